What follows belongs to an exercise in optimizing a design on an open flow for small area, a short achievable clock period and few clock cycles; a production flow would make more cautious choices. Where RTL was checked, it was by simulation tests only, not by an equivalence proof against the original. Runs are listed by start time; runs that overlapped did not see each other's results, and the first one shown may already differ from the original design. Some runs may be left out. An edit can pass the tests and still lose a function that they never use. The RTL of runs 2 to 5, 8 to 10, 16 to 19, 21, 23, 32 and 38 was laid out without a check of its function.

--- design/flow/run.sh ---
#!/bin/bash
# synth_recipe.tcl (not shown) runs the flow's synth.tcl, then flattens the netlist and writes it again
# the make line also repeats each setting of config.mk as NAME=value (left out here)
make -C /OpenROAD-flow-scripts/flow DESIGN_CONFIG=/design/flow/config.mk WORK_HOME=/design/flow/orfs CLKGATE_MAP_FILE= SYNTH_SCRIPT=/design/flow/synth_recipe.tcl finish
--- design/flow/config.mk ---
export PLATFORM = sky130hd
export DESIGN_NAME = sdiv_op
export DESIGN_NICKNAME = sdiv_op
export VERILOG_FILES = /design/flow/design.v
export SDC_FILE = /design/flow/constraint.sdc
export NUM_CORES = 4
export LEC_CHECK = 0
export CAP_MARGIN = 20
export CORE_MARGIN = 2
export CORE_UTILIZATION = 45
export PLACE_DENSITY = 0.6
export SLEW_MARGIN = 20
--- design/flow/constraint.sdc ---
create_clock -name core_clock -period 5.0 [get_ports {clk}]
set_input_delay 1.0000 -clock core_clock [delete_from_list [all_inputs] [get_ports {clk}]]
set_output_delay 1.0000 -clock core_clock [all_outputs]
set_load 0.01 [all_outputs]
--- design/flow/design.v ---
module joinC #(parameter N = 5)(
	input [N - 1 : 0] valid_in,
	output reg  [N - 1 : 0] ready_in,
	output valid_out,
	input ready_out
);
	assign valid_out = &valid_in; 
	reg[N - 1 : 0] singleValid;
	integer i, j;
	always @(*)begin
		for(i = 0; i < N; i = i + 1)begin
			singleValid[i] = 1;
			for(j = 0; j < N; j = j + 1)
				if(i != j)
					singleValid[i] = singleValid[i] & valid_in[j];
		end
		for(i = 0; i < N; i = i + 1)begin
			ready_in[i] = singleValid[i] & ready_out;
		end
	end
endmodule
module OEHB #(parameter INPUTS = 1,
		parameter OUTPUTS = 1,
		parameter DATA_IN_SIZE = 32,
		parameter DATA_OUT_SIZE = 32)
	(
		input clk,
		input rst,
		input [INPUTS * (DATA_IN_SIZE)- 1 : 0]data_in_bus,
		input [INPUTS - 1 : 0]valid_in_bus,
		output [INPUTS - 1 : 0] ready_in_bus,
		output [OUTPUTS * (DATA_OUT_SIZE) - 1 : 0]data_out_bus,
		output reg [OUTPUTS - 1 : 0]valid_out_bus,
		input 	[OUTPUTS - 1 : 0] ready_out_bus
);
	wire reg_en;
	reg [DATA_IN_SIZE - 1 : 0] data_reg;
	always@(posedge clk, posedge rst)
		if(rst)
			valid_out_bus[0] <= 0;
		else
			valid_out_bus[0] <= valid_in_bus[0] | ~ready_in_bus[0];
	always@(posedge clk, posedge rst)
		if(rst)
			data_reg <= 0;
		else if(reg_en)
			data_reg <= data_in_bus[0 * DATA_IN_SIZE +: DATA_IN_SIZE];
	assign data_out_bus[0 * DATA_OUT_SIZE +: DATA_OUT_SIZE] = data_reg;
	assign ready_in_bus[0] = ~valid_out_bus[0] | ready_out_bus[0];
	assign reg_en = ready_in_bus[0] & valid_in_bus[0];
endmodule
module delay_buffer #(parameter SIZE = 32) (
	input clk, rst,
	input valid_in, ready_in,
	output valid_out
);
	reg [SIZE - 1 : 0] shift_reg;
	always @(posedge clk)begin
		if(ready_in | rst)
			shift_reg[0] <= valid_in;
	end
	always @(posedge clk)begin
		if(rst)
			shift_reg[SIZE - 1 : 1] <= 0;
		else if(ready_in)
			shift_reg[SIZE - 1 : 1] <= shift_reg[SIZE - 2 : 0];
	end
	assign valid_out = shift_reg[SIZE - 1];
endmodule
`timescale 1 ns / 1 ps
module dynamatic_units_sdiv_32ns_32ns_32_36_1_div_u
#(parameter
    in0_WIDTH = 32,
    in1_WIDTH = 32,
    out_WIDTH = 32
)
(
    input                       clk,
    input                       reset,
    input                       ce,
    input       [in0_WIDTH-1:0] dividend,
    input       [in1_WIDTH-1:0] divisor,
    input       [1:0]           sign_i,
    output wire [1:0]           sign_o,
    output wire [out_WIDTH-1:0] quot,
    output wire [out_WIDTH-1:0] remd
);
localparam cal_WIDTH = (in0_WIDTH > in1_WIDTH)? in0_WIDTH : in1_WIDTH;
reg  [in0_WIDTH-1:0] dividend_tmp[0:in0_WIDTH];
reg  [in1_WIDTH-1:0] divisor_tmp[0:in0_WIDTH];
reg  [in0_WIDTH-1:0] remd_tmp[0:in0_WIDTH];
wire [in0_WIDTH-1:0] comb_tmp[0:in0_WIDTH-1];
wire [cal_WIDTH:0]   cal_tmp[0:in0_WIDTH-1];
reg  [1:0]           sign_tmp[0:in0_WIDTH];
assign  quot    = dividend_tmp[in0_WIDTH];
assign  remd    = remd_tmp[in0_WIDTH];
assign  sign_o  = sign_tmp[in0_WIDTH];
always @(posedge clk)
begin
    if (ce) begin
        dividend_tmp[0] <= dividend;
        divisor_tmp[0]  <= divisor;
        sign_tmp[0]     <= sign_i;
        remd_tmp[0]     <= 1'b0;
    end
end
genvar i;
generate 
    for (i = 0; i < in0_WIDTH; i = i + 1)
    begin : loop
        if (in0_WIDTH == 1) assign  comb_tmp[i]     = dividend_tmp[i][0];
        else                assign  comb_tmp[i]     = {remd_tmp[i][in0_WIDTH-2:0], dividend_tmp[i][in0_WIDTH-1]};
        assign  cal_tmp[i]      = {1'b0, comb_tmp[i]} - {1'b0, divisor_tmp[i]};
        always @(posedge clk)
        begin
            if (ce) begin
                if (in0_WIDTH == 1) dividend_tmp[i+1] <= ~cal_tmp[i][cal_WIDTH];
                else                dividend_tmp[i+1] <= {dividend_tmp[i][in0_WIDTH-2:0], ~cal_tmp[i][cal_WIDTH]};
                divisor_tmp[i+1]  <= divisor_tmp[i];
                remd_tmp[i+1]     <= cal_tmp[i][cal_WIDTH]? comb_tmp[i] : cal_tmp[i][in0_WIDTH-1:0];
                sign_tmp[i+1]     <= sign_tmp[i];
            end
        end
    end
endgenerate
endmodule
module dynamatic_units_sdiv_32ns_32ns_32_36_1_div
#(parameter
        in0_WIDTH   = 32,
        in1_WIDTH   = 32,
        out_WIDTH   = 32
)
(
        input                           clk,
        input                           reset,
        input                           ce,
        input           [in0_WIDTH-1:0] dividend,
        input           [in1_WIDTH-1:0] divisor,
        output  reg     [out_WIDTH-1:0] quot,
        output  reg     [out_WIDTH-1:0] remd
);
reg     [in0_WIDTH-1:0] dividend0;
reg     [in1_WIDTH-1:0] divisor0;
wire    [in0_WIDTH-1:0] dividend_u;
wire    [in1_WIDTH-1:0] divisor_u;
wire    [out_WIDTH-1:0] quot_u;
wire    [out_WIDTH-1:0] remd_u;
wire    [1:0]   sign_i;
wire    [1:0]   sign_o;
dynamatic_units_sdiv_32ns_32ns_32_36_1_div_u #(
    .in0_WIDTH      ( in0_WIDTH ),
    .in1_WIDTH      ( in1_WIDTH ),
    .out_WIDTH      ( out_WIDTH )
) dynamatic_units_sdiv_32ns_32ns_32_36_1_div_u_0 (
    .clk      ( clk ),
    .reset    ( reset ),
    .ce       ( ce ),
    .dividend ( dividend_u ),
    .divisor  ( divisor_u ),
    .sign_i   ( sign_i ),
    .sign_o   ( sign_o ),
    .quot     ( quot_u ),
    .remd     ( remd_u )
);
assign sign_i     = {dividend0[in0_WIDTH-1] ^ divisor0[in1_WIDTH-1], dividend0[in0_WIDTH-1]};
assign dividend_u = dividend0[in0_WIDTH-1]? ~dividend0[in0_WIDTH-1:0] + 1'b1 :
                                              dividend0[in0_WIDTH-1:0];
assign divisor_u  = divisor0[in1_WIDTH-1]?  ~divisor0[in1_WIDTH-1:0] + 1'b1 :
                                              divisor0[in1_WIDTH-1:0];
always @(posedge clk)
begin
    if (ce) begin
        dividend0 <= dividend;
        divisor0  <= divisor;
    end
end
always @(posedge clk)
begin
    if (ce) begin
        if (sign_o[1])
            quot <= ~quot_u + 1'b1;
        else
            quot <= quot_u;
    end
end
always @(posedge clk)
begin
    if (ce) begin
        if (sign_o[0])
            remd <= ~remd_u + 1'b1;
        else
            remd <= remd_u;
    end
end
endmodule
`timescale 1 ns / 1 ps
module dynamatic_units_sdiv_32ns_32ns_32_36_1(
    clk,
    reset,
    ce,
    din0,
    din1,
    dout);
parameter ID = 32'd1;
parameter NUM_STAGE = 32'd1;
parameter din0_WIDTH = 32'd1;
parameter din1_WIDTH = 32'd1;
parameter dout_WIDTH = 32'd1;
input clk;
input reset;
input ce;
input[din0_WIDTH - 1:0] din0;
input[din1_WIDTH - 1:0] din1;
output[dout_WIDTH - 1:0] dout;
wire[dout_WIDTH - 1:0] sig_remd;
dynamatic_units_sdiv_32ns_32ns_32_36_1_div #(
.in0_WIDTH( din0_WIDTH ),
.in1_WIDTH( din1_WIDTH ),
.out_WIDTH( dout_WIDTH ))
dynamatic_units_sdiv_32ns_32ns_32_36_1_div_U(
    .dividend( din0 ),
    .divisor( din1 ),
    .quot( dout ),
    .remd( sig_remd ),
    .clk( clk ),
    .ce( ce ),
    .reset( reset ));
endmodule
module sdiv_op #(parameter INPUTS = 2,
		parameter OUTPUTS = 1,
		parameter DATA_IN_SIZE = 32,
		parameter DATA_OUT_SIZE = 32)
		(
		input clk,
		input rst,
		input [INPUTS * (DATA_IN_SIZE)- 1 : 0]data_in_bus,
		input [INPUTS - 1 : 0]valid_in_bus,
		output [INPUTS - 1 : 0] ready_in_bus,
		output [OUTPUTS * (DATA_OUT_SIZE) - 1 : 0]data_out_bus,
		output [OUTPUTS - 1 : 0]valid_out_bus,
		input [OUTPUTS - 1 : 0] ready_out_bus
);
	localparam LATENCY = 35;
	wire join_valid;
	wire buff_valid, oehb_valid, oehb_ready;
	wire oehb_dataOut, oehb_datain;
	joinC #(
		.N(INPUTS))
		j0 (
			.valid_in(valid_in_bus),
			.ready_in(ready_in_bus),
			.valid_out(join_valid),
			.ready_out(oehb_ready));
	dynamatic_units_sdiv_32ns_32ns_32_36_1 #(
		.ID( 1 ),
		.NUM_STAGE( LATENCY + 1 ),
		.din0_WIDTH( 32 ),
		.din1_WIDTH( 32 ),
		.dout_WIDTH( 32 ))
		dynamatic_units_sdiv_32ns_32ns_32_36_1_U40 (
			.clk(clk),
			.reset(rst),
			.din0(data_in_bus[0 * DATA_IN_SIZE +: DATA_IN_SIZE]),
			.din1(data_in_bus[1 * DATA_IN_SIZE +: DATA_IN_SIZE]),
			.ce(oehb_ready),
			.dout(data_out_bus[0 * DATA_OUT_SIZE +: DATA_OUT_SIZE])
		);
	delay_buffer #(
		.SIZE(LATENCY - 1))
		d0 (
			.clk(clk),
			.rst(rst),
			.valid_in(join_valid),
			.ready_in(oehb_ready),
			.valid_out(buff_valid));
	OEHB #(
		.INPUTS(1),
		.OUTPUTS(1),
		.DATA_IN_SIZE(1),
		.DATA_OUT_SIZE(1))
		oehb_buffer (
			.clk(clk),
			.rst(rst),
			.data_in_bus(1'b0),
			.valid_in_bus(buff_valid),
			.ready_in_bus(oehb_ready),
			.data_out_bus(oehb_dataOut),
			.valid_out_bus(valid_out_bus[0]),
			.ready_out_bus(ready_out_bus[0])
		); 
endmodule
==> metrics.md, run 1 <==
| Metric | Value |
|---|---|
| Run status | finished clean |
| RSZ-0062 raised after global routing | no |
| Fin cells | 17527 |
| Synth Warn # | 9 |
| Area growth syn-to-layout | 11.9% |
| Most frequent cells after synthesis | edfxtp_1, inv_1, a21oi_1 |
| CP Data Arrival Time | 5.28 ns |
| Post-Syn Instances | roughly 12000 |
| Critical path cell sequence | ha_1 > fa_1 > nand2b_1 > a21o_1 > a21oi_1 > nor3b_1 > o21ba_2 > o31ai_1 > buf_4 > a21o_1 > a211oi_2 > nor2_4 > buf_12 > mux2_2 |
| Post-synth EDFFs | between 3000 and 4000 |
| Overall routing resource usage | 17.3% |
| Max-cap violations | 0 |
| Layout cells sized above 1 | 8.57% |
| Synth top area cells | edfxtp_1, ha_1, a21oi_1 |
| Number of antenna violations at the first check in global routing | 1 |
| Final slew viol count | 0 |
| Post-synth top area share | between 60% and 70% |
| Mapped Area | 156000 um^2 |
| HPWL after DPL | between 200 and 250 mm |
| CTS clk-pin slew, worst paths | 0.06 ns |
| Fin nets | 13760 |
| Largest family of logic cells by synthesized area | compound AO/OA/AOI/OAI gates |
| Synth Area in Compound Gates | 11.8% |
| Flop-to-flop setup slack | around 0.40 ns |
| Slew at the pin with the worst max-slew slack | roughly 1.2 ns |
| Cts bufs inserted | 353 |
| Fmax | 217 MHz |
| Crit start category | register |
| Register bit total from synthesis | 3205 |
| H-Tree Depth | 5 |
| Via/cell ratio | 5.35 |
| Insertion delay to the later sink of the worst-skew pair | 0.93 ns |
| Core ar. | roughly 350000 um^2 |
| Hold-fix buffers at CTS | 0 |
| Reg area | 95900 um^2 |
| Die X | 593 um |
| Synth Area in Adders | 8.36% |
| Gates resized, CTS repair | 0 |
| Pre-CTS setup slack | 0.377 ns |
| Final WS setup | between 0.3 and 0.4 ns |
| GR Overflow Total | 0 |
| Final Hold Fails | 0 |
| Final Util | slightly above 50% |
| Vias in the first global route | between 90000 and 100k |
| Synthesized area per cell | 12.7 um^2 |
| Worst hold path type | in2async |
| Setup TNS | 0 ns |
| Post-synth top area cell | edfxtp_1 |
| Initial DRC Count | 6492 |
| Drt drc | 0 |
| Cell Rows | around 220 |
| Fin crit share | approximately 92% |
| DR pass1 iterations | 6 |
| Setup bufs post-CTS | 0 |
| Final GP Congestion | around 0.91 |
| Routed wire length | 310 mm |
| Critical Path RT | approximately 5.7 ns |
| Port Buf Inserts | roughly 100 |
| Clock Path Buffers | 4 |
| Synth Area in Simple Gates | roughly 7% |
| Final setup violation count | 0 |
| Ports | 104 |
| Crit-path slowest cell | a21oi_1 |
| Global-route wire length before repair | 496 mm |
| Root buffer cell | clkbuf_16 |
| Clock sinks | 3205 |
| Antenna Nets Post-Route | 0 |
| Placed cell count | around 17000 |
| Multi-input logic area | 55100 um^2 |
| Post-synthesis sequential area ratio | 61.4% |
| Largest net degree at the start of global routing | 195 |
| Die Span Y | 593 um |
| Async set or reset register ratio after synthesis | 0.0312% |
| Min Tclk post-route | 4.60 ns |
| Worst rel slew slack | 23.3% |
| Area share of xor/xnor cells in the synthesized design | 4.77% |
| Crit. End Element | register |
| Number of fill cells in the layout | 29238 |
| Crit-path most repeated cell | a21o_1 |
| Starting Density | 45.2% |
| Total number of vias | roughly 94000 |
| DR WL/cell | between 15 and 20 um |
| Worst path max stage delay | 0.49 ns |
| Worst-path fanout max | 30 |
| Most common cell in the netlist | edfxtp_1 |
| Worst Skew | 0.0326 ns |
| Top_reg_cell synth | edfxtp_1 |
| CTS tree | yes |
| Unique cell type count in the Yosys netlist | 95 |
| Die area | 352000 um^2 |
| Multiplexer share of the synthesized area | 3.09% |
| Crit Path Class | reg2reg |
[area by class of cell]
type                            instances  area share (%)
Antenna cell                            1         0.00143
Clock buffer                          433            5.27
Clock inverter                        205            1.11
Inverter                             1241            2.68
Multi-Input combinational cell       7646            31.5
Sequential cell                      3205            54.8
Tap cell                             4578            3.27
Timing Repair Buffer                  218            1.36
[worst max-delay path, delay by kind of cell (launching register included)]
| kind | cells | cell delay [ns] |
|---|---|---|
| and+or+nand+nor | 3 | 0.74 |
| DFF | 1 | 0.39 |
| muxes | 1 | 0.37 |
| adders and majority gates | 2 | 0.65 |
| AOI/OAI and AO/OA | 6 | 1.76 |
| buffers and inverters | 2 | 0.40 |
[placed cells by master, fill, tap and decap left out, types with 86 or more instances in the layout]
cell             netlist  layout
a21o_1               422     421
xor2_1               332     332
nand2b_1             127     127
o21ai_0              621     620
o21a_1               148     147
ha_1                 996     996
nor2b_1              137     136
a21oi_1             1024    1023
inv_1               1238    1238
clkbuf_16              0     357
xnor2_1              519     519
nor3_1               111     111
and3_1                88      88
nor2_1               698     697
clkdlybuf4s50_1        0     102
nand3_1              151     151
edfxtp_1            3171    3171
mux2_2               371     371
nand2_1              759     759
o21bai_1              86      86
a31oi_1               96      91
[logic make-up (layout without fill, tap and decap cells)]
group                    Yosys count  count (layout)
adder cells (fa/ha/maj)         1026            1026
AO/OA/AOI/OAI                   2947            2947
buffers and inverters           1459            2097
multiplexers                     433             433
AND/OR/NAND/NOR                 2374            2374
XOR/XNOR                         851             851
flip-flops                      3205            3205
other                              1              16
[per-layer routing]
metal / track usage [%] / routed length (um) / up-vias
met4: 6.77 / 11800 / 0
li1: - / - / 46007
met5: 0 / 0 / -
met3: 2.08 / 11000 / 616
met1: 21.4 / 132000 / 45330
met2: 30.8 / 155000 / 1873
[path summary, 6_finish.rpt]
kind                            cells after the start                   endpoint
worst min-delay path                                2  oehb_buffer.valid_out_bus
worst max-delay path                               14                   register
worst min register to register                      0                   register
min in group core_clock                             0                   register
max in group asynchronous                           2  oehb_buffer.valid_out_bus
worst max register to register                     14                   register
[metrics by stage]
stage | area, um^2 | hold slack [ns]
floorplan | 156000 | 0.400
global placement | 164000 | 0.400
detailed placement | 164000 | 0.405
CTS | 175000 | 0.403
global route | 175000 | 0.196
finish | 175000 | 0.202
Testbench counts, summed over its fixed seeds: cycles 4,640.
Power of run 1 is not shown: the default activity estimate is doubtful for this run.
==> run 2: changes to the inputs <==
==> design/flow/design.v (replaced) <==
module sdiv_op #(parameter INPUTS = 2,
		parameter OUTPUTS = 1,
		parameter DATA_IN_SIZE = 32,
		parameter DATA_OUT_SIZE = 32)
		(
		input clk,
		input rst,
		input [INPUTS * (DATA_IN_SIZE)- 1 : 0]data_in_bus,
		input [INPUTS - 1 : 0]valid_in_bus,
		output [INPUTS - 1 : 0] ready_in_bus,
		output [OUTPUTS * (DATA_OUT_SIZE) - 1 : 0]data_out_bus,
		output [OUTPUTS - 1 : 0]valid_out_bus,
		input [OUTPUTS - 1 : 0] ready_out_bus
);
	localparam S_ACC = 2'd0, S_PRE = 2'd1, S_SHF = 2'd2, S_DIV = 2'd3;
	reg [1:0]  state;
	reg        neg;       
	reg [1:0]  got;       
	reg        ov;        
	reg [31:0] r;         
	reg [31:0] d;         
	reg [31:0] q;         
	reg [4:0]  cnt;
	reg        sa, sb;    
	function [4:0] msb;
		input [31:0] x;
		reg [15:0] v1; reg [15:0] p1;
		reg [7:0]  v2; reg [15:0] p2;
		reg [3:0]  v3; reg [11:0] p3;
		reg [1:0]  v4; reg [7:0]  p4;
		integer i;
		begin
			for (i = 0; i < 16; i = i + 1) begin
				v1[i] = x[2*i+1] | x[2*i];
				p1[i] = x[2*i+1];
			end
			for (i = 0; i < 8; i = i + 1) begin
				v2[i] = v1[2*i+1] | v1[2*i];
				p2[2*i +: 2] = v1[2*i+1] ? {1'b1, p1[2*i+1]} : {1'b0, p1[2*i]};
			end
			for (i = 0; i < 4; i = i + 1) begin
				v3[i] = v2[2*i+1] | v2[2*i];
				p3[3*i +: 3] = v2[2*i+1] ? {1'b1, p2[2*(2*i+1) +: 2]} : {1'b0, p2[2*(2*i) +: 2]};
			end
			for (i = 0; i < 2; i = i + 1) begin
				v4[i] = v3[2*i+1] | v3[2*i];
				p4[4*i +: 4] = v3[2*i+1] ? {1'b1, p3[3*(2*i+1) +: 3]} : {1'b0, p3[3*(2*i) +: 3]};
			end
			msb = v4[1] ? {1'b1, p4[7:4]} : {1'b0, p4[3:0]};
		end
	endfunction
	wire acc = (state == S_ACC);
	assign ready_in_bus = {2{acc}} & ~got;
	wire [1:0] fire = valid_in_bus & ready_in_bus;
	wire [1:0] got_n = got | fire;
	wire qfree = ~ov | ready_out_bus[0];
	wire [31:0] ain = data_in_bus[31:0];
	wire [31:0] bin = data_in_bus[63:32];
	reg [31:0] kg, kp, kgn, kpn;
	reg [32:0] cy;
	integer i, s;
	always @* begin
		kg = r & ~d;
		kp = r | ~d;
		for (s = 1; s < 32; s = s * 2) begin
			kgn = kg; kpn = kp;
			for (i = s; i < 32; i = i + 1) begin
				kgn[i] = kg[i] | (kp[i] & kg[i-s]);
				kpn[i] = kp[i] & kp[i-s];
			end
			kg = kgn; kp = kpn;
		end
		cy[0] = 1'b1;
		for (i = 0; i < 32; i = i + 1) cy[i+1] = kg[i] | kp[i];
	end
	wire [31:0] hx = (r | ~d) & ~(r & ~d);
	wire [31:0] diff = hx ^ cy[31:0];
	wire qb = cy[32];
	assign valid_out_bus = ov;
	assign data_out_bus = q;
	always @(posedge clk, posedge rst)
		if (rst) begin
			state <= S_ACC;
			neg <= 1'b0;
			got <= 2'b00;
			ov <= 1'b0;
		end else begin
			if (ov & ready_out_bus[0]) ov <= 1'b0;
			case (state)
				S_ACC: begin
					neg <= 1'b0;
					if (neg) ov <= 1'b1;
					if (&got_n) begin
						got <= 2'b00;
						state <= S_PRE;
					end else
						got <= got_n;
				end
				S_PRE: if (qfree) begin
					if (~qb) begin
						ov <= 1'b1;
						state <= S_ACC;
					end else
						state <= S_SHF;
				end
				S_SHF: state <= S_DIV;
				default: if (cnt == 5'd0) begin
					neg <= 1'b1;
					state <= S_ACC;
				end
			endcase
		end
	always @(posedge clk) begin
		case (state)
			S_ACC: begin
				if (ready_in_bus[0]) r <= ain[31] ? -ain : ain;
				if (ready_in_bus[1]) d <= bin[31] ? -bin : bin;
				if (ready_in_bus[0]) sa <= ain[31];
				if (ready_in_bus[1]) sb <= bin[31];
				if (neg & (sa ^ sb)) q <= -q;
			end
			S_PRE: if (qfree) begin
				cnt <= msb(r) - msb(d);
				q <= 32'd0;
			end
			S_SHF: d <= d << cnt;
			default: begin
				if (qb) r <= diff;
				q <= {q[30:0], qb};
				d <= d >> 1;
				cnt <= cnt - 5'd1;
			end
		endcase
	end
endmodule
--- a/design/flow/config.mk
+++ b/design/flow/config.mk
@@ -10,3 +10,4 @@
 export CORE_UTILIZATION = 45
 export PLACE_DENSITY = 0.6
+export SETUP_SLACK_MARGIN = 2.5
 export SLEW_MARGIN = 20
==> metrics.md, run 2 <==
| Metric | Value |
|---|---|
| Most frequent cells in the layout | buf_4, inv_1, nand2_1 |
| Most common cell after layout, fill and taps aside | buf_4 |
| Min Tclk post-route | 3.23 ns (-1.37 ns) |
| Worst hold path type | reg2reg |
| Area growth syn-to-layout | 35.7% |
| Critical Path RT | 5.11 ns (-0.57 ns) |
| Max-cap violations | 0 (unchanged) |
| Unique cell type count in the Yosys netlist | 71 (-25%) |
| Run status | finished clean |
| CTS clk-pin slew, worst paths | 0.09 ns (+0.03 ns) |
| Die Span Y | 161 um (-73%) |
| Total number of vias | 11092 (-88%) |
| Layout cells sized above 1 | 25.2% (+17 points) |
| Critical path cell sequence | buf_6 > or4_4 > or3_4 > or4b_4 > or2_4 > buf_12 > o31ai_4 > xor2_1 > o21ai_1 |
| Placed cell count | 1694 (-90%) |
| Largest net degree at the start of global routing | 85 (-56%) |
| Ant diodes | 0 (-1) |
| Top flop regs | d: 32 flops, q: 32 flops, r: 32 flops |
| Hold-fix buffers at CTS | 0 (unchanged) |
| Most common cell in the netlist | inv_1 |
| HPWL after DPL | 25.7 mm (-88%) |
| GR Overflow Total | 0 (unchanged) |
| Initial DRC Count | 794 (-88%) |
| Cts bufs inserted | 9 (-97%) |
| CP Data Arrival Time | 3.35 ns (-1.93 ns) |
| Placed Area | 12800 um^2 (-92%) |
| Most frequent cells after synthesis | inv_1, o21ai_0, nand2_1 |
| Fin nets | 1678 (-88%) |
| RSZ-0062 raised after global routing | yes |
| Register bit total from synthesis | 109 (-97%) |
| Top_reg_cell synth | edfxtp_1 |
| Cell Rows | 57 (-74%) |
| Mapped Area | 11100 um^2 (-93%) |
| Number of fill cells in the layout | 2133 (-93%) |
| Starting Density | 45.7% (+0.53 points) |
| Synth top area cells | edfxtp_1, ha_1, o21ai_0 |
| Antenna Nets Post-Route | 0 (unchanged) |
| Ports | 104 (unchanged) |
| Worst rel slew slack | 35.8% (+12 points) |
| Slew at the pin with the worst max-slew slack | 0.964 ns (-0.186 ns) |
| H-Tree Depth | 3 (-2) |
| Synth Warn # | 1 (-8) |
| Worst Skew | 0.0187 ns (-0.0140 ns) |
| Hold WS | 0.575 ns (+0.373 ns) |
| Worst path max stage delay | 0.53 ns (+0.04 ns) |
| Fin cells | 1860 (-89%) |
| Final setup violation count | 0 (unchanged) |
| Post-synth top area share | 27.8% (-33 points) |
| Routed wire length | 37.7 mm (-88%) |
| Final Hold Fails | 0 (unchanged) |
| Crit start category | input port |
| CTS tree | yes |
| Worst-path fanout max | 5 (-83%) |
| DR WL/cell | 20.3 um (+14%) |
| Overall routing resource usage | 28.3% (+11 points) |
| Via/cell ratio | 5.96 (+11%) |
| Drt drc | 0 (unchanged) |
| Post-synth EDFFs | 103 (-97%) |
| Core ar. | 24300 um^2 (-93%) |
| Root buffer cell | clkbuf_16 |
| Post-synth top area cell | edfxtp_1 |
| Crit-path slowest cell | or4_4 |
| Die X | 161 um (-73%) |
| Fin crit share | 64.7% (-27 points) |
| Die area | 26000 um^2 (-93%) |
| Port Buf Inserts | 103 (unchanged) |
| Post-synthesis sequential area ratio | 29.2% (-32 points) |
| Number of antenna violations at the first check in global routing | 0 (-1) |
| Global-route wire length before repair | 58.4 mm (-88%) |
| Vias in the first global route | 10728 (-89%) |
| Final GP Congestion | 0.911 (+0.16%) |
| DR pass1 iterations | 5 (-1) |
| Fin area | 15100 um^2 (-91%) |
| Crit Path Class | in2reg |
| Crit. End Element | register |
| Insertion delay to the later sink of the worst-skew pair | 0.38 ns (-0.55 ns) |
| Async set or reset register ratio after synthesis | 5.50% (+5.5 points) |
| Fmax | 309 MHz (+42%) |
| Clock Path Buffers | 2 (-2) |
| Synthesized area per cell | 8.41 um^2 (-34%) |
| Post-Syn Instances | 1321 (-89%) |
| Setup TNS | 0 ns (unchanged) |
| Final slew viol count | 0 (unchanged) |
| Clock sinks | 109 (-97%) |
==> run 2: cell types whose count changed in the layout (fill, tap and decap cells not counted), moves of 543 or more <==
| cell | change |
|---|---|
| nand2_1 | -655 |
| a21oi_1 | -934 |
| edfxtp_1 | -3068 |
| o21ai_0 | -543 |
| ha_1 | -933 |
| nor2_1 | -601 |
| inv_1 | -1119 |
==> run 2: layout make-up <==
cell class	count	area (um^2)	share of cell area, %
clock inverters	7	77.6	0.514
well taps	324	405	2.69
inverters	122	467	3.09
repair buffers	261	2340	15.5
flip-flops and latches	109	3240	21.5
multi-input cells	1027	8320	55.1
repair inverters	1	7.51	0.0498
clock buffers	9	225	1.49
==> run 2: logic make-up after synthesis <==
kind of cell	synth area share [%]
buffers and inverters	6.48
adder cells (fa/ha/maj)	8.85
AND/OR/NAND/NOR	16.3
AO/OA/AOI/OAI	22.6
XOR/XNOR	8.51
multiplexers	8.12
flip-flops	29.2
==> run 2: what timing repair did <==
action,CTS,global route
pin swaps,78,59
setup buffers,99,46
gates cloned,4,0
endpoints found under the setup margin,151,151
resized for setup,219,86
==> run 2: worst max-delay path, delay by kind of cell <==
family	cells	cell delay, ns
xor gates and xnor gates	1	0.18
AOI/OAI and AO/OA	2	0.27
and+or+nand+nor	4	1.66
buffers and inverters	2	0.23
==> run 2: layer usage <==
layer	vias to the layer above	global-route usage [%]	part of all wire, %
met2	329	49.0	50
met5	-	0	0
met3	65	3.98	5.1
met4	0	10.6	3.2
li1	5281	-	-
met1	5417	36.1	42
==> run 2: worst paths after layout <==
check                      slack (ns)            start      to  cells after the start
max                              1.77  data_in_bus[45]   d[20]                      9
min                              0.58              neg      ov                      2
max reg2reg                      1.84            d[25]  cnt[4]                     15
min reg2reg                      0.58              neg      ov                      2
max in group asynchronous        3.97              rst      ov                      2
min in group asynchronous        0.83              rst  got[0]                      2
==> run 2: through the flow <==
stage          utilization [%]  setup slack (ns)
4_1_cts                   59.2              1.73
2_1_floorplan                -              1.43
5_1_grt                   62.0              1.67
3_3_place_gp              52.4             0.902
3_5_place_dp              52.4             0.892
6_report                  62.0              1.77
Power of run 2 is not shown: the default activity estimate is doubtful for this run.
==> run 3: changes to the inputs <==
--- a/design/flow/config.mk
+++ b/design/flow/config.mk
@@ -10,4 +10,4 @@
 export CORE_UTILIZATION = 45
 export PLACE_DENSITY = 0.6
-export SETUP_SLACK_MARGIN = 2.5
+export SETUP_SLACK_MARGIN = 3.0
 export SLEW_MARGIN = 20
==> metrics.md, run 3 <==
| Metric | Value |
|---|---|
| Multiplexer share of the synthesized area | 8.12% (unchanged) |
| DR pass1 iterations | 6 (+1) |
| Drt drc | 0 (unchanged) |
| Worst path max stage delay | 0.49 ns (-0.04 ns) |
| Fin nets | 1808 (+7.7%) |
| Critical Path RT | 5.12 ns (about the same) |
| Multi-input logic area | 8980 um^2 (+7.9%) |
| GR Overflow Total | 0 (unchanged) |
| HPWL after DPL | 25.6 mm (-0.38%) |
| Routed wire length | 43.9 mm (+16%) |
| Antenna Nets Post-Route | 0 (unchanged) |
| Synth Area in Simple Gates | 16.3% (unchanged) |
| Crit Path Class | reg2reg |
| Worst rel slew slack | 47.6% (+12 points) |
| Most frequent cells in the layout | buf_4, buf_6, edfxtp_1 |
| Critical path cell sequence | inv_2 > nand4_1 > nor2b_4 > nand4_1 > inv_1 > o211ai_1 > o22a_1 > ha_4 > fa_2 > inv_2 > a21o_1 > a21oi_2 > xor2_1 > xnor2_1 > a21oi_1 |
| Crit. End Element | register |
| Overall routing resource usage | 31.0% (+2.7 points) |
| Fmax | 298 MHz (-3.6%) |
| Vias in the first global route | 11305 (+5.4%) |
| Placed Area | 13000 um^2 (+1.9%) |
| Total number of vias | 12299 (+11%) |
| Final Hold Fails | 0 (unchanged) |
| Async set or reset register ratio after synthesis | 5.50% (unchanged) |
| Post-synthesis sequential area ratio | 29.2% (unchanged) |
| Critical path's top delay family | compound AO/OA/AOI/OAI gates |
| R2R Path Start | d[25] |
| Core ar. | 24300 um^2 (unchanged) |
| Post-Syn Instances | 1321 (unchanged) |
| Crit-path slowest cell | edfxtp_1 |
| H-Tree Depth | 3 (unchanged) |
| Mapped Area | 11100 um^2 (unchanged) |
| Layout cells sized above 1 | 39.7% (+14 points) |
| Setup crit start | d[25] |
| Global-route wire length before repair | 63.5 mm (+8.8%) |
| Hold-fix buffers at CTS | 0 (unchanged) |
| Largest net degree at the start of global routing | 66 (-22%) |
| Starting Density | 45.7% (unchanged) |
| Final GP Congestion | 0.896 (-1.7%) |
| Synth Warn # | 1 (unchanged) |
| Fin crit share | 67.1% (+2.4 points) |
| Crit start category | register |
| Final setup violation count | 0 (unchanged) |
| Number of fill cells in the layout | 1840 (-14%) |
| Cts bufs inserted | 9 (unchanged) |
| Top flop regs | d: 32 flops, q: 32 flops, r: 32 flops |
| Hold_sp | neg |
| Ports | 104 (unchanged) |
| Fin area | 17200 um^2 (+14%) |
| Final slew viol count | 0 (unchanged) |
| Max-cap violations | 0 (unchanged) |
| Cell Rows | 57 (unchanged) |
| Clock Path Buffers | 2 (unchanged) |
| RSZ-0062 raised after global routing | yes |
| Worst Skew | 0.0167 ns (-0.00193 ns) |
| Top_reg_cell synth | edfxtp_1 |
| Die area | 26000 um^2 (unchanged) |
| Hold WS | 0.553 ns (-0.0218 ns) |
| Synth Area in Adders | 8.85% (unchanged) |
| Largest family of logic cells by synthesized area | compound AO/OA/AOI/OAI gates |
| Most common cell after layout, fill and taps aside | buf_4 |
| Min Tclk post-route | 3.35 ns (+0.121 ns) |
| Synthesized area per cell | 8.41 um^2 (unchanged) |
| Area growth syn-to-layout | 55.1% |
| Area share of xor/xnor cells in the synthesized design | 8.51% (unchanged) |
| Initial DRC Count | 1327 (+67%) |
| Reg area | 3240 um^2 (unchanged) |
| Clock sinks | 109 (unchanged) |
| Ant diodes | 0 (unchanged) |
| Register bit total from synthesis | 109 (unchanged) |
| DR WL/cell | 22.0 um (+8.8%) |
| Insertion delay to the later sink of the worst-skew pair | 0.38 ns (about the same) |
| Setup TNS | 0 ns (unchanged) |
| Worst hold path type | reg2reg |
| Number of antenna violations at the first check in global routing | 1 (+1) |
| CP Data Arrival Time | 3.48 ns (+0.13 ns) |
| Most common cell in the netlist | inv_1 |
| Die Span Y | 161 um (unchanged) |
| Die X | 161 um (unchanged) |
| Worst path bufs/invs | 3 (+1) |
| Port Buf Inserts | 103 (unchanged) |
| Run status | finished clean |
| Via/cell ratio | 6.18 (+3.6%) |
| Post-synth top area share | 27.8% (unchanged) |
| CTS tree | yes |
| Most frequent cells after synthesis | inv_1, o21ai_0, nand2_1 |
| Post-synth top area cell | edfxtp_1 |
| Synth Area in Compound Gates | 22.6% (unchanged) |
| CTS clk-pin slew, worst paths | 0.09 ns (about the same) |
| Synth top area cells | edfxtp_1, ha_1, o21ai_0 |
| Unique cell type count in the Yosys netlist | 71 (unchanged) |
| Post-synth EDFFs | 103 (unchanged) |
| Root buffer cell | clkbuf_16 |
| Slew at the pin with the worst max-slew slack | 0.786 ns (-0.178 ns) |
| Worst-path fanout max | 4 (-1) |
[run 3: changes by cell type in the layout (fill, tap and decap cells not counted), moves of 18 or more]
cell,change
clkdlybuf4s50_1,-35
inv_1,-18
buf_4,+57
dlygate4sd2_1,-18
buf_6,+87
buf_2,+18
[run 3: final cells by class]
type / instances / area share [%]
tap: 324 / 2.35
clock buffer: 9 / 1.31
inverter: 122 / 2.79
timing repair inverter: 1 / 0.0436
timing repair buffer: 392 / 22.2
sequential: 109 / 18.8
clock inverter: 7 / 0.370
multi-input combinational: 1026 / 52.1
[run 3: metal layers]
metal	up-vias	part of all wire, %	global-route usage, %
li1	5558	-	-
met5	-	0	0
met3	105	9.9	4.67
met1	5954	42	44.2
met4	0	3.1	9.17
met2	682	45	48.8
[run 3: stage by stage]
| stage | setup WS (ns) | utilization, % | std cells |
|---|---|---|---|
| 3_3_place_gp | 0.886 | 53.4 | 1694 |
| 6_report | 1.65 | 70.9 | 1990 |
| 4_1_cts | 1.69 | 64.8 | 1909 |
| 5_1_grt | 1.55 | 70.9 | 1990 |
| 3_5_place_dp | 0.817 | 53.4 | 1694 |
| 2_1_floorplan | 1.43 | - | 1321 |
[run 3: final timing paths]
path                            slack, ns  cells after the start  endpoint
worst max-delay path                 1.65                     15    cnt[4]
worst min-delay path                 0.55                      2        ov
worst max register to register       1.65                     15    cnt[4]
worst min register to register       0.55                      2        ov
max in group asynchronous            3.93                      2  state[0]
min in group asynchronous            0.85                      2    got[1]
[run 3: worst reg2reg max path: cells and delay by family, from the launching register on]
family | cells | cell delay (ns)
XOR/XNOR | 2 | 0.44
AO/OA/AOI/OAI | 5 | 0.64
buffers and inverters | 3 | 0.36
flip-flops | 1 | 0.49
AND/OR/NAND/NOR | 3 | 0.59
adder cells (fa/ha/maj) | 2 | 0.60
[run 3: cells by family (layout without fill, tap and decap cells)]
logic type | count (synthesis) | in the layout
adder cells (fa/ha/maj) | 78 | 78
flip-flops | 109 | 109
AND/OR/NAND/NOR | 370 | 370
buffers and inverters | 188 | 531
AO/OA/AOI/OAI | 400 | 402
XOR/XNOR | 108 | 108
multiplexers | 68 | 68
[run 3: timing repair]
action / in CTS / in global routing
cloned: 7 / 5
gates resized for setup: 566 / 176
setup endpoints to repair: 236 / 207
pin swaps: 120 / 90
buffers inserted: 192 / 75
Power of run 3 is not shown: the default activity estimate is doubtful for this run.
==> run 4: changes to the inputs <==
==> design/flow/design.v (replaced) <==
module sdiv_op #(parameter INPUTS = 2,
		parameter OUTPUTS = 1,
		parameter DATA_IN_SIZE = 32,
		parameter DATA_OUT_SIZE = 32)
		(
		input clk,
		input rst,
		input [INPUTS * (DATA_IN_SIZE)- 1 : 0]data_in_bus,
		input [INPUTS - 1 : 0]valid_in_bus,
		output [INPUTS - 1 : 0] ready_in_bus,
		output [OUTPUTS * (DATA_OUT_SIZE) - 1 : 0]data_out_bus,
		output [OUTPUTS - 1 : 0]valid_out_bus,
		input [OUTPUTS - 1 : 0] ready_out_bus
);
	localparam S_ACC = 2'd0, S_PRE = 2'd1, S_SHF = 2'd2, S_DIV = 2'd3;
	reg [1:0]  state;
	reg        rdy;       
	reg [1:0]  rin;       
	reg [1:0]  got;       
	reg        ov;        
	reg [31:0] r;         
	reg [31:0] d;         
	reg [31:0] q;         
	reg [4:0]  cnt;       
	reg        sa, sb;    
	function [4:0] msb;
		input [31:0] x;
		reg [15:0] v1; reg [15:0] p1;
		reg [7:0]  v2; reg [15:0] p2;
		reg [3:0]  v3; reg [11:0] p3;
		reg [1:0]  v4; reg [7:0]  p4;
		integer i;
		begin
			for (i = 0; i < 16; i = i + 1) begin
				v1[i] = x[2*i+1] | x[2*i];
				p1[i] = x[2*i+1];
			end
			for (i = 0; i < 8; i = i + 1) begin
				v2[i] = v1[2*i+1] | v1[2*i];
				p2[2*i +: 2] = v1[2*i+1] ? {1'b1, p1[2*i+1]} : {1'b0, p1[2*i]};
			end
			for (i = 0; i < 4; i = i + 1) begin
				v3[i] = v2[2*i+1] | v2[2*i];
				p3[3*i +: 3] = v2[2*i+1] ? {1'b1, p2[2*(2*i+1) +: 2]} : {1'b0, p2[2*(2*i) +: 2]};
			end
			for (i = 0; i < 2; i = i + 1) begin
				v4[i] = v3[2*i+1] | v3[2*i];
				p4[4*i +: 4] = v3[2*i+1] ? {1'b1, p3[3*(2*i+1) +: 3]} : {1'b0, p3[3*(2*i) +: 3]};
			end
			msb = v4[1] ? {1'b1, p4[7:4]} : {1'b0, p4[3:0]};
		end
	endfunction
	wire [1:0] rdy2 = {2{rdy}} & ~got;    
	assign ready_in_bus = rin;
	wire [1:0] fire = valid_in_bus & rdy2;
	wire [1:0] got_n = got | fire;
	wire qfree = ~ov | ready_out_bus[0];
	wire sq = sa ^ sb;
	wire [31:0] ain = data_in_bus[31:0];
	wire [31:0] bin = data_in_bus[63:32];
	wire [31:0] aabs;
	sdiv_abs u_abs (.a(ain), .y(aabs));
	wire [31:0] diff;
	wire qb;
	sdiv_sub u_sub (.r(r), .d(d), .cin(~sb), .diff(diff), .ge(qb));
	wire take = rdy & (&got_n);
	assign valid_out_bus = ov;
	assign data_out_bus = q;
	reg [1:0] state_n;
	reg       rdy_n, ov_n;
	reg [1:0] got_nx;
	always @* begin
		state_n = state;
		rdy_n = rdy;
		ov_n = ov & ~ready_out_bus[0];
		got_nx = got;
		if (rdy) got_nx = take ? 2'b00 : got_n;
		case (state)
			S_ACC: if (take) begin
				state_n = S_PRE;
				rdy_n = 1'b0;
			end
			S_PRE: if (qfree) begin
				if (~qb) begin
					ov_n = 1'b1;
					state_n = S_ACC;
					rdy_n = 1'b1;
				end else
					state_n = S_SHF;
			end
			S_SHF: begin
				state_n = S_DIV;
				rdy_n = (cnt == 5'd0);
			end
			default: begin
				rdy_n = (cnt == 5'd1);
				if (cnt == 5'd0) begin
					ov_n = 1'b1;
					if (take) state_n = S_PRE;
					else begin
						state_n = S_ACC;
						rdy_n = 1'b1;
					end
				end
			end
		endcase
	end
	always @(posedge clk, posedge rst)
		if (rst) begin
			state <= S_ACC;
			rdy <= 1'b1;
			rin <= 2'b11;
			got <= 2'b00;
			ov <= 1'b0;
		end else begin
			state <= state_n;
			rdy <= rdy_n;
			rin <= {2{rdy_n}} & ~got_nx;
			got <= got_nx;
			ov <= ov_n;
		end
	wire [4:0] cnt_n = msb(r) - msb(d);
	always @(posedge clk) begin
		case (state)
			S_PRE: if (qfree) begin
				cnt <= cnt_n;
				q <= {32{sq & qb}};
				if (sq) r <= diff;
			end
			S_SHF: d <= (d << cnt) | ({32{sb}} >> (6'd32 - {1'b0, cnt}));
			S_DIV: begin
				if (qb) r <= diff;
				q <= {q[30:0], qb ^ sq};
				d <= d >> 1;
				cnt <= cnt - 5'd1;
			end
			default: ;
		endcase
		if (rdy2[0]) begin
			r <= aabs;
			sa <= ain[31];
		end
		if (rdy2[1]) begin
			d <= bin ^ {32{bin[31]}};
			sb <= bin[31];
		end
	end
endmodule
module sdiv_sub (
	input  [31:0] r,
	input  [31:0] d,
	input         cin,
	output [31:0] diff,
	output        ge
);
	reg [31:0] kg, kp, kgn, kpn;
	reg [32:0] cy;
	integer i, s;
	always @* begin
		kg = r & ~d;
		kp = r | ~d;
		for (s = 1; s < 32; s = s * 2) begin
			kgn = kg; kpn = kp;
			for (i = s; i < 32; i = i + 1) begin
				kgn[i] = kg[i] | (kp[i] & kg[i-s]);
				kpn[i] = kp[i] & kp[i-s];
			end
			kg = kgn; kp = kpn;
		end
		cy[0] = cin;
		for (i = 0; i < 32; i = i + 1) cy[i+1] = kg[i] | (kp[i] & cin);
	end
	assign diff = r ^ ~d ^ cy[31:0];
	assign ge = cy[32];
endmodule
module sdiv_abs (
	input  [31:0] a,
	output [31:0] y
);
	reg [31:0] po, pon;
	integer m, t;
	always @* begin
		po = {a[30:0], 1'b0};
		for (t = 1; t < 32; t = t * 2) begin
			pon = po;
			for (m = t; m < 32; m = m + 1) pon[m] = po[m] | po[m-t];
			po = pon;
		end
	end
	assign y = a ^ ({32{a[31]}} & po);
endmodule
--- a/design/flow/config.mk
+++ b/design/flow/config.mk
@@ -10,4 +10,5 @@
 export CORE_UTILIZATION = 45
 export PLACE_DENSITY = 0.6
-export SETUP_SLACK_MARGIN = 3.0
+export SETUP_SLACK_MARGIN = 2.4
 export SLEW_MARGIN = 20
+export SYNTH_HIERARCHICAL = 1
==> metrics.md, run 4 <==
| Metric | Value |
|---|---|
| Run status | finished clean |
| Overall routing resource usage | 29.7% (-1.2 points) |
| Post-synth EDFFs | 103 (unchanged) |
| Post-synth top area share | 27.1% (-0.71 points) |
| Critical path cell sequence | or4_4 > nor4b_4 > nand2_2 > o211ai_1 > o221ai_2 > ha_2 > fa_2 > inv_1 > a21o_1 > a21oi_2 > xnor2_1 > xnor2_1 > a21oi_1 |
| Worst path max stage delay | 0.59 ns (+0.10 ns) |
| Max-cap violations | 0 (unchanged) |
| Die area | 26600 um^2 (+2.5%) |
| Root buffer cell | clkbuf_16 |
| Top_reg_cell synth | edfxtp_1 |
| Final Hold Fails | 0 (unchanged) |
| Worst hold path type | reg2reg |
| H-Tree Depth | 3 (unchanged) |
| Cts bufs inserted | 9 (unchanged) |
| Area growth syn-to-layout | 40.0% |
| Port Buf Inserts | 103 (unchanged) |
| Worst rel slew slack | 24.5% (-23 points) |
| Unique cell type count in the Yosys netlist | 95 (+34%) |
| Register bit total from synthesis | 111 (+1.8%) |
| Cell Rows | 58 (+1.8%) |
| Crit-path most repeated cell | xnor2_1 |
| Number of antenna violations at the first check in global routing | 0 (-1) |
| Most frequent cells in the layout | buf_4, edfxtp_1, inv_1 |
| Synthesized area per cell | 9.12 um^2 (+8.3%) |
| Final slew viol count | 0 (unchanged) |
| HPWL after DPL | 26.1 mm (+1.9%) |
| Clock sinks | 111 (+1.8%) |
| Crit Path Class | reg2reg |
| Largest net degree at the start of global routing | 51 (-23%) |
| Mapped Area | 11400 um^2 (+2.6%) |
| Insertion delay to the later sink of the worst-skew pair | 0.38 ns (about the same) |
| Post-synth top area cell | edfxtp_1 |
| Worst-path fanout max | 3 (-1) |
| Antenna Nets Post-Route | 0 (unchanged) |
| Worst Skew | 0.0134 ns (-0.00335 ns) |
| Most frequent cells after synthesis | inv_1, edfxtp_1, nor2_1 |
| Hold-fix buffers at CTS | 0 (unchanged) |
| Starting Density | 45.6% (-0.15 points) |
| Setup TNS | 0 ns (unchanged) |
| Clock Path Buffers | 2 (unchanged) |
| CP Data Arrival Time | 3.35 ns (-0.13 ns) |
| Post-synthesis sequential area ratio | 28.9% (-0.27 points) |
| Final GP Congestion | 0.945 (+5.5%) |
| Ports | 104 (unchanged) |
| Async set or reset register ratio after synthesis | 7.21% (+1.7 points) |
| Core ar. | 25000 um^2 (+2.9%) |
| GR Overflow Total | 0 (unchanged) |
| CTS tree | yes |
| Crit-path slowest cell | or4_4 |
| Critical Path RT | 5.12 ns (about the same) |
| Synth Warn # | 9 (+8) |
| Via/cell ratio | 6.16 (-0.34%) |
| Fin crit share | 64.6% (-2.5 points) |
| Critical path's top delay family | simple AND/OR/NAND/NOR gates |
| Global-route wire length before repair | 60.7 mm (-4.3%) |
| CTS clk-pin slew, worst paths | 0.10 ns (about the same) |
| Drt drc | 0 (unchanged) |
| Synth top area cells | edfxtp_1, ha_1, mux2_2 |
| Most common cell in the netlist | inv_1 |
| Final setup violation count | 0 (unchanged) |
| Slew at the pin with the worst max-slew slack | 1.13 ns (+0.347 ns) |
| Top flop regs | d: 32 flops, q: 32 flops, r: 32 flops |
| Post-Syn Instances | 1251 (-5.3%) |
| Fin nets | 1633 (-9.7%) |
| Die X | 163 um (+1.3%) |
| Crit. End Element | register |
| Vias in the first global route | 10301 (-8.9%) |
| Fmax | 310 MHz (+3.9%) |
| Ant diodes | 0 (unchanged) |
| Die Span Y | 163 um (+1.3%) |
| RSZ-0062 raised after global routing | yes |
| Total number of vias | 11216 (-8.8%) |
| Initial DRC Count | 863 (-35%) |
| Most common cell after layout, fill and taps aside | buf_4 |
| Min Tclk post-route | 3.23 ns (-0.125 ns) |
| Layout cells sized above 1 | 34.2% (-5.5 points) |
| Routed wire length | 41.3 mm (-5.8%) |
| DR WL/cell | 22.7 um (+2.9%) |
| DR pass1 iterations | 6 (unchanged) |
| Crit start category | register |
| Worst path bufs/invs | 1 (-2) |
## run 4: what timing repair did
item | CTS | global route
pin swaps | 58 | 45
setup endpoints to repair | 149 | 135
cloned | 5 | 2
buffers inserted | 110 | 56
gates resized for setup | 199 | 149
## run 4: cell families after synthesis
logic type	after synthesis	synth area share, %
flip-flops	111	28.9
adder cells (fa/ha/maj)	78	8.69
AND/OR/NAND/NOR	304	13.9
XOR/XNOR	99	7.60
buffers and inverters	182	6.71
multiplexers	100	10.8
AO/OA/AOI/OAI	377	23.4
## run 4: per-module statistics from Yosys, one instance, submodules excluded
module | flops+latches | area [um^2]
sdiv_abs | 0 | 769
sdiv_sub | 0 | 2690
sdiv_op | 111 | 7940
## run 4: area by class of cell
| cell class | instances | area (um^2) |
|---|---|---|
| tap | 330 | 413 |
| timing repair buffer | 285 | 2650 |
| inverter | 116 | 449 |
| fill | 2075 | 9070 |
| clock inverter | 7 | 93.8 |
| clock buffer | 9 | 225 |
| multi-input combinational | 963 | 8840 |
| sequential | 111 | 3300 |
## run 4: path summary, 6_finish.rpt
check | slack, ns | end | start | cells after the start
max in group asynchronous | 3.83 | rin[1] | rst | 2
setup / recovery | 1.77 | cnt[4] | r[20] | 13
hold / removal | 0.55 | q[31] | q[30] | 1
min in group asynchronous | 0.88 | got[0] | rst | 2
hold reg to reg | 0.55 | q[31] | q[30] | 1
setup reg to reg | 1.77 | cnt[4] | r[20] | 13
## run 4: layer usage
| metal | up-vias | part of all wire [%] | global-route usage [%] | routed length, um |
|---|---|---|---|---|
| li1 | 5112 | - | - | - |
| met1 | 5479 | 42 | 40.4 | 17400 |
| met4 | 0 | 3.9 | 11.6 | 1610 |
| met5 | - | 0 | 0 | 0 |
| met2 | 528 | 47 | 47.4 | 19200 |
| met3 | 97 | 7.3 | 4.82 | 3000 |
## run 4: through the flow
stage | cells | hold WS, ns | utilization (%) | instance area, um^2 | worst slack, ns
2_1_floorplan | 1251 | 0.541 | - | 11800 | 2.00
3_3_place_gp | 1632 | 0.527 | 51.6 | 12900 | 1.33
3_5_place_dp | 1632 | 0.536 | 51.6 | 12900 | 1.32
4_1_cts | 1763 | 0.555 | 59.5 | 14900 | 1.79
5_1_grt | 1821 | 0.570 | 63.8 | 16000 | 1.58
6_report | 1821 | 0.550 | 63.8 | 16000 | 1.77
Power of run 4 is not shown: the default activity estimate is doubtful for this run.
==> run 5: changes to the inputs <==
--- a/design/flow/config.mk
+++ b/design/flow/config.mk
@@ -12,3 +12,2 @@
 export SETUP_SLACK_MARGIN = 2.4
 export SLEW_MARGIN = 20
-export SYNTH_HIERARCHICAL = 1
==> metrics.md, run 5 <==
| Metric | Value |
|---|---|
| Run status | finished clean |
| Drt drc | 0 (unchanged) |
| Synth top area cells | edfxtp_1, ha_1, mux4_2 |
| Async set or reset register ratio after synthesis | 7.21% (unchanged) |
| Critical Path RT | 5.10 ns (-0.02 ns) |
| Global-route wire length before repair | 53.8 mm (-11%) |
| Ant diodes | 0 (unchanged) |
| Unique cell type count in the Yosys netlist | 70 (-26%) |
| Antenna Nets Post-Route | 0 (unchanged) |
| Largest net degree at the start of global routing | 61 (+20%) |
| Fin area | 14200 um^2 (-11%) |
| Mapped Area | 10300 um^2 (-9.4%) |
| Area growth syn-to-layout | 37.3% |
| Final GP Congestion | 0.952 (+0.77%) |
| Critical path's top delay family | simple AND/OR/NAND/NOR gates |
| Hold_sp | q[3] |
| Worst hold path type | reg2reg |
| RSZ-0062 raised after global routing | yes |
| Most frequent cells after synthesis | nand2_1, edfxtp_1, o21ai_0 |
| Die area | 24200 um^2 (-9.1%) |
| Most common cell in the netlist | nand2_1 |
| Most common cell after layout, fill and taps aside | edfxtp_1 |
| Fin cells | 1654 (-9.2%) |
| Ports | 104 (unchanged) |
| Number of fill cells in the layout | 1954 (-5.8%) |
| Clock Path Buffers | 2 (unchanged) |
| DR pass1 iterations | 6 (unchanged) |
| Final Hold Fails | 0 (unchanged) |
| Register bit total from synthesis | 111 (unchanged) |
| Cts bufs inserted | 9 (unchanged) |
| Port Buf Inserts | 103 (unchanged) |
| CTS clk-pin slew, worst paths | 0.08 ns (-0.02 ns) |
| Placed cell count | 1504 (-7.8%) |
| Worst hold path depth | 1 (unchanged) |
| Crit Path Class | in2reg |
| Met3 usage | 4.31% (-0.52 points) |
| Via/cell ratio | 6.03 (-2.0%) |
| DR WL/cell | 21.3 um (-6.1%) |
| Worst Skew | 0.0110 ns (-0.00235 ns) |
| CP Data Arrival Time | 3.49 ns (+0.14 ns) |
| Final setup violation count | 0 (unchanged) |
| Fmax | 295 MHz (-4.6%) |
| Worst rel slew slack | 38.3% (+14 points) |
| Critical path cell sequence | buf_6 > or4_4 > or4_4 > or4_4 > or2_4 > buf_6 > nand2b_4 > o21ai_2 > xor2_1 > mux2i_1 |
| Hold-fix buffers at CTS | 0 (unchanged) |
| Post-synthesis sequential area ratio | 31.9% (+3.0 points) |
| Total number of vias | 9981 (-11%) |
| Met1 Usage GRT | 41.4% (+1.0 points) |
| Max-cap violations | 0 (unchanged) |
| Vias in the first global route | 9577 (-7.0%) |
| Top_reg_cell synth | edfxtp_1 |
| Crit-path slowest cell | or4_4 |
| Most frequent cells in the layout | edfxtp_1, nand2_1, buf_4 |
| Top flop regs | d: 32 flops, q: 32 flops, r: 32 flops |
| Die X | 156 um (-4.7%) |
| Starting Density | 45.8% (+0.24 points) |
| CTS tree | yes |
| Layout cells sized above 1 | 27.4% (-6.8 points) |
| Fin nets | 1507 (-7.7%) |
| Post-synth top area share | 29.9% (+2.8 points) |
| Number of antenna violations at the first check in global routing | 0 (unchanged) |
| Worst path bufs/invs | 2 (+1) |
| Initial DRC Count | 949 (+10%) |
| Placed Area | 11700 um^2 (-9.1%) |
| Crit. End Element | register |
| HPWL after DPL | 23.6 mm (-9.6%) |
| WHS Endpoint | q[4] |
| Clock sinks | 111 (unchanged) |
| Final slew viol count | 0 (unchanged) |
| Worst R2R End | r[14] |
| Overall routing resource usage | 28.6% (-1.1 points) |
| Fin crit share | 67.7% (+3.1 points) |
| Post-synth EDFFs | 103 (unchanged) |
| Core ar. | 22600 um^2 (-9.8%) |
| Insertion delay to the later sink of the worst-skew pair | 0.37 ns (about the same) |
| Cell Rows | 55 (-5.2%) |
| R2R Path Start | d[1] |
| GR Overflow Total | 0 (unchanged) |
| Flop-to-flop setup slack | 1.68 ns (-0.09 ns) |
| Die Span Y | 156 um (-4.7%) |
| Gr busiest metal | met2 |
| Met2 Usage GRT | 44.3% (-3.1 points) |
| Crit start category | input port |
| Post-Syn Instances | 1163 (-7.0%) |
| Setup TNS | 0 ns (unchanged) |
| Post-synth top area cell | edfxtp_1 |
| Crit-path most repeated cell | or4_4 |
| Worst path max stage delay | 0.53 ns (-0.06 ns) |
| Min Tclk post-route | 3.38 ns (+0.156 ns) |
| Synthesized area per cell | 8.89 um^2 (-2.5%) |
| Routed wire length | 35.2 mm (-15%) |
| R2R depth | 14 (+1) |
| Synth Warn # | 3 (-6) |
| H-Tree Depth | 3 (unchanged) |
| Slew at the pin with the worst max-slew slack | 0.926 ns (-0.207 ns) |
| Worst-path fanout max | 3 (unchanged) |
| Root buffer cell | clkbuf_16 |
-- run 5: changes by cell type after synthesis, moves of 8 or more --
cell	before	now
mux2_2	50	2
o21ai_0	60	101
nand2_1	74	112
o22ai_1	28	3
mux2i_1	37	15
o211ai_1	17	38
mux4_2	12	32
xnor2_1	58	77
xor2_1	41	22
a31oi_1	22	8
clkbuf_1	41	55
inv_1	110	99
nor2b_1	18	9
nor3_1	29	21
-- run 5: metrics by stage --
step                util, %  hold slack, ns  setup WS (ns)
global route           62.9           0.571           1.57
detailed placement     52.0           0.538          0.885
finish                 62.9           0.557           1.62
CTS                    59.6           0.559           1.55
floorplan                 -           0.515           1.54
global placement       52.0           0.529          0.910
-- run 5: worst max path at each step --
| stage | start | to | slack [ns] | cells after the start |
|---|---|---|---|---|
| after detailed placement | data_in_bus[16] | r[28] | 0.89 | 9 |
| after floorplan | data_in_bus[18] | r[28] | 1.54 | 8 |
| final | data_in_bus[18] | r[30] | 1.62 | 10 |
| after global placement | d[1] | q[22] | 0.91 | 11 |
| after CTS | data_in_bus[14] | r[28] | 1.55 | 9 |
| after global routing | d[1] | r[14] | 1.57 | 14 |
-- run 5: repair_timing --
item / 4_1_cts / 5_1_grt
cloned: 7 / 1
setup buffers: 88 / 38
setup endpoints to repair: 132 / 127
gates resized for setup: 212 / 118
pin swaps: 54 / 69
-- run 5: cell type report --
type                            instances  area, um^2  area share [%]
Sequential cell                       111        3300            23.2
Clock inverter                          7        75.1           0.529
Timing Repair Buffer                  252        2420            17.0
Tap cell                              285         357            2.51
Clock buffer                            9         225            1.59
Multi-Input combinational cell        890        7440            52.4
Inverter                              100         389            2.74
-- run 5: logic make-up (layout without fill, tap and decap cells) --
logic type               Yosys count  after routing  share of synthesized area (%)
XOR/XNOR                          99             99                           8.39
AO/OA/AOI/OAI                    355            355                           22.2
adder cells (fa/ha/maj)           74             74                           9.10
buffers and inverters            166            368                           6.05
flip-flops                       111            111                           31.9
AND/OR/NAND/NOR                  309            313                           13.8
multiplexers                      49             49                           8.64
-- run 5: worst reg2reg max path, delay by kind of cell (launching register included) --
kind                       cells  cell delay (ns)
AOI/OAI and AO/OA              7             1.62
buffers and inverters          4             0.58
DFF                            1             0.44
and+or+nand+nor                2             0.30
adders and majority gates      1             0.16
-- run 5: metal layers --
| layer | share of wire [%] | vias to the layer above |
|---|---|---|
| met4 | 2.7 | 0 |
| met5 | 0 | - |
| met1 | 45 | 4861 |
| met3 | 6.4 | 58 |
| met2 | 46 | 393 |
| li1 | - | 4669 |
Power of run 5 is not shown: the default activity estimate is doubtful for this run.
==> run 6: changes to the inputs <==
==> design/flow/design.v (replaced) <==
module sdiv_op #(parameter INPUTS = 2,
		parameter OUTPUTS = 1,
		parameter DATA_IN_SIZE = 32,
		parameter DATA_OUT_SIZE = 32)
		(
		input clk,
		input rst,
		input [INPUTS * (DATA_IN_SIZE)- 1 : 0]data_in_bus,
		input [INPUTS - 1 : 0]valid_in_bus,
		output [INPUTS - 1 : 0] ready_in_bus,
		output [OUTPUTS * (DATA_OUT_SIZE) - 1 : 0]data_out_bus,
		output [OUTPUTS - 1 : 0]valid_out_bus,
		input [OUTPUTS - 1 : 0] ready_out_bus
);
	localparam S_ACC = 2'd0, S_PRE = 2'd1, S_SHF = 2'd2, S_DIV = 2'd3;
	reg [1:0]  state;
	reg        rdy;       
	reg [1:0]  rin;       
	reg [1:0]  got;       
	reg        ov;        
	reg [31:0] r;         
	reg [31:0] d;         
	reg [31:0] q;         
	reg [4:0]  cnt;       
	reg [4:0]  shr;       
	reg        zq;        
	reg        sa, sb;    
	reg        cin_f;     
	reg        sb_f;      
	wire [1:0] rdy2 = {2{rdy}} & ~got;    
	assign ready_in_bus = rin;
	wire [1:0] fire = valid_in_bus & rdy2;
	wire [1:0] got_n = got | fire;
	wire qfree = ~ov | ready_out_bus[0];
	wire sq = sa ^ sb;
	wire [31:0] ain = data_in_bus[31:0];
	wire [31:0] bin = data_in_bus[63:32];
	wire [31:0] aabs;
	sdiv_abs u_abs (.a(ain), .y(aabs));
	wire [31:0] diff;
	wire qb;
	sdiv_sub u_sub (.r(r), .d(d), .cin(cin_f), .diff(diff), .ge(qb));
	wire take = rdy & (&got_n);
	wire [31:0] dsh, d_nx;
	sdiv_dnext u_dn (.ld(rdy2[1]), .ldv(bin ^ {32{bin[31]}}), .shf(state == S_SHF), .dsh(dsh),
		.div(state == S_DIV), .d(d), .y(d_nx));
	sdiv_shl u_shl (.x(d), .fill(sb_f), .s(shr), .y(dsh));
	wire [4:0] mr, md, sh;
	wire sh_ge;
	sdiv_msb u_mr (.x(r), .m(mr));
	sdiv_msb u_md (.x(d), .m(md));
	sdiv_sub5 u_sh (.r(mr), .d(md), .cin(1'b1), .diff(sh), .ge(sh_ge));
	assign valid_out_bus = ov;
	assign data_out_bus = q;
	reg [1:0] state_n;
	reg       rdy_n, ov_n;
	reg [1:0] got_nx;
	always @* begin
		state_n = state;
		rdy_n = rdy;
		ov_n = ov & ~ready_out_bus[0];
		got_nx = got;
		if (rdy) got_nx = take ? 2'b00 : got_n;
		case (state)
			S_ACC: begin
				if (zq) ov_n = 1'b1;
				if (take) begin
					state_n = S_PRE;
					rdy_n = 1'b0;
				end
			end
			S_PRE: if (qfree) begin
				if (~qb) begin
					state_n = S_ACC;
					rdy_n = 1'b1;
				end else
					state_n = S_SHF;
			end
			S_SHF: begin
				state_n = S_DIV;
				rdy_n = (shr == 5'd0);
			end
			default: begin
				rdy_n = (cnt == 5'd1);
				if (cnt == 5'd0) begin
					ov_n = 1'b1;
					if (take) state_n = S_PRE;
					else begin
						state_n = S_ACC;
						rdy_n = 1'b1;
					end
				end
			end
		endcase
	end
	always @(posedge clk, posedge rst)
		if (rst) begin
			state <= S_ACC;
			zq <= 1'b0;
			rdy <= 1'b1;
			rin <= 2'b11;
			got <= 2'b00;
			ov <= 1'b0;
		end else begin
			state <= state_n;
			zq <= (state == S_PRE) & qfree & ~qb;
			rdy <= rdy_n;
			rin <= {2{rdy_n}} & ~got_nx;
			got <= got_nx;
			ov <= ov_n;
		end
	always @(posedge clk) begin
		case (state)
			S_ACC: if (zq) q <= 32'd0;
			S_PRE: if (qfree) begin
				q <= {32{sq}};
				if (sq) r <= diff;
			end
			S_DIV: begin
				if (qb) r <= diff;
				q <= {q[30:0], qb ^ sq};
				cnt <= cnt - 5'd1;
			end
			default: ;
		endcase
		if (rdy2[0]) begin
			r <= aabs;
			sa <= ain[31];
		end
		d <= d_nx;
		shr <= sh;
		if (state == S_SHF) cnt <= shr;
		if (rdy2[1]) begin
			sb <= bin[31];
			sb_f <= bin[31];
			cin_f <= ~bin[31];
		end
	end
endmodule
module sdiv_sub (
	input  [31:0] r,
	input  [31:0] d,
	input         cin,
	output [31:0] diff,
	output        ge
);
	wire [31:0] g0, p0;
	wire [31:0] g1, p1;
	wire [31:0] g2, p2;
	wire [31:0] g3, p3;
	wire [31:0] g4, p4;
	wire [31:0] g5, p5;
	wire [31:0] t = r ^ ~d;
	sdiv_pg0c u0_0 (.a(r[0]), .b(d[0]), .c(cin), .gn(g0[0]), .pn(p0[0]));
	sdiv_pg0 u0_1 (.a(r[1]), .b(d[1]), .gn(g0[1]), .pn(p0[1]));
	sdiv_pg0 u0_2 (.a(r[2]), .b(d[2]), .gn(g0[2]), .pn(p0[2]));
	sdiv_pg0 u0_3 (.a(r[3]), .b(d[3]), .gn(g0[3]), .pn(p0[3]));
	sdiv_pg0 u0_4 (.a(r[4]), .b(d[4]), .gn(g0[4]), .pn(p0[4]));
	sdiv_pg0 u0_5 (.a(r[5]), .b(d[5]), .gn(g0[5]), .pn(p0[5]));
	sdiv_pg0 u0_6 (.a(r[6]), .b(d[6]), .gn(g0[6]), .pn(p0[6]));
	sdiv_pg0 u0_7 (.a(r[7]), .b(d[7]), .gn(g0[7]), .pn(p0[7]));
	sdiv_pg0 u0_8 (.a(r[8]), .b(d[8]), .gn(g0[8]), .pn(p0[8]));
	sdiv_pg0 u0_9 (.a(r[9]), .b(d[9]), .gn(g0[9]), .pn(p0[9]));
	sdiv_pg0 u0_10 (.a(r[10]), .b(d[10]), .gn(g0[10]), .pn(p0[10]));
	sdiv_pg0 u0_11 (.a(r[11]), .b(d[11]), .gn(g0[11]), .pn(p0[11]));
	sdiv_pg0 u0_12 (.a(r[12]), .b(d[12]), .gn(g0[12]), .pn(p0[12]));
	sdiv_pg0 u0_13 (.a(r[13]), .b(d[13]), .gn(g0[13]), .pn(p0[13]));
	sdiv_pg0 u0_14 (.a(r[14]), .b(d[14]), .gn(g0[14]), .pn(p0[14]));
	sdiv_pg0 u0_15 (.a(r[15]), .b(d[15]), .gn(g0[15]), .pn(p0[15]));
	sdiv_pg0 u0_16 (.a(r[16]), .b(d[16]), .gn(g0[16]), .pn(p0[16]));
	sdiv_pg0 u0_17 (.a(r[17]), .b(d[17]), .gn(g0[17]), .pn(p0[17]));
	sdiv_pg0 u0_18 (.a(r[18]), .b(d[18]), .gn(g0[18]), .pn(p0[18]));
	sdiv_pg0 u0_19 (.a(r[19]), .b(d[19]), .gn(g0[19]), .pn(p0[19]));
	sdiv_pg0 u0_20 (.a(r[20]), .b(d[20]), .gn(g0[20]), .pn(p0[20]));
	sdiv_pg0 u0_21 (.a(r[21]), .b(d[21]), .gn(g0[21]), .pn(p0[21]));
	sdiv_pg0 u0_22 (.a(r[22]), .b(d[22]), .gn(g0[22]), .pn(p0[22]));
	sdiv_pg0 u0_23 (.a(r[23]), .b(d[23]), .gn(g0[23]), .pn(p0[23]));
	sdiv_pg0 u0_24 (.a(r[24]), .b(d[24]), .gn(g0[24]), .pn(p0[24]));
	sdiv_pg0 u0_25 (.a(r[25]), .b(d[25]), .gn(g0[25]), .pn(p0[25]));
	sdiv_pg0 u0_26 (.a(r[26]), .b(d[26]), .gn(g0[26]), .pn(p0[26]));
	sdiv_pg0 u0_27 (.a(r[27]), .b(d[27]), .gn(g0[27]), .pn(p0[27]));
	sdiv_pg0 u0_28 (.a(r[28]), .b(d[28]), .gn(g0[28]), .pn(p0[28]));
	sdiv_pg0 u0_29 (.a(r[29]), .b(d[29]), .gn(g0[29]), .pn(p0[29]));
	sdiv_pg0 u0_30 (.a(r[30]), .b(d[30]), .gn(g0[30]), .pn(p0[30]));
	sdiv_pg0 u0_31 (.a(r[31]), .b(d[31]), .gn(g0[31]), .pn(p0[31]));
	sdiv_inv2 u1_0 (.g(g0[0]), .p(p0[0]), .go(g1[0]), .po(p1[0]));
	sdiv_oai u1_1 (.gh(g0[1]), .ph(p0[1]), .gl(g0[0]), .pl(p0[0]), .go(g1[1]), .po(p1[1]));
	sdiv_oai u1_2 (.gh(g0[2]), .ph(p0[2]), .gl(g0[1]), .pl(p0[1]), .go(g1[2]), .po(p1[2]));
	sdiv_oai u1_3 (.gh(g0[3]), .ph(p0[3]), .gl(g0[2]), .pl(p0[2]), .go(g1[3]), .po(p1[3]));
	sdiv_oai u1_4 (.gh(g0[4]), .ph(p0[4]), .gl(g0[3]), .pl(p0[3]), .go(g1[4]), .po(p1[4]));
	sdiv_oai u1_5 (.gh(g0[5]), .ph(p0[5]), .gl(g0[4]), .pl(p0[4]), .go(g1[5]), .po(p1[5]));
	sdiv_oai u1_6 (.gh(g0[6]), .ph(p0[6]), .gl(g0[5]), .pl(p0[5]), .go(g1[6]), .po(p1[6]));
	sdiv_oai u1_7 (.gh(g0[7]), .ph(p0[7]), .gl(g0[6]), .pl(p0[6]), .go(g1[7]), .po(p1[7]));
	sdiv_oai u1_8 (.gh(g0[8]), .ph(p0[8]), .gl(g0[7]), .pl(p0[7]), .go(g1[8]), .po(p1[8]));
	sdiv_oai u1_9 (.gh(g0[9]), .ph(p0[9]), .gl(g0[8]), .pl(p0[8]), .go(g1[9]), .po(p1[9]));
	sdiv_oai u1_10 (.gh(g0[10]), .ph(p0[10]), .gl(g0[9]), .pl(p0[9]), .go(g1[10]), .po(p1[10]));
	sdiv_oai u1_11 (.gh(g0[11]), .ph(p0[11]), .gl(g0[10]), .pl(p0[10]), .go(g1[11]), .po(p1[11]));
	sdiv_oai u1_12 (.gh(g0[12]), .ph(p0[12]), .gl(g0[11]), .pl(p0[11]), .go(g1[12]), .po(p1[12]));
	sdiv_oai u1_13 (.gh(g0[13]), .ph(p0[13]), .gl(g0[12]), .pl(p0[12]), .go(g1[13]), .po(p1[13]));
	sdiv_oai u1_14 (.gh(g0[14]), .ph(p0[14]), .gl(g0[13]), .pl(p0[13]), .go(g1[14]), .po(p1[14]));
	sdiv_oai u1_15 (.gh(g0[15]), .ph(p0[15]), .gl(g0[14]), .pl(p0[14]), .go(g1[15]), .po(p1[15]));
	sdiv_oai u1_16 (.gh(g0[16]), .ph(p0[16]), .gl(g0[15]), .pl(p0[15]), .go(g1[16]), .po(p1[16]));
	sdiv_oai u1_17 (.gh(g0[17]), .ph(p0[17]), .gl(g0[16]), .pl(p0[16]), .go(g1[17]), .po(p1[17]));
	sdiv_oai u1_18 (.gh(g0[18]), .ph(p0[18]), .gl(g0[17]), .pl(p0[17]), .go(g1[18]), .po(p1[18]));
	sdiv_oai u1_19 (.gh(g0[19]), .ph(p0[19]), .gl(g0[18]), .pl(p0[18]), .go(g1[19]), .po(p1[19]));
	sdiv_oai u1_20 (.gh(g0[20]), .ph(p0[20]), .gl(g0[19]), .pl(p0[19]), .go(g1[20]), .po(p1[20]));
	sdiv_oai u1_21 (.gh(g0[21]), .ph(p0[21]), .gl(g0[20]), .pl(p0[20]), .go(g1[21]), .po(p1[21]));
	sdiv_oai u1_22 (.gh(g0[22]), .ph(p0[22]), .gl(g0[21]), .pl(p0[21]), .go(g1[22]), .po(p1[22]));
	sdiv_oai u1_23 (.gh(g0[23]), .ph(p0[23]), .gl(g0[22]), .pl(p0[22]), .go(g1[23]), .po(p1[23]));
	sdiv_oai u1_24 (.gh(g0[24]), .ph(p0[24]), .gl(g0[23]), .pl(p0[23]), .go(g1[24]), .po(p1[24]));
	sdiv_oai u1_25 (.gh(g0[25]), .ph(p0[25]), .gl(g0[24]), .pl(p0[24]), .go(g1[25]), .po(p1[25]));
	sdiv_oai u1_26 (.gh(g0[26]), .ph(p0[26]), .gl(g0[25]), .pl(p0[25]), .go(g1[26]), .po(p1[26]));
	sdiv_oai u1_27 (.gh(g0[27]), .ph(p0[27]), .gl(g0[26]), .pl(p0[26]), .go(g1[27]), .po(p1[27]));
	sdiv_oai u1_28 (.gh(g0[28]), .ph(p0[28]), .gl(g0[27]), .pl(p0[27]), .go(g1[28]), .po(p1[28]));
	sdiv_oai u1_29 (.gh(g0[29]), .ph(p0[29]), .gl(g0[28]), .pl(p0[28]), .go(g1[29]), .po(p1[29]));
	sdiv_oai u1_30 (.gh(g0[30]), .ph(p0[30]), .gl(g0[29]), .pl(p0[29]), .go(g1[30]), .po(p1[30]));
	sdiv_oai u1_31 (.gh(g0[31]), .ph(p0[31]), .gl(g0[30]), .pl(p0[30]), .go(g1[31]), .po(p1[31]));
	sdiv_inv2 u2_0 (.g(g1[0]), .p(p1[0]), .go(g2[0]), .po(p2[0]));
	sdiv_inv2 u2_1 (.g(g1[1]), .p(p1[1]), .go(g2[1]), .po(p2[1]));
	sdiv_aoi u2_2 (.gh(g1[2]), .ph(p1[2]), .gl(g1[0]), .pl(p1[0]), .go(g2[2]), .po(p2[2]));
	sdiv_aoi u2_3 (.gh(g1[3]), .ph(p1[3]), .gl(g1[1]), .pl(p1[1]), .go(g2[3]), .po(p2[3]));
	sdiv_aoi u2_4 (.gh(g1[4]), .ph(p1[4]), .gl(g1[2]), .pl(p1[2]), .go(g2[4]), .po(p2[4]));
	sdiv_aoi u2_5 (.gh(g1[5]), .ph(p1[5]), .gl(g1[3]), .pl(p1[3]), .go(g2[5]), .po(p2[5]));
	sdiv_aoi u2_6 (.gh(g1[6]), .ph(p1[6]), .gl(g1[4]), .pl(p1[4]), .go(g2[6]), .po(p2[6]));
	sdiv_aoi u2_7 (.gh(g1[7]), .ph(p1[7]), .gl(g1[5]), .pl(p1[5]), .go(g2[7]), .po(p2[7]));
	sdiv_aoi u2_8 (.gh(g1[8]), .ph(p1[8]), .gl(g1[6]), .pl(p1[6]), .go(g2[8]), .po(p2[8]));
	sdiv_aoi u2_9 (.gh(g1[9]), .ph(p1[9]), .gl(g1[7]), .pl(p1[7]), .go(g2[9]), .po(p2[9]));
	sdiv_aoi u2_10 (.gh(g1[10]), .ph(p1[10]), .gl(g1[8]), .pl(p1[8]), .go(g2[10]), .po(p2[10]));
	sdiv_aoi u2_11 (.gh(g1[11]), .ph(p1[11]), .gl(g1[9]), .pl(p1[9]), .go(g2[11]), .po(p2[11]));
	sdiv_aoi u2_12 (.gh(g1[12]), .ph(p1[12]), .gl(g1[10]), .pl(p1[10]), .go(g2[12]), .po(p2[12]));
	sdiv_aoi u2_13 (.gh(g1[13]), .ph(p1[13]), .gl(g1[11]), .pl(p1[11]), .go(g2[13]), .po(p2[13]));
	sdiv_aoi u2_14 (.gh(g1[14]), .ph(p1[14]), .gl(g1[12]), .pl(p1[12]), .go(g2[14]), .po(p2[14]));
	sdiv_aoi u2_15 (.gh(g1[15]), .ph(p1[15]), .gl(g1[13]), .pl(p1[13]), .go(g2[15]), .po(p2[15]));
	sdiv_aoi u2_16 (.gh(g1[16]), .ph(p1[16]), .gl(g1[14]), .pl(p1[14]), .go(g2[16]), .po(p2[16]));
	sdiv_aoi u2_17 (.gh(g1[17]), .ph(p1[17]), .gl(g1[15]), .pl(p1[15]), .go(g2[17]), .po(p2[17]));
	sdiv_aoi u2_18 (.gh(g1[18]), .ph(p1[18]), .gl(g1[16]), .pl(p1[16]), .go(g2[18]), .po(p2[18]));
	sdiv_aoi u2_19 (.gh(g1[19]), .ph(p1[19]), .gl(g1[17]), .pl(p1[17]), .go(g2[19]), .po(p2[19]));
	sdiv_aoi u2_20 (.gh(g1[20]), .ph(p1[20]), .gl(g1[18]), .pl(p1[18]), .go(g2[20]), .po(p2[20]));
	sdiv_aoi u2_21 (.gh(g1[21]), .ph(p1[21]), .gl(g1[19]), .pl(p1[19]), .go(g2[21]), .po(p2[21]));
	sdiv_aoi u2_22 (.gh(g1[22]), .ph(p1[22]), .gl(g1[20]), .pl(p1[20]), .go(g2[22]), .po(p2[22]));
	sdiv_aoi u2_23 (.gh(g1[23]), .ph(p1[23]), .gl(g1[21]), .pl(p1[21]), .go(g2[23]), .po(p2[23]));
	sdiv_aoi u2_24 (.gh(g1[24]), .ph(p1[24]), .gl(g1[22]), .pl(p1[22]), .go(g2[24]), .po(p2[24]));
	sdiv_aoi u2_25 (.gh(g1[25]), .ph(p1[25]), .gl(g1[23]), .pl(p1[23]), .go(g2[25]), .po(p2[25]));
	sdiv_aoi u2_26 (.gh(g1[26]), .ph(p1[26]), .gl(g1[24]), .pl(p1[24]), .go(g2[26]), .po(p2[26]));
	sdiv_aoi u2_27 (.gh(g1[27]), .ph(p1[27]), .gl(g1[25]), .pl(p1[25]), .go(g2[27]), .po(p2[27]));
	sdiv_aoi u2_28 (.gh(g1[28]), .ph(p1[28]), .gl(g1[26]), .pl(p1[26]), .go(g2[28]), .po(p2[28]));
	sdiv_aoi u2_29 (.gh(g1[29]), .ph(p1[29]), .gl(g1[27]), .pl(p1[27]), .go(g2[29]), .po(p2[29]));
	sdiv_aoi u2_30 (.gh(g1[30]), .ph(p1[30]), .gl(g1[28]), .pl(p1[28]), .go(g2[30]), .po(p2[30]));
	sdiv_aoi u2_31 (.gh(g1[31]), .ph(p1[31]), .gl(g1[29]), .pl(p1[29]), .go(g2[31]), .po(p2[31]));
	sdiv_inv2 u3_0 (.g(g2[0]), .p(p2[0]), .go(g3[0]), .po(p3[0]));
	sdiv_inv2 u3_1 (.g(g2[1]), .p(p2[1]), .go(g3[1]), .po(p3[1]));
	sdiv_inv2 u3_2 (.g(g2[2]), .p(p2[2]), .go(g3[2]), .po(p3[2]));
	sdiv_inv2 u3_3 (.g(g2[3]), .p(p2[3]), .go(g3[3]), .po(p3[3]));
	sdiv_oai u3_4 (.gh(g2[4]), .ph(p2[4]), .gl(g2[0]), .pl(p2[0]), .go(g3[4]), .po(p3[4]));
	sdiv_oai u3_5 (.gh(g2[5]), .ph(p2[5]), .gl(g2[1]), .pl(p2[1]), .go(g3[5]), .po(p3[5]));
	sdiv_oai u3_6 (.gh(g2[6]), .ph(p2[6]), .gl(g2[2]), .pl(p2[2]), .go(g3[6]), .po(p3[6]));
	sdiv_oai u3_7 (.gh(g2[7]), .ph(p2[7]), .gl(g2[3]), .pl(p2[3]), .go(g3[7]), .po(p3[7]));
	sdiv_oai u3_8 (.gh(g2[8]), .ph(p2[8]), .gl(g2[4]), .pl(p2[4]), .go(g3[8]), .po(p3[8]));
	sdiv_oai u3_9 (.gh(g2[9]), .ph(p2[9]), .gl(g2[5]), .pl(p2[5]), .go(g3[9]), .po(p3[9]));
	sdiv_oai u3_10 (.gh(g2[10]), .ph(p2[10]), .gl(g2[6]), .pl(p2[6]), .go(g3[10]), .po(p3[10]));
	sdiv_oai u3_11 (.gh(g2[11]), .ph(p2[11]), .gl(g2[7]), .pl(p2[7]), .go(g3[11]), .po(p3[11]));
	sdiv_oai u3_12 (.gh(g2[12]), .ph(p2[12]), .gl(g2[8]), .pl(p2[8]), .go(g3[12]), .po(p3[12]));
	sdiv_oai u3_13 (.gh(g2[13]), .ph(p2[13]), .gl(g2[9]), .pl(p2[9]), .go(g3[13]), .po(p3[13]));
	sdiv_oai u3_14 (.gh(g2[14]), .ph(p2[14]), .gl(g2[10]), .pl(p2[10]), .go(g3[14]), .po(p3[14]));
	sdiv_oai u3_15 (.gh(g2[15]), .ph(p2[15]), .gl(g2[11]), .pl(p2[11]), .go(g3[15]), .po(p3[15]));
	sdiv_oai u3_16 (.gh(g2[16]), .ph(p2[16]), .gl(g2[12]), .pl(p2[12]), .go(g3[16]), .po(p3[16]));
	sdiv_oai u3_17 (.gh(g2[17]), .ph(p2[17]), .gl(g2[13]), .pl(p2[13]), .go(g3[17]), .po(p3[17]));
	sdiv_oai u3_18 (.gh(g2[18]), .ph(p2[18]), .gl(g2[14]), .pl(p2[14]), .go(g3[18]), .po(p3[18]));
	sdiv_oai u3_19 (.gh(g2[19]), .ph(p2[19]), .gl(g2[15]), .pl(p2[15]), .go(g3[19]), .po(p3[19]));
	sdiv_oai u3_20 (.gh(g2[20]), .ph(p2[20]), .gl(g2[16]), .pl(p2[16]), .go(g3[20]), .po(p3[20]));
	sdiv_oai u3_21 (.gh(g2[21]), .ph(p2[21]), .gl(g2[17]), .pl(p2[17]), .go(g3[21]), .po(p3[21]));
	sdiv_oai u3_22 (.gh(g2[22]), .ph(p2[22]), .gl(g2[18]), .pl(p2[18]), .go(g3[22]), .po(p3[22]));
	sdiv_oai u3_23 (.gh(g2[23]), .ph(p2[23]), .gl(g2[19]), .pl(p2[19]), .go(g3[23]), .po(p3[23]));
	sdiv_oai u3_24 (.gh(g2[24]), .ph(p2[24]), .gl(g2[20]), .pl(p2[20]), .go(g3[24]), .po(p3[24]));
	sdiv_oai u3_25 (.gh(g2[25]), .ph(p2[25]), .gl(g2[21]), .pl(p2[21]), .go(g3[25]), .po(p3[25]));
	sdiv_oai u3_26 (.gh(g2[26]), .ph(p2[26]), .gl(g2[22]), .pl(p2[22]), .go(g3[26]), .po(p3[26]));
	sdiv_oai u3_27 (.gh(g2[27]), .ph(p2[27]), .gl(g2[23]), .pl(p2[23]), .go(g3[27]), .po(p3[27]));
	sdiv_oai u3_28 (.gh(g2[28]), .ph(p2[28]), .gl(g2[24]), .pl(p2[24]), .go(g3[28]), .po(p3[28]));
	sdiv_oai u3_29 (.gh(g2[29]), .ph(p2[29]), .gl(g2[25]), .pl(p2[25]), .go(g3[29]), .po(p3[29]));
	sdiv_oai u3_30 (.gh(g2[30]), .ph(p2[30]), .gl(g2[26]), .pl(p2[26]), .go(g3[30]), .po(p3[30]));
	sdiv_oai u3_31 (.gh(g2[31]), .ph(p2[31]), .gl(g2[27]), .pl(p2[27]), .go(g3[31]), .po(p3[31]));
	sdiv_inv2 u4_0 (.g(g3[0]), .p(p3[0]), .go(g4[0]), .po(p4[0]));
	sdiv_inv2 u4_1 (.g(g3[1]), .p(p3[1]), .go(g4[1]), .po(p4[1]));
	sdiv_inv2 u4_2 (.g(g3[2]), .p(p3[2]), .go(g4[2]), .po(p4[2]));
	sdiv_inv2 u4_3 (.g(g3[3]), .p(p3[3]), .go(g4[3]), .po(p4[3]));
	sdiv_inv2 u4_4 (.g(g3[4]), .p(p3[4]), .go(g4[4]), .po(p4[4]));
	sdiv_inv2 u4_5 (.g(g3[5]), .p(p3[5]), .go(g4[5]), .po(p4[5]));
	sdiv_inv2 u4_6 (.g(g3[6]), .p(p3[6]), .go(g4[6]), .po(p4[6]));
	sdiv_inv2 u4_7 (.g(g3[7]), .p(p3[7]), .go(g4[7]), .po(p4[7]));
	sdiv_aoi u4_8 (.gh(g3[8]), .ph(p3[8]), .gl(g3[0]), .pl(p3[0]), .go(g4[8]), .po(p4[8]));
	sdiv_aoi u4_9 (.gh(g3[9]), .ph(p3[9]), .gl(g3[1]), .pl(p3[1]), .go(g4[9]), .po(p4[9]));
	sdiv_aoi u4_10 (.gh(g3[10]), .ph(p3[10]), .gl(g3[2]), .pl(p3[2]), .go(g4[10]), .po(p4[10]));
	sdiv_aoi u4_11 (.gh(g3[11]), .ph(p3[11]), .gl(g3[3]), .pl(p3[3]), .go(g4[11]), .po(p4[11]));
	sdiv_aoi u4_12 (.gh(g3[12]), .ph(p3[12]), .gl(g3[4]), .pl(p3[4]), .go(g4[12]), .po(p4[12]));
	sdiv_aoi u4_13 (.gh(g3[13]), .ph(p3[13]), .gl(g3[5]), .pl(p3[5]), .go(g4[13]), .po(p4[13]));
	sdiv_aoi u4_14 (.gh(g3[14]), .ph(p3[14]), .gl(g3[6]), .pl(p3[6]), .go(g4[14]), .po(p4[14]));
	sdiv_aoi u4_15 (.gh(g3[15]), .ph(p3[15]), .gl(g3[7]), .pl(p3[7]), .go(g4[15]), .po(p4[15]));
	sdiv_aoi u4_16 (.gh(g3[16]), .ph(p3[16]), .gl(g3[8]), .pl(p3[8]), .go(g4[16]), .po(p4[16]));
	sdiv_aoi u4_17 (.gh(g3[17]), .ph(p3[17]), .gl(g3[9]), .pl(p3[9]), .go(g4[17]), .po(p4[17]));
	sdiv_aoi u4_18 (.gh(g3[18]), .ph(p3[18]), .gl(g3[10]), .pl(p3[10]), .go(g4[18]), .po(p4[18]));
	sdiv_aoi u4_19 (.gh(g3[19]), .ph(p3[19]), .gl(g3[11]), .pl(p3[11]), .go(g4[19]), .po(p4[19]));
	sdiv_aoi u4_20 (.gh(g3[20]), .ph(p3[20]), .gl(g3[12]), .pl(p3[12]), .go(g4[20]), .po(p4[20]));
	sdiv_aoi u4_21 (.gh(g3[21]), .ph(p3[21]), .gl(g3[13]), .pl(p3[13]), .go(g4[21]), .po(p4[21]));
	sdiv_aoi u4_22 (.gh(g3[22]), .ph(p3[22]), .gl(g3[14]), .pl(p3[14]), .go(g4[22]), .po(p4[22]));
	sdiv_aoi u4_23 (.gh(g3[23]), .ph(p3[23]), .gl(g3[15]), .pl(p3[15]), .go(g4[23]), .po(p4[23]));
	sdiv_aoi u4_24 (.gh(g3[24]), .ph(p3[24]), .gl(g3[16]), .pl(p3[16]), .go(g4[24]), .po(p4[24]));
	sdiv_aoi u4_25 (.gh(g3[25]), .ph(p3[25]), .gl(g3[17]), .pl(p3[17]), .go(g4[25]), .po(p4[25]));
	sdiv_aoi u4_26 (.gh(g3[26]), .ph(p3[26]), .gl(g3[18]), .pl(p3[18]), .go(g4[26]), .po(p4[26]));
	sdiv_aoi u4_27 (.gh(g3[27]), .ph(p3[27]), .gl(g3[19]), .pl(p3[19]), .go(g4[27]), .po(p4[27]));
	sdiv_aoi u4_28 (.gh(g3[28]), .ph(p3[28]), .gl(g3[20]), .pl(p3[20]), .go(g4[28]), .po(p4[28]));
	sdiv_aoi u4_29 (.gh(g3[29]), .ph(p3[29]), .gl(g3[21]), .pl(p3[21]), .go(g4[29]), .po(p4[29]));
	sdiv_aoi u4_30 (.gh(g3[30]), .ph(p3[30]), .gl(g3[22]), .pl(p3[22]), .go(g4[30]), .po(p4[30]));
	sdiv_aoi u4_31 (.gh(g3[31]), .ph(p3[31]), .gl(g3[23]), .pl(p3[23]), .go(g4[31]), .po(p4[31]));
	sdiv_inv2 u5_0 (.g(g4[0]), .p(p4[0]), .go(g5[0]), .po(p5[0]));
	sdiv_inv2 u5_1 (.g(g4[1]), .p(p4[1]), .go(g5[1]), .po(p5[1]));
	sdiv_inv2 u5_2 (.g(g4[2]), .p(p4[2]), .go(g5[2]), .po(p5[2]));
	sdiv_inv2 u5_3 (.g(g4[3]), .p(p4[3]), .go(g5[3]), .po(p5[3]));
	sdiv_inv2 u5_4 (.g(g4[4]), .p(p4[4]), .go(g5[4]), .po(p5[4]));
	sdiv_inv2 u5_5 (.g(g4[5]), .p(p4[5]), .go(g5[5]), .po(p5[5]));
	sdiv_inv2 u5_6 (.g(g4[6]), .p(p4[6]), .go(g5[6]), .po(p5[6]));
	sdiv_inv2 u5_7 (.g(g4[7]), .p(p4[7]), .go(g5[7]), .po(p5[7]));
	sdiv_inv2 u5_8 (.g(g4[8]), .p(p4[8]), .go(g5[8]), .po(p5[8]));
	sdiv_inv2 u5_9 (.g(g4[9]), .p(p4[9]), .go(g5[9]), .po(p5[9]));
	sdiv_inv2 u5_10 (.g(g4[10]), .p(p4[10]), .go(g5[10]), .po(p5[10]));
	sdiv_inv2 u5_11 (.g(g4[11]), .p(p4[11]), .go(g5[11]), .po(p5[11]));
	sdiv_inv2 u5_12 (.g(g4[12]), .p(p4[12]), .go(g5[12]), .po(p5[12]));
	sdiv_inv2 u5_13 (.g(g4[13]), .p(p4[13]), .go(g5[13]), .po(p5[13]));
	sdiv_inv2 u5_14 (.g(g4[14]), .p(p4[14]), .go(g5[14]), .po(p5[14]));
	sdiv_inv2 u5_15 (.g(g4[15]), .p(p4[15]), .go(g5[15]), .po(p5[15]));
	sdiv_oai u5_16 (.gh(g4[16]), .ph(p4[16]), .gl(g4[0]), .pl(p4[0]), .go(g5[16]), .po(p5[16]));
	sdiv_oai u5_17 (.gh(g4[17]), .ph(p4[17]), .gl(g4[1]), .pl(p4[1]), .go(g5[17]), .po(p5[17]));
	sdiv_oai u5_18 (.gh(g4[18]), .ph(p4[18]), .gl(g4[2]), .pl(p4[2]), .go(g5[18]), .po(p5[18]));
	sdiv_oai u5_19 (.gh(g4[19]), .ph(p4[19]), .gl(g4[3]), .pl(p4[3]), .go(g5[19]), .po(p5[19]));
	sdiv_oai u5_20 (.gh(g4[20]), .ph(p4[20]), .gl(g4[4]), .pl(p4[4]), .go(g5[20]), .po(p5[20]));
	sdiv_oai u5_21 (.gh(g4[21]), .ph(p4[21]), .gl(g4[5]), .pl(p4[5]), .go(g5[21]), .po(p5[21]));
	sdiv_oai u5_22 (.gh(g4[22]), .ph(p4[22]), .gl(g4[6]), .pl(p4[6]), .go(g5[22]), .po(p5[22]));
	sdiv_oai u5_23 (.gh(g4[23]), .ph(p4[23]), .gl(g4[7]), .pl(p4[7]), .go(g5[23]), .po(p5[23]));
	sdiv_oai u5_24 (.gh(g4[24]), .ph(p4[24]), .gl(g4[8]), .pl(p4[8]), .go(g5[24]), .po(p5[24]));
	sdiv_oai u5_25 (.gh(g4[25]), .ph(p4[25]), .gl(g4[9]), .pl(p4[9]), .go(g5[25]), .po(p5[25]));
	sdiv_oai u5_26 (.gh(g4[26]), .ph(p4[26]), .gl(g4[10]), .pl(p4[10]), .go(g5[26]), .po(p5[26]));
	sdiv_oai u5_27 (.gh(g4[27]), .ph(p4[27]), .gl(g4[11]), .pl(p4[11]), .go(g5[27]), .po(p5[27]));
	sdiv_oai u5_28 (.gh(g4[28]), .ph(p4[28]), .gl(g4[12]), .pl(p4[12]), .go(g5[28]), .po(p5[28]));
	sdiv_oai u5_29 (.gh(g4[29]), .ph(p4[29]), .gl(g4[13]), .pl(p4[13]), .go(g5[29]), .po(p5[29]));
	sdiv_oai u5_30 (.gh(g4[30]), .ph(p4[30]), .gl(g4[14]), .pl(p4[14]), .go(g5[30]), .po(p5[30]));
	sdiv_oai u5_31 (.gh(g4[31]), .ph(p4[31]), .gl(g4[15]), .pl(p4[15]), .go(g5[31]), .po(p5[31]));
	wire [32:0] c = {g5, cin};
	assign diff = t ^ c[31:0];
	assign ge = c[32];
endmodule
module sdiv_sub5 (
	input  [4:0] r,
	input  [4:0] d,
	input         cin,
	output [4:0] diff,
	output        ge
);
	wire [4:0] g0, p0;
	wire [4:0] g1, p1;
	wire [4:0] g2, p2;
	wire [4:0] g3, p3;
	wire [4:0] t = r ^ ~d;
	sdiv_pg0c u0_0 (.a(r[0]), .b(d[0]), .c(cin), .gn(g0[0]), .pn(p0[0]));
	sdiv_pg0 u0_1 (.a(r[1]), .b(d[1]), .gn(g0[1]), .pn(p0[1]));
	sdiv_pg0 u0_2 (.a(r[2]), .b(d[2]), .gn(g0[2]), .pn(p0[2]));
	sdiv_pg0 u0_3 (.a(r[3]), .b(d[3]), .gn(g0[3]), .pn(p0[3]));
	sdiv_pg0 u0_4 (.a(r[4]), .b(d[4]), .gn(g0[4]), .pn(p0[4]));
	sdiv_inv2 u1_0 (.g(g0[0]), .p(p0[0]), .go(g1[0]), .po(p1[0]));
	sdiv_oai u1_1 (.gh(g0[1]), .ph(p0[1]), .gl(g0[0]), .pl(p0[0]), .go(g1[1]), .po(p1[1]));
	sdiv_oai u1_2 (.gh(g0[2]), .ph(p0[2]), .gl(g0[1]), .pl(p0[1]), .go(g1[2]), .po(p1[2]));
	sdiv_oai u1_3 (.gh(g0[3]), .ph(p0[3]), .gl(g0[2]), .pl(p0[2]), .go(g1[3]), .po(p1[3]));
	sdiv_oai u1_4 (.gh(g0[4]), .ph(p0[4]), .gl(g0[3]), .pl(p0[3]), .go(g1[4]), .po(p1[4]));
	sdiv_inv2 u2_0 (.g(g1[0]), .p(p1[0]), .go(g2[0]), .po(p2[0]));
	sdiv_inv2 u2_1 (.g(g1[1]), .p(p1[1]), .go(g2[1]), .po(p2[1]));
	sdiv_aoi u2_2 (.gh(g1[2]), .ph(p1[2]), .gl(g1[0]), .pl(p1[0]), .go(g2[2]), .po(p2[2]));
	sdiv_aoi u2_3 (.gh(g1[3]), .ph(p1[3]), .gl(g1[1]), .pl(p1[1]), .go(g2[3]), .po(p2[3]));
	sdiv_aoi u2_4 (.gh(g1[4]), .ph(p1[4]), .gl(g1[2]), .pl(p1[2]), .go(g2[4]), .po(p2[4]));
	sdiv_inv2 u3_0 (.g(g2[0]), .p(p2[0]), .go(g3[0]), .po(p3[0]));
	sdiv_inv2 u3_1 (.g(g2[1]), .p(p2[1]), .go(g3[1]), .po(p3[1]));
	sdiv_inv2 u3_2 (.g(g2[2]), .p(p2[2]), .go(g3[2]), .po(p3[2]));
	sdiv_inv2 u3_3 (.g(g2[3]), .p(p2[3]), .go(g3[3]), .po(p3[3]));
	sdiv_oai u3_4 (.gh(g2[4]), .ph(p2[4]), .gl(g2[0]), .pl(p2[0]), .go(g3[4]), .po(p3[4]));
	wire [5:0] c = {g3, cin};
	assign diff = t ^ c[4:0];
	assign ge = c[5];
endmodule
module sdiv_pg0c (input a, input b, input c, output gn, output pn);
	assign gn = ~((a & ~b) | ((a | ~b) & c));
	assign pn = ~(a | ~b);
endmodule
module sdiv_pg0 (input a, input b, output gn, output pn);
	assign gn = ~(a & ~b);
	assign pn = ~(a | ~b);
endmodule
module sdiv_oai (input gh, input ph, input gl, input pl, output go, output po);
	assign go = ~(gh & (ph | gl));
	assign po = ~(ph | pl);
endmodule
module sdiv_aoi (input gh, input ph, input gl, input pl, output go, output po);
	assign go = ~(gh | (ph & gl));
	assign po = ~(ph & pl);
endmodule
module sdiv_inv2 (input g, input p, output go, output po);
	assign go = ~g;
	assign po = ~p;
endmodule
module sdiv_abs (
	input  [31:0] a,
	output [31:0] y
);
	wire [31:0] o0;
	wire [31:0] o1;
	wire [31:0] o2;
	wire [31:0] o3;
	wire [31:0] o4;
	wire [31:0] o5;
	assign o0 = {a[30:0], 1'b0};    
	sdiv_inv1 v1_0 (.a(o0[0]), .y(o1[0]));
	sdiv_nor2 v1_1 (.a(o0[1]), .b(o0[0]), .y(o1[1]));
	sdiv_nor2 v1_2 (.a(o0[2]), .b(o0[1]), .y(o1[2]));
	sdiv_nor2 v1_3 (.a(o0[3]), .b(o0[2]), .y(o1[3]));
	sdiv_nor2 v1_4 (.a(o0[4]), .b(o0[3]), .y(o1[4]));
	sdiv_nor2 v1_5 (.a(o0[5]), .b(o0[4]), .y(o1[5]));
	sdiv_nor2 v1_6 (.a(o0[6]), .b(o0[5]), .y(o1[6]));
	sdiv_nor2 v1_7 (.a(o0[7]), .b(o0[6]), .y(o1[7]));
	sdiv_nor2 v1_8 (.a(o0[8]), .b(o0[7]), .y(o1[8]));
	sdiv_nor2 v1_9 (.a(o0[9]), .b(o0[8]), .y(o1[9]));
	sdiv_nor2 v1_10 (.a(o0[10]), .b(o0[9]), .y(o1[10]));
	sdiv_nor2 v1_11 (.a(o0[11]), .b(o0[10]), .y(o1[11]));
	sdiv_nor2 v1_12 (.a(o0[12]), .b(o0[11]), .y(o1[12]));
	sdiv_nor2 v1_13 (.a(o0[13]), .b(o0[12]), .y(o1[13]));
	sdiv_nor2 v1_14 (.a(o0[14]), .b(o0[13]), .y(o1[14]));
	sdiv_nor2 v1_15 (.a(o0[15]), .b(o0[14]), .y(o1[15]));
	sdiv_nor2 v1_16 (.a(o0[16]), .b(o0[15]), .y(o1[16]));
	sdiv_nor2 v1_17 (.a(o0[17]), .b(o0[16]), .y(o1[17]));
	sdiv_nor2 v1_18 (.a(o0[18]), .b(o0[17]), .y(o1[18]));
	sdiv_nor2 v1_19 (.a(o0[19]), .b(o0[18]), .y(o1[19]));
	sdiv_nor2 v1_20 (.a(o0[20]), .b(o0[19]), .y(o1[20]));
	sdiv_nor2 v1_21 (.a(o0[21]), .b(o0[20]), .y(o1[21]));
	sdiv_nor2 v1_22 (.a(o0[22]), .b(o0[21]), .y(o1[22]));
	sdiv_nor2 v1_23 (.a(o0[23]), .b(o0[22]), .y(o1[23]));
	sdiv_nor2 v1_24 (.a(o0[24]), .b(o0[23]), .y(o1[24]));
	sdiv_nor2 v1_25 (.a(o0[25]), .b(o0[24]), .y(o1[25]));
	sdiv_nor2 v1_26 (.a(o0[26]), .b(o0[25]), .y(o1[26]));
	sdiv_nor2 v1_27 (.a(o0[27]), .b(o0[26]), .y(o1[27]));
	sdiv_nor2 v1_28 (.a(o0[28]), .b(o0[27]), .y(o1[28]));
	sdiv_nor2 v1_29 (.a(o0[29]), .b(o0[28]), .y(o1[29]));
	sdiv_nor2 v1_30 (.a(o0[30]), .b(o0[29]), .y(o1[30]));
	sdiv_nor2 v1_31 (.a(o0[31]), .b(o0[30]), .y(o1[31]));
	sdiv_inv1 v2_0 (.a(o1[0]), .y(o2[0]));
	sdiv_inv1 v2_1 (.a(o1[1]), .y(o2[1]));
	sdiv_nand2 v2_2 (.a(o1[2]), .b(o1[0]), .y(o2[2]));
	sdiv_nand2 v2_3 (.a(o1[3]), .b(o1[1]), .y(o2[3]));
	sdiv_nand2 v2_4 (.a(o1[4]), .b(o1[2]), .y(o2[4]));
	sdiv_nand2 v2_5 (.a(o1[5]), .b(o1[3]), .y(o2[5]));
	sdiv_nand2 v2_6 (.a(o1[6]), .b(o1[4]), .y(o2[6]));
	sdiv_nand2 v2_7 (.a(o1[7]), .b(o1[5]), .y(o2[7]));
	sdiv_nand2 v2_8 (.a(o1[8]), .b(o1[6]), .y(o2[8]));
	sdiv_nand2 v2_9 (.a(o1[9]), .b(o1[7]), .y(o2[9]));
	sdiv_nand2 v2_10 (.a(o1[10]), .b(o1[8]), .y(o2[10]));
	sdiv_nand2 v2_11 (.a(o1[11]), .b(o1[9]), .y(o2[11]));
	sdiv_nand2 v2_12 (.a(o1[12]), .b(o1[10]), .y(o2[12]));
	sdiv_nand2 v2_13 (.a(o1[13]), .b(o1[11]), .y(o2[13]));
	sdiv_nand2 v2_14 (.a(o1[14]), .b(o1[12]), .y(o2[14]));
	sdiv_nand2 v2_15 (.a(o1[15]), .b(o1[13]), .y(o2[15]));
	sdiv_nand2 v2_16 (.a(o1[16]), .b(o1[14]), .y(o2[16]));
	sdiv_nand2 v2_17 (.a(o1[17]), .b(o1[15]), .y(o2[17]));
	sdiv_nand2 v2_18 (.a(o1[18]), .b(o1[16]), .y(o2[18]));
	sdiv_nand2 v2_19 (.a(o1[19]), .b(o1[17]), .y(o2[19]));
	sdiv_nand2 v2_20 (.a(o1[20]), .b(o1[18]), .y(o2[20]));
	sdiv_nand2 v2_21 (.a(o1[21]), .b(o1[19]), .y(o2[21]));
	sdiv_nand2 v2_22 (.a(o1[22]), .b(o1[20]), .y(o2[22]));
	sdiv_nand2 v2_23 (.a(o1[23]), .b(o1[21]), .y(o2[23]));
	sdiv_nand2 v2_24 (.a(o1[24]), .b(o1[22]), .y(o2[24]));
	sdiv_nand2 v2_25 (.a(o1[25]), .b(o1[23]), .y(o2[25]));
	sdiv_nand2 v2_26 (.a(o1[26]), .b(o1[24]), .y(o2[26]));
	sdiv_nand2 v2_27 (.a(o1[27]), .b(o1[25]), .y(o2[27]));
	sdiv_nand2 v2_28 (.a(o1[28]), .b(o1[26]), .y(o2[28]));
	sdiv_nand2 v2_29 (.a(o1[29]), .b(o1[27]), .y(o2[29]));
	sdiv_nand2 v2_30 (.a(o1[30]), .b(o1[28]), .y(o2[30]));
	sdiv_nand2 v2_31 (.a(o1[31]), .b(o1[29]), .y(o2[31]));
	sdiv_inv1 v3_0 (.a(o2[0]), .y(o3[0]));
	sdiv_inv1 v3_1 (.a(o2[1]), .y(o3[1]));
	sdiv_inv1 v3_2 (.a(o2[2]), .y(o3[2]));
	sdiv_inv1 v3_3 (.a(o2[3]), .y(o3[3]));
	sdiv_nor2 v3_4 (.a(o2[4]), .b(o2[0]), .y(o3[4]));
	sdiv_nor2 v3_5 (.a(o2[5]), .b(o2[1]), .y(o3[5]));
	sdiv_nor2 v3_6 (.a(o2[6]), .b(o2[2]), .y(o3[6]));
	sdiv_nor2 v3_7 (.a(o2[7]), .b(o2[3]), .y(o3[7]));
	sdiv_nor2 v3_8 (.a(o2[8]), .b(o2[4]), .y(o3[8]));
	sdiv_nor2 v3_9 (.a(o2[9]), .b(o2[5]), .y(o3[9]));
	sdiv_nor2 v3_10 (.a(o2[10]), .b(o2[6]), .y(o3[10]));
	sdiv_nor2 v3_11 (.a(o2[11]), .b(o2[7]), .y(o3[11]));
	sdiv_nor2 v3_12 (.a(o2[12]), .b(o2[8]), .y(o3[12]));
	sdiv_nor2 v3_13 (.a(o2[13]), .b(o2[9]), .y(o3[13]));
	sdiv_nor2 v3_14 (.a(o2[14]), .b(o2[10]), .y(o3[14]));
	sdiv_nor2 v3_15 (.a(o2[15]), .b(o2[11]), .y(o3[15]));
	sdiv_nor2 v3_16 (.a(o2[16]), .b(o2[12]), .y(o3[16]));
	sdiv_nor2 v3_17 (.a(o2[17]), .b(o2[13]), .y(o3[17]));
	sdiv_nor2 v3_18 (.a(o2[18]), .b(o2[14]), .y(o3[18]));
	sdiv_nor2 v3_19 (.a(o2[19]), .b(o2[15]), .y(o3[19]));
	sdiv_nor2 v3_20 (.a(o2[20]), .b(o2[16]), .y(o3[20]));
	sdiv_nor2 v3_21 (.a(o2[21]), .b(o2[17]), .y(o3[21]));
	sdiv_nor2 v3_22 (.a(o2[22]), .b(o2[18]), .y(o3[22]));
	sdiv_nor2 v3_23 (.a(o2[23]), .b(o2[19]), .y(o3[23]));
	sdiv_nor2 v3_24 (.a(o2[24]), .b(o2[20]), .y(o3[24]));
	sdiv_nor2 v3_25 (.a(o2[25]), .b(o2[21]), .y(o3[25]));
	sdiv_nor2 v3_26 (.a(o2[26]), .b(o2[22]), .y(o3[26]));
	sdiv_nor2 v3_27 (.a(o2[27]), .b(o2[23]), .y(o3[27]));
	sdiv_nor2 v3_28 (.a(o2[28]), .b(o2[24]), .y(o3[28]));
	sdiv_nor2 v3_29 (.a(o2[29]), .b(o2[25]), .y(o3[29]));
	sdiv_nor2 v3_30 (.a(o2[30]), .b(o2[26]), .y(o3[30]));
	sdiv_nor2 v3_31 (.a(o2[31]), .b(o2[27]), .y(o3[31]));
	sdiv_inv1 v4_0 (.a(o3[0]), .y(o4[0]));
	sdiv_inv1 v4_1 (.a(o3[1]), .y(o4[1]));
	sdiv_inv1 v4_2 (.a(o3[2]), .y(o4[2]));
	sdiv_inv1 v4_3 (.a(o3[3]), .y(o4[3]));
	sdiv_inv1 v4_4 (.a(o3[4]), .y(o4[4]));
	sdiv_inv1 v4_5 (.a(o3[5]), .y(o4[5]));
	sdiv_inv1 v4_6 (.a(o3[6]), .y(o4[6]));
	sdiv_inv1 v4_7 (.a(o3[7]), .y(o4[7]));
	sdiv_nand2 v4_8 (.a(o3[8]), .b(o3[0]), .y(o4[8]));
	sdiv_nand2 v4_9 (.a(o3[9]), .b(o3[1]), .y(o4[9]));
	sdiv_nand2 v4_10 (.a(o3[10]), .b(o3[2]), .y(o4[10]));
	sdiv_nand2 v4_11 (.a(o3[11]), .b(o3[3]), .y(o4[11]));
	sdiv_nand2 v4_12 (.a(o3[12]), .b(o3[4]), .y(o4[12]));
	sdiv_nand2 v4_13 (.a(o3[13]), .b(o3[5]), .y(o4[13]));
	sdiv_nand2 v4_14 (.a(o3[14]), .b(o3[6]), .y(o4[14]));
	sdiv_nand2 v4_15 (.a(o3[15]), .b(o3[7]), .y(o4[15]));
	sdiv_nand2 v4_16 (.a(o3[16]), .b(o3[8]), .y(o4[16]));
	sdiv_nand2 v4_17 (.a(o3[17]), .b(o3[9]), .y(o4[17]));
	sdiv_nand2 v4_18 (.a(o3[18]), .b(o3[10]), .y(o4[18]));
	sdiv_nand2 v4_19 (.a(o3[19]), .b(o3[11]), .y(o4[19]));
	sdiv_nand2 v4_20 (.a(o3[20]), .b(o3[12]), .y(o4[20]));
	sdiv_nand2 v4_21 (.a(o3[21]), .b(o3[13]), .y(o4[21]));
	sdiv_nand2 v4_22 (.a(o3[22]), .b(o3[14]), .y(o4[22]));
	sdiv_nand2 v4_23 (.a(o3[23]), .b(o3[15]), .y(o4[23]));
	sdiv_nand2 v4_24 (.a(o3[24]), .b(o3[16]), .y(o4[24]));
	sdiv_nand2 v4_25 (.a(o3[25]), .b(o3[17]), .y(o4[25]));
	sdiv_nand2 v4_26 (.a(o3[26]), .b(o3[18]), .y(o4[26]));
	sdiv_nand2 v4_27 (.a(o3[27]), .b(o3[19]), .y(o4[27]));
	sdiv_nand2 v4_28 (.a(o3[28]), .b(o3[20]), .y(o4[28]));
	sdiv_nand2 v4_29 (.a(o3[29]), .b(o3[21]), .y(o4[29]));
	sdiv_nand2 v4_30 (.a(o3[30]), .b(o3[22]), .y(o4[30]));
	sdiv_nand2 v4_31 (.a(o3[31]), .b(o3[23]), .y(o4[31]));
	sdiv_inv1 v5_0 (.a(o4[0]), .y(o5[0]));
	sdiv_inv1 v5_1 (.a(o4[1]), .y(o5[1]));
	sdiv_inv1 v5_2 (.a(o4[2]), .y(o5[2]));
	sdiv_inv1 v5_3 (.a(o4[3]), .y(o5[3]));
	sdiv_inv1 v5_4 (.a(o4[4]), .y(o5[4]));
	sdiv_inv1 v5_5 (.a(o4[5]), .y(o5[5]));
	sdiv_inv1 v5_6 (.a(o4[6]), .y(o5[6]));
	sdiv_inv1 v5_7 (.a(o4[7]), .y(o5[7]));
	sdiv_inv1 v5_8 (.a(o4[8]), .y(o5[8]));
	sdiv_inv1 v5_9 (.a(o4[9]), .y(o5[9]));
	sdiv_inv1 v5_10 (.a(o4[10]), .y(o5[10]));
	sdiv_inv1 v5_11 (.a(o4[11]), .y(o5[11]));
	sdiv_inv1 v5_12 (.a(o4[12]), .y(o5[12]));
	sdiv_inv1 v5_13 (.a(o4[13]), .y(o5[13]));
	sdiv_inv1 v5_14 (.a(o4[14]), .y(o5[14]));
	sdiv_inv1 v5_15 (.a(o4[15]), .y(o5[15]));
	sdiv_nor2 v5_16 (.a(o4[16]), .b(o4[0]), .y(o5[16]));
	sdiv_nor2 v5_17 (.a(o4[17]), .b(o4[1]), .y(o5[17]));
	sdiv_nor2 v5_18 (.a(o4[18]), .b(o4[2]), .y(o5[18]));
	sdiv_nor2 v5_19 (.a(o4[19]), .b(o4[3]), .y(o5[19]));
	sdiv_nor2 v5_20 (.a(o4[20]), .b(o4[4]), .y(o5[20]));
	sdiv_nor2 v5_21 (.a(o4[21]), .b(o4[5]), .y(o5[21]));
	sdiv_nor2 v5_22 (.a(o4[22]), .b(o4[6]), .y(o5[22]));
	sdiv_nor2 v5_23 (.a(o4[23]), .b(o4[7]), .y(o5[23]));
	sdiv_nor2 v5_24 (.a(o4[24]), .b(o4[8]), .y(o5[24]));
	sdiv_nor2 v5_25 (.a(o4[25]), .b(o4[9]), .y(o5[25]));
	sdiv_nor2 v5_26 (.a(o4[26]), .b(o4[10]), .y(o5[26]));
	sdiv_nor2 v5_27 (.a(o4[27]), .b(o4[11]), .y(o5[27]));
	sdiv_nor2 v5_28 (.a(o4[28]), .b(o4[12]), .y(o5[28]));
	sdiv_nor2 v5_29 (.a(o4[29]), .b(o4[13]), .y(o5[29]));
	sdiv_nor2 v5_30 (.a(o4[30]), .b(o4[14]), .y(o5[30]));
	sdiv_nor2 v5_31 (.a(o4[31]), .b(o4[15]), .y(o5[31]));
	assign y = a ^ ({32{a[31]}} & ~o5);
endmodule
module sdiv_nor2 (input a, input b, output y);
	assign y = ~(a | b);
endmodule
module sdiv_nand2 (input a, input b, output y);
	assign y = ~(a & b);
endmodule
module sdiv_inv1 (input a, output y);
	assign y = ~a;
endmodule
module sdiv_shl (
	input  [31:0] x,
	input         fill,
	input  [4:0]  s,
	output [31:0] y
);
	wire [31:0] y0 = s[0] ? {x[30:0],  {1{fill}}}  : x;
	wire [31:0] y1 = s[1] ? {y0[29:0], {2{fill}}}  : y0;
	wire [31:0] y2 = s[2] ? {y1[27:0], {4{fill}}}  : y1;
	wire [31:0] y3 = s[3] ? {y2[23:0], {8{fill}}}  : y2;
	assign y       = s[4] ? {y3[15:0], {16{fill}}} : y3;
endmodule
module sdiv_msb (
input  [31:0] x,
output reg [4:0] m
);
	reg [15:0] v1; reg [15:0] p1;
	reg [7:0]  v2; reg [15:0] p2;
	reg [3:0]  v3; reg [11:0] p3;
	reg [1:0]  v4; reg [7:0]  p4;
	integer i;
	always @* begin
		for (i = 0; i < 16; i = i + 1) begin
			v1[i] = x[2*i+1] | x[2*i];
			p1[i] = x[2*i+1];
		end
		for (i = 0; i < 8; i = i + 1) begin
			v2[i] = v1[2*i+1] | v1[2*i];
			p2[2*i +: 2] = v1[2*i+1] ? {1'b1, p1[2*i+1]} : {1'b0, p1[2*i]};
		end
		for (i = 0; i < 4; i = i + 1) begin
			v3[i] = v2[2*i+1] | v2[2*i];
			p3[3*i +: 3] = v2[2*i+1] ? {1'b1, p2[2*(2*i+1) +: 2]} : {1'b0, p2[2*(2*i) +: 2]};
		end
		for (i = 0; i < 2; i = i + 1) begin
			v4[i] = v3[2*i+1] | v3[2*i];
			p4[4*i +: 4] = v3[2*i+1] ? {1'b1, p3[3*(2*i+1) +: 3]} : {1'b0, p3[3*(2*i) +: 3]};
		end
		m = v4[1] ? {1'b1, p4[7:4]} : {1'b0, p4[3:0]};
	end
endmodule
module sdiv_dnext (
	input         ld,
	input  [31:0] ldv,
	input         shf,
	input  [31:0] dsh,
	input         div,
	input  [31:0] d,
	output [31:0] y
);
	wire [31:0] base = div ? {1'b0, d[31:1]} : d;
	assign y = ld ? ldv : (shf ? dsh : base);
endmodule
--- a/design/flow/config.mk
+++ b/design/flow/config.mk
@@ -10,4 +10,5 @@
 export CORE_UTILIZATION = 45
 export PLACE_DENSITY = 0.6
-export SETUP_SLACK_MARGIN = 2.4
+export SETUP_SLACK_MARGIN = 2.7
 export SLEW_MARGIN = 20
+export SYNTH_HIERARCHICAL = 1
==> metrics.md, run 6 <==
| Metric | Value |
|---|---|
| Worst path bufs/invs | 3 (+1) |
| Antenna Nets Post-Route | 0 (unchanged) |
| Top flop regs | d: 32 flops, q: 32 flops, r: 32 flops |
| Ant diodes | 0 (unchanged) |
| Final GP Congestion | 0.930 (-2.3%) |
| Critical Path RT | 5.15 ns (+0.05 ns) |
| Worst R2R End | r[12] |
| Worst Skew | 0.0138 ns (+0.00279 ns) |
| Fmax | 405 MHz (+37%) |
| Synthesized area per cell | 9.11 um^2 (+2.5%) |
| Root buffer cell | clkbuf_16 |
| Final setup violation count | 0 (unchanged) |
| Core ar. | 28500 um^2 (+26%) |
| Cts bufs inserted | 17 (+8) |
| Flop-to-flop setup slack | 2.53 ns (+0.85 ns) |
| CP Data Arrival Time | 2.61 ns (-0.88 ns) |
| Critical path's top delay family | compound AO/OA/AOI/OAI gates |
| Hold-fix buffers at CTS | 0 (unchanged) |
| R2R depth | 11 (-3) |
| Clock sinks | 118 (+6.3%) |
| GR Overflow Total | 0 (unchanged) |
| Max-cap violations | 0 (unchanged) |
| Number of antenna violations at the first check in global routing | 0 (unchanged) |
| DR WL/cell | 20.4 um (-4.4%) |
| Post-Syn Instances | 1418 (+22%) |
| Fin cells | 1994 (+21%) |
| Final Hold Fails | 0 (unchanged) |
| Port Buf Inserts | 103 (unchanged) |
| Overall routing resource usage | 26.5% (-2.1 points) |
| Synth Warn # | 8 (+5) |
| Drt drc | 0 (unchanged) |
| Fin nets | 1673 (+11%) |
| Largest net degree at the start of global routing | 70 (+15%) |
| Critical path cell sequence | nor2b_4 > o21ai_2 > a21oi_2 > o21ai_2 > a21oi_2 > o21ai_4 > mux2i_4 > buf_12 > o21ai_4 > buf_4 > buf_12 |
| Insertion delay to the later sink of the worst-skew pair | 0.44 ns (+0.07 ns) |
| CTS clk-pin slew, worst paths | 0.07 ns (about the same) |
| Crit Path Class | reg2reg |
| Placed cell count | 1856 (+23%) |
| Layout cells sized above 1 | 38.6% (+11 points) |
| Die Span Y | 173 um (+11%) |
| Setup TNS | 0 ns (unchanged) |
| Worst rel slew slack | 23.9% (-14 points) |
| Most common cell after layout, fill and taps aside | nand2_1 |
| Run status | finished clean |
| Clock Path Buffers | 2 (unchanged) |
| Ports | 104 (unchanged) |
| R2R Path Start | r[9] |
| Min Tclk post-route | 2.47 ns (-0.918 ns) |
| Slew at the pin with the worst max-slew slack | 1.14 ns (+0.214 ns) |
| Crit-path slowest cell | edfxtp_1 |
| Worst hold path depth | 2 (+1) |
| Crit. End Element | register |
| Die area | 30100 um^2 (+24%) |
| Fin crit share | 49.3% (-18 points) |
| CTS tree | yes |
| Total number of vias | 11459 (+15%) |
| Mapped Area | 12900 um^2 (+25%) |
| Cell Rows | 62 (+13%) |
| Hold_sp | q[23] |
| Placed Area | 14300 um^2 (+22%) |
| Initial DRC Count | 886 (-6.6%) |
| WHS Endpoint | q[24] |
| Die X | 173 um (+11%) |
| Number of fill cells in the layout | 2553 (+31%) |
| Worst path max stage delay | 0.55 ns (+0.02 ns) |
| Via/cell ratio | 5.75 (-4.8%) |
| HPWL after DPL | 28.3 mm (+20%) |
| Vias in the first global route | 11230 (+17%) |
| H-Tree Depth | 4 (+1) |
| Starting Density | 45.4% (-0.43 points) |
| Area growth syn-to-layout | 27.7% |
| Worst-path fanout max | 8 (+5) |
| Routed wire length | 40.6 mm (+15%) |
| DR pass1 iterations | 5 (-1) |
| RSZ-0062 raised after global routing | yes |
| Crit start category | register |
| Worst hold path type | reg2reg |
| Most frequent cells in the layout | nand2_1, nor2_1, buf_4 |
| Final slew viol count | 0 (unchanged) |
| Global-route wire length before repair | 62.4 mm (+16%) |
| Fin area | 16500 um^2 (+16%) |
## run 6: changes by cell type in the layout (fill, tap and decap cells not counted), sizes merged, moves of 37 or more
cell	before	now
nor2	86	173
nand2	112	183
nor2b	9	79
ha	72	7
nand2b	10	73
dlygate4sd2	5	61
mux2i	15	68
clkdlybuf4s50	83	38
xnor2	77	32
buf	158	114
mux2	2	43
a21o	39	0
dfxtp	0	37
xnor3	0	37
## run 6: how the worst max path moves through the flow
stage | from | to | slack (ns) | depth (start not counted)
global placement | ready_out_bus[0] | r[8] | 1.88 | 4
detailed placement | shr[1] | d[27] | 1.86 | 7
floorplan | ready_out_bus[0] | q[0] | 2.65 | 2
CTS | r[5] | r[27] | 2.60 | 11
global route | cin_f | r[16] | 2.45 | 12
finish | r[9] | r[12] | 2.53 | 11
## run 6: layer usage
layer / share of wire (%) / track usage, % / vias up
met5: 0 / 0 / -
met4: 2.6 / 8.02 / 0
met3: 4.9 / 3.38 / 67
met2: 50 / 46.2 / 399
met1: 42 / 34.3 / 5612
li1: - / - / 5381
## run 6: tightest hold or removal path: stages, from the launching register on
cell	delay [ns]
edfxtp_1	0.34
nand2_1	0.05
nand2_1	0.05
## run 6: stage by stage
stage          worst slack (ns)  hold WS, ns  utilization (%)
2_1_floorplan              2.65        0.493                -
3_3_place_gp               1.88        0.526             50.2
3_5_place_dp               1.86        0.535             50.2
4_1_cts                    2.60        0.549             56.1
5_1_grt                    2.45        0.573             57.9
6_report                   2.53        0.547             57.9
## run 6: cell type report
type,instances,area (um^2),share of cell area (%)
clock buffers,17,425,2.58
clock inverters,15,159,0.963
inverters,94,357,2.16
multi-input cells,1148,9830,59.6
flip-flops and latches,118,3230,19.6
well taps,384,480,2.91
repair buffers,218,2020,12.2
## run 6: timing repair
item                                    CTS  global route
endpoints found under the setup margin  168           141
cloned                                    3             3
buffers inserted                         80            20
pin swaps                                26            35
resized for setup                       191            82
Testbench counts for the RTL of run 6, summed over its fixed seeds: cycles 16,327.
Power of run 6 is not shown: the default activity estimate is doubtful for this run.
==> run 7: changes to the inputs <==
--- a/design/flow/config.mk
+++ b/design/flow/config.mk
@@ -10,5 +10,5 @@
 export CORE_UTILIZATION = 45
 export PLACE_DENSITY = 0.6
-export SETUP_SLACK_MARGIN = 2.7
+export SETUP_SLACK_MARGIN = 2.4
 export SLEW_MARGIN = 20
 export SYNTH_HIERARCHICAL = 1
==> metrics.md, run 7 <==
| Metric | Value |
|---|---|
| Min Tclk post-route | 2.53 ns (+0.0652 ns) |
| Critical path's top delay family | simple AND/OR/NAND/NOR gates |
| CTS tree | yes |
| Cts bufs inserted | 17 (unchanged) |
| Die Span Y | 173 um (unchanged) |
| Cell Rows | 62 (unchanged) |
| Port Buf Inserts | 103 (unchanged) |
| Synth Warn # | 8 (unchanged) |
| Setup TNS | 0 ns (unchanged) |
| Crit. End Element | register |
| Worst path bufs/invs | 1 (-2) |
| Clock Path Buffers | 2 (unchanged) |
| Final slew viol count | 0 (unchanged) |
| Final setup violation count | 0 (unchanged) |
| HPWL after DPL | 28.7 mm (+1.5%) |
| Global-route wire length before repair | 60.5 mm (-3.0%) |
| Root buffer cell | clkbuf_16 |
| Final Hold Fails | 0 (unchanged) |
| Fin nets | 1606 (-4.0%) |
| Worst rel slew slack | 35.3% (+11 points) |
| Mapped Area | 12900 um^2 (unchanged) |
| Hold_sp | q[21] |
| WHS Endpoint | q[22] |
| DR WL/cell | 20.0 um (-1.7%) |
| Number of antenna violations at the first check in global routing | 0 (unchanged) |
| Routed wire length | 38.6 mm (-5.0%) |
| Initial DRC Count | 797 (-10%) |
| Starting Density | 45.4% (unchanged) |
| Crit Path Class | in2reg |
| Layout cells sized above 1 | 28.5% (-10 points) |
| Critical Path RT | 5.17 ns (+0.02 ns) |
| Flop-to-flop setup slack | 2.48 ns (-0.05 ns) |
| Ant diodes | 0 (unchanged) |
| Worst hold path depth | 2 (unchanged) |
| CTS clk-pin slew, worst paths | 0.06 ns (about the same) |
| RSZ-0062 raised after global routing | yes |
| R2R depth | 9 (-2) |
| Fin crit share | 50.6% (+1.3 points) |
| Antenna Nets Post-Route | 0 (unchanged) |
| Die X | 173 um (unchanged) |
| Top flop regs | d: 32 flops, q: 32 flops, r: 32 flops |
| Synthesized area per cell | 9.11 um^2 (unchanged) |
| Multi-input logic area | 9250 um^2 (-5.8%) |
| Core ar. | 28500 um^2 (unchanged) |
| Worst Skew | 0.0103 ns (-0.00355 ns) |
| Post-Syn Instances | 1418 (unchanged) |
| Crit start category | input port |
| Number of fill cells in the layout | 2637 (+3.3%) |
| Drt drc | 0 (unchanged) |
| Most frequent cells in the layout | nand2_1, nor2_1, clkdlybuf4s50_1 |
| Worst hold path type | reg2reg |
| Critical path cell sequence | clkdlybuf4s50_1 > nor2_1 > nand2_1 > nor2_2 > nand2_1 > nor2_1 > nand2b_2 > xnor2_1 > mux2_1 |
| Reg area | 3170 um^2 (-2.0%) |
| Run status | finished clean |
| Worst R2R End | shr[4] |
| Worst path max stage delay | 0.49 ns (-0.06 ns) |
| Ports | 104 (unchanged) |
| CP Data Arrival Time | 2.70 ns (+0.09 ns) |
| Via/cell ratio | 5.68 (-1.2%) |
| Final GP Congestion | 0.932 (+0.22%) |
| Worst-path fanout max | 3 (-5) |
| Fmax | 395 MHz (-2.6%) |
| Crit-path slowest cell | clkdlybuf4s50_1 |
| GR Overflow Total | 0 (unchanged) |
| Total number of vias | 10939 (-4.5%) |
| Max-cap violations | 0 (unchanged) |
| Largest net degree at the start of global routing | 70 (unchanged) |
| Slew at the pin with the worst max-slew slack | 0.971 ns (-0.169 ns) |
| DR pass1 iterations | 6 (+1) |
| Insertion delay to the later sink of the worst-skew pair | 0.43 ns (about the same) |
| R2R Path Start | r[14] |
| Most common cell after layout, fill and taps aside | nand2_1 |
| Overall routing resource usage | 25.5% (-0.94 points) |
| Clock sinks | 118 (unchanged) |
| H-Tree Depth | 4 (unchanged) |
| Vias in the first global route | 10766 (-4.1%) |
| Die area | 30100 um^2 (unchanged) |
| Area growth syn-to-layout | 18.3% |
run 7: area by class of cell:
class | instances | area share (%)
multi-input combinational | 1147 | 60.5
timing repair buffer | 152 | 9.52
clock inverter | 15 | 0.950
clock buffer | 17 | 2.78
inverter | 94 | 2.33
tap | 384 | 3.14
sequential | 118 | 20.7
run 7: worst max-delay path by stage:
stage	from	endpoint	depth (start not counted)	slack (ns)
after floorplan	d[21]	r[0]	8	2.50
after global placement	shr[1]	d[27]	7	1.92
after detailed placement	d[21]	r[0]	8	1.88
after CTS	state[1]	q[3]	5	2.36
after global routing	data_in_bus[2]	r[28]	9	2.37
final	data_in_bus[6]	r[28]	9	2.47
run 7: what timing repair did:
| action | CTS | global route |
|---|---|---|
| cloned | 1 | 0 |
| setup buffers | 9 | 23 |
| hold buffers | 0 | 0 |
| endpoints found under the setup margin | 65 | 98 |
| pin swaps | 2 | 3 |
| resized for setup | 19 | 42 |
run 7: routing by layer:
metal	share of wire (%)	vias to the layer above	track usage, %
met5	0	-	0
met4	3.2	0	9.53
met3	5.2	67	3.14
met2	48	377	42.0
met1	44	5248	34.5
li1	-	5247	-
run 7: worst min-delay path, cell delays in order, from the launching register on:
cell,delay (ns)
edfxtp_1,0.34
nand2_1,0.05
nand2_1,0.05
run 7: through the flow:
step / instances / util (%) / hold slack (ns) / cell area, um^2 / setup slack (ns)
2_1_floorplan: 1421 / - / 0.493 / 13000 / 2.50
3_3_place_gp: 1861 / 49.9 / 0.525 / 14200 / 1.92
3_5_place_dp: 1862 / 50.0 / 0.531 / 14200 / 1.88
4_1_cts: 1904 / 52.7 / 0.549 / 15000 / 2.36
5_1_grt: 1927 / 53.7 / 0.569 / 15300 / 2.37
6_report: 1927 / 53.7 / 0.547 / 15300 / 2.47
Power of run 7 is not shown: the default activity estimate is doubtful for this run.
==> run 8: changes to the inputs <==
--- a/design/flow/design.v
+++ b/design/flow/design.v
@@ -42,4 +42,7 @@
 	sdiv_sub u_sub (.r(r), .d(d), .cin(cin_f), .diff(diff), .ge(qb));
 	wire take = rdy & (&got_n);
+	wire [31:0] r_nx;
+	sdiv_rnext u_rn (.ld(rdy2[0]), .ldv(aabs), .en((state == S_DIV) | ((state == S_PRE) & sq & qfree)),
+		.ge(qb), .diff(diff), .r(r), .y(r_nx));
 	wire [31:0] dsh, d_nx;
 	sdiv_dnext u_dn (.ld(rdy2[1]), .ldv(bin ^ {32{bin[31]}}), .shf(state == S_SHF), .dsh(dsh),
@@ -115,8 +118,6 @@
 			S_PRE: if (qfree) begin
 				q <= {32{sq}};
-				if (sq) r <= diff;
 			end
 			S_DIV: begin
-				if (qb) r <= diff;
 				q <= {q[30:0], qb ^ sq};
 				cnt <= cnt - 5'd1;
@@ -124,6 +125,6 @@
 			default: ;
 		endcase
+		r <= r_nx;
 		if (rdy2[0]) begin
-			r <= aabs;
 			sa <= ain[31];
 		end
@@ -151,37 +152,37 @@
 	wire [31:0] g4, p4;
 	wire [31:0] g5, p5;
-	wire [31:0] t = r ^ ~d;
-	sdiv_pg0c u0_0 (.a(r[0]), .b(d[0]), .c(cin), .gn(g0[0]), .pn(p0[0]));
-	sdiv_pg0 u0_1 (.a(r[1]), .b(d[1]), .gn(g0[1]), .pn(p0[1]));
-	sdiv_pg0 u0_2 (.a(r[2]), .b(d[2]), .gn(g0[2]), .pn(p0[2]));
-	sdiv_pg0 u0_3 (.a(r[3]), .b(d[3]), .gn(g0[3]), .pn(p0[3]));
-	sdiv_pg0 u0_4 (.a(r[4]), .b(d[4]), .gn(g0[4]), .pn(p0[4]));
-	sdiv_pg0 u0_5 (.a(r[5]), .b(d[5]), .gn(g0[5]), .pn(p0[5]));
-	sdiv_pg0 u0_6 (.a(r[6]), .b(d[6]), .gn(g0[6]), .pn(p0[6]));
-	sdiv_pg0 u0_7 (.a(r[7]), .b(d[7]), .gn(g0[7]), .pn(p0[7]));
-	sdiv_pg0 u0_8 (.a(r[8]), .b(d[8]), .gn(g0[8]), .pn(p0[8]));
-	sdiv_pg0 u0_9 (.a(r[9]), .b(d[9]), .gn(g0[9]), .pn(p0[9]));
-	sdiv_pg0 u0_10 (.a(r[10]), .b(d[10]), .gn(g0[10]), .pn(p0[10]));
-	sdiv_pg0 u0_11 (.a(r[11]), .b(d[11]), .gn(g0[11]), .pn(p0[11]));
-	sdiv_pg0 u0_12 (.a(r[12]), .b(d[12]), .gn(g0[12]), .pn(p0[12]));
-	sdiv_pg0 u0_13 (.a(r[13]), .b(d[13]), .gn(g0[13]), .pn(p0[13]));
-	sdiv_pg0 u0_14 (.a(r[14]), .b(d[14]), .gn(g0[14]), .pn(p0[14]));
-	sdiv_pg0 u0_15 (.a(r[15]), .b(d[15]), .gn(g0[15]), .pn(p0[15]));
-	sdiv_pg0 u0_16 (.a(r[16]), .b(d[16]), .gn(g0[16]), .pn(p0[16]));
-	sdiv_pg0 u0_17 (.a(r[17]), .b(d[17]), .gn(g0[17]), .pn(p0[17]));
-	sdiv_pg0 u0_18 (.a(r[18]), .b(d[18]), .gn(g0[18]), .pn(p0[18]));
-	sdiv_pg0 u0_19 (.a(r[19]), .b(d[19]), .gn(g0[19]), .pn(p0[19]));
-	sdiv_pg0 u0_20 (.a(r[20]), .b(d[20]), .gn(g0[20]), .pn(p0[20]));
-	sdiv_pg0 u0_21 (.a(r[21]), .b(d[21]), .gn(g0[21]), .pn(p0[21]));
-	sdiv_pg0 u0_22 (.a(r[22]), .b(d[22]), .gn(g0[22]), .pn(p0[22]));
-	sdiv_pg0 u0_23 (.a(r[23]), .b(d[23]), .gn(g0[23]), .pn(p0[23]));
-	sdiv_pg0 u0_24 (.a(r[24]), .b(d[24]), .gn(g0[24]), .pn(p0[24]));
-	sdiv_pg0 u0_25 (.a(r[25]), .b(d[25]), .gn(g0[25]), .pn(p0[25]));
-	sdiv_pg0 u0_26 (.a(r[26]), .b(d[26]), .gn(g0[26]), .pn(p0[26]));
-	sdiv_pg0 u0_27 (.a(r[27]), .b(d[27]), .gn(g0[27]), .pn(p0[27]));
-	sdiv_pg0 u0_28 (.a(r[28]), .b(d[28]), .gn(g0[28]), .pn(p0[28]));
-	sdiv_pg0 u0_29 (.a(r[29]), .b(d[29]), .gn(g0[29]), .pn(p0[29]));
-	sdiv_pg0 u0_30 (.a(r[30]), .b(d[30]), .gn(g0[30]), .pn(p0[30]));
-	sdiv_pg0 u0_31 (.a(r[31]), .b(d[31]), .gn(g0[31]), .pn(p0[31]));
+	wire [31:0] t;
+	sdiv_pg0c u0_0 (.a(r[0]), .b(d[0]), .c(cin), .gn(g0[0]), .pn(p0[0]), .t(t[0]));
+	sdiv_pg0 u0_1 (.a(r[1]), .b(d[1]), .gn(g0[1]), .pn(p0[1]), .t(t[1]));
+	sdiv_pg0 u0_2 (.a(r[2]), .b(d[2]), .gn(g0[2]), .pn(p0[2]), .t(t[2]));
+	sdiv_pg0 u0_3 (.a(r[3]), .b(d[3]), .gn(g0[3]), .pn(p0[3]), .t(t[3]));
+	sdiv_pg0 u0_4 (.a(r[4]), .b(d[4]), .gn(g0[4]), .pn(p0[4]), .t(t[4]));
+	sdiv_pg0 u0_5 (.a(r[5]), .b(d[5]), .gn(g0[5]), .pn(p0[5]), .t(t[5]));
+	sdiv_pg0 u0_6 (.a(r[6]), .b(d[6]), .gn(g0[6]), .pn(p0[6]), .t(t[6]));
+	sdiv_pg0 u0_7 (.a(r[7]), .b(d[7]), .gn(g0[7]), .pn(p0[7]), .t(t[7]));
+	sdiv_pg0 u0_8 (.a(r[8]), .b(d[8]), .gn(g0[8]), .pn(p0[8]), .t(t[8]));
+	sdiv_pg0 u0_9 (.a(r[9]), .b(d[9]), .gn(g0[9]), .pn(p0[9]), .t(t[9]));
+	sdiv_pg0 u0_10 (.a(r[10]), .b(d[10]), .gn(g0[10]), .pn(p0[10]), .t(t[10]));
+	sdiv_pg0 u0_11 (.a(r[11]), .b(d[11]), .gn(g0[11]), .pn(p0[11]), .t(t[11]));
+	sdiv_pg0 u0_12 (.a(r[12]), .b(d[12]), .gn(g0[12]), .pn(p0[12]), .t(t[12]));
+	sdiv_pg0 u0_13 (.a(r[13]), .b(d[13]), .gn(g0[13]), .pn(p0[13]), .t(t[13]));
+	sdiv_pg0 u0_14 (.a(r[14]), .b(d[14]), .gn(g0[14]), .pn(p0[14]), .t(t[14]));
+	sdiv_pg0 u0_15 (.a(r[15]), .b(d[15]), .gn(g0[15]), .pn(p0[15]), .t(t[15]));
+	sdiv_pg0 u0_16 (.a(r[16]), .b(d[16]), .gn(g0[16]), .pn(p0[16]), .t(t[16]));
+	sdiv_pg0 u0_17 (.a(r[17]), .b(d[17]), .gn(g0[17]), .pn(p0[17]), .t(t[17]));
+	sdiv_pg0 u0_18 (.a(r[18]), .b(d[18]), .gn(g0[18]), .pn(p0[18]), .t(t[18]));
+	sdiv_pg0 u0_19 (.a(r[19]), .b(d[19]), .gn(g0[19]), .pn(p0[19]), .t(t[19]));
+	sdiv_pg0 u0_20 (.a(r[20]), .b(d[20]), .gn(g0[20]), .pn(p0[20]), .t(t[20]));
+	sdiv_pg0 u0_21 (.a(r[21]), .b(d[21]), .gn(g0[21]), .pn(p0[21]), .t(t[21]));
+	sdiv_pg0 u0_22 (.a(r[22]), .b(d[22]), .gn(g0[22]), .pn(p0[22]), .t(t[22]));
+	sdiv_pg0 u0_23 (.a(r[23]), .b(d[23]), .gn(g0[23]), .pn(p0[23]), .t(t[23]));
+	sdiv_pg0 u0_24 (.a(r[24]), .b(d[24]), .gn(g0[24]), .pn(p0[24]), .t(t[24]));
+	sdiv_pg0 u0_25 (.a(r[25]), .b(d[25]), .gn(g0[25]), .pn(p0[25]), .t(t[25]));
+	sdiv_pg0 u0_26 (.a(r[26]), .b(d[26]), .gn(g0[26]), .pn(p0[26]), .t(t[26]));
+	sdiv_pg0 u0_27 (.a(r[27]), .b(d[27]), .gn(g0[27]), .pn(p0[27]), .t(t[27]));
+	sdiv_pg0 u0_28 (.a(r[28]), .b(d[28]), .gn(g0[28]), .pn(p0[28]), .t(t[28]));
+	sdiv_pg0 u0_29 (.a(r[29]), .b(d[29]), .gn(g0[29]), .pn(p0[29]), .t(t[29]));
+	sdiv_pg0 u0_30 (.a(r[30]), .b(d[30]), .gn(g0[30]), .pn(p0[30]), .t(t[30]));
+	sdiv_pg0 u0_31 (.a(r[31]), .b(d[31]), .gn(g0[31]), .pn(p0[31]), .t(t[31]));
 	sdiv_inv2 u1_0 (.g(g0[0]), .p(p0[0]), .go(g1[0]), .po(p1[0]));
 	sdiv_oai u1_1 (.gh(g0[1]), .ph(p0[1]), .gl(g0[0]), .pl(p0[0]), .go(g1[1]), .po(p1[1]));
@@ -359,10 +360,10 @@
 	wire [4:0] g2, p2;
 	wire [4:0] g3, p3;
-	wire [4:0] t = r ^ ~d;
-	sdiv_pg0c u0_0 (.a(r[0]), .b(d[0]), .c(cin), .gn(g0[0]), .pn(p0[0]));
-	sdiv_pg0 u0_1 (.a(r[1]), .b(d[1]), .gn(g0[1]), .pn(p0[1]));
-	sdiv_pg0 u0_2 (.a(r[2]), .b(d[2]), .gn(g0[2]), .pn(p0[2]));
-	sdiv_pg0 u0_3 (.a(r[3]), .b(d[3]), .gn(g0[3]), .pn(p0[3]));
-	sdiv_pg0 u0_4 (.a(r[4]), .b(d[4]), .gn(g0[4]), .pn(p0[4]));
+	wire [4:0] t;
+	sdiv_pg0c u0_0 (.a(r[0]), .b(d[0]), .c(cin), .gn(g0[0]), .pn(p0[0]), .t(t[0]));
+	sdiv_pg0 u0_1 (.a(r[1]), .b(d[1]), .gn(g0[1]), .pn(p0[1]), .t(t[1]));
+	sdiv_pg0 u0_2 (.a(r[2]), .b(d[2]), .gn(g0[2]), .pn(p0[2]), .t(t[2]));
+	sdiv_pg0 u0_3 (.a(r[3]), .b(d[3]), .gn(g0[3]), .pn(p0[3]), .t(t[3]));
+	sdiv_pg0 u0_4 (.a(r[4]), .b(d[4]), .gn(g0[4]), .pn(p0[4]), .t(t[4]));
 	sdiv_inv2 u1_0 (.g(g0[0]), .p(p0[0]), .go(g1[0]), .po(p1[0]));
 	sdiv_oai u1_1 (.gh(g0[1]), .ph(p0[1]), .gl(g0[0]), .pl(p0[0]), .go(g1[1]), .po(p1[1]));
@@ -384,11 +385,13 @@
 	assign ge = c[5];
 endmodule
-module sdiv_pg0c (input a, input b, input c, output gn, output pn);
+module sdiv_pg0c (input a, input b, input c, output gn, output pn, output t);
 	assign gn = ~((a & ~b) | ((a | ~b) & c));
 	assign pn = ~(a | ~b);
+	assign t = a ^ ~b;
 endmodule
-module sdiv_pg0 (input a, input b, output gn, output pn);
+module sdiv_pg0 (input a, input b, output gn, output pn, output t);
 	assign gn = ~(a & ~b);
 	assign pn = ~(a | ~b);
+	assign t = a ^ ~b;
 endmodule
 module sdiv_oai (input gh, input ph, input gl, input pl, output go, output po);
@@ -639,2 +642,13 @@
 	assign y = ld ? ldv : (shf ? dsh : base);
 endmodule
+module sdiv_rnext (
+	input         ld,
+	input  [31:0] ldv,
+	input         en,
+	input         ge,
+	input  [31:0] diff,
+	input  [31:0] r,
+	output [31:0] y
+);
+	assign y = ld ? ldv : ((ge & en) ? diff : r);
+endmodule
--- a/design/flow/config.mk
+++ b/design/flow/config.mk
@@ -8,6 +8,6 @@
 export CAP_MARGIN = 20
 export CORE_MARGIN = 2
-export CORE_UTILIZATION = 45
-export PLACE_DENSITY = 0.6
+export CORE_UTILIZATION = 60
+export PLACE_DENSITY = 0.7
 export SETUP_SLACK_MARGIN = 2.4
 export SLEW_MARGIN = 20
==> metrics.md, run 8 <==
| Metric | Value |
|---|---|
| Run status | finished clean |
| Final GP Congestion | 1.00 (+7.7%) |
| Worst hold path type | reg2reg |
| Worst-path fanout max | 6 (+3) |
| Hold-fix buffers at CTS | 0 (unchanged) |
| Die area | 24100 um^2 (-20%) |
| GR Overflow Total | 0 (unchanged) |
| Layout cells sized above 1 | 26.6% (-1.8 points) |
| Final Hold Fails | 0 (unchanged) |
| Overall routing resource usage | 32.6% (+7.1 points) |
| Top flop regs | d: 32 flops, q: 32 flops, r: 32 flops |
| Fmax | 374 MHz (-5.3%) |
| HPWL after DPL | 29.4 mm (+2.2%) |
| Core ar. | 22500 um^2 (-21%) |
| Largest net degree at the start of global routing | 68 (-2.9%) |
| Ports | 104 (unchanged) |
| Hold WS | 0.552 ns (+0.00518 ns) |
| Total number of vias | 12185 (+11%) |
| Port Buf Inserts | 103 (unchanged) |
| Initial DRC Count | 1135 (+42%) |
| CP Data Arrival Time | 2.98 ns (+0.28 ns) |
| Post-Syn Instances | 1642 (+16%) |
| Final slew viol count | 0 (unchanged) |
| Fin crit share | 53.5% (+2.8 points) |
| Mapped Area | 13700 um^2 (+6.1%) |
| Clock sinks | 118 (unchanged) |
| Drt drc | 0 (unchanged) |
| Min Tclk post-route | 2.67 ns (+0.141 ns) |
| Cell Rows | 55 (-11%) |
| Final setup violation count | 0 (unchanged) |
| Setup TNS | 0 ns (unchanged) |
| Root buffer cell | clkbuf_16 |
| Worst rel slew slack | 31.3% (-4.0 points) |
| Critical path's top delay family | simple AND/OR/NAND/NOR gates |
| Fin nets | 1879 (+17%) |
| Crit Path Class | reg2reg |
| Crit-path most repeated cell | a21oi_2 |
| Critical path cell sequence | or4_1 > nor2b_4 > o211a_4 > o32ai_4 > buf_4 > ha_1 > a21oi_2 > o21ai_2 > a21oi_2 > inv_1 > xor2_1 |
| Max-cap violations | 0 (unchanged) |
| Pre-CTS setup slack | 1.90 ns (+0.0222 ns) |
| Number of antenna violations at the first check in global routing | 0 (unchanged) |
| Antenna Nets Post-Route | 0 (unchanged) |
| CTS clk-pin slew, worst paths | 0.07 ns (about the same) |
| CTS tree | yes |
| Die X | 155 um (-11%) |
| Cts bufs inserted | 17 (unchanged) |
| Area growth syn-to-layout | 16.2% |
| DR pass1 iterations | 6 (unchanged) |
| Via/cell ratio | 6.00 (+5.7%) |
| Synthesized area per cell | 8.34 um^2 (-8.4%) |
| Most frequent cells in the layout | inv_1, nand2_1, nor2_1 |
| Crit start category | register |
| Worst path max stage delay | 0.61 ns (+0.12 ns) |
| Final WS setup | 2.33 ns (-0.141 ns) |
| Slew at the pin with the worst max-slew slack | 1.02 ns (+0.0466 ns) |
| Routed wire length | 39.7 mm (+3.1%) |
| DR WL/cell | 19.6 um (-2.2%) |
| Clock Path Buffers | 2 (unchanged) |
| Die Span Y | 155 um (-11%) |
| Worst path bufs/invs | 2 (+1) |
| Synth Warn # | 8 (unchanged) |
| H-Tree Depth | 4 (unchanged) |
| Crit-path slowest cell | or4_1 |
| Most common cell after layout, fill and taps aside | inv_1 |
| Global-route wire length before repair | 61.9 mm (+2.2%) |
| Worst Skew | 0.0125 ns (+0.00225 ns) |
| Vias in the first global route | 11399 (+5.9%) |
| Starting Density | 60.9% (+16 points) |
| Insertion delay to the later sink of the worst-skew pair | 0.43 ns (about the same) |
| Critical Path RT | 5.31 ns (+0.14 ns) |
| Crit. End Element | register |
| RSZ-0062 raised after global routing | yes |
[run 8: metal layers]
layer  part of all wire, %  wire [um]  global-route usage [%]  up-vias
met4                   1.9        771                    8.60        0
li1                      -          -                       -     5813
met2                    45      18000                    52.0      528
met5                     0          0                       0        -
met1                    44      17600                    45.9     5784
met3                   8.6       3400                    5.54       60
[run 8: final timing paths]
kind,end,slack [ns],startpoint,cells after the start
setup / recovery,shr[4],2.33,r[14],11
hold / removal,r[26],0.55,r[26],2
setup reg to reg,shr[4],2.33,r[14],11
hold reg to reg,r[26],0.55,r[26],2
max in group asynchronous,rin[0],3.85,rst,2
min in group asynchronous,got[0],0.84,rst,2
[run 8: layout make-up]
type | instances | area, um^2
repair buffers | 146 | 1450
fillers | 1805 | 6580
well taps | 285 | 357
clock buffers | 17 | 425
inverters | 234 | 878
clock inverters | 15 | 184
multi-input cells | 1213 | 9700
diodes | 2 | 5.00
flip-flops and latches | 118 | 2930
[run 8: repair_timing]
item,4_1_cts,5_1_grt
endpoints found under the setup margin,70,55
gates resized for setup,53,60
gates cloned,1,0
endpoints found under the hold margin,0,0
buffers inserted,6,21
pin swaps,4,8
[run 8: worst reg2reg max path: stages, from the launching register on]
cell and delay [ns]:
dfxtp_2 0.36, or4_1 0.61, nor2b_4 0.23, o211a_4 0.24, o32ai_4 0.10, buf_4 0.19, ha_1 0.20, a21oi_2 0.18
o21ai_2 0.10, a21oi_2 0.12, inv_1 0.05, xor2_1 0.17
[run 8: metrics by stage]
step	instances	util [%]	area, um^2
floorplan	1644	-	13700
global placement	1967	65.5	14700
detailed placement	1967	65.5	14700
CTS	2006	69.2	15600
global route	2028	70.8	15900
finish	2030	70.8	15900
Power of run 8 is not shown: the default activity estimate is doubtful for this run.
## Run 9: large edit since run 8, in outline
design/flow/design.v: 654 -> 687 lines; modules unchanged: 8
  sdiv_op: edited, 140 -> 157 lines, not shown
  sdiv_sub: edited, 210 -> 245 lines, not shown
  sdiv_pg0c: edited, 5 -> 4 lines
  sdiv_pg0: edited, 5 -> 4 lines
  sdiv_xnor: new, 3 lines
  sdiv_oai_en: new, 3 lines
  sdiv_shl: edited, 12 -> 14 lines, not shown
  sdiv_dnext: edited, 12 -> 12 lines
  sdiv_rnext: edited, 11 -> 11 lines
  sdiv_shamt: new, 11 lines
  removed: sdiv_sub5
==> module sdiv_pg0c as of run 9 <==
module sdiv_pg0c (input a, input b, input c, output gn, output pn);
	assign gn = ~((a & ~b) | ((a | ~b) & c));
	assign pn = ~(a | ~b);
endmodule
==> module sdiv_pg0 as of run 9 <==
module sdiv_pg0 (input a, input b, output gn, output pn);
	assign gn = ~(a & ~b);
	assign pn = ~(a | ~b);
endmodule
==> module sdiv_xnor as of run 9 <==
module sdiv_xnor (input a, input b, output y);
	assign y = a ^ ~b;
endmodule
==> module sdiv_oai_en as of run 9 <==
module sdiv_oai_en (input gh, input ph, input gl, input en, output y);
	assign y = ~(gh & (ph | gl)) & en;
endmodule
==> module sdiv_dnext as of run 9 <==
module sdiv_dnext (
	input         ld,
	input  [31:0] ldv,
	input         shf,
	input  [31:0] dsh,
	input         div,
	input  [31:0] d,
	output [31:0] y
);
	wire [31:0] base = ld ? ldv : (div ? {1'b0, d[31:1]} : d);
	assign y = shf ? dsh : base;
endmodule
==> module sdiv_rnext as of run 9 <==
module sdiv_rnext (
	input         ld,
	input  [31:0] ldv,
	input         sel,
	input  [31:0] diff,
	input  [31:0] r,
	output [31:0] y
);
	wire [31:0] base = ld ? ldv : r;
	assign y = sel ? diff : base;
endmodule
==> module sdiv_shamt as of run 9 <==
module sdiv_shamt (
	input  [4:0] ma,
	input  [4:0] mb,
	input        pa,
	output [4:0] sh,
	output       sp
);
	wire [5:0] df = {1'b0, ma} - {1'b0, mb};
	assign sh = df[5] ? 5'd0 : df[4:0];
	assign sp = pa & ~df[5];
endmodule
--- a/design/flow/config.mk
+++ b/design/flow/config.mk
@@ -8,6 +8,6 @@
 export CAP_MARGIN = 20
 export CORE_MARGIN = 2
-export CORE_UTILIZATION = 60
-export PLACE_DENSITY = 0.7
+export CORE_UTILIZATION = 45
+export PLACE_DENSITY = 0.6
 export SETUP_SLACK_MARGIN = 2.4
 export SLEW_MARGIN = 20
==> metrics.md, run 9 <==
| Metric | Value |
|---|---|
| Most common cell after layout, fill and taps aside | nand2_1 |
| Synthesized area per cell | 8.33 um^2 (-0.18%) |
| H-Tree Depth | 4 (unchanged) |
| Crit start category | input port |
| Worst path bufs/invs | 3 (+1) |
| RSZ-0062 raised after global routing | yes |
| CTS tree | yes |
| Setup crit start | data_in_bus[3] |
| Drt drc | 0 (unchanged) |
| Antenna Nets Post-Route | 0 (unchanged) |
| Clock sinks | 131 (+11%) |
| Pre-CTS setup slack | 1.66 ns (-0.241 ns) |
| Worst path max stage delay | 0.66 ns (+0.05 ns) |
| Setup TNS | 0 ns (unchanged) |
| Die X | 183 um (+18%) |
| Final GP Congestion | 1.00 (-0.42%) |
| GR Overflow Total | 0 (unchanged) |
| Slew at the pin with the worst max-slew slack | 0.876 ns (-0.141 ns) |
| Number of fill cells in the layout | 3019 (+67%) |
| Die area | 33500 um^2 (+39%) |
| Crit Path Class | in2reg |
| Initial DRC Count | 1042 (-8.2%) |
| Post-Syn Instances | 1731 (+5.4%) |
| Cts bufs inserted | 17 (unchanged) |
| Final Hold Fails | 0 (unchanged) |
| Ant diodes | 0 (-2) |
| Final slew viol count | 0 (unchanged) |
| Crit. End Element | register |
| DR pass1 iterations | 5 (-1) |
| Wire length on met3 | 2.66 mm (-22%) |
| Fmax | 391 MHz (+4.5%) |
| Cell Rows | 65 (+18%) |
| Total number of vias | 12914 (+6.0%) |
| Min Tclk post-route | 2.56 ns (-0.116 ns) |
| Area growth syn-to-layout | 16.0% |
| Layout cells sized above 1 | 23.9% (-2.7 points) |
| Insertion delay to the later sink of the worst-skew pair | 0.44 ns (about the same) |
| Final setup violation count | 0 (unchanged) |
| Overall routing resource usage | 27.1% (-5.5 points) |
| Final WS setup | 2.44 ns (+0.116 ns) |
| Crit-path most repeated cell | inv_1 |
| Top Layer Used | met4 |
| Port Buf Inserts | 103 (unchanged) |
| HPWL after DPL | 34.3 mm (+17%) |
| Worst rel slew slack | 41.1% (+9.8 points) |
| Worst Skew | 0.0145 ns (+0.00201 ns) |
| Clock Path Buffers | 2 (unchanged) |
| Met2 WL | 20.8 mm (+15%) |
| Root buffer cell | clkbuf_16 |
| Run status | finished clean |
| Die Span Y | 183 um (+18%) |
| Critical Path RT | 5.36 ns (+0.05 ns) |
| R2R Path Start | shr[1] |
| Mapped Area | 14400 um^2 (+5.2%) |
| Crit-path slowest cell | clkdlybuf4s50_1 |
| Worst hold path type | reg2reg |
| Met1 WL | 20.4 mm (+16%) |
| Fin crit share | 51.1% (-2.3 points) |
| Ports | 104 (unchanged) |
| Synth Warn # | 8 (unchanged) |
| Critical path's top delay family | buffers and inverters |
| Most frequent cells in the layout | nand2_1, nor2_1, inv_1 |
| Global-route wire length before repair | 70.1 mm (+13%) |
| Via/cell ratio | 5.78 (-3.7%) |
| Core ar. | 31600 um^2 (+40%) |
| Max-cap violations | 0 (unchanged) |
| Largest net degree at the start of global routing | 82 (+21%) |
| Worst-path fanout max | 6 (unchanged) |
| Number of antenna violations at the first check in global routing | 3 (+3) |
| DR WL/cell | 20.5 um (+4.9%) |
| Critical path cell sequence | clkdlybuf4s50_1 > nor2_2 > nand2_1 > nor2_1 > inv_1 > inv_1 > nand2b_2 > xnor2_1 > mux2i_1 > o21ai_1 |
| Top flop regs | d: 32 flops, q: 32 flops, r: 32 flops |
| Fin nets | 1901 (+1.2%) |
| Routed wire length | 45.8 mm (+15%) |
| CP Data Arrival Time | 2.92 ns (-0.06 ns) |
| Starting Density | 45.7% (-15 points) |
| Hold_sp | pa |
| CTS clk-pin slew, worst paths | 0.07 ns (about the same) |
| Vias in the first global route | 12407 (+8.8%) |
==> run 9: layer usage <==
metal | up-vias | GRT usage [%]
li1 | 6199 | -
met1 | 6180 | 36.6
met2 | 441 | 43.2
met3 | 94 | 4.01
met4 | 0 | 12.2
met5 | - | 0
==> run 9: worst paths after layout <==
kind                       cells after the start      to  slack [ns]
max                                           10    r[5]        2.44
min                                            1     spr        0.47
max reg2reg                                    8   d[19]        2.46
min reg2reg                                    1     spr        0.47
max in group asynchronous                      2  rin[0]        3.86
min in group asynchronous                      2  got[1]        0.83
==> run 9: worst register-to-register path, cell delays in order, from the launching register on <==
cell      delay [ns]
dfxtp_4         0.39
buf_12          0.16
mux4_1          0.60
mux4_2          0.54
mux2_2          0.31
nor2_1          0.09
a31oi_1         0.06
nor2b_1         0.19
a211oi_2        0.06
==> run 9: stage by stage <==
step / instances / hold WS (ns) / area, um^2 / utilization (%)
after detailed placement: 2179 / 0.461 / 15700 / 49.7
after CTS: 2221 / 0.470 / 16400 / 52.1
final: 2233 / 0.467 / 16700 / 53.0
after floorplan: 1738 / 0.429 / 14600 / -
after global placement: 2179 / 0.456 / 15700 / 49.7
after global routing: 2233 / 0.508 / 16700 / 53.0
==> run 9: layout make-up <==
cell class | instances | area, um^2 | area share [%]
Clock buffer | 17 | 425 | 2.54
Clock inverter | 15 | 188 | 1.12
Inverter | 104 | 394 | 2.36
Multi-Input combinational cell | 1425 | 10600 | 63.5
Sequential cell | 131 | 3220 | 19.3
Tap cell | 402 | 503 | 3.01
Timing Repair Buffer | 139 | 1380 | 8.23
==> run 9: what timing repair did <==
action                                 in CTS  in global routing
hold buffers                                0                  0
pin swaps                                   3                  0
setup buffers                               7                 11
endpoints found under the hold margin       0                  0
gates resized for setup                    21                 60
gates cloned                                3                  1
setup endpoints to repair                  71                111
Power of run 9 is not shown: the default activity estimate is doubtful for this run.
==> run 10: changes to the inputs <==
==> design/flow/flow/run.sh (new file) <==
#!/bin/bash
# The standard layout, with small plain buffers on the ports instead of the
# delay cells buffer_ports picks by default. Every port still gets a buffer.
set -euo pipefail
export BUFFER_PORTS_ARGS="-buffer_cell sky130_fd_sc_hd__buf_2"
bash standard.sh > standard.log 2>&1
==> design/flow/standard.sh (new file) <==
#!/bin/bash
# synth_recipe.tcl (not shown) runs the flow's synth.tcl, then flattens the netlist and writes it again
# the make line also repeats each setting of config.mk as NAME=value (left out here)
make -C /OpenROAD-flow-scripts/flow DESIGN_CONFIG=/design/flow/config.mk WORK_HOME=/design/flow/orfs CLKGATE_MAP_FILE= SYNTH_SCRIPT=/design/flow/synth_recipe.tcl "${@:-finish}"
removed: design/flow/run.sh
==> metrics.md, run 10 <==
| Metric | Value |
|---|---|
| Clock Path Buffers | 2 (unchanged) |
| Via/cell ratio | 5.78 (about the same) |
| Setup TNS | 0 ns (unchanged) |
| DR pass1 iterations | 7 (+2) |
| Ports | 104 (unchanged) |
| Final Util | 50.6% (-2.4 points) |
| Area growth syn-to-layout | 10.8% |
| Slew at the pin with the worst max-slew slack | 1.09 ns (+0.214 ns) |
| Run status | finished clean |
| Die X | 183 um (unchanged) |
| Cts bufs inserted | 17 (unchanged) |
| GR Overflow Total | 0 (unchanged) |
| Initial DRC Count | 1143 (+9.7%) |
| Fin nets | 1892 (-0.47%) |
| Final Hold Fails | 0 (unchanged) |
| Root buffer cell | clkbuf_16 |
| Layout cells sized above 1 | 28.3% (+4.3 points) |
| Fin crit share | 50.1% (-1.0 points) |
| Number of antenna violations at the first check in global routing | 0 (-3) |
| Most frequent cells in the layout | nand2_1, nor2_1, inv_1, mux2i_1, buf_2 |
| Worst Skew | 0.0139 ns (-0.000588 ns) |
| Die area | 33500 um^2 (unchanged) |
| HPWL after DPL | 33.9 mm (-1.2%) |
| Max-cap violations | 0 (unchanged) |
| Starting Density | 45.7% (unchanged) |
| Fmax | 399 MHz (+2.1%) |
| Number of fill cells in the layout | 3019 (unchanged) |
| Worst-path fanout max | 14 (+8) |
| Synthesized area per cell | 8.33 um^2 (unchanged) |
| Worst hold path type | reg2reg |
| Crit. End Element | register |
| Crit start category | register |
| Antenna Nets Post-Route | 0 (unchanged) |
| Min Tclk post-route | 2.50 ns (-0.0519 ns) |
| Worst rel slew slack | 27.1% (-14 points) |
| Largest net degree at the start of global routing | 82 (unchanged) |
| CTS clk-pin slew, worst paths | 0.07 ns (about the same) |
| Crit Path Class | reg2reg |
| CP Data Arrival Time | 2.78 ns (-0.14 ns) |
| Hold-fix buffers at CTS | 0 (unchanged) |
| Final GP Congestion | 0.956 (-4.4%) |
| Overall routing resource usage | 26.5% (-0.63 points) |
| Final slew viol count | 0 (unchanged) |
| CTS tree | yes |
| Routed wire length | 44.6 mm (-2.7%) |
| Port Buf Inserts | 103 (unchanged) |
| Final setup violation count | 0 (unchanged) |
| Synth Warn # | 8 (unchanged) |
| H-Tree Depth | 4 (unchanged) |
| Most common cell after layout, fill and taps aside | nand2_1 |
| Top flop regs | d: 32 flops, q: 32 flops, r: 32 flops |
| Core ar. | 31600 um^2 (unchanged) |
| Insertion delay to the later sink of the worst-skew pair | 0.44 ns (about the same) |
| Clock sinks | 131 (unchanged) |
| Global-route wire length before repair | 69.2 mm (-1.2%) |
| Post-Syn Instances | 1731 (unchanged) |
| Mapped Area | 14400 um^2 (unchanged) |
| Hold WS | 0.495 ns (+0.0283 ns) |
| Cell Rows | 65 (unchanged) |
| Drt drc | 0 (unchanged) |
| Critical Path RT | 5.27 ns (-0.09 ns) |
| Total number of vias | 12857 (-0.44%) |
| RSZ-0062 raised after global routing | no |
| DR WL/cell | 20.0 um (-2.3%) |
| Vias in the first global route | 12330 (-0.62%) |
| Die Span Y | 183 um (unchanged) |
==> run 10: critical path, cell delays in order, from the launching register on <==
cell and delay (ns):
dfxtp_4 0.51, buf_6 0.24, mux2_2 0.38, a22o_1 0.25
o31ai_2 0.41, o21a_1 0.22, mux2i_1 0.11, nor2b_1 0.17
a211oi_2 0.06
==> run 10: area by class of cell <==
| type | count | area, um^2 | area share, % |
|---|---|---|---|
| Inverter | 104 | 390 | 2.44 |
| Timing Repair Buffer | 132 | 777 | 4.86 |
| Multi-Input combinational cell | 1423 | 10500 | 65.7 |
| Antenna cell | 1 | 2.50 | 0.0157 |
| Clock buffer | 17 | 425 | 2.66 |
| Tap cell | 402 | 503 | 3.15 |
| Sequential cell | 131 | 3220 | 20.1 |
| Clock inverter | 15 | 158 | 0.987 |
==> run 10: layer usage <==
metal | track usage, % | vias to the layer above | wire (um)
met3 | 3.65 | 82 | 2430
met1 | 36.3 | 6143 | 20200
met5 | 0 | - | 0
met4 | 9.44 | 0 | 1370
li1 | - | 6193 | -
met2 | 42.8 | 439 | 20600
==> run 10: path summary, 6_finish.rpt <==
path / from / end / slack [ns] / depth (start not counted)
max: shr[1] / d[26] / 2.50 / 8
min: pa / spr / 0.50 / 1
max reg2reg: shr[1] / d[26] / 2.50 / 8
min reg2reg: pa / spr / 0.50 / 1
max in group asynchronous: rst / rin[0] / 4.19 / 2
min in group asynchronous: rst / zq / 0.51 / 2
==> run 10: what timing repair did <==
item / in CTS / in global routing
cloned: 2 / 0
buffers inserted: 2 / 7
pin swaps: 2 / 2
endpoints found under the setup margin: 67 / 63
resized for setup: 12 / 27
==> run 10: per-stage QoR <==
stage / area [um^2] / setup WS [ns] / std cells
2_1_floorplan: 14600 / 2.35 / 1738
3_3_place_gp: 15200 / 1.78 / 2181
3_5_place_dp: 15200 / 1.66 / 2181
4_1_cts: 15800 / 2.40 / 2217
5_1_grt: 16000 / 2.33 / 2224
6_report: 16000 / 2.50 / 2225
Power of run 10 is not shown: the default activity estimate is doubtful for this run.
==> run 11: changes to the inputs <==
==> design/flow/design.v: back to that of run 6 <==
==> metrics.md, run 11 <==
| Metric | Value |
|---|---|
| Cts bufs inserted | 17 (unchanged) |
| Overall routing resource usage | 25.6% (-0.91 points) |
| Run status | finished clean |
| Clock Path Buffers | 2 (unchanged) |
| Starting Density | 45.4% (-0.33 points) |
| Synthesized area per cell | 9.11 um^2 (+9.3%) |
| Root buffer cell | clkbuf_16 |
| Cell Rows | 62 (-4.6%) |
| H-Tree Depth | 4 (unchanged) |
| Total number of vias | 10932 (-15%) |
| Ports | 104 (unchanged) |
| HPWL after DPL | 29.0 mm (-14%) |
| Routed wire length | 38.6 mm (-13%) |
| Final GP Congestion | 0.925 (-3.3%) |
| Worst R2R End | shr[4] |
| Crit-path slowest cell | or4_4 |
| DR pass1 iterations | 8 (+1) |
| CP Data Arrival Time | 2.80 ns (+0.02 ns) |
| Critical Path Sink | shr[4] |
| Flop-to-flop setup slack | 2.50 ns (about the same) |
| Core ar. | 28500 um^2 (-9.8%) |
| Initial DRC Count | 1192 (+4.3%) |
| Antenna Nets Post-Route | 0 (unchanged) |
| CTS tree | yes |
| DR WL/cell | 20.1 um (+0.45%) |
| Placed Area | 13700 um^2 (-9.5%) |
| CTS clk-pin slew, worst paths | 0.06 ns (about the same) |
| Worst Skew | 0.0104 ns (-0.00352 ns) |
| R2R depth | 9 (+1) |
| Insertion delay to the later sink of the worst-skew pair | 0.42 ns (-0.02 ns) |
| Clock sinks | 118 (-9.9%) |
| Largest net degree at the start of global routing | 70 (-15%) |
| RSZ-0062 raised after global routing | no |
| Most common cell after layout, fill and taps aside | nand2_1 |
| Port Buf Inserts | 103 (unchanged) |
| Worst hold path type | in2async |
| Final Hold Fails | 0 (unchanged) |
| Die area | 30100 um^2 (-10%) |
| Layout cells sized above 1 | 34.2% (+6.0 points) |
| Setup crit start | r[12] |
| Ant diodes | 0 (-1) |
| Die Span Y | 173 um (-5.2%) |
| Min Tclk post-route | 2.50 ns (-0.00180 ns) |
| GR Overflow Total | 0 (unchanged) |
| Final Util | 51.8% (+1.2 points) |
| Worst path max stage delay | 0.56 ns (+0.05 ns) |
| Worst rel slew slack | 32.3% (+5.1 points) |
| Most frequent cells in the layout | nand2_1, nor2_1, buf_2 |
| Hold-fix buffers at CTS | 0 (unchanged) |
| Vias in the first global route | 10699 (-13%) |
| Fin nets | 1596 (-16%) |
| Area growth syn-to-layout | 14.2% |
| Critical path cell sequence | or4_4 > nor2b_4 > a32o_1 > o21ai_1 > nand2b_1 > o21ai_2 > a21oi_2 > inv_1 > xnor3_1 |
| Critical Path RT | 5.30 ns (+0.03 ns) |
| Setup TNS | 0 ns (unchanged) |
| Slew at the pin with the worst max-slew slack | 1.01 ns (-0.0770 ns) |
| Mapped Area | 12900 um^2 (-10%) |
| Fin area | 14800 um^2 (-7.7%) |
| Fmax | 400 MHz (about the same) |
| Drt drc | 0 (unchanged) |
| Post-Syn Instances | 1418 (-18%) |
| Die X | 173 um (-5.2%) |
| Final setup violation count | 0 (unchanged) |
| R2R Path Start | r[12] |
| Crit Path Class | reg2reg |
| Final slew viol count | 0 (unchanged) |
| Worst-path fanout max | 6 (-8) |
| Max-cap violations | 0 (unchanged) |
| Via/cell ratio | 5.70 (-1.3%) |
| Crit start category | register |
| Synth Warn # | 8 (unchanged) |
| Number of antenna violations at the first check in global routing | 2 (+2) |
| Top flop regs | d: 32 flops, q: 32 flops, r: 32 flops |
| Fin crit share | 50.1% (about the same) |
| Global-route wire length before repair | 60.4 mm (-13%) |
| Crit. End Element | register |
-- run 11: changes by cell type in the layout (fill, tap and decap cells not counted), moves of 12 or more --
cell      before  now
xnor2_1       65   32
o21ai_0       35   23
o21ai_1       32    5
dfxtp_1       55   14
mux2_1         0   32
edfxtp_1      52   72
xor2_1        88   35
mux2i_1      103   67
xnor3_1        0   37
nor2_1       187  163
a21oi_1       48   24
nand2_1      239  183
-- run 11: how the worst min path moves through the flow --
| stage | from | endpoint | slack [ns] | cells past startpoint |
|---|---|---|---|---|
| final | rst | got[1] | 0.52 | 2 |
| after global routing | rst | got[1] | 0.55 | 2 |
| after CTS | rst | got[1] | 0.52 | 2 |
| after detailed placement | q[21] | q[22] | 0.53 | 2 |
| after global placement | q[29] | q[30] | 0.52 | 2 |
| after floorplan | state[0] | state[1] | 0.49 | 1 |
-- run 11: what timing repair did --
item | in CTS | in global routing
pin swaps | 2 | 2
endpoints found under the setup margin | 66 | 90
gates cloned | 1 | 0
resized for setup | 19 | 37
endpoints found under the hold margin | 0 | 0
buffers inserted | 9 | 12
-- run 11: worst max-delay path: cells and delay by family (launching register included) --
family	cells	cell delay [ns]
AND/OR/NAND/NOR	3	0.98
AO/OA/AOI/OAI	4	0.65
buffers and inverters	1	0.05
flip-flops	1	0.51
XOR/XNOR	1	0.18
-- run 11: stage by stage --
stage          instances  worst slack (ns)  hold WS (ns)
6_report            1917              2.50         0.524
3_3_place_gp        1862              1.87         0.522
3_5_place_dp        1863              1.78         0.530
4_1_cts             1905              2.41         0.518
5_1_grt             1917              2.40         0.555
2_1_floorplan       1421              2.50         0.493
-- run 11: layout make-up --
class | count | area [um^2]
Timing Repair Buffer | 142 | 867
Tap cell | 384 | 480
Multi-Input combinational cell | 1147 | 9280
Clock buffer | 17 | 425
Clock inverter | 15 | 170
Inverter | 94 | 357
Sequential cell | 118 | 3170
Fill cell | 2659 | 13700
-- run 11: layer usage --
layer  vias up  share of wire [%]  routed length (um)  GRT usage, %
li1       5203                  -                   -             -
met1      5261                 45               17400          35.4
met2       380                 46               17900          41.3
met3        88                4.6                1790          3.31
met4         0                3.7                1420          9.22
met5         -                  0                   0             0
Testbench counts for the RTL of run 11, summed over its fixed seeds: cycles 16,327.
Power of run 11 is not shown: the default activity estimate is doubtful for this run.
==> run 12: changes to the inputs <==
--- a/design/flow/config.mk
+++ b/design/flow/config.mk
@@ -10,5 +10,5 @@
 export CORE_UTILIZATION = 45
 export PLACE_DENSITY = 0.6
-export SETUP_SLACK_MARGIN = 2.4
+export SETUP_SLACK_MARGIN = 2.0
 export SLEW_MARGIN = 20
 export SYNTH_HIERARCHICAL = 1
==> metrics.md, run 12 <==
| Metric | Value |
|---|---|
| Global-route wire length before repair | 58.9 mm (-2.4%) |
| Starting Density | 45.4% (unchanged) |
| Die area | 30100 um^2 (unchanged) |
| Number of antenna violations at the first check in global routing | 1 (-1) |
| Crit start category | register |
| Drt drc | 0 (unchanged) |
| Die Span Y | 173 um (unchanged) |
| Cts bufs inserted | 17 (unchanged) |
| Clock Path Buffers | 2 (unchanged) |
| R2R depth | 9 (unchanged) |
| Min Tclk post-route | 2.79 ns (+0.289 ns) |
| CTS tree | yes |
| RSZ-0062 raised after global routing | no |
| Final slew viol count | 0 (unchanged) |
| Post-Syn Instances | 1418 (unchanged) |
| Worst hold path type | in2async |
| Vias in the first global route | 10671 (-0.26%) |
| Antenna Nets Post-Route | 0 (unchanged) |
| CTS clk-pin slew, worst paths | 0.07 ns (about the same) |
| Fin nets | 1574 (-1.4%) |
| GR Overflow Total | 0 (unchanged) |
| Via/cell ratio | 5.67 (-0.52%) |
| Synth Warn # | 8 (unchanged) |
| Overall routing resource usage | 25.0% (-0.59 points) |
| Hold-fix buffers at CTS | 0 (unchanged) |
| Fmax | 358 MHz (-10%) |
| Insertion delay to the later sink of the worst-skew pair | 0.44 ns (+0.02 ns) |
| Run status | finished clean |
| Mapped Area | 12900 um^2 (unchanged) |
| Worst Skew | 0.0131 ns (+0.00265 ns) |
| Largest net degree at the start of global routing | 68 (-2.9%) |
| HPWL after DPL | 28.3 mm (-2.4%) |
| Most common cell after layout, fill and taps aside | nand2_1 |
| Total number of vias | 10750 (-1.7%) |
| Crit. End Element | register |
| Top flop regs | d: 32 flops, q: 32 flops, r: 32 flops |
| Die X | 173 um (unchanged) |
| Area growth syn-to-layout | 11.3% |
| Core ar. | 28500 um^2 (unchanged) |
| Layout cells sized above 1 | 30.3% (-3.9 points) |
| Final setup violation count | 0 (unchanged) |
| Setup TNS | 0 ns (unchanged) |
| Worst rel slew slack | 31.7% (-0.57 points) |
| Routed wire length | 37.5 mm (-2.9%) |
| Clock sinks | 118 (unchanged) |
| Port Buf Inserts | 103 (unchanged) |
| Fin crit share | 55.8% (+5.8 points) |
| Ant diodes | 0 (unchanged) |
| DR pass1 iterations | 5 (-3) |
| H-Tree Depth | 4 (unchanged) |
| Crit Path Class | reg2reg |
| DR WL/cell | 19.8 um (-1.7%) |
| CP Data Arrival Time | 2.89 ns (+0.09 ns) |
| Root buffer cell | clkbuf_16 |
| Max-cap violations | 0 (unchanged) |
| Critical Path RT | 5.10 ns (-0.20 ns) |
| Ports | 104 (unchanged) |
| Cell Rows | 62 (unchanged) |
| Initial DRC Count | 762 (-36%) |
| Synthesized area per cell | 9.11 um^2 (unchanged) |
| Worst-path fanout max | 32 (+26) |
| Final Hold Fails | 0 (unchanged) |
| Final GP Congestion | 0.947 (+2.5%) |
| Most frequent cells in the layout | nand2_1, nor2_1, buf_2 |
| Slew at the pin with the worst max-slew slack | 1.02 ns (+0.0110 ns) |
-- run 12: path summary, 6_finish.rpt --
kind | from | end | slack (ns)
hold reg to reg | state[0] | state[1] | 0.55
setup / recovery | d[17] | r[6] | 2.21
max in group asynchronous | rst | rin[0] | 4.18
hold / removal | rst | got[1] | 0.52
setup reg to reg | d[17] | r[6] | 2.21
min in group core_clock | state[0] | state[1] | 0.55
-- run 12: layout make-up --
type                            instances  area (um^2)
Clock buffer                           17          425
Clock inverter                         15          203
Fill cell                            2817        14100
Inverter                               94          353
Multi-Input combinational cell       1146         9100
Sequential cell                       118         3140
Tap cell                              384          480
Timing Repair Buffer                  121          674
-- run 12: through the flow --
step                      area, um^2  utilization (%)  setup WS (ns)  cells  hold WS, ns
after floorplan                12900                -           2.00   1421        0.493
after global placement         13700             48.1           2.07   1861        0.520
after detailed placement       13700             48.1           2.04   1861        0.531
after CTS                      14300             50.3           2.17   1893        0.522
after global routing           14400             50.5           2.01   1895        0.544
final                          14400             50.5           2.21   1895        0.518
-- run 12: what timing repair did --
item / CTS / global route
setup buffers: 0 / 0
pin swaps: 0 / 0
setup endpoints to repair: 1 / 32
gates resized for setup: 1 / 1
-- run 12: routing by layer --
metal  part of all wire, %  global-route usage, %
met4                   3.0                   9.29
met2                    49                   42.4
met1                    44                   32.8
met3                   3.9                   3.03
met5                     0                      0
-- run 12: critical path: stages, from the launching register on --
cell and delay [ns]:
dfxtp_1 0.49, nor2b_2 0.27, nor2_1 0.25, nand2_1 0.18
nor2_1 0.25, nand2_1 0.11, o21ai_2 0.27, mux2i_1 0.14
o21ai_2 0.15, buf_6 0.29
Power of run 12 is not shown: the default activity estimate is doubtful for this run.
==> run 13: changes to the inputs <==
--- a/design/flow/config.mk
+++ b/design/flow/config.mk
@@ -6,9 +6,10 @@
 export NUM_CORES = 4
 export LEC_CHECK = 0
+export ABC_AREA = 1
 export CAP_MARGIN = 20
 export CORE_MARGIN = 2
 export CORE_UTILIZATION = 45
 export PLACE_DENSITY = 0.6
-export SETUP_SLACK_MARGIN = 2.0
+export SETUP_SLACK_MARGIN = 2.4
 export SLEW_MARGIN = 20
 export SYNTH_HIERARCHICAL = 1
==> metrics.md, run 13 <==
| Metric | Value |
|---|---|
| Crit-path slowest cell | dfxtp_1 |
| Final Hold Fails | 0 (unchanged) |
| Largest net degree at the start of global routing | 65 (-4.4%) |
| Pre-CTS setup slack | 2.29 ns (+0.247 ns) |
| Layout cells sized above 1 | 18.6% (-12 points) |
| DR WL/cell | 15.2 um (-23%) |
| Critical path cell sequence | inv_1 > nand2_1 > o21ai_2 > a21oi_2 > o21ai_2 > a21oi_2 > o21ai_4 > inv_2 > nand2_1 > o21ai_2 > o31ai_4 > buf_6 > clkbuf_16 |
| Die Span Y | 178 um (+2.6%) |
| Cell Rows | 63 (+1.6%) |
| Fin cells | 2848 (+50%) |
| Flop-to-flop setup slack | 2.46 ns (+0.25 ns) |
| Worst-path fanout max | 9 (-72%) |
| CP Data Arrival Time | 2.70 ns (-0.19 ns) |
| Crit start category | register |
| Root buffer cell | clkbuf_16 |
| Worst rel slew slack | 26.2% (-5.5 points) |
| Clock sinks | 118 (unchanged) |
| CTS clk-pin slew, worst paths | 0.07 ns (about the same) |
| Final slew viol count | 0 (unchanged) |
| Crit. End Element | register |
| Min Tclk post-route | 2.54 ns (-0.251 ns) |
| Max-cap violations | 0 (unchanged) |
| Insertion delay to the later sink of the worst-skew pair | 0.45 ns (about the same) |
| Vias in the first global route | 13097 (+23%) |
| DR pass1 iterations | 9 (+4) |
| Setup TNS | 0 ns (unchanged) |
| Placed cell count | 2799 (+50%) |
| Number of antenna violations at the first check in global routing | 0 (-1) |
| GR Overflow Total | 0 (unchanged) |
| Area growth syn-to-layout | 11.2% (about the same) |
| Synthesized area per cell | 5.74 um^2 (-37%) |
| Worst path max stage delay | 0.39 ns (-0.10 ns) |
| Mapped Area | 13600 um^2 (+5.4%) |
| Final GP Congestion | 0.940 (-0.83%) |
| Slew at the pin with the worst max-slew slack | 1.11 ns (+0.0818 ns) |
| Via/cell ratio | 5.09 (-10%) |
| Global-route wire length before repair | 68.2 mm (+16%) |
| Most frequent cells in the layout | nand2_1, inv_1, nand3_1 |
| Most common cell after layout, fill and taps aside | nand2_1 |
| Final WS setup | 2.46 ns (+0.251 ns) |
| H-Tree Depth | 4 (unchanged) |
| Ant diodes | 0 (unchanged) |
| Die area | 31600 um^2 (+5.2%) |
| Fin nets | 2521 (+60%) |
| Multi-input logic area | 8560 um^2 (-5.9%) |
| Final setup violation count | 0 (unchanged) |
| Crit-path most repeated cell | o21ai_2 |
| Routed wire length | 43.3 mm (+15%) |
| Cts bufs inserted | 17 (unchanged) |
| Clock Path Buffers | 2 (unchanged) |
| Critical Path RT | 5.16 ns (+0.06 ns) |
| Starting Density | 45.8% (+0.43 points) |
| Synth Warn # | 8 (unchanged) |
| RSZ-0062 raised after global routing | yes |
| Ports | 104 (unchanged) |
| Crit Path Class | reg2reg |
| Reg area | 3170 um^2 (+1.2%) |
| Drt drc | 0 (unchanged) |
| R2R depth | 13 (+4) |
| Run status | finished clean |
| Fmax | 394 MHz (+9.9%) |
| Worst hold path type | in2async |
| Initial DRC Count | 1205 (+58%) |
| Fin crit share | 50.8% (-5.0 points) |
| Total number of vias | 14493 (+35%) |
| Worst R2R End | r[18] |
| CTS tree | yes |
| R2R Path Start | d[10] |
| Die X | 178 um (+2.6%) |
| Worst path bufs/invs | 4 (+3) |
| Top flop regs | d: 32 flops, q: 32 flops, r: 32 flops |
| Worst Skew | 0.0104 ns (-0.00265 ns) |
| Number of fill cells in the layout | 3185 (+13%) |
| Critical path's top delay family | compound AO/OA/AOI/OAI gates |
| Post-Syn Instances | 2371 (+67%) |
| HPWL after DPL | 33.2 mm (+17%) |
| Overall routing resource usage | 27.4% (+2.4 points) |
| Crit. path cell count | 13 (+4) |
| Antenna Nets Post-Route | 0 (unchanged) |
| Port Buf Inserts | 103 (unchanged) |
| Core ar. | 29700 um^2 (+4.4%) |
[run 13: metal layers]
| layer | track usage [%] | share of wire (%) | vias to the layer above |
|---|---|---|---|
| met5 | 0 | 0 | - |
| met4 | 6.83 | 1.7 | 0 |
| met3 | 4.95 | 7.2 | 52 |
| met2 | 43.0 | 44 | 500 |
| met1 | 38.8 | 47 | 6474 |
| li1 | - | - | 7467 |
[run 13: worst max-delay path by stage]
stage          startpoint    end  slack, ns
2_1_floorplan       r[14]   r[0]       2.38
3_3_place_gp         d[5]   r[1]       2.32
4_1_cts            shr[2]   d[6]       2.42
5_1_grt              r[0]  r[29]       2.31
6_report            d[10]  r[18]       2.46
3_5_place_dp         d[1]   r[2]       2.29
[run 13: what timing repair did]
| action | 4_1_cts | 5_1_grt |
|---|---|---|
| gates cloned | 0 | 5 |
| pin swaps | 0 | 1 |
| gates resized for setup | 2 | 29 |
| buffers inserted | 0 | 11 |
| endpoints found under the setup margin | 32 | 75 |
| hold buffers | 0 | 0 |
| hold endpoints to repair | 0 | 0 |
[run 13: stage by stage]
stage               util [%]  cell area [um^2]  hold WS [ns]
floorplan                  -             13700         0.489
global placement        48.0             14300         0.521
detailed placement      48.0             14300         0.537
CTS                     50.1             14900         0.492
global route            50.9             15100         0.523
finish                  50.9             15100         0.497
[run 13: area by class of cell]
cell class,count,share of cell area (%)
Clock buffer,17,2.81
Clock inverter,15,1.13
Inverter,404,10.1
Multi-Input combinational cell,1776,56.6
Sequential cell,118,21.0
Tap cell,390,3.22
Timing Repair Buffer,127,5.13
Timing Repair inverter,1,0.0331
[run 13: worst reg2reg max path: cells and delay by family (launching register included)]
kind	cells	cell delay, ns
buffers and inverters	4	0.58
AO/OA/AOI/OAI	7	1.11
flip-flops	1	0.39
AND/OR/NAND/NOR	2	0.17
Power of run 13 is not shown: the default activity estimate is doubtful for this run.
==> run 14: changes to the inputs <==
--- a/design/flow/config.mk
+++ b/design/flow/config.mk
@@ -6,5 +6,4 @@
 export NUM_CORES = 4
 export LEC_CHECK = 0
-export ABC_AREA = 1
 export CAP_MARGIN = 20
 export CORE_MARGIN = 2
@@ -14,2 +13,3 @@
 export SLEW_MARGIN = 20
 export SYNTH_HIERARCHICAL = 1
+export TNS_END_PERCENT = 10
==> metrics.md, run 14 <==
| Metric | Value |
|---|---|
| Run status | finished clean |
| Met2 WL | 18.0 mm (-6.2%) |
| Area growth syn-to-layout | 12.6% |
| Port Buf Inserts | 103 (unchanged) |
| Fin nets | 1586 (-37%) |
| Cts bufs inserted | 17 (unchanged) |
| DR WL/cell | 19.7 um (+30%) |
| Top flop regs | d: 32 flops, q: 32 flops, r: 32 flops |
| Starting Density | 45.4% (-0.43 points) |
| H-Tree Depth | 4 (unchanged) |
| Clock sinks | 118 (unchanged) |
| Crit Path Class | reg2reg |
| Most frequent cells in the layout | nand2_1, nor2_1, buf_2 |
| Insertion delay to the later sink of the worst-skew pair | 0.43 ns (-0.02 ns) |
| Routed wire length | 37.5 mm (-13%) |
| R2R Path Start | r[15] |
| Ant diodes | 0 (unchanged) |
| Worst-path fanout max | 6 (-3) |
| Antenna Nets Post-Route | 0 (unchanged) |
| Min Tclk post-route | 2.57 ns (+0.0263 ns) |
| Ports | 104 (unchanged) |
| Largest net degree at the start of global routing | 68 (+4.6%) |
| Layout cells sized above 1 | 33.4% (+15 points) |
| Post-Syn Instances | 1418 (-40%) |
| Overall routing resource usage | 24.9% (-2.5 points) |
| Crit. End Element | register |
| Worst hold path type | in2async |
| DR pass1 iterations | 7 (-2) |
| Max-cap violations | 0 (unchanged) |
| Die Span Y | 173 um (-2.5%) |
| Final GP Congestion | 0.966 (+2.9%) |
| Setup TNS | 0 ns (unchanged) |
| Met1 WL | 16.6 mm (-18%) |
| Number of antenna violations at the first check in global routing | 0 (unchanged) |
| Slew at the pin with the worst max-slew slack | 0.995 ns (-0.111 ns) |
| RSZ-0062 raised after global routing | yes |
| Crit start category | register |
| Most common cell after layout, fill and taps aside | nand2_1 |
| Die X | 173 um (-2.5%) |
| CTS clk-pin slew, worst paths | 0.07 ns (about the same) |
| Total number of vias | 10734 (-26%) |
| Final slew viol count | 0 (unchanged) |
| Fmax | 390 MHz (-1.0%) |
| Die area | 30100 um^2 (-5.0%) |
| Mapped Area | 12900 um^2 (-5.1%) |
| Top Layer Used | met4 |
| Wire length on met3 | 1.68 mm (-46%) |
| CTS tree | yes |
| Fin crit share | 51.3% (+0.53 points) |
| Final Hold Fails | 0 (unchanged) |
| Root buffer cell | clkbuf_16 |
| Setup crit start | r[15] |
| Clock Path Buffers | 2 (unchanged) |
| Number of fill cells in the layout | 2726 (-14%) |
| Worst Skew | 0.0124 ns (+0.00197 ns) |
| Cell Rows | 62 (-1.6%) |
| Synthesized area per cell | 9.11 um^2 (+59%) |
| Synth Warn # | 8 (unchanged) |
| Worst rel slew slack | 33.5% (+7.3 points) |
| HPWL after DPL | 28.3 mm (-15%) |
| CP Data Arrival Time | 2.87 ns (+0.17 ns) |
| Final setup violation count | 0 (unchanged) |
| Core ar. | 28500 um^2 (-4.2%) |
| Via/cell ratio | 5.63 (+11%) |
| Global-route wire length before repair | 58.8 mm (-14%) |
| Initial DRC Count | 808 (-33%) |
| Critical Path RT | 5.31 ns (+0.15 ns) |
| GR Overflow Total | 0 (unchanged) |
| Drt drc | 0 (unchanged) |
| Vias in the first global route | 10705 (-18%) |
==> run 14: what timing repair did <==
item / 4_1_cts / 5_1_grt
setup endpoints to repair: 67 / 64
hold buffers: 0 / 0
setup buffers: 1 / 13
pin swaps: 0 / 2
resized for setup: 3 / 46
==> run 14: worst paths after layout <==
path                           to  slack [ns]  depth (start not counted)
max                        shr[3]        2.43                          9
min reg2reg                 q[19]        0.54                          2
max in group asynchronous  rin[0]        4.19                          2
min in group core_clock     q[19]        0.54                          2
min                        got[1]        0.52                          2
max reg2reg                shr[3]        2.43                          9
==> run 14: routing by layer <==
layer,global-route usage [%],vias up
met4,9.25,0
met3,3.18,75
met5,0,-
li1,-,5176
met2,41.7,322
met1,33.0,5161
==> run 14: cell type report <==
cell class,count,area [um^2],area share [%]
sequential,118,3160,21.8
timing repair buffer,133,777,5.34
tap,384,480,3.30
multi-input combinational,1146,9190,63.2
inverter,94,353,2.43
clock inverter,15,153,1.05
clock buffer,17,425,2.92
==> run 14: through the flow <==
step                      utilization, %  hold WS (ns)  setup WS (ns)  cells  area, um^2
after floorplan                        -         0.493           2.22   1421       12900
after global placement              48.1         0.522           2.07   1860       13700
after detailed placement            48.2         0.529           2.07   1861       13700
after CTS                           50.3         0.519           2.24   1894       14300
after global routing                51.1         0.538           2.33   1907       14500
final                               51.1         0.516           2.43   1907       14500
==> run 14: critical path, cell delays in order, from the launching register on <==
cell,delay [ns]
edfxtp_1,0.52
or4_1,0.62
nor2b_4,0.22
a32o_1,0.28
o21ai_1,0.15
nor2b_2,0.21
nor2_1,0.07
a21oi_2,0.13
inv_1,0.05
xnor3_1,0.18
Power of run 14 is not shown: the default activity estimate is doubtful for this run.
==> run 15: changes to the inputs <==
==> design/flow/flow/run.sh (replaced) <==
#!/bin/bash
# The standard layout, with two changes to how it is made:
#  - small plain buffers on the ports instead of the delay cells buffer_ports
#    picks by default (every port still gets a buffer);
#  - the resizer may swap a cell for one with a different footprint
#    (MATCH_CELL_FOOTPRINT=0), so timing repair can upsize weak cells.
set -euo pipefail
export BUFFER_PORTS_ARGS="-buffer_cell sky130_fd_sc_hd__buf_2"
bash standard.sh MATCH_CELL_FOOTPRINT=0 finish > standard.log 2>&1
--- a/design/flow/config.mk
+++ b/design/flow/config.mk
@@ -13,3 +13,2 @@
 export SLEW_MARGIN = 20
 export SYNTH_HIERARCHICAL = 1
-export TNS_END_PERCENT = 10
==> metrics.md, run 15 <==
| Metric | Value |
|---|---|
| Final setup violation count | 0 (unchanged) |
| Fin crit share | 50.4% (-0.99 points) |
| Setup TNS | 0 ns (unchanged) |
| Ports | 104 (unchanged) |
| HPWL after DPL | 29.0 mm (+2.8%) |
| Initial DRC Count | 1063 (+32%) |
| Top flop regs | d: 32 flops, q: 32 flops, r: 32 flops |
| Slew at the pin with the worst max-slew slack | 1.02 ns (+0.0258 ns) |
| CTS tree | yes |
| Clock sinks | 118 (unchanged) |
| R2R depth | 9 (unchanged) |
| Die area | 30100 um^2 (unchanged) |
| Placed cell count | 1863 (+0.11%) |
| Vias in the first global route | 10694 (-0.10%) |
| Root buffer cell | clkbuf_16 |
| Largest net degree at the start of global routing | 70 (+2.9%) |
| Drt drc | 0 (unchanged) |
| Worst rel slew slack | 31.8% (-1.7 points) |
| Fin cells | 1917 (+0.52%) |
| CP Data Arrival Time | 2.82 ns (-0.05 ns) |
| Flop-to-flop setup slack | 2.48 ns (+0.05 ns) |
| Total number of vias | 10869 (+1.3%) |
| Die X | 173 um (unchanged) |
| Most frequent cells in the layout | nand2_1, nor2_1, buf_2 |
| H-Tree Depth | 4 (unchanged) |
| Layout cells sized above 1 | 34.2% (+0.83 points) |
| Worst Skew | 0.0112 ns (-0.00119 ns) |
| R2R Path Start | r[12] |
| Max-cap violations | 0 (unchanged) |
| Mapped Area | 12900 um^2 (unchanged) |
| Die Span Y | 173 um (unchanged) |
| RSZ-0062 raised after global routing | no |
| Cts bufs inserted | 17 (unchanged) |
| Synth Warn # | 8 (unchanged) |
| Worst R2R End | shr[4] |
| Critical Path RT | 5.30 ns (about the same) |
| Worst-path fanout max | 6 (unchanged) |
| Final Hold Fails | 0 (unchanged) |
| Via/cell ratio | 5.67 (+0.73%) |
| Core ar. | 28500 um^2 (unchanged) |
| Worst hold path type | in2async |
| Cell Rows | 62 (unchanged) |
| Overall routing resource usage | 25.6% (+0.64 points) |
| Port Buf Inserts | 103 (unchanged) |
| Crit Path Class | reg2reg |
| DR WL/cell | 20.1 um (+2.4%) |
| Post-Syn Instances | 1418 (unchanged) |
| Insertion delay to the later sink of the worst-skew pair | 0.43 ns (about the same) |
| Crit. End Element | register |
| Fin nets | 1596 (+0.63%) |
| Crit start category | register |
| Final GP Congestion | 0.925 (-4.3%) |
| Ant diodes | 0 (unchanged) |
| Starting Density | 45.4% (unchanged) |
| Final slew viol count | 0 (unchanged) |
| Global-route wire length before repair | 60.3 mm (+2.5%) |
| Fmax | 397 MHz (+2.0%) |
| CTS clk-pin slew, worst paths | 0.06 ns (about the same) |
| Antenna Nets Post-Route | 0 (unchanged) |
| DR pass1 iterations | 6 (-1) |
| Hold-fix buffers at CTS | 0 (unchanged) |
| Min Tclk post-route | 2.52 ns (-0.0493 ns) |
| Number of antenna violations at the first check in global routing | 2 (+2) |
| GR Overflow Total | 0 (unchanged) |
| Clock Path Buffers | 2 (unchanged) |
| Area growth syn-to-layout | 14.3% |
| Synthesized area per cell | 9.11 um^2 (unchanged) |
| Routed wire length | 38.6 mm (+2.9%) |
| Most common cell after layout, fill and taps aside | nand2_1 |
| Run status | finished clean |
==> run 15: cell count changes in the layout (fill, tap and decap cells not counted), moves of 3 or more <==
| cell | delta |
|---|---|
| nor2_2 | -3 |
| o41ai_1 | -3 |
| o41ai_2 | +3 |
| buf_4 | +7 |
| nor2_1 | +3 |
| inv_8 | -4 |
==> run 15: metal layers <==
layer	up-vias	global-route usage (%)	wire, um	share of wire, %
met4	0	9.22	1460	3.8
met1	5207	35.3	17200	45
met3	89	3.31	1960	5.1
met5	-	0	0	0
met2	378	41.2	18000	47
li1	5195	-	-	-
==> run 15: what timing repair did <==
| action | CTS | global route |
|---|---|---|
| pin swaps | 2 | 2 |
| resized for setup | 19 | 37 |
| endpoints found under the setup margin | 66 | 90 |
| setup buffers | 9 | 12 |
| cloned | 1 | 0 |
==> run 15: critical path, stage by stage, from the launching register on <==
cell      delay [ns]
edfxtp_1        0.51
or4_4           0.56
nor2b_4         0.23
a32o_1          0.28
o21ai_1         0.16
nand2b_1        0.19
o21ai_2         0.09
a21oi_2         0.12
inv_1           0.06
xnor3_1         0.18
==> run 15: area by class of cell <==
| class | count | area (um^2) |
|---|---|---|
| well taps | 384 | 480 |
| fillers | 2658 | 13700 |
| clock inverters | 15 | 170 |
| repair buffers | 142 | 877 |
| multi-input cells | 1147 | 9280 |
| clock buffers | 17 | 425 |
| flip-flops and latches | 118 | 3170 |
| inverters | 94 | 357 |
==> run 15: per-stage QoR <==
step                      setup slack, ns  hold WS, ns  util [%]  area, um^2
after global routing                 2.40        0.555      51.9       14800
after detailed placement             1.78        0.530      48.3       13700
after CTS                            2.41        0.518      51.0       14500
after global placement               1.87        0.522      48.2       13700
final                                2.48        0.523      51.9       14800
after floorplan                      2.50        0.493         -       13000
==> run 15: worst max-delay path by stage <==
| stage | from | endpoint | slack [ns] |
|---|---|---|---|
| floorplan | d[21] | r[0] | 2.50 |
| global placement | d[21] | r[4] | 1.87 |
| detailed placement | d[21] | r[5] | 1.78 |
| CTS | r[15] | shr[4] | 2.41 |
| global route | r[10] | r[21] | 2.40 |
| finish | r[12] | shr[4] | 2.48 |
Power of run 15 is not shown: the default activity estimate is doubtful for this run.
==> run 16: changes to the inputs <==
--- a/design/flow/design.v
+++ b/design/flow/design.v
@@ -151,5 +151,37 @@
 	wire [31:0] g4, p4;
 	wire [31:0] g5, p5;
-	wire [31:0] t = r ^ ~d;
+	wire [31:0] t;
+	sdiv_xnor ut_0 (.a(r[0]), .b(d[0]), .y(t[0]));
+	sdiv_xnor ut_1 (.a(r[1]), .b(d[1]), .y(t[1]));
+	sdiv_xnor ut_2 (.a(r[2]), .b(d[2]), .y(t[2]));
+	sdiv_xnor ut_3 (.a(r[3]), .b(d[3]), .y(t[3]));
+	sdiv_xnor ut_4 (.a(r[4]), .b(d[4]), .y(t[4]));
+	sdiv_xnor ut_5 (.a(r[5]), .b(d[5]), .y(t[5]));
+	sdiv_xnor ut_6 (.a(r[6]), .b(d[6]), .y(t[6]));
+	sdiv_xnor ut_7 (.a(r[7]), .b(d[7]), .y(t[7]));
+	sdiv_xnor ut_8 (.a(r[8]), .b(d[8]), .y(t[8]));
+	sdiv_xnor ut_9 (.a(r[9]), .b(d[9]), .y(t[9]));
+	sdiv_xnor ut_10 (.a(r[10]), .b(d[10]), .y(t[10]));
+	sdiv_xnor ut_11 (.a(r[11]), .b(d[11]), .y(t[11]));
+	sdiv_xnor ut_12 (.a(r[12]), .b(d[12]), .y(t[12]));
+	sdiv_xnor ut_13 (.a(r[13]), .b(d[13]), .y(t[13]));
+	sdiv_xnor ut_14 (.a(r[14]), .b(d[14]), .y(t[14]));
+	sdiv_xnor ut_15 (.a(r[15]), .b(d[15]), .y(t[15]));
+	sdiv_xnor ut_16 (.a(r[16]), .b(d[16]), .y(t[16]));
+	sdiv_xnor ut_17 (.a(r[17]), .b(d[17]), .y(t[17]));
+	sdiv_xnor ut_18 (.a(r[18]), .b(d[18]), .y(t[18]));
+	sdiv_xnor ut_19 (.a(r[19]), .b(d[19]), .y(t[19]));
+	sdiv_xnor ut_20 (.a(r[20]), .b(d[20]), .y(t[20]));
+	sdiv_xnor ut_21 (.a(r[21]), .b(d[21]), .y(t[21]));
+	sdiv_xnor ut_22 (.a(r[22]), .b(d[22]), .y(t[22]));
+	sdiv_xnor ut_23 (.a(r[23]), .b(d[23]), .y(t[23]));
+	sdiv_xnor ut_24 (.a(r[24]), .b(d[24]), .y(t[24]));
+	sdiv_xnor ut_25 (.a(r[25]), .b(d[25]), .y(t[25]));
+	sdiv_xnor ut_26 (.a(r[26]), .b(d[26]), .y(t[26]));
+	sdiv_xnor ut_27 (.a(r[27]), .b(d[27]), .y(t[27]));
+	sdiv_xnor ut_28 (.a(r[28]), .b(d[28]), .y(t[28]));
+	sdiv_xnor ut_29 (.a(r[29]), .b(d[29]), .y(t[29]));
+	sdiv_xnor ut_30 (.a(r[30]), .b(d[30]), .y(t[30]));
+	sdiv_xnor ut_31 (.a(r[31]), .b(d[31]), .y(t[31]));
 	sdiv_pg0c u0_0 (.a(r[0]), .b(d[0]), .c(cin), .gn(g0[0]), .pn(p0[0]));
 	sdiv_pg0 u0_1 (.a(r[1]), .b(d[1]), .gn(g0[1]), .pn(p0[1]));
@@ -359,5 +391,10 @@
 	wire [4:0] g2, p2;
 	wire [4:0] g3, p3;
-	wire [4:0] t = r ^ ~d;
+	wire [4:0] t;
+	sdiv_xnor ut_0 (.a(r[0]), .b(d[0]), .y(t[0]));
+	sdiv_xnor ut_1 (.a(r[1]), .b(d[1]), .y(t[1]));
+	sdiv_xnor ut_2 (.a(r[2]), .b(d[2]), .y(t[2]));
+	sdiv_xnor ut_3 (.a(r[3]), .b(d[3]), .y(t[3]));
+	sdiv_xnor ut_4 (.a(r[4]), .b(d[4]), .y(t[4]));
 	sdiv_pg0c u0_0 (.a(r[0]), .b(d[0]), .c(cin), .gn(g0[0]), .pn(p0[0]));
 	sdiv_pg0 u0_1 (.a(r[1]), .b(d[1]), .gn(g0[1]), .pn(p0[1]));
@@ -392,4 +429,7 @@
 	assign pn = ~(a | ~b);
 endmodule
+module sdiv_xnor (input a, input b, output y);
+	assign y = a ^ ~b;
+endmodule
 module sdiv_oai (input gh, input ph, input gl, input pl, output go, output po);
 	assign go = ~(gh & (ph | gl));
@@ -636,5 +676,5 @@
 	output [31:0] y
 );
-	wire [31:0] base = div ? {1'b0, d[31:1]} : d;
-	assign y = ld ? ldv : (shf ? dsh : base);
+	wire [31:0] base = ld ? ldv : (div ? {1'b0, d[31:1]} : d);
+	assign y = shf ? dsh : base;
 endmodule
==> design/flow/flow/run.sh (replaced) <==
#!/bin/bash
# The standard layout, with small plain buffers on the ports instead of the
# delay cells buffer_ports picks by default. Every port still gets a buffer.
set -euo pipefail
export BUFFER_PORTS_ARGS="-buffer_cell sky130_fd_sc_hd__buf_2"
bash standard.sh > standard.log 2>&1
==> metrics.md, run 16 <==
| Metric | Value |
|---|---|
| CTS clk-pin slew, worst paths | 0.06 ns (about the same) |
| Most frequent cells in the layout | nand2_1, nor2_1, buf_2 |
| Die X | 172 um (-0.70%) |
| Min Tclk post-route | 2.58 ns (+0.0578 ns) |
| Run status | finished clean |
| HPWL after DPL | 28.4 mm (-2.2%) |
| Ant diodes | 0 (unchanged) |
| Fmax | 388 MHz (-2.2%) |
| Clock sinks | 118 (unchanged) |
| Final GP Congestion | 0.981 (+6.1%) |
| Fin nets | 1633 (+2.3%) |
| Total number of vias | 10842 (-0.25%) |
| Die Span Y | 172 um (-0.70%) |
| Worst path max stage delay | 0.63 ns (+0.07 ns) |
| Overall routing resource usage | 24.9% (-0.64 points) |
| Synthesized area per cell | 8.75 um^2 (-3.9%) |
| Insertion delay to the later sink of the worst-skew pair | 0.42 ns (about the same) |
| Crit start category | register |
| Crit. End Element | register |
| Synth Warn # | 8 (unchanged) |
| Antenna Nets Post-Route | 0 (unchanged) |
| Clock Path Buffers | 2 (unchanged) |
| CTS tree | yes |
| Largest net degree at the start of global routing | 70 (unchanged) |
| Crit-path slowest cell | or4_1 |
| GR Overflow Total | 0 (unchanged) |
| Critical path's top delay family | simple AND/OR/NAND/NOR gates |
| Root buffer cell | clkbuf_16 |
| Setup TNS | 0 ns (unchanged) |
| Slew at the pin with the worst max-slew slack | 1.06 ns (+0.0392 ns) |
| DR WL/cell | 18.9 um (-6.0%) |
| Max-cap violations | 0 (unchanged) |
| Global-route wire length before repair | 56.8 mm (-5.8%) |
| Drt drc | 0 (unchanged) |
| Layout cells sized above 1 | 33.1% (-1.2 points) |
| Critical Path RT | 5.29 ns (about the same) |
| Critical path cell sequence | or4_1 > nor2b_4 > a32o_1 > o21ai_1 > nor2b_2 > o21ai_2 > a21oi_2 > inv_1 > xor2_1 |
| Crit Path Class | reg2reg |
| Number of antenna violations at the first check in global routing | 0 (-2) |
| Final setup violation count | 0 (unchanged) |
| Die area | 29600 um^2 (-1.4%) |
| RSZ-0062 raised after global routing | yes |
| Final Hold Fails | 0 (unchanged) |
| Post-Syn Instances | 1455 (+2.6%) |
| Hold-fix buffers at CTS | 0 (unchanged) |
| DR pass1 iterations | 5 (-1) |
| Worst rel slew slack | 29.3% (-2.5 points) |
| Final slew viol count | 0 (unchanged) |
| Worst hold path type | in2async |
| Port Buf Inserts | 103 (unchanged) |
| Core ar. | 27800 um^2 (-2.4%) |
| Worst path bufs/invs | 1 (unchanged) |
| H-Tree Depth | 4 (unchanged) |
| Area growth syn-to-layout | 13.4% |
| Most common cell after layout, fill and taps aside | nand2_1 |
| Worst-path fanout max | 3 (-3) |
| Via/cell ratio | 5.57 (-1.8%) |
| Starting Density | 45.8% (+0.46 points) |
| Vias in the first global route | 10056 (-6.0%) |
| Mapped Area | 12700 um^2 (-1.4%) |
| Routed wire length | 36.9 mm (-4.5%) |
| CP Data Arrival Time | 2.87 ns (+0.05 ns) |
| Initial DRC Count | 1048 (-1.4%) |
| Cts bufs inserted | 17 (unchanged) |
| Fin crit share | 51.5% (+1.2 points) |
| Cell Rows | 61 (-1.6%) |
| Ports | 104 (unchanged) |
| Top flop regs | d: 32 flops, q: 32 flops, r: 32 flops |
| Worst Skew | 0.0137 ns (+0.00255 ns) |
==> run 16: final timing paths <==
path / startpoint / to / slack (ns) / cells after the start
min in group core_clock: q[13] / q[14] / 0.55 / 2
hold reg to reg: q[13] / q[14] / 0.55 / 2
max in group asynchronous: rst / rdy / 4.16 / 2
hold / removal: rst / ov / 0.53 / 2
setup / recovery: r[14] / shr[4] / 2.42 / 9
setup reg to reg: r[14] / shr[4] / 2.42 / 9
==> run 16: repair_timing <==
| action | in CTS | in global routing |
|---|---|---|
| gates cloned | 0 | 0 |
| hold endpoints to repair | 0 | 0 |
| resized for setup | 13 | 31 |
| setup buffers | 5 | 15 |
| setup endpoints to repair | 66 | 83 |
| pin swaps | 1 | 3 |
==> run 16: per-stage QoR <==
stage | instance area, um^2 | hold WS [ns] | std cells | util [%] | worst slack, ns
after CTS | 14200 | 0.526 | 1932 | 51.2 | 2.40
final | 14400 | 0.535 | 1948 | 52.0 | 2.42
after floorplan | 12800 | 0.493 | 1458 | - | 2.49
after global placement | 13500 | 0.525 | 1894 | 48.7 | 1.82
after global routing | 14400 | 0.551 | 1948 | 52.0 | 2.37
after detailed placement | 13600 | 0.535 | 1895 | 48.8 | 1.98
==> run 16: area by class of cell <==
type	count	area, um^2
Clock buffer	18	429
Clock inverter	14	118
Fill cell	2725	13300
Inverter	94	353
Multi-Input combinational cell	1183	9010
Sequential cell	118	3160
Tap cell	378	473
Timing Repair Buffer	143	888
==> run 16: metal layers <==
metal | part of all wire (%) | up-vias | global-route usage [%] | wire length [um]
met5 | 0 | - | 0 | 0
met4 | 2.8 | 0 | 8.00 | 1020
met3 | 5.1 | 64 | 3.57 | 1880
met2 | 45 | 370 | 39.3 | 16800
met1 | 47 | 5109 | 35.2 | 17200
li1 | - | 5299 | - | -
Power of run 16 is not shown: the default activity estimate is doubtful for this run.
==> run 17: changes to the inputs <==
==> design/flow/flow/run.sh (replaced) <==
#!/bin/bash
# The standard layout, with small plain buffers on the ports instead of the
# delay cells buffer_ports picks by default. Every port still gets a buffer.
set -euo pipefail
export BUFFER_PORTS_ARGS="-buffer_cell sky130_fd_sc_hd__buf_1"
bash standard.sh > standard.log 2>&1
--- a/design/flow/config.mk
+++ b/design/flow/config.mk
@@ -8,6 +8,7 @@
 export CAP_MARGIN = 20
 export CORE_MARGIN = 2
-export CORE_UTILIZATION = 45
-export PLACE_DENSITY = 0.6
+export CORE_UTILIZATION = 55
+export CTS_BUF_LIST = sky130_fd_sc_hd__clkbuf_4 sky130_fd_sc_hd__clkbuf_8
+export PLACE_DENSITY = 0.65
 export SETUP_SLACK_MARGIN = 2.4
 export SLEW_MARGIN = 20
==> metrics.md, run 17 <==
| Metric | Value |
|---|---|
| Overall routing resource usage | 29.9% (+4.9 points) |
| Starting Density | 56.1% (+10 points) |
| Worst Skew | 0.0228 ns (+0.00909 ns) |
| Antenna Nets Post-Route | 0 (unchanged) |
| Final setup violation count | 0 (unchanged) |
| Global-route wire length before repair | 56.1 mm (-1.2%) |
| Worst-path fanout max | 6 (+3) |
| Hold WS | 0.470 ns (-0.0643 ns) |
| Worst rel slew slack | 25.7% (-3.6 points) |
| HPWL after DPL | 28.5 mm (+0.29%) |
| Cts bufs inserted | 17 (unchanged) |
| Crit. End Element | register |
| Routed wire length | 36.8 mm (-0.27%) |
| Root buffer cell | clkbuf_8 |
| Mapped Area | 12700 um^2 (unchanged) |
| DR pass1 iterations | 6 (+1) |
| Post-Syn Instances | 1455 (unchanged) |
| Synthesized area per cell | 8.75 um^2 (unchanged) |
| Initial DRC Count | 947 (-9.6%) |
| Critical path cell sequence | or4_4 > nor2b_4 > a32o_1 > o21ai_1 > nor2b_2 > o21ai_2 > a21oi_2 > inv_1 > xor2_2 |
| Port Buf Inserts | 103 (unchanged) |
| Clock Path Buffers | 2 (unchanged) |
| Drt drc | 0 (unchanged) |
| Setup TNS | 0 ns (unchanged) |
| Crit Path Class | reg2reg |
| Layout cells sized above 1 | 26.6% (-6.4 points) |
| GR Overflow Total | 0 (unchanged) |
| CTS clk-pin slew, worst paths | 0.09 ns (+0.03 ns) |
| CP Data Arrival Time | 2.93 ns (+0.06 ns) |
| Area growth syn-to-layout | 10.2% |
| Die X | 156 um (-9.3%) |
| Largest net degree at the start of global routing | 78 (+11%) |
| Worst hold path type | in2async |
| Number of antenna violations at the first check in global routing | 0 (unchanged) |
| Total number of vias | 10851 (+0.083%) |
| Via/cell ratio | 5.88 (+5.6%) |
| Top flop regs | d: 32 flops, q: 32 flops, r: 32 flops |
| Crit-path slowest cell | or4_4 |
| RSZ-0062 raised after global routing | no |
| Die area | 24400 um^2 (-18%) |
| Core ar. | 22700 um^2 (-18%) |
| Slew at the pin with the worst max-slew slack | 1.11 ns (+0.0544 ns) |
| H-Tree Depth | 4 (unchanged) |
| Worst path bufs/invs | 1 (unchanged) |
| Fin nets | 1624 (-0.55%) |
| Number of fill cells in the layout | 2069 (-24%) |
| Final slew viol count | 0 (unchanged) |
| Ant diodes | 0 (unchanged) |
| Insertion delay to the later sink of the worst-skew pair | 0.45 ns (+0.03 ns) |
| Critical path's top delay family | simple AND/OR/NAND/NOR gates |
| Most common cell after layout, fill and taps aside | nand2_1 |
| Vias in the first global route | 9909 (-1.5%) |
| Critical Path RT | 5.34 ns (+0.05 ns) |
| Worst R2R End | shr[4] |
| R2R Path Start | r[12] |
| Fin crit share | 51.9% (+0.38 points) |
| Crit start category | register |
| Most frequent cells in the layout | nand2_1, nor2_1, buf_1 |
| Final GP Congestion | 0.986 (+0.49%) |
| Max-cap violations | 0 (unchanged) |
| Flop-to-flop setup slack | 2.41 ns (-0.02 ns) |
| DR WL/cell | 19.9 um (+5.2%) |
| Run status | finished clean |
| R2R depth | 9 (unchanged) |
| Synth Warn # | 8 (unchanged) |
| Cell Rows | 55 (-9.8%) |
| CTS tree | yes |
| Die Span Y | 156 um (-9.3%) |
| Fmax | 385 MHz (-0.73%) |
| Final Hold Fails | 0 (unchanged) |
| Min Tclk post-route | 2.59 ns (+0.0189 ns) |
| Ports | 104 (unchanged) |
| Worst path max stage delay | 0.56 ns (-0.07 ns) |
| Clock sinks | 118 (unchanged) |
| Hold-fix buffers at CTS | 0 (unchanged) |
run 17: repair_timing:
item                                    4_1_cts  5_1_grt
gates resized for setup                      14       39
buffers inserted                              5        7
gates cloned                                  1        0
endpoints found under the setup margin       91       47
pin swaps                                     2        2
run 17: area by class of cell:
cell class | instances | area [um^2] | area share, %
multi-input cells | 1184 | 9090 | 64.8
inverters | 94 | 353 | 2.52
clock inverters | 15 | 144 | 1.03
well taps | 285 | 357 | 2.54
flip-flops and latches | 118 | 3170 | 22.6
clock buffers | 17 | 234 | 1.67
repair buffers | 133 | 676 | 4.82
run 17: how the worst max path moves through the flow:
stage | start | to | slack (ns) | depth (start not counted)
global route | r[14] | shr[4] | 2.37 | 9
CTS | shr[1] | d[26] | 2.40 | 7
detailed placement | d[21] | r[3] | 1.85 | 8
floorplan | d[21] | r[0] | 2.49 | 8
global placement | d[21] | r[3] | 1.88 | 8
finish | r[12] | shr[4] | 2.41 | 9
run 17: through the flow:
step                cell area (um^2)  cells  setup WS [ns]  util (%)
floorplan                      12800   1458           2.49         -
global placement               13300   1800           1.88      58.5
detailed placement             13300   1800           1.85      58.5
CTS                            13800   1838           2.40      60.9
global route                   14000   1846           2.37      61.8
finish                         14000   1846           2.41      61.8
run 17: layer usage:
metal / part of all wire [%] / global-route usage, % / up-vias / routed length, um
met3: 6.5 / 5.14 / 48 / 2380
met4: 1.9 / 7.65 / 0 / 687
li1: - / - / 5278 / -
met2: 46 / 47.3 / 385 / 16900
met1: 46 / 42.3 / 5140 / 16800
met5: 0 / 0 / - / 0
Power of run 17 is not shown: the default activity estimate is doubtful for this run.
==> run 18: changes to the inputs <==
--- a/design/flow/design.v
+++ b/design/flow/design.v
@@ -639,31 +639,107 @@
 endmodule
 module sdiv_msb (
-input  [31:0] x,
-output reg [4:0] m
+	input  [31:0] x,
+	output [4:0]  m
 );
-	reg [15:0] v1; reg [15:0] p1;
-	reg [7:0]  v2; reg [15:0] p2;
-	reg [3:0]  v3; reg [11:0] p3;
-	reg [1:0]  v4; reg [7:0]  p4;
-	integer i;
-	always @* begin
-		for (i = 0; i < 16; i = i + 1) begin
-			v1[i] = x[2*i+1] | x[2*i];
-			p1[i] = x[2*i+1];
-		end
-		for (i = 0; i < 8; i = i + 1) begin
-			v2[i] = v1[2*i+1] | v1[2*i];
-			p2[2*i +: 2] = v1[2*i+1] ? {1'b1, p1[2*i+1]} : {1'b0, p1[2*i]};
-		end
-		for (i = 0; i < 4; i = i + 1) begin
-			v3[i] = v2[2*i+1] | v2[2*i];
-			p3[3*i +: 3] = v2[2*i+1] ? {1'b1, p2[2*(2*i+1) +: 2]} : {1'b0, p2[2*(2*i) +: 2]};
-		end
-		for (i = 0; i < 2; i = i + 1) begin
-			v4[i] = v3[2*i+1] | v3[2*i];
-			p4[4*i +: 4] = v3[2*i+1] ? {1'b1, p3[3*(2*i+1) +: 3]} : {1'b0, p3[3*(2*i) +: 3]};
-		end
-		m = v4[1] ? {1'b1, p4[7:4]} : {1'b0, p4[3:0]};
-	end
+	wire [31:0] a0 = x;
+	wire [15:0] a1;
+	sdiv_or2 o1_0 (.a(a0[1]), .b(a0[0]), .y(a1[0]));
+	sdiv_or2 o1_1 (.a(a0[3]), .b(a0[2]), .y(a1[1]));
+	sdiv_or2 o1_2 (.a(a0[5]), .b(a0[4]), .y(a1[2]));
+	sdiv_or2 o1_3 (.a(a0[7]), .b(a0[6]), .y(a1[3]));
+	sdiv_or2 o1_4 (.a(a0[9]), .b(a0[8]), .y(a1[4]));
+	sdiv_or2 o1_5 (.a(a0[11]), .b(a0[10]), .y(a1[5]));
+	sdiv_or2 o1_6 (.a(a0[13]), .b(a0[12]), .y(a1[6]));
+	sdiv_or2 o1_7 (.a(a0[15]), .b(a0[14]), .y(a1[7]));
+	sdiv_or2 o1_8 (.a(a0[17]), .b(a0[16]), .y(a1[8]));
+	sdiv_or2 o1_9 (.a(a0[19]), .b(a0[18]), .y(a1[9]));
+	sdiv_or2 o1_10 (.a(a0[21]), .b(a0[20]), .y(a1[10]));
+	sdiv_or2 o1_11 (.a(a0[23]), .b(a0[22]), .y(a1[11]));
+	sdiv_or2 o1_12 (.a(a0[25]), .b(a0[24]), .y(a1[12]));
+	sdiv_or2 o1_13 (.a(a0[27]), .b(a0[26]), .y(a1[13]));
+	sdiv_or2 o1_14 (.a(a0[29]), .b(a0[28]), .y(a1[14]));
+	sdiv_or2 o1_15 (.a(a0[31]), .b(a0[30]), .y(a1[15]));
+	wire [7:0] a2;
+	sdiv_or2 o2_0 (.a(a1[1]), .b(a1[0]), .y(a2[0]));
+	sdiv_or2 o2_1 (.a(a1[3]), .b(a1[2]), .y(a2[1]));
+	sdiv_or2 o2_2 (.a(a1[5]), .b(a1[4]), .y(a2[2]));
+	sdiv_or2 o2_3 (.a(a1[7]), .b(a1[6]), .y(a2[3]));
+	sdiv_or2 o2_4 (.a(a1[9]), .b(a1[8]), .y(a2[4]));
+	sdiv_or2 o2_5 (.a(a1[11]), .b(a1[10]), .y(a2[5]));
+	sdiv_or2 o2_6 (.a(a1[13]), .b(a1[12]), .y(a2[6]));
+	sdiv_or2 o2_7 (.a(a1[15]), .b(a1[14]), .y(a2[7]));
+	wire [3:0] a3;
+	sdiv_or2 o3_0 (.a(a2[1]), .b(a2[0]), .y(a3[0]));
+	sdiv_or2 o3_1 (.a(a2[3]), .b(a2[2]), .y(a3[1]));
+	sdiv_or2 o3_2 (.a(a2[5]), .b(a2[4]), .y(a3[2]));
+	sdiv_or2 o3_3 (.a(a2[7]), .b(a2[6]), .y(a3[3]));
+	wire [1:0] a4;
+	sdiv_or2 o4_0 (.a(a3[1]), .b(a3[0]), .y(a4[0]));
+	sdiv_or2 o4_1 (.a(a3[3]), .b(a3[2]), .y(a4[1]));
+	wire [0:0] a5;
+	sdiv_or2 o5_0 (.a(a4[1]), .b(a4[0]), .y(a5[0]));
+	wire f0_0_0;
+	sdiv_pm p0_0_0 (.fh(a0[3]), .ah(a1[1]), .fl(a0[1]), .f(f0_0_0));
+	wire f0_0_1;
+	sdiv_pm p0_0_1 (.fh(a0[7]), .ah(a1[3]), .fl(a0[5]), .f(f0_0_1));
+	wire f0_0_2;
+	sdiv_pm p0_0_2 (.fh(a0[11]), .ah(a1[5]), .fl(a0[9]), .f(f0_0_2));
+	wire f0_0_3;
+	sdiv_pm p0_0_3 (.fh(a0[15]), .ah(a1[7]), .fl(a0[13]), .f(f0_0_3));
+	wire f0_0_4;
+	sdiv_pm p0_0_4 (.fh(a0[19]), .ah(a1[9]), .fl(a0[17]), .f(f0_0_4));
+	wire f0_0_5;
+	sdiv_pm p0_0_5 (.fh(a0[23]), .ah(a1[11]), .fl(a0[21]), .f(f0_0_5));
+	wire f0_0_6;
+	sdiv_pm p0_0_6 (.fh(a0[27]), .ah(a1[13]), .fl(a0[25]), .f(f0_0_6));
+	wire f0_0_7;
+	sdiv_pm p0_0_7 (.fh(a0[31]), .ah(a1[15]), .fl(a0[29]), .f(f0_0_7));
+	wire f0_1_0;
+	sdiv_pm p0_1_0 (.fh(f0_0_1), .ah(a2[1]), .fl(f0_0_0), .f(f0_1_0));
+	wire f0_1_1;
+	sdiv_pm p0_1_1 (.fh(f0_0_3), .ah(a2[3]), .fl(f0_0_2), .f(f0_1_1));
+	wire f0_1_2;
+	sdiv_pm p0_1_2 (.fh(f0_0_5), .ah(a2[5]), .fl(f0_0_4), .f(f0_1_2));
+	wire f0_1_3;
+	sdiv_pm p0_1_3 (.fh(f0_0_7), .ah(a2[7]), .fl(f0_0_6), .f(f0_1_3));
+	wire f0_2_0;
+	sdiv_pm p0_2_0 (.fh(f0_1_1), .ah(a3[1]), .fl(f0_1_0), .f(f0_2_0));
+	wire f0_2_1;
+	sdiv_pm p0_2_1 (.fh(f0_1_3), .ah(a3[3]), .fl(f0_1_2), .f(f0_2_1));
+	wire f0_3_0;
+	sdiv_pm p0_3_0 (.fh(f0_2_1), .ah(a4[1]), .fl(f0_2_0), .f(f0_3_0));
+	assign m[0] = f0_3_0;
+	wire f1_0_0;
+	sdiv_pm p1_0_0 (.fh(a1[3]), .ah(a2[1]), .fl(a1[1]), .f(f1_0_0));
+	wire f1_0_1;
+	sdiv_pm p1_0_1 (.fh(a1[7]), .ah(a2[3]), .fl(a1[5]), .f(f1_0_1));
+	wire f1_0_2;
+	sdiv_pm p1_0_2 (.fh(a1[11]), .ah(a2[5]), .fl(a1[9]), .f(f1_0_2));
+	wire f1_0_3;
+	sdiv_pm p1_0_3 (.fh(a1[15]), .ah(a2[7]), .fl(a1[13]), .f(f1_0_3));
+	wire f1_1_0;
+	sdiv_pm p1_1_0 (.fh(f1_0_1), .ah(a3[1]), .fl(f1_0_0), .f(f1_1_0));
+	wire f1_1_1;
+	sdiv_pm p1_1_1 (.fh(f1_0_3), .ah(a3[3]), .fl(f1_0_2), .f(f1_1_1));
+	wire f1_2_0;
+	sdiv_pm p1_2_0 (.fh(f1_1_1), .ah(a4[1]), .fl(f1_1_0), .f(f1_2_0));
+	assign m[1] = f1_2_0;
+	wire f2_0_0;
+	sdiv_pm p2_0_0 (.fh(a2[3]), .ah(a3[1]), .fl(a2[1]), .f(f2_0_0));
+	wire f2_0_1;
+	sdiv_pm p2_0_1 (.fh(a2[7]), .ah(a3[3]), .fl(a2[5]), .f(f2_0_1));
+	wire f2_1_0;
+	sdiv_pm p2_1_0 (.fh(f2_0_1), .ah(a4[1]), .fl(f2_0_0), .f(f2_1_0));
+	assign m[2] = f2_1_0;
+	wire f3_0_0;
+	sdiv_pm p3_0_0 (.fh(a3[3]), .ah(a4[1]), .fl(a3[1]), .f(f3_0_0));
+	assign m[3] = f3_0_0;
+	assign m[4] = a4[1];
+endmodule
+module sdiv_pm (input fh, input ah, input fl, output f);
+	assign f = fh | (~ah & fl);
+endmodule
+module sdiv_or2 (input a, input b, output y);
+	assign y = a | b;
 endmodule
 module sdiv_dnext (
==> metrics.md, run 18 <==
| Metric | Value |
|---|---|
| Run status | finished clean |
| Top flop regs | d: 32 flops, q: 32 flops, r: 32 flops |
| Insertion delay to the later sink of the worst-skew pair | 0.46 ns (about the same) |
| Via/cell ratio | 5.71 (-2.8%) |
| Routed wire length | 37.2 mm (+1.1%) |
| DR WL/cell | 19.2 um (-3.9%) |
| Worst rel slew slack | 30.8% (+5.1 points) |
| Clock Path Buffers | 2 (unchanged) |
| Die X | 158 um (+1.4%) |
| Global-route wire length before repair | 56.6 mm (+0.85%) |
| Fmax | 393 MHz (+1.8%) |
| Ports | 104 (unchanged) |
| DR pass1 iterations | 5 (-1) |
| HPWL after DPL | 28.1 mm (-1.4%) |
| Ant diodes | 0 (unchanged) |
| Cts bufs inserted | 17 (unchanged) |
| Root buffer cell | clkbuf_8 |
| Antenna Nets Post-Route | 0 (unchanged) |
| Port Buf Inserts | 103 (unchanged) |
| Critical Path RT | 5.17 ns (-0.17 ns) |
| Number of fill cells in the layout | 2133 (+3.1%) |
| Area growth syn-to-layout | 8.92% |
| Total number of vias | 11091 (+2.2%) |
| Die area | 25100 um^2 (+2.8%) |
| CTS tree | yes |
| Most common cell after layout, fill and taps aside | nand2_1 |
| Drt drc | 0 (unchanged) |
| Fin crit share | 51.0% (-0.94 points) |
| Post-Syn Instances | 1520 (+4.5%) |
| Layout cells sized above 1 | 25.9% (-0.77 points) |
| Mapped Area | 13100 um^2 (+2.8%) |
| Cell Rows | 56 (+1.8%) |
| Min Tclk post-route | 2.55 ns (-0.0470 ns) |
| Reg area | 3160 um^2 (-0.24%) |
| CTS clk-pin slew, worst paths | 0.09 ns (about the same) |
| Hold-fix buffers at CTS | 0 (unchanged) |
| RSZ-0062 raised after global routing | no |
| Number of antenna violations at the first check in global routing | 0 (unchanged) |
| Worst hold path type | in2async |
| Most frequent cells in the layout | nand2_1, nor2_1, inv_1 |
| Core ar. | 23400 um^2 (+3.1%) |
| Largest net degree at the start of global routing | 75 (-3.8%) |
| Synth Warn # | 7 (-1) |
| Starting Density | 55.9% (-0.12 points) |
| Final slew viol count | 0 (unchanged) |
| Final GP Congestion | 1.01 (+2.6%) |
| Fin nets | 1686 (+3.8%) |
| Initial DRC Count | 1003 (+5.9%) |
| Crit Path Class | reg2reg |
| Synthesized area per cell | 8.61 um^2 (-1.6%) |
| Final Hold Fails | 0 (unchanged) |
| GR Overflow Total | 0 (unchanged) |
| Die Span Y | 158 um (+1.4%) |
| Final setup violation count | 0 (unchanged) |
| Multi-input logic area | 9090 um^2 (about the same) |
| Max-cap violations | 0 (unchanged) |
| H-Tree Depth | 4 (unchanged) |
| Clock sinks | 118 (unchanged) |
| Slew at the pin with the worst max-slew slack | 1.04 ns (-0.0761 ns) |
| Crit start category | register |
| Worst Skew | 0.0147 ns (-0.00814 ns) |
| CP Data Arrival Time | 2.72 ns (-0.21 ns) |
| Crit. End Element | register |
| Setup TNS | 0 ns (unchanged) |
| Worst-path fanout max | 16 (+10) |
| Overall routing resource usage | 29.7% (-0.15 points) |
| Vias in the first global route | 10602 (+7.0%) |
## run 18: area by class of cell
cell class	count	share of cell area [%]
Clock buffer	17	1.64
Timing Repair Buffer	139	5.05
Multi-Input combinational cell	1200	63.8
Tap cell	319	2.80
Clock inverter	15	1.06
Inverter	134	3.53
Sequential cell	118	22.2
## run 18: final timing paths
kind	from	endpoint	slack [ns]	cells past startpoint
setup / recovery	d[25]	r[19]	2.45	9
hold / removal	rst	ov	0.46	2
setup reg to reg	d[25]	r[19]	2.45	9
hold reg to reg	q[26]	q[27]	0.55	2
max in group asynchronous	rst	rin[1]	4.25	2
min in group core_clock	q[26]	q[27]	0.55	2
## run 18: timing repair
item                                    4_1_cts  5_1_grt
gates cloned                                  1        0
resized for setup                             7       25
buffers inserted                              8       13
endpoints found under the setup margin       54       40
pin swaps                                     2        0
## run 18: layer usage
metal	track usage, %	wire, um	part of all wire (%)
met2	48.8	17400	47
met3	3.81	1970	5.3
met5	0	0	0
met4	12.2	1330	3.6
met1	39.7	16500	44
## run 18: worst max-delay path, cell delays in order (launching register included)
cell and delay (ns):
dfxtp_1 0.42, nor2b_2 0.22, nor2_1 0.22, nand2_1 0.14, nor2_1 0.27, nand2_1 0.14
o21ai_4 0.28, mux2i_4 0.17, o21ai_4 0.21, buf_12 0.18
## run 18: per-stage QoR
| stage | util (%) | std cells | area [um^2] | worst slack, ns | hold slack [ns] |
|---|---|---|---|---|---|
| 5_1_grt | 60.9 | 1942 | 14300 | 2.40 | 0.462 |
| 3_3_place_gp | 58.0 | 1887 | 13600 | 2.00 | 0.524 |
| 3_5_place_dp | 58.0 | 1887 | 13600 | 1.95 | 0.534 |
| 6_report | 60.9 | 1942 | 14300 | 2.45 | 0.457 |
| 4_1_cts | 60.1 | 1928 | 14100 | 2.40 | 0.431 |
| 2_1_floorplan | - | 1523 | 13100 | 2.53 | 0.521 |
Power of run 18 is not shown: the default activity estimate is doubtful for this run.
==> run 19: changes to the inputs <==
--- a/design/flow/design.v
+++ b/design/flow/design.v
@@ -13,6 +13,6 @@
 		input [OUTPUTS - 1 : 0] ready_out_bus
 );
-	localparam S_ACC = 2'd0, S_PRE = 2'd1, S_SHF = 2'd2, S_DIV = 2'd3;
-	reg [1:0]  state;
+	localparam S_ACC = 4'b0001, S_PRE = 4'b0010, S_SHF = 4'b0100, S_DIV = 4'b1000;
+	reg [3:0]  state;
 	reg        rdy;       
 	reg [1:0]  rin;       
@@ -24,4 +24,5 @@
 	reg [4:0]  cnt;       
 	reg [4:0]  shr;       
+	reg [4:0]  shr2;      
 	reg        zq;        
 	reg        sa, sb;    
@@ -39,11 +40,11 @@
 	sdiv_abs u_abs (.a(ain), .y(aabs));
 	wire [31:0] diff;
-	wire qb;
-	sdiv_sub u_sub (.r(r), .d(d), .cin(cin_f), .diff(diff), .ge(qb));
+	wire qb, rsel;
+	wire ren = state[3] | (state[1] & sq & qfree);
+	sdiv_sub u_sub (.r(r), .d(d), .cin(cin_f), .en(ren), .diff(diff), .ge(qb), .ge_en(rsel));
 	wire take = rdy & (&got_n);
-	wire [31:0] dsh, d_nx;
-	sdiv_dnext u_dn (.ld(rdy2[1]), .ldv(bin ^ {32{bin[31]}}), .shf(state == S_SHF), .dsh(dsh),
-		.div(state == S_DIV), .d(d), .y(d_nx));
-	sdiv_shl u_shl (.x(d), .fill(sb_f), .s(shr), .y(dsh));
+	wire [31:0] d_nx;
+	sdiv_dnext u_dn (.ld(rdy2[1]), .ldv(bin ^ {32{bin[31]}}), .shf(state[2]), .fill(sb_f), .s(shr), .s2(shr2),
+		.div(state[3]), .d(d), .y(d_nx));
 	wire [4:0] mr, md, sh;
 	wire sh_ge;
@@ -51,7 +52,10 @@
 	sdiv_msb u_md (.x(d), .m(md));
 	sdiv_sub5 u_sh (.r(mr), .d(md), .cin(1'b1), .diff(sh), .ge(sh_ge));
+	wire [4:0] sh2;
+	wire sh2_ge;
+	sdiv_sub5 u_sh2 (.r(mr), .d(md), .cin(1'b1), .diff(sh2), .ge(sh2_ge));
 	assign valid_out_bus = ov;
 	assign data_out_bus = q;
-	reg [1:0] state_n;
+	reg [3:0] state_n;
 	reg       rdy_n, ov_n;
 	reg [1:0] got_nx;
@@ -62,6 +66,6 @@
 		got_nx = got;
 		if (rdy) got_nx = take ? 2'b00 : got_n;
-		case (state)
-			S_ACC: begin
+		case (1'b1)
+			state[0]: begin
 				if (zq) ov_n = 1'b1;
 				if (take) begin
@@ -70,5 +74,5 @@
 				end
 			end
-			S_PRE: if (qfree) begin
+			state[1]: if (qfree) begin
 				if (~qb) begin
 					state_n = S_ACC;
@@ -77,5 +81,5 @@
 					state_n = S_SHF;
 			end
-			S_SHF: begin
+			state[2]: begin
 				state_n = S_DIV;
 				rdy_n = (shr == 5'd0);
@@ -104,5 +108,5 @@
 		end else begin
 			state <= state_n;
-			zq <= (state == S_PRE) & qfree & ~qb;
+			zq <= state[1] & qfree & ~qb;
 			rdy <= rdy_n;
 			rin <= {2{rdy_n}} & ~got_nx;
@@ -111,12 +115,10 @@
 		end
 	always @(posedge clk) begin
-		case (state)
-			S_ACC: if (zq) q <= 32'd0;
-			S_PRE: if (qfree) begin
+		case (1'b1)
+			state[0]: if (zq) q <= 32'd0;
+			state[1]: if (qfree) begin
 				q <= {32{sq}};
-				if (sq) r <= diff;
 			end
-			S_DIV: begin
-				if (qb) r <= diff;
+			state[3]: begin
 				q <= {q[30:0], qb ^ sq};
 				cnt <= cnt - 5'd1;
@@ -124,11 +126,11 @@
 			default: ;
 		endcase
-		if (rdy2[0]) begin
-			r <= aabs;
-			sa <= ain[31];
-		end
+		if (rdy2[0]) r <= aabs;
+		else if (rsel) r <= diff;
+		if (rdy2[0]) sa <= ain[31];
 		d <= d_nx;
 		shr <= sh;
-		if (state == S_SHF) cnt <= shr;
+		shr2 <= sh2;
+		if (state[2]) cnt <= shr;
 		if (rdy2[1]) begin
 			sb <= bin[31];
@@ -142,6 +144,8 @@
 	input  [31:0] d,
 	input         cin,
+	input         en,
 	output [31:0] diff,
-	output        ge
+	output        ge,
+	output        ge_en
 );
 	wire [31:0] g0, p0;
@@ -379,4 +383,5 @@
 	assign diff = t ^ c[31:0];
 	assign ge = c[32];
+	sdiv_oai_en ue (.gh(g4[31]), .ph(p4[31]), .gl(g4[15]), .en(en), .y(ge_en));
 endmodule
 module sdiv_sub5 (
@@ -432,4 +437,7 @@
 	assign y = a ^ ~b;
 endmodule
+module sdiv_oai_en (input gh, input ph, input gl, input en, output y);
+	assign y = ~(gh & (ph | gl)) & en;
+endmodule
 module sdiv_oai (input gh, input ph, input gl, input pl, output go, output po);
 	assign go = ~(gh & (ph | gl));
@@ -626,16 +634,4 @@
 	assign y = ~a;
 endmodule
-module sdiv_shl (
-	input  [31:0] x,
-	input         fill,
-	input  [4:0]  s,
-	output [31:0] y
-);
-	wire [31:0] y0 = s[0] ? {x[30:0],  {1{fill}}}  : x;
-	wire [31:0] y1 = s[1] ? {y0[29:0], {2{fill}}}  : y0;
-	wire [31:0] y2 = s[2] ? {y1[27:0], {4{fill}}}  : y1;
-	wire [31:0] y3 = s[3] ? {y2[23:0], {8{fill}}}  : y2;
-	assign y       = s[4] ? {y3[15:0], {16{fill}}} : y3;
-endmodule
 module sdiv_msb (
 	input  [31:0] x,
@@ -747,9 +743,23 @@
 	input  [31:0] ldv,
 	input         shf,
-	input  [31:0] dsh,
+	input         fill,
+	input  [4:0]  s,
+	input  [4:0]  s2,
 	input         div,
 	input  [31:0] d,
 	output [31:0] y
 );
+	wire [31:0] y0, y1, y2, y3, dsh;
+	genvar i;
+	generate
+		for (i = 0; i < 32; i = i + 1) begin : g
+			wire [4:0] c = (i < 16) ? s : s2;
+			assign y0[i]  = c[0] ? ((i >= 1)  ? d[i-1]   : fill) : d[i];
+			assign y1[i]  = c[1] ? ((i >= 2)  ? y0[i-2]  : fill) : y0[i];
+			assign y2[i]  = c[2] ? ((i >= 4)  ? y1[i-4]  : fill) : y1[i];
+			assign y3[i]  = c[3] ? ((i >= 8)  ? y2[i-8]  : fill) : y2[i];
+			assign dsh[i] = c[4] ? ((i >= 16) ? y3[i-16] : fill) : y3[i];
+		end
+	endgenerate
 	wire [31:0] base = ld ? ldv : (div ? {1'b0, d[31:1]} : d);
 	assign y = shf ? dsh : base;
==> metrics.md, run 19 <==
| Metric | Value |
|---|---|
| CTS clk-pin slew, worst paths | 0.09 ns (about the same) |
| HPWL after DPL | 27.7 mm (-1.4%) |
| Critical path's top delay family | simple AND/OR/NAND/NOR gates |
| Port Buf Inserts | 103 (unchanged) |
| Critical Path RT | 5.33 ns (+0.16 ns) |
| Fin nets | 1681 (-0.30%) |
| Worst path bufs/invs | 3 (+2) |
| Overall routing resource usage | 28.8% (-0.88 points) |
| Top flop regs | d: 32 flops, q: 32 flops, r: 32 flops |
| Via/cell ratio | 5.61 (-1.7%) |
| H-Tree Depth | 4 (unchanged) |
| Fmax | 392 MHz (about the same) |
| R2R Path Start | r[30] |
| Final setup violation count | 0 (unchanged) |
| Crit-path most repeated cell | or2_4 |
| Crit-path slowest cell | edfxtp_1 |
| Vias in the first global route | 9920 (-6.4%) |
| Largest net degree at the start of global routing | 57 (-24%) |
| DR WL/cell | 18.5 um (-3.3%) |
| Synthesized area per cell | 8.54 um^2 (-0.81%) |
| Reg area | 3310 um^2 (+4.8%) |
| Die X | 157 um (-0.62%) |
| Clock sinks | 125 (+5.9%) |
| Worst path max stage delay | 0.43 ns (about the same) |
| Number of antenna violations at the first check in global routing | 0 (unchanged) |
| Core ar. | 23300 um^2 (-0.60%) |
| Fin crit share | 51.0% (about the same) |
| GR Overflow Total | 0 (unchanged) |
| Crit. End Element | register |
| Setup TNS | 0 ns (unchanged) |
| Cts bufs inserted | 17 (unchanged) |
| RSZ-0062 raised after global routing | yes |
| Final Hold Fails | 0 (unchanged) |
| Max-cap violations | 0 (unchanged) |
| Insertion delay to the later sink of the worst-skew pair | 0.47 ns (about the same) |
| Most common cell after layout, fill and taps aside | nor2_1 |
| Antenna Nets Post-Route | 0 (unchanged) |
| Final slew viol count | 0 (unchanged) |
| Initial DRC Count | 1002 (-0.10%) |
| Final GP Congestion | 0.945 (-6.5%) |
| Multi-input logic area | 8850 um^2 (-2.7%) |
| Mapped Area | 12900 um^2 (-1.3%) |
| Drt drc | 0 (unchanged) |
| Min Tclk post-route | 2.55 ns (+0.00143 ns) |
| Slew at the pin with the worst max-slew slack | 0.989 ns (-0.0496 ns) |
| Number of fill cells in the layout | 2175 (+2.0%) |
| CTS tree | yes |
| Routed wire length | 35.9 mm (-3.4%) |
| Crit start category | register |
| Worst rel slew slack | 34.1% (+3.3 points) |
| Worst Skew | 0.0195 ns (+0.00482 ns) |
| Post-Syn Instances | 1513 (-0.46%) |
| Clock Path Buffers | 2 (unchanged) |
| Crit Path Class | reg2reg |
| Run status | finished clean |
| Cell Rows | 56 (unchanged) |
| Die Span Y | 157 um (-0.62%) |
| Worst hold path type | in2async |
| Area growth syn-to-layout | 9.64% |
| DR pass1 iterations | 5 (unchanged) |
| Worst-path fanout max | 6 (-10) |
| Root buffer cell | clkbuf_8 |
| Most frequent cells in the layout | nor2_1, nand2_1, inv_1 |
| Die area | 24700 um^2 (-1.2%) |
| Ant diodes | 0 (unchanged) |
| Synth Warn # | 7 (unchanged) |
| Global-route wire length before repair | 54.4 mm (-3.8%) |
| Critical path cell sequence | or2_1 > or2_4 > or2_4 > or2_4 > inv_1 > a21o_1 > buf_4 > buf_4 > xnor2_1 > xor2_1 |
| Flop-to-flop setup slack | 2.45 ns (about the same) |
| Starting Density | 55.6% (-0.38 points) |
| Setup crit start | r[30] |
| CP Data Arrival Time | 2.88 ns (+0.16 ns) |
| Ports | 104 (unchanged) |
| Layout cells sized above 1 | 23.1% (-2.8 points) |
| Total number of vias | 10893 (-1.8%) |
## run 19: path summary, 6_finish.rpt
check | end | cells after the start
hold reg to reg | ov | 2
setup reg to reg | shr2[0] | 10
hold / removal | got[1] | 2
min in group core_clock | ov | 2
setup / recovery | shr2[0] | 10
max in group asynchronous | state[0] | 2
## run 19: cell type report
cell class	count	share of cell area, %
clock buffer	17	1.65
clock inverter	15	1.41
inverter	142	3.76
multi-input combinational	1186	62.4
sequential	125	23.4
tap	319	2.82
timing repair buffer	137	4.55
## run 19: metal layers
layer  wire length (um)  track usage (%)
met2              16200             44.6
met1              16300             40.4
met4               1040             9.87
met5                  0                0
met3               2450             5.40
## run 19: timing repair
action | CTS | global route
gates resized for setup | 13 | 27
pin swaps | 1 | 6
cloned | 0 | 1
setup buffers | 9 | 16
setup endpoints to repair | 40 | 42
hold buffers | 0 | 0
## run 19: stage by stage
| step | util, % | cell area (um^2) | setup slack [ns] | cells | hold WS [ns] |
|---|---|---|---|---|---|
| final | 60.9 | 14200 | 2.45 | 1941 | 0.485 |
| after global placement | 57.8 | 13400 | 2.12 | 1883 | 0.489 |
| after detailed placement | 57.8 | 13400 | 2.09 | 1883 | 0.492 |
| after floorplan | - | 12900 | 2.63 | 1519 | 0.467 |
| after global routing | 60.9 | 14200 | 2.37 | 1941 | 0.504 |
| after CTS | 60.1 | 14000 | 2.40 | 1924 | 0.480 |
Power of run 19 is not shown: the default activity estimate is doubtful for this run.
==> run 20: changes to the inputs <==
--- a/design/flow/design.v
+++ b/design/flow/design.v
@@ -24,5 +24,4 @@
 	reg [4:0]  cnt;       
 	reg [4:0]  shr;       
-	reg [4:0]  shr2;      
 	reg        zq;        
 	reg        sa, sb;    
@@ -40,10 +39,9 @@
 	sdiv_abs u_abs (.a(ain), .y(aabs));
 	wire [31:0] diff;
-	wire qb, rsel;
-	wire ren = state[3] | (state[1] & sq & qfree);
-	sdiv_sub u_sub (.r(r), .d(d), .cin(cin_f), .en(ren), .diff(diff), .ge(qb), .ge_en(rsel));
+	wire qb;
+	sdiv_sub u_sub (.r(r), .d(d), .cin(cin_f), .diff(diff), .ge(qb));
 	wire take = rdy & (&got_n);
 	wire [31:0] d_nx;
-	sdiv_dnext u_dn (.ld(rdy2[1]), .ldv(bin ^ {32{bin[31]}}), .shf(state[2]), .fill(sb_f), .s(shr), .s2(shr2),
+	sdiv_dnext u_dn (.ld(rdy2[1]), .ldv(bin ^ {32{bin[31]}}), .shf(state[2]), .fill(sb_f), .s(shr),
 		.div(state[3]), .d(d), .y(d_nx));
 	wire [4:0] mr, md, sh;
@@ -52,7 +50,4 @@
 	sdiv_msb u_md (.x(d), .m(md));
 	sdiv_sub5 u_sh (.r(mr), .d(md), .cin(1'b1), .diff(sh), .ge(sh_ge));
-	wire [4:0] sh2;
-	wire sh2_ge;
-	sdiv_sub5 u_sh2 (.r(mr), .d(md), .cin(1'b1), .diff(sh2), .ge(sh2_ge));
 	assign valid_out_bus = ov;
 	assign data_out_bus = q;
@@ -119,6 +114,8 @@
 			state[1]: if (qfree) begin
 				q <= {32{sq}};
+				if (sq) r <= diff;
 			end
 			state[3]: begin
+				if (qb) r <= diff;
 				q <= {q[30:0], qb ^ sq};
 				cnt <= cnt - 5'd1;
@@ -126,10 +123,10 @@
 			default: ;
 		endcase
-		if (rdy2[0]) r <= aabs;
-		else if (rsel) r <= diff;
-		if (rdy2[0]) sa <= ain[31];
+		if (rdy2[0]) begin
+			r <= aabs;
+			sa <= ain[31];
+		end
 		d <= d_nx;
 		shr <= sh;
-		shr2 <= sh2;
 		if (state[2]) cnt <= shr;
 		if (rdy2[1]) begin
@@ -144,8 +141,6 @@
 	input  [31:0] d,
 	input         cin,
-	input         en,
 	output [31:0] diff,
-	output        ge,
-	output        ge_en
+	output        ge
 );
 	wire [31:0] g0, p0;
@@ -383,5 +378,4 @@
 	assign diff = t ^ c[31:0];
 	assign ge = c[32];
-	sdiv_oai_en ue (.gh(g4[31]), .ph(p4[31]), .gl(g4[15]), .en(en), .y(ge_en));
 endmodule
 module sdiv_sub5 (
@@ -437,7 +431,4 @@
 	assign y = a ^ ~b;
 endmodule
-module sdiv_oai_en (input gh, input ph, input gl, input en, output y);
-	assign y = ~(gh & (ph | gl)) & en;
-endmodule
 module sdiv_oai (input gh, input ph, input gl, input pl, output go, output po);
 	assign go = ~(gh & (ph | gl));
@@ -745,21 +736,13 @@
 	input         fill,
 	input  [4:0]  s,
-	input  [4:0]  s2,
 	input         div,
 	input  [31:0] d,
 	output [31:0] y
 );
-	wire [31:0] y0, y1, y2, y3, dsh;
-	genvar i;
-	generate
-		for (i = 0; i < 32; i = i + 1) begin : g
-			wire [4:0] c = (i < 16) ? s : s2;
-			assign y0[i]  = c[0] ? ((i >= 1)  ? d[i-1]   : fill) : d[i];
-			assign y1[i]  = c[1] ? ((i >= 2)  ? y0[i-2]  : fill) : y0[i];
-			assign y2[i]  = c[2] ? ((i >= 4)  ? y1[i-4]  : fill) : y1[i];
-			assign y3[i]  = c[3] ? ((i >= 8)  ? y2[i-8]  : fill) : y2[i];
-			assign dsh[i] = c[4] ? ((i >= 16) ? y3[i-16] : fill) : y3[i];
-		end
-	endgenerate
+	wire [31:0] y0 = s[0] ? {d[30:0],  {1{fill}}}  : d;
+	wire [31:0] y1 = s[1] ? {y0[29:0], {2{fill}}}  : y0;
+	wire [31:0] y2 = s[2] ? {y1[27:0], {4{fill}}}  : y1;
+	wire [31:0] y3 = s[3] ? {y2[23:0], {8{fill}}}  : y2;
+	wire [31:0] dsh = s[4] ? {y3[15:0], {16{fill}}} : y3;
 	wire [31:0] base = ld ? ldv : (div ? {1'b0, d[31:1]} : d);
 	assign y = shf ? dsh : base;
==> metrics.md, run 20 <==
| Metric | Value |
|---|---|
| Run status | finished clean |
| Worst path max stage delay | 0.66 ns (+0.23 ns) |
| Post-Syn Instances | 1510 (-0.20%) |
| H-Tree Depth | 4 (unchanged) |
| Slew at the pin with the worst max-slew slack | 0.980 ns (-0.00909 ns) |
| Initial DRC Count | 860 (-14%) |
| Area growth syn-to-layout | 9.67% (about the same) |
| Insertion delay to the later sink of the worst-skew pair | 0.46 ns (about the same) |
| Critical Path RT | 5.30 ns (-0.03 ns) |
| Cell Rows | 55 (-1.8%) |
| Fin crit share | 51.2% (+0.17 points) |
| Port Buf Inserts | 103 (unchanged) |
| Vias in the first global route | 10195 (+2.8%) |
| Crit start category | register |
| Crit-path slowest cell | dfxtp_2 |
| Critical path's top delay family | buffers and inverters |
| Synthesized area per cell | 8.38 um^2 (-1.9%) |
| Worst Skew | 0.0243 ns (+0.00479 ns) |
| Clock Path Buffers | 2 (unchanged) |
| Worst hold path type | in2async |
| Global-route wire length before repair | 55.8 mm (+2.6%) |
| Crit Path Class | reg2reg |
| Hold-fix buffers at CTS | 0 (unchanged) |
| Max-cap violations | 0 (unchanged) |
| Crit. End Element | register |
| Top flop regs | d: 32 flops, q: 32 flops, r: 32 flops |
| Worst rel slew slack | 34.7% (+0.61 points) |
| Final Hold Fails | 0 (unchanged) |
| Worst-path fanout max | 21 (+15) |
| Mapped Area | 12600 um^2 (-2.1%) |
| Overall routing resource usage | 30.0% (+1.2 points) |
| Final slew viol count | 0 (unchanged) |
| Starting Density | 55.9% (+0.30 points) |
| Antenna Nets Post-Route | 0 (unchanged) |
| Clock sinks | 120 (-4.0%) |
| Fin nets | 1669 (-0.71%) |
| Ant diodes | 0 (unchanged) |
| CP Data Arrival Time | 2.85 ns (-0.03 ns) |
| Core ar. | 22600 um^2 (-2.7%) |
| Final GP Congestion | 0.996 (+5.3%) |
| RSZ-0062 raised after global routing | yes |
| HPWL after DPL | 27.9 mm (+0.88%) |
| Min Tclk post-route | 2.56 ns (+0.00843 ns) |
| Drt drc | 0 (unchanged) |
| Setup TNS | 0 ns (unchanged) |
| DR pass1 iterations | 7 (+2) |
| Worst path bufs/invs | 2 (-1) |
| Layout cells sized above 1 | 25.0% (+1.9 points) |
| DR WL/cell | 19.3 um (+4.5%) |
| Ports | 104 (unchanged) |
| Placed cell count | 1842 (-2.2%) |
| Crit. path cell count | 6 (-4) |
| Die Span Y | 156 um (-1.0%) |
| Via/cell ratio | 5.72 (+1.9%) |
| Number of antenna violations at the first check in global routing | 0 (unchanged) |
| Final setup violation count | 0 (unchanged) |
| CTS tree | yes |
| Number of fill cells in the layout | 2105 (-3.2%) |
| Most frequent cells in the layout | nor2_1, nand2_1, inv_1 |
| Die area | 24200 um^2 (-2.1%) |
| Hold WS | 0.485 ns (-0.000810 ns) |
| Root buffer cell | clkbuf_8 |
| Fmax | 391 MHz (-0.33%) |
| Die X | 156 um (-1.0%) |
| Largest net degree at the start of global routing | 40 (-30%) |
| GR Overflow Total | 0 (unchanged) |
| Total number of vias | 10835 (-0.53%) |
| CTS clk-pin slew, worst paths | 0.09 ns (about the same) |
| Synth Warn # | 7 (unchanged) |
| Fin cells | 1895 (-2.4%) |
| Critical path cell sequence | buf_4 > clkinvlp_4 > nand2_1 > a21oi_1 > o21ai_0 > a31oi_1 |
| Routed wire length | 36.7 mm (+2.0%) |
| Most common cell after layout, fill and taps aside | nor2_1 |
| R2R depth | 6 (-4) |
| Cts bufs inserted | 17 (unchanged) |
## run 20: layout make-up
| cell class | count | area (um^2) | area share [%] |
|---|---|---|---|
| clock buffer | 17 | 234 | 1.69 |
| sequential | 120 | 3230 | 23.3 |
| multi-input combinational | 1191 | 8730 | 63.0 |
| tap | 285 | 357 | 2.57 |
| timing repair buffer | 136 | 682 | 4.92 |
| clock inverter | 15 | 145 | 1.05 |
| inverter | 131 | 495 | 3.57 |
## run 20: path summary, 6_finish.rpt
path	end	from	slack (ns)
max in group asynchronous	rdy	rst	4.19
min	got[1]	rst	0.48
min reg2reg	ov	zq	0.53
max	d[28]	shr[3]	2.44
max reg2reg	d[28]	shr[3]	2.44
min in group core_clock	ov	zq	0.53
## run 20: layer usage
metal	up-vias	track usage (%)	share of wire, %
li1	5311	-	-
met2	409	47.9	46
met3	72	2.86	5.1
met4	0	11.3	3.0
met1	5043	42.5	46
met5	-	0	0
## run 20: metrics by stage
step / setup slack (ns) / util, % / area (um^2)
floorplan: 2.40 / - / 12700
global placement: 1.74 / 58.2 / 13200
detailed placement: 1.67 / 58.2 / 13200
CTS: 2.41 / 60.5 / 13700
global route: 2.39 / 61.3 / 13900
finish: 2.44 / 61.3 / 13900
## run 20: repair_timing
| item | in CTS | in global routing |
|---|---|---|
| resized for setup | 22 | 28 |
| setup buffers | 6 | 14 |
| gates cloned | 1 | 0 |
| pin swaps | 3 | 2 |
| endpoints found under the setup margin | 53 | 44 |
| endpoints found under the hold margin | 0 | 0 |
Testbench counts for the RTL of run 20, summed over its fixed seeds: cycles 16,327.
Power of run 20 is not shown: the default activity estimate is doubtful for this run.
==> run 21: changes to the inputs <==
==> design/flow/design.v: back to that of run 19 <==
--- a/design/flow/config.mk
+++ b/design/flow/config.mk
@@ -11,5 +11,5 @@
 export CTS_BUF_LIST = sky130_fd_sc_hd__clkbuf_4 sky130_fd_sc_hd__clkbuf_8
 export PLACE_DENSITY = 0.65
-export SETUP_SLACK_MARGIN = 2.4
+export SETUP_SLACK_MARGIN = 2.7
 export SLEW_MARGIN = 20
 export SYNTH_HIERARCHICAL = 1
==> metrics.md, run 21 <==
| Metric | Value |
|---|---|
| Crit start category | register |
| Synthesized area per cell | 8.54 um^2 (+2.0%) |
| Final GP Congestion | 0.963 (-3.3%) |
| DR pass1 iterations | 5 (-2) |
| Fin crit share | 48.3% (-2.9 points) |
| CTS tree | yes |
| Core ar. | 23300 um^2 (+2.7%) |
| Most frequent cells in the layout | nor2_1, nand2_1, inv_1 |
| Die area | 24700 um^2 (+2.1%) |
| Worst Skew | 0.0187 ns (-0.00562 ns) |
| Via/cell ratio | 5.62 (-1.8%) |
| Ports | 104 (unchanged) |
| Synth Warn # | 7 (unchanged) |
| Final Hold Fails | 0 (unchanged) |
| Min Tclk post-route | 2.41 ns (-0.143 ns) |
| Worst rel slew slack | 33.3% (-1.3 points) |
| Cts bufs inserted | 17 (unchanged) |
| Drt drc | 0 (unchanged) |
| Starting Density | 55.6% (-0.30 points) |
| Insertion delay to the later sink of the worst-skew pair | 0.47 ns (about the same) |
| Critical path cell sequence | or2_1 > or2_1 > or2_4 > buf_6 > inv_2 > a21o_1 > a21o_4 > nor2b_4 > o21ai_2 > a21oi_2 > inv_1 > xor2_1 |
| Die Span Y | 157 um (+1.1%) |
| Root buffer cell | clkbuf_8 |
| CP Data Arrival Time | 2.80 ns (-0.05 ns) |
| Worst-path fanout max | 6 (-71%) |
| Port Buf Inserts | 103 (unchanged) |
| Critical Path RT | 5.39 ns (+0.09 ns) |
| Vias in the first global route | 10416 (+2.2%) |
| Crit-path most repeated cell | or2_1 |
| Layout cells sized above 1 | 30.8% (+5.8 points) |
| Clock sinks | 125 (+4.2%) |
| Antenna Nets Post-Route | 0 (unchanged) |
| Fin nets | 1751 (+4.9%) |
| HPWL after DPL | 27.4 mm (-1.8%) |
| Worst hold path type | in2async |
| Final slew viol count | 0 (unchanged) |
| Area growth syn-to-layout | 16.7% |
| RSZ-0062 raised after global routing | yes |
| Die X | 157 um (+1.1%) |
| Run status | finished clean |
| Total number of vias | 11294 (+4.2%) |
| Worst path max stage delay | 0.40 ns (-0.26 ns) |
| Crit-path slowest cell | edfxtp_1 |
| Routed wire length | 38.4 mm (+4.7%) |
| Crit Path Class | reg2reg |
| Most common cell after layout, fill and taps aside | nor2_1 |
| Final setup violation count | 0 (unchanged) |
| Number of fill cells in the layout | 2022 (-3.9%) |
| GR Overflow Total | 0 (unchanged) |
| Cell Rows | 56 (+1.8%) |
| Overall routing resource usage | 30.7% (+0.69 points) |
| Post-Syn Instances | 1513 (+0.20%) |
| Max-cap violations | 0 (unchanged) |
| Clock Path Buffers | 2 (unchanged) |
| Mapped Area | 12900 um^2 (+2.2%) |
| Top flop regs | d: 32 flops, q: 32 flops, r: 32 flops |
| Largest net degree at the start of global routing | 57 (+43%) |
| H-Tree Depth | 4 (unchanged) |
| Global-route wire length before repair | 58.0 mm (+4.0%) |
| CTS clk-pin slew, worst paths | 0.09 ns (about the same) |
| Setup TNS | 0 ns (unchanged) |
| Fmax | 414 MHz (+5.9%) |
| Ant diodes | 0 (unchanged) |
| DR WL/cell | 19.1 um (-1.4%) |
| Slew at the pin with the worst max-slew slack | 1.00 ns (+0.0200 ns) |
| Initial DRC Count | 1095 (+27%) |
| Crit. End Element | register |
| Number of antenna violations at the first check in global routing | 0 (unchanged) |
==> run 21: cell types whose count changed in the layout (fill, tap and decap cells not counted), sizes merged, moves of 7 or more <==
| cell | previous run | this run |
|---|---|---|
| o21ai | 112 | 102 |
| inv | 142 | 149 |
| buf | 134 | 203 |
| a21oi | 101 | 88 |
| nand2 | 155 | 141 |
| mux2i | 44 | 58 |
| nand2b | 69 | 81 |
==> run 21: worst paths after layout <==
kind | cells after the start | slack, ns | startpoint | endpoint
max | 12 | 2.59 | r[27] | shr2[4]
min | 2 | 0.48 | rst | got[0]
max reg2reg | 12 | 2.59 | r[27] | shr2[4]
min reg2reg | 2 | 0.49 | zq | ov
max in group asynchronous | 2 | 4.17 | rst | state[0]
min in group core_clock | 2 | 0.49 | zq | ov
==> run 21: final cells by class <==
type	instances	area (um^2)	area share (%)
clock buffer	17	234	1.55
clock inverter	15	151	1.00
inverter	142	533	3.53
multi-input combinational	1187	9110	60.4
sequential	125	3400	22.5
tap	319	399	2.65
timing repair buffer	206	1250	8.31
==> run 21: through the flow <==
| step | hold slack, ns | util, % | setup WS [ns] | area (um^2) | cells |
|---|---|---|---|---|---|
| finish | 0.483 | 64.8 | 2.59 | 15100 | 2011 |
| global route | 0.492 | 64.8 | 2.50 | 15100 | 2011 |
| CTS | 0.484 | 62.6 | 2.63 | 14600 | 1978 |
| detailed placement | 0.493 | 57.8 | 2.27 | 13500 | 1882 |
| global placement | 0.481 | 57.8 | 2.31 | 13500 | 1882 |
| floorplan | 0.467 | - | 2.68 | 13000 | 1519 |
==> run 21: critical path: cells and delay by family, from the launching register on <==
family | cells | cell delay, ns
simple gates | 4 | 0.91
flops | 1 | 0.40
buf+inv | 3 | 0.22
compound gates | 4 | 0.66
xor+xnor | 1 | 0.14
==> run 21: repair_timing <==
| item | 4_1_cts | 5_1_grt |
|---|---|---|
| endpoints found under the setup margin | 81 | 75 |
| gates resized for setup | 81 | 80 |
| buffers inserted | 62 | 32 |
| cloned | 2 | 1 |
| hold buffers | 0 | 0 |
| pin swaps | 24 | 41 |
==> run 21: routing by layer <==
metal | GRT usage (%) | wire [um] | share of wire, %
met5 | 0 | 0 | 0
met4 | 11.0 | 1450 | 3.8
met3 | 5.01 | 2710 | 7.0
met2 | 46.9 | 17000 | 44
met1 | 43.9 | 17300 | 45
Power of run 21 is not shown: the default activity estimate is doubtful for this run.
==> run 22: changes to the inputs <==
==> design/flow/design.v: back to that of run 20 <==
==> metrics.md, run 22 <==
| Metric | Value |
|---|---|
| CTS tree | yes |
| Largest net degree at the start of global routing | 53 (-7.0%) |
| Area growth syn-to-layout | 17.5% |
| Routed wire length | 40.4 mm (+5.2%) |
| Via/cell ratio | 5.82 (+3.7%) |
| R2R Path Start | r[23] |
| Clock sinks | 120 (-4.0%) |
| Port Buf Inserts | 103 (unchanged) |
| GR Overflow Total | 0 (unchanged) |
| Crit. End Element | register |
| Slew at the pin with the worst max-slew slack | 1.05 ns (+0.0500 ns) |
| RSZ-0062 raised after global routing | yes |
| Most frequent cells in the layout | nor2_1, nand2_1, inv_1 |
| Final slew viol count | 0 (unchanged) |
| Global-route wire length before repair | 60.3 mm (+3.8%) |
| Antenna Nets Post-Route | 0 (unchanged) |
| Gr busiest metal | met2 |
| Die area | 24200 um^2 (-2.1%) |
| Insertion delay to the later sink of the worst-skew pair | 0.46 ns (about the same) |
| Hold-fix buffers at CTS | 0 (unchanged) |
| Multi-input logic area | 9040 um^2 (-0.71%) |
| Overall routing resource usage | 32.7% (+2.0 points) |
| Final setup violation count | 0 (unchanged) |
| Reg area | 3270 um^2 (-3.7%) |
| CTS clk-pin slew, worst paths | 0.09 ns (about the same) |
| Most common cell after layout, fill and taps aside | nor2_1 |
| Core ar. | 22600 um^2 (-2.7%) |
| Die Span Y | 156 um (-1.0%) |
| Number of antenna violations at the first check in global routing | 0 (unchanged) |
| Number of fill cells in the layout | 1953 (-3.4%) |
| Vias in the first global route | 10765 (+3.4%) |
| Synthesized area per cell | 8.38 um^2 (-1.9%) |
| Setup crit start | r[23] |
| Worst hold path type | in2async |
| Final GP Congestion | 0.997 (+3.5%) |
| Critical path cell sequence | buf_6 > nor2b_4 > o21ai_2 > a21oi_2 > o21ai_2 > a21oi_2 > o21ai_4 > nor2b_4 > a2bb2oi_4 > o21ai_4 > buf_6 |
| Worst-path fanout max | 7 (+1) |
| Worst path max stage delay | 0.48 ns (+0.08 ns) |
| Clock Path Buffers | 2 (unchanged) |
| Critical Path RT | 5.22 ns (-0.17 ns) |
| Fmax | 412 MHz (-0.47%) |
| Final Hold Fails | 0 (unchanged) |
| Mapped Area | 12600 um^2 (-2.1%) |
| Min Tclk post-route | 2.43 ns (+0.0113 ns) |
| Met2 Usage GRT | 52.2% (+5.3 points) |
| Initial DRC Count | 939 (-14%) |
| Cts bufs inserted | 17 (unchanged) |
| Fin nets | 1748 (-0.17%) |
| Layout cells sized above 1 | 31.3% (+0.53 points) |
| HPWL after DPL | 28.9 mm (+5.2%) |
| Worst rel slew slack | 29.7% (-3.6 points) |
| DR WL/cell | 20.5 um (+7.2%) |
| Crit start category | register |
| Run status | finished clean |
| Cell Rows | 55 (-1.8%) |
| Met3 usage | 4.50% (-0.51 points) |
| CP Data Arrival Time | 2.65 ns (-0.15 ns) |
| Root buffer cell | clkbuf_8 |
| Starting Density | 55.9% (+0.30 points) |
| Max-cap violations | 0 (unchanged) |
| Ant diodes | 0 (unchanged) |
| DR pass1 iterations | 5 (unchanged) |
| Die X | 156 um (-1.0%) |
| Setup TNS | 0 ns (unchanged) |
| Crit Path Class | reg2reg |
| Drt drc | 0 (unchanged) |
| R2R depth | 11 (-1) |
| Met1 Usage GRT | 44.8% (+0.86 points) |
| Ports | 104 (unchanged) |
| Post-Syn Instances | 1510 (-0.20%) |
| Worst Skew | 0.0200 ns (+0.00135 ns) |
| Total number of vias | 11496 (+1.8%) |
| Fin crit share | 48.5% (+0.23 points) |
| Top flop regs | d: 32 flops, q: 32 flops, r: 32 flops |
| Crit-path slowest cell | edfxtp_1 |
| H-Tree Depth | 4 (unchanged) |
| Synth Warn # | 7 (unchanged) |
[run 22: worst paths after layout]
path                       endpoint  slack (ns)
setup / recovery              r[26]        2.57
hold / removal               got[0]        0.48
setup reg to reg              r[26]        2.57
hold reg to reg               q[31]        0.54
max in group asynchronous  state[0]        4.20
min in group core_clock       q[31]        0.54
[run 22: cell type report]
cell class / count / area share [%]
multi-input combinational: 1193 / 60.9
clock buffer: 17 / 1.57
tap: 285 / 2.40
timing repair buffer: 211 / 8.64
sequential: 120 / 22.0
timing repair inverter: 2 / 0.0674
clock inverter: 15 / 1.06
inverter: 131 / 3.36
[run 22: metal layers]
layer / vias to the layer above / share of wire [%]
met5: - / 0
met1: 5422 / 43
met2: 510 / 46
met4: 0 / 4.2
li1: 5464 / -
met3: 100 / 7.1
[run 22: critical path, delay by kind of cell (launching register included)]
kind	cells	cell delay (ns)
AOI/OAI and AO/OA	7	1.04
DFF	1	0.48
buffers and inverters	2	0.35
and+or+nand+nor	2	0.33
[run 22: what timing repair did]
action | in CTS | in global routing
setup buffers | 54 | 41
setup endpoints to repair | 70 | 70
resized for setup | 56 | 68
cloned | 5 | 2
pin swaps | 21 | 20
[run 22: through the flow]
| step | cell area (um^2) | utilization (%) | hold WS [ns] | worst slack (ns) | cells |
|---|---|---|---|---|---|
| 2_1_floorplan | 12800 | - | 0.510 | 2.54 | 1513 |
| 3_3_place_gp | 13200 | 58.5 | 0.522 | 1.98 | 1840 |
| 3_5_place_dp | 13200 | 58.5 | 0.533 | 1.92 | 1840 |
| 4_1_cts | 14300 | 63.1 | 0.474 | 2.63 | 1931 |
| 5_1_grt | 14900 | 65.6 | 0.523 | 2.48 | 1974 |
| 6_report | 14900 | 65.6 | 0.480 | 2.57 | 1974 |
Testbench counts for the RTL of run 22, summed over its fixed seeds: cycles 16,327.
Power of run 22 is not shown: the default activity estimate is doubtful for this run.
==> run 23: changes to the inputs <==
--- a/design/flow/design.v
+++ b/design/flow/design.v
@@ -13,6 +13,6 @@
 		input [OUTPUTS - 1 : 0] ready_out_bus
 );
-	localparam S_ACC = 4'b0001, S_PRE = 4'b0010, S_SHF = 4'b0100, S_DIV = 4'b1000;
-	reg [3:0]  state;
+	localparam S_ACC = 3'b001, S_PRE = 3'b010, S_DIV = 3'b100;
+	reg [2:0]  state;
 	reg        rdy;       
 	reg [1:0]  rin;       
@@ -23,5 +23,10 @@
 	reg [31:0] q;         
 	reg [4:0]  cnt;       
+	reg        xtra;      
+	reg [4:0]  ma;        
+	reg        pa;        
+	reg [4:0]  mb;        
 	reg [4:0]  shr;       
+	reg        spr;       
 	reg        zq;        
 	reg        sa, sb;    
@@ -38,19 +43,24 @@
 	wire [31:0] aabs;
 	sdiv_abs u_abs (.a(ain), .y(aabs));
+	wire [31:0] bone = bin ^ {32{bin[31]}};
+	wire [4:0] ma_in, mb_in;
+	sdiv_msb u_ma (.x(ain ^ {32{ain[31]}}), .m(ma_in));
+	sdiv_msb u_mb (.x(bone), .m(mb_in));
+	wire pa_in = ain[31] & ~|(~ain[31:1] & ain[30:0]);
+	wire [4:0] sh;
+	wire sp;
+	sdiv_shamt u_sh (.ma(rdy2[0] ? ma_in : ma), .mb(rdy2[1] ? mb_in : mb),
+		.pa(rdy2[0] ? pa_in : pa), .sh(sh), .sp(sp));
 	wire [31:0] diff;
 	wire qb;
 	sdiv_sub u_sub (.r(r), .d(d), .cin(cin_f), .diff(diff), .ge(qb));
 	wire take = rdy & (&got_n);
+	wire align = state[1] & qfree;     
 	wire [31:0] d_nx;
-	sdiv_dnext u_dn (.ld(rdy2[1]), .ldv(bin ^ {32{bin[31]}}), .shf(state[2]), .fill(sb_f), .s(shr),
-		.div(state[3]), .d(d), .y(d_nx));
-	wire [4:0] mr, md, sh;
-	wire sh_ge;
-	sdiv_msb u_mr (.x(r), .m(mr));
-	sdiv_msb u_md (.x(d), .m(md));
-	sdiv_sub5 u_sh (.r(mr), .d(md), .cin(1'b1), .diff(sh), .ge(sh_ge));
+	sdiv_dnext u_dn (.ld(rdy2[1]), .ldv(bone), .shf(align), .fill(sb_f), .s(shr), .s0(spr),
+		.div(state[2]), .d(d), .y(d_nx));
 	assign valid_out_bus = ov;
 	assign data_out_bus = q;
-	reg [3:0] state_n;
+	reg [2:0] state_n;
 	reg       rdy_n, ov_n;
 	reg [1:0] got_nx;
@@ -73,14 +83,12 @@
 					state_n = S_ACC;
 					rdy_n = 1'b1;
-				end else
-					state_n = S_SHF;
-			end
-			state[2]: begin
-				state_n = S_DIV;
-				rdy_n = (shr == 5'd0);
+				end else begin
+					state_n = S_DIV;
+					rdy_n = (shr == 5'd0) & ~spr;
+				end
 			end
 			default: begin
-				rdy_n = (cnt == 5'd1);
-				if (cnt == 5'd0) begin
+				rdy_n = xtra ? (cnt == 5'd0) : (cnt == 5'd1);
+				if (cnt == 5'd0 && !xtra) begin
 					ov_n = 1'b1;
 					if (take) state_n = S_PRE;
@@ -115,9 +123,12 @@
 				q <= {32{sq}};
 				if (sq) r <= diff;
+				cnt <= shr;
+				xtra <= spr;
 			end
-			state[3]: begin
+			state[2]: begin
 				if (qb) r <= diff;
 				q <= {q[30:0], qb ^ sq};
-				cnt <= cnt - 5'd1;
+				if (cnt == 5'd0) xtra <= 1'b0;
+				else cnt <= cnt - 5'd1;
 			end
 			default: ;
@@ -126,12 +137,17 @@
 			r <= aabs;
 			sa <= ain[31];
+			ma <= ma_in;
+			pa <= pa_in;
 		end
 		d <= d_nx;
-		shr <= sh;
-		if (state[2]) cnt <= shr;
+		if (~state[1]) begin
+			shr <= sh;
+			spr <= sp;
+		end
 		if (rdy2[1]) begin
 			sb <= bin[31];
 			sb_f <= bin[31];
 			cin_f <= ~bin[31];
+			mb <= mb_in;
 		end
 	end
@@ -736,4 +752,5 @@
 	input         fill,
 	input  [4:0]  s,
+	input         s0,
 	input         div,
 	input  [31:0] d,
@@ -744,6 +761,18 @@
 	wire [31:0] y2 = s[2] ? {y1[27:0], {4{fill}}}  : y1;
 	wire [31:0] y3 = s[3] ? {y2[23:0], {8{fill}}}  : y2;
-	wire [31:0] dsh = s[4] ? {y3[15:0], {16{fill}}} : y3;
+	wire [31:0] y4 = s[4] ? {y3[15:0], {16{fill}}} : y3;
+	wire [31:0] dsh = s0  ? {y4[30:0], {1{fill}}}  : y4;
 	wire [31:0] base = ld ? ldv : (div ? {1'b0, d[31:1]} : d);
 	assign y = shf ? dsh : base;
 endmodule
+module sdiv_shamt (
+	input  [4:0] ma,
+	input  [4:0] mb,
+	input        pa,
+	output [4:0] sh,
+	output       sp
+);
+	wire [5:0] df = {1'b0, ma} - {1'b0, mb};
+	assign sh = df[5] ? 5'd0 : df[4:0];
+	assign sp = pa & ~df[5];
+endmodule
--- a/design/flow/config.mk
+++ b/design/flow/config.mk
@@ -11,5 +11,5 @@
 export CTS_BUF_LIST = sky130_fd_sc_hd__clkbuf_4 sky130_fd_sc_hd__clkbuf_8
 export PLACE_DENSITY = 0.65
-export SETUP_SLACK_MARGIN = 2.7
+export SETUP_SLACK_MARGIN = 2.4
 export SLEW_MARGIN = 20
 export SYNTH_HIERARCHICAL = 1
==> metrics.md, run 23 <==
| Metric | Value |
|---|---|
| Final WS setup | 1.34 ns (-1.23 ns) |
| Via/cell ratio | 6.11 (+4.9%) |
| Insertion delay to the later sink of the worst-skew pair | 0.47 ns (about the same) |
| Area growth syn-to-layout | 14.5% |
| Die X | 168 um (+7.7%) |
| RSZ-0062 raised after global routing | yes |
| Root buffer cell | clkbuf_8 |
| Crit. End Element | register |
| Hold WS | 0.459 ns (-0.0214 ns) |
| Largest net degree at the start of global routing | 75 (+42%) |
| Routed wire length | 49.0 mm (+21%) |
| DR WL/cell | 22.0 um (+7.7%) |
| Vias in the first global route | 12969 (+20%) |
| Top flop regs | d: 32 flops, q: 32 flops, r: 32 flops |
| Die area | 28100 um^2 (+16%) |
| Worst rel slew slack | 42.5% (+13 points) |
| CP Data Arrival Time | 3.97 ns (+1.32 ns) |
| Most frequent cells in the layout | nor2_1, nand2_1, inv_1 |
| Pre-CTS setup slack | 0.510 ns (-1.41 ns) |
| Cts bufs inserted | 17 (unchanged) |
| Ant diodes | 0 (unchanged) |
| Number of antenna violations at the first check in global routing | 2 (+2) |
| Initial DRC Count | 1482 (+58%) |
| R2R depth | 10 (-1) |
| Die Span Y | 168 um (+7.7%) |
| Final Hold Fails | 0 (unchanged) |
| GR Overflow Total | 0 (unchanged) |
| Slew at the pin with the worst max-slew slack | 0.859 ns (-0.191 ns) |
| CTS clk-pin slew, worst paths | 0.10 ns (about the same) |
| Starting Density | 56.2% (+0.31 points) |
| H-Tree Depth | 4 (unchanged) |
| Global-route wire length before repair | 75.0 mm (+24%) |
| Placed Area | 15400 um^2 (+17%) |
| Clock sinks | 132 (+10%) |
| Most common cell after layout, fill and taps aside | nor2_1 |
| Critical Path RT | 5.31 ns (+0.09 ns) |
| HPWL after DPL | 35.0 mm (+21%) |
| Clock Path Buffers | 2 (unchanged) |
| Synthesized area per cell | 8.37 um^2 (-0.13%) |
| Layout cells sized above 1 | 27.2% (-4.1 points) |
| Cell Rows | 59 (+7.3%) |
| Final slew viol count | 0 (unchanged) |
| Flop-to-flop setup slack | 2.29 ns (-0.28 ns) |
| Ports | 104 (unchanged) |
| Fin nets | 1954 (+12%) |
| Fin crit share | 73.1% (+25 points) |
| Fin area | 16900 um^2 (+13%) |
| Drt drc | 0 (unchanged) |
| Total number of vias | 13586 (+18%) |
| Post-Syn Instances | 1760 (+17%) |
| Overall routing resource usage | 34.4% (+1.7 points) |
| Worst Skew | 0.0243 ns (+0.00424 ns) |
| Antenna Nets Post-Route | 0 (unchanged) |
| Crit start category | input port |
| Worst hold path type | in2async |
| Port Buf Inserts | 103 (unchanged) |
| Synth Warn # | 7 (unchanged) |
| Worst-path fanout max | 8 (+1) |
| Crit Path Class | in2reg |
| Setup TNS | 0 ns (unchanged) |
| Core ar. | 26200 um^2 (+16%) |
| Final setup violation count | 0 (unchanged) |
| Worst R2R End | shr[4] |
| Fmax | 273 MHz (-34%) |
| Max-cap violations | 0 (unchanged) |
| Final GP Congestion | 1.00 (+0.29%) |
| DR pass1 iterations | 5 (unchanged) |
| Min Tclk post-route | 3.66 ns (+1.23 ns) |
| Run status | finished clean |
| Mapped Area | 14700 um^2 (+16%) |
| CTS tree | yes |
| R2R Path Start | got[0] |
## run 23: how the worst max path moves through the flow
stage	startpoint	to	slack [ns]	depth (start not counted)
detailed placement	data_in_bus[31]	shr[4]	0.51	18
finish	data_in_bus[63]	shr[4]	1.34	16
global route	data_in_bus[31]	shr[4]	1.32	17
global placement	data_in_bus[31]	shr[4]	0.62	18
floorplan	data_in_bus[31]	shr[4]	0.93	18
CTS	data_in_bus[31]	shr[4]	1.49	17
## run 23: metal layers
| metal | vias up | track usage [%] | wire length, um |
|---|---|---|---|
| li1 | 6302 | - | - |
| met1 | 6517 | 49.2 | 21300 |
| met2 | 674 | 53.3 | 21900 |
| met3 | 91 | 6.07 | 4420 |
| met4 | 2 | 10.3 | 1290 |
| met5 | - | 0 | 13 |
## run 23: what timing repair did
action	4_1_cts	5_1_grt
hold buffers	0	0
gates cloned	5	2
setup buffers	37	5
gates resized for setup	84	41
endpoints found under the setup margin	82	98
pin swaps	23	6
## run 23: critical path: stages
cell,delay [ns]
clkbuf_16,0.15
buf_16,0.17
xor2_2,0.23
or2_1,0.16
inv_1,0.05
a21o_1,0.18
a21o_1,0.16
a21o_1,0.18
a21o_1,0.20
mux2_4,0.30
ha_4,0.18
fa_2,0.34
nand2b_4,0.16
a21oi_4,0.15
xor2_1,0.19
o2bb2ai_1,0.14
## run 23: final cells by class
cell class | instances | area, um^2
inverters | 146 | 559
clock inverters | 15 | 213
repair buffers | 191 | 1280
flip-flops and latches | 132 | 3510
multi-input cells | 1386 | 10600
repair inverters | 1 | 5.00
clock buffers | 17 | 234
well taps | 335 | 419
fillers | 2258 | 9340
## run 23: stage by stage
step	util, %	std cells
2_1_floorplan	-	1765
3_3_place_gp	58.9	2141
3_5_place_dp	59.0	2142
4_1_cts	63.5	2216
5_1_grt	64.4	2223
6_report	64.4	2223
Power of run 23 is not shown: the default activity estimate is doubtful for this run.
==> run 24: changes to the inputs <==
==> design/flow/design.v: back to that of run 20 <==
--- a/design/flow/config.mk
+++ b/design/flow/config.mk
@@ -11,5 +11,5 @@
 export CTS_BUF_LIST = sky130_fd_sc_hd__clkbuf_4 sky130_fd_sc_hd__clkbuf_8
 export PLACE_DENSITY = 0.65
-export SETUP_SLACK_MARGIN = 2.4
+export SETUP_SLACK_MARGIN = 2.3
 export SLEW_MARGIN = 20
 export SYNTH_HIERARCHICAL = 1
==> metrics.md, run 24 <==
| Metric | Value |
|---|---|
| Cell Rows | 55 (-6.8%) |
| Drt drc | 0 (unchanged) |
| Final slew viol count | 0 (unchanged) |
| Ant diodes | 0 (unchanged) |
| Routed wire length | 36.1 mm (-26%) |
| Most common cell after layout, fill and taps aside | nor2_1 |
| Ports | 104 (unchanged) |
| DR WL/cell | 19.2 um (-13%) |
| Worst Skew | 0.0154 ns (-0.00890 ns) |
| Post-Syn Instances | 1510 (-14%) |
| CP Data Arrival Time | 2.78 ns (-1.19 ns) |
| Clock Path Buffers | 2 (unchanged) |
| Final GP Congestion | 0.983 (-1.7%) |
| Die X | 156 um (-7.1%) |
| Min Tclk post-route | 2.62 ns (-1.04 ns) |
| Overall routing resource usage | 29.9% (-4.5 points) |
| Synth Warn # | 7 (unchanged) |
| Mapped Area | 12600 um^2 (-14%) |
| Clock sinks | 120 (-9.1%) |
| Port Buf Inserts | 103 (unchanged) |
| Number of antenna violations at the first check in global routing | 0 (-2) |
| Crit start category | register |
| Most frequent cells in the layout | nor2_1, nand2_1, inv_1 |
| Worst rel slew slack | 32.2% (-10 points) |
| Worst path max stage delay | 0.46 ns (+0.12 ns) |
| Final setup violation count | 0 (unchanged) |
| Starting Density | 55.9% (-0.31 points) |
| Final Hold Fails | 0 (unchanged) |
| Worst hold path type | in2async |
| Die area | 24200 um^2 (-14%) |
| Setup TNS | 0 ns (unchanged) |
| Critical Path RT | 5.16 ns (-0.15 ns) |
| Worst-path fanout max | 16 (+8) |
| GR Overflow Total | 0 (unchanged) |
| Vias in the first global route | 10291 (-21%) |
| Root buffer cell | clkbuf_8 |
| H-Tree Depth | 4 (unchanged) |
| HPWL after DPL | 27.9 mm (-20%) |
| CTS clk-pin slew, worst paths | 0.08 ns (-0.02 ns) |
| Top flop regs | d: 32 flops, q: 32 flops, r: 32 flops |
| Fmax | 382 MHz (+40%) |
| Multi-input logic area | 8710 um^2 (-18%) |
| Via/cell ratio | 5.81 (-5.0%) |
| Area growth syn-to-layout | 8.42% |
| Crit. End Element | register |
| Synthesized area per cell | 8.38 um^2 (+0.13%) |
| Slew at the pin with the worst max-slew slack | 1.02 ns (+0.158 ns) |
| Global-route wire length before repair | 55.8 mm (-26%) |
| Critical path cell sequence | o21a_1 > o21ai_2 > a21oi_2 > o21ai_2 > a21oi_2 > o21ai_4 > nor2b_4 > a2bb2oi_2 > o21ai_4 > buf_12 |
| Fin nets | 1654 (-15%) |
| Crit Path Class | reg2reg |
| CTS tree | yes |
| Insertion delay to the later sink of the worst-skew pair | 0.46 ns (about the same) |
| Reg area | 3210 um^2 (-8.6%) |
| Antenna Nets Post-Route | 0 (unchanged) |
| Number of fill cells in the layout | 2058 (-8.9%) |
| Fin crit share | 52.4% (-21 points) |
| Run status | finished clean |
| RSZ-0062 raised after global routing | no |
| Crit-path slowest cell | dfxtp_1 |
| Die Span Y | 156 um (-7.1%) |
| Layout cells sized above 1 | 22.9% (-4.3 points) |
| Largest net degree at the start of global routing | 43 (-43%) |
| DR pass1 iterations | 6 (+1) |
| Initial DRC Count | 1073 (-28%) |
| Max-cap violations | 0 (unchanged) |
| Cts bufs inserted | 17 (unchanged) |
| Total number of vias | 10919 (-20%) |
| Core ar. | 22600 um^2 (-14%) |
[run 24: what timing repair did]
action                                  in CTS  in global routing
buffers inserted                             3                  2
pin swaps                                    2                  1
resized for setup                            9                 25
cloned                                       1                  0
hold buffers                                 0                  0
endpoints found under the setup margin      39                 43
[run 24: worst paths after layout]
| check | startpoint | endpoint | slack (ns) | depth (start not counted) |
|---|---|---|---|---|
| max reg2reg | d[0] | r[17] | 2.38 | 10 |
| max | d[0] | r[17] | 2.38 | 10 |
| min | rst | got[0] | 0.49 | 2 |
| max in group asynchronous | rst | state[0] | 4.19 | 2 |
| min reg2reg | zq | ov | 0.55 | 2 |
| min in group core_clock | zq | ov | 0.55 | 2 |
[run 24: stage by stage]
step           std cells  hold WS [ns]  instance area (um^2)  worst slack (ns)  utilization, %
2_1_floorplan       1513         0.476                 12700              2.38               -
3_3_place_gp        1842         0.523                 13100              1.77            58.1
4_1_cts             1878         0.486                 13600              2.32            60.3
5_1_grt             1880         0.501                 13700              2.29            60.6
6_report            1880         0.486                 13700              2.38            60.6
3_5_place_dp        1842         0.520                 13100              1.71            58.1
[run 24: layer usage]
| metal | wire length [um] | GRT usage (%) | vias up | share of wire, % |
|---|---|---|---|---|
| met4 | 1190 | 11.6 | 0 | 3.3 |
| li1 | - | - | 5277 | - |
| met3 | 2230 | 3.67 | 76 | 6.2 |
| met2 | 16600 | 48.3 | 459 | 46 |
| met5 | 0 | 0 | - | 0 |
| met1 | 16100 | 41.2 | 5107 | 45 |
[run 24: critical path: cells and delay by family (launching register included)]
| kind | cells | cell delay [ns] |
|---|---|---|
| buffers and inverters | 1 | 0.18 |
| flip-flops | 1 | 0.46 |
| AO/OA/AOI/OAI | 8 | 1.43 |
| AND/OR/NAND/NOR | 1 | 0.24 |
[run 24: area by class of cell]
type	instances	share of cell area (%)
Multi-Input combinational cell	1191	63.5
Sequential cell	120	23.4
Timing Repair Buffer	121	3.94
Inverter	131	3.59
Tap cell	285	2.60
Clock buffer	17	1.71
Clock inverter	15	1.28
Testbench counts for the RTL of run 24, summed over its fixed seeds: cycles 16,327.
Power of run 24 is not shown: the default activity estimate is doubtful for this run.
==> run 25: changes to the inputs <==
--- a/design/flow/config.mk
+++ b/design/flow/config.mk
@@ -11,5 +11,5 @@
 export CTS_BUF_LIST = sky130_fd_sc_hd__clkbuf_4 sky130_fd_sc_hd__clkbuf_8
 export PLACE_DENSITY = 0.65
-export SETUP_SLACK_MARGIN = 2.3
+export SETUP_SLACK_MARGIN = 2.5
 export SLEW_MARGIN = 20
 export SYNTH_HIERARCHICAL = 1
==> metrics.md, run 25 <==
| Metric | Value |
|---|---|
| Run status | finished clean |
| Number of fill cells in the layout | 2014 (-2.1%) |
| Via/cell ratio | 5.78 (-0.53%) |
| Area growth syn-to-layout | 11.0% |
| CTS tree | yes |
| Die X | 156 um (unchanged) |
| Clock Path Buffers | 2 (unchanged) |
| CTS clk-pin slew, worst paths | 0.09 ns (about the same) |
| Cts bufs inserted | 17 (unchanged) |
| Number of antenna violations at the first check in global routing | 0 (unchanged) |
| RSZ-0062 raised after global routing | yes |
| Final Util | 62.0% (+1.4 points) |
| Vias in the first global route | 10382 (+0.88%) |
| R2R Path Start | r[27] |
| Total number of vias | 11034 (+1.1%) |
| Setup TNS | 0 ns (unchanged) |
| Ant diodes | 0 (unchanged) |
| Root buffer cell | clkbuf_8 |
| DR WL/cell | 19.7 um (+2.8%) |
| Final Hold Fails | 0 (unchanged) |
| Reg area | 3230 um^2 (+0.82%) |
| Worst-path fanout max | 5 (-11) |
| Post-Syn Instances | 1510 (unchanged) |
| Hold-fix buffers at CTS | 0 (unchanged) |
| Overall routing resource usage | 30.7% (+0.79 points) |
| Most frequent cells in the layout | nor2_1, nand2_1, inv_1 |
| Initial DRC Count | 812 (-24%) |
| Slew at the pin with the worst max-slew slack | 0.975 ns (-0.0429 ns) |
| Ports | 104 (unchanged) |
| Insertion delay to the later sink of the worst-skew pair | 0.46 ns (about the same) |
| Mapped Area | 12600 um^2 (unchanged) |
| Worst hold path type | in2async |
| R2R depth | 12 (+2) |
| Hold WS | 0.479 ns (-0.00715 ns) |
| Fin crit share | 50.9% (-1.5 points) |
| Multi-input logic area | 8780 um^2 (+0.86%) |
| Clock sinks | 120 (unchanged) |
| Fin nets | 1684 (+1.8%) |
| Routed wire length | 37.7 mm (+4.5%) |
| Worst Skew | 0.0176 ns (+0.00227 ns) |
| Synthesized area per cell | 8.38 um^2 (unchanged) |
| Max-cap violations | 0 (unchanged) |
| Fin area | 14000 um^2 (+2.4%) |
| Placed Area | 13200 um^2 (+0.56%) |
| Synth Warn # | 7 (unchanged) |
| Core ar. | 22600 um^2 (unchanged) |
| HPWL after DPL | 28.4 mm (+1.9%) |
| Most common cell after layout, fill and taps aside | nor2_1 |
| Die Span Y | 156 um (unchanged) |
| Die area | 24200 um^2 (unchanged) |
| Global-route wire length before repair | 56.7 mm (+1.6%) |
| Flop-to-flop setup slack | 2.45 ns (+0.07 ns) |
| Critical Path RT | 5.40 ns (+0.24 ns) |
| GR Overflow Total | 0 (unchanged) |
| Final GP Congestion | 1.01 (+2.4%) |
| Crit start category | register |
| H-Tree Depth | 4 (unchanged) |
| DR pass1 iterations | 5 (-1) |
| Antenna Nets Post-Route | 0 (unchanged) |
| Final setup violation count | 0 (unchanged) |
| Top flop regs | d: 32 flops, q: 32 flops, r: 32 flops |
| Drt drc | 0 (unchanged) |
| Worst R2R End | shr[4] |
| Layout cells sized above 1 | 26.5% (+3.6 points) |
| Starting Density | 55.9% (unchanged) |
| CP Data Arrival Time | 2.94 ns (+0.16 ns) |
| Cell Rows | 55 (unchanged) |
| Crit Path Class | reg2reg |
| Largest net degree at the start of global routing | 45 (+4.7%) |
| Crit. End Element | register |
| Min Tclk post-route | 2.55 ns (-0.0734 ns) |
| Fmax | 393 MHz (+2.9%) |
| Port Buf Inserts | 103 (unchanged) |
| Final slew viol count | 0 (unchanged) |
| Worst rel slew slack | 35.0% (+2.9 points) |
[run 25: layout make-up]
cell class | instances | share of cell area, %
Multi-Input combinational cell | 1192 | 62.6
Inverter | 131 | 3.50
Timing Repair Buffer | 150 | 5.56
Tap cell | 285 | 2.54
Sequential cell | 120 | 23.0
Clock inverter | 15 | 1.11
Clock buffer | 17 | 1.67
[run 25: routing by layer]
layer | GRT usage [%] | up-vias | routed length [um] | share of wire [%]
met5 | 0 | - | 0 | 0
met4 | 11.9 | 0 | 1430 | 3.8
met3 | 3.47 | 83 | 2590 | 6.9
met2 | 49.7 | 470 | 17300 | 46
met1 | 42.3 | 5153 | 16400 | 43
li1 | - | 5328 | - | -
[run 25: timing repair]
action,4_1_cts,5_1_grt
endpoints found under the setup margin,52,48
resized for setup,26,25
gates cloned,1,2
pin swaps,5,12
buffers inserted,14,18
endpoints found under the hold margin,0,0
[run 25: worst max path at each step]
stage,startpoint,end
4_1_cts,d[20],r[4]
2_1_floorplan,d[14],r[0]
6_report,r[27],shr[4]
3_3_place_gp,d[27],r[30]
3_5_place_dp,d[27],r[31]
5_1_grt,r[27],shr[4]
[run 25: stage by stage]
step / instances / setup WS [ns]
final: 1910 / 2.45
after global routing: 1910 / 2.40
after CTS: 1890 / 2.50
after detailed placement: 1843 / 1.90
after global placement: 1843 / 1.94
after floorplan: 1513 / 2.50
[run 25: worst max-delay path, stage by stage, from the launching register on]
cell,delay [ns]
edfxtp_1,0.48
or2_1,0.30
or2_1,0.24
or2_4,0.28
or2_4,0.29
buf_4,0.15
inv_1,0.05
a21o_1,0.23
nor2b_2,0.08
nor2_1,0.12
a21oi_2,0.07
inv_1,0.07
xor2_1,0.12
Power of run 25 is not shown: the default activity estimate is doubtful for this run.
==> run 26: changes to the inputs <==
--- a/design/flow/config.mk
+++ b/design/flow/config.mk
@@ -11,5 +11,6 @@
 export CTS_BUF_LIST = sky130_fd_sc_hd__clkbuf_4 sky130_fd_sc_hd__clkbuf_8
 export PLACE_DENSITY = 0.65
-export SETUP_SLACK_MARGIN = 2.5
+export SETUP_SLACK_MARGIN = 2.4
 export SLEW_MARGIN = 20
 export SYNTH_HIERARCHICAL = 1
+export TNS_END_PERCENT = 10
==> metrics.md, run 26 <==
| Metric | Value |
|---|---|
| Run status | finished clean |
| H-Tree Depth | 4 (unchanged) |
| DR pass1 iterations | 5 (unchanged) |
| Ant diodes | 0 (unchanged) |
| Worst rel slew slack | 34.1% (-0.90 points) |
| Worst path bufs/invs | 2 (-1) |
| Starting Density | 55.9% (unchanged) |
| Layout cells sized above 1 | 23.5% (-3.0 points) |
| Critical path cell sequence | buf_4 > inv_1 > nor2_1 > a2111oi_0 > nor2_1 > o21ai_0 |
| Crit. End Element | register |
| Worst hold path type | in2async |
| Final GP Congestion | 0.996 (-1.1%) |
| Crit-path slowest cell | a2111oi_0 |
| Root buffer cell | clkbuf_8 |
| Final setup violation count | 0 (unchanged) |
| Initial DRC Count | 814 (+0.25%) |
| Crit Path Class | reg2reg |
| Via/cell ratio | 5.68 (-1.8%) |
| Crit start category | register |
| Die Span Y | 156 um (unchanged) |
| Drt drc | 0 (unchanged) |
| Reg area | 3210 um^2 (-0.74%) |
| HPWL after DPL | 27.9 mm (-1.7%) |
| Largest net degree at the start of global routing | 40 (-11%) |
| DR WL/cell | 19.3 um (-2.5%) |
| Fmax | 382 MHz (-2.7%) |
| Overall routing resource usage | 30.0% (-0.73 points) |
| Worst-path fanout max | 21 (+16) |
| Insertion delay to the later sink of the worst-skew pair | 0.46 ns (about the same) |
| Antenna Nets Post-Route | 0 (unchanged) |
| Total number of vias | 10721 (-2.8%) |
| Clock Path Buffers | 2 (unchanged) |
| CP Data Arrival Time | 2.96 ns (+0.02 ns) |
| Setup TNS | 0 ns (unchanged) |
| Slew at the pin with the worst max-slew slack | 0.988 ns (+0.0135 ns) |
| Global-route wire length before repair | 55.7 mm (-1.7%) |
| Mapped Area | 12600 um^2 (unchanged) |
| Top flop regs | d: 32 flops, q: 32 flops, r: 32 flops |
| Max-cap violations | 0 (unchanged) |
| Routed wire length | 36.4 mm (-3.5%) |
| Die area | 24200 um^2 (unchanged) |
| Synthesized area per cell | 8.38 um^2 (unchanged) |
| Min Tclk post-route | 2.62 ns (+0.0718 ns) |
| Critical Path RT | 5.34 ns (-0.06 ns) |
| Final slew viol count | 0 (unchanged) |
| Most common cell after layout, fill and taps aside | nor2_1 |
| Most frequent cells in the layout | nor2_1, nand2_1, inv_1 |
| Post-Syn Instances | 1510 (unchanged) |
| Worst path max stage delay | 0.72 ns (+0.24 ns) |
| GR Overflow Total | 0 (unchanged) |
| Crit-path most repeated cell | nor2_1 |
| Die X | 156 um (unchanged) |
| Vias in the first global route | 10175 (-2.0%) |
| Port Buf Inserts | 103 (unchanged) |
| Clock sinks | 120 (unchanged) |
| Number of antenna violations at the first check in global routing | 0 (unchanged) |
| Critical path's top delay family | compound AO/OA/AOI/OAI gates |
| Hold-fix buffers at CTS | 0 (unchanged) |
| Multi-input logic area | 8710 um^2 (-0.83%) |
| Final Hold Fails | 0 (unchanged) |
| Fin nets | 1663 (-1.2%) |
| Synth Warn # | 7 (unchanged) |
| Cell Rows | 55 (unchanged) |
| Fin crit share | 52.4% (+1.4 points) |
| Area growth syn-to-layout | 8.95% |
| Worst Skew | 0.0227 ns (+0.00503 ns) |
| Ports | 104 (unchanged) |
| Cts bufs inserted | 17 (unchanged) |
| RSZ-0062 raised after global routing | yes |
| Number of fill cells in the layout | 2121 (+5.3%) |
| CTS tree | yes |
| Core ar. | 22600 um^2 (unchanged) |
| CTS clk-pin slew, worst paths | 0.09 ns (about the same) |
-- run 26: changes by cell type in the layout (fill, tap and decap cells not counted), sizes merged --
cell | previous run | this run
nor2 | 198 | 197
clkinv | 1 | 0
inv | 141 | 143
bufinv | 1 | 0
buf | 148 | 128
-- run 26: worst register-to-register path, cell delays in order, from the launching register on --
cell,delay (ns)
dfxtp_2,0.49
buf_4,0.30
inv_1,0.54
nor2_1,0.21
a2111oi_0,0.73
nor2_1,0.10
o21ai_0,0.15
-- run 26: metrics by stage --
step | setup WS, ns | hold slack (ns) | instance area [um^2] | util (%) | instances
after floorplan | 2.40 | 0.476 | 12700 | - | 1513
after global placement | 1.74 | 0.517 | 13200 | 58.2 | 1842
after detailed placement | 1.67 | 0.497 | 13200 | 58.2 | 1842
after CTS | 2.32 | 0.468 | 13700 | 60.4 | 1878
after global routing | 2.34 | 0.484 | 13800 | 60.9 | 1889
final | 2.38 | 0.485 | 13800 | 60.9 | 1889
-- run 26: repair_timing --
| item | in CTS | in global routing |
|---|---|---|
| gates resized for setup | 17 | 12 |
| endpoints found under the setup margin | 53 | 45 |
| cloned | 1 | 0 |
| setup buffers | 3 | 11 |
| pin swaps | 2 | 5 |
-- run 26: area by class of cell --
type                    instances  share of cell area [%]
multi-input cells            1191                    63.2
flip-flops and latches        120                    23.3
repair buffers                130                    4.59
inverters                     131                    3.57
well taps                     285                    2.59
clock buffers                  17                    1.70
clock inverters                15                    1.05
-- run 26: path summary, 6_finish.rpt --
check / start / to / slack, ns / cells after the start
worst max-delay path: shr[3] / d[20] / 2.38 / 6
worst min-delay path: rst / got[1] / 0.48 / 2
worst max register to register: shr[3] / d[20] / 2.38 / 6
worst min register to register: zq / ov / 0.52 / 2
max in group asynchronous: rst / rdy / 4.19 / 2
min in group core_clock: zq / ov / 0.52 / 2
-- run 26: per-layer routing --
metal  track usage (%)  share of wire (%)
met5                 0                  0
met3              2.86                5.4
met1              42.5                 45
met4              11.3                3.1
met2              47.7                 46
Power of run 26 is not shown: the default activity estimate is doubtful for this run.
==> run 27: changes to the inputs <==
--- a/design/flow/config.mk
+++ b/design/flow/config.mk
@@ -8,9 +8,8 @@
 export CAP_MARGIN = 20
 export CORE_MARGIN = 2
-export CORE_UTILIZATION = 55
+export CORE_UTILIZATION = 65
 export CTS_BUF_LIST = sky130_fd_sc_hd__clkbuf_4 sky130_fd_sc_hd__clkbuf_8
-export PLACE_DENSITY = 0.65
+export PLACE_DENSITY = 0.75
 export SETUP_SLACK_MARGIN = 2.4
 export SLEW_MARGIN = 20
 export SYNTH_HIERARCHICAL = 1
-export TNS_END_PERCENT = 10
==> metrics.md, run 27 <==
| Metric | Value |
|---|---|
| Run status | finished clean |
| Vias in the first global route | 10412 (+2.3%) |
| Max-cap violations | 0 (unchanged) |
| Insertion delay to the later sink of the worst-skew pair | 0.46 ns (about the same) |
| Clock Path Buffers | 2 (unchanged) |
| Top flop regs | d: 32 flops, q: 32 flops, r: 32 flops |
| Area growth syn-to-layout | 9.49% |
| Number of antenna violations at the first check in global routing | 0 (unchanged) |
| CP Data Arrival Time | 2.75 ns (-0.21 ns) |
| Port Buf Inserts | 103 (unchanged) |
| Fin cells | 1875 (-0.74%) |
| Final Hold Fails | 0 (unchanged) |
| Flop-to-flop setup slack | 2.47 ns (+0.08 ns) |
| Critical Path RT | 5.22 ns (-0.12 ns) |
| DR pass1 iterations | 5 (unchanged) |
| Crit. End Element | register |
| Fin nets | 1669 (+0.36%) |
| Total number of vias | 11227 (+4.7%) |
| Die X | 143 um (-7.8%) |
| Fmax | 395 MHz (+3.3%) |
| Overall routing resource usage | 36.0% (+6.0 points) |
| Worst hold path type | in2async |
| Global-route wire length before repair | 56.1 mm (+0.64%) |
| Worst path bufs/invs | 2 (unchanged) |
| Crit-path slowest cell | edfxtp_1 |
| Hold-fix buffers at CTS | 0 (unchanged) |
| Initial DRC Count | 1115 (+37%) |
| Die Span Y | 143 um (-7.8%) |
| Mapped Area | 12600 um^2 (unchanged) |
| H-Tree Depth | 4 (unchanged) |
| Synthesized area per cell | 8.38 um^2 (unchanged) |
| Slew at the pin with the worst max-slew slack | 0.992 ns (+0.00404 ns) |
| Worst-path fanout max | 8 (-62%) |
| Root buffer cell | clkbuf_8 |
| HPWL after DPL | 28.5 mm (+2.1%) |
| Fin crit share | 50.7% (-1.7 points) |
| Largest net degree at the start of global routing | 39 (-2.5%) |
| Starting Density | 65.6% (+9.8 points) |
| Layout cells sized above 1 | 25.2% (+1.7 points) |
| Crit start category | register |
| CTS clk-pin slew, worst paths | 0.10 ns (about the same) |
| Clock sinks | 120 (unchanged) |
| Most common cell after layout, fill and taps aside | nor2_1 |
| CTS tree | yes |
| RSZ-0062 raised after global routing | yes |
| R2R Path Start | r[23] |
| Post-Syn Instances | 1510 (unchanged) |
| Most frequent cells in the layout | nor2_1, nand2_1, inv_1 |
| Worst Skew | 0.0178 ns (-0.00489 ns) |
| Final GP Congestion | 1.02 (+2.7%) |
| Crit Path Class | reg2reg |
| Gr busiest metal | met2 |
| Met1 Usage GRT | 47.7% (+5.2 points) |
| Worst rel slew slack | 33.9% (-0.27 points) |
| Antenna Nets Post-Route | 0 (unchanged) |
| Met3 usage | 5.00% (+2.1 points) |
| Placed cell count | 1822 (-1.1%) |
| Ant diodes | 0 (unchanged) |
| Hold WS | 0.476 ns (-0.00845 ns) |
| DR WL/cell | 20.2 um (+4.9%) |
| Min Tclk post-route | 2.53 ns (-0.0839 ns) |
| Ports | 104 (unchanged) |
| Cell Rows | 51 (-7.3%) |
| Final slew viol count | 0 (unchanged) |
| Drt drc | 0 (unchanged) |
| Worst path max stage delay | 0.42 ns (-0.30 ns) |
| Final setup violation count | 0 (unchanged) |
| Number of fill cells in the layout | 1606 (-24%) |
| Placed Area | 13100 um^2 (-0.19%) |
| Cts bufs inserted | 17 (unchanged) |
| R2R depth | 11 (+5) |
| Fin area | 13800 um^2 (+0.49%) |
| Setup TNS | 0 ns (unchanged) |
| Critical path cell sequence | buf_4 > nor2b_2 > nor2_2 > a21oi_2 > o21ai_2 > a21oi_2 > o21ai_4 > nor2b_4 > a2bb2oi_2 > o21ai_4 > buf_6 |
| Core ar. | 19300 um^2 (-15%) |
| Die area | 20600 um^2 (-15%) |
| Critical path's top delay family | compound AO/OA/AOI/OAI gates |
| GR Overflow Total | 0 (unchanged) |
| Synth Warn # | 7 (unchanged) |
| Routed wire length | 37.9 mm (+4.2%) |
| Via/cell ratio | 5.99 (+5.5%) |
| Worst R2R End | r[0] |
| Met2 Usage GRT | 59.3% (+12 points) |
-- run 27: through the flow --
| step | setup slack [ns] | util (%) |
|---|---|---|
| after floorplan | 2.40 | - |
| after global placement | 1.80 | 68.2 |
| after detailed placement | 1.68 | 68.2 |
| after CTS | 2.40 | 71.0 |
| after global routing | 2.37 | 71.9 |
| final | 2.47 | 71.9 |
-- run 27: layout make-up --
cell class	instances	area, um^2	area share, %
sequential	120	3230	23.3
clock inverter	15	154	1.11
timing repair buffer	135	661	4.77
tap	265	332	2.39
inverter	131	492	3.55
multi-input combinational	1192	8750	63.2
clock buffer	17	234	1.69
-- run 27: worst max path at each step --
stage                from  endpoint  slack, ns  depth (start not counted)
finish              r[23]      r[0]       2.47                         11
floorplan           d[19]      r[0]       2.40                          9
global placement    d[27]     r[30]       1.80                          9
detailed placement  d[27]     r[27]       1.68                          9
CTS                 r[23]    shr[4]       2.40                         12
global route        cin_f      r[0]       2.37                         11
-- run 27: worst reg2reg max path, stage by stage (launching register included) --
cell and delay [ns]:
edfxtp_1 0.42, buf_4 0.18, nor2b_2 0.20, nor2_2 0.10
a21oi_2 0.21, o21ai_2 0.11, a21oi_2 0.18, o21ai_4 0.11
nor2b_4 0.15, a2bb2oi_2 0.35, o21ai_4 0.12, buf_6 0.18
-- run 27: routing by layer --
layer	routed length, um	vias to the layer above	share of wire [%]
met1	16100	5334	42
met5	0	-	0
met3	2710	82	7.2
met4	1460	0	3.9
met2	17600	520	47
li1	-	5291	-
-- run 27: repair_timing --
action | CTS | global route
cloned | 1 | 1
endpoints found under the hold margin | 0 | 0
pin swaps | 2 | 5
endpoints found under the setup margin | 40 | 50
setup buffers | 9 | 10
gates resized for setup | 24 | 35
Power of run 27 is not shown: the default activity estimate is doubtful for this run.
==> run 28: changes to the inputs <==
--- a/design/flow/design.v
+++ b/design/flow/design.v
@@ -39,6 +39,7 @@
 	sdiv_abs u_abs (.a(ain), .y(aabs));
 	wire [31:0] diff;
-	wire qb;
-	sdiv_sub u_sub (.r(r), .d(d), .cin(cin_f), .diff(diff), .ge(qb));
+	wire qb, rsel;
+	wire ren = state[3] | (state[1] & sq & qfree);
+	sdiv_sub u_sub (.r(r), .d(d), .cin(cin_f), .en(ren), .diff(diff), .ge(qb), .ge_en(rsel));
 	wire take = rdy & (&got_n);
 	wire [31:0] d_nx;
@@ -114,8 +115,6 @@
 			state[1]: if (qfree) begin
 				q <= {32{sq}};
-				if (sq) r <= diff;
 			end
 			state[3]: begin
-				if (qb) r <= diff;
 				q <= {q[30:0], qb ^ sq};
 				cnt <= cnt - 5'd1;
@@ -123,8 +122,7 @@
 			default: ;
 		endcase
-		if (rdy2[0]) begin
-			r <= aabs;
-			sa <= ain[31];
-		end
+		if (rdy2[0]) r <= aabs;
+		else if (rsel) r <= diff;
+		if (rdy2[0]) sa <= ain[31];
 		d <= d_nx;
 		shr <= sh;
@@ -141,6 +139,8 @@
 	input  [31:0] d,
 	input         cin,
+	input         en,
 	output [31:0] diff,
-	output        ge
+	output        ge,
+	output        ge_en
 );
 	wire [31:0] g0, p0;
@@ -378,4 +378,5 @@
 	assign diff = t ^ c[31:0];
 	assign ge = c[32];
+	sdiv_oai_en ue (.gh(g4[31]), .ph(p4[31]), .gl(g4[15]), .en(en), .y(ge_en));
 endmodule
 module sdiv_sub5 (
@@ -431,4 +432,7 @@
 	assign y = a ^ ~b;
 endmodule
+module sdiv_oai_en (input gh, input ph, input gl, input en, output y);
+	assign y = ~(gh & (ph | gl)) & en;
+endmodule
 module sdiv_oai (input gh, input ph, input gl, input pl, output go, output po);
 	assign go = ~(gh & (ph | gl));
==> metrics.md, run 28 <==
| Metric | Value |
|---|---|
| Run status | finished clean |
| Setup crit start | d[16] |
| Min Tclk post-route | 2.53 ns (+0.00130 ns) |
| Via/cell ratio | 5.93 (-1.0%) |
| Number of antenna violations at the first check in global routing | 0 (unchanged) |
| Die Span Y | 144 um (about the same) |
| DR pass1 iterations | 6 (+1) |
| Fin crit share | 50.7% (about the same) |
| Worst rel slew slack | 33.6% (-0.25 points) |
| Root buffer cell | clkbuf_8 |
| Fin nets | 1683 (+0.84%) |
| RSZ-0062 raised after global routing | yes |
| Number of fill cells in the layout | 1640 (+2.1%) |
| Final slew viol count | 0 (unchanged) |
| Antenna Nets Post-Route | 0 (unchanged) |
| Routed wire length | 36.2 mm (-4.5%) |
| Overall routing resource usage | 34.7% (-1.3 points) |
| Initial DRC Count | 1263 (+13%) |
| Vias in the first global route | 10292 (-1.2%) |
| H-Tree Depth | 4 (unchanged) |
| Cts bufs inserted | 17 (unchanged) |
| Worst Skew | 0.0185 ns (+0.000683 ns) |
| Crit Path Class | reg2reg |
| Cell Rows | 51 (unchanged) |
| Drt drc | 0 (unchanged) |
| Die X | 144 um (about the same) |
| Core ar. | 19300 um^2 (unchanged) |
| Most common cell after layout, fill and taps aside | nor2_1 |
| Synthesized area per cell | 8.37 um^2 (about the same) |
| Final GP Congestion | 1.01 (-1.1%) |
| Placed cell count | 1824 (+0.11%) |
| Top flop regs | d: 32 flops, q: 32 flops, r: 32 flops |
| Fin cells | 1889 (+0.75%) |
| GR Overflow Total | 0 (unchanged) |
| Port Buf Inserts | 103 (unchanged) |
| Crit. End Element | register |
| Final setup violation count | 0 (unchanged) |
| Clock Path Buffers | 2 (unchanged) |
| Reg area | 3200 um^2 (-0.97%) |
| Global-route wire length before repair | 54.7 mm (-2.4%) |
| Critical Path RT | 5.14 ns (-0.08 ns) |
| Crit start category | register |
| Worst-path fanout max | 16 (+8) |
| Largest net degree at the start of global routing | 55 (+41%) |
| Mapped Area | 12700 um^2 (about the same) |
| Most frequent cells in the layout | nor2_1, nand2_1, inv_1 |
| Post-Syn Instances | 1511 (+0.066%) |
| Total number of vias | 11196 (-0.28%) |
| DR WL/cell | 19.1 um (-5.2%) |
| Ports | 104 (unchanged) |
| CTS tree | yes |
| Synth Warn # | 7 (unchanged) |
| Multi-input logic area | 8690 um^2 (-0.63%) |
| CTS clk-pin slew, worst paths | 0.09 ns (about the same) |
| Die area | 20600 um^2 (about the same) |
| Starting Density | 65.7% (about the same) |
| Insertion delay to the later sink of the worst-skew pair | 0.47 ns (about the same) |
| Area growth syn-to-layout | 9.46% (about the same) |
| HPWL after DPL | 27.0 mm (-5.4%) |
| Layout cells sized above 1 | 24.9% (-0.22 points) |
| Ant diodes | 0 (unchanged) |
| Hold-fix buffers at CTS | 0 (unchanged) |
| Fmax | 394 MHz (about the same) |
| Clock sinks | 120 (unchanged) |
| Worst hold path type | in2async |
| CP Data Arrival Time | 2.67 ns (-0.08 ns) |
| Max-cap violations | 0 (unchanged) |
| Slew at the pin with the worst max-slew slack | 0.996 ns (+0.00378 ns) |
| R2R Path Start | d[16] |
| Final Hold Fails | 0 (unchanged) |
| Setup TNS | 0 ns (unchanged) |
## run 28: cell count changes in the layout (fill, tap and decap cells not counted), moves of 9 or more
cell     change
dfxtp_2     -25
nor2_2      -13
buf_4       +16
dfxtp_1     +25
mux2_2      +32
nor2_1       +9
mux2_1      -32
## run 28: area by class of cell
| cell class | instances | area share [%] |
|---|---|---|
| Tap cell | 265 | 2.39 |
| Sequential cell | 120 | 23.1 |
| Inverter | 132 | 3.58 |
| Clock inverter | 15 | 1.11 |
| Timing Repair Buffer | 149 | 5.38 |
| Clock buffer | 17 | 1.69 |
| Multi-Input combinational cell | 1191 | 62.7 |
## run 28: critical path: stages (launching register included)
cell	delay (ns)
dfxtp_1	0.49
nor2b_2	0.26
nor2_1	0.21
nand2_1	0.15
nor2_1	0.26
nand2_1	0.17
o21ai_1	0.13
and2_1	0.19
nand2b_4	0.33
## run 28: metal layers
metal / routed length (um) / GRT usage [%] / up-vias
met4: 1380 / 12.9 / 0
met1: 15100 / 47.4 / 5207
li1: - / - / 5332
met2: 16900 / 55.9 / 560
met3: 2770 / 5.26 / 97
met5: 0 / 0 / -
## run 28: per-stage QoR
step                area [um^2]  hold slack [ns]  util [%]  setup slack, ns
global placement          13100            0.527      68.2             1.96
floorplan                 12700            0.512         -             2.47
CTS                       13500            0.464      70.3             2.43
global route              13900            0.495      71.9             2.32
finish                    13900            0.480      71.9             2.47
detailed placement        13100            0.535      68.2             1.93
## run 28: final timing paths
path | slack [ns] | depth (start not counted) | end
min in group core_clock | 0.55 | 1 | q[18]
setup / recovery | 2.47 | 8 | r[5]
max in group asynchronous | 4.19 | 2 | rdy
setup reg to reg | 2.47 | 8 | r[5]
hold / removal | 0.48 | 2 | ov
hold reg to reg | 0.55 | 1 | q[18]
## run 28: what timing repair did
item,in CTS,in global routing
setup endpoints to repair,41,44
gates resized for setup,4,17
buffers inserted,0,32
cloned,0,1
pin swaps,0,2
Testbench counts for the RTL of run 28, summed over its fixed seeds: cycles 16,327.
Power of run 28 is not shown: the default activity estimate is doubtful for this run.
==> run 29: changes to the inputs <==
--- a/design/flow/config.mk
+++ b/design/flow/config.mk
@@ -11,5 +11,5 @@
 export CTS_BUF_LIST = sky130_fd_sc_hd__clkbuf_4 sky130_fd_sc_hd__clkbuf_8
 export PLACE_DENSITY = 0.75
-export SETUP_SLACK_MARGIN = 2.4
+export SETUP_SLACK_MARGIN = 2.5
 export SLEW_MARGIN = 20
 export SYNTH_HIERARCHICAL = 1
==> metrics.md, run 29 <==
| Metric | Value |
|---|---|
| Final setup violation count | 0 (unchanged) |
| Largest net degree at the start of global routing | 55 (unchanged) |
| Synth Warn # | 7 (unchanged) |
| Overall routing resource usage | 34.5% (-0.17 points) |
| Critical Path RT | 5.36 ns (+0.22 ns) |
| Fmax | 406 MHz (+3.0%) |
| Vias in the first global route | 10388 (+0.93%) |
| Via/cell ratio | 6.00 (+1.3%) |
| CP Data Arrival Time | 2.82 ns (+0.15 ns) |
| Hold WS | 0.498 ns (+0.0175 ns) |
| Number of fill cells in the layout | 1580 (-3.7%) |
| Fin cells | 1886 (-0.16%) |
| Flop-to-flop setup slack | 2.54 ns (+0.07 ns) |
| R2R Path Start | r[21] |
| R2R depth | 11 (+3) |
| Max-cap violations | 0 (unchanged) |
| Global-route wire length before repair | 54.9 mm (+0.33%) |
| Most frequent cells in the layout | nor2_1, nand2_1, inv_1 |
| Crit Path Class | reg2reg |
| Worst path max stage delay | 0.47 ns (-0.02 ns) |
| Final Util | 72.2% (+0.36 points) |
| Run status | finished clean |
| DR pass1 iterations | 5 (-1) |
| CTS clk-pin slew, worst paths | 0.09 ns (about the same) |
| Mapped Area | 12700 um^2 (unchanged) |
| Fin nets | 1680 (-0.18%) |
| Multi-input logic area | 8760 um^2 (+0.76%) |
| Critical path cell sequence | buf_4 > nor2b_2 > nor2_1 > nand2_1 > nor2_2 > nand2_1 > o21ai_4 > nor2_1 > a222oi_1 > buf_4 > a211oi_1 |
| Slew at the pin with the worst max-slew slack | 1.00 ns (+0.00466 ns) |
| Die X | 144 um (unchanged) |
| Ant diodes | 0 (unchanged) |
| Ports | 104 (unchanged) |
| Cts bufs inserted | 17 (unchanged) |
| Antenna Nets Post-Route | 0 (unchanged) |
| Worst Skew | 0.0161 ns (-0.00236 ns) |
| Placed cell count | 1821 (-0.16%) |
| Crit start category | register |
| Synthesized area per cell | 8.37 um^2 (unchanged) |
| Final slew viol count | 0 (unchanged) |
| Layout cells sized above 1 | 27.0% (+2.0 points) |
| Number of antenna violations at the first check in global routing | 0 (unchanged) |
| Area growth syn-to-layout | 10.0% |
| Drt drc | 0 (unchanged) |
| Final GP Congestion | 1.03 (+1.9%) |
| Worst path bufs/invs | 2 (+2) |
| Final Hold Fails | 0 (unchanged) |
| Initial DRC Count | 1018 (-19%) |
| Insertion delay to the later sink of the worst-skew pair | 0.46 ns (about the same) |
| Most common cell after layout, fill and taps aside | nor2_1 |
| RSZ-0062 raised after global routing | yes |
| Die Span Y | 144 um (unchanged) |
| Fin crit share | 49.2% (-1.5 points) |
| Worst hold path type | in2async |
| Top flop regs | d: 32 flops, q: 32 flops, r: 32 flops |
| HPWL after DPL | 26.8 mm (-0.49%) |
| Total number of vias | 11321 (+1.1%) |
| Cell Rows | 51 (unchanged) |
| Routed wire length | 36.2 mm (about the same) |
| Die area | 20600 um^2 (unchanged) |
| Crit-path slowest cell | edfxtp_1 |
| Port Buf Inserts | 103 (unchanged) |
| Reg area | 3230 um^2 (+1.1%) |
| CTS tree | yes |
| Clock Path Buffers | 2 (unchanged) |
| Crit. End Element | register |
| Clock sinks | 120 (unchanged) |
| DR WL/cell | 19.2 um (+0.17%) |
| Min Tclk post-route | 2.46 ns (-0.0730 ns) |
| GR Overflow Total | 0 (unchanged) |
| H-Tree Depth | 4 (unchanged) |
| Setup TNS | 0 ns (unchanged) |
| Root buffer cell | clkbuf_8 |
| Starting Density | 65.7% (unchanged) |
| Worst rel slew slack | 33.3% (-0.31 points) |
| Worst R2R End | rin[1] |
| Worst-path fanout max | 5 (-11) |
| Post-Syn Instances | 1511 (unchanged) |
| Core ar. | 19300 um^2 (unchanged) |
| Critical path's top delay family | simple AND/OR/NAND/NOR gates |
## run 29: layer usage
metal  global-route usage, %  wire length [um]  vias up
met5                       0                 0        -
met4                    10.9              1140        0
met3                    5.76              2840       96
met2                    57.0             17200      572
met1                    46.6             15000     5315
li1                        -                 -     5338
## run 29: layout make-up
cell class	instances	share of cell area, %
repair buffers	144	5.15
inverters	132	3.56
multi-input cells	1193	62.9
clock buffers	17	1.68
clock inverters	15	1.09
well taps	265	2.38
flip-flops and latches	120	23.2
## run 29: repair_timing
item / 4_1_cts / 5_1_grt
hold buffers: 0 / 0
gates cloned: 1 / 2
gates resized for setup: 11 / 48
setup endpoints to repair: 55 / 46
setup buffers: 8 / 22
pin swaps: 0 / 11
## run 29: how the worst max path moves through the flow
stage / start / endpoint / slack [ns] / cells after the start
global placement: ready_out_bus[0] / r[25] / 2.00 / 6
CTS: r[22] / shr[4] / 2.51 / 12
detailed placement: ready_out_bus[0] / r[25] / 2.01 / 6
finish: r[21] / rin[1] / 2.54 / 11
global route: r[21] / rin[0] / 2.43 / 11
floorplan: ready_out_bus[0] / q[0] / 2.51 / 2
## run 29: metrics by stage
stage               worst slack (ns)  cell area [um^2]
floorplan                       2.51             12700
global placement                2.00             13100
detailed placement              2.01             13100
CTS                             2.51             13600
global route                    2.43             13900
finish                          2.54             13900
Power of run 29 is not shown: the default activity estimate is doubtful for this run.
==> run 30: changes to the inputs <==
--- a/design/flow/config.mk
+++ b/design/flow/config.mk
@@ -11,5 +11,5 @@
 export CTS_BUF_LIST = sky130_fd_sc_hd__clkbuf_4 sky130_fd_sc_hd__clkbuf_8
 export PLACE_DENSITY = 0.75
-export SETUP_SLACK_MARGIN = 2.5
+export SETUP_SLACK_MARGIN = 2.8
 export SLEW_MARGIN = 20
 export SYNTH_HIERARCHICAL = 1
==> metrics.md, run 30 <==
| Metric | Value |
|---|---|
| Run status | finished clean |
| CTS clk-pin slew, worst paths | 0.09 ns (about the same) |
| Reg area | 3270 um^2 (+1.2%) |
| Insertion delay to the later sink of the worst-skew pair | 0.48 ns (+0.02 ns) |
| Clock sinks | 120 (unchanged) |
| Starting Density | 65.7% (unchanged) |
| HPWL after DPL | 27.2 mm (+1.3%) |
| Top flop regs | d: 32 flops, q: 32 flops, r: 32 flops |
| CTS tree | yes |
| Routed wire length | 40.5 mm (+12%) |
| Worst-path fanout max | 3 (-2) |
| Global-route wire length before repair | 59.0 mm (+7.4%) |
| Die Span Y | 144 um (unchanged) |
| Total number of vias | 12095 (+6.8%) |
| Post-Syn Instances | 1511 (unchanged) |
| R2R depth | 13 (+2) |
| Slew at the pin with the worst max-slew slack | 0.967 ns (-0.0339 ns) |
| Cts bufs inserted | 17 (unchanged) |
| RSZ-0062 raised after global routing | yes |
| Max-cap violations | 0 (unchanged) |
| Drt drc | 0 (unchanged) |
| Final setup violation count | 0 (unchanged) |
| Clock Path Buffers | 2 (unchanged) |
| Worst Skew | 0.0175 ns (+0.00137 ns) |
| Most frequent cells in the layout | nor2_1, nand2_1, inv_1 |
| Fin crit share | 48.1% (-1.1 points) |
| Area growth syn-to-layout | 17.9% |
| Layout cells sized above 1 | 33.6% (+6.7 points) |
| Critical Path RT | 5.36 ns (about the same) |
| Final slew viol count | 0 (unchanged) |
| Ant diodes | 0 (unchanged) |
| Crit start category | register |
| Cell Rows | 51 (unchanged) |
| Overall routing resource usage | 37.4% (+2.9 points) |
| Number of antenna violations at the first check in global routing | 0 (unchanged) |
| Final GP Congestion | 0.980 (-4.9%) |
| Antenna Nets Post-Route | 0 (unchanged) |
| Final Hold Fails | 0 (unchanged) |
| Ports | 104 (unchanged) |
| Largest net degree at the start of global routing | 55 (unchanged) |
| Fin nets | 1745 (+3.9%) |
| Setup TNS | 0 ns (unchanged) |
| Min Tclk post-route | 2.41 ns (-0.0551 ns) |
| DR WL/cell | 20.7 um (+8.1%) |
| R2R Path Start | r[17] |
| DR pass1 iterations | 6 (+1) |
| GR Overflow Total | 0 (unchanged) |
| Fmax | 415 MHz (+2.3%) |
| Die area | 20600 um^2 (unchanged) |
| Core ar. | 19300 um^2 (unchanged) |
| H-Tree Depth | 4 (unchanged) |
| Worst R2R End | shr[0] |
| Port Buf Inserts | 103 (unchanged) |
| Worst hold path type | in2async |
| Root buffer cell | clkbuf_8 |
| Via/cell ratio | 6.20 (+3.3%) |
| Vias in the first global route | 11083 (+6.7%) |
| Initial DRC Count | 1214 (+19%) |
| Mapped Area | 12700 um^2 (unchanged) |
| Synth Warn # | 7 (unchanged) |
| Flop-to-flop setup slack | 2.59 ns (+0.06 ns) |
| Multi-input logic area | 9140 um^2 (+4.4%) |
| Worst rel slew slack | 35.6% (+2.3 points) |
| Most common cell after layout, fill and taps aside | nor2_1 |
| CP Data Arrival Time | 2.77 ns (-0.05 ns) |
| Crit. End Element | register |
| Number of fill cells in the layout | 1394 (-12%) |
| Crit Path Class | reg2reg |
| Die X | 144 um (unchanged) |
| Synthesized area per cell | 8.37 um^2 (unchanged) |
[run 30: changes by cell type in the layout (fill, tap and decap cells not counted), sizes merged]
cell      previous run  this run
clkbuf              19        21
inv                142       140
clkinvlp             2         5
buf                142       204
[run 30: how the worst max path moves through the flow]
stage,start,to,slack (ns),depth (start not counted)
global route,r[10],shr[4],2.47,12
detailed placement,ready_out_bus[0],r[11],2.14,6
global placement,ready_out_bus[0],r[7],2.19,6
finish,r[17],shr[0],2.59,13
CTS,r[30],shr[4],2.67,12
floorplan,ready_out_bus[0],q[0],2.51,2
[run 30: through the flow]
| stage | hold slack, ns | area, um^2 | setup WS (ns) | util (%) | std cells |
|---|---|---|---|---|---|
| 2_1_floorplan | 0.512 | 12700 | 2.51 | - | 1514 |
| 3_3_place_gp | 0.510 | 13200 | 2.19 | 68.3 | 1822 |
| 3_5_place_dp | 0.525 | 13200 | 2.14 | 68.3 | 1822 |
| 4_1_cts | 0.488 | 14300 | 2.67 | 74.3 | 1919 |
| 5_1_grt | 0.499 | 14900 | 2.47 | 77.4 | 1951 |
| 6_report | 0.479 | 14900 | 2.59 | 77.4 | 1951 |
[run 30: layer usage]
metal,track usage (%),routed length (um),vias to the layer above
li1,-,-,5485
met3,6.13,3740,212
met4,19.0,2710,0
met2,61.7,18500,735
met5,0,0,-
met1,47.5,15500,5663
[run 30: worst max-delay path, cell delays in order, from the launching register on]
cell and delay, ns:
edfxtp_1 0.53, buf_4 0.20, buf_6 0.11, buf_6 0.12
a21o_1 0.14, a21o_1 0.14, a21o_1 0.20, a21o_1 0.17
buf_4 0.13, buf_6 0.10, buf_6 0.10, buf_6 0.12
xnor2_4 0.15, xor2_1 0.08
[run 30: area by class of cell]
type / instances / share of cell area, %
inverter: 132 / 3.35
sequential: 120 / 21.9
clock buffer: 17 / 1.57
timing repair buffer: 208 / 8.65
clock inverter: 15 / 1.01
multi-input combinational: 1193 / 61.3
tap: 265 / 2.22
timing repair inverter: 1 / 0.0335
[run 30: what timing repair did]
item / in CTS / in global routing
hold endpoints to repair: 0 / 0
buffers inserted: 62 / 29
resized for setup: 101 / 82
pin swaps: 34 / 35
hold buffers: 0 / 0
endpoints found under the setup margin: 98 / 74
cloned: 3 / 3
Power of run 30 is not shown: the default activity estimate is doubtful for this run.
==> run 31: changes to the inputs <==
--- a/design/flow/config.mk
+++ b/design/flow/config.mk
@@ -11,5 +11,5 @@
 export CTS_BUF_LIST = sky130_fd_sc_hd__clkbuf_4 sky130_fd_sc_hd__clkbuf_8
 export PLACE_DENSITY = 0.75
-export SETUP_SLACK_MARGIN = 2.8
+export SETUP_SLACK_MARGIN = 2.7
 export SLEW_MARGIN = 20
 export SYNTH_HIERARCHICAL = 1
==> metrics.md, run 31 <==
| Metric | Value |
|---|---|
| CP Data Arrival Time | 2.71 ns (-0.06 ns) |
| Worst Skew | 0.0235 ns (+0.00605 ns) |
| Slew at the pin with the worst max-slew slack | 0.989 ns (+0.0220 ns) |
| Crit start category | register |
| H-Tree Depth | 4 (unchanged) |
| Worst rel slew slack | 34.1% (-1.5 points) |
| Synthesized area per cell | 8.37 um^2 (unchanged) |
| Ports | 104 (unchanged) |
| GR Overflow Total | 0 (unchanged) |
| Fin area | 14600 um^2 (-2.4%) |
| Worst hold path type | in2async |
| Max-cap violations | 0 (unchanged) |
| Insertion delay to the later sink of the worst-skew pair | 0.48 ns (about the same) |
| Crit. End Element | register |
| Post-Syn Instances | 1511 (unchanged) |
| Drt drc | 0 (unchanged) |
| Fmax | 418 MHz (+0.49%) |
| Starting Density | 65.7% (unchanged) |
| CTS tree | yes |
| Layout cells sized above 1 | 31.2% (-2.4 points) |
| Fin nets | 1731 (-0.80%) |
| DR WL/cell | 19.9 um (-4.1%) |
| Most common cell after layout, fill and taps aside | nor2_1 |
| Cell Rows | 51 (unchanged) |
| Crit Path Class | reg2reg |
| Clock sinks | 120 (unchanged) |
| Run status | finished clean |
| Clock Path Buffers | 2 (unchanged) |
| Placed Area | 13100 um^2 (-0.27%) |
| Die X | 144 um (unchanged) |
| Global-route wire length before repair | 57.8 mm (-2.0%) |
| Vias in the first global route | 11086 (+0.027%) |
| Total number of vias | 11897 (-1.6%) |
| Port Buf Inserts | 103 (unchanged) |
| Final GP Congestion | 0.973 (-0.73%) |
| Initial DRC Count | 1232 (+1.5%) |
| Fin crit share | 47.9% (-0.23 points) |
| Pre-CTS setup slack | 2.23 ns (+0.0871 ns) |
| Area growth syn-to-layout | 15.1% |
| Worst-path fanout max | 21 (+18) |
| Most frequent cells in the layout | nor2_1, nand2_1, inv_1 |
| DR pass1 iterations | 5 (-1) |
| Routed wire length | 38.5 mm (-4.8%) |
| Root buffer cell | clkbuf_8 |
| Ant diodes | 0 (unchanged) |
| Cts bufs inserted | 17 (unchanged) |
| Mapped Area | 12700 um^2 (unchanged) |
| Hold-fix buffers at CTS | 0 (unchanged) |
| RSZ-0062 raised after global routing | yes |
| CTS clk-pin slew, worst paths | 0.10 ns (about the same) |
| Die area | 20600 um^2 (unchanged) |
| Min Tclk post-route | 2.40 ns (-0.0117 ns) |
| Die Span Y | 144 um (unchanged) |
| Top flop regs | d: 32 flops, q: 32 flops, r: 32 flops |
| Final WS setup | 2.60 ns (+0.0117 ns) |
| Antenna Nets Post-Route | 0 (unchanged) |
| Final Hold Fails | 0 (unchanged) |
| Overall routing resource usage | 36.6% (-0.85 points) |
| Final setup violation count | 0 (unchanged) |
| Largest net degree at the start of global routing | 48 (-13%) |
| Final slew viol count | 0 (unchanged) |
| Via/cell ratio | 6.14 (-0.93%) |
| Synth Warn # | 7 (unchanged) |
| Setup TNS | 0 ns (unchanged) |
| HPWL after DPL | 26.6 mm (-2.1%) |
| Number of antenna violations at the first check in global routing | 0 (unchanged) |
| Critical Path RT | 5.32 ns (-0.04 ns) |
| Core ar. | 19300 um^2 (unchanged) |
[run 31: path summary, 6_finish.rpt]
check | slack, ns | end | cells past startpoint | from
setup / recovery | 2.60 | d[28] | 6 | shr[3]
hold / removal | 0.49 | state[2] | 2 | rst
setup reg to reg | 2.60 | d[28] | 6 | shr[3]
hold reg to reg | 0.55 | q[15] | 1 | q[14]
max in group asynchronous | 4.18 | rin[0] | 2 | rst
min in group core_clock | 0.55 | q[15] | 1 | q[14]
[run 31: layout make-up]
type,instances,area [um^2]
Inverter,132,495
Tap cell,265,332
Sequential cell,120,3270
Fill cell,1483,4710
Multi-Input combinational cell,1193,8930
Clock inverter,15,175
Timing Repair Buffer,195,1120
Clock buffer,17,234
[run 31: worst max-delay path, stage by stage (launching register included)]
cell and delay (ns):
dfxtp_2 0.57, buf_4 0.34, mux2_2 0.36, nor3b_1 0.32, nor4_2 0.12, o21ai_0 0.35
a31oi_1 0.16
[run 31: layer usage]
layer | track usage (%) | wire (um)
met3 | 6.06 | 2900
met2 | 60.1 | 18300
met5 | 0 | 0
met4 | 18.4 | 1950
met1 | 46.7 | 15300
[run 31: metrics by stage]
| stage | cells | util [%] | hold slack [ns] |
|---|---|---|---|
| CTS | 1923 | 73.8 | 0.478 |
| finish | 1937 | 75.6 | 0.487 |
| global placement | 1820 | 68.1 | 0.525 |
| global route | 1937 | 75.6 | 0.513 |
| floorplan | 1514 | - | 0.512 |
| detailed placement | 1820 | 68.1 | 0.533 |
[run 31: repair_timing]
| action | CTS | global route |
|---|---|---|
| pin swaps | 25 | 29 |
| setup buffers | 68 | 14 |
| resized for setup | 71 | 60 |
| gates cloned | 3 | 0 |
| endpoints found under the setup margin | 80 | 68 |
Power of run 31 is not shown: the default activity estimate is doubtful for this run.
## Run 32: large edit since run 31, in outline
design/flow/design.v: 753 -> 766 lines; modules unchanged: 13
  sdiv_op: edited, 136 -> 141 lines
  sdiv_msb: edited, 99 -> 99 lines, not shown
  sdiv_pmt: new, 3 lines
  sdiv_pmi: new, 3 lines
  sdiv_dnext: edited, 18 -> 26 lines, not shown
  removed: sdiv_pm, sdiv_or2
==> module sdiv_op, changes in run 32 <==
@@ -24,4 +24,5 @@
 	reg [4:0]  cnt;       
 	reg [4:0]  shr;       
+	reg [4:0]  shr2;      
 	reg        zq;        
 	reg        sa, sb;    
@@ -44,5 +45,5 @@
 	wire take = rdy & (&got_n);
 	wire [31:0] d_nx;
-	sdiv_dnext u_dn (.ld(rdy2[1]), .ldv(bin ^ {32{bin[31]}}), .shf(state[2]), .fill(sb_f), .s(shr),
+	sdiv_dnext u_dn (.ld(rdy2[1]), .ldv(bin ^ {32{bin[31]}}), .shf(state[2]), .fill(sb_f), .s(shr), .s2(shr2),
 		.div(state[3]), .d(d), .y(d_nx));
 	wire [4:0] mr, md, sh;
@@ -51,4 +52,7 @@
 	sdiv_msb u_md (.x(d), .m(md));
 	sdiv_sub5 u_sh (.r(mr), .d(md), .cin(1'b1), .diff(sh), .ge(sh_ge));
+	wire [4:0] sh2;
+	wire sh2_ge;
+	sdiv_sub5 u_sh2 (.r(mr), .d(md), .cin(1'b1), .diff(sh2), .ge(sh2_ge));
 	assign valid_out_bus = ov;
 	assign data_out_bus = q;
@@ -127,4 +131,5 @@
 		d <= d_nx;
 		shr <= sh;
+		shr2 <= sh2;
 		if (state[2]) cnt <= shr;
 		if (rdy2[1]) begin
==> module sdiv_pmt as of run 32 <==
module sdiv_pmt (input fh, input ahn, input fl, output fn);
	assign fn = ~(fh | (ahn & fl));
endmodule
==> module sdiv_pmi as of run 32 <==
module sdiv_pmi (input fhn, input ah, input fln, output f);
	assign f = ~(fhn & (ah | fln));
endmodule
--- a/design/flow/config.mk
+++ b/design/flow/config.mk
@@ -11,5 +11,5 @@
 export CTS_BUF_LIST = sky130_fd_sc_hd__clkbuf_4 sky130_fd_sc_hd__clkbuf_8
 export PLACE_DENSITY = 0.75
-export SETUP_SLACK_MARGIN = 2.7
+export SETUP_SLACK_MARGIN = 2.6
 export SLEW_MARGIN = 20
 export SYNTH_HIERARCHICAL = 1
==> metrics.md, run 32 <==
| Metric | Value |
|---|---|
| Run status | finished clean |
| Final slew viol count | 0 (unchanged) |
| Fin nets | 1620 (-6.4%) |
| Crit Path Class | reg2reg |
| Port Buf Inserts | 103 (unchanged) |
| Final Hold Fails | 0 (unchanged) |
| CTS clk-pin slew, worst paths | 0.08 ns (-0.02 ns) |
| Worst hold path type | in2async |
| Via/cell ratio | 5.93 (-3.5%) |
| Critical Path RT | 5.15 ns (-0.17 ns) |
| Initial DRC Count | 1098 (-11%) |
| Crit start category | register |
| Final setup violation count | 0 (unchanged) |
| Crit. End Element | register |
| Fmax | 419 MHz (+0.36%) |
| Cts bufs inserted | 17 (unchanged) |
| R2R depth | 8 (+2) |
| Worst R2R End | r[1] |
| DR WL/cell | 18.8 um (-5.4%) |
| Mapped Area | 12600 um^2 (-0.62%) |
| Routed wire length | 34.3 mm (-11%) |
| Largest net degree at the start of global routing | 57 (+19%) |
| GR Overflow Total | 0 (unchanged) |
| Clock Path Buffers | 2 (unchanged) |
| Drt drc | 0 (unchanged) |
| Cell Rows | 50 (-2.0%) |
| Die X | 143 um (-0.30%) |
| Flop-to-flop setup slack | 2.61 ns (about the same) |
| Clock sinks | 125 (+4.2%) |
| Slew at the pin with the worst max-slew slack | 1.00 ns (+0.0152 ns) |
| HPWL after DPL | 26.1 mm (-1.9%) |
| Crit-path slowest cell | dfxtp_1 |
| Vias in the first global route | 9920 (-11%) |
| RSZ-0062 raised after global routing | yes |
| Fin cells | 1821 (-6.0%) |
| Critical path cell sequence | nor2b_2 > o21ai_2 > a21oi_2 > o21ai_2 > a21oi_2 > o21ai_1 > and2_1 > nand2b_4 |
| Global-route wire length before repair | 52.9 mm (-8.5%) |
| Fin crit share | 47.7% (-0.17 points) |
| Number of fill cells in the layout | 1512 (+2.0%) |
| Min Tclk post-route | 2.39 ns (-0.00870 ns) |
| Total number of vias | 10797 (-9.2%) |
| Setup TNS | 0 ns (unchanged) |
| Layout cells sized above 1 | 26.2% (-5.0 points) |
| Starting Density | 66.8% (+1.1 points) |
| Most frequent cells in the layout | nor2_1, nand2_1, buf_1 |
| Pre-CTS setup slack | 2.01 ns (-0.224 ns) |
| Placed Area | 13000 um^2 (-0.83%) |
| CP Data Arrival Time | 2.54 ns (-0.17 ns) |
| Number of antenna violations at the first check in global routing | 0 (unchanged) |
| Synth Warn # | 7 (unchanged) |
| Placed cell count | 1772 (-2.6%) |
| DR pass1 iterations | 5 (unchanged) |
| Top flop regs | d: 32 flops, q: 32 flops, r: 32 flops |
| Ports | 104 (unchanged) |
| Area growth syn-to-layout | 9.42% |
| Max-cap violations | 0 (unchanged) |
| Worst path max stage delay | 0.61 ns (+0.04 ns) |
| Root buffer cell | clkbuf_8 |
| Core ar. | 18800 um^2 (-2.3%) |
| H-Tree Depth | 4 (unchanged) |
| R2R Path Start | d[21] |
| Overall routing resource usage | 33.6% (-2.9 points) |
| CTS tree | yes |
| Worst Skew | 0.0162 ns (-0.00735 ns) |
| Die Span Y | 143 um (-0.30%) |
| Most common cell after layout, fill and taps aside | nor2_1 |
| Synthesized area per cell | 8.61 um^2 (+2.8%) |
| Hold-fix buffers at CTS | 0 (unchanged) |
| Fin area | 13800 um^2 (-5.5%) |
| Final GP Congestion | 0.991 (+1.8%) |
| Worst rel slew slack | 33.1% (-1.0 points) |
| Post-Syn Instances | 1461 (-3.3%) |
| Final WS setup | 2.61 ns (+0.00870 ns) |
| Ant diodes | 0 (unchanged) |
| Worst-path fanout max | 16 (-24%) |
| Insertion delay to the later sink of the worst-skew pair | 0.47 ns (about the same) |
| Die area | 20500 um^2 (-0.61%) |
| Antenna Nets Post-Route | 0 (unchanged) |
-- run 32: cell count changes in the layout (fill, tap and decap cells not counted), moves of 34 or more --
cell	before	now
or2_1	43	1
a21oi_2	52	86
buf_4	85	24
inv_1	123	88
a21o_1	84	32
nor2_1	171	206
-- run 32: final cells by class --
cell class,count,area (um^2),area share [%]
Clock buffer,17,234,1.70
Clock inverter,15,165,1.20
Inverter,90,338,2.46
Multi-Input combinational cell,1186,8810,64.0
Sequential cell,125,3310,24.1
Tap cell,260,325,2.36
Timing Repair Buffer,128,581,4.22
-- run 32: critical path: cells and delay by family (launching register included) --
kind            cells  cell delay (ns)
compound gates      5             0.66
simple gates        3             0.79
flops               1             0.61
-- run 32: how the worst max path moves through the flow --
stage	startpoint	endpoint	slack [ns]	cells past startpoint
after detailed placement	r[31]	shr[4]	2.01	10
after floorplan	ready_out_bus[0]	r[0]	2.67	5
after global routing	r[7]	rin[1]	2.51	10
final	d[21]	r[1]	2.61	8
after CTS	r[31]	shr2[2]	2.60	11
after global placement	r[31]	shr[4]	2.14	10
-- run 32: stage by stage --
stage          hold slack [ns]  utilization [%]
6_report                 0.495             73.1
5_1_grt                  0.511             73.1
4_1_cts                  0.492             71.9
3_5_place_dp             0.494             69.1
3_3_place_gp             0.484             69.1
2_1_floorplan            0.467                -
-- run 32: timing repair --
item | CTS | global route
endpoints found under the setup margin | 44 | 77
gates resized for setup | 28 | 38
buffers inserted | 0 | 16
pin swaps | 0 | 5
gates cloned | 1 | 0
-- run 32: per-layer routing --
metal / global-route usage (%) / share of wire [%] / routed length [um] / vias to the layer above
met1: 46.8 / 44 / 15200 / 5071
met2: 53.5 / 46 / 15600 / 466
met5: 0 / 0 / 0 / -
met4: 10.0 / 1.9 / 650 / 0
met3: 6.10 / 8.0 / 2750 / 49
li1: - / - / - / 5211
Power of run 32 is not shown: the default activity estimate is doubtful for this run.
==> run 33: changes to the inputs <==
==> design/flow/design.v: back to that of run 28 <==
==> metrics.md, run 33 <==
| Metric | Value |
|---|---|
| Vias in the first global route | 10553 (+6.4%) |
| Drt drc | 0 (unchanged) |
| Ports | 104 (unchanged) |
| Die area | 20600 um^2 (+0.61%) |
| CTS tree | yes |
| Worst hold path type | in2async |
| Reg area | 3240 um^2 (-2.2%) |
| Worst path max stage delay | 0.39 ns (-0.22 ns) |
| Clock Path Buffers | 2 (unchanged) |
| Die Span Y | 144 um (+0.30%) |
| Number of fill cells in the layout | 1554 (+2.8%) |
| Largest net degree at the start of global routing | 55 (-3.5%) |
| Port Buf Inserts | 103 (unchanged) |
| Critical Path RT | 5.34 ns (+0.19 ns) |
| Multi-input logic area | 8830 um^2 (+0.26%) |
| Total number of vias | 11411 (+5.7%) |
| Critical path's top delay family | simple AND/OR/NAND/NOR gates |
| Fin area | 14100 um^2 (+2.6%) |
| Crit-path most repeated cell | or2_4 |
| R2R Path Start | d[31] |
| Root buffer cell | clkbuf_8 |
| GR Overflow Total | 0 (unchanged) |
| Area growth syn-to-layout | 11.5% |
| Worst R2R End | shr[4] |
| HPWL after DPL | 26.8 mm (+2.8%) |
| Placed Area | 13100 um^2 (+0.84%) |
| Fin nets | 1695 (+4.6%) |
| Insertion delay to the later sink of the worst-skew pair | 0.46 ns (about the same) |
| Final slew viol count | 0 (unchanged) |
| Final Util | 73.2% (+0.16 points) |
| Worst rel slew slack | 33.3% (+0.27 points) |
| Crit Path Class | reg2reg |
| Crit start category | register |
| Synthesized area per cell | 8.37 um^2 (-2.7%) |
| RSZ-0062 raised after global routing | yes |
| Flop-to-flop setup slack | 2.56 ns (-0.06 ns) |
| Critical path cell sequence | or2_1 > or2_4 > or2_4 > or2_4 > inv_1 > a21o_1 > nor2b_4 > nor2_1 > a21oi_2 > inv_1 > xor2_1 |
| Via/cell ratio | 6.00 (+1.2%) |
| R2R depth | 11 (+3) |
| Cell Rows | 51 (+2.0%) |
| CTS clk-pin slew, worst paths | 0.09 ns (about the same) |
| Global-route wire length before repair | 55.6 mm (+5.1%) |
| Most frequent cells in the layout | nor2_1, nand2_1, inv_1 |
| Slew at the pin with the worst max-slew slack | 1.00 ns (-0.00404 ns) |
| Post-Syn Instances | 1511 (+3.4%) |
| Mapped Area | 12700 um^2 (+0.63%) |
| DR pass1 iterations | 6 (+1) |
| Core ar. | 19300 um^2 (+2.3%) |
| Worst path bufs/invs | 2 (+2) |
| Final GP Congestion | 1.03 (+4.1%) |
| Worst-path fanout max | 8 (-8) |
| Run status | finished clean |
| Clock sinks | 120 (-4.0%) |
| Overall routing resource usage | 34.9% (+1.3 points) |
| Worst Skew | 0.0171 ns (+0.000918 ns) |
| Fin crit share | 48.9% (+1.1 points) |
| Starting Density | 65.7% (-1.1 points) |
| Initial DRC Count | 1093 (-0.46%) |
| Crit-path slowest cell | dfxtp_2 |
| Die X | 144 um (+0.30%) |
| Fmax | 409 MHz (-2.3%) |
| Layout cells sized above 1 | 28.9% (+2.6 points) |
| Top flop regs | d: 32 flops, q: 32 flops, r: 32 flops |
| Final Hold Fails | 0 (unchanged) |
| Antenna Nets Post-Route | 0 (unchanged) |
| CP Data Arrival Time | 2.78 ns (+0.24 ns) |
| Most common cell after layout, fill and taps aside | nor2_1 |
| H-Tree Depth | 4 (unchanged) |
| Synth Warn # | 7 (unchanged) |
| Min Tclk post-route | 2.44 ns (+0.0572 ns) |
| Cts bufs inserted | 17 (unchanged) |
| Number of antenna violations at the first check in global routing | 0 (unchanged) |
| Final setup violation count | 0 (unchanged) |
| Routed wire length | 36.5 mm (+6.5%) |
| Ant diodes | 0 (unchanged) |
| Setup TNS | 0 ns (unchanged) |
| Max-cap violations | 0 (unchanged) |
| DR WL/cell | 19.2 um (+2.0%) |
| Crit. End Element | register |
run 33: area by class of cell:
type / count / area share (%)
Clock buffer: 17 / 1.66
Clock inverter: 15 / 1.07
Inverter: 132 / 3.51
Multi-Input combinational cell: 1193 / 62.6
Sequential cell: 120 / 22.9
Tap cell: 265 / 2.35
Timing Repair Buffer: 159 / 5.90
run 33: worst max path at each step:
stage	start	endpoint	slack, ns	cells past startpoint
floorplan	ready_out_bus[0]	q[0]	2.51	2
global placement	ready_out_bus[0]	r[25]	2.00	6
detailed placement	ready_out_bus[0]	r[25]	2.01	6
CTS	d[29]	shr[3]	2.60	12
global route	d[29]	shr[4]	2.50	12
finish	d[31]	shr[4]	2.56	11
run 33: worst register-to-register path, delay by kind of cell (launching register included):
kind            cells  cell delay [ns]
flops               1             0.39
simple gates        6             1.35
buf+inv             2             0.13
xor+xnor            1             0.15
compound gates      2             0.32
run 33: routing by layer:
layer	up-vias	global-route usage [%]	part of all wire [%]
li1	5369	-	-
met1	5404	46.7	42
met2	534	57.2	48
met3	104	6.03	7.2
met4	0	12.5	3.7
met5	-	0	0
run 33: what timing repair did:
| item | 4_1_cts | 5_1_grt |
|---|---|---|
| endpoints found under the setup margin | 62 | 66 |
| gates cloned | 3 | 0 |
| hold buffers | 0 | 0 |
| gates resized for setup | 29 | 58 |
| pin swaps | 3 | 14 |
| setup buffers | 28 | 17 |
run 33: per-stage QoR:
stage               hold WS (ns)  std cells  setup slack (ns)
floorplan                  0.512       1514              2.51
global placement           0.523       1821              2.00
CTS                        0.500       1884              2.60
finish                     0.500       1901              2.56
global route               0.513       1901              2.50
detailed placement         0.533       1821              2.01
Testbench counts for the RTL of run 33, summed over its fixed seeds: cycles 16,327.
Power of run 33 is not shown: the default activity estimate is doubtful for this run.
==> run 34: changes to the inputs <==
--- a/design/flow/design.v
+++ b/design/flow/design.v
@@ -635,102 +635,102 @@
 	wire [31:0] a0 = x;
 	wire [15:0] a1;
-	sdiv_or2 o1_0 (.a(a0[1]), .b(a0[0]), .y(a1[0]));
-	sdiv_or2 o1_1 (.a(a0[3]), .b(a0[2]), .y(a1[1]));
-	sdiv_or2 o1_2 (.a(a0[5]), .b(a0[4]), .y(a1[2]));
-	sdiv_or2 o1_3 (.a(a0[7]), .b(a0[6]), .y(a1[3]));
-	sdiv_or2 o1_4 (.a(a0[9]), .b(a0[8]), .y(a1[4]));
-	sdiv_or2 o1_5 (.a(a0[11]), .b(a0[10]), .y(a1[5]));
-	sdiv_or2 o1_6 (.a(a0[13]), .b(a0[12]), .y(a1[6]));
-	sdiv_or2 o1_7 (.a(a0[15]), .b(a0[14]), .y(a1[7]));
-	sdiv_or2 o1_8 (.a(a0[17]), .b(a0[16]), .y(a1[8]));
-	sdiv_or2 o1_9 (.a(a0[19]), .b(a0[18]), .y(a1[9]));
-	sdiv_or2 o1_10 (.a(a0[21]), .b(a0[20]), .y(a1[10]));
-	sdiv_or2 o1_11 (.a(a0[23]), .b(a0[22]), .y(a1[11]));
-	sdiv_or2 o1_12 (.a(a0[25]), .b(a0[24]), .y(a1[12]));
-	sdiv_or2 o1_13 (.a(a0[27]), .b(a0[26]), .y(a1[13]));
-	sdiv_or2 o1_14 (.a(a0[29]), .b(a0[28]), .y(a1[14]));
-	sdiv_or2 o1_15 (.a(a0[31]), .b(a0[30]), .y(a1[15]));
+	sdiv_nor2 o1_0 (.a(a0[1]), .b(a0[0]), .y(a1[0]));
+	sdiv_nor2 o1_1 (.a(a0[3]), .b(a0[2]), .y(a1[1]));
+	sdiv_nor2 o1_2 (.a(a0[5]), .b(a0[4]), .y(a1[2]));
+	sdiv_nor2 o1_3 (.a(a0[7]), .b(a0[6]), .y(a1[3]));
+	sdiv_nor2 o1_4 (.a(a0[9]), .b(a0[8]), .y(a1[4]));
+	sdiv_nor2 o1_5 (.a(a0[11]), .b(a0[10]), .y(a1[5]));
+	sdiv_nor2 o1_6 (.a(a0[13]), .b(a0[12]), .y(a1[6]));
+	sdiv_nor2 o1_7 (.a(a0[15]), .b(a0[14]), .y(a1[7]));
+	sdiv_nor2 o1_8 (.a(a0[17]), .b(a0[16]), .y(a1[8]));
+	sdiv_nor2 o1_9 (.a(a0[19]), .b(a0[18]), .y(a1[9]));
+	sdiv_nor2 o1_10 (.a(a0[21]), .b(a0[20]), .y(a1[10]));
+	sdiv_nor2 o1_11 (.a(a0[23]), .b(a0[22]), .y(a1[11]));
+	sdiv_nor2 o1_12 (.a(a0[25]), .b(a0[24]), .y(a1[12]));
+	sdiv_nor2 o1_13 (.a(a0[27]), .b(a0[26]), .y(a1[13]));
+	sdiv_nor2 o1_14 (.a(a0[29]), .b(a0[28]), .y(a1[14]));
+	sdiv_nor2 o1_15 (.a(a0[31]), .b(a0[30]), .y(a1[15]));
 	wire [7:0] a2;
-	sdiv_or2 o2_0 (.a(a1[1]), .b(a1[0]), .y(a2[0]));
-	sdiv_or2 o2_1 (.a(a1[3]), .b(a1[2]), .y(a2[1]));
-	sdiv_or2 o2_2 (.a(a1[5]), .b(a1[4]), .y(a2[2]));
-	sdiv_or2 o2_3 (.a(a1[7]), .b(a1[6]), .y(a2[3]));
-	sdiv_or2 o2_4 (.a(a1[9]), .b(a1[8]), .y(a2[4]));
-	sdiv_or2 o2_5 (.a(a1[11]), .b(a1[10]), .y(a2[5]));
-	sdiv_or2 o2_6 (.a(a1[13]), .b(a1[12]), .y(a2[6]));
-	sdiv_or2 o2_7 (.a(a1[15]), .b(a1[14]), .y(a2[7]));
+	sdiv_nand2 o2_0 (.a(a1[1]), .b(a1[0]), .y(a2[0]));
+	sdiv_nand2 o2_1 (.a(a1[3]), .b(a1[2]), .y(a2[1]));
+	sdiv_nand2 o2_2 (.a(a1[5]), .b(a1[4]), .y(a2[2]));
+	sdiv_nand2 o2_3 (.a(a1[7]), .b(a1[6]), .y(a2[3]));
+	sdiv_nand2 o2_4 (.a(a1[9]), .b(a1[8]), .y(a2[4]));
+	sdiv_nand2 o2_5 (.a(a1[11]), .b(a1[10]), .y(a2[5]));
+	sdiv_nand2 o2_6 (.a(a1[13]), .b(a1[12]), .y(a2[6]));
+	sdiv_nand2 o2_7 (.a(a1[15]), .b(a1[14]), .y(a2[7]));
 	wire [3:0] a3;
-	sdiv_or2 o3_0 (.a(a2[1]), .b(a2[0]), .y(a3[0]));
-	sdiv_or2 o3_1 (.a(a2[3]), .b(a2[2]), .y(a3[1]));
-	sdiv_or2 o3_2 (.a(a2[5]), .b(a2[4]), .y(a3[2]));
-	sdiv_or2 o3_3 (.a(a2[7]), .b(a2[6]), .y(a3[3]));
+	sdiv_nor2 o3_0 (.a(a2[1]), .b(a2[0]), .y(a3[0]));
+	sdiv_nor2 o3_1 (.a(a2[3]), .b(a2[2]), .y(a3[1]));
+	sdiv_nor2 o3_2 (.a(a2[5]), .b(a2[4]), .y(a3[2]));
+	sdiv_nor2 o3_3 (.a(a2[7]), .b(a2[6]), .y(a3[3]));
 	wire [1:0] a4;
-	sdiv_or2 o4_0 (.a(a3[1]), .b(a3[0]), .y(a4[0]));
-	sdiv_or2 o4_1 (.a(a3[3]), .b(a3[2]), .y(a4[1]));
+	sdiv_nand2 o4_0 (.a(a3[1]), .b(a3[0]), .y(a4[0]));
+	sdiv_nand2 o4_1 (.a(a3[3]), .b(a3[2]), .y(a4[1]));
 	wire [0:0] a5;
-	sdiv_or2 o5_0 (.a(a4[1]), .b(a4[0]), .y(a5[0]));
-	wire f0_0_0;
-	sdiv_pm p0_0_0 (.fh(a0[3]), .ah(a1[1]), .fl(a0[1]), .f(f0_0_0));
-	wire f0_0_1;
-	sdiv_pm p0_0_1 (.fh(a0[7]), .ah(a1[3]), .fl(a0[5]), .f(f0_0_1));
-	wire f0_0_2;
-	sdiv_pm p0_0_2 (.fh(a0[11]), .ah(a1[5]), .fl(a0[9]), .f(f0_0_2));
-	wire f0_0_3;
-	sdiv_pm p0_0_3 (.fh(a0[15]), .ah(a1[7]), .fl(a0[13]), .f(f0_0_3));
-	wire f0_0_4;
-	sdiv_pm p0_0_4 (.fh(a0[19]), .ah(a1[9]), .fl(a0[17]), .f(f0_0_4));
-	wire f0_0_5;
-	sdiv_pm p0_0_5 (.fh(a0[23]), .ah(a1[11]), .fl(a0[21]), .f(f0_0_5));
-	wire f0_0_6;
-	sdiv_pm p0_0_6 (.fh(a0[27]), .ah(a1[13]), .fl(a0[25]), .f(f0_0_6));
-	wire f0_0_7;
-	sdiv_pm p0_0_7 (.fh(a0[31]), .ah(a1[15]), .fl(a0[29]), .f(f0_0_7));
+	sdiv_nor2 o5_0 (.a(a4[1]), .b(a4[0]), .y(a5[0]));
 	wire f0_1_0;
-	sdiv_pm p0_1_0 (.fh(f0_0_1), .ah(a2[1]), .fl(f0_0_0), .f(f0_1_0));
+	sdiv_pmt p0_1_0 (.fh(a0[3]), .ahn(a1[1]), .fl(a0[1]), .fn(f0_1_0));
 	wire f0_1_1;
-	sdiv_pm p0_1_1 (.fh(f0_0_3), .ah(a2[3]), .fl(f0_0_2), .f(f0_1_1));
+	sdiv_pmt p0_1_1 (.fh(a0[7]), .ahn(a1[3]), .fl(a0[5]), .fn(f0_1_1));
 	wire f0_1_2;
-	sdiv_pm p0_1_2 (.fh(f0_0_5), .ah(a2[5]), .fl(f0_0_4), .f(f0_1_2));
+	sdiv_pmt p0_1_2 (.fh(a0[11]), .ahn(a1[5]), .fl(a0[9]), .fn(f0_1_2));
 	wire f0_1_3;
-	sdiv_pm p0_1_3 (.fh(f0_0_7), .ah(a2[7]), .fl(f0_0_6), .f(f0_1_3));
+	sdiv_pmt p0_1_3 (.fh(a0[15]), .ahn(a1[7]), .fl(a0[13]), .fn(f0_1_3));
+	wire f0_1_4;
+	sdiv_pmt p0_1_4 (.fh(a0[19]), .ahn(a1[9]), .fl(a0[17]), .fn(f0_1_4));
+	wire f0_1_5;
+	sdiv_pmt p0_1_5 (.fh(a0[23]), .ahn(a1[11]), .fl(a0[21]), .fn(f0_1_5));
+	wire f0_1_6;
+	sdiv_pmt p0_1_6 (.fh(a0[27]), .ahn(a1[13]), .fl(a0[25]), .fn(f0_1_6));
+	wire f0_1_7;
+	sdiv_pmt p0_1_7 (.fh(a0[31]), .ahn(a1[15]), .fl(a0[29]), .fn(f0_1_7));
 	wire f0_2_0;
-	sdiv_pm p0_2_0 (.fh(f0_1_1), .ah(a3[1]), .fl(f0_1_0), .f(f0_2_0));
+	sdiv_pmi p0_2_0 (.fhn(f0_1_1), .ah(a2[1]), .fln(f0_1_0), .f(f0_2_0));
 	wire f0_2_1;
-	sdiv_pm p0_2_1 (.fh(f0_1_3), .ah(a3[3]), .fl(f0_1_2), .f(f0_2_1));
+	sdiv_pmi p0_2_1 (.fhn(f0_1_3), .ah(a2[3]), .fln(f0_1_2), .f(f0_2_1));
+	wire f0_2_2;
+	sdiv_pmi p0_2_2 (.fhn(f0_1_5), .ah(a2[5]), .fln(f0_1_4), .f(f0_2_2));
+	wire f0_2_3;
+	sdiv_pmi p0_2_3 (.fhn(f0_1_7), .ah(a2[7]), .fln(f0_1_6), .f(f0_2_3));
 	wire f0_3_0;
-	sdiv_pm p0_3_0 (.fh(f0_2_1), .ah(a4[1]), .fl(f0_2_0), .f(f0_3_0));
-	assign m[0] = f0_3_0;
-	wire f1_0_0;
-	sdiv_pm p1_0_0 (.fh(a1[3]), .ah(a2[1]), .fl(a1[1]), .f(f1_0_0));
-	wire f1_0_1;
-	sdiv_pm p1_0_1 (.fh(a1[7]), .ah(a2[3]), .fl(a1[5]), .f(f1_0_1));
-	wire f1_0_2;
-	sdiv_pm p1_0_2 (.fh(a1[11]), .ah(a2[5]), .fl(a1[9]), .f(f1_0_2));
-	wire f1_0_3;
-	sdiv_pm p1_0_3 (.fh(a1[15]), .ah(a2[7]), .fl(a1[13]), .f(f1_0_3));
+	sdiv_pmt p0_3_0 (.fh(f0_2_1), .ahn(a3[1]), .fl(f0_2_0), .fn(f0_3_0));
+	wire f0_3_1;
+	sdiv_pmt p0_3_1 (.fh(f0_2_3), .ahn(a3[3]), .fl(f0_2_2), .fn(f0_3_1));
+	wire f0_4_0;
+	sdiv_pmi p0_4_0 (.fhn(f0_3_1), .ah(a4[1]), .fln(f0_3_0), .f(f0_4_0));
+	assign m[0] = f0_4_0;
 	wire f1_1_0;
-	sdiv_pm p1_1_0 (.fh(f1_0_1), .ah(a3[1]), .fl(f1_0_0), .f(f1_1_0));
+	sdiv_pmi p1_1_0 (.fhn(a1[3]), .ah(a2[1]), .fln(a1[1]), .f(f1_1_0));
 	wire f1_1_1;
-	sdiv_pm p1_1_1 (.fh(f1_0_3), .ah(a3[3]), .fl(f1_0_2), .f(f1_1_1));
+	sdiv_pmi p1_1_1 (.fhn(a1[7]), .ah(a2[3]), .fln(a1[5]), .f(f1_1_1));
+	wire f1_1_2;
+	sdiv_pmi p1_1_2 (.fhn(a1[11]), .ah(a2[5]), .fln(a1[9]), .f(f1_1_2));
+	wire f1_1_3;
+	sdiv_pmi p1_1_3 (.fhn(a1[15]), .ah(a2[7]), .fln(a1[13]), .f(f1_1_3));
 	wire f1_2_0;
-	sdiv_pm p1_2_0 (.fh(f1_1_1), .ah(a4[1]), .fl(f1_1_0), .f(f1_2_0));
-	assign m[1] = f1_2_0;
-	wire f2_0_0;
-	sdiv_pm p2_0_0 (.fh(a2[3]), .ah(a3[1]), .fl(a2[1]), .f(f2_0_0));
-	wire f2_0_1;
-	sdiv_pm p2_0_1 (.fh(a2[7]), .ah(a3[3]), .fl(a2[5]), .f(f2_0_1));
+	sdiv_pmt p1_2_0 (.fh(f1_1_1), .ahn(a3[1]), .fl(f1_1_0), .fn(f1_2_0));
+	wire f1_2_1;
+	sdiv_pmt p1_2_1 (.fh(f1_1_3), .ahn(a3[3]), .fl(f1_1_2), .fn(f1_2_1));
+	wire f1_3_0;
+	sdiv_pmi p1_3_0 (.fhn(f1_2_1), .ah(a4[1]), .fln(f1_2_0), .f(f1_3_0));
+	assign m[1] = f1_3_0;
 	wire f2_1_0;
-	sdiv_pm p2_1_0 (.fh(f2_0_1), .ah(a4[1]), .fl(f2_0_0), .f(f2_1_0));
-	assign m[2] = f2_1_0;
-	wire f3_0_0;
-	sdiv_pm p3_0_0 (.fh(a3[3]), .ah(a4[1]), .fl(a3[1]), .f(f3_0_0));
-	assign m[3] = f3_0_0;
+	sdiv_pmt p2_1_0 (.fh(a2[3]), .ahn(a3[1]), .fl(a2[1]), .fn(f2_1_0));
+	wire f2_1_1;
+	sdiv_pmt p2_1_1 (.fh(a2[7]), .ahn(a3[3]), .fl(a2[5]), .fn(f2_1_1));
+	wire f2_2_0;
+	sdiv_pmi p2_2_0 (.fhn(f2_1_1), .ah(a4[1]), .fln(f2_1_0), .f(f2_2_0));
+	assign m[2] = f2_2_0;
+	wire f3_1_0;
+	sdiv_pmi p3_1_0 (.fhn(a3[3]), .ah(a4[1]), .fln(a3[1]), .f(f3_1_0));
+	assign m[3] = f3_1_0;
 	assign m[4] = a4[1];
 endmodule
-module sdiv_pm (input fh, input ah, input fl, output f);
-	assign f = fh | (~ah & fl);
+module sdiv_pmt (input fh, input ahn, input fl, output fn);
+	assign fn = ~(fh | (ahn & fl));
 endmodule
-module sdiv_or2 (input a, input b, output y);
-	assign y = a | b;
+module sdiv_pmi (input fhn, input ah, input fln, output f);
+	assign f = ~(fhn & (ah | fln));
 endmodule
 module sdiv_dnext (
--- a/design/flow/config.mk
+++ b/design/flow/config.mk
@@ -11,5 +11,5 @@
 export CTS_BUF_LIST = sky130_fd_sc_hd__clkbuf_4 sky130_fd_sc_hd__clkbuf_8
 export PLACE_DENSITY = 0.75
-export SETUP_SLACK_MARGIN = 2.6
+export SETUP_SLACK_MARGIN = 2.8
 export SLEW_MARGIN = 20
 export SYNTH_HIERARCHICAL = 1
==> metrics.md, run 34 <==
| Metric | Value |
|---|---|
| Worst path bufs/invs | 1 (-1) |
| Crit-path slowest cell | dfxtp_2 |
| Max-cap violations | 0 (unchanged) |
| Crit start category | register |
| RSZ-0062 raised after global routing | yes |
| Hold-fix buffers at CTS | 0 (unchanged) |
| Setup TNS | 0 ns (unchanged) |
| Starting Density | 66.0% (+0.33 points) |
| Flop-to-flop setup slack | 2.67 ns (+0.11 ns) |
| Slew at the pin with the worst max-slew slack | 0.988 ns (-0.0123 ns) |
| Root buffer cell | clkbuf_8 |
| HPWL after DPL | 26.0 mm (-3.3%) |
| Most common cell after layout, fill and taps aside | nor2_1 |
| Core ar. | 18600 um^2 (-3.3%) |
| Crit-path most repeated cell | nand2_1 |
| DR WL/cell | 20.2 um (+5.5%) |
| Insertion delay to the later sink of the worst-skew pair | 0.47 ns (about the same) |
| Worst R2R End | d[22] |
| Worst rel slew slack | 34.2% (+0.82 points) |
| Port Buf Inserts | 103 (unchanged) |
| Area growth syn-to-layout | 13.5% |
| Number of fill cells in the layout | 1457 (-6.2%) |
| Die X | 142 um (-1.4%) |
| Placed cell count | 1739 (-4.5%) |
| R2R Path Start | shr[2] |
| Post-Syn Instances | 1459 (-3.4%) |
| Final slew viol count | 0 (unchanged) |
| Fin nets | 1648 (-2.8%) |
| Layout cells sized above 1 | 34.1% (+5.3 points) |
| Ports | 104 (unchanged) |
| Crit. End Element | register |
| Final Hold Fails | 0 (unchanged) |
| Total number of vias | 11319 (-0.81%) |
| DR pass1 iterations | 6 (unchanged) |
| Top flop regs | d: 32 flops, q: 32 flops, r: 32 flops |
| Run status | finished clean |
| CTS clk-pin slew, worst paths | 0.09 ns (about the same) |
| Worst Skew | 0.0125 ns (-0.00464 ns) |
| Clock sinks | 120 (unchanged) |
| Worst hold path type | in2async |
| Cts bufs inserted | 17 (unchanged) |
| Drt drc | 0 (unchanged) |
| CP Data Arrival Time | 2.65 ns (-0.13 ns) |
| Initial DRC Count | 1339 (+23%) |
| Via/cell ratio | 6.21 (+3.4%) |
| Die area | 20000 um^2 (-2.7%) |
| Mapped Area | 12300 um^2 (-2.8%) |
| Antenna Nets Post-Route | 0 (unchanged) |
| Most frequent cells in the layout | nor2_1, nand2_1, buf_1 |
| CTS tree | yes |
| Min Tclk post-route | 2.33 ns (-0.112 ns) |
| Fmax | 429 MHz (+4.8%) |
| Number of antenna violations at the first check in global routing | 0 (unchanged) |
| Final setup violation count | 0 (unchanged) |
| Worst path max stage delay | 0.67 ns (+0.28 ns) |
| Clock Path Buffers | 2 (unchanged) |
| Cell Rows | 50 (-2.0%) |
| Synthesized area per cell | 8.43 um^2 (+0.70%) |
| Fin cells | 1823 (-4.1%) |
| Crit Path Class | reg2reg |
| Final GP Congestion | 0.946 (-8.2%) |
| H-Tree Depth | 4 (unchanged) |
| Synth Warn # | 7 (unchanged) |
| Critical Path RT | 5.32 ns (-0.02 ns) |
| Overall routing resource usage | 35.7% (+0.75 points) |
| R2R depth | 5 (-6) |
| Global-route wire length before repair | 55.9 mm (+0.68%) |
| Critical path cell sequence | clkinvlp_4 > nand2_1 > nand2_1 > o21ai_0 > o221ai_1 |
| Critical path's top delay family | compound AO/OA/AOI/OAI gates |
| Die Span Y | 142 um (-1.4%) |
| Worst-path fanout max | 21 (+13) |
| Largest net degree at the start of global routing | 55 (unchanged) |
| Fin crit share | 46.6% (-2.2 points) |
| Ant diodes | 0 (unchanged) |
| GR Overflow Total | 0 (unchanged) |
| Routed wire length | 36.9 mm (+1.1%) |
| Vias in the first global route | 10252 (-2.9%) |
run 34: metal layers:
metal	track usage, %	part of all wire, %	up-vias
li1	-	-	5276
met1	50.6	43	5292
met2	53.9	44	654
met3	8.77	10	97
met4	11.3	3.2	0
met5	0	0	-
run 34: what timing repair did:
item | in CTS | in global routing
buffers inserted | 10 | 37
gates resized for setup | 77 | 77
endpoints found under the setup margin | 85 | 75
cloned | 5 | 0
pin swaps | 2 | 17
run 34: cell type report:
| type | count | area (um^2) | share of cell area [%] |
|---|---|---|---|
| multi-input combinational | 1193 | 8820 | 63.2 |
| sequential | 120 | 3270 | 23.4 |
| timing repair buffer | 162 | 873 | 6.25 |
| inverter | 80 | 308 | 2.20 |
| tap | 234 | 293 | 2.10 |
| clock buffer | 17 | 234 | 1.68 |
| clock inverter | 15 | 156 | 1.12 |
| timing repair inverter | 2 | 10.0 | 0.0717 |
run 34: worst register-to-register path, stage by stage, from the launching register on:
cell	delay (ns)
dfxtp_2	0.67
clkinvlp_4	0.46
nand2_1	0.18
nand2_1	0.12
o21ai_0	0.51
o221ai_1	0.24
run 34: worst max path at each step:
| stage | from | to | slack (ns) | depth (start not counted) |
|---|---|---|---|---|
| after floorplan | ready_out_bus[0] | q[0] | 2.51 | 2 |
| after global placement | data_in_bus[31] | r[30] | 2.32 | 4 |
| after detailed placement | data_in_bus[31] | r[30] | 2.30 | 4 |
| after CTS | r[0] | r[10] | 2.76 | 9 |
| after global routing | r[6] | shr[4] | 2.68 | 11 |
| final | shr[2] | d[22] | 2.67 | 5 |
run 34: stage by stage:
| step | worst slack (ns) | utilization [%] | hold WS (ns) | cell area (um^2) |
|---|---|---|---|---|
| after floorplan | 2.51 | - | 0.512 | 12300 |
| final | 2.67 | 74.9 | 0.493 | 14000 |
| after CTS | 2.76 | 72.1 | 0.504 | 13400 |
| after global routing | 2.68 | 74.9 | 0.521 | 14000 |
| after detailed placement | 2.30 | 68.4 | 0.535 | 12700 |
| after global placement | 2.32 | 68.4 | 0.526 | 12700 |
Testbench counts for the RTL of run 34, summed over its fixed seeds: cycles 16,327.
Power of run 34 is not shown: the default activity estimate is doubtful for this run.
==> run 35: changes to the inputs <==
--- a/design/flow/config.mk
+++ b/design/flow/config.mk
@@ -11,5 +11,5 @@
 export CTS_BUF_LIST = sky130_fd_sc_hd__clkbuf_4 sky130_fd_sc_hd__clkbuf_8
 export PLACE_DENSITY = 0.75
-export SETUP_SLACK_MARGIN = 2.8
+export SETUP_SLACK_MARGIN = 2.6
 export SLEW_MARGIN = 20
 export SYNTH_HIERARCHICAL = 1
==> metrics.md, run 35 <==
| Metric | Value |
|---|---|
| CP Data Arrival Time | 2.56 ns (-0.09 ns) |
| Global-route wire length before repair | 55.9 mm (-0.14%) |
| Slew at the pin with the worst max-slew slack | 1.02 ns (+0.0322 ns) |
| Overall routing resource usage | 36.0% (+0.33 points) |
| Synth Warn # | 7 (unchanged) |
| Cts bufs inserted | 17 (unchanged) |
| Fin crit share | 46.8% (+0.15 points) |
| Most common cell after layout, fill and taps aside | nor2_1 |
| RSZ-0062 raised after global routing | yes |
| Crit start category | register |
| Worst path max stage delay | 0.63 ns (-0.04 ns) |
| Die X | 142 um (unchanged) |
| Crit. End Element | register |
| Mapped Area | 12300 um^2 (unchanged) |
| Ant diodes | 0 (unchanged) |
| Fin nets | 1622 (-1.6%) |
| Antenna Nets Post-Route | 0 (unchanged) |
| Hold WS | 0.464 ns (-0.0283 ns) |
| Run status | finished clean |
| Worst-path fanout max | 5 (-76%) |
| DR WL/cell | 20.4 um (+0.73%) |
| Area growth syn-to-layout | 10.9% |
| Fmax | 428 MHz (-0.32%) |
| Final Util | 73.2% (-1.7 points) |
| Initial DRC Count | 1408 (+5.2%) |
| Port Buf Inserts | 103 (unchanged) |
| Number of fill cells in the layout | 1501 (+3.0%) |
| Root buffer cell | clkbuf_8 |
| Starting Density | 66.0% (unchanged) |
| Setup TNS | 0 ns (unchanged) |
| Worst path bufs/invs | 0 (-1) |
| Vias in the first global route | 10280 (+0.27%) |
| Final Hold Fails | 0 (unchanged) |
| Crit-path slowest cell | edfxtp_1 |
| Insertion delay to the later sink of the worst-skew pair | 0.48 ns (about the same) |
| Core ar. | 18600 um^2 (unchanged) |
| Crit Path Class | reg2reg |
| Final setup violation count | 0 (unchanged) |
| Layout cells sized above 1 | 30.3% (-3.8 points) |
| Top flop regs | d: 32 flops, q: 32 flops, r: 32 flops |
| Max-cap violations | 0 (unchanged) |
| Final slew viol count | 0 (unchanged) |
| Die Span Y | 142 um (unchanged) |
| Number of antenna violations at the first check in global routing | 0 (unchanged) |
| GR Overflow Total | 0 (unchanged) |
| Worst rel slew slack | 32.0% (-2.1 points) |
| H-Tree Depth | 4 (unchanged) |
| Worst Skew | 0.0162 ns (+0.00372 ns) |
| Critical path cell sequence | nor2b_4 > nor2_1 > nand2_1 > nor2_1 > nand2_1 > o21ai_2 > xor2_1 > mux2_2 |
| Clock sinks | 120 (unchanged) |
| Most frequent cells in the layout | nor2_1, nand2_1, buf_1 |
| Min Tclk post-route | 2.34 ns (+0.00747 ns) |
| Critical Path RT | 5.22 ns (-0.10 ns) |
| Post-Syn Instances | 1459 (unchanged) |
| Via/cell ratio | 6.19 (-0.33%) |
| Ports | 104 (unchanged) |
| Drt drc | 0 (unchanged) |
| Critical path's top delay family | simple AND/OR/NAND/NOR gates |
| Cell Rows | 50 (unchanged) |
| Hold-fix buffers at CTS | 0 (unchanged) |
| Largest net degree at the start of global routing | 40 (-27%) |
| CTS tree | yes |
| Flop-to-flop setup slack | 2.66 ns (about the same) |
| Worst hold path type | in2async |
| Die area | 20000 um^2 (unchanged) |
| Total number of vias | 11121 (-1.7%) |
| Synthesized area per cell | 8.43 um^2 (unchanged) |
| Clock Path Buffers | 2 (unchanged) |
| CTS clk-pin slew, worst paths | 0.09 ns (about the same) |
| Routed wire length | 36.6 mm (-0.71%) |
| HPWL after DPL | 27.3 mm (+5.2%) |
| Final GP Congestion | 1.06 (+12%) |
| DR pass1 iterations | 8 (+2) |
==> run 35: changes by cell type in the layout (fill, tap and decap cells not counted), moves of 3 or more <==
cell / before / now
nor2b_4: 6 / 2
nand2_1: 160 / 167
o21ai_1: 21 / 24
dfxtp_4: 17 / 4
inv_1: 75 / 79
clkinvlp_4: 5 / 2
buf_4: 53 / 27
nor2_4: 10 / 3
nor2b_2: 29 / 33
nor2_1: 181 / 210
nor2_2: 37 / 15
inv_2: 3 / 0
dfxtp_2: 18 / 30
nand2_2: 8 / 2
==> run 35: final cells by class <==
type                       count  area (um^2)  area share (%)
inverter                      80          304            2.23
multi-input combinational   1192         8630            63.3
clock inverter                15          204            1.50
clock buffer                  17          234            1.72
tap                          234          293            2.15
timing repair buffer         138          729            5.35
timing repair inverter         1         5.00          0.0367
sequential                   120         3240            23.7
==> run 35: final timing paths <==
| check | start | end | cells past startpoint |
|---|---|---|---|
| max in group asynchronous | rst | rdy | 2 |
| setup reg to reg | r[15] | r[25] | 8 |
| hold reg to reg | q[8] | q[9] | 1 |
| hold / removal | rst | state[1] | 2 |
| setup / recovery | r[15] | r[25] | 8 |
| min in group core_clock | q[8] | q[9] | 1 |
==> run 35: layer usage <==
layer / vias to the layer above / routed length, um / global-route usage (%)
met5: - / 0 / 0
met4: 0 / 1130 / 12.0
met3: 83 / 3820 / 9.25
met2: 602 / 16300 / 55.0
met1: 5198 / 15400 / 50.2
li1: 5238 / - / -
==> run 35: what timing repair did <==
item / in CTS / in global routing
gates cloned: 1 / 3
buffers inserted: 4 / 19
setup endpoints to repair: 57 / 72
pin swaps: 2 / 2
resized for setup: 28 / 56
==> run 35: metrics by stage <==
step	setup WS, ns	instances	area, um^2
5_1_grt	2.57	1797	13600
6_report	2.66	1797	13600
4_1_cts	2.61	1775	13300
3_3_place_gp	2.20	1738	12700
3_5_place_dp	2.13	1738	12700
2_1_floorplan	2.51	1462	12300
Power of run 35 is not shown: the default activity estimate is doubtful for this run.
==> run 36: changes to the inputs <==
--- a/design/flow/config.mk
+++ b/design/flow/config.mk
@@ -11,5 +11,5 @@
 export CTS_BUF_LIST = sky130_fd_sc_hd__clkbuf_4 sky130_fd_sc_hd__clkbuf_8
 export PLACE_DENSITY = 0.75
-export SETUP_SLACK_MARGIN = 2.6
+export SETUP_SLACK_MARGIN = 2.5
 export SLEW_MARGIN = 20
 export SYNTH_HIERARCHICAL = 1
==> metrics.md, run 36 <==
| Metric | Value |
|---|---|
| Setup TNS | 0 ns (unchanged) |
| Initial DRC Count | 1446 (+2.7%) |
| Top flop regs | d: 32 flops, q: 32 flops, r: 32 flops |
| Setup crit start | d[23] |
| Min Tclk post-route | 2.45 ns (+0.109 ns) |
| Critical path's top delay family | simple AND/OR/NAND/NOR gates |
| Insertion delay to the later sink of the worst-skew pair | 0.48 ns (about the same) |
| Worst rel slew slack | 32.3% (+0.32 points) |
| Overall routing resource usage | 35.7% (-0.36 points) |
| Via/cell ratio | 6.17 (-0.31%) |
| Antenna Nets Post-Route | 0 (unchanged) |
| H-Tree Depth | 4 (unchanged) |
| Final WS setup | 2.55 ns (-0.109 ns) |
| Clock sinks | 120 (unchanged) |
| Cts bufs inserted | 17 (unchanged) |
| RSZ-0062 raised after global routing | yes |
| Die area | 20000 um^2 (unchanged) |
| Total number of vias | 10975 (-1.3%) |
| Root buffer cell | clkbuf_8 |
| Crit start category | register |
| CTS tree | yes |
| Area growth syn-to-layout | 8.80% |
| R2R Path Start | d[23] |
| Critical path cell sequence | nor2b_2 > nor2_2 > a21oi_2 > o21ai_2 > a21oi_2 > o21ai_1 > and2_2 > nand2b_4 |
| Hold WS | 0.466 ns (+0.00139 ns) |
| Port Buf Inserts | 103 (unchanged) |
| Max-cap violations | 0 (unchanged) |
| Run status | finished clean |
| Synth Warn # | 7 (unchanged) |
| Routed wire length | 35.8 mm (-2.3%) |
| Crit. End Element | register |
| Worst path max stage delay | 0.65 ns (+0.02 ns) |
| Most frequent cells in the layout | nor2_1, nand2_1, buf_1 |
| Vias in the first global route | 10175 (-1.0%) |
| Ant diodes | 0 (unchanged) |
| Largest net degree at the start of global routing | 40 (unchanged) |
| DR WL/cell | 20.1 um (-1.3%) |
| Slew at the pin with the worst max-slew slack | 1.02 ns (-0.00474 ns) |
| Critical Path RT | 5.18 ns (-0.04 ns) |
| Worst-path fanout max | 11 (+6) |
| Starting Density | 66.0% (unchanged) |
| Mapped Area | 12300 um^2 (unchanged) |
| Crit Path Class | reg2reg |
| Worst path bufs/invs | 0 (unchanged) |
| Post-Syn Instances | 1459 (unchanged) |
| Worst Skew | 0.0184 ns (+0.00224 ns) |
| Worst hold path type | in2async |
| GR Overflow Total | 0 (unchanged) |
| Drt drc | 0 (unchanged) |
| Core ar. | 18600 um^2 (unchanged) |
| Final GP Congestion | 1.06 (unchanged) |
| Cell Rows | 50 (unchanged) |
| CP Data Arrival Time | 2.63 ns (+0.07 ns) |
| Pre-CTS setup slack | 2.13 ns (unchanged) |
| Die X | 142 um (unchanged) |
| Most common cell after layout, fill and taps aside | nor2_1 |
| Synthesized area per cell | 8.43 um^2 (unchanged) |
| Final slew viol count | 0 (unchanged) |
| CTS clk-pin slew, worst paths | 0.09 ns (about the same) |
| Final setup violation count | 0 (unchanged) |
| Crit-path most repeated cell | a21oi_2 |
| Final Util | 71.8% (-1.4 points) |
| Die Span Y | 142 um (unchanged) |
| HPWL after DPL | 27.3 mm (unchanged) |
| Clock Path Buffers | 2 (unchanged) |
| Layout cells sized above 1 | 27.3% (-2.9 points) |
| Global-route wire length before repair | 55.4 mm (-0.93%) |
| Final Hold Fails | 0 (unchanged) |
| Crit-path slowest cell | dfxtp_1 |
| Fmax | 409 MHz (-4.4%) |
| Fin crit share | 49.0% (+2.2 points) |
| Ports | 104 (unchanged) |
| Fin nets | 1604 (-1.1%) |
| Number of antenna violations at the first check in global routing | 0 (unchanged) |
| DR pass1 iterations | 8 (unchanged) |
[run 36: layer usage]
layer	GRT usage [%]	wire length, um
met3	9.04	3840
met2	55.0	16000
met4	10.6	990
met1	49.8	15000
met5	0	0
[run 36: stage by stage]
step | std cells | cell area [um^2]
5_1_grt | 1779 | 13400
3_3_place_gp | 1738 | 12700
4_1_cts | 1770 | 13200
6_report | 1779 | 13400
2_1_floorplan | 1462 | 12300
3_5_place_dp | 1738 | 12700
[run 36: final cells by class]
type                       instances  area [um^2]
timing repair inverter             1         5.00
tap                              234          293
clock buffer                      17          234
sequential                       120         3200
inverter                          80          304
timing repair buffer             119          537
fill                            1525         5260
clock inverter                    15          204
multi-input combinational       1193         8610
[run 36: worst reg2reg max path: cells and delay by family (launching register included)]
family	cells	cell delay (ns)
flip-flops	1	0.65
AND/OR/NAND/NOR	4	0.92
AO/OA/AOI/OAI	4	0.60
[run 36: what timing repair did]
| item | in CTS | in global routing |
|---|---|---|
| setup endpoints to repair | 46 | 52 |
| resized for setup | 18 | 29 |
| hold buffers | 0 | 0 |
| setup buffers | 0 | 5 |
| pin swaps | 0 | 2 |
| cloned | 0 | 4 |
[run 36: final timing paths]
path / slack, ns / to / depth (start not counted)
worst min register to register: 0.55 / q[9] / 1
worst max-delay path: 2.55 / r[11] / 8
worst min-delay path: 0.47 / state[1] / 2
max in group asynchronous: 4.20 / rdy / 2
worst max register to register: 2.55 / r[11] / 8
min in group core_clock: 0.55 / q[9] / 1
Power of run 36 is not shown: the default activity estimate is doubtful for this run.
==> run 37: changes to the inputs <==
--- a/design/flow/config.mk
+++ b/design/flow/config.mk
@@ -11,5 +11,5 @@
 export CTS_BUF_LIST = sky130_fd_sc_hd__clkbuf_4 sky130_fd_sc_hd__clkbuf_8
 export PLACE_DENSITY = 0.75
-export SETUP_SLACK_MARGIN = 2.5
+export SETUP_SLACK_MARGIN = 2.7
 export SLEW_MARGIN = 20
 export SYNTH_HIERARCHICAL = 1
==> metrics.md, run 37 <==
| Metric | Value |
|---|---|
| Port Buf Inserts | 103 (unchanged) |
| Setup crit start | d[15] |
| Max-cap violations | 0 (unchanged) |
| Global-route wire length before repair | 54.9 mm (-0.86%) |
| Worst path bufs/invs | 1 (+1) |
| Worst rel slew slack | 34.1% (+1.7 points) |
| Largest net degree at the start of global routing | 55 (+38%) |
| Cts bufs inserted | 17 (unchanged) |
| Starting Density | 66.0% (unchanged) |
| Die area | 20000 um^2 (unchanged) |
| RSZ-0062 raised after global routing | yes |
| Final GP Congestion | 0.946 (-10%) |
| Critical path cell sequence | buf_4 > nor2b_2 > nor2_1 > nand2_1 > nor2_1 > nand2_1 > o21ai_2 > xor2_1 > mux2_2 |
| Worst hold path type | in2async |
| Vias in the first global route | 10108 (-0.66%) |
| Setup TNS | 0 ns (unchanged) |
| Worst path max stage delay | 0.31 ns (-0.34 ns) |
| Core ar. | 18600 um^2 (unchanged) |
| Critical Path RT | 5.22 ns (+0.04 ns) |
| DR pass1 iterations | 7 (-1) |
| Min Tclk post-route | 2.25 ns (-0.198 ns) |
| Mapped Area | 12300 um^2 (unchanged) |
| Ports | 104 (unchanged) |
| DR WL/cell | 19.9 um (-1.2%) |
| Crit Path Class | reg2reg |
| GR Overflow Total | 0 (unchanged) |
| Die X | 142 um (unchanged) |
| Post-Syn Instances | 1459 (unchanged) |
| Insertion delay to the later sink of the worst-skew pair | 0.47 ns (about the same) |
| Hold-fix buffers at CTS | 0 (unchanged) |
| Fin nets | 1624 (+1.2%) |
| Critical path's top delay family | simple AND/OR/NAND/NOR gates |
| Antenna Nets Post-Route | 0 (unchanged) |
| Crit start category | register |
| Final slew viol count | 0 (unchanged) |
| Final Hold Fails | 0 (unchanged) |
| CP Data Arrival Time | 2.47 ns (-0.16 ns) |
| CTS tree | yes |
| Initial DRC Count | 1319 (-8.8%) |
| Fin crit share | 45.0% (-4.0 points) |
| Area growth syn-to-layout | 10.7% |
| Drt drc | 0 (unchanged) |
| Run status | finished clean |
| Final Util | 73.0% (+1.2 points) |
| Clock Path Buffers | 2 (unchanged) |
| Clock sinks | 120 (unchanged) |
| Top flop regs | d: 32 flops, q: 32 flops, r: 32 flops |
| H-Tree Depth | 4 (unchanged) |
| Most common cell after layout, fill and taps aside | nor2_1 |
| Die Span Y | 142 um (unchanged) |
| Layout cells sized above 1 | 31.5% (+4.2 points) |
| Root buffer cell | clkbuf_8 |
| R2R Path Start | d[15] |
| Cell Rows | 50 (unchanged) |
| Synth Warn # | 7 (unchanged) |
| Total number of vias | 11161 (+1.7%) |
| Slew at the pin with the worst max-slew slack | 0.989 ns (-0.0262 ns) |
| Worst Skew | 0.0125 ns (-0.00587 ns) |
| Fmax | 445 MHz (+8.8%) |
| Synthesized area per cell | 8.43 um^2 (unchanged) |
| HPWL after DPL | 26.0 mm (-4.9%) |
| Crit-path slowest cell | dfxtp_1 |
| Number of antenna violations at the first check in global routing | 0 (unchanged) |
| Most frequent cells in the layout | nor2_1, nand2_1, buf_1 |
| CTS clk-pin slew, worst paths | 0.09 ns (about the same) |
| Via/cell ratio | 6.20 (+0.51%) |
| Crit. End Element | register |
| Routed wire length | 35.8 mm (about the same) |
| Worst-path fanout max | 12 (+1) |
| Overall routing resource usage | 35.0% (-0.71 points) |
| Final setup violation count | 0 (unchanged) |
==> run 37: final cells by class <==
type,count,area [um^2]
timing repair buffer,138,687
multi-input combinational,1193,8680
clock buffer,17,234
clock inverter,15,156
sequential,120,3250
fill,1523,5030
antenna,1,2.50
inverter,80,308
tap,234,293
timing repair inverter,2,10.0
==> run 37: path summary, 6_finish.rpt <==
check	to	cells past startpoint	slack, ns
min in group core_clock	q[17]	1	0.55
max in group asynchronous	state[0]	2	4.15
worst min register to register	q[17]	1	0.55
worst max-delay path	r[27]	9	2.75
worst min-delay path	state[3]	2	0.50
worst max register to register	r[27]	9	2.75
==> run 37: layer usage <==
| layer | up-vias | global-route usage [%] | wire length [um] |
|---|---|---|---|
| met5 | - | 0 | 0 |
| met4 | 0 | 11.4 | 1060 |
| met3 | 93 | 7.69 | 3780 |
| met2 | 636 | 52.6 | 15700 |
| met1 | 5195 | 50.2 | 15200 |
| li1 | 5237 | - | - |
==> run 37: what timing repair did <==
action,in CTS,in global routing
resized for setup,43,58
setup endpoints to repair,73,66
cloned,4,1
setup buffers,2,21
pin swaps,2,4
==> run 37: per-stage QoR <==
stage / std cells / area [um^2] / setup WS, ns / hold slack, ns
CTS: 1777 / 13300 / 2.70 / 0.504
global placement: 1739 / 12700 / 2.32 / 0.526
detailed placement: 1739 / 12700 / 2.30 / 0.535
global route: 1799 / 13600 / 2.62 / 0.522
floorplan: 1462 / 12300 / 2.51 / 0.512
finish: 1800 / 13600 / 2.75 / 0.502
Power of run 37 is not shown: the default activity estimate is doubtful for this run.
==> run 38: changes to the inputs <==
--- a/design/flow/design.v
+++ b/design/flow/design.v
@@ -24,4 +24,5 @@
 	reg [4:0]  cnt;       
 	reg [4:0]  shr;       
+	reg [4:0]  shr2;      
 	reg        zq;        
 	reg        sa, sb;    
@@ -44,5 +45,5 @@
 	wire take = rdy & (&got_n);
 	wire [31:0] d_nx;
-	sdiv_dnext u_dn (.ld(rdy2[1]), .ldv(bin ^ {32{bin[31]}}), .shf(state[2]), .fill(sb_f), .s(shr),
+	sdiv_dnext u_dn (.ld(rdy2[1]), .ldv(bin ^ {32{bin[31]}}), .shf(state[2]), .fill(sb_f), .s(shr), .s2(shr2),
 		.div(state[3]), .d(d), .y(d_nx));
 	wire [4:0] mr, md, sh;
@@ -51,4 +52,7 @@
 	sdiv_msb u_md (.x(d), .m(md));
 	sdiv_sub5 u_sh (.r(mr), .d(md), .cin(1'b1), .diff(sh), .ge(sh_ge));
+	wire [4:0] sh2;
+	wire sh2_ge;
+	sdiv_sub5 u_sh2 (.r(mr), .d(md), .cin(1'b1), .diff(sh2), .ge(sh2_ge));
 	assign valid_out_bus = ov;
 	assign data_out_bus = q;
@@ -127,4 +131,5 @@
 		d <= d_nx;
 		shr <= sh;
+		shr2 <= sh2;
 		if (state[2]) cnt <= shr;
 		if (rdy2[1]) begin
@@ -740,13 +745,21 @@
 	input         fill,
 	input  [4:0]  s,
+	input  [4:0]  s2,
 	input         div,
 	input  [31:0] d,
 	output [31:0] y
 );
-	wire [31:0] y0 = s[0] ? {d[30:0],  {1{fill}}}  : d;
-	wire [31:0] y1 = s[1] ? {y0[29:0], {2{fill}}}  : y0;
-	wire [31:0] y2 = s[2] ? {y1[27:0], {4{fill}}}  : y1;
-	wire [31:0] y3 = s[3] ? {y2[23:0], {8{fill}}}  : y2;
-	wire [31:0] dsh = s[4] ? {y3[15:0], {16{fill}}} : y3;
+	wire [31:0] y0, y1, y2, y3, dsh;
+	genvar i;
+	generate
+		for (i = 0; i < 32; i = i + 1) begin : g
+			wire [4:0] c = (i < 16) ? s : s2;
+			if (i >= 1)  assign y0[i]  = c[0] ? d[i-1]   : d[i];   else assign y0[i]  = c[0] ? fill : d[i];
+			if (i >= 2)  assign y1[i]  = c[1] ? y0[i-2]  : y0[i];  else assign y1[i]  = c[1] ? fill : y0[i];
+			if (i >= 4)  assign y2[i]  = c[2] ? y1[i-4]  : y1[i];  else assign y2[i]  = c[2] ? fill : y1[i];
+			if (i >= 8)  assign y3[i]  = c[3] ? y2[i-8]  : y2[i];  else assign y3[i]  = c[3] ? fill : y2[i];
+			if (i >= 16) assign dsh[i] = c[4] ? y3[i-16] : y3[i];  else assign dsh[i] = c[4] ? fill : y3[i];
+		end
+	endgenerate
 	wire [31:0] base = ld ? ldv : (div ? {1'b0, d[31:1]} : d);
 	assign y = shf ? dsh : base;
==> metrics.md, run 38 <==
| Metric | Value |
|---|---|
| Largest net degree at the start of global routing | 57 (+3.6%) |
| Overall routing resource usage | 33.9% (-1.0 points) |
| Vias in the first global route | 10219 (+1.1%) |
| Cell Rows | 50 (unchanged) |
| Min Tclk post-route | 2.30 ns (+0.0457 ns) |
| Cts bufs inserted | 17 (unchanged) |
| Crit Path Class | reg2reg |
| Post-Syn Instances | 1461 (+0.14%) |
| Drt drc | 0 (unchanged) |
| Fin cells | 1839 (+2.2%) |
| Crit start category | register |
| Total number of vias | 11041 (-1.1%) |
| Hold-fix buffers at CTS | 0 (unchanged) |
| Area growth syn-to-layout | 12.3% |
| H-Tree Depth | 4 (unchanged) |
| Worst hold path type | in2async |
| Slew at the pin with the worst max-slew slack | 0.990 ns (+0.00134 ns) |
| Die area | 20500 um^2 (+2.1%) |
| Worst Skew | 0.0163 ns (+0.00380 ns) |
| Via/cell ratio | 6.00 (-3.2%) |
| DR pass1 iterations | 7 (unchanged) |
| Crit. End Element | register |
| Die Span Y | 143 um (+1.1%) |
| Placed cell count | 1771 (+1.8%) |
| Final Hold Fails | 0 (unchanged) |
| HPWL after DPL | 26.1 mm (+0.57%) |
| Die X | 143 um (+1.1%) |
| Final slew viol count | 0 (unchanged) |
| Fin crit share | 45.9% (+0.91 points) |
| Number of fill cells in the layout | 1482 (-2.7%) |
| Number of antenna violations at the first check in global routing | 0 (unchanged) |
| Clock sinks | 125 (+4.2%) |
| DR WL/cell | 19.1 um (-4.0%) |
| Fin nets | 1638 (+0.86%) |
| Core ar. | 18800 um^2 (+1.0%) |
| CTS tree | yes |
| Port Buf Inserts | 103 (unchanged) |
| Reg area | 3370 um^2 (+3.7%) |
| Top flop regs | d: 32 flops, q: 32 flops, r: 32 flops |
| RSZ-0062 raised after global routing | yes |
| Initial DRC Count | 952 (-28%) |
| Final GP Congestion | 1.05 (+11%) |
| Starting Density | 66.8% (+0.78 points) |
| Worst-path fanout max | 15 (+3) |
| Worst rel slew slack | 34.0% (-0.089 points) |
| Antenna Nets Post-Route | 0 (unchanged) |
| CP Data Arrival Time | 2.62 ns (+0.15 ns) |
| Routed wire length | 35.1 mm (-1.9%) |
| Root buffer cell | clkbuf_8 |
| Most common cell after layout, fill and taps aside | nor2_1 |
| Synth Warn # | 7 (unchanged) |
| Final setup violation count | 0 (unchanged) |
| Layout cells sized above 1 | 29.8% (-1.7 points) |
| Run status | finished clean |
| Mapped Area | 12600 um^2 (+2.2%) |
| Synthesized area per cell | 8.61 um^2 (+2.1%) |
| GR Overflow Total | 0 (unchanged) |
| Ant diodes | 0 (-1) |
| Critical Path RT | 5.33 ns (+0.11 ns) |
| Ports | 104 (unchanged) |
| CTS clk-pin slew, worst paths | 0.09 ns (about the same) |
| Clock Path Buffers | 2 (unchanged) |
| Global-route wire length before repair | 53.8 mm (-1.9%) |
| Setup TNS | 0 ns (unchanged) |
| Insertion delay to the later sink of the worst-skew pair | 0.46 ns (about the same) |
| Fmax | 436 MHz (-2.0%) |
| Multi-input logic area | 8980 um^2 (+3.5%) |
| Max-cap violations | 0 (unchanged) |
| Most frequent cells in the layout | nor2_1, nand2_1, buf_1 |
[run 38: worst paths after layout]
check,endpoint,depth (start not counted),slack (ns),startpoint
worst max-delay path,d[6],5,2.70,sb
worst min-delay path,got[0],2,0.49,rst
worst max register to register,d[6],5,2.70,sb
worst min register to register,ov,2,0.50,zq
max in group asynchronous,state[0],2,4.19,rst
min in group core_clock,ov,2,0.50,zq
[run 38: per-layer routing]
metal / part of all wire (%) / up-vias / global-route usage (%)
met5: 0 / - / 0
met1: 44 / 5228 / 48.1
met3: 8.5 / 73 / 6.51
met4: 2.8 / 0 / 10.9
met2: 44 / 492 / 52.2
li1: - / 5248 / -
[run 38: cell type report]
type	instances	share of cell area, %
Multi-Input combinational cell	1187	63.6
Timing Repair Buffer	145	5.22
Tap cell	260	2.30
Inverter	90	2.39
Clock inverter	15	0.957
Clock buffer	17	1.66
Sequential cell	125	23.9
[run 38: metrics by stage]
step / setup WS [ns] / utilization [%] / hold WS [ns] / area [um^2]
2_1_floorplan: 2.70 / - / 0.467 / 12600
3_3_place_gp: 2.25 / 69.1 / 0.479 / 13000
3_5_place_dp: 2.21 / 69.1 / 0.483 / 13000
4_1_cts: 2.66 / 72.4 / 0.497 / 13600
5_1_grt: 2.67 / 75.0 / 0.515 / 14100
6_report: 2.70 / 75.0 / 0.488 / 14100
[run 38: what timing repair did]
item | in CTS | in global routing
resized for setup | 58 | 84
cloned | 2 | 0
buffers inserted | 7 | 27
endpoints found under the setup margin | 78 | 81
pin swaps | 2 | 17
[run 38: worst max-delay path, cell delays in order (launching register included)]
cell and delay [ns]:
edfxtp_1 0.66, mux4_1 0.57, mux2i_1 0.28, o21ai_0 0.33, nor2_1 0.22, o22ai_1 0.10
Power of run 38 is not shown: the default activity estimate is doubtful for this run.
==> run 39: changes to the inputs <==
--- a/design/flow/design.v
+++ b/design/flow/design.v
@@ -24,5 +24,4 @@
 	reg [4:0]  cnt;       
 	reg [4:0]  shr;       
-	reg [4:0]  shr2;      
 	reg        zq;        
 	reg        sa, sb;    
@@ -45,5 +44,5 @@
 	wire take = rdy & (&got_n);
 	wire [31:0] d_nx;
-	sdiv_dnext u_dn (.ld(rdy2[1]), .ldv(bin ^ {32{bin[31]}}), .shf(state[2]), .fill(sb_f), .s(shr), .s2(shr2),
+	sdiv_dnext u_dn (.ld(rdy2[1]), .ldv(bin ^ {32{bin[31]}}), .shf(state[2]), .fill(sb_f), .s(shr),
 		.div(state[3]), .d(d), .y(d_nx));
 	wire [4:0] mr, md, sh;
@@ -52,7 +51,4 @@
 	sdiv_msb u_md (.x(d), .m(md));
 	sdiv_sub5 u_sh (.r(mr), .d(md), .cin(1'b1), .diff(sh), .ge(sh_ge));
-	wire [4:0] sh2;
-	wire sh2_ge;
-	sdiv_sub5 u_sh2 (.r(mr), .d(md), .cin(1'b1), .diff(sh2), .ge(sh2_ge));
 	assign valid_out_bus = ov;
 	assign data_out_bus = q;
@@ -131,5 +127,4 @@
 		d <= d_nx;
 		shr <= sh;
-		shr2 <= sh2;
 		if (state[2]) cnt <= shr;
 		if (rdy2[1]) begin
@@ -745,21 +740,13 @@
 	input         fill,
 	input  [4:0]  s,
-	input  [4:0]  s2,
 	input         div,
 	input  [31:0] d,
 	output [31:0] y
 );
-	wire [31:0] y0, y1, y2, y3, dsh;
-	genvar i;
-	generate
-		for (i = 0; i < 32; i = i + 1) begin : g
-			wire [4:0] c = (i < 16) ? s : s2;
-			if (i >= 1)  assign y0[i]  = c[0] ? d[i-1]   : d[i];   else assign y0[i]  = c[0] ? fill : d[i];
-			if (i >= 2)  assign y1[i]  = c[1] ? y0[i-2]  : y0[i];  else assign y1[i]  = c[1] ? fill : y0[i];
-			if (i >= 4)  assign y2[i]  = c[2] ? y1[i-4]  : y1[i];  else assign y2[i]  = c[2] ? fill : y1[i];
-			if (i >= 8)  assign y3[i]  = c[3] ? y2[i-8]  : y2[i];  else assign y3[i]  = c[3] ? fill : y2[i];
-			if (i >= 16) assign dsh[i] = c[4] ? y3[i-16] : y3[i];  else assign dsh[i] = c[4] ? fill : y3[i];
-		end
-	endgenerate
+	wire [31:0] y0 = s[0] ? {d[30:0],  {1{fill}}}  : d;
+	wire [31:0] y1 = s[1] ? {y0[29:0], {2{fill}}}  : y0;
+	wire [31:0] y2 = s[2] ? {y1[27:0], {4{fill}}}  : y1;
+	wire [31:0] y3 = s[3] ? {y2[23:0], {8{fill}}}  : y2;
+	wire [31:0] dsh = s[4] ? {y3[15:0], {16{fill}}} : y3;
 	wire [31:0] base = ld ? ldv : (div ? {1'b0, d[31:1]} : d);
 	assign y = shf ? dsh : base;
--- a/design/flow/config.mk
+++ b/design/flow/config.mk
@@ -8,7 +8,7 @@
 export CAP_MARGIN = 20
 export CORE_MARGIN = 2
-export CORE_UTILIZATION = 65
+export CORE_UTILIZATION = 75
 export CTS_BUF_LIST = sky130_fd_sc_hd__clkbuf_4 sky130_fd_sc_hd__clkbuf_8
-export PLACE_DENSITY = 0.75
+export PLACE_DENSITY = 0.85
 export SETUP_SLACK_MARGIN = 2.7
 export SLEW_MARGIN = 20
==> metrics.md, run 39 <==
| Metric | Value |
|---|---|
| Run status | finished clean |
| Max-cap violations | 0 (unchanged) |
| Fin nets | 1619 (-1.2%) |
| Crit start category | register |
| Final Hold Fails | 0 (unchanged) |
| Critical Path Sink | r[16] |
| Via/cell ratio | 6.48 (+7.9%) |
| Crit. End Element | register |
| Core ar. | 15900 um^2 (-15%) |
| Crit Path Class | reg2reg |
| GR Overflow Total | 0 (unchanged) |
| Final slew viol count | 0 (unchanged) |
| Die area | 17400 um^2 (-15%) |
| Antenna Nets Post-Route | 0 (unchanged) |
| DR pass1 iterations | 6 (-1) |
| Worst path max stage delay | 0.52 ns (-0.14 ns) |
| Total number of vias | 11507 (+4.2%) |
| Worst Skew | 0.0165 ns (+0.000196 ns) |
| Die X | 132 um (-7.7%) |
| Flop-to-flop setup slack | 2.63 ns (-0.08 ns) |
| Ports | 104 (unchanged) |
| Min Tclk post-route | 2.37 ns (+0.0765 ns) |
| Final setup violation count | 0 (unchanged) |
| H-Tree Depth | 4 (unchanged) |
| CTS tree | yes |
| Reg area | 3270 um^2 (-2.9%) |
| Die Span Y | 132 um (-7.7%) |
| CTS clk-pin slew, worst paths | 0.08 ns (about the same) |
| Largest net degree at the start of global routing | 55 (-3.5%) |
| Synthesized area per cell | 8.43 um^2 (-2.0%) |
| Routed wire length | 35.8 mm (+2.0%) |
| Top flop regs | d: 32 flops, q: 32 flops, r: 32 flops |
| Worst-path fanout max | 8 (-7) |
| Vias in the first global route | 10622 (+3.9%) |
| Crit-path slowest cell | edfxtp_1 |
| Fmax | 422 MHz (-3.2%) |
| Final GP Congestion | 1.02 (-2.9%) |
| Clock Path Buffers | 2 (unchanged) |
| Critical path cell sequence | nor2b_2 > nor2_2 > a21oi_2 > o21ai_2 > a21oi_4 > o21ai_1 > and2_2 > nand2b_4 |
| R2R depth | 8 (+3) |
| Most common cell after layout, fill and taps aside | nor2_1 |
| Clock sinks | 120 (-4.0%) |
| Cts bufs inserted | 17 (unchanged) |
| Worst R2R End | r[16] |
| Mapped Area | 12300 um^2 (-2.2%) |
| Initial DRC Count | 1723 (+81%) |
| Ant diodes | 0 (unchanged) |
| Cell Rows | 46 (-8.0%) |
| Number of fill cells in the layout | 969 (-35%) |
| RSZ-0062 raised after global routing | yes |
| DR WL/cell | 20.2 um (+5.6%) |
| Number of antenna violations at the first check in global routing | 0 (unchanged) |
| Layout cells sized above 1 | 30.6% (+0.81 points) |
| Critical Path RT | 5.17 ns (-0.16 ns) |
| Starting Density | 77.2% (+10 points) |
| Setup TNS | 0 ns (unchanged) |
| Drt drc | 0 (unchanged) |
| R2R Path Start | r[11] |
| Area growth syn-to-layout | 10.4% |
| Post-Syn Instances | 1459 (-0.14%) |
| Slew at the pin with the worst max-slew slack | 1.06 ns (+0.0716 ns) |
| Global-route wire length before repair | 55.4 mm (+3.0%) |
| Worst rel slew slack | 29.2% (-4.8 points) |
| Hold-fix buffers at CTS | 0 (unchanged) |
| Port Buf Inserts | 103 (unchanged) |
| Most frequent cells in the layout | nor2_1, nand2_1, buf_1 |
| Worst hold path type | in2async |
| Final Util | 85.2% (+10 points) |
| CP Data Arrival Time | 2.54 ns (-0.08 ns) |
| Synth Warn # | 7 (unchanged) |
| Fin crit share | 47.4% (+1.5 points) |
| HPWL after DPL | 24.9 mm (-4.7%) |
| Overall routing resource usage | 39.8% (+5.9 points) |
| Root buffer cell | clkbuf_8 |
| Multi-input logic area | 8700 um^2 (-3.1%) |
| Setup crit start | r[11] |
| Insertion delay to the later sink of the worst-skew pair | 0.47 ns (about the same) |
-- run 39: how the worst min path moves through the flow --
stage,startpoint,to,slack [ns]
floorplan,zq,ov,0.51
global placement,zq,ov,0.52
detailed placement,zq,ov,0.53
CTS,rst,ov,0.49
global route,rst,got[0],0.51
finish,rst,got[0],0.48
-- run 39: layer usage --
metal,up-vias,GRT usage (%),wire length (um)
li1,5215,-,-
met1,5309,54.8,14300
met2,853,61.2,16000
met3,130,8.30,4150
met4,0,16.2,1410
met5,-,0,0
-- run 39: stage by stage --
stage	instance area (um^2)	setup WS, ns	std cells	hold WS (ns)
2_1_floorplan	12300	2.51	1462	0.512
3_3_place_gp	12700	2.34	1720	0.523
3_5_place_dp	12700	2.34	1720	0.532
4_1_cts	13300	2.70	1760	0.490
5_1_grt	13600	2.59	1776	0.506
6_report	13600	2.63	1776	0.484
-- run 39: layout make-up --
cell class                      instances  share of cell area, %
Timing Repair Buffer                  134                   4.72
Inverter                               80                   2.24
Sequential cell                       120                   24.1
Tap cell                              216                   1.99
Multi-Input combinational cell       1193                   64.1
Clock inverter                         15                   1.13
Clock buffer                           17                   1.72
Timing Repair inverter                  1                 0.0369
-- run 39: worst max-delay path, delay by kind of cell, from the launching register on --
kind,cells,cell delay (ns)
AND/OR/NAND/NOR,4,0.89
AO/OA/AOI/OAI,4,0.66
flip-flops,1,0.52
-- run 39: what timing repair did --
item	4_1_cts	5_1_grt
cloned	3	1
buffers inserted	5	15
gates resized for setup	43	61
endpoints found under the setup margin	84	63
pin swaps	1	4
Testbench counts for the RTL of run 39, summed over its fixed seeds: cycles 16,327.
Power of run 39 is not shown: the default activity estimate is doubtful for this run.
==> run 40: changes to the inputs <==
--- a/design/flow/config.mk
+++ b/design/flow/config.mk
@@ -8,7 +8,7 @@
 export CAP_MARGIN = 20
 export CORE_MARGIN = 2
-export CORE_UTILIZATION = 75
+export CORE_UTILIZATION = 55
 export CTS_BUF_LIST = sky130_fd_sc_hd__clkbuf_4 sky130_fd_sc_hd__clkbuf_8
-export PLACE_DENSITY = 0.85
+export PLACE_DENSITY = 0.65
 export SETUP_SLACK_MARGIN = 2.7
 export SLEW_MARGIN = 20
==> metrics.md, run 40 <==
| Metric | Value |
|---|---|
| Critical path cell sequence | nor2b_2 > o21ai_2 > a21oi_2 > o21ai_2 > a21oi_2 > o21ai_1 > and2_4 > nand2b_4 |
| Synthesized area per cell | 8.43 um^2 (unchanged) |
| Vias in the first global route | 10144 (-4.5%) |
| Most common cell after layout, fill and taps aside | nor2_1 |
| Clock Path Buffers | 2 (unchanged) |
| Port Buf Inserts | 103 (unchanged) |
| Final GP Congestion | 0.939 (-7.7%) |
| Synth Warn # | 7 (unchanged) |
| Global-route wire length before repair | 55.4 mm (about the same) |
| Layout cells sized above 1 | 31.2% (+0.52 points) |
| Starting Density | 56.2% (-21 points) |
| Crit Path Class | reg2reg |
| H-Tree Depth | 4 (unchanged) |
| Final slew viol count | 0 (unchanged) |
| Reg area | 3250 um^2 (-0.54%) |
| Min Tclk post-route | 2.25 ns (-0.120 ns) |
| Core ar. | 21900 um^2 (+37%) |
| CTS clk-pin slew, worst paths | 0.09 ns (about the same) |
| CTS tree | yes |
| Multi-input logic area | 8730 um^2 (+0.29%) |
| Initial DRC Count | 1080 (-37%) |
| Insertion delay to the later sink of the worst-skew pair | 0.47 ns (about the same) |
| Total number of vias | 10794 (-6.2%) |
| Root buffer cell | clkbuf_8 |
| Slew at the pin with the worst max-slew slack | 1.01 ns (-0.0547 ns) |
| Hold-fix buffers at CTS | 0 (unchanged) |
| HPWL after DPL | 26.1 mm (+4.8%) |
| Crit. End Element | register |
| DR WL/cell | 19.4 um (-3.8%) |
| DR pass1 iterations | 5 (-1) |
| Worst rel slew slack | 32.9% (+3.6 points) |
| RSZ-0062 raised after global routing | no |
| Fin nets | 1622 (+0.19%) |
| Cts bufs inserted | 17 (unchanged) |
| Worst Skew | 0.0145 ns (-0.00203 ns) |
| Post-Syn Instances | 1459 (unchanged) |
| Routed wire length | 35.8 mm (-0.15%) |
| GR Overflow Total | 0 (unchanged) |
| Number of antenna violations at the first check in global routing | 0 (unchanged) |
| Die Span Y | 154 um (+16%) |
| Ant diodes | 0 (unchanged) |
| Worst hold path type | in2async |
| Critical Path RT | 5.18 ns (about the same) |
| Crit start category | register |
| Die area | 23600 um^2 (+35%) |
| Fmax | 444 MHz (+5.3%) |
| Via/cell ratio | 5.86 (-9.6%) |
| Max-cap violations | 0 (unchanged) |
| Ports | 104 (unchanged) |
| Final Hold Fails | 0 (unchanged) |
| Setup TNS | 0 ns (unchanged) |
| Clock sinks | 120 (unchanged) |
| Final setup violation count | 0 (unchanged) |
| Antenna Nets Post-Route | 0 (unchanged) |
| Crit-path slowest cell | edfxtp_1 |
| Largest net degree at the start of global routing | 55 (unchanged) |
| Cell Rows | 54 (+17%) |
| CP Data Arrival Time | 2.44 ns (-0.10 ns) |
| Overall routing resource usage | 29.7% (-10 points) |
| Fin crit share | 45.0% (-2.4 points) |
| Drt drc | 0 (unchanged) |
| Most frequent cells in the layout | nor2_1, nand2_1, buf_1 |
| Area growth syn-to-layout | 11.7% |
| Mapped Area | 12300 um^2 (unchanged) |
| Die X | 154 um (+16%) |
| Top flop regs | d: 32 flops, q: 32 flops, r: 32 flops |
| Worst-path fanout max | 8 (unchanged) |
| Number of fill cells in the layout | 2012 (+110%) |
| Run status | finished clean |
| Worst path max stage delay | 0.51 ns (about the same) |
[run 40: layout make-up]
cell class              instances  share of cell area (%)
clock inverters                15                    1.50
inverters                      80                    2.24
well taps                     280                    2.55
flip-flops and latches        120                    23.7
multi-input cells            1193                    63.5
clock buffers                  17                    1.70
repair buffers                136                    4.74
repair inverters                2                  0.0729
[run 40: worst max-delay path: cells and delay by family (launching register included)]
| kind | cells | cell delay (ns) |
|---|---|---|
| compound gates | 5 | 0.80 |
| simple gates | 3 | 0.65 |
| flops | 1 | 0.51 |
[run 40: per-layer routing]
layer	wire length, um	global-route usage, %	vias to the layer above
met5	50	0	-
met4	873	8.74	2
met3	2550	5.92	63
met2	15900	45.7	436
met1	16400	42.4	5063
li1	-	-	5230
[run 40: worst paths after layout]
kind	startpoint	end	slack [ns]	cells after the start
max in group asynchronous	rst	rin[1]	4.17	2
hold reg to reg	q[26]	q[27]	0.55	1
setup reg to reg	r[5]	r[30]	2.75	8
setup / recovery	r[5]	r[30]	2.75	8
min in group core_clock	q[26]	q[27]	0.55	1
hold / removal	rst	zq	0.49	2
[run 40: what timing repair did]
| item | 4_1_cts | 5_1_grt |
|---|---|---|
| setup endpoints to repair | 84 | 62 |
| endpoints found under the hold margin | 0 | 0 |
| resized for setup | 41 | 63 |
| setup buffers | 3 | 18 |
| pin swaps | 1 | 11 |
| gates cloned | 2 | 3 |
[run 40: through the flow]
| step | worst slack, ns | cell area [um^2] | utilization (%) | hold WS, ns | std cells |
|---|---|---|---|---|---|
| global placement | 2.33 | 12800 | 58.5 | 0.526 | 1785 |
| detailed placement | 2.33 | 12800 | 58.5 | 0.533 | 1785 |
| finish | 2.75 | 13700 | 62.8 | 0.492 | 1843 |
| global route | 2.66 | 13700 | 62.8 | 0.517 | 1843 |
| floorplan | 2.51 | 12300 | - | 0.512 | 1462 |
| CTS | 2.62 | 13400 | 61.1 | 0.484 | 1822 |
Power of run 40 is not shown: the default activity estimate is doubtful for this run.
==> run 41: changes to the inputs <==
--- a/design/flow/config.mk
+++ b/design/flow/config.mk
@@ -8,7 +8,7 @@
 export CAP_MARGIN = 20
 export CORE_MARGIN = 2
-export CORE_UTILIZATION = 55
+export CORE_UTILIZATION = 45
 export CTS_BUF_LIST = sky130_fd_sc_hd__clkbuf_4 sky130_fd_sc_hd__clkbuf_8
-export PLACE_DENSITY = 0.65
+export PLACE_DENSITY = 0.6
 export SETUP_SLACK_MARGIN = 2.7
 export SLEW_MARGIN = 20
==> metrics.md, run 41 <==
| Metric | Value |
|---|---|
| Run status | finished clean |
| Met1 Usage GRT | 36.6% (-5.9 points) |
| R2R Path Start | d[14] |
| Gr busiest metal | met2 |
| RSZ-0062 raised after global routing | yes |
| Vias in the first global route | 10162 (+0.18%) |
| Antenna Nets Post-Route | 0 (unchanged) |
| Crit start category | register |
| Initial DRC Count | 996 (-7.8%) |
| CP Data Arrival Time | 2.49 ns (+0.05 ns) |
| Final GP Congestion | 0.938 (about the same) |
| Final setup violation count | 0 (unchanged) |
| Routed wire length | 36.8 mm (+2.8%) |
| Die Span Y | 169 um (+10%) |
| Via/cell ratio | 5.65 (-3.6%) |
| Number of antenna violations at the first check in global routing | 1 (+1) |
| Most common cell after layout, fill and taps aside | nor2_1 |
| Cell Rows | 60 (+11%) |
| Worst-path fanout max | 11 (+3) |
| GR Overflow Total | 0 (unchanged) |
| Crit. path cell count | 9 (+1) |
| Pre-CTS setup slack | 2.21 ns (-0.125 ns) |
| Worst path bufs/invs | 1 (+1) |
| Crit. End Element | register |
| Crit-path slowest cell | dfxtp_2 |
| Min Tclk post-route | 2.27 ns (+0.0171 ns) |
| Critical path's top delay family | simple AND/OR/NAND/NOR gates |
| Clock sinks | 120 (unchanged) |
| Critical path cell sequence | nor2b_2 > nor2_1 > a21oi_2 > o21ai_4 > a21oi_4 > o21ai_1 > and2_4 > nand2b_4 > buf_12 |
| CTS tree | yes |
| Insertion delay to the later sink of the worst-skew pair | 0.45 ns (-0.02 ns) |
| Worst path max stage delay | 0.49 ns (-0.02 ns) |
| Total number of vias | 10922 (+1.2%) |
| Crit Path Class | reg2reg |
| Slew at the pin with the worst max-slew slack | 1.01 ns (+0.000104 ns) |
| Critical Path RT | 5.22 ns (+0.04 ns) |
| Post-Syn Instances | 1459 (unchanged) |
| Top flop regs | d: 32 flops, q: 32 flops, r: 32 flops |
| Area growth syn-to-layout | 14.6% |
| Synth Warn # | 7 (unchanged) |
| Fin crit share | 45.4% (+0.34 points) |
| Die X | 169 um (+10%) |
| Worst rel slew slack | 32.9% (about the same) |
| Largest net degree at the start of global routing | 55 (unchanged) |
| HPWL after DPL | 27.1 mm (+4.1%) |
| Met3 usage | 4.03% (-1.9 points) |
| DR WL/cell | 19.0 um (-2.0%) |
| Hold-fix buffers at CTS | 0 (unchanged) |
| Mapped Area | 12300 um^2 (unchanged) |
| CTS clk-pin slew, worst paths | 0.08 ns (about the same) |
| Cts bufs inserted | 17 (unchanged) |
| Final Hold Fails | 0 (unchanged) |
| Overall routing resource usage | 25.3% (-4.4 points) |
| Most frequent cells in the layout | nor2_1, nand2_1, buf_1 |
| Worst Skew | 0.0147 ns (+0.000189 ns) |
| Max-cap violations | 0 (unchanged) |
| Flop-to-flop setup slack | 2.73 ns (-0.02 ns) |
| Die area | 28700 um^2 (+22%) |
| Starting Density | 45.8% (-10 points) |
| Met2 Usage GRT | 38.8% (-6.8 points) |
| Synthesized area per cell | 8.43 um^2 (unchanged) |
| R2R depth | 9 (+1) |
| DR pass1 iterations | 7 (+2) |
| Global-route wire length before repair | 56.6 mm (+2.2%) |
| Fmax | 441 MHz (-0.75%) |
| Root buffer cell | clkbuf_8 |
| Layout cells sized above 1 | 32.1% (+0.92 points) |
| H-Tree Depth | 4 (unchanged) |
| Setup TNS | 0 ns (unchanged) |
| Fin nets | 1652 (+1.8%) |
| Setup crit start | d[14] |
| Clock Path Buffers | 2 (unchanged) |
| Worst R2R End | r[8] |
| Port Buf Inserts | 103 (unchanged) |
| Worst hold path type | in2async |
| Ant diodes | 0 (unchanged) |
| Final slew viol count | 0 (unchanged) |
| Ports | 104 (unchanged) |
| Core ar. | 26900 um^2 (+23%) |
| Final WS setup | 2.73 ns (-0.0171 ns) |
| Drt drc | 0 (unchanged) |
run 41: changes by cell type in the layout (fill, tap and decap cells not counted), moves of 3 or more:
| cell | delta |
|---|---|
| dfxtp_4 | +7 |
| nor2b_4 | -4 |
| buf_4 | +28 |
| bufinv_16 | +3 |
| inv_6 | -5 |
| nor2b_2 | +4 |
| nor2_2 | +3 |
| nor2_4 | -3 |
| dfxtp_2 | -5 |
| buf_12 | +3 |
run 41: metrics by stage:
step                cell area [um^2]  instances  hold slack, ns  utilization [%]
floorplan                      12300       1462           0.512                -
global placement               12900       1845           0.526             47.9
detailed placement             12900       1845           0.529             47.9
CTS                            13600       1889           0.515             50.7
global route                   14100       1934           0.536             52.5
finish                         14100       1934           0.516             52.5
run 41: layer usage:
layer	wire length (um)	part of all wire, %	vias to the layer above
li1	-	-	5292
met1	17300	47	5148
met2	16100	44	425
met3	2450	6.7	55
met4	936	2.5	2
met5	9	0.024	-
run 41: worst max path at each step:
stage | to | slack [ns]
floorplan | q[0] | 2.51
global placement | d[31] | 2.26
detailed placement | d[31] | 2.21
CTS | d[31] | 2.65
global route | rin[1] | 2.59
finish | r[8] | 2.73
run 41: area by class of cell:
type | instances | area (um^2)
fillers | 2585 | 12800
clock inverters | 15 | 248
clock buffers | 17 | 234
inverters | 80 | 304
repair buffers | 168 | 940
repair inverters | 1 | 5.00
multi-input cells | 1192 | 8670
flip-flops and latches | 120 | 3270
well taps | 341 | 427
run 41: worst reg2reg max path: cells and delay by family, from the launching register on:
kind,cells,cell delay [ns]
simple gates,4,0.73
buf+inv,1,0.18
compound gates,4,0.65
flops,1,0.49
run 41: repair_timing:
action,4_1_cts,5_1_grt
buffers inserted,10,43
endpoints found under the hold margin,0,0
cloned,2,2
resized for setup,63,41
pin swaps,3,3
setup endpoints to repair,87,71
Power of run 41 is not shown: the default activity estimate is doubtful for this run.

static timing again, ports no longer ideal:
The results above use ideal ports. As a check the final layouts listed here were re-extracted and re-timed, cells and wires unchanged. Step 1 (the two cells are an assumption about what drives the block):
set clk [get_ports {clk}]
set_driving_cell -lib_cell sky130_fd_sc_hd__clkbuf_16 $clk
set_driving_cell -lib_cell sky130_fd_sc_hd__buf_2 [delete_from_list [all_inputs] $clk]
Step 2 adds t to the input delays and takes it off the output delays; t is the mean of the earliest and latest rising clock arrival at the registers after step 1. Input paths then give back, and output paths get back, about the clock's delay inside the block. a / b / c = ideal ports / drivers / drivers and shift; a / b = the first two.
| run | shift t [ns] | slack for setup (ns) | worst hold slack (ns) | worst slew at a driven data input, ns |
|---|---|---|---|---|
| run 1 | 1.012 | 0.397 / 0.397 / 0.397 | 0.202 / 0.122 / 0.401 | 0.05 |
| run 2 | 0.415 | 1.767 / 1.784 / 1.369 | 0.575 / 0.575 / 0.575 | 0.05 |
| run 3 | 0.419 | 1.646 / 1.646 / 1.310 | 0.553 / 0.553 / 0.553 | 0.06 |
| run 4 | 0.418 | 1.771 / 1.771 / 1.771 | 0.550 / 0.550 / 0.550 | 0.05 |
| run 5 | 0.414 | 1.615 / 1.618 / 1.203 | 0.557 / 0.557 / 0.557 | 0.06 |
| run 6 | 0.481 | 2.533 / 2.533 / 2.162 | 0.547 / 0.547 / 0.547 | 0.04 |
| run 7 | 0.472 | 2.468 / 2.478 / 2.025 | 0.547 / 0.547 / 0.547 | 0.04 |
| run 8 | 0.472 | 2.327 / 2.327 / 2.130 | 0.552 / 0.552 / 0.552 | 0.05 |
| run 9 | 0.481 | 2.443 / 2.463 / 1.987 | 0.467 / 0.467 / 0.467 | 0.05 |
| run 10 | 0.480 | 2.495 / 2.495 / 2.023 | 0.495 / 0.484 / 0.495 | 0.05 |
| run 11 | 0.472 | 2.497 / 2.497 / 2.309 | 0.524 / 0.494 / 0.543 | 0.03 |
| run 12 | 0.480 | 2.208 / 2.208 / 2.208 | 0.518 / 0.487 / 0.549 | 0.03 |
| run 13 | 0.496 | 2.459 / 2.459 / 2.330 | 0.497 / 0.464 / 0.545 | 0.04 |
| run 14 | 0.477 | 2.433 / 2.433 / 2.343 | 0.516 / 0.486 / 0.544 | 0.03 |
| run 15 | 0.473 | 2.482 / 2.482 / 2.310 | 0.523 / 0.493 / 0.540 | 0.03 |
| run 16 | 0.464 | 2.424 / 2.424 / 2.282 | 0.535 / 0.504 / 0.547 | 0.03 |
| run 17 | 0.484 | 2.405 / 2.405 / 2.194 | 0.470 / 0.449 / 0.554 | 0.03 |
| run 18 | 0.498 | 2.452 / 2.452 / 2.314 | 0.457 / 0.435 / 0.549 | 0.04 |
| run 19 | 0.504 | 2.451 / 2.451 / 2.274 | 0.485 / 0.461 / 0.516 | 0.04 |
| run 20 | 0.497 | 2.442 / 2.442 / 2.281 | 0.485 / 0.462 / 0.527 | 0.04 |
| run 21 | 0.504 | 2.585 / 2.585 / 2.283 | 0.483 / 0.457 / 0.493 | 0.05 |
| run 22 | 0.496 | 2.574 / 2.574 / 2.255 | 0.480 / 0.457 / 0.539 | 0.03 |
| run 23 | 0.506 | 1.343 / 1.349 / 0.842 | 0.459 / 0.432 / 0.487 | 0.05 |
| run 24 | 0.490 | 2.381 / 2.381 / 2.289 | 0.486 / 0.467 / 0.546 | 0.04 |
| run 25 | 0.499 | 2.454 / 2.454 / 2.264 | 0.479 / 0.457 / 0.527 | 0.04 |
| run 26 | 0.496 | 2.382 / 2.382 / 2.274 | 0.485 / 0.464 / 0.522 | 0.04 |
| run 27 | 0.498 | 2.466 / 2.466 / 2.292 | 0.476 / 0.453 / 0.524 | 0.04 |
| run 28 | 0.508 | 2.465 / 2.465 / 2.233 | 0.480 / 0.458 / 0.546 | 0.04 |
| run 29 | 0.494 | 2.538 / 2.538 / 2.234 | 0.498 / 0.476 / 0.552 | 0.03 |
| run 30 | 0.514 | 2.593 / 2.593 / 2.389 | 0.479 / 0.454 / 0.537 | 0.04 |
| run 31 | 0.514 | 2.605 / 2.605 / 2.284 | 0.487 / 0.465 / 0.553 | 0.03 |
| run 32 | 0.512 | 2.614 / 2.614 / 2.255 | 0.495 / 0.467 / 0.495 | 0.04 |
| run 33 | 0.489 | 2.556 / 2.556 / 2.237 | 0.500 / 0.481 / 0.552 | 0.03 |
| run 34 | 0.513 | 2.668 / 2.668 / 2.391 | 0.493 / 0.467 / 0.553 | 0.04 |
| run 35 | 0.512 | 2.661 / 2.661 / 2.254 | 0.464 / 0.440 / 0.551 | 0.05 |
| run 36 | 0.512 | 2.552 / 2.552 / 2.253 | 0.466 / 0.441 / 0.552 | 0.05 |
| run 37 | 0.506 | 2.750 / 2.750 / 2.306 | 0.502 / 0.477 / 0.553 | 0.04 |
| run 38 | 0.499 | 2.705 / 2.705 / 2.369 | 0.488 / 0.463 / 0.501 | 0.04 |
| run 39 | 0.506 | 2.628 / 2.628 / 2.317 | 0.484 / 0.462 / 0.547 | 0.04 |
| run 40 | 0.508 | 2.748 / 2.748 / 2.325 | 0.492 / 0.470 / 0.554 | 0.04 |
| run 41 | 0.484 | 2.731 / 2.731 / 2.329 | 0.516 / 0.493 / 0.548 | 0.03 |
After both steps every run listed still meets setup and hold. For run 23, which loses most, drivers alone change the setup slack by +0.006 ns; drivers and shift together by -0.501 ns.
